What follows belongs to an exercise in optimizing a design on an open flow for small area; a production flow would make more cautious choices. RTL that was checked went through simulation tests only; none was proved equivalent to the original. The runs stand in the order in which they began. Some may have run side by side, so a run need not build on the results above it, and the first need not be the original design. Some runs may be left out. An edit can pass the tests and still lose a function that they never use. No functional check of the RTL was part of runs 1, 2, 5, 11, 15 to 18, 22, 24 and 25. Power figures rest on the tool's default switching activity, not on a simulated workload.

### flow/run.sh
#!/bin/bash
# synth_recipe.tcl (not shown) runs the flow's synth.tcl, then flattens the netlist and writes it again
# the make line also repeats each setting of config.mk as NAME=value (left out here)
make -C /OpenROAD-flow-scripts/flow DESIGN_CONFIG=/design/flow/config.mk WORK_HOME=/design/flow/orfs CLKGATE_MAP_FILE= SYNTH_SCRIPT=/design/flow/synth_recipe.tcl finish
### flow/config.mk
export PLATFORM = sky130hd
export DESIGN_NAME = cordic_rotation_top
export DESIGN_NICKNAME = cordic_rotation_top
export VERILOG_FILES = /design/flow/design.v
export SDC_FILE = /design/flow/constraint.sdc
export NUM_CORES = 4
export LEC_CHECK = 0
export CAP_MARGIN = 20
export CORE_MARGIN = 2
export CORE_UTILIZATION = 40
export PLACE_DENSITY = 0.6
export SLEW_MARGIN = 20
### flow/constraint.sdc
create_clock -name core_clock -period 6.0 [get_ports {clk}]
set_input_delay 1.2000 -clock core_clock [delete_from_list [all_inputs] [get_ports {clk}]]
set_output_delay 1.2000 -clock core_clock [all_outputs]
set_load 0.01 [all_outputs]
### flow/design.v
`timescale 1ns / 1ps
module stages_rotation #(parameter data_width=16,angle_width=16,cordic_steps=16,stage_number=1)(
    input clk,
    input nreset,
    input enable,
    input signed [data_width-1:0] x_vec_in,
    input signed [data_width-1:0] y_vec_in,
    input signed [angle_width-1:0]angle_in,
    input signed [angle_width-1:0]target_angle,
    output signed [data_width-1:0] x_vec_out,
    output signed [data_width-1:0] y_vec_out,
    output reg signed [angle_width-1:0]angle_out,
    output reg signed [angle_width-1:0]target_angle_out,
    output reg done
    );
    wire signed [angle_width-1:0] atan [cordic_steps-1:0];
    assign atan[0] = 20'h02000; 
    assign atan[1] = 20'h012E4;
    assign atan[2] = 20'h009FB;
    assign atan[3] = 20'h00511;
    assign atan[4] = 20'h0028B;
    assign atan[5] = 20'h00145;
    assign atan[6] = 20'h000A2;
    assign atan[7] = 20'h00051;
    assign atan[8] = 20'h00028;
    assign atan[9] = 20'h00014;
    assign atan[10] = 20'h0000A;
    assign atan[11] = 20'h00005;
    assign atan[12] = 20'h00002;
    assign atan[13] = 20'h00001;
    assign atan[14] = 20'h00000;
    assign atan[15] = 20'h00000;
    reg signed [data_width-1:0]x_temp_out,y_temp_out;
    assign x_vec_out = x_temp_out;
    assign y_vec_out = y_temp_out;
    always @(posedge clk) begin
        if (~nreset) begin
            x_temp_out <= $signed({data_width{1'b0}});
            y_temp_out <= $signed({data_width{1'b0}});
				angle_out <= 0;
            done <= 1'b0;
        end
        else begin
            if (enable) begin
                if ($signed(target_angle) <= $signed(angle_in)) begin
                    x_temp_out <= x_vec_in + (y_vec_in>>>(stage_number-1));
                    y_temp_out <= y_vec_in - (x_vec_in>>>(stage_number-1));
                    angle_out <= angle_in - atan[stage_number-1];
                end
                else begin
                    x_temp_out <= x_vec_in - (y_vec_in>>>(stage_number-1));
                    y_temp_out <= y_vec_in + (x_vec_in>>>(stage_number-1));
                    angle_out <= angle_in + atan[(stage_number-1)];
                end
                target_angle_out <= target_angle;
                done <= 1'b1;
            end
            else begin
                x_temp_out <= $signed({data_width{1'b0}});
                y_temp_out <= $signed({data_width{1'b0}});
					 angle_out <= 0;
                done <= 1'b0;
            end
        end
    end
endmodule
`timescale 1ns / 1ps
module cordic_rotation_top#(parameter data_width=16,cordic_steps=16,angle_width=20)(
    input clk,
    input nreset,
    input enable,
    input signed [data_width-1:0] x_vec_in,
    input signed [data_width-1:0] y_vec_in,
    input [angle_width-1:0] target_angle,
    output wire signed  [data_width-1:0] x_vec_out,
    output wire signed  [data_width-1:0] y_vec_out,
    output reg done
    );
    wire signed [data_width-1:0] x [0:cordic_steps-1];
    wire signed [data_width-1:0] y [0:cordic_steps-1];
    wire signed [angle_width-1:0] angle_stages [0:cordic_steps-1];
    wire [1:cordic_steps] status;
	 reg signed [data_width-1+16:0] temp_x_vec_out,temp_y_vec_out;
	 wire done_last_stage;
	 reg signed [data_width-1:0] temp_x_vec_in,temp_y_vec_in;
	 reg [angle_width-1:0]temp_t_ang;
	 wire signed [angle_width-1:0] temp_target_angle [0:cordic_steps-1];
	 reg temp_enable;
	 always @(posedge clk) begin
		if(~nreset) begin
			temp_x_vec_in <= {data_width{1'b0}};
			temp_y_vec_in <= {data_width{1'b0}};
			temp_t_ang <= {angle_width{1'b0}};
			temp_enable <= 1'b0;
		end
		else begin
			if (enable) begin
				temp_enable <= 1'b1;				
				if ($signed(target_angle)>=$signed(20'h04000)) begin
				    if ($signed(target_angle)>=$signed(20'h08000)) begin
				        if ($signed(target_angle)>=$signed(20'h0C000)) begin
				            temp_x_vec_in <= x_vec_in;
                            temp_y_vec_in <= y_vec_in;
                            temp_t_ang <= $signed(target_angle) - $signed(20'h10000);
   				        end
				        else begin
				            temp_x_vec_in <= -x_vec_in;
                            temp_y_vec_in <= -y_vec_in;
                            temp_t_ang <= $signed(target_angle) - $signed(20'h08000);
				        end
				    end
				    else begin
                        temp_x_vec_in <= -x_vec_in;
                        temp_y_vec_in <= -y_vec_in;
                        temp_t_ang <= $signed(target_angle) - $signed(20'h08000);
  				    end
				end
                else if ($signed(target_angle)<=$signed(-20'h04000)) begin
                    if ($signed(target_angle)<=$signed(-20'h08000)) begin
                        if ($signed(target_angle)<=$signed(-20'h0C000)) begin
				            temp_x_vec_in <= x_vec_in;
                            temp_y_vec_in <= y_vec_in;
                            temp_t_ang <= $signed(target_angle) + $signed(20'h10000);
                        end
                        else begin
				            temp_x_vec_in <= -x_vec_in;
                            temp_y_vec_in <= -y_vec_in;
                            temp_t_ang <= $signed(target_angle) + $signed(20'h08000);
                        end
                    end
                    else begin
                        temp_x_vec_in <= -x_vec_in;
                        temp_y_vec_in <= -y_vec_in;
                        temp_t_ang <= $signed(target_angle) + $signed(20'h08000);
                    end
                end
				else begin
					temp_x_vec_in <= x_vec_in;
					temp_y_vec_in <= y_vec_in;
					temp_t_ang <= $signed(target_angle);
				end
			end
			else begin
				temp_enable <= 1'b0;
				temp_x_vec_in <= {data_width{1'b0}};
				temp_y_vec_in <= {data_width{1'b0}};
				temp_t_ang <= {angle_width{1'b0}};
			end
		end
	 end
    assign status[1] = temp_enable;
    assign x[0] = temp_x_vec_in;
    assign y[0] = temp_y_vec_in;
    assign angle_stages[0] = {angle_width{1'b0}};
    assign temp_target_angle[0] = temp_t_ang;
    genvar i;
    generate
        for (i=1;i<cordic_steps-1;i=i+1) begin:gen_rotation
            stages_rotation #(
                .data_width(data_width),
                .angle_width(angle_width),
                .cordic_steps(cordic_steps),
                .stage_number(i)
                )
            first(
                .clk(clk),
                .nreset(nreset),
                .enable(status[i]),
                .x_vec_in(x[i-1]),
                .y_vec_in(y[i-1]),
                .angle_in(angle_stages[i-1]),
                .target_angle(temp_target_angle[i-1]),
                .x_vec_out(x[i]),
                .y_vec_out(y[i]),
                .angle_out(angle_stages[i]),
                .target_angle_out(temp_target_angle[i]),
                .done(status[i+1])
                );
        end
    endgenerate
    stages_rotation #(
        .data_width(data_width),
        .angle_width(angle_width),
        .cordic_steps(cordic_steps),
        .stage_number(cordic_steps-1)
        )
    last(
        .clk(clk),
        .nreset(nreset),
        .enable(status[cordic_steps-1]),
        .x_vec_in(x[cordic_steps-2]),
        .y_vec_in(y[cordic_steps-2]),
        .angle_in(angle_stages[cordic_steps-2]),
        .target_angle(temp_target_angle[cordic_steps-2]),
        .x_vec_out(x[cordic_steps-1]),
        .y_vec_out(y[cordic_steps-1]),
        .angle_out(angle_stages[cordic_steps-1]),
        .target_angle_out(temp_target_angle[cordic_steps-1]),
        .done(done_last_stage)
        );
    reg counter;
	assign x_vec_out = temp_x_vec_out[data_width+7:8];
	assign y_vec_out = temp_y_vec_out[data_width+7:8];
	 always @(posedge clk) begin
        if (~nreset) begin
            done <= 1'b0;
        end
        else begin
            done <= done_last_stage;
            if (done_last_stage) begin
                    temp_x_vec_out <= $signed(x[cordic_steps-1])*$signed(16'b0000000010011011);
                    temp_y_vec_out <= $signed(y[cordic_steps-1])*$signed(16'b0000000010011011);
            end
        end
    end
endmodule
==> summary.md, run 1 <==
| Metric | Value |
|---|---|
| Register area share after synthesis | `34.3%` |
| Ys flop type | `dfxtp_1` |
| CP Buf/Inv Count | `2` |
| Largest net degree at the start of global routing | `52` |
| Iter 0 DRT Violations | `2835` |
| Post-Layout Cell Count | `10800` |
| Number of iterations in the first detailed-routing pass | `5` |
| Slowest stage delay, CP | `530 ps` |
| Crit-path max FO | `7` |
| Arrival @ worst endpoint | `6390 ps` |
| Final setup vio count | `0` |
| GRT Total Usage | `18.1%` |
| Post-Synth XOR/XNOR Area | `8.82%` |
| RR Startpoint | `gen_rotation[6].first.target_angle_out[5]$_DFFE_PP_` |
| CP startpoint | `gen_rotation[6].first.target_angle_out[5]$_DFFE_PP_` |
| CTS clock-pin slew for the worst setup and hold paths | `60 ps` |
| Max Slew Vio Count | `0` |
| FF/Latch Area | `25300 um^2` |
| R2R setup slack | `250 ps` |
| Family with the most delay on the worst path | `compound AO/OA/AOI/OAI gates` |
| CTS tree | `done` |
| Number of fill cells in the layout | `17500` |
| Seq pwr share | `45.9%` |
| Cell area after synthesis | `73800 um^2` |
| Synth Instances | `8108` |
| Worst path slowest cell | `edfxtp_1` |
| Post-detail-place hpwl | `138000 um` |
| Die Y | `434 um` |
| Worst skew pair latency | `760 ps` |
| Cell repeated most along the worst path | `o21ai_0` |
| Net Sw Power | `4.01 mW` |
| Total gr overflow | `0` |
| TritonCTS Sinks | `1109` |
| Final Skew | `20.0 ps` |
| Layout cell share with drive strength beyond 1 | `4.53%` |
| Worst slew pin tran | `990 ps` |
| Area contributors post-synth | `dfxtp_1 (22%), ha_1 (18%), edfxtp_1 (13%)` |
| Fin crit share | `95.9%` |
| Area of the multi-input gates | `45200 um^2` |
| Max clock buf depth | `3` |
| Capture point of the worst reg-to-reg path | `gen_rotation[7].first.y_temp_out[15]$_SDFF_PN0_` |
| Post-synth EDFFs | `312` |
| Hold path cells | `0` |
| CP Depth | `25` |
| Most frequent cells in the layout | `ha_1 (1082), nor2_1 (1044), dfxtp_1 (797)` |
| Core Region | `183000 um^2` |
| Post-DR wirelength/cell | `15.9 um` |
| Leading area contributor after synthesis | `dfxtp_1` |
| Pwr Total | `16.9 mW` |
| Vias in the first global route | `54800` |
| I/O pin cnt | `88` |
| Num rows | `157` |
| Comb pwr share | `8.1%` |
| Synth Area in Adders | `21.8%` |
| Switching share of total power | `23.7%` |
| CP startpoint kind | `flip-flop` |
| Max VDD drop | `0.285 mV` |
| Post-Synth Simple-Gate Area | `14.6%` |
| GPL Wtd Cong | `0.881` |
| DR vias | `55600` |
| Htree depth | `3` |
| Max frequency | `0.174 GHz` |
| Layout area overhead | `11.3%` |
| Mux cell area share after synthesis | `0.995%` |
| # placed instances | `10600` |
| Full die area | `188000 um^2` |
| Most common cell after layout, fill and taps aside | `ha_1` |
| Die X | `434 um` |
| Hold Path Class | `flip-flop to flip-flop` |
| Max-slew headroom | `33.8%` |
| Worst R2R Path Depth | `25` |
| CTS Hold Buffers Added | `0` |
| # DRC | `0` |
| Worst Setup EP | `gen_rotation[7].first.y_temp_out[15]$_SDFF_PN0_` |
| Final WS setup | `246 ps` |
| Period minus WS final | `5750 ps` |
| Cell-internal power | `12.9 mW` |
| Ys async rst share | `0%` |
| Synth cell types | `88` |
| Clock root cell | `clkbuf_16` |
| Power per Cell Area | `206 nW/um^2` |
| Input/output buffers | `87` |
| Layout net count | `9493` |
| Seq cells post-synth | `1109` |
| LEAKAGE | `36.6 nW` |
| Mean post-synth cell area | `9.10 um^2` |
| First-pass GRT wire length | `280000 um` |
| CP Data Required Time | `6630 ps` |
| Clock network power share | `46.0%` |
| Largest family of logic cells by synthesized area | `adder cells` |
| Post-route ant nets | `0` |
| Post-Route WL | `172000 um` |
| Final Hold Fails | `0` |
| Post-synth top area share | `21.6%` |
| Synth Net Count | `9371` |
| Post-layout util | `44.8%` |
| TritonCTS Buffers | `121` |
| Vias per inst | `5.15` |
| Dpl ws | `38.7 ps` |
| Initial antenna violation count | `2` |
| Crit path kind | `flip-flop to flip-flop` |
| Crit end category | `flip-flop` |
| YS warnings | `16` |
| Max-cap violations | `0` |
| Final hold slack | `432 ps` |
| Synth Area in Compound Gates | `14.6%` |
| Outcome | `finished clean` |
| Initial core utilization | `40.3%` |
==> registers in the layout, summed over array words and instances (netlist names), 20 cells and up <==
signal	count
gen_rotation.first.angle_out	249
gen_rotation.first.target_angle_out	280
gen_rotation.first.x_temp_out	224
gen_rotation.first.y_temp_out	223
temp_t_ang	20
==> cells by family (layout without fill, tap and decap cells) <==
logic type      count (synthesis)  count (layout)
fa+ha+maj                    1214            1214
flops                        1109            1109
mux                            70              70
buf+inv                       936            1167
compound gates               1702            1702
xor+xnor                      737             737
simple gates                 2340            2340
other cells                     0               1
==> cells in the mapped netlist, drive strengths merged, types with 8 or more instances <==
| library cell | count |
|---|---|
| nand3 | 84 |
| fa | 126 |
| ha | 1082 |
| nor3 | 286 |
| o31ai | 37 |
| a211oi | 51 |
| or4 | 12 |
| o21bai | 81 |
| nor3b | 21 |
| or3 | 55 |
| a31oi | 75 |
| mux2 | 24 |
| a211o | 16 |
| nand2 | 355 |
| o31a | 19 |
| nand2b | 77 |
| o21a | 79 |
| and4 | 11 |
| a31o | 9 |
| nor4b | 8 |
| mux2i | 46 |
| clkbuf | 149 |
| and3 | 116 |
| o21ai | 389 |
| dfxtp | 797 |
| a21o | 251 |
| xnor2 | 450 |
| nor2 | 1044 |
| buf | 14 |
| a21oi | 487 |
| a21boi | 57 |
| nor2b | 116 |
| nand3b | 11 |
| xor2 | 283 |
| o41ai | 58 |
| edfxtp | 312 |
| a221oi | 8 |
| and2 | 20 |
| nand4 | 69 |
| inv | 772 |
| nor4 | 33 |
| o211ai | 10 |
| or2 | 20 |
==> timing repair <==
action / CTS / global route
gates resized for setup: 1 / 52
pin swaps: 0 / 3
setup endpoints to repair: 1 / 54
setup buffers: 0 / 9
gates cloned: 0 / 1
==> stage by stage <==
step	setup TNS [ps]	cell area, um^2
after detailed placement	0	77700
after global routing	-54.8	82100
after CTS	0	81800
final	0	82100
after floorplan	0	73800
after global placement	0	77700
==> final cells by class <==
type                    instances  area share (%)
well taps                    2464            3.75
repair buffers                162            1.81
flip-flops and latches       1109            30.8
multi-input cells            6063            55.0
clock buffers                 154            4.00
diodes                          1         0.00305
clock inverters                78            1.08
inverters                     773            3.54
==> worst min-delay path by stage <==
stage	slack [ps]	endpoint	start
finish	430	gen_rotation[1].first.target_angle_out[8]$_DFFE_PP_	temp_t_ang[8]$_SDFF_PN0_
global route	450	gen_rotation[1].first.target_angle_out[14]$_DFFE_PP_	temp_t_ang[14]$_SDFF_PN0_
CTS	430	gen_rotation[1].first.target_angle_out[19]$_DFFE_PP_	temp_t_ang[19]$_SDFF_PN0_
detailed placement	420	gen_rotation[1].first.target_angle_out[8]$_DFFE_PP_	temp_t_ang[8]$_SDFF_PN0_
global placement	420	gen_rotation[1].first.target_angle_out[0]$_DFFE_PP_	temp_t_ang[0]$_SDFF_PN0_
floorplan	410	gen_rotation[1].first.target_angle_out[19]$_DFFE_PP_	temp_t_ang[19]$_SDFF_PN0_
==> per-layer routing <==
metal | up-vias | GRT usage (%) | part of all wire, %
met5 | - | 0 | 0
met1 | 26100 | 23.8 | 47
li1 | 28500 | - | -
met3 | 280 | 2.10 | 2.9
met4 | 0 | 5.42 | 3.0
met2 | 754 | 31.1 | 47
==> power groups by stage <==
stage / combinational, mW / clock, mW / sequential (mW)
2_1_floorplan: 1.06 / 0 / 7.90
3_3_place_gp: 1.33 / 0 / 7.92
3_5_place_dp: 1.35 / 0 / 7.92
4_1_cts: 1.36 / 7.99 / 7.76
5_1_grt: 1.53 / 8.28 / 7.76
6_report: 1.37 / 7.78 / 7.76
==> run 2: changes to the inputs <==
==> flow/design.v (replaced) <==
`timescale 1ns / 1ps
module cordic_rotation_top(
    input clk, input nreset, input enable,
    input signed [15:0] x_vec_in, input signed [15:0] y_vec_in,
    input [19:0] target_angle,
    output wire signed [15:0] x_vec_out, output wire signed [15:0] y_vec_out,
    output reg done);
    wire [0:0] t_ge4;
    wire [0:0] t_geC;
    wire [0:0] t_le4;
    wire [0:0] t_leC;
    wire [0:0] negv;
    wire [19:0] tpre;
    wire [0:0] big_pos;
    wire [0:0] big_neg;
    wire [15:0] r0;
    wire [0:0] d0;
    wire [14:0] q1;
    wire [0:0] dd0;
    wire [0:0] dd1;
    wire [13:0] q2;
    reg [13:0] q2_p1;
    wire [0:0] dd2;
    wire [12:0] q3;
    wire [0:0] dd3;
    wire [11:0] q4;
    reg [11:0] q4_p2;
    wire [0:0] dd4;
    wire [10:0] q5;
    wire [0:0] dd5;
    wire [9:0] q6;
    reg [9:0] q6_p3;
    wire [0:0] dd6;
    wire [8:0] q7;
    wire [0:0] dd7;
    wire [7:0] q8;
    reg [7:0] q8_p4;
    wire [0:0] dd8;
    wire [6:0] q9;
    wire [0:0] dd9;
    wire [5:0] q10;
    reg [5:0] q10_p5;
    wire [0:0] dd10;
    wire [4:0] q11;
    wire [0:0] dd11;
    wire [3:0] q12;
    reg [3:0] q12_p6;
    wire [0:0] dd12;
    wire [3:0] q13;
    wire [0:0] dd13;
    wire [3:0] q14;
    reg [3:0] q14_p7;
    wire [0:0] dd14;
    wire [15:0] nx;
    wire [15:0] ny;
    wire [15:0] xn;
    wire [15:0] yn;
    reg [15:0] xn_p1;
    reg [15:0] yn_p1;
    reg [0:0] dd0_p1;
    wire [15:0] ysh0;
    wire [15:0] xsh0;
    wire [15:0] yop0;
    wire [15:0] xop0;
    wire [15:0] x1;
    wire [15:0] y1;
    reg [0:0] dd1_p1;
    wire [15:0] ysh1;
    wire [15:0] xsh1;
    wire [15:0] yop1;
    wire [15:0] xop1;
    wire [15:0] x2;
    wire [15:0] y2;
    reg [15:0] x2_p2;
    reg [15:0] y2_p2;
    reg [0:0] dd2_p2;
    wire [15:0] ysh2;
    wire [15:0] xsh2;
    wire [15:0] yop2;
    wire [15:0] xop2;
    wire [15:0] x3;
    wire [15:0] y3;
    reg [0:0] dd3_p2;
    wire [15:0] ysh3;
    wire [15:0] xsh3;
    wire [15:0] yop3;
    wire [15:0] xop3;
    wire [15:0] x4;
    wire [15:0] y4;
    reg [15:0] x4_p3;
    reg [15:0] y4_p3;
    reg [0:0] dd4_p3;
    wire [15:0] ysh4;
    wire [15:0] xsh4;
    wire [15:0] yop4;
    wire [15:0] xop4;
    wire [15:0] x5;
    wire [15:0] y5;
    reg [0:0] dd5_p3;
    wire [15:0] ysh5;
    wire [15:0] xsh5;
    wire [15:0] yop5;
    wire [15:0] xop5;
    wire [15:0] x6;
    wire [15:0] y6;
    reg [15:0] x6_p4;
    reg [15:0] y6_p4;
    reg [0:0] dd6_p4;
    wire [15:0] ysh6;
    wire [15:0] xsh6;
    wire [15:0] yop6;
    wire [15:0] xop6;
    wire [15:0] x7;
    wire [15:0] y7;
    reg [0:0] dd7_p4;
    wire [15:0] ysh7;
    wire [15:0] xsh7;
    wire [15:0] yop7;
    wire [15:0] xop7;
    wire [15:0] x8;
    wire [15:0] y8;
    reg [15:0] x8_p5;
    reg [15:0] y8_p5;
    reg [0:0] dd8_p5;
    wire [15:0] ysh8;
    wire [15:0] xsh8;
    wire [15:0] yop8;
    wire [15:0] xop8;
    wire [15:0] x9;
    wire [15:0] y9;
    reg [0:0] dd9_p5;
    wire [15:0] ysh9;
    wire [15:0] xsh9;
    wire [15:0] yop9;
    wire [15:0] xop9;
    wire [15:0] x10;
    wire [15:0] y10;
    reg [15:0] x10_p6;
    reg [15:0] y10_p6;
    reg [0:0] dd10_p6;
    wire [15:0] ysh10;
    wire [15:0] xsh10;
    wire [15:0] yop10;
    wire [15:0] xop10;
    wire [15:0] x11;
    wire [15:0] y11;
    reg [0:0] dd11_p6;
    wire [15:0] ysh11;
    wire [15:0] xsh11;
    wire [15:0] yop11;
    wire [15:0] xop11;
    wire [15:0] x12;
    wire [15:0] y12;
    reg [15:0] x12_p7;
    reg [15:0] y12_p7;
    reg [0:0] dd12_p7;
    wire [15:0] ysh12;
    wire [15:0] xsh12;
    wire [15:0] yop12;
    wire [15:0] xop12;
    wire [15:0] x13;
    wire [15:0] y13;
    reg [0:0] dd13_p7;
    wire [15:0] ysh13;
    wire [15:0] xsh13;
    wire [15:0] yop13;
    wire [15:0] xop13;
    wire [15:0] x14;
    wire [15:0] y14;
    reg [15:0] x14_p8;
    reg [15:0] y14_p8;
    reg [0:0] dd14_p8;
    wire [15:0] ysh14;
    wire [15:0] xsh14;
    wire [15:0] yop14;
    wire [15:0] xop14;
    wire [15:0] x15;
    wire [15:0] y15;
    reg [15:0] x15_p9;
    wire [23:0] mxa;
    wire [23:0] mxb;
    wire [23:0] mx5;
    wire [23:0] mxc;
    wire [23:0] mxd;
    wire [23:0] mx155;
    wire [15:0] mxo;
    reg [15:0] y15_p9;
    wire [23:0] mya;
    wire [23:0] myb;
    wire [23:0] my5;
    wire [23:0] myc;
    wire [23:0] myd;
    wire [23:0] my155;
    wire [15:0] myo;
    reg [8:0] vld;
    assign t_ge4 = $signed(target_angle) >= $signed(20'h04000);
    assign t_geC = $signed(target_angle) >= $signed(20'h0C000);
    assign t_le4 = $signed(target_angle) <= -$signed(20'h04000);
    assign t_leC = $signed(target_angle) <= -$signed(20'h0C000);
    assign negv = (t_ge4 & ~t_geC) | (t_le4 & ~t_leC);
    assign tpre = t_ge4 ? (t_geC ? target_angle - 20'h10000 : target_angle - 20'h08000) : t_le4 ? (t_leC ? target_angle + 20'h10000 : target_angle + 20'h08000) : target_angle;
    assign big_pos = $signed(tpre) > $signed(20'd18177);
    assign big_neg = $signed(tpre) < -$signed(20'd18177);
    assign r0 = big_pos ? 16'd18178 : big_neg ? -16'sd18177 : tpre[15:0];
    assign d0 = r0[15] | (r0 == 16'd0);
    assign q1 = r0[14:0] + (d0 ? 15'd8191 : 15'd24575);
    assign dd0 = d0;
    assign dd1 = q1[14];
    assign q2 = q1[13:0] + (q1[14] ? 14'd4836 : 14'd11548);
    assign dd2 = q2_p1[13];
    assign q3 = q2_p1[12:0] + (q2_p1[13] ? 13'd2555 : 13'd5637);
    assign dd3 = q3[12];
    assign q4 = q3[11:0] + (q3[12] ? 12'd1297 : 12'd2799);
    assign dd4 = q4_p2[11];
    assign q5 = q4_p2[10:0] + (q4_p2[11] ? 11'd651 : 11'd1397);
    assign dd5 = q5[10];
    assign q6 = q5[9:0] + (q5[10] ? 10'd325 : 10'd699);
    assign dd6 = q6_p3[9];
    assign q7 = q6_p3[8:0] + (q6_p3[9] ? 9'd162 : 9'd350);
    assign dd7 = q7[8];
    assign q8 = q7[7:0] + (q7[8] ? 8'd81 : 8'd175);
    assign dd8 = q8_p4[7];
    assign q9 = q8_p4[6:0] + (q8_p4[7] ? 7'd40 : 7'd88);
    assign dd9 = q9[6];
    assign q10 = q9[5:0] + (q9[6] ? 6'd20 : 6'd44);
    assign dd10 = q10_p5[5];
    assign q11 = q10_p5[4:0] + (q10_p5[5] ? 5'd10 : 5'd22);
    assign dd11 = q11[4];
    assign q12 = q11[3:0] + (q11[4] ? 4'd5 : 4'd11);
    assign dd12 = q12_p6[3];
    assign q13 = q12_p6[3:0] + (q12_p6[3] ? 4'd2 : 4'd14);
    assign dd13 = q13[3];
    assign q14 = q13[3:0] + (q13[3] ? 4'd1 : 4'd15);
    assign dd14 = q14_p7[3];
    assign nx = x_vec_in ^ {16{negv}};
    assign ny = y_vec_in ^ {16{negv}};
    assign xn = nx + 16'd0 + {15'd0,negv};
    assign yn = ny + 16'd0 + {15'd0,negv};
    assign ysh0 = $signed(yn_p1) >>> 0;
    assign xsh0 = $signed(xn_p1) >>> 0;
    assign yop0 = ysh0 ^ {16{~dd0_p1}};
    assign xop0 = xsh0 ^ {16{dd0_p1}};
    assign x1 = xn_p1 + yop0 + {15'd0,~dd0_p1};
    assign y1 = yn_p1 + xop0 + {15'd0,dd0_p1};
    assign ysh1 = $signed(y1) >>> 1;
    assign xsh1 = $signed(x1) >>> 1;
    assign yop1 = ysh1 ^ {16{~dd1_p1}};
    assign xop1 = xsh1 ^ {16{dd1_p1}};
    assign x2 = x1 + yop1 + {15'd0,~dd1_p1};
    assign y2 = y1 + xop1 + {15'd0,dd1_p1};
    assign ysh2 = $signed(y2_p2) >>> 2;
    assign xsh2 = $signed(x2_p2) >>> 2;
    assign yop2 = ysh2 ^ {16{~dd2_p2}};
    assign xop2 = xsh2 ^ {16{dd2_p2}};
    assign x3 = x2_p2 + yop2 + {15'd0,~dd2_p2};
    assign y3 = y2_p2 + xop2 + {15'd0,dd2_p2};
    assign ysh3 = $signed(y3) >>> 3;
    assign xsh3 = $signed(x3) >>> 3;
    assign yop3 = ysh3 ^ {16{~dd3_p2}};
    assign xop3 = xsh3 ^ {16{dd3_p2}};
    assign x4 = x3 + yop3 + {15'd0,~dd3_p2};
    assign y4 = y3 + xop3 + {15'd0,dd3_p2};
    assign ysh4 = $signed(y4_p3) >>> 4;
    assign xsh4 = $signed(x4_p3) >>> 4;
    assign yop4 = ysh4 ^ {16{~dd4_p3}};
    assign xop4 = xsh4 ^ {16{dd4_p3}};
    assign x5 = x4_p3 + yop4 + {15'd0,~dd4_p3};
    assign y5 = y4_p3 + xop4 + {15'd0,dd4_p3};
    assign ysh5 = $signed(y5) >>> 5;
    assign xsh5 = $signed(x5) >>> 5;
    assign yop5 = ysh5 ^ {16{~dd5_p3}};
    assign xop5 = xsh5 ^ {16{dd5_p3}};
    assign x6 = x5 + yop5 + {15'd0,~dd5_p3};
    assign y6 = y5 + xop5 + {15'd0,dd5_p3};
    assign ysh6 = $signed(y6_p4) >>> 6;
    assign xsh6 = $signed(x6_p4) >>> 6;
    assign yop6 = ysh6 ^ {16{~dd6_p4}};
    assign xop6 = xsh6 ^ {16{dd6_p4}};
    assign x7 = x6_p4 + yop6 + {15'd0,~dd6_p4};
    assign y7 = y6_p4 + xop6 + {15'd0,dd6_p4};
    assign ysh7 = $signed(y7) >>> 7;
    assign xsh7 = $signed(x7) >>> 7;
    assign yop7 = ysh7 ^ {16{~dd7_p4}};
    assign xop7 = xsh7 ^ {16{dd7_p4}};
    assign x8 = x7 + yop7 + {15'd0,~dd7_p4};
    assign y8 = y7 + xop7 + {15'd0,dd7_p4};
    assign ysh8 = $signed(y8_p5) >>> 8;
    assign xsh8 = $signed(x8_p5) >>> 8;
    assign yop8 = ysh8 ^ {16{~dd8_p5}};
    assign xop8 = xsh8 ^ {16{dd8_p5}};
    assign x9 = x8_p5 + yop8 + {15'd0,~dd8_p5};
    assign y9 = y8_p5 + xop8 + {15'd0,dd8_p5};
    assign ysh9 = $signed(y9) >>> 9;
    assign xsh9 = $signed(x9) >>> 9;
    assign yop9 = ysh9 ^ {16{~dd9_p5}};
    assign xop9 = xsh9 ^ {16{dd9_p5}};
    assign x10 = x9 + yop9 + {15'd0,~dd9_p5};
    assign y10 = y9 + xop9 + {15'd0,dd9_p5};
    assign ysh10 = $signed(y10_p6) >>> 10;
    assign xsh10 = $signed(x10_p6) >>> 10;
    assign yop10 = ysh10 ^ {16{~dd10_p6}};
    assign xop10 = xsh10 ^ {16{dd10_p6}};
    assign x11 = x10_p6 + yop10 + {15'd0,~dd10_p6};
    assign y11 = y10_p6 + xop10 + {15'd0,dd10_p6};
    assign ysh11 = $signed(y11) >>> 11;
    assign xsh11 = $signed(x11) >>> 11;
    assign yop11 = ysh11 ^ {16{~dd11_p6}};
    assign xop11 = xsh11 ^ {16{dd11_p6}};
    assign x12 = x11 + yop11 + {15'd0,~dd11_p6};
    assign y12 = y11 + xop11 + {15'd0,dd11_p6};
    assign ysh12 = $signed(y12_p7) >>> 12;
    assign xsh12 = $signed(x12_p7) >>> 12;
    assign yop12 = ysh12 ^ {16{~dd12_p7}};
    assign xop12 = xsh12 ^ {16{dd12_p7}};
    assign x13 = x12_p7 + yop12 + {15'd0,~dd12_p7};
    assign y13 = y12_p7 + xop12 + {15'd0,dd12_p7};
    assign ysh13 = $signed(y13) >>> 13;
    assign xsh13 = $signed(x13) >>> 13;
    assign yop13 = ysh13 ^ {16{~dd13_p7}};
    assign xop13 = xsh13 ^ {16{dd13_p7}};
    assign x14 = x13 + yop13 + {15'd0,~dd13_p7};
    assign y14 = y13 + xop13 + {15'd0,dd13_p7};
    assign ysh14 = $signed(y14_p8) >>> 14;
    assign xsh14 = $signed(x14_p8) >>> 14;
    assign yop14 = ysh14 ^ {16{~dd14_p8}};
    assign xop14 = xsh14 ^ {16{dd14_p8}};
    assign x15 = x14_p8 + yop14 + {15'd0,~dd14_p8};
    assign y15 = y14_p8 + xop14 + {15'd0,dd14_p8};
    assign mxa = {{8{x15_p9[15]}},x15_p9};
    assign mxb = {{6{x15_p9[15]}},x15_p9,2'b00};
    assign mx5 = mxa + mxb + {23'd0,1'b0};
    assign mxc = {mx5[18:0],5'b0};
    assign mxd = ~mx5;
    assign mx155 = mxc + mxd + {23'd0,1'b1};
    assign mxo = mx155[23:8];
    assign mya = {{8{y15_p9[15]}},y15_p9};
    assign myb = {{6{y15_p9[15]}},y15_p9,2'b00};
    assign my5 = mya + myb + {23'd0,1'b0};
    assign myc = {my5[18:0],5'b0};
    assign myd = ~my5;
    assign my155 = myc + myd + {23'd0,1'b1};
    assign myo = my155[23:8];
    assign x_vec_out = mxo;
    assign y_vec_out = myo;
    always @(posedge clk) begin
        q2_p1 <= q2;
        q4_p2 <= q4;
        q6_p3 <= q6;
        q8_p4 <= q8;
        q10_p5 <= q10;
        q12_p6 <= q12;
        q14_p7 <= q14;
        xn_p1 <= xn;
        yn_p1 <= yn;
        dd0_p1 <= dd0;
        dd1_p1 <= dd1;
        x2_p2 <= x2;
        y2_p2 <= y2;
        dd2_p2 <= dd2;
        dd3_p2 <= dd3;
        x4_p3 <= x4;
        y4_p3 <= y4;
        dd4_p3 <= dd4;
        dd5_p3 <= dd5;
        x6_p4 <= x6;
        y6_p4 <= y6;
        dd6_p4 <= dd6;
        dd7_p4 <= dd7;
        x8_p5 <= x8;
        y8_p5 <= y8;
        dd8_p5 <= dd8;
        dd9_p5 <= dd9;
        x10_p6 <= x10;
        y10_p6 <= y10;
        dd10_p6 <= dd10;
        dd11_p6 <= dd11;
        x12_p7 <= x12;
        y12_p7 <= y12;
        dd12_p7 <= dd12;
        dd13_p7 <= dd13;
        x14_p8 <= x14;
        y14_p8 <= y14;
        dd14_p8 <= dd14;
        x15_p9 <= x15;
        y15_p9 <= y15;
    end
    always @(posedge clk) begin
        vld[0] <= nreset & enable;
        vld[1] <= nreset & vld[0];
        vld[2] <= nreset & vld[1];
        vld[3] <= nreset & vld[2];
        vld[4] <= nreset & vld[3];
        vld[5] <= nreset & vld[4];
        vld[6] <= nreset & vld[5];
        vld[7] <= nreset & vld[6];
        done <= nreset & vld[7];
    end
endmodule
--- a/flow/config.mk
+++ b/flow/config.mk
@@ -7,2 +7,3 @@
 export LEC_CHECK = 0
+export ABC_AREA = 1
 export CAP_MARGIN = 20
==> summary.md, run 2 <==
| Metric | Value |
|---|---|
| Synth Area in Adders | `22.3%` |
| Crit end category | `output port` |
| CTS tree | `done` |
| Max frequency | `0.164 GHz` |
| Hold Path Class | `flip-flop to flip-flop` |
| Input/output buffers | `87` |
| I/O pin cnt | `88` |
| Die Y | `302 um` |
| R2R setup slack | `440 ps` |
| Worst skew pair latency | `590 ps` |
| Hold path cells | `0` |
| CTS clock-pin slew for the worst setup and hold paths | `50 ps` |
| Post-Route WL | `71900 um` |
| Design Area, Final | `40300 um^2` |
| First-pass GRT wire length | `123000 um` |
| Area of the multi-input gates | `25600 um^2` |
| Total gr overflow | `0` |
| Number of fill cells in the layout | `8928` |
| Post-Synth XOR/XNOR Area | `21.7%` |
| Largest family of logic cells by synthesized area | `adder cells` |
| Die X | `302 um` |
| Cell repeated most along the worst path | `a21oi_2` |
| SO Viols | `setup timing` |
| Iter 0 DRT Violations | `809` |
| Number of iterations in the first detailed-routing pass | `5` |
| Arrival @ worst endpoint | `4880 ps` |
| Outcome | `finished with violations` |
| Synth cell types | `59` |
| Post-layout util | `45.7%` |
| Post-synth EDFFs | `0` |
| # DRC | `0` |
| Mean post-synth cell area | `7.80 um^2` |
| Vias in the first global route | `27800` |
| YS warnings | `1` |
| Final Skew | `20.2 ps` |
| RR Startpoint | `dd12_p7$_DFF_P_` |
| Slowest stage delay, CP | `360 ps` |
| Crit path kind | `flip-flop to output port` |
| CTS Hold Buffers Added | `0` |
| TritonCTS Sinks | `367` |
| CP Data Required Time | `4800 ps` |
| Full die area | `91100 um^2` |
| Post-detail-place hpwl | `60600 um` |
| Final setup vio count | `2` |
| Hold Path Origin | `q8_p4[0]$_DFF_P_` |
| Seq cells post-synth | `367` |
| Ys async rst share | `0%` |
| Placed cell areas | `38000 um^2` |
| Dpl ws | `-333 ps` |
| Post-DR wirelength/cell | `12.1 um` |
| Count leader, synth | `inv_1` |
| Synth Net Count | `5210` |
| Period minus WS final | `6080 ps` |
| Max Slew Vio Count | `0` |
| Area contributors post-synth | `dfxtp_1 (21%), ha_1 (20%), xor2_1 (16%)` |
| Layout area overhead | `13.4%` |
| Max-slew headroom | `52.9%` |
| Max-cap violations | `0` |
| Worst path slowest cell | `dfxtp_4` |
| Num rows | `109` |
| TritonCTS Buffers | `45` |
| Initial antenna violation count | `0` |
| Final Hold Fails | `0` |
| Most common cell after layout, fill and taps aside | `inv_1` |
| Layout net count | `5396` |
| Worst slew pin tran | `704 ps` |
| Register area share after synthesis | `20.7%` |
| RSZ-0062 raised after global routing | `true` |
| Post-synth top cells | `inv_1 (688), xor2_1 (650), ha_1 (566)` |
| GRT Total Usage | `15.9%` |
| Initial core utilization | `40.3%` |
| Post-Synth Simple-Gate Area | `12.8%` |
| Antenna Cells | `0` |
| Capture point of the worst reg-to-reg path | `x14_p8[14]$_DFF_P_` |
| Htree depth | `2` |
| Synth Area in Compound Gates | `14.0%` |
| GPL Wtd Cong | `0.841` |
| Core Region | `88100 um^2` |
| Cell area after synthesis | `35500 um^2` |
| Post-route ant nets | `0` |
| Worst R2R Path Depth | `38` |
| Mux cell area share after synthesis | `0.0599%` |
| Ys flop type | `dfxtp_1` |
| Final WS setup | `-81.8 ps` |
| Hold endpoint | `q10_p5[0]$_DFF_P_` |
| Clock root cell | `clkbuf_16` |
| Synth Instances | `4548` |
| Fin crit share | `101%` |
| Crit-path max FO | `3` |
| Leading area contributor after synthesis | `dfxtp_1` |
| Largest net degree at the start of global routing | `35` |
| Layout cell share with drive strength beyond 1 | `7.74%` |
| Vias per inst | `4.75` |
| FF/Latch Area | `7370 um^2` |
| Max clock buf depth | `3` |
| CP startpoint kind | `flip-flop` |
| Most frequent cells in the layout | `inv_1 (679), xor2_1 (645), ha_1 (554)` |
| Post-synth top area share | `20.7%` |
| DR vias | `28200` |
[run 2: cell types whose count changed in the layout (fill, tap and decap cells not counted), moves of 215 or more]
| cell | change |
|---|---|
| edfxtp_1 | -312 |
| ha_1 | -528 |
| nor2_1 | -872 |
| a21o_1 | -226 |
| dfxtp_1 | -441 |
| nor3_1 | -263 |
| xor2_1 | +362 |
| xnor2_1 | -228 |
| o21ai_0 | -215 |
[run 2: area by class of cell]
cell class	count	share of cell area (%)
inverters	701	6.53
multi-input cells	3417	63.6
well taps	1165	3.62
flip-flops and latches	367	18.3
clock buffers	66	3.24
clock inverters	15	0.482
repair buffers	202	4.20
[run 2: kinds of logic after synthesis]
family,count (synthesis)
AND/OR/NAND/NOR,1040
AO/OA/AOI/OAI,891
XOR/XNOR,877
buffers and inverters,764
adder cells (fa/ha/maj),607
flip-flops,367
multiplexers,2
[run 2: worst max-delay path, delay by kind of cell, from the launching register on]
kind	cells	cell delay [ps]
flops	1	360
simple gates	6	440
compound gates	16	2280
fa+ha+maj	2	530
buf+inv	4	350
xor+xnor	2	320
[run 2: worst max path at each step]
stage,from,endpoint
5_1_grt,y15_p9[4]$_DFF_P_,y_vec_out[14]
2_1_floorplan,y15_p9[0]$_DFF_P_,y_vec_out[14]
3_3_place_gp,y15_p9[2]$_DFF_P_,y_vec_out[14]
6_report,y15_p9[2]$_DFF_P_,y_vec_out[14]
4_1_cts,y15_p9[2]$_DFF_P_,y_vec_out[14]
3_5_place_dp,y15_p9[2]$_DFF_P_,y_vec_out[14]
[run 2: timing repair]
item / CTS / global route
pin swaps: 23 / 30
gates resized for setup: 107 / 78
setup endpoints to repair: 18 / 26
cloned: 0 / 0
setup buffers: 21 / 17
[run 2: per-layer routing]
metal  global-route usage [%]  vias to the layer above  routed length [um]
met5                        0                        -                   0
met4                     4.68                        0                1980
met3                     1.79                      112                1670
met2                     31.2                      283               37300
met1                     17.6                    12500               30900
li1                         -                    15300                   -
[run 2: through the flow]
| stage | hold WS [ps] | cells | TNS, ps |
|---|---|---|---|
| after floorplan | 310 | 4548 | 0 |
| after global placement | 313 | 5818 | -744 |
| after CTS | 331 | 5920 | -294 |
| after global routing | 332 | 5933 | -2410 |
| after detailed placement | 315 | 5818 | -1890 |
| final | 327 | 5933 | -137 |
Power of run 2 is not shown: default switching activity piles up to over one toggle a cycle in this logic, so the estimate is an artifact.
==> run 3: changes to the inputs <==
--- a/flow/design.v
+++ b/flow/design.v
@@ -178,3 +178,2 @@
     wire [15:0] y15;
-    reg [15:0] x15_p9;
     wire [23:0] mxa;
@@ -186,3 +185,3 @@
     wire [15:0] mxo;
-    reg [15:0] y15_p9;
+    reg [15:0] mxo_p9;
     wire [23:0] mya;
@@ -194,2 +193,3 @@
     wire [15:0] myo;
+    reg [15:0] myo_p9;
     reg [8:0] vld;
@@ -328,4 +328,4 @@
     assign y15 = y14_p8 + xop14 + {15'd0,dd14_p8};
-    assign mxa = {{8{x15_p9[15]}},x15_p9};
-    assign mxb = {{6{x15_p9[15]}},x15_p9,2'b00};
+    assign mxa = {{8{x15[15]}},x15};
+    assign mxb = {{6{x15[15]}},x15,2'b00};
     assign mx5 = mxa + mxb + {23'd0,1'b0};
@@ -335,4 +335,4 @@
     assign mxo = mx155[23:8];
-    assign mya = {{8{y15_p9[15]}},y15_p9};
-    assign myb = {{6{y15_p9[15]}},y15_p9,2'b00};
+    assign mya = {{8{y15[15]}},y15};
+    assign myb = {{6{y15[15]}},y15,2'b00};
     assign my5 = mya + myb + {23'd0,1'b0};
@@ -342,4 +342,4 @@
     assign myo = my155[23:8];
-    assign x_vec_out = mxo;
-    assign y_vec_out = myo;
+    assign x_vec_out = mxo_p9;
+    assign y_vec_out = myo_p9;
     always @(posedge clk) begin
@@ -383,4 +383,4 @@
         dd14_p8 <= dd14;
-        x15_p9 <= x15;
-        y15_p9 <= y15;
+        mxo_p9 <= mxo;
+        myo_p9 <= myo;
     end
==> summary.md, run 3 <==
| Metric | Value |
|---|---|
| Outcome | `finished clean` |
| CP Buf/Inv Count | `5` |
| Vias per inst | `4.68` |
| Register area share after synthesis | `21.0%` |
| CTS Hold Buffers Added | `0` |
| Worst slew pin tran | `748 ps` |
| I/O pin cnt | `88` |
| Post-Synth Simple-Gate Area | `12.6%` |
| Num rows | `108` |
| Core Region | `86600 um^2` |
| Layout net count | `5278` |
| Largest net degree at the start of global routing | `35` |
| Vias in the first global route | `26600` |
| Post-DR wirelength/cell | `12.2 um` |
| CP Data Required Time | `6490 ps` |
| Post-route ant nets | `0` |
| Ys async rst share | `0%` |
| Post-synth EDFFs | `0` |
| Synth Area in Compound Gates | `13.6%` |
| Synth Net Count | `5102` |
| Routed length on met2 | `34900 um` |
| Total gr overflow | `0` |
| Post-Route WL | `70800 um` |
| Seq cells post-synth | `367` |
| Slowest stage delay, CP | `370 ps` |
| Iter 0 DRT Violations | `900` |
| Max frequency | `0.177 GHz` |
| Mean post-synth cell area | `7.86 um^2` |
| Clock root cell | `clkbuf_16` |
| Synth Area in Adders | `22.6%` |
| Post-synth top area share | `21.0%` |
| DR vias | `27200` |
| FF/Latch Area | `7360 um^2` |
| Hold Path Class | `flip-flop to flip-flop` |
| Antenna Cells | `0` |
| Post-detail-place hpwl | `59400 um` |
| Cell area after synthesis | `34900 um^2` |
| Area of the multi-input gates | `25300 um^2` |
| Post-Synth XOR/XNOR Area | `22.4%` |
| Most frequent cells in the layout | `xor2_1 (660), inv_1 (651), nand2_1 (561)` |
| WL met3 | `1850 um` |
| Largest family of logic cells by synthesized area | `adder cells` |
| Number of iterations in the first detailed-routing pass | `5` |
| Final Skew | `34.4 ps` |
| Final setup vio count | `0` |
| # DRC | `0` |
| Layout cell share with drive strength beyond 1 | `5.86%` |
| Final Hold Fails | `0` |
| Leading area contributor after synthesis | `dfxtp_1` |
| Period minus WS final | `5660 ps` |
| Max-cap violations | `0` |
| Full die area | `89600 um^2` |
| First-pass GRT wire length | `121000 um` |
| Max Slew Vio Count | `0` |
| Fin crit share | `94.3%` |
| CTS tree | `done` |
| Final hold slack | `324 ps` |
| RSZ-0062 raised after global routing | `true` |
| CP startpoint kind | `flip-flop` |
| Max-slew headroom | `50.0%` |
| Number of fill cells in the layout | `8617` |
| Crit path kind | `flip-flop to flip-flop` |
| Initial core utilization | `40.3%` |
| Ys flop type | `dfxtp_1` |
| Die X | `299 um` |
| Max clock buf depth | `3` |
| Htree depth | `2` |
| Count leader, synth | `xor2_1` |
| Family with the most delay on the worst path | `compound AO/OA/AOI/OAI gates` |
| WL met1 | `32700 um` |
| Worst skew pair latency | `630 ps` |
| Area contributors post-synth | `dfxtp_1 (21%), ha_1 (20%), xor2_1 (17%)` |
| Synth Instances | `4440` |
| Die Y | `299 um` |
| CTS clock-pin slew for the worst setup and hold paths | `60 ps` |
| TritonCTS Buffers | `48` |
| Initial antenna violation count | `0` |
| Arrival @ worst endpoint | `6150 ps` |
| GPL Wtd Cong | `0.834` |
| Post-synth top cells | `xor2_1 (665), inv_1 (653), ha_1 (566)` |
| Worst path slowest cell | `dfxtp_4` |
| Synth cell types | `56` |
| Crit-path max FO | `4` |
| Input/output buffers | `87` |
| GRT Total Usage | `15.8%` |
| Crit end category | `flip-flop` |
| Most common cell after layout, fill and taps aside | `xor2_1` |
| TritonCTS Sinks | `367` |
| Design Area, Final | `39700 um^2` |
| Placed cell areas | `37400 um^2` |
| Top Metal Used | `met4` |
| Mux cell area share after synthesis | `0.0574%` |
| TNS Setup | `0 ps` |
| YS warnings | `1` |
| Layout area overhead | `13.7%` |
-- run 3: changes by cell type after synthesis, moves of 8 or more --
| cell | delta |
|---|---|
| a21oi_1 | -23 |
| a31oi_1 | -9 |
| buf_4 | -30 |
| inv_1 | -35 |
| nand3_1 | -15 |
| o21ai_1 | -8 |
| xor2_1 | +15 |
-- run 3: cells by family (layout without fill, tap and decap cells) --
logic type	after synthesis	count (layout)
DFF	367	367
and+or+nand+nor	1025	1025
xor gates and xnor gates	890	890
AOI/OAI and AO/OA	854	854
muxes	2	2
adders and majority gates	607	607
buffers and inverters	695	911
-- run 3: path summary, 6_finish.rpt --
| kind | cells past startpoint | slack, ps | startpoint | end |
|---|---|---|---|---|
| hold reg to reg | 0 | 320 | q8_p4[0]$_DFF_P_ | q10_p5[0]$_DFF_P_ |
| setup reg to reg | 34 | 340 | dd14_p8$_DFF_P_ | myo_p9[14]$_DFF_P_ |
| setup / recovery | 34 | 340 | dd14_p8$_DFF_P_ | myo_p9[14]$_DFF_P_ |
| hold / removal | 0 | 320 | q8_p4[0]$_DFF_P_ | q10_p5[0]$_DFF_P_ |
-- run 3: what timing repair did --
item | CTS | global route
pin swaps | 0 | 43
setup endpoints to repair | 4 | 22
setup buffers | 0 | 27
gates resized for setup | 5 | 75
-- run 3: metal layers --
layer | vias to the layer above | GRT usage [%]
met5 | - | 0
met4 | 0 | 3.83
met3 | 82 | 2.13
met2 | 281 | 29.3
met1 | 11900 | 19.3
li1 | 14900 | -
-- run 3: layout make-up --
type,count,area share (%)
multi-input combinational,3378,63.7
sequential,367,18.5
inverter,662,6.26
tap,1155,3.64
timing repair buffer,159,3.57
clock buffer,51,3.08
clock inverter,39,1.23
-- run 3: per-stage QoR --
step,util [%],std cells,worst slack [ps]
floorplan,-,4440,120
global placement,43.2,5694,68.8
detailed placement,43.2,5694,-65.9
CTS,45.2,5784,-6.43
global route,45.8,5811,-164
finish,45.8,5811,342
Power of run 3 is left out for the same reason.
==> run 4: changes to the inputs <==
--- a/flow/config.mk
+++ b/flow/config.mk
@@ -10,4 +10,5 @@
 export CORE_MARGIN = 2
-export CORE_UTILIZATION = 40
-export PLACE_DENSITY = 0.6
+export CORE_UTILIZATION = 60
+export CTS_BUF_LIST = sky130_fd_sc_hd__clkbuf_4 sky130_fd_sc_hd__clkbuf_8
+export PLACE_DENSITY = 0.7
 export SLEW_MARGIN = 20
==> summary.md, run 4 <==
| Metric | Value |
|---|---|
| Outcome | `finished clean` |
| Post-Synth Simple-Gate Area | `12.6%` |
| Num rows | `88` |
| CP Data Required Time | `6570 ps` |
| # DRC | `0` |
| Layout net count | `5305` |
| Max clock buf depth | `3` |
| Most common cell after layout, fill and taps aside | `xor2_1` |
| GRT busiest layer | `met2` |
| Hold Path Class | `flip-flop to flip-flop` |
| Synth Area in Compound Gates | `13.6%` |
| Total gr overflow | `0` |
| Period minus WS final | `5720 ps` |
| Worst R2R Path Depth | `37` |
| Initial antenna violation count | `1` |
| Htree depth | `3` |
| Crit-path max FO | `11` |
| Clock root cell | `clkbuf_8` |
| Post-synth EDFFs | `0` |
| Synth Instances | `4440` |
| CP startpoint kind | `flip-flop` |
| # placed instances | `5301` |
| Post-DR wirelength/cell | `12.8 um` |
| Crit end category | `flip-flop` |
| Post-Route WL | `70100 um` |
| Area contributors post-synth | `dfxtp_1 (21%), ha_1 (20%), xor2_1 (17%)` |
| Arrival @ worst endpoint | `6300 ps` |
| Post-Synth XOR/XNOR Area | `22.4%` |
| Die X | `245 um` |
| Seq cells post-synth | `367` |
| Synth Area in Adders | `22.6%` |
| Fin crit share | `95.4%` |
| Largest net degree at the start of global routing | `35` |
| Hold path cells | `0` |
| Post-detail-place hpwl | `57700 um` |
| Layout cell share with drive strength beyond 1 | `7.03%` |
| First-pass GRT wire length | `117000 um` |
| I/O pin cnt | `88` |
| Met1 Usage GRT | `28.6%` |
| R2R setup slack | `280 ps` |
| Final setup vio count | `0` |
| Vias per inst | `5.06` |
| Die Y | `245 um` |
| Input/output buffers | `87` |
| Max-slew headroom | `49.6%` |
| Final Hold Fails | `0` |
| TNS Setup | `0 ps` |
| Post-synth top area share | `21.0%` |
| GRT Total Usage | `23.2%` |
| Final Skew | `33.9 ps` |
| Hold endpoint | `q10_p5[1]$_DFF_P_` |
| Cell repeated most along the worst path | `inv_1` |
| Met2 GRT Util | `41.5%` |
| Post-route ant nets | `0` |
| CTS tree | `done` |
| Full die area | `60100 um^2` |
| Synth cell types | `56` |
| Slowest stage delay, CP | `390 ps` |
| TritonCTS Sinks | `367` |
| Final hold slack | `327 ps` |
| Max-cap violations | `0` |
| Post-Layout Cell Count | `5461` |
| RR Startpoint | `dd14_p8$_DFF_P_` |
| DR vias | `27600` |
| Core Region | `57600 um^2` |
| Worst slew pin tran | `751 ps` |
| Worst skew pair latency | `660 ps` |
| TritonCTS Buffers | `70` |
| Initial core utilization | `60.6%` |
| YS warnings | `1` |
| Count leader, synth | `xor2_1` |
| Max Slew Vio Count | `0` |
| Synth Net Count | `5102` |
| CTS clock-pin slew for the worst setup and hold paths | `60 ps` |
| Worst path slowest cell | `dfxtp_4` |
| Number of iterations in the first detailed-routing pass | `5` |
| Cell area after synthesis | `34900 um^2` |
| GPL Wtd Cong | `0.863` |
| Register area share after synthesis | `21.0%` |
| Met3 Usage GRT | `3.32%` |
| Hold Path Origin | `q8_p4[1]$_DFF_P_` |
| Crit path kind | `flip-flop to flip-flop` |
| Ys async rst share | `0%` |
| Vias in the first global route | `26300` |
| Most frequent cells in the layout | `xor2_1 (660), inv_1 (648), nand2_1 (558)` |
| Ys flop type | `dfxtp_1` |
| Largest family of logic cells by synthesized area | `adder cells` |
| Post-synth top cells | `xor2_1 (665), inv_1 (653), ha_1 (566)` |
| CTS Hold Buffers Added | `0` |
| Capture point of the worst reg-to-reg path | `mxo_p9[14]$_DFF_P_` |
| Layout area overhead | `12.2%` |
| Mean post-synth cell area | `7.86 um^2` |
| Leading area contributor after synthesis | `dfxtp_1` |
| Mux cell area share after synthesis | `0.0574%` |
| Max frequency | `0.175 GHz` |
| Iter 0 DRT Violations | `1000` |
run 4: what timing repair did:
action	4_1_cts	5_1_grt
endpoints found under the setup margin	6	25
hold endpoints to repair	0	0
buffers inserted	1	34
resized for setup	3	98
pin swaps	0	78
run 4: logic make-up after synthesis:
kind of cell    count (synthesis)
simple gates                 1025
fa+ha+maj                     607
mux                             2
compound gates                854
flops                         367
buf+inv                       695
xor+xnor                      890
run 4: cell type report:
| class | count | area [um^2] |
|---|---|---|
| antenna | 1 | 2.50 |
| clock buffer | 103 | 1340 |
| clock inverter | 21 | 224 |
| fill | 5042 | 18400 |
| inverter | 662 | 2480 |
| multi-input combinational | 3378 | 25300 |
| sequential | 367 | 7360 |
| tap | 765 | 957 |
| timing repair buffer | 164 | 1470 |
run 4: worst max-delay path: cells and delay by family, from the launching register on:
family	cells	cell delay, ps
AO/OA/AOI/OAI	15	2300
flip-flops	1	390
AND/OR/NAND/NOR	6	490
XOR/XNOR	4	770
adder cells (fa/ha/maj)	3	850
buffers and inverters	9	850
run 4: layer usage:
layer	part of all wire [%]	vias to the layer above
met5	0	-
met4	2.3	0
met3	3.1	129
met2	48	336
met1	46	12200
li1	-	15000
run 4: worst max path at each step:
stage                          startpoint                 end  slack [ps]  cells after the start
final                     dd14_p8$_DFF_P_  mxo_p9[14]$_DFF_P_         280                     37
after global routing      dd14_p8$_DFF_P_  mxo_p9[14]$_DFF_P_        -260                     37
after CTS                 dd14_p8$_DFF_P_  mxo_p9[14]$_DFF_P_         -50                     36
after detailed placement  dd14_p8$_DFF_P_  myo_p9[14]$_DFF_P_        -230                     34
after global placement    dd14_p8$_DFF_P_  myo_p9[14]$_DFF_P_         -80                     35
after floorplan           dd14_p8$_DFF_P_  myo_p9[14]$_DFF_P_         120                     35
run 4: metrics by stage:
stage	utilization, %	cell area, um^2	worst slack, ps
detailed placement	64.1	36900	-234
finish	68.0	39200	275
floorplan	-	34900	120
global route	68.0	39200	-262
CTS	66.8	38500	-50.7
global placement	64.1	36900	-82.0
Power of run 4 is left out for the same reason.
==> run 5: too many edits to list; what changed since run 4 <==
flow/design.v: 398 -> 4970 lines; modules unchanged: 0
  cordic_rotation_top: edited, 397 -> 4969 lines, shown in part
==> module cordic_rotation_top, changes in run 5, first 76 of 4915 lines <==
@@ -54,3 +54,139 @@
     wire [15:0] ny;
+    wire [15:0] xn_b;
+    wire [15:0] xn_p;
+    wire [15:0] xn_g;
+    wire [0:0] xn_g0c;
+    wire [0:0] xn_G1;
+    wire [0:0] xn_P1;
+    wire [0:0] xn_G2;
+    wire [0:0] xn_P2;
+    wire [0:0] xn_G3;
+    wire [0:0] xn_P3;
+    wire [0:0] xn_G4;
+    wire [0:0] xn_P4;
+    wire [0:0] xn_G5;
+    wire [0:0] xn_P5;
+    wire [0:0] xn_G6;
+    wire [0:0] xn_P6;
+    wire [0:0] xn_G7;
+    wire [0:0] xn_P7;
+    wire [0:0] xn_G8;
+    wire [0:0] xn_P8;
+    wire [0:0] xn_G9;
+    wire [0:0] xn_P9;
+    wire [0:0] xn_G10;
+    wire [0:0] xn_P10;
+    wire [0:0] xn_G11;
+    wire [0:0] xn_P11;
+    wire [0:0] xn_G12;
+    wire [0:0] xn_P12;
+    wire [0:0] xn_G13;
+    wire [0:0] xn_P13;
+    wire [0:0] xn_G14;
+    wire [0:0] xn_P14;
+    wire [0:0] xn_G15;
+    wire [0:0] xn_P15;
+    wire [0:0] xn_G16;
+    wire [0:0] xn_P16;
+    wire [0:0] xn_G17;
+    wire [0:0] xn_P17;
+    wire [0:0] xn_G18;
+    wire [0:0] xn_P18;
+    wire [0:0] xn_G19;
+    wire [0:0] xn_P19;
+    wire [0:0] xn_G20;
+    wire [0:0] xn_P20;
+    wire [0:0] xn_G21;
+    wire [0:0] xn_P21;
+    wire [0:0] xn_G22;
+    wire [0:0] xn_P22;
+    wire [0:0] xn_G23;
+    wire [0:0] xn_P23;
+    wire [0:0] xn_G24;
+    wire [0:0] xn_P24;
+    wire [0:0] xn_G25;
+    wire [0:0] xn_P25;
+    wire [0:0] xn_G26;
+    wire [0:0] xn_P26;
+    wire [0:0] xn_G27;
+    wire [0:0] xn_P27;
+    wire [0:0] xn_G28;
+    wire [0:0] xn_P28;
+    wire [0:0] xn_G29;
+    wire [0:0] xn_P29;
+    wire [0:0] xn_G30;
+    wire [0:0] xn_P30;
+    wire [0:0] xn_G31;
+    wire [0:0] xn_P31;
+    wire [0:0] xn_G32;
+    wire [0:0] xn_P32;
     wire [15:0] xn;
+    wire [15:0] yn_b;
+    wire [15:0] yn_p;
+    wire [15:0] yn_g;
+    wire [0:0] yn_g0c;
+    wire [0:0] yn_G1;
--- a/flow/config.mk
+++ b/flow/config.mk
@@ -10,5 +10,4 @@
 export CORE_MARGIN = 2
-export CORE_UTILIZATION = 60
-export CTS_BUF_LIST = sky130_fd_sc_hd__clkbuf_4 sky130_fd_sc_hd__clkbuf_8
-export PLACE_DENSITY = 0.7
+export CORE_UTILIZATION = 40
+export PLACE_DENSITY = 0.6
 export SLEW_MARGIN = 20
==> summary.md, run 5 <==
| Metric | Value |
|---|---|
| Crit path kind | `flip-flop to flip-flop` |
| Mean post-synth cell area | `7.83 um^2` |
| Capture point of the worst reg-to-reg path | `mxo_p9[14]$_DFF_P_` |
| Post-synth top area share | `23.0%` |
| Total gr overflow | `0` |
| RR Startpoint | `y14_p8[14]$_DFF_P_` |
| CP startpoint kind | `flip-flop` |
| Outcome | `finished clean` |
| Clock root cell | `clkbuf_16` |
| Hold endpoint | `q10_p5[0]$_DFF_P_` |
| Final Hold Fails | `0` |
| Cell area after synthesis | `32000 um^2` |
| Arrival @ worst endpoint | `6140 ps` |
| YS warnings | `1` |
| Cell repeated most along the worst path | `nand2_2` |
| Post-Route WL | `62600 um` |
| Post-synth top cells | `nand2_1 (681), inv_1 (661), xor2_1 (582)` |
| Ys flop type | `dfxtp_1` |
| Period minus WS final | `5660 ps` |
| Register area share after synthesis | `23.0%` |
| Layout area overhead | `14.3%` |
| Area of the multi-input gates | `22200 um^2` |
| Area contributors post-synth | `dfxtp_1 (23%), xor2_1 (16%), ha_1 (14%)` |
| Max Slew Vio Count | `0` |
| Vias per inst | `4.61` |
| CTS clock-pin slew for the worst setup and hold paths | `60 ps` |
| Number of fill cells in the layout | `7843` |
| Max-slew headroom | `51.7%` |
| CTS tree | `done` |
| Slowest stage delay, CP | `590 ps` |
| Die Y | `287 um` |
| Hold Path Class | `flip-flop to flip-flop` |
| GRT Total Usage | `15.5%` |
| Leading area contributor after synthesis | `dfxtp_1` |
| Worst skew pair latency | `600 ps` |
| I/O pin cnt | `88` |
| Worst slew pin tran | `715 ps` |
| Ys async rst share | `0%` |
| Full die area | `82300 um^2` |
| Core Region | `79100 um^2` |
| CP Data Required Time | `6480 ps` |
| Final Skew | `15.3 ps` |
| Iter 0 DRT Violations | `616` |
| Most common cell after layout, fill and taps aside | `nand2_1` |
| Worst R2R Path Depth | `39` |
| Final setup vio count | `0` |
| Post-DR wirelength/cell | `11.7 um` |
| TNS Setup | `0 ps` |
| # DRC | `0` |
| Max-cap violations | `0` |
| Synth cell types | `63` |
| Vias in the first global route | `24200` |
| TritonCTS Buffers | `47` |
| Number of iterations in the first detailed-routing pass | `4` |
| Post-synth EDFFs | `0` |
| Fin crit share | `94.3%` |
| Final WS setup | `343 ps` |
| Dpl ws | `71.5 ps` |
| Initial antenna violation count | `0` |
| GPL Wtd Cong | `0.870` |
| Synth Instances | `4084` |
| Initial core utilization | `40.4%` |
| Layout net count | `4787` |
| CTS Hold Buffers Added | `0` |
| Crit-path max FO | `5` |
| FF/Latch Area | `7360 um^2` |
| Die X | `287 um` |
| R2R setup slack | `340 ps` |
| Worst path slowest cell | `fa_2` |
| DR vias | `24600` |
| First-pass GRT wire length | `108000 um` |
| Htree depth | `2` |
| Hold path cells | `0` |
| Layout cell share with drive strength beyond 1 | `8.41%` |
| Num rows | `103` |
| Post-route ant nets | `0` |
| Input/output buffers | `87` |
| Hold Path Origin | `q8_p4[0]$_DFF_P_` |
| Seq cells post-synth | `367` |
| Final hold slack | `328 ps` |
| TritonCTS Sinks | `367` |
| Max clock buf depth | `3` |
| Count leader, synth | `nand2_1` |
| Max frequency | `0.177 GHz` |
| Most frequent cells in the layout | `nand2_1 (667), inv_1 (654), xor2_1 (574)` |
| Largest net degree at the start of global routing | `34` |
| Synth Net Count | `4615` |
| Post-detail-place hpwl | `52900 um` |
| Antenna Cells | `0` |
| Crit end category | `flip-flop` |
[run 5: how the worst max path moves through the flow]
| stage | startpoint | endpoint | slack (ps) | depth (start not counted) |
|---|---|---|---|---|
| floorplan | x14_p8[15]$_DFF_P_ | myo_p9[14]$_DFF_P_ | 360 | 34 |
| global placement | dd8_p5$_DFF_P_ | y10_p6[14]$_DFF_P_ | 90 | 35 |
| detailed placement | dd14_p8$_DFF_P_ | myo_p9[14]$_DFF_P_ | 70 | 35 |
| CTS | dd14_p8$_DFF_P_ | myo_p9[14]$_DFF_P_ | 50 | 35 |
| global route | y14_p8[14]$_DFF_P_ | mxo_p9[14]$_DFF_P_ | -120 | 40 |
| finish | y14_p8[14]$_DFF_P_ | mxo_p9[14]$_DFF_P_ | 340 | 39 |
[run 5: stage by stage]
stage          instance area [um^2]  std cells  util (%)
5_1_grt                       36600       5342      46.2
3_3_place_gp                  34500       5244      43.6
3_5_place_dp                  34500       5244      43.6
2_1_floorplan                 32000       4084         -
4_1_cts                       36100       5329      45.7
6_report                      36600       5342      46.2
[run 5: final cells by class]
type / count / share of cell area [%]
clock inverter: 23 / 0.907
timing repair buffer: 164 / 4.00
tap: 1050 / 3.59
inverter: 690 / 7.08
clock buffer: 62 / 3.64
multi-input combinational: 2986 / 60.7
sequential: 367 / 20.1
[run 5: metal layers]
layer	GRT usage (%)	vias up	share of wire [%]
li1	-	13200	-
met1	16.8	11000	41
met2	30.6	271	53
met3	1.95	108	2.7
met4	5.09	0	3.0
met5	0	-	0
[run 5: cell families (layout without fill, tap and decap cells)]
kind of cell	Yosys count	after routing	synth area share, %
buffers and inverters	731	939	8.69
XOR/XNOR	772	772	21.1
flip-flops	367	367	23.0
multiplexers	5	5	0.164
adder cells (fa/ha/maj)	476	476	21.4
AND/OR/NAND/NOR	1245	1245	17.0
AO/OA/AOI/OAI	488	488	8.65
[run 5: repair_timing]
item                       4_1_cts  5_1_grt
gates resized for setup          0      101
setup buffers                    0       13
setup endpoints to repair        0       47
[run 5: worst max-delay path: cells and delay by family, from the launching register on]
kind	cells	cell delay [ps]
compound gates	11	1730
simple gates	17	1450
fa+ha+maj	4	1370
flops	1	350
buf+inv	5	330
xor+xnor	2	280
Power of run 5 is left out for the same reason.
==> run 6: changes to the inputs <==
--- a/flow/design.v
+++ b/flow/design.v
@@ -17,2 +17,64 @@
     wire [0:0] d0;
+    wire [14:0] q1_k;
+    wire [14:0] q1_r;
+    wire [14:0] q1s_p;
+    wire [14:0] q1s_g;
+    wire [0:0] q1s_g0c;
+    wire [0:0] q1s_G1;
+    wire [0:0] q1s_P1;
+    wire [0:0] q1s_G2;
+    wire [0:0] q1s_P2;
+    wire [0:0] q1s_G3;
+    wire [0:0] q1s_P3;
+    wire [0:0] q1s_G4;
+    wire [0:0] q1s_P4;
+    wire [0:0] q1s_G5;
+    wire [0:0] q1s_P5;
+    wire [0:0] q1s_G6;
+    wire [0:0] q1s_P6;
+    wire [0:0] q1s_G7;
+    wire [0:0] q1s_P7;
+    wire [0:0] q1s_G8;
+    wire [0:0] q1s_P8;
+    wire [0:0] q1s_G9;
+    wire [0:0] q1s_P9;
+    wire [0:0] q1s_G10;
+    wire [0:0] q1s_P10;
+    wire [0:0] q1s_G11;
+    wire [0:0] q1s_P11;
+    wire [0:0] q1s_G12;
+    wire [0:0] q1s_P12;
+    wire [0:0] q1s_G13;
+    wire [0:0] q1s_P13;
+    wire [0:0] q1s_G14;
+    wire [0:0] q1s_P14;
+    wire [0:0] q1s_G15;
+    wire [0:0] q1s_P15;
+    wire [0:0] q1s_G16;
+    wire [0:0] q1s_P16;
+    wire [0:0] q1s_G17;
+    wire [0:0] q1s_P17;
+    wire [0:0] q1s_G18;
+    wire [0:0] q1s_P18;
+    wire [0:0] q1s_G19;
+    wire [0:0] q1s_P19;
+    wire [0:0] q1s_G20;
+    wire [0:0] q1s_P20;
+    wire [0:0] q1s_G21;
+    wire [0:0] q1s_P21;
+    wire [0:0] q1s_G22;
+    wire [0:0] q1s_P22;
+    wire [0:0] q1s_G23;
+    wire [0:0] q1s_P23;
+    wire [0:0] q1s_G24;
+    wire [0:0] q1s_P24;
+    wire [0:0] q1s_G25;
+    wire [0:0] q1s_P25;
+    wire [0:0] q1s_G26;
+    wire [0:0] q1s_P26;
+    wire [0:0] q1s_G27;
+    wire [0:0] q1s_P27;
+    wire [0:0] q1s_G28;
+    wire [0:0] q1s_P28;
+    wire [14:0] q1s;
     wire [14:0] q1;
@@ -20,2 +82,58 @@
     wire [0:0] dd1;
+    wire [13:0] q2_k;
+    wire [13:0] q2_r;
+    wire [13:0] q2s_p;
+    wire [13:0] q2s_g;
+    wire [0:0] q2s_g0c;
+    wire [0:0] q2s_G1;
+    wire [0:0] q2s_P1;
+    wire [0:0] q2s_G2;
+    wire [0:0] q2s_P2;
+    wire [0:0] q2s_G3;
+    wire [0:0] q2s_P3;
+    wire [0:0] q2s_G4;
+    wire [0:0] q2s_P4;
+    wire [0:0] q2s_G5;
+    wire [0:0] q2s_P5;
+    wire [0:0] q2s_G6;
+    wire [0:0] q2s_P6;
+    wire [0:0] q2s_G7;
+    wire [0:0] q2s_P7;
+    wire [0:0] q2s_G8;
+    wire [0:0] q2s_P8;
+    wire [0:0] q2s_G9;
+    wire [0:0] q2s_P9;
+    wire [0:0] q2s_G10;
+    wire [0:0] q2s_P10;
+    wire [0:0] q2s_G11;
+    wire [0:0] q2s_P11;
+    wire [0:0] q2s_G12;
+    wire [0:0] q2s_P12;
+    wire [0:0] q2s_G13;
+    wire [0:0] q2s_P13;
+    wire [0:0] q2s_G14;
+    wire [0:0] q2s_P14;
+    wire [0:0] q2s_G15;
+    wire [0:0] q2s_P15;
+    wire [0:0] q2s_G16;
+    wire [0:0] q2s_P16;
+    wire [0:0] q2s_G17;
+    wire [0:0] q2s_P17;
+    wire [0:0] q2s_G18;
+    wire [0:0] q2s_P18;
+    wire [0:0] q2s_G19;
+    wire [0:0] q2s_P19;
+    wire [0:0] q2s_G20;
+    wire [0:0] q2s_P20;
+    wire [0:0] q2s_G21;
+    wire [0:0] q2s_P21;
+    wire [0:0] q2s_G22;
+    wire [0:0] q2s_P22;
+    wire [0:0] q2s_G23;
+    wire [0:0] q2s_P23;
+    wire [0:0] q2s_G24;
+    wire [0:0] q2s_P24;
+    wire [0:0] q2s_G25;
+    wire [0:0] q2s_P25;
+    wire [13:0] q2s;
     wire [13:0] q2;
@@ -23,4 +141,100 @@
     wire [0:0] dd2;
+    wire [12:0] q3_k;
+    wire [12:0] q3_r;
+    wire [12:0] q3s_p;
+    wire [12:0] q3s_g;
+    wire [0:0] q3s_g0c;
+    wire [0:0] q3s_G1;
+    wire [0:0] q3s_P1;
+    wire [0:0] q3s_G2;
+    wire [0:0] q3s_P2;
+    wire [0:0] q3s_G3;
+    wire [0:0] q3s_P3;
+    wire [0:0] q3s_G4;
+    wire [0:0] q3s_P4;
+    wire [0:0] q3s_G5;
+    wire [0:0] q3s_P5;
+    wire [0:0] q3s_G6;
+    wire [0:0] q3s_P6;
+    wire [0:0] q3s_G7;
+    wire [0:0] q3s_P7;
+    wire [0:0] q3s_G8;
+    wire [0:0] q3s_P8;
+    wire [0:0] q3s_G9;
+    wire [0:0] q3s_P9;
+    wire [0:0] q3s_G10;
+    wire [0:0] q3s_P10;
+    wire [0:0] q3s_G11;
+    wire [0:0] q3s_P11;
+    wire [0:0] q3s_G12;
+    wire [0:0] q3s_P12;
+    wire [0:0] q3s_G13;
+    wire [0:0] q3s_P13;
+    wire [0:0] q3s_G14;
+    wire [0:0] q3s_P14;
+    wire [0:0] q3s_G15;
+    wire [0:0] q3s_P15;
+    wire [0:0] q3s_G16;
+    wire [0:0] q3s_P16;
+    wire [0:0] q3s_G17;
+    wire [0:0] q3s_P17;
+    wire [0:0] q3s_G18;
+    wire [0:0] q3s_P18;
+    wire [0:0] q3s_G19;
+    wire [0:0] q3s_P19;
+    wire [0:0] q3s_G20;
+    wire [0:0] q3s_P20;
+    wire [0:0] q3s_G21;
+    wire [0:0] q3s_P21;
+    wire [0:0] q3s_G22;
+    wire [0:0] q3s_P22;
+    wire [12:0] q3s;
     wire [12:0] q3;
     wire [0:0] dd3;
+    wire [11:0] q4_k;
+    wire [11:0] q4_r;
+    wire [11:0] q4s_p;
+    wire [11:0] q4s_g;
+    wire [0:0] q4s_g0c;
+    wire [0:0] q4s_G1;
+    wire [0:0] q4s_P1;
+    wire [0:0] q4s_G2;
+    wire [0:0] q4s_P2;
+    wire [0:0] q4s_G3;
+    wire [0:0] q4s_P3;
+    wire [0:0] q4s_G4;
+    wire [0:0] q4s_P4;
+    wire [0:0] q4s_G5;
+    wire [0:0] q4s_P5;
+    wire [0:0] q4s_G6;
+    wire [0:0] q4s_P6;
+    wire [0:0] q4s_G7;
+    wire [0:0] q4s_P7;
+    wire [0:0] q4s_G8;
+    wire [0:0] q4s_P8;
+    wire [0:0] q4s_G9;
+    wire [0:0] q4s_P9;
+    wire [0:0] q4s_G10;
+    wire [0:0] q4s_P10;
+    wire [0:0] q4s_G11;
+    wire [0:0] q4s_P11;
+    wire [0:0] q4s_G12;
+    wire [0:0] q4s_P12;
+    wire [0:0] q4s_G13;
+    wire [0:0] q4s_P13;
+    wire [0:0] q4s_G14;
+    wire [0:0] q4s_P14;
+    wire [0:0] q4s_G15;
+    wire [0:0] q4s_P15;
+    wire [0:0] q4s_G16;
+    wire [0:0] q4s_P16;
+    wire [0:0] q4s_G17;
+    wire [0:0] q4s_P17;
+    wire [0:0] q4s_G18;
+    wire [0:0] q4s_P18;
+    wire [0:0] q4s_G19;
+    wire [0:0] q4s_P19;
+    wire [0:0] q4s_G20;
+    wire [0:0] q4s_P20;
+    wire [11:0] q4s;
     wire [11:0] q4;
@@ -28,4 +242,80 @@
     wire [0:0] dd4;
+    wire [10:0] q5_k;
+    wire [10:0] q5_r;
+    wire [10:0] q5s_p;
+    wire [10:0] q5s_g;
+    wire [0:0] q5s_g0c;
+    wire [0:0] q5s_G1;
+    wire [0:0] q5s_P1;
+    wire [0:0] q5s_G2;
+    wire [0:0] q5s_P2;
+    wire [0:0] q5s_G3;
+    wire [0:0] q5s_P3;
+    wire [0:0] q5s_G4;
+    wire [0:0] q5s_P4;
+    wire [0:0] q5s_G5;
+    wire [0:0] q5s_P5;
+    wire [0:0] q5s_G6;
+    wire [0:0] q5s_P6;
+    wire [0:0] q5s_G7;
+    wire [0:0] q5s_P7;
+    wire [0:0] q5s_G8;
+    wire [0:0] q5s_P8;
+    wire [0:0] q5s_G9;
+    wire [0:0] q5s_P9;
+    wire [0:0] q5s_G10;
+    wire [0:0] q5s_P10;
+    wire [0:0] q5s_G11;
+    wire [0:0] q5s_P11;
+    wire [0:0] q5s_G12;
+    wire [0:0] q5s_P12;
+    wire [0:0] q5s_G13;
+    wire [0:0] q5s_P13;
+    wire [0:0] q5s_G14;
+    wire [0:0] q5s_P14;
+    wire [0:0] q5s_G15;
+    wire [0:0] q5s_P15;
+    wire [0:0] q5s_G16;
+    wire [0:0] q5s_P16;
+    wire [0:0] q5s_G17;
+    wire [0:0] q5s_P17;
+    wire [10:0] q5s;
     wire [10:0] q5;
     wire [0:0] dd5;
+    wire [9:0] q6_k;
+    wire [9:0] q6_r;
+    wire [9:0] q6s_p;
+    wire [9:0] q6s_g;
+    wire [0:0] q6s_g0c;
+    wire [0:0] q6s_G1;
+    wire [0:0] q6s_P1;
+    wire [0:0] q6s_G2;
+    wire [0:0] q6s_P2;
+    wire [0:0] q6s_G3;
+    wire [0:0] q6s_P3;
+    wire [0:0] q6s_G4;
+    wire [0:0] q6s_P4;
+    wire [0:0] q6s_G5;
+    wire [0:0] q6s_P5;
+    wire [0:0] q6s_G6;
+    wire [0:0] q6s_P6;
+    wire [0:0] q6s_G7;
+    wire [0:0] q6s_P7;
+    wire [0:0] q6s_G8;
+    wire [0:0] q6s_P8;
+    wire [0:0] q6s_G9;
+    wire [0:0] q6s_P9;
+    wire [0:0] q6s_G10;
+    wire [0:0] q6s_P10;
+    wire [0:0] q6s_G11;
+    wire [0:0] q6s_P11;
+    wire [0:0] q6s_G12;
+    wire [0:0] q6s_P12;
+    wire [0:0] q6s_G13;
+    wire [0:0] q6s_P13;
+    wire [0:0] q6s_G14;
+    wire [0:0] q6s_P14;
+    wire [0:0] q6s_G15;
+    wire [0:0] q6s_P15;
+    wire [9:0] q6s;
     wire [9:0] q6;
@@ -33,4 +323,40 @@
     wire [0:0] dd6;
+    wire [8:0] q7_k;
+    wire [8:0] q7_r;
+    wire [8:0] q7s_p;
+    wire [8:0] q7s_g;
+    wire [0:0] q7s_g0c;
+    wire [0:0] q7s_G1;
+    wire [0:0] q7s_P1;
+    wire [0:0] q7s_G2;
+    wire [0:0] q7s_P2;
+    wire [0:0] q7s_G3;
+    wire [0:0] q7s_P3;
+    wire [0:0] q7s_G4;
+    wire [0:0] q7s_P4;
+    wire [0:0] q7s_G5;
+    wire [0:0] q7s_P5;
+    wire [0:0] q7s_G6;
+    wire [0:0] q7s_P6;
+    wire [0:0] q7s_G7;
+    wire [0:0] q7s_P7;
+    wire [0:0] q7s_G8;
+    wire [0:0] q7s_P8;
+    wire [0:0] q7s_G9;
+    wire [0:0] q7s_P9;
+    wire [0:0] q7s_G10;
+    wire [0:0] q7s_P10;
+    wire [0:0] q7s_G11;
+    wire [0:0] q7s_P11;
+    wire [0:0] q7s_G12;
+    wire [0:0] q7s_P12;
+    wire [0:0] q7s_G13;
+    wire [0:0] q7s_P13;
+    wire [8:0] q7s;
     wire [8:0] q7;
     wire [0:0] dd7;
+    wire [7:0] q8_k;
+    wire [7:0] q8_r;
+    wire [8:0] q8s_c;
+    wire [7:0] q8s;
     wire [7:0] q8;
@@ -38,4 +364,12 @@
     wire [0:0] dd8;
+    wire [6:0] q9_k;
+    wire [6:0] q9_r;
+    wire [7:0] q9s_c;
+    wire [6:0] q9s;
     wire [6:0] q9;
     wire [0:0] dd9;
+    wire [5:0] q10_k;
+    wire [5:0] q10_r;
+    wire [6:0] q10s_c;
+    wire [5:0] q10s;
     wire [5:0] q10;
@@ -43,4 +377,12 @@
     wire [0:0] dd10;
+    wire [4:0] q11_k;
+    wire [4:0] q11_r;
+    wire [5:0] q11s_c;
+    wire [4:0] q11s;
     wire [4:0] q11;
     wire [0:0] dd11;
+    wire [3:0] q12_k;
+    wire [3:0] q12_r;
+    wire [4:0] q12s_c;
+    wire [3:0] q12s;
     wire [3:0] q12;
@@ -48,4 +390,12 @@
     wire [0:0] dd12;
+    wire [3:0] q13_k;
+    wire [3:0] q13_r;
+    wire [4:0] q13s_c;
+    wire [3:0] q13s;
     wire [3:0] q13;
     wire [0:0] dd13;
+    wire [3:0] q14_k;
+    wire [3:0] q14_r;
+    wire [4:0] q14s_c;
+    wire [3:0] q14s;
     wire [3:0] q14;
@@ -1435,15 +1785,3 @@
     wire [4:0] x13_lb;
-    wire [4:0] x13_lo_p;
-    wire [4:0] x13_lo_g;
-    wire [0:0] x13_lo_g0c;
-    wire [0:0] x13_lo_G1;
-    wire [0:0] x13_lo_P1;
-    wire [0:0] x13_lo_G2;
-    wire [0:0] x13_lo_P2;
-    wire [0:0] x13_lo_G3;
-    wire [0:0] x13_lo_P3;
-    wire [0:0] x13_lo_G4;
-    wire [0:0] x13_lo_P4;
-    wire [0:0] x13_lo_G5;
-    wire [0:0] x13_lo_P5;
+    wire [5:0] x13_lo_c;
     wire [4:0] x13_lo;
@@ -1457,15 +1795,3 @@
     wire [4:0] y13_lb;
-    wire [4:0] y13_lo_p;
-    wire [4:0] y13_lo_g;
-    wire [0:0] y13_lo_g0c;
-    wire [0:0] y13_lo_G1;
-    wire [0:0] y13_lo_P1;
-    wire [0:0] y13_lo_G2;
-    wire [0:0] y13_lo_P2;
-    wire [0:0] y13_lo_G3;
-    wire [0:0] y13_lo_P3;
-    wire [0:0] y13_lo_G4;
-    wire [0:0] y13_lo_P4;
-    wire [0:0] y13_lo_G5;
-    wire [0:0] y13_lo_P5;
+    wire [5:0] y13_lo_c;
     wire [4:0] y13_lo;
@@ -1480,13 +1806,3 @@
     wire [3:0] x14_lb;
-    wire [3:0] x14_lo_p;
-    wire [3:0] x14_lo_g;
-    wire [0:0] x14_lo_g0c;
-    wire [0:0] x14_lo_G1;
-    wire [0:0] x14_lo_P1;
-    wire [0:0] x14_lo_G2;
-    wire [0:0] x14_lo_P2;
-    wire [0:0] x14_lo_G3;
-    wire [0:0] x14_lo_P3;
-    wire [0:0] x14_lo_G4;
-    wire [0:0] x14_lo_P4;
+    wire [4:0] x14_lo_c;
     wire [3:0] x14_lo;
@@ -1500,13 +1816,3 @@
     wire [3:0] y14_lb;
-    wire [3:0] y14_lo_p;
-    wire [3:0] y14_lo_g;
-    wire [0:0] y14_lo_g0c;
-    wire [0:0] y14_lo_G1;
-    wire [0:0] y14_lo_P1;
-    wire [0:0] y14_lo_G2;
-    wire [0:0] y14_lo_P2;
-    wire [0:0] y14_lo_G3;
-    wire [0:0] y14_lo_P3;
-    wire [0:0] y14_lo_G4;
-    wire [0:0] y14_lo_P4;
+    wire [4:0] y14_lo_c;
     wire [3:0] y14_lo;
@@ -1523,9 +1829,3 @@
     wire [2:0] x15_lb;
-    wire [2:0] x15_lo_p;
-    wire [2:0] x15_lo_g;
-    wire [0:0] x15_lo_g0c;
-    wire [0:0] x15_lo_G1;
-    wire [0:0] x15_lo_P1;
-    wire [0:0] x15_lo_G2;
-    wire [0:0] x15_lo_P2;
+    wire [3:0] x15_lo_c;
     wire [2:0] x15_lo;
@@ -1539,9 +1839,3 @@
     wire [2:0] y15_lb;
-    wire [2:0] y15_lo_p;
-    wire [2:0] y15_lo_g;
-    wire [0:0] y15_lo_g0c;
-    wire [0:0] y15_lo_G1;
-    wire [0:0] y15_lo_P1;
-    wire [0:0] y15_lo_G2;
-    wire [0:0] y15_lo_P2;
+    wire [3:0] y15_lo_c;
     wire [2:0] y15_lo;
@@ -2007,30 +2301,485 @@
     assign d0 = r0[15] | (r0 == 16'd0);
-    assign q1 = r0[14:0] + (d0 ? 15'd8191 : 15'd24575);
+    assign q1_k = d0 ? 15'd8191 : 15'd24575;
+    assign q1_r = r0[14:0];
+    assign q1s_p = q1_r ^ q1_k;
+    assign q1s_g = q1_r & q1_k;
+    assign q1s_g0c = q1s_g[0] | (q1s_p[0] & 1'b0);
+    assign q1s_G1 = q1s_g[1] | (q1s_p[1] & q1s_g0c);
+    assign q1s_P1 = q1s_p[1] & q1s_p[0];
+    assign q1s_G2 = q1s_g[3] | (q1s_p[3] & q1s_g[2]);
+    assign q1s_P2 = q1s_p[3] & q1s_p[2];
+    assign q1s_G3 = q1s_g[5] | (q1s_p[5] & q1s_g[4]);
+    assign q1s_P3 = q1s_p[5] & q1s_p[4];
+    assign q1s_G4 = q1s_g[7] | (q1s_p[7] & q1s_g[6]);
+    assign q1s_P4 = q1s_p[7] & q1s_p[6];
+    assign q1s_G5 = q1s_g[9] | (q1s_p[9] & q1s_g[8]);
+    assign q1s_P5 = q1s_p[9] & q1s_p[8];
+    assign q1s_G6 = q1s_g[11] | (q1s_p[11] & q1s_g[10]);
+    assign q1s_P6 = q1s_p[11] & q1s_p[10];
+    assign q1s_G7 = q1s_g[13] | (q1s_p[13] & q1s_g[12]);
+    assign q1s_P7 = q1s_p[13] & q1s_p[12];
+    assign q1s_G8 = q1s_g[2] | (q1s_p[2] & q1s_G1);
+    assign q1s_P8 = q1s_p[2] & q1s_P1;
+    assign q1s_G9 = q1s_G2 | (q1s_P2 & q1s_G1);
+    assign q1s_P9 = q1s_P2 & q1s_P1;
+    assign q1s_G10 = q1s_g[6] | (q1s_p[6] & q1s_G3);
+    assign q1s_P10 = q1s_p[6] & q1s_P3;
+    assign q1s_G11 = q1s_G4 | (q1s_P4 & q1s_G3);
+    assign q1s_P11 = q1s_P4 & q1s_P3;
+    assign q1s_G12 = q1s_g[10] | (q1s_p[10] & q1s_G5);
+    assign q1s_P12 = q1s_p[10] & q1s_P5;
+    assign q1s_G13 = q1s_G6 | (q1s_P6 & q1s_G5);
+    assign q1s_P13 = q1s_P6 & q1s_P5;
+    assign q1s_G14 = q1s_g[14] | (q1s_p[14] & q1s_G7);
+    assign q1s_P14 = q1s_p[14] & q1s_P7;
+    assign q1s_G15 = q1s_g[4] | (q1s_p[4] & q1s_G9);
+    assign q1s_P15 = q1s_p[4] & q1s_P9;
+    assign q1s_G16 = q1s_G3 | (q1s_P3 & q1s_G9);
+    assign q1s_P16 = q1s_P3 & q1s_P9;
+    assign q1s_G17 = q1s_G10 | (q1s_P10 & q1s_G9);
+    assign q1s_P17 = q1s_P10 & q1s_P9;
+    assign q1s_G18 = q1s_G11 | (q1s_P11 & q1s_G9);
+    assign q1s_P18 = q1s_P11 & q1s_P9;
+    assign q1s_G19 = q1s_g[12] | (q1s_p[12] & q1s_G13);
+    assign q1s_P19 = q1s_p[12] & q1s_P13;
+    assign q1s_G20 = q1s_G7 | (q1s_P7 & q1s_G13);
+    assign q1s_P20 = q1s_P7 & q1s_P13;
+    assign q1s_G21 = q1s_G14 | (q1s_P14 & q1s_G13);
+    assign q1s_P21 = q1s_P14 & q1s_P13;
+    assign q1s_G22 = q1s_g[8] | (q1s_p[8] & q1s_G18);
+    assign q1s_P22 = q1s_p[8] & q1s_P18;
+    assign q1s_G23 = q1s_G5 | (q1s_P5 & q1s_G18);
+    assign q1s_P23 = q1s_P5 & q1s_P18;
+    assign q1s_G24 = q1s_G12 | (q1s_P12 & q1s_G18);
+    assign q1s_P24 = q1s_P12 & q1s_P18;
+    assign q1s_G25 = q1s_G13 | (q1s_P13 & q1s_G18);
+    assign q1s_P25 = q1s_P13 & q1s_P18;
+    assign q1s_G26 = q1s_G19 | (q1s_P19 & q1s_G18);
+    assign q1s_P26 = q1s_P19 & q1s_P18;
+    assign q1s_G27 = q1s_G20 | (q1s_P20 & q1s_G18);
+    assign q1s_P27 = q1s_P20 & q1s_P18;
+    assign q1s_G28 = q1s_G21 | (q1s_P21 & q1s_G18);
+    assign q1s_P28 = q1s_P21 & q1s_P18;
+    assign q1s[0] = q1s_p[0] ^ 1'b0;
+    assign q1s[1] = q1s_p[1] ^ q1s_g0c;
+    assign q1s[2] = q1s_p[2] ^ q1s_G1;
+    assign q1s[3] = q1s_p[3] ^ q1s_G8;
+    assign q1s[4] = q1s_p[4] ^ q1s_G9;
+    assign q1s[5] = q1s_p[5] ^ q1s_G15;
+    assign q1s[6] = q1s_p[6] ^ q1s_G16;
+    assign q1s[7] = q1s_p[7] ^ q1s_G17;
+    assign q1s[8] = q1s_p[8] ^ q1s_G18;
+    assign q1s[9] = q1s_p[9] ^ q1s_G22;
+    assign q1s[10] = q1s_p[10] ^ q1s_G23;
+    assign q1s[11] = q1s_p[11] ^ q1s_G24;
+    assign q1s[12] = q1s_p[12] ^ q1s_G25;
+    assign q1s[13] = q1s_p[13] ^ q1s_G26;
+    assign q1s[14] = q1s_p[14] ^ q1s_G27;
+    assign q1 = q1s;
     assign dd0 = d0;
     assign dd1 = q1[14];
-    assign q2 = q1[13:0] + (q1[14] ? 14'd4836 : 14'd11548);
+    assign q2_k = q1[14] ? 14'd4836 : 14'd11548;
+    assign q2_r = q1[13:0];
+    assign q2s_p = q2_r ^ q2_k;
+    assign q2s_g = q2_r & q2_k;
+    assign q2s_g0c = q2s_g[0] | (q2s_p[0] & 1'b0);
+    assign q2s_G1 = q2s_g[1] | (q2s_p[1] & q2s_g0c);
+    assign q2s_P1 = q2s_p[1] & q2s_p[0];
+    assign q2s_G2 = q2s_g[3] | (q2s_p[3] & q2s_g[2]);
+    assign q2s_P2 = q2s_p[3] & q2s_p[2];
+    assign q2s_G3 = q2s_g[5] | (q2s_p[5] & q2s_g[4]);
+    assign q2s_P3 = q2s_p[5] & q2s_p[4];
+    assign q2s_G4 = q2s_g[7] | (q2s_p[7] & q2s_g[6]);
+    assign q2s_P4 = q2s_p[7] & q2s_p[6];
+    assign q2s_G5 = q2s_g[9] | (q2s_p[9] & q2s_g[8]);
+    assign q2s_P5 = q2s_p[9] & q2s_p[8];
+    assign q2s_G6 = q2s_g[11] | (q2s_p[11] & q2s_g[10]);
+    assign q2s_P6 = q2s_p[11] & q2s_p[10];
+    assign q2s_G7 = q2s_g[13] | (q2s_p[13] & q2s_g[12]);
+    assign q2s_P7 = q2s_p[13] & q2s_p[12];
+    assign q2s_G8 = q2s_g[2] | (q2s_p[2] & q2s_G1);
+    assign q2s_P8 = q2s_p[2] & q2s_P1;
+    assign q2s_G9 = q2s_G2 | (q2s_P2 & q2s_G1);
+    assign q2s_P9 = q2s_P2 & q2s_P1;
+    assign q2s_G10 = q2s_g[6] | (q2s_p[6] & q2s_G3);
+    assign q2s_P10 = q2s_p[6] & q2s_P3;
+    assign q2s_G11 = q2s_G4 | (q2s_P4 & q2s_G3);
+    assign q2s_P11 = q2s_P4 & q2s_P3;
+    assign q2s_G12 = q2s_g[10] | (q2s_p[10] & q2s_G5);
+    assign q2s_P12 = q2s_p[10] & q2s_P5;
+    assign q2s_G13 = q2s_G6 | (q2s_P6 & q2s_G5);
+    assign q2s_P13 = q2s_P6 & q2s_P5;
+    assign q2s_G14 = q2s_g[4] | (q2s_p[4] & q2s_G9);
+    assign q2s_P14 = q2s_p[4] & q2s_P9;
+    assign q2s_G15 = q2s_G3 | (q2s_P3 & q2s_G9);
+    assign q2s_P15 = q2s_P3 & q2s_P9;
+    assign q2s_G16 = q2s_G10 | (q2s_P10 & q2s_G9);
+    assign q2s_P16 = q2s_P10 & q2s_P9;
+    assign q2s_G17 = q2s_G11 | (q2s_P11 & q2s_G9);
+    assign q2s_P17 = q2s_P11 & q2s_P9;
+    assign q2s_G18 = q2s_g[12] | (q2s_p[12] & q2s_G13);
+    assign q2s_P18 = q2s_p[12] & q2s_P13;
+    assign q2s_G19 = q2s_G7 | (q2s_P7 & q2s_G13);
+    assign q2s_P19 = q2s_P7 & q2s_P13;
+    assign q2s_G20 = q2s_g[8] | (q2s_p[8] & q2s_G17);
+    assign q2s_P20 = q2s_p[8] & q2s_P17;
+    assign q2s_G21 = q2s_G5 | (q2s_P5 & q2s_G17);
+    assign q2s_P21 = q2s_P5 & q2s_P17;
+    assign q2s_G22 = q2s_G12 | (q2s_P12 & q2s_G17);
+    assign q2s_P22 = q2s_P12 & q2s_P17;
+    assign q2s_G23 = q2s_G13 | (q2s_P13 & q2s_G17);
+    assign q2s_P23 = q2s_P13 & q2s_P17;
+    assign q2s_G24 = q2s_G18 | (q2s_P18 & q2s_G17);
+    assign q2s_P24 = q2s_P18 & q2s_P17;
+    assign q2s_G25 = q2s_G19 | (q2s_P19 & q2s_G17);
+    assign q2s_P25 = q2s_P19 & q2s_P17;
+    assign q2s[0] = q2s_p[0] ^ 1'b0;
+    assign q2s[1] = q2s_p[1] ^ q2s_g0c;
+    assign q2s[2] = q2s_p[2] ^ q2s_G1;
+    assign q2s[3] = q2s_p[3] ^ q2s_G8;
+    assign q2s[4] = q2s_p[4] ^ q2s_G9;
+    assign q2s[5] = q2s_p[5] ^ q2s_G14;
+    assign q2s[6] = q2s_p[6] ^ q2s_G15;
+    assign q2s[7] = q2s_p[7] ^ q2s_G16;
+    assign q2s[8] = q2s_p[8] ^ q2s_G17;
+    assign q2s[9] = q2s_p[9] ^ q2s_G20;
+    assign q2s[10] = q2s_p[10] ^ q2s_G21;
+    assign q2s[11] = q2s_p[11] ^ q2s_G22;
+    assign q2s[12] = q2s_p[12] ^ q2s_G23;
+    assign q2s[13] = q2s_p[13] ^ q2s_G24;
+    assign q2 = q2s;
     assign dd2 = q2_p1[13];
-    assign q3 = q2_p1[12:0] + (q2_p1[13] ? 13'd2555 : 13'd5637);
+    assign q3_k = q2_p1[13] ? 13'd2555 : 13'd5637;
+    assign q3_r = q2_p1[12:0];
+    assign q3s_p = q3_r ^ q3_k;
+    assign q3s_g = q3_r & q3_k;
+    assign q3s_g0c = q3s_g[0] | (q3s_p[0] & 1'b0);
+    assign q3s_G1 = q3s_g[1] | (q3s_p[1] & q3s_g0c);
+    assign q3s_P1 = q3s_p[1] & q3s_p[0];
+    assign q3s_G2 = q3s_g[3] | (q3s_p[3] & q3s_g[2]);
+    assign q3s_P2 = q3s_p[3] & q3s_p[2];
+    assign q3s_G3 = q3s_g[5] | (q3s_p[5] & q3s_g[4]);
+    assign q3s_P3 = q3s_p[5] & q3s_p[4];
+    assign q3s_G4 = q3s_g[7] | (q3s_p[7] & q3s_g[6]);
+    assign q3s_P4 = q3s_p[7] & q3s_p[6];
+    assign q3s_G5 = q3s_g[9] | (q3s_p[9] & q3s_g[8]);
+    assign q3s_P5 = q3s_p[9] & q3s_p[8];
+    assign q3s_G6 = q3s_g[11] | (q3s_p[11] & q3s_g[10]);
+    assign q3s_P6 = q3s_p[11] & q3s_p[10];
+    assign q3s_G7 = q3s_g[2] | (q3s_p[2] & q3s_G1);
+    assign q3s_P7 = q3s_p[2] & q3s_P1;
+    assign q3s_G8 = q3s_G2 | (q3s_P2 & q3s_G1);
+    assign q3s_P8 = q3s_P2 & q3s_P1;
+    assign q3s_G9 = q3s_g[6] | (q3s_p[6] & q3s_G3);
+    assign q3s_P9 = q3s_p[6] & q3s_P3;
+    assign q3s_G10 = q3s_G4 | (q3s_P4 & q3s_G3);
+    assign q3s_P10 = q3s_P4 & q3s_P3;
+    assign q3s_G11 = q3s_g[10] | (q3s_p[10] & q3s_G5);
+    assign q3s_P11 = q3s_p[10] & q3s_P5;
+    assign q3s_G12 = q3s_G6 | (q3s_P6 & q3s_G5);
+    assign q3s_P12 = q3s_P6 & q3s_P5;
+    assign q3s_G13 = q3s_g[4] | (q3s_p[4] & q3s_G8);
+    assign q3s_P13 = q3s_p[4] & q3s_P8;
+    assign q3s_G14 = q3s_G3 | (q3s_P3 & q3s_G8);
+    assign q3s_P14 = q3s_P3 & q3s_P8;
+    assign q3s_G15 = q3s_G9 | (q3s_P9 & q3s_G8);
+    assign q3s_P15 = q3s_P9 & q3s_P8;
+    assign q3s_G16 = q3s_G10 | (q3s_P10 & q3s_G8);
+    assign q3s_P16 = q3s_P10 & q3s_P8;
+    assign q3s_G17 = q3s_g[12] | (q3s_p[12] & q3s_G12);
+    assign q3s_P17 = q3s_p[12] & q3s_P12;
+    assign q3s_G18 = q3s_g[8] | (q3s_p[8] & q3s_G16);
+    assign q3s_P18 = q3s_p[8] & q3s_P16;
+    assign q3s_G19 = q3s_G5 | (q3s_P5 & q3s_G16);
+    assign q3s_P19 = q3s_P5 & q3s_P16;
+    assign q3s_G20 = q3s_G11 | (q3s_P11 & q3s_G16);
+    assign q3s_P20 = q3s_P11 & q3s_P16;
+    assign q3s_G21 = q3s_G12 | (q3s_P12 & q3s_G16);
+    assign q3s_P21 = q3s_P12 & q3s_P16;
+    assign q3s_G22 = q3s_G17 | (q3s_P17 & q3s_G16);
+    assign q3s_P22 = q3s_P17 & q3s_P16;
+    assign q3s[0] = q3s_p[0] ^ 1'b0;
+    assign q3s[1] = q3s_p[1] ^ q3s_g0c;
+    assign q3s[2] = q3s_p[2] ^ q3s_G1;
+    assign q3s[3] = q3s_p[3] ^ q3s_G7;
+    assign q3s[4] = q3s_p[4] ^ q3s_G8;
+    assign q3s[5] = q3s_p[5] ^ q3s_G13;
+    assign q3s[6] = q3s_p[6] ^ q3s_G14;
+    assign q3s[7] = q3s_p[7] ^ q3s_G15;
+    assign q3s[8] = q3s_p[8] ^ q3s_G16;
+    assign q3s[9] = q3s_p[9] ^ q3s_G18;
+    assign q3s[10] = q3s_p[10] ^ q3s_G19;
+    assign q3s[11] = q3s_p[11] ^ q3s_G20;
+    assign q3s[12] = q3s_p[12] ^ q3s_G21;
+    assign q3 = q3s;
     assign dd3 = q3[12];
-    assign q4 = q3[11:0] + (q3[12] ? 12'd1297 : 12'd2799);
+    assign q4_k = q3[12] ? 12'd1297 : 12'd2799;
+    assign q4_r = q3[11:0];
+    assign q4s_p = q4_r ^ q4_k;
+    assign q4s_g = q4_r & q4_k;
+    assign q4s_g0c = q4s_g[0] | (q4s_p[0] & 1'b0);
+    assign q4s_G1 = q4s_g[1] | (q4s_p[1] & q4s_g0c);
+    assign q4s_P1 = q4s_p[1] & q4s_p[0];
+    assign q4s_G2 = q4s_g[3] | (q4s_p[3] & q4s_g[2]);
+    assign q4s_P2 = q4s_p[3] & q4s_p[2];
+    assign q4s_G3 = q4s_g[5] | (q4s_p[5] & q4s_g[4]);
+    assign q4s_P3 = q4s_p[5] & q4s_p[4];
+    assign q4s_G4 = q4s_g[7] | (q4s_p[7] & q4s_g[6]);
+    assign q4s_P4 = q4s_p[7] & q4s_p[6];
+    assign q4s_G5 = q4s_g[9] | (q4s_p[9] & q4s_g[8]);
+    assign q4s_P5 = q4s_p[9] & q4s_p[8];
+    assign q4s_G6 = q4s_g[11] | (q4s_p[11] & q4s_g[10]);
+    assign q4s_P6 = q4s_p[11] & q4s_p[10];
+    assign q4s_G7 = q4s_g[2] | (q4s_p[2] & q4s_G1);
+    assign q4s_P7 = q4s_p[2] & q4s_P1;
+    assign q4s_G8 = q4s_G2 | (q4s_P2 & q4s_G1);
+    assign q4s_P8 = q4s_P2 & q4s_P1;
+    assign q4s_G9 = q4s_g[6] | (q4s_p[6] & q4s_G3);
+    assign q4s_P9 = q4s_p[6] & q4s_P3;
+    assign q4s_G10 = q4s_G4 | (q4s_P4 & q4s_G3);
+    assign q4s_P10 = q4s_P4 & q4s_P3;
+    assign q4s_G11 = q4s_g[10] | (q4s_p[10] & q4s_G5);
+    assign q4s_P11 = q4s_p[10] & q4s_P5;
+    assign q4s_G12 = q4s_G6 | (q4s_P6 & q4s_G5);
+    assign q4s_P12 = q4s_P6 & q4s_P5;
+    assign q4s_G13 = q4s_g[4] | (q4s_p[4] & q4s_G8);
+    assign q4s_P13 = q4s_p[4] & q4s_P8;
+    assign q4s_G14 = q4s_G3 | (q4s_P3 & q4s_G8);
+    assign q4s_P14 = q4s_P3 & q4s_P8;
+    assign q4s_G15 = q4s_G9 | (q4s_P9 & q4s_G8);
+    assign q4s_P15 = q4s_P9 & q4s_P8;
+    assign q4s_G16 = q4s_G10 | (q4s_P10 & q4s_G8);
+    assign q4s_P16 = q4s_P10 & q4s_P8;
+    assign q4s_G17 = q4s_g[8] | (q4s_p[8] & q4s_G16);
+    assign q4s_P17 = q4s_p[8] & q4s_P16;
+    assign q4s_G18 = q4s_G5 | (q4s_P5 & q4s_G16);
+    assign q4s_P18 = q4s_P5 & q4s_P16;
+    assign q4s_G19 = q4s_G11 | (q4s_P11 & q4s_G16);
+    assign q4s_P19 = q4s_P11 & q4s_P16;
+    assign q4s_G20 = q4s_G12 | (q4s_P12 & q4s_G16);
+    assign q4s_P20 = q4s_P12 & q4s_P16;
+    assign q4s[0] = q4s_p[0] ^ 1'b0;
+    assign q4s[1] = q4s_p[1] ^ q4s_g0c;
+    assign q4s[2] = q4s_p[2] ^ q4s_G1;
+    assign q4s[3] = q4s_p[3] ^ q4s_G7;
+    assign q4s[4] = q4s_p[4] ^ q4s_G8;
+    assign q4s[5] = q4s_p[5] ^ q4s_G13;
+    assign q4s[6] = q4s_p[6] ^ q4s_G14;
+    assign q4s[7] = q4s_p[7] ^ q4s_G15;
+    assign q4s[8] = q4s_p[8] ^ q4s_G16;
+    assign q4s[9] = q4s_p[9] ^ q4s_G17;
+    assign q4s[10] = q4s_p[10] ^ q4s_G18;
+    assign q4s[11] = q4s_p[11] ^ q4s_G19;
+    assign q4 = q4s;
     assign dd4 = q4_p2[11];
-    assign q5 = q4_p2[10:0] + (q4_p2[11] ? 11'd651 : 11'd1397);
+    assign q5_k = q4_p2[11] ? 11'd651 : 11'd1397;
+    assign q5_r = q4_p2[10:0];
+    assign q5s_p = q5_r ^ q5_k;
+    assign q5s_g = q5_r & q5_k;
+    assign q5s_g0c = q5s_g[0] | (q5s_p[0] & 1'b0);
+    assign q5s_G1 = q5s_g[1] | (q5s_p[1] & q5s_g0c);
+    assign q5s_P1 = q5s_p[1] & q5s_p[0];
+    assign q5s_G2 = q5s_g[3] | (q5s_p[3] & q5s_g[2]);
+    assign q5s_P2 = q5s_p[3] & q5s_p[2];
+    assign q5s_G3 = q5s_g[5] | (q5s_p[5] & q5s_g[4]);
+    assign q5s_P3 = q5s_p[5] & q5s_p[4];
+    assign q5s_G4 = q5s_g[7] | (q5s_p[7] & q5s_g[6]);
+    assign q5s_P4 = q5s_p[7] & q5s_p[6];
+    assign q5s_G5 = q5s_g[9] | (q5s_p[9] & q5s_g[8]);
+    assign q5s_P5 = q5s_p[9] & q5s_p[8];
+    assign q5s_G6 = q5s_g[2] | (q5s_p[2] & q5s_G1);
+    assign q5s_P6 = q5s_p[2] & q5s_P1;
+    assign q5s_G7 = q5s_G2 | (q5s_P2 & q5s_G1);
+    assign q5s_P7 = q5s_P2 & q5s_P1;
+    assign q5s_G8 = q5s_g[6] | (q5s_p[6] & q5s_G3);
+    assign q5s_P8 = q5s_p[6] & q5s_P3;
+    assign q5s_G9 = q5s_G4 | (q5s_P4 & q5s_G3);
+    assign q5s_P9 = q5s_P4 & q5s_P3;
+    assign q5s_G10 = q5s_g[10] | (q5s_p[10] & q5s_G5);
+    assign q5s_P10 = q5s_p[10] & q5s_P5;
+    assign q5s_G11 = q5s_g[4] | (q5s_p[4] & q5s_G7);
+    assign q5s_P11 = q5s_p[4] & q5s_P7;
+    assign q5s_G12 = q5s_G3 | (q5s_P3 & q5s_G7);
+    assign q5s_P12 = q5s_P3 & q5s_P7;
+    assign q5s_G13 = q5s_G8 | (q5s_P8 & q5s_G7);
+    assign q5s_P13 = q5s_P8 & q5s_P7;
+    assign q5s_G14 = q5s_G9 | (q5s_P9 & q5s_G7);
+    assign q5s_P14 = q5s_P9 & q5s_P7;
+    assign q5s_G15 = q5s_g[8] | (q5s_p[8] & q5s_G14);
+    assign q5s_P15 = q5s_p[8] & q5s_P14;
+    assign q5s_G16 = q5s_G5 | (q5s_P5 & q5s_G14);
+    assign q5s_P16 = q5s_P5 & q5s_P14;
+    assign q5s_G17 = q5s_G10 | (q5s_P10 & q5s_G14);
+    assign q5s_P17 = q5s_P10 & q5s_P14;
+    assign q5s[0] = q5s_p[0] ^ 1'b0;
+    assign q5s[1] = q5s_p[1] ^ q5s_g0c;
+    assign q5s[2] = q5s_p[2] ^ q5s_G1;
+    assign q5s[3] = q5s_p[3] ^ q5s_G6;
+    assign q5s[4] = q5s_p[4] ^ q5s_G7;
+    assign q5s[5] = q5s_p[5] ^ q5s_G11;
+    assign q5s[6] = q5s_p[6] ^ q5s_G12;
+    assign q5s[7] = q5s_p[7] ^ q5s_G13;
+    assign q5s[8] = q5s_p[8] ^ q5s_G14;
+    assign q5s[9] = q5s_p[9] ^ q5s_G15;
+    assign q5s[10] = q5s_p[10] ^ q5s_G16;
+    assign q5 = q5s;
     assign dd5 = q5[10];
-    assign q6 = q5[9:0] + (q5[10] ? 10'd325 : 10'd699);
+    assign q6_k = q5[10] ? 10'd325 : 10'd699;
+    assign q6_r = q5[9:0];
+    assign q6s_p = q6_r ^ q6_k;
+    assign q6s_g = q6_r & q6_k;
+    assign q6s_g0c = q6s_g[0] | (q6s_p[0] & 1'b0);
+    assign q6s_G1 = q6s_g[1] | (q6s_p[1] & q6s_g0c);
+    assign q6s_P1 = q6s_p[1] & q6s_p[0];
+    assign q6s_G2 = q6s_g[3] | (q6s_p[3] & q6s_g[2]);
+    assign q6s_P2 = q6s_p[3] & q6s_p[2];
+    assign q6s_G3 = q6s_g[5] | (q6s_p[5] & q6s_g[4]);
+    assign q6s_P3 = q6s_p[5] & q6s_p[4];
+    assign q6s_G4 = q6s_g[7] | (q6s_p[7] & q6s_g[6]);
+    assign q6s_P4 = q6s_p[7] & q6s_p[6];
+    assign q6s_G5 = q6s_g[9] | (q6s_p[9] & q6s_g[8]);
+    assign q6s_P5 = q6s_p[9] & q6s_p[8];
+    assign q6s_G6 = q6s_g[2] | (q6s_p[2] & q6s_G1);
+    assign q6s_P6 = q6s_p[2] & q6s_P1;
+    assign q6s_G7 = q6s_G2 | (q6s_P2 & q6s_G1);
+    assign q6s_P7 = q6s_P2 & q6s_P1;
+    assign q6s_G8 = q6s_g[6] | (q6s_p[6] & q6s_G3);
+    assign q6s_P8 = q6s_p[6] & q6s_P3;
+    assign q6s_G9 = q6s_G4 | (q6s_P4 & q6s_G3);
+    assign q6s_P9 = q6s_P4 & q6s_P3;
+    assign q6s_G10 = q6s_g[4] | (q6s_p[4] & q6s_G7);
+    assign q6s_P10 = q6s_p[4] & q6s_P7;
+    assign q6s_G11 = q6s_G3 | (q6s_P3 & q6s_G7);
+    assign q6s_P11 = q6s_P3 & q6s_P7;
+    assign q6s_G12 = q6s_G8 | (q6s_P8 & q6s_G7);
+    assign q6s_P12 = q6s_P8 & q6s_P7;
+    assign q6s_G13 = q6s_G9 | (q6s_P9 & q6s_G7);
+    assign q6s_P13 = q6s_P9 & q6s_P7;
+    assign q6s_G14 = q6s_g[8] | (q6s_p[8] & q6s_G13);
+    assign q6s_P14 = q6s_p[8] & q6s_P13;
+    assign q6s_G15 = q6s_G5 | (q6s_P5 & q6s_G13);
+    assign q6s_P15 = q6s_P5 & q6s_P13;
+    assign q6s[0] = q6s_p[0] ^ 1'b0;
+    assign q6s[1] = q6s_p[1] ^ q6s_g0c;
+    assign q6s[2] = q6s_p[2] ^ q6s_G1;
+    assign q6s[3] = q6s_p[3] ^ q6s_G6;
+    assign q6s[4] = q6s_p[4] ^ q6s_G7;
+    assign q6s[5] = q6s_p[5] ^ q6s_G10;
+    assign q6s[6] = q6s_p[6] ^ q6s_G11;
+    assign q6s[7] = q6s_p[7] ^ q6s_G12;
+    assign q6s[8] = q6s_p[8] ^ q6s_G13;
+    assign q6s[9] = q6s_p[9] ^ q6s_G14;
+    assign q6 = q6s;
     assign dd6 = q6_p3[9];
-    assign q7 = q6_p3[8:0] + (q6_p3[9] ? 9'd162 : 9'd350);
+    assign q7_k = q6_p3[9] ? 9'd162 : 9'd350;
+    assign q7_r = q6_p3[8:0];
+    assign q7s_p = q7_r ^ q7_k;
+    assign q7s_g = q7_r & q7_k;
+    assign q7s_g0c = q7s_g[0] | (q7s_p[0] & 1'b0);
+    assign q7s_G1 = q7s_g[1] | (q7s_p[1] & q7s_g0c);
+    assign q7s_P1 = q7s_p[1] & q7s_p[0];
+    assign q7s_G2 = q7s_g[3] | (q7s_p[3] & q7s_g[2]);
+    assign q7s_P2 = q7s_p[3] & q7s_p[2];
+    assign q7s_G3 = q7s_g[5] | (q7s_p[5] & q7s_g[4]);
+    assign q7s_P3 = q7s_p[5] & q7s_p[4];
+    assign q7s_G4 = q7s_g[7] | (q7s_p[7] & q7s_g[6]);
+    assign q7s_P4 = q7s_p[7] & q7s_p[6];
+    assign q7s_G5 = q7s_g[2] | (q7s_p[2] & q7s_G1);
+    assign q7s_P5 = q7s_p[2] & q7s_P1;
+    assign q7s_G6 = q7s_G2 | (q7s_P2 & q7s_G1);
+    assign q7s_P6 = q7s_P2 & q7s_P1;
+    assign q7s_G7 = q7s_g[6] | (q7s_p[6] & q7s_G3);
+    assign q7s_P7 = q7s_p[6] & q7s_P3;
+    assign q7s_G8 = q7s_G4 | (q7s_P4 & q7s_G3);
+    assign q7s_P8 = q7s_P4 & q7s_P3;
+    assign q7s_G9 = q7s_g[4] | (q7s_p[4] & q7s_G6);
+    assign q7s_P9 = q7s_p[4] & q7s_P6;
+    assign q7s_G10 = q7s_G3 | (q7s_P3 & q7s_G6);
+    assign q7s_P10 = q7s_P3 & q7s_P6;
+    assign q7s_G11 = q7s_G7 | (q7s_P7 & q7s_G6);
+    assign q7s_P11 = q7s_P7 & q7s_P6;
+    assign q7s_G12 = q7s_G8 | (q7s_P8 & q7s_G6);
+    assign q7s_P12 = q7s_P8 & q7s_P6;
+    assign q7s_G13 = q7s_g[8] | (q7s_p[8] & q7s_G12);
+    assign q7s_P13 = q7s_p[8] & q7s_P12;
+    assign q7s[0] = q7s_p[0] ^ 1'b0;
+    assign q7s[1] = q7s_p[1] ^ q7s_g0c;
+    assign q7s[2] = q7s_p[2] ^ q7s_G1;
+    assign q7s[3] = q7s_p[3] ^ q7s_G5;
+    assign q7s[4] = q7s_p[4] ^ q7s_G6;
+    assign q7s[5] = q7s_p[5] ^ q7s_G9;
+    assign q7s[6] = q7s_p[6] ^ q7s_G10;
+    assign q7s[7] = q7s_p[7] ^ q7s_G11;
+    assign q7s[8] = q7s_p[8] ^ q7s_G12;
+    assign q7 = q7s;
     assign dd7 = q7[8];
-    assign q8 = q7[7:0] + (q7[8] ? 8'd81 : 8'd175);
+    assign q8_k = q7[8] ? 8'd81 : 8'd175;
+    assign q8_r = q7[7:0];
+    assign q8s_c[0] = 1'b0;
+    genvar q8s_i;
+    for (q8s_i=0;q8s_i<8;q8s_i=q8s_i+1) begin : q8s_g
+        assign q8s[q8s_i] = q8_r[q8s_i] ^ q8_k[q8s_i] ^ q8s_c[q8s_i];
+        assign q8s_c[q8s_i+1] = (q8_r[q8s_i] & q8_k[q8s_i]) | (q8_r[q8s_i] & q8s_c[q8s_i]) | (q8_k[q8s_i] & q8s_c[q8s_i]);
+    end
+    assign q8 = q8s;
     assign dd8 = q8_p4[7];
-    assign q9 = q8_p4[6:0] + (q8_p4[7] ? 7'd40 : 7'd88);
+    assign q9_k = q8_p4[7] ? 7'd40 : 7'd88;
+    assign q9_r = q8_p4[6:0];
+    assign q9s_c[0] = 1'b0;
+    genvar q9s_i;
+    for (q9s_i=0;q9s_i<7;q9s_i=q9s_i+1) begin : q9s_g
+        assign q9s[q9s_i] = q9_r[q9s_i] ^ q9_k[q9s_i] ^ q9s_c[q9s_i];
+        assign q9s_c[q9s_i+1] = (q9_r[q9s_i] & q9_k[q9s_i]) | (q9_r[q9s_i] & q9s_c[q9s_i]) | (q9_k[q9s_i] & q9s_c[q9s_i]);
+    end
+    assign q9 = q9s;
     assign dd9 = q9[6];
-    assign q10 = q9[5:0] + (q9[6] ? 6'd20 : 6'd44);
+    assign q10_k = q9[6] ? 6'd20 : 6'd44;
+    assign q10_r = q9[5:0];
+    assign q10s_c[0] = 1'b0;
+    genvar q10s_i;
+    for (q10s_i=0;q10s_i<6;q10s_i=q10s_i+1) begin : q10s_g
+        assign q10s[q10s_i] = q10_r[q10s_i] ^ q10_k[q10s_i] ^ q10s_c[q10s_i];
+        assign q10s_c[q10s_i+1] = (q10_r[q10s_i] & q10_k[q10s_i]) | (q10_r[q10s_i] & q10s_c[q10s_i]) | (q10_k[q10s_i] & q10s_c[q10s_i]);
+    end
+    assign q10 = q10s;
     assign dd10 = q10_p5[5];
-    assign q11 = q10_p5[4:0] + (q10_p5[5] ? 5'd10 : 5'd22);
+    assign q11_k = q10_p5[5] ? 5'd10 : 5'd22;
+    assign q11_r = q10_p5[4:0];
+    assign q11s_c[0] = 1'b0;
+    genvar q11s_i;
+    for (q11s_i=0;q11s_i<5;q11s_i=q11s_i+1) begin : q11s_g
+        assign q11s[q11s_i] = q11_r[q11s_i] ^ q11_k[q11s_i] ^ q11s_c[q11s_i];
+        assign q11s_c[q11s_i+1] = (q11_r[q11s_i] & q11_k[q11s_i]) | (q11_r[q11s_i] & q11s_c[q11s_i]) | (q11_k[q11s_i] & q11s_c[q11s_i]);
+    end
+    assign q11 = q11s;
     assign dd11 = q11[4];
-    assign q12 = q11[3:0] + (q11[4] ? 4'd5 : 4'd11);
+    assign q12_k = q11[4] ? 4'd5 : 4'd11;
+    assign q12_r = q11[3:0];
+    assign q12s_c[0] = 1'b0;
+    genvar q12s_i;
+    for (q12s_i=0;q12s_i<4;q12s_i=q12s_i+1) begin : q12s_g
+        assign q12s[q12s_i] = q12_r[q12s_i] ^ q12_k[q12s_i] ^ q12s_c[q12s_i];
+        assign q12s_c[q12s_i+1] = (q12_r[q12s_i] & q12_k[q12s_i]) | (q12_r[q12s_i] & q12s_c[q12s_i]) | (q12_k[q12s_i] & q12s_c[q12s_i]);
+    end
+    assign q12 = q12s;
     assign dd12 = q12_p6[3];
-    assign q13 = q12_p6[3:0] + (q12_p6[3] ? 4'd2 : 4'd14);
+    assign q13_k = q12_p6[3] ? 4'd2 : 4'd14;
+    assign q13_r = q12_p6[3:0];
+    assign q13s_c[0] = 1'b0;
+    genvar q13s_i;
+    for (q13s_i=0;q13s_i<4;q13s_i=q13s_i+1) begin : q13s_g
+        assign q13s[q13s_i] = q13_r[q13s_i] ^ q13_k[q13s_i] ^ q13s_c[q13s_i];
+        assign q13s_c[q13s_i+1] = (q13_r[q13s_i] & q13_k[q13s_i]) | (q13_r[q13s_i] & q13s_c[q13s_i]) | (q13_k[q13s_i] & q13s_c[q13s_i]);
+    end
+    assign q13 = q13s;
     assign dd13 = q13[3];
-    assign q14 = q13[3:0] + (q13[3] ? 4'd1 : 4'd15);
+    assign q14_k = q13[3] ? 4'd1 : 4'd15;
+    assign q14_r = q13[3:0];
+    assign q14s_c[0] = 1'b0;
+    genvar q14s_i;
+    for (q14s_i=0;q14s_i<4;q14s_i=q14s_i+1) begin : q14s_g
+        assign q14s[q14s_i] = q14_r[q14s_i] ^ q14_k[q14s_i] ^ q14s_c[q14s_i];
+        assign q14s_c[q14s_i+1] = (q14_r[q14s_i] & q14_k[q14s_i]) | (q14_r[q14s_i] & q14s_c[q14s_i]) | (q14_k[q14s_i] & q14s_c[q14s_i]);
+    end
+    assign q14 = q14s;
     assign dd14 = q14_p7[3];
@@ -4021,20 +4770,8 @@
     assign x13_lb = {1'b0,x13_op};
-    assign x13_lo_p = x13_la ^ x13_lb;
-    assign x13_lo_g = x13_la & x13_lb;
-    assign x13_lo_g0c = x13_lo_g[0] | (x13_lo_p[0] & ~dd12_p7);
-    assign x13_lo_G1 = x13_lo_g[1] | (x13_lo_p[1] & x13_lo_g0c);
-    assign x13_lo_P1 = x13_lo_p[1] & x13_lo_p[0];
-    assign x13_lo_G2 = x13_lo_g[3] | (x13_lo_p[3] & x13_lo_g[2]);
-    assign x13_lo_P2 = x13_lo_p[3] & x13_lo_p[2];
-    assign x13_lo_G3 = x13_lo_g[2] | (x13_lo_p[2] & x13_lo_G1);
-    assign x13_lo_P3 = x13_lo_p[2] & x13_lo_P1;
-    assign x13_lo_G4 = x13_lo_G2 | (x13_lo_P2 & x13_lo_G1);
-    assign x13_lo_P4 = x13_lo_P2 & x13_lo_P1;
-    assign x13_lo_G5 = x13_lo_g[4] | (x13_lo_p[4] & x13_lo_G4);
-    assign x13_lo_P5 = x13_lo_p[4] & x13_lo_P4;
-    assign x13_lo[0] = x13_lo_p[0] ^ ~dd12_p7;
-    assign x13_lo[1] = x13_lo_p[1] ^ x13_lo_g0c;
-    assign x13_lo[2] = x13_lo_p[2] ^ x13_lo_G1;
-    assign x13_lo[3] = x13_lo_p[3] ^ x13_lo_G3;
-    assign x13_lo[4] = x13_lo_p[4] ^ x13_lo_G4;
+    assign x13_lo_c[0] = ~dd12_p7;
+    genvar x13_lo_i;
+    for (x13_lo_i=0;x13_lo_i<5;x13_lo_i=x13_lo_i+1) begin : x13_lo_g
+        assign x13_lo[x13_lo_i] = x13_la[x13_lo_i] ^ x13_lb[x13_lo_i] ^ x13_lo_c[x13_lo_i];
+        assign x13_lo_c[x13_lo_i+1] = (x13_la[x13_lo_i] & x13_lb[x13_lo_i]) | (x13_la[x13_lo_i] & x13_lo_c[x13_lo_i]) | (x13_lb[x13_lo_i] & x13_lo_c[x13_lo_i]);
+    end
     assign x13_ao[0] = 1'b1;
@@ -4082,20 +4819,8 @@
     assign y13_lb = {1'b0,y13_op};
-    assign y13_lo_p = y13_la ^ y13_lb;
-    assign y13_lo_g = y13_la & y13_lb;
-    assign y13_lo_g0c = y13_lo_g[0] | (y13_lo_p[0] & dd12_p7);
-    assign y13_lo_G1 = y13_lo_g[1] | (y13_lo_p[1] & y13_lo_g0c);
-    assign y13_lo_P1 = y13_lo_p[1] & y13_lo_p[0];
-    assign y13_lo_G2 = y13_lo_g[3] | (y13_lo_p[3] & y13_lo_g[2]);
-    assign y13_lo_P2 = y13_lo_p[3] & y13_lo_p[2];
-    assign y13_lo_G3 = y13_lo_g[2] | (y13_lo_p[2] & y13_lo_G1);
-    assign y13_lo_P3 = y13_lo_p[2] & y13_lo_P1;
-    assign y13_lo_G4 = y13_lo_G2 | (y13_lo_P2 & y13_lo_G1);
-    assign y13_lo_P4 = y13_lo_P2 & y13_lo_P1;
-    assign y13_lo_G5 = y13_lo_g[4] | (y13_lo_p[4] & y13_lo_G4);
-    assign y13_lo_P5 = y13_lo_p[4] & y13_lo_P4;
-    assign y13_lo[0] = y13_lo_p[0] ^ dd12_p7;
-    assign y13_lo[1] = y13_lo_p[1] ^ y13_lo_g0c;
-    assign y13_lo[2] = y13_lo_p[2] ^ y13_lo_G1;
-    assign y13_lo[3] = y13_lo_p[3] ^ y13_lo_G3;
-    assign y13_lo[4] = y13_lo_p[4] ^ y13_lo_G4;
+    assign y13_lo_c[0] = dd12_p7;
+    genvar y13_lo_i;
+    for (y13_lo_i=0;y13_lo_i<5;y13_lo_i=y13_lo_i+1) begin : y13_lo_g
+        assign y13_lo[y13_lo_i] = y13_la[y13_lo_i] ^ y13_lb[y13_lo_i] ^ y13_lo_c[y13_lo_i];
+        assign y13_lo_c[y13_lo_i+1] = (y13_la[y13_lo_i] & y13_lb[y13_lo_i]) | (y13_la[y13_lo_i] & y13_lo_c[y13_lo_i]) | (y13_lb[y13_lo_i] & y13_lo_c[y13_lo_i]);
+    end
     assign y13_ao[0] = 1'b1;
@@ -4143,17 +4868,8 @@
     assign x14_lb = {1'b0,x14_op};
-    assign x14_lo_p = x14_la ^ x14_lb;
-    assign x14_lo_g = x14_la & x14_lb;
-    assign x14_lo_g0c = x14_lo_g[0] | (x14_lo_p[0] & ~dd13_p7);
-    assign x14_lo_G1 = x14_lo_g[1] | (x14_lo_p[1] & x14_lo_g0c);
-    assign x14_lo_P1 = x14_lo_p[1] & x14_lo_p[0];
-    assign x14_lo_G2 = x14_lo_g[3] | (x14_lo_p[3] & x14_lo_g[2]);
-    assign x14_lo_P2 = x14_lo_p[3] & x14_lo_p[2];
-    assign x14_lo_G3 = x14_lo_g[2] | (x14_lo_p[2] & x14_lo_G1);
-    assign x14_lo_P3 = x14_lo_p[2] & x14_lo_P1;
-    assign x14_lo_G4 = x14_lo_G2 | (x14_lo_P2 & x14_lo_G1);
-    assign x14_lo_P4 = x14_lo_P2 & x14_lo_P1;
-    assign x14_lo[0] = x14_lo_p[0] ^ ~dd13_p7;
-    assign x14_lo[1] = x14_lo_p[1] ^ x14_lo_g0c;
-    assign x14_lo[2] = x14_lo_p[2] ^ x14_lo_G1;
-    assign x14_lo[3] = x14_lo_p[3] ^ x14_lo_G3;
+    assign x14_lo_c[0] = ~dd13_p7;
+    genvar x14_lo_i;
+    for (x14_lo_i=0;x14_lo_i<4;x14_lo_i=x14_lo_i+1) begin : x14_lo_g
+        assign x14_lo[x14_lo_i] = x14_la[x14_lo_i] ^ x14_lb[x14_lo_i] ^ x14_lo_c[x14_lo_i];
+        assign x14_lo_c[x14_lo_i+1] = (x14_la[x14_lo_i] & x14_lb[x14_lo_i]) | (x14_la[x14_lo_i] & x14_lo_c[x14_lo_i]) | (x14_lb[x14_lo_i] & x14_lo_c[x14_lo_i]);
+    end
     assign x14_ao[0] = 1'b1;
@@ -4204,17 +4920,8 @@
     assign y14_lb = {1'b0,y14_op};
-    assign y14_lo_p = y14_la ^ y14_lb;
-    assign y14_lo_g = y14_la & y14_lb;
-    assign y14_lo_g0c = y14_lo_g[0] | (y14_lo_p[0] & dd13_p7);
-    assign y14_lo_G1 = y14_lo_g[1] | (y14_lo_p[1] & y14_lo_g0c);
-    assign y14_lo_P1 = y14_lo_p[1] & y14_lo_p[0];
-    assign y14_lo_G2 = y14_lo_g[3] | (y14_lo_p[3] & y14_lo_g[2]);
-    assign y14_lo_P2 = y14_lo_p[3] & y14_lo_p[2];
-    assign y14_lo_G3 = y14_lo_g[2] | (y14_lo_p[2] & y14_lo_G1);
-    assign y14_lo_P3 = y14_lo_p[2] & y14_lo_P1;
-    assign y14_lo_G4 = y14_lo_G2 | (y14_lo_P2 & y14_lo_G1);
-    assign y14_lo_P4 = y14_lo_P2 & y14_lo_P1;
-    assign y14_lo[0] = y14_lo_p[0] ^ dd13_p7;
-    assign y14_lo[1] = y14_lo_p[1] ^ y14_lo_g0c;
-    assign y14_lo[2] = y14_lo_p[2] ^ y14_lo_G1;
-    assign y14_lo[3] = y14_lo_p[3] ^ y14_lo_G3;
+    assign y14_lo_c[0] = dd13_p7;
+    genvar y14_lo_i;
+    for (y14_lo_i=0;y14_lo_i<4;y14_lo_i=y14_lo_i+1) begin : y14_lo_g
+        assign y14_lo[y14_lo_i] = y14_la[y14_lo_i] ^ y14_lb[y14_lo_i] ^ y14_lo_c[y14_lo_i];
+        assign y14_lo_c[y14_lo_i+1] = (y14_la[y14_lo_i] & y14_lb[y14_lo_i]) | (y14_la[y14_lo_i] & y14_lo_c[y14_lo_i]) | (y14_lb[y14_lo_i] & y14_lo_c[y14_lo_i]);
+    end
     assign y14_ao[0] = 1'b1;
@@ -4265,12 +4972,8 @@
     assign x15_lb = {1'b0,x15_op};
-    assign x15_lo_p = x15_la ^ x15_lb;
-    assign x15_lo_g = x15_la & x15_lb;
-    assign x15_lo_g0c = x15_lo_g[0] | (x15_lo_p[0] & ~dd14_p8);
-    assign x15_lo_G1 = x15_lo_g[1] | (x15_lo_p[1] & x15_lo_g0c);
-    assign x15_lo_P1 = x15_lo_p[1] & x15_lo_p[0];
-    assign x15_lo_G2 = x15_lo_g[2] | (x15_lo_p[2] & x15_lo_G1);
-    assign x15_lo_P2 = x15_lo_p[2] & x15_lo_P1;
-    assign x15_lo[0] = x15_lo_p[0] ^ ~dd14_p8;
-    assign x15_lo[1] = x15_lo_p[1] ^ x15_lo_g0c;
-    assign x15_lo[2] = x15_lo_p[2] ^ x15_lo_G1;
+    assign x15_lo_c[0] = ~dd14_p8;
+    genvar x15_lo_i;
+    for (x15_lo_i=0;x15_lo_i<3;x15_lo_i=x15_lo_i+1) begin : x15_lo_g
+        assign x15_lo[x15_lo_i] = x15_la[x15_lo_i] ^ x15_lb[x15_lo_i] ^ x15_lo_c[x15_lo_i];
+        assign x15_lo_c[x15_lo_i+1] = (x15_la[x15_lo_i] & x15_lb[x15_lo_i]) | (x15_la[x15_lo_i] & x15_lo_c[x15_lo_i]) | (x15_lb[x15_lo_i] & x15_lo_c[x15_lo_i]);
+    end
     assign x15_ao[0] = 1'b1;
@@ -4324,12 +5027,8 @@
     assign y15_lb = {1'b0,y15_op};
-    assign y15_lo_p = y15_la ^ y15_lb;
-    assign y15_lo_g = y15_la & y15_lb;
-    assign y15_lo_g0c = y15_lo_g[0] | (y15_lo_p[0] & dd14_p8);
-    assign y15_lo_G1 = y15_lo_g[1] | (y15_lo_p[1] & y15_lo_g0c);
-    assign y15_lo_P1 = y15_lo_p[1] & y15_lo_p[0];
-    assign y15_lo_G2 = y15_lo_g[2] | (y15_lo_p[2] & y15_lo_G1);
-    assign y15_lo_P2 = y15_lo_p[2] & y15_lo_P1;
-    assign y15_lo[0] = y15_lo_p[0] ^ dd14_p8;
-    assign y15_lo[1] = y15_lo_p[1] ^ y15_lo_g0c;
-    assign y15_lo[2] = y15_lo_p[2] ^ y15_lo_G1;
+    assign y15_lo_c[0] = dd14_p8;
+    genvar y15_lo_i;
+    for (y15_lo_i=0;y15_lo_i<3;y15_lo_i=y15_lo_i+1) begin : y15_lo_g
+        assign y15_lo[y15_lo_i] = y15_la[y15_lo_i] ^ y15_lb[y15_lo_i] ^ y15_lo_c[y15_lo_i];
+        assign y15_lo_c[y15_lo_i+1] = (y15_la[y15_lo_i] & y15_lb[y15_lo_i]) | (y15_la[y15_lo_i] & y15_lo_c[y15_lo_i]) | (y15_lb[y15_lo_i] & y15_lo_c[y15_lo_i]);
+    end
     assign y15_ao[0] = 1'b1;
--- a/flow/config.mk
+++ b/flow/config.mk
@@ -11,2 +11,4 @@
 export CORE_UTILIZATION = 40
+export CTS_CLUSTER_DIAMETER = 80
+export CTS_CLUSTER_SIZE = 28
 export PLACE_DENSITY = 0.6
==> summary.md, run 6 <==
| Metric | Value |
|---|---|
| Worst R2R Path Depth | `30` |
| Post-route ant nets | `0` |
| Final setup vio count | `0` |
| Post-detail-place hpwl | `50600 um` |
| GPL Wtd Cong | `0.865` |
| Seq cells post-synth | `367` |
| Largest net degree at the start of global routing | `35` |
| Core Region | `77500 um^2` |
| Fin crit share | `93.4%` |
| Final Skew | `30.9 ps` |
| Mean post-synth cell area | `8.04 um^2` |
| Post-DR wirelength/cell | `11.7 um` |
| TNS Setup | `0 ps` |
| Max-cap violations | `0` |
| YS warnings | `1` |
| CTS tree | `done` |
| Synth Net Count | `4421` |
| Synth Instances | `3890` |
| Most common cell after layout, fill and taps aside | `inv_1` |
| Vias per inst | `4.55` |
| RR Startpoint | `dd14_p8$_DFF_P_` |
| Initial core utilization | `40.4%` |
| Synth cell types | `58` |
| Number of fill cells in the layout | `7660` |
| Antenna Cells | `0` |
| CTS clock-pin slew for the worst setup and hold paths | `70 ps` |
| Htree depth | `1` |
| Num rows | `102` |
| Layout cell share with drive strength beyond 1 | `8.67%` |
| Max Slew Vio Count | `0` |
| Arrival @ worst endpoint | `6090 ps` |
| TritonCTS Sinks | `367` |
| Period minus WS final | `5600 ps` |
| First-pass GRT wire length | `104000 um` |
| CP Data Required Time | `6480 ps` |
| Cell repeated most along the worst path | `a21o_1` |
| Post-Route WL | `59800 um` |
| Post-synth top area share | `23.5%` |
| CP startpoint kind | `flip-flop` |
| Final Hold Fails | `0` |
| Post-synth EDFFs | `0` |
| Worst path slowest cell | `fa_1` |
| Layout area overhead | `13.3%` |
| RSZ-0062 raised after global routing | `true` |
| Family with the most delay on the worst path | `compound AO/OA/AOI/OAI gates` |
| Ys async rst share | `0%` |
| Slowest stage delay, CP | `460 ps` |
| Leading area contributor after synthesis | `dfxtp_1` |
| Max frequency | `0.178 GHz` |
| Area contributors post-synth | `dfxtp_1 (23%), xor2_1 (16%), ha_1 (13%)` |
| Crit path kind | `flip-flop to flip-flop` |
| Cell area after synthesis | `31300 um^2` |
| Max-slew headroom | `46.6%` |
| I/O pin cnt | `88` |
| Hold Path Class | `flip-flop to flip-flop` |
| Worst slew pin tran | `795 ps` |
| Hold endpoint | `dd14_p8$_DFF_P_` |
| Register area share after synthesis | `23.5%` |
| Hold Path Origin | `q14_p7[3]$_DFF_P_` |
| Crit end category | `flip-flop` |
| Full die area | `80500 um^2` |
| CP Buf/Inv Count | `3` |
| Layout net count | `4592` |
| # DRC | `0` |
| DR vias | `23300` |
| Total gr overflow | `0` |
| GRT Total Usage | `15.1%` |
| R2R setup slack | `400 ps` |
| Die X | `284 um` |
| Most frequent cells in the layout | `inv_1 (615), nand2_1 (614), xor2_1 (552)` |
| Ys flop type | `dfxtp_1` |
| Outcome | `finished clean` |
| Crit-path max FO | `6` |
| Die Y | `284 um` |
| Count leader, synth | `inv_1` |
| Number of iterations in the first detailed-routing pass | `5` |
| Iter 0 DRT Violations | `751` |
| Input/output buffers | `87` |
| TritonCTS Buffers | `31` |
| Vias in the first global route | `23000` |
| Hold path cells | `0` |
| Initial antenna violation count | `0` |
| Capture point of the worst reg-to-reg path | `myo_p9[14]$_DFF_P_` |
| Max clock buf depth | `3` |
| Post-synth top cells | `inv_1 (619), nand2_1 (617), xor2_1 (560)` |
| Worst skew pair latency | `620 ps` |
| Clock root cell | `clkbuf_16` |
-- run 6: cell count changes after synthesis, moves of 13 or more --
cell	before	now
a21oi_1	195	174
xnor2_1	190	203
xor2_1	582	560
nand2_1	681	617
nand3_1	160	144
nand4_1	38	25
fa_1	119	143
o21ai_0	165	133
inv_1	661	619
ha_1	357	333
-- run 6: worst register-to-register path, delay by kind of cell (launching register included) --
kind	cells	cell delay, ps
buffers and inverters	3	290
adders and majority gates	5	1650
xor gates and xnor gates	2	330
AOI/OAI and AO/OA	14	2140
DFF	1	390
and+or+nand+nor	6	670
-- run 6: what timing repair did --
item | 4_1_cts | 5_1_grt
endpoints found under the setup margin | 0 | 64
resized for setup | 0 | 111
hold buffers | 0 | 0
buffers inserted | 0 | 9
-- run 6: through the flow --
| stage | setup WS [ps] | cells | utilization [%] | hold slack, ps | cell area, um^2 |
|---|---|---|---|---|---|
| finish | 396 | 5125 | 45.8 | 328 | 35500 |
| detailed placement | 23.9 | 5059 | 43.8 | 319 | 33900 |
| floorplan | 301 | 3890 | - | 310 | 31300 |
| global route | -130 | 5125 | 45.8 | 341 | 35500 |
| CTS | 6.50 | 5116 | 45.2 | 335 | 35000 |
| global placement | 158 | 5059 | 43.8 | 312 | 33900 |
-- run 6: how the worst max path moves through the flow --
stage          slack [ps]               start                  to  cells past startpoint
2_1_floorplan         300  x12_p7[12]$_DFF_P_  x14_p8[15]$_DFF_P_                     35
3_3_place_gp          160  x12_p7[12]$_DFF_P_  x14_p8[15]$_DFF_P_                     35
3_5_place_dp           20     dd14_p8$_DFF_P_  myo_p9[14]$_DFF_P_                     30
4_1_cts                 7     dd14_p8$_DFF_P_  myo_p9[14]$_DFF_P_                     30
5_1_grt              -130  x12_p7[12]$_DFF_P_  x14_p8[15]$_DFF_P_                     35
6_report              400     dd14_p8$_DFF_P_  myo_p9[14]$_DFF_P_                     30
-- run 6: layer usage --
metal	routed length (um)	global-route usage, %
met5	0	0
met4	1380	3.69
met3	1410	1.55
met2	29800	28.1
met1	27200	18.4
-- run 6: area by class of cell --
cell class / count / area [um^2] / area share, %
Multi-Input combinational cell: 2843 / 21700 / 61.2
Sequential cell: 367 / 7370 / 20.8
Inverter: 635 / 2390 / 6.73
Timing Repair Buffer: 183 / 1590 / 4.49
Tap cell: 1040 / 1300 / 3.67
Clock buffer: 35 / 811 / 2.29
Clock inverter: 22 / 304 / 0.857
-- run 6: logic make-up after synthesis --
kind of cell    after synthesis  share of synthesized area (%)
xor+xnor                    764                           21.4
fa+ha+maj                   476                           22.5
buf+inv                     680                           8.25
compound gates              444                           8.23
mux                           5                          0.168
flops                       367                           23.5
simple gates               1154                           16.0
Power of run 6 is left out for the same reason.
==> run 7: changes to the inputs <==
--- a/flow/config.mk
+++ b/flow/config.mk
@@ -11,4 +11,2 @@
 export CORE_UTILIZATION = 40
-export CTS_CLUSTER_DIAMETER = 80
-export CTS_CLUSTER_SIZE = 28
 export PLACE_DENSITY = 0.6
==> summary.md, run 7 <==
| Metric | Value |
|---|---|
| Outcome | `finished clean` |
| Initial antenna violation count | `0` |
| RR Startpoint | `dd14_p8$_DFF_P_` |
| Seq cells post-synth | `367` |
| Register area share after synthesis | `23.5%` |
| Most common cell after layout, fill and taps aside | `inv_1` |
| YS warnings | `1` |
| Die X | `284 um` |
| Cell repeated most along the worst path | `a21o_1` |
| CTS tree | `done` |
| Max Slew Vio Count | `0` |
| Hold Path Origin | `q14_p7[3]$_DFF_P_` |
| Htree depth | `2` |
| Crit-path max FO | `6` |
| Iter 0 DRT Violations | `802` |
| TritonCTS Sinks | `367` |
| R2R setup slack | `370 ps` |
| Arrival @ worst endpoint | `6090 ps` |
| Largest net degree at the start of global routing | `35` |
| Worst slew pin tran | `790 ps` |
| Initial core utilization | `40.4%` |
| Period minus WS final | `5630 ps` |
| Post-Route WL | `60300 um` |
| Area contributors post-synth | `dfxtp_1 (23%), xor2_1 (16%), ha_1 (13%)` |
| Max-cap violations | `0` |
| Layout cell share with drive strength beyond 1 | `9.26%` |
| Worst R2R Path Depth | `30` |
| Final Hold Fails | `0` |
| Post-synth top area share | `23.5%` |
| Number of fill cells in the layout | `7603` |
| Synth Net Count | `4421` |
| Final setup vio count | `0` |
| FF/Latch Area | `7370 um^2` |
| CP Buf/Inv Count | `3` |
| Max-slew headroom | `46.9%` |
| # DRC | `0` |
| Mean post-synth cell area | `8.04 um^2` |
| Slowest stage delay, CP | `460 ps` |
| Most frequent cells in the layout | `inv_1 (615), nand2_1 (614), xor2_1 (552)` |
| Core Region | `77500 um^2` |
| Vias in the first global route | `23100` |
| CTS clock-pin slew for the worst setup and hold paths | `60 ps` |
| I/O pin cnt | `88` |
| Max frequency | `0.177 GHz` |
| TNS Setup | `0 ps` |
| CP Data Required Time | `6460 ps` |
| Number of iterations in the first detailed-routing pass | `5` |
| Layout area overhead | `14.7%` |
| GRT Total Usage | `15.2%` |
| Full die area | `80500 um^2` |
| Num rows | `102` |
| Hold Path Class | `flip-flop to flip-flop` |
| Worst skew pair latency | `570 ps` |
| Ys flop type | `dfxtp_1` |
| Post-DR wirelength/cell | `11.7 um` |
| Ys async rst share | `0%` |
| CTS Hold Buffers Added | `0` |
| Crit end category | `flip-flop` |
| Max clock buf depth | `3` |
| Worst path slowest cell | `fa_1` |
| Count leader, synth | `inv_1` |
| Post-synth EDFFs | `0` |
| Capture point of the worst reg-to-reg path | `myo_p9[14]$_DFF_P_` |
| GPL Wtd Cong | `0.865` |
| Input/output buffers | `87` |
| Cell area after synthesis | `31300 um^2` |
| Synth Instances | `3890` |
| CP startpoint kind | `flip-flop` |
| Hold endpoint | `dd14_p8$_DFF_P_` |
| Die Y | `284 um` |
| TritonCTS Buffers | `46` |
| Post-detail-place hpwl | `50600 um` |
| Vias per inst | `4.55` |
| Layout net count | `4608` |
| Fin crit share | `93.9%` |
| Total gr overflow | `0` |
| Clock root cell | `clkbuf_16` |
| Hold path cells | `0` |
| Post-synth top cells | `inv_1 (619), nand2_1 (617), xor2_1 (560)` |
| Crit path kind | `flip-flop to flip-flop` |
| Post-route ant nets | `0` |
| DR vias | `23400` |
| Leading area contributor after synthesis | `dfxtp_1` |
| Antenna Cells | `0` |
| Family with the most delay on the worst path | `compound AO/OA/AOI/OAI gates` |
| Area of the multi-input gates | `21700 um^2` |
| Final Skew | `26.1 ps` |
| Synth cell types | `58` |
| First-pass GRT wire length | `104000 um` |
## run 7: cell counts after synthesis
No cell type changed its count.
## run 7: through the flow
stage                     worst slack [ps]  area [um^2]  utilization [%]  std cells  hold WS [ps]
after detailed placement              23.9        33900             43.8       5059           319
final                                  366        35900             46.3       5153           325
after floorplan                        301        31300                -       3890           310
after CTS                             5.95        35400             45.8       5143           327
after global placement                 158        33900             43.8       5059           312
after global routing                 -81.5        35900             46.3       5153           337
## run 7: layer usage
layer / GRT usage [%] / vias up / wire length [um]
met5: 0 / - / 0
met4: 4.39 / 0 / 1570
met2: 28.1 / 261 / 30000
li1: - / 12600 / -
met1: 18.3 / 10500 / 27100
met3: 2.00 / 88 / 1620
## run 7: how the worst max path moves through the flow
stage	to	from	cells after the start	slack [ps]
2_1_floorplan	x14_p8[15]$_DFF_P_	x12_p7[12]$_DFF_P_	35	300
6_report	myo_p9[14]$_DFF_P_	dd14_p8$_DFF_P_	30	370
3_3_place_gp	x14_p8[15]$_DFF_P_	x12_p7[12]$_DFF_P_	35	160
5_1_grt	x12_p7[13]$_DFF_P_	dd10_p6$_DFF_P_	30	-80
3_5_place_dp	myo_p9[14]$_DFF_P_	dd14_p8$_DFF_P_	30	20
4_1_cts	myo_p9[14]$_DFF_P_	dd14_p8$_DFF_P_	30	6
## run 7: cell families after synthesis
logic type	share of synthesized area, %
adders and majority gates	22.5
AOI/OAI and AO/OA	8.23
DFF	23.5
buffers and inverters	8.25
muxes	0.168
and+or+nand+nor	16.0
xor gates and xnor gates	21.4
## run 7: layout make-up
cell class	count	share of cell area, %
Sequential cell	367	20.5
Timing Repair Buffer	184	4.46
Clock buffer	62	3.66
Inverter	635	6.65
Tap cell	1040	3.63
Multi-Input combinational cell	2843	60.5
Clock inverter	22	0.582
## run 7: what timing repair did
| action | in CTS | in global routing |
|---|---|---|
| setup buffers | 0 | 10 |
| setup endpoints to repair | 0 | 63 |
| gates resized for setup | 0 | 115 |
| hold endpoints to repair | 0 | 0 |
Power of run 7 is left out for the same reason.
==> run 8: changes to the inputs <==
--- a/flow/config.mk
+++ b/flow/config.mk
@@ -8,6 +8,8 @@
 export ABC_AREA = 1
-export CAP_MARGIN = 20
+export CAP_MARGIN = 5
 export CORE_MARGIN = 2
 export CORE_UTILIZATION = 40
+export CTS_CLUSTER_DIAMETER = 80
+export CTS_CLUSTER_SIZE = 28
 export PLACE_DENSITY = 0.6
-export SLEW_MARGIN = 20
+export SLEW_MARGIN = 5
==> summary.md, run 8 <==
| Metric | Value |
|---|---|
| CP startpoint kind | `flip-flop` |
| Antenna Cells | `0` |
| Max-cap violations | `0` |
| Count leader, synth | `inv_1` |
| Max frequency | `0.178 GHz` |
| Layout net count | `4592` |
| Layout cell share with drive strength beyond 1 | `8.67%` |
| Seq cells post-synth | `367` |
| Dpl ws | `23.9 ps` |
| Number of fill cells in the layout | `7660` |
| Post-route ant nets | `0` |
| TNS Setup | `0 ps` |
| RSZ-0062 raised after global routing | `true` |
| Final Hold Fails | `0` |
| Largest net degree at the start of global routing | `35` |
| Synth Instances | `3890` |
| Initial antenna violation count | `0` |
| Routed length on met2 | `29800 um` |
| Synth Net Count | `4421` |
| Most frequent cells in the layout | `inv_1 (615), nand2_1 (614), xor2_1 (552)` |
| Final Skew | `30.9 ps` |
| Arrival @ worst endpoint | `6090 ps` |
| Worst skew pair latency | `620 ps` |
| Period minus WS final | `5600 ps` |
| Vias in the first global route | `23000` |
| Post-synth top cells | `inv_1 (619), nand2_1 (617), xor2_1 (560)` |
| Num rows | `102` |
| Worst path slowest cell | `fa_1` |
| Total gr overflow | `0` |
| Fin crit share | `93.4%` |
| WL met1 | `27200 um` |
| CTS clock-pin slew for the worst setup and hold paths | `70 ps` |
| Max Slew Vio Count | `0` |
| GRT Total Usage | `15.1%` |
| Post-synth EDFFs | `0` |
| Clock root cell | `clkbuf_16` |
| CTS Hold Buffers Added | `0` |
| Hold Path Class | `flip-flop to flip-flop` |
| YS warnings | `1` |
| CP Data Required Time | `6480 ps` |
| Die X | `284 um` |
| # DRC | `0` |
| Crit-path max FO | `6` |
| Post-synth top area share | `23.5%` |
| Max clock buf depth | `3` |
| Post-detail-place hpwl | `50600 um` |
| Area contributors post-synth | `dfxtp_1 (23%), xor2_1 (16%), ha_1 (13%)` |
| Final WS setup | `396 ps` |
| Cell area after synthesis | `31300 um^2` |
| Final setup vio count | `0` |
| Ys async rst share | `0%` |
| Max-slew headroom | `46.6%` |
| Core Region | `77500 um^2` |
| Most common cell after layout, fill and taps aside | `inv_1` |
| Initial core utilization | `40.4%` |
| Mean post-synth cell area | `8.04 um^2` |
| Placed cell areas | `33900 um^2` |
| Cell repeated most along the worst path | `a21o_1` |
| Layout area overhead | `13.3%` |
| Top Metal Used | `met4` |
| GPL Wtd Cong | `0.865` |
| Worst slew pin tran | `795 ps` |
| Crit path kind | `flip-flop to flip-flop` |
| Post-DR wirelength/cell | `11.7 um` |
| Full die area | `80500 um^2` |
| Input/output buffers | `87` |
| Design Area, Final | `35500 um^2` |
| Htree depth | `1` |
| I/O pin cnt | `88` |
| Synth cell types | `58` |
| Number of iterations in the first detailed-routing pass | `5` |
| Post-Route WL | `59800 um` |
| Iter 0 DRT Violations | `751` |
| TritonCTS Sinks | `367` |
| TritonCTS Buffers | `31` |
| First-pass GRT wire length | `104000 um` |
| DR vias | `23300` |
| Leading area contributor after synthesis | `dfxtp_1` |
| Ys flop type | `dfxtp_1` |
| Crit end category | `flip-flop` |
| Slowest stage delay, CP | `460 ps` |
| CTS tree | `done` |
| Register area share after synthesis | `23.5%` |
| Post-layout util | `45.8%` |
| Die Y | `284 um` |
| WL met3 | `1410 um` |
| Outcome | `finished clean` |
| Vias per inst | `4.55` |
## run 8: cell types whose count changed in the layout (fill, tap and decap cells not counted), moves of 2 or more
cell,change
clkbuf_16,-16
clkinv_2,-12
inv_8,+7
clkbuf_8,-6
clkbuf_1,-5
clkinv_4,-2
inv_12,+2
inv_6,+2
nor2_1,+2
nor2_2,-2
## run 8: path summary, 6_finish.rpt
path              cells after the start  slack (ps)         startpoint                  to
hold / removal                        0         330  q14_p7[3]$_DFF_P_     dd14_p8$_DFF_P_
setup / recovery                     30         400    dd14_p8$_DFF_P_  myo_p9[14]$_DFF_P_
setup reg to reg                     30         400    dd14_p8$_DFF_P_  myo_p9[14]$_DFF_P_
hold reg to reg                       0         330  q14_p7[3]$_DFF_P_     dd14_p8$_DFF_P_
## run 8: critical path, delay by kind of cell (launching register included)
| kind | cells | cell delay [ps] |
|---|---|---|
| compound gates | 14 | 2140 |
| xor+xnor | 2 | 330 |
| fa+ha+maj | 5 | 1650 |
| buf+inv | 3 | 290 |
| flops | 1 | 390 |
| simple gates | 6 | 670 |
## run 8: area by class of cell
class | count | area (um^2) | area share, %
inverters | 635 | 2390 | 6.73
multi-input cells | 2843 | 21700 | 61.2
clock inverters | 22 | 304 | 0.857
well taps | 1040 | 1300 | 3.67
repair buffers | 183 | 1590 | 4.49
clock buffers | 35 | 811 | 2.29
flip-flops and latches | 367 | 7370 | 20.8
## run 8: what timing repair did
action,in CTS,in global routing
setup buffers,0,9
endpoints found under the setup margin,0,64
resized for setup,0,111
## run 8: kinds of logic (layout without fill, tap and decap cells)
logic type                 Yosys count  after routing  synth area share, %
and+or+nand+nor                   1154           1154                 16.0
xor gates and xnor gates           764            764                 21.4
buffers and inverters              680            875                 8.25
adders and majority gates          476            476                 22.5
AOI/OAI and AO/OA                  444            444                 8.23
DFF                                367            367                 23.5
muxes                                5              5                0.168
## run 8: layer usage
| layer | GRT usage [%] | vias up |
|---|---|---|
| met5 | 0 | - |
| met4 | 3.69 | 0 |
| met3 | 1.55 | 80 |
| met2 | 28.1 | 205 |
| met1 | 18.4 | 10500 |
| li1 | - | 12500 |
## run 8: stage by stage
step           instances  hold slack (ps)
6_report            5125              328
5_1_grt             5125              341
4_1_cts             5116              335
3_5_place_dp        5059              319
3_3_place_gp        5059              312
2_1_floorplan       3890              310
Power of run 8 is left out for the same reason.
==> run 9: changes to the inputs <==
--- a/flow/config.mk
+++ b/flow/config.mk
@@ -8,8 +8,8 @@
 export ABC_AREA = 1
-export CAP_MARGIN = 5
+export CAP_MARGIN = 20
 export CORE_MARGIN = 2
 export CORE_UTILIZATION = 40
-export CTS_CLUSTER_DIAMETER = 80
-export CTS_CLUSTER_SIZE = 28
+export CTS_CLUSTER_DIAMETER = 100
+export CTS_CLUSTER_SIZE = 34
 export PLACE_DENSITY = 0.6
-export SLEW_MARGIN = 5
+export SLEW_MARGIN = 20
==> summary.md, run 9 <==
| Metric | Value |
|---|---|
| Outcome | `finished clean` |
| TritonCTS Buffers | `23` |
| Most frequent cells in the layout | `inv_1 (615), nand2_1 (613), xor2_1 (552)` |
| First-pass GRT wire length | `103000 um` |
| RSZ-0062 raised after global routing | `true` |
| Crit-path max FO | `6` |
| Count leader, synth | `inv_1` |
| Hold Path Origin | `q8_p4[1]$_DFF_P_` |
| Total gr overflow | `0` |
| YS warnings | `1` |
| Layout cell share with drive strength beyond 1 | `8.49%` |
| Max frequency | `0.179 GHz` |
| Crit path kind | `flip-flop to flip-flop` |
| CTS clock-pin slew for the worst setup and hold paths | `110 ps` |
| Hold path cells | `0` |
| TritonCTS Sinks | `367` |
| Dpl ws | `23.9 ps` |
| CTS Hold Buffers Added | `0` |
| Vias in the first global route | `22900` |
| DR vias | `23300` |
| Leading area contributor after synthesis | `dfxtp_1` |
| Final Hold Fails | `0` |
| Synth cell types | `58` |
| Die Y | `284 um` |
| Full die area | `80500 um^2` |
| Placed cell areas | `33900 um^2` |
| Post-synth top area share | `23.5%` |
| Period minus WS final | `5580 ps` |
| GPL Wtd Cong | `0.865` |
| Cell repeated most along the worst path | `a21o_1` |
| FF/Latch Area | `7370 um^2` |
| Post-detail-place hpwl | `50600 um` |
| Post-synth EDFFs | `0` |
| Initial antenna violation count | `0` |
| Final hold slack | `340 ps` |
| Max clock buf depth | `3` |
| Area contributors post-synth | `dfxtp_1 (23%), xor2_1 (16%), ha_1 (13%)` |
| Post-DR wirelength/cell | `11.7 um` |
| Ys flop type | `dfxtp_1` |
| Worst slew pin tran | `794 ps` |
| Area of the multi-input gates | `21700 um^2` |
| Number of iterations in the first detailed-routing pass | `5` |
| Initial core utilization | `40.4%` |
| TNS Setup | `0 ps` |
| Most common cell after layout, fill and taps aside | `inv_1` |
| Core Region | `77500 um^2` |
| Worst path slowest cell | `fa_1` |
| Cell area after synthesis | `31300 um^2` |
| Fin crit share | `93.1%` |
| Max-cap violations | `0` |
| Final setup vio count | `0` |
| Post-route ant nets | `0` |
| Htree depth | `1` |
| Register area share after synthesis | `23.5%` |
| Synth Net Count | `4421` |
| Clock root cell | `clkbuf_16` |
| Worst R2R Path Depth | `30` |
| Seq cells post-synth | `367` |
| Design Area, Final | `35200 um^2` |
| CP startpoint kind | `flip-flop` |
| Arrival @ worst endpoint | `6050 ps` |
| Number of fill cells in the layout | `7684` |
| Synth Instances | `3890` |
| Max-slew headroom | `46.7%` |
| GRT Total Usage | `15.0%` |
| Crit end category | `flip-flop` |
| Post-Route WL | `59600 um` |
| Hold Path Class | `flip-flop to flip-flop` |
| Layout area overhead | `12.5%` |
| Post-synth top cells | `inv_1 (619), nand2_1 (617), xor2_1 (560)` |
| Worst skew pair latency | `600 ps` |
| Max Slew Vio Count | `0` |
| Input/output buffers | `87` |
| # DRC | `0` |
| Num rows | `102` |
| RR Startpoint | `dd14_p8$_DFF_P_` |
| Ys async rst share | `0%` |
| CTS tree | `done` |
| Capture point of the worst reg-to-reg path | `myo_p9[14]$_DFF_P_` |
| Hold endpoint | `q10_p5[1]$_DFF_P_` |
| Largest net degree at the start of global routing | `35` |
| Iter 0 DRT Violations | `813` |
| CP Data Required Time | `6470 ps` |
| R2R setup slack | `420 ps` |
| Slowest stage delay, CP | `460 ps` |
| Antenna Cells | `0` |
| Final WS setup | `416 ps` |
| Final Skew | `34.8 ps` |
| Layout net count | `4587` |
| Vias per inst | `4.56` |
| Mean post-synth cell area | `8.04 um^2` |
| Die X | `284 um` |
| I/O pin cnt | `88` |
[run 9: through the flow]
stage	util (%)	cells
finish	45.4	5113
global route	45.4	5113
CTS	44.8	5101
detailed placement	43.8	5059
global placement	43.8	5059
floorplan	-	3890
[run 9: repair_timing]
action	CTS	global route
buffers inserted	0	12
resized for setup	0	117
setup endpoints to repair	0	65
[run 9: final cells by class]
type | count | share of cell area, %
Clock buffer | 24 | 1.65
Clock inverter | 18 | 0.690
Inverter | 635 | 6.78
Multi-Input combinational cell | 2843 | 61.6
Sequential cell | 367 | 21.0
Tap cell | 1040 | 3.70
Timing Repair Buffer | 186 | 4.59
[run 9: cell families (layout without fill, tap and decap cells)]
| logic type | after synthesis | in the layout | share of synthesized area, % |
|---|---|---|---|
| xor gates and xnor gates | 764 | 764 | 21.4 |
| and+or+nand+nor | 1154 | 1154 | 16.0 |
| buffers and inverters | 680 | 863 | 8.25 |
| DFF | 367 | 367 | 23.5 |
| muxes | 5 | 5 | 0.168 |
| adders and majority gates | 476 | 476 | 22.5 |
| AOI/OAI and AO/OA | 444 | 444 | 8.23 |
[run 9: worst max path at each step]
| stage | startpoint | endpoint | slack [ps] | depth (start not counted) |
|---|---|---|---|---|
| 2_1_floorplan | x12_p7[12]$_DFF_P_ | x14_p8[15]$_DFF_P_ | 300 | 35 |
| 3_3_place_gp | x12_p7[12]$_DFF_P_ | x14_p8[15]$_DFF_P_ | 160 | 35 |
| 3_5_place_dp | dd14_p8$_DFF_P_ | myo_p9[14]$_DFF_P_ | 20 | 30 |
| 4_1_cts | dd14_p8$_DFF_P_ | myo_p9[14]$_DFF_P_ | 10 | 30 |
| 5_1_grt | y14_p8[14]$_DFF_P_ | mxo_p9[14]$_DFF_P_ | -60 | 36 |
| 6_report | dd14_p8$_DFF_P_ | myo_p9[14]$_DFF_P_ | 420 | 30 |
[run 9: metal layers]
metal / global-route usage [%] / up-vias / wire length (um) / share of wire, %
met3: 1.41 / 74 / 1250 / 2.1
li1: - / 12500 / - / -
met5: 0 / - / 0 / 0
met1: 18.3 / 10500 / 27200 / 46
met2: 27.9 / 226 / 29600 / 50
met4: 3.72 / 0 / 1460 / 2.4
[run 9: worst max-delay path, delay by kind of cell, from the launching register on]
family	cells	cell delay [ps]
AOI/OAI and AO/OA	13	2070
xor gates and xnor gates	2	330
adders and majority gates	5	1510
buffers and inverters	3	260
DFF	1	380
and+or+nand+nor	7	920
Power of run 9 is left out for the same reason.
==> run 10: changes to the inputs <==
--- a/flow/design.v
+++ b/flow/design.v
@@ -406,138 +406,6 @@
     wire [15:0] xn_b;
-    wire [15:0] xn_p;
-    wire [15:0] xn_g;
-    wire [0:0] xn_g0c;
-    wire [0:0] xn_G1;
-    wire [0:0] xn_P1;
-    wire [0:0] xn_G2;
-    wire [0:0] xn_P2;
-    wire [0:0] xn_G3;
-    wire [0:0] xn_P3;
-    wire [0:0] xn_G4;
-    wire [0:0] xn_P4;
-    wire [0:0] xn_G5;
-    wire [0:0] xn_P5;
-    wire [0:0] xn_G6;
-    wire [0:0] xn_P6;
-    wire [0:0] xn_G7;
-    wire [0:0] xn_P7;
-    wire [0:0] xn_G8;
-    wire [0:0] xn_P8;
-    wire [0:0] xn_G9;
-    wire [0:0] xn_P9;
-    wire [0:0] xn_G10;
-    wire [0:0] xn_P10;
-    wire [0:0] xn_G11;
-    wire [0:0] xn_P11;
-    wire [0:0] xn_G12;
-    wire [0:0] xn_P12;
-    wire [0:0] xn_G13;
-    wire [0:0] xn_P13;
-    wire [0:0] xn_G14;
-    wire [0:0] xn_P14;
-    wire [0:0] xn_G15;
-    wire [0:0] xn_P15;
-    wire [0:0] xn_G16;
-    wire [0:0] xn_P16;
-    wire [0:0] xn_G17;
-    wire [0:0] xn_P17;
-    wire [0:0] xn_G18;
-    wire [0:0] xn_P18;
-    wire [0:0] xn_G19;
-    wire [0:0] xn_P19;
-    wire [0:0] xn_G20;
-    wire [0:0] xn_P20;
-    wire [0:0] xn_G21;
-    wire [0:0] xn_P21;
-    wire [0:0] xn_G22;
-    wire [0:0] xn_P22;
-    wire [0:0] xn_G23;
-    wire [0:0] xn_P23;
-    wire [0:0] xn_G24;
-    wire [0:0] xn_P24;
-    wire [0:0] xn_G25;
-    wire [0:0] xn_P25;
-    wire [0:0] xn_G26;
-    wire [0:0] xn_P26;
-    wire [0:0] xn_G27;
-    wire [0:0] xn_P27;
-    wire [0:0] xn_G28;
-    wire [0:0] xn_P28;
-    wire [0:0] xn_G29;
-    wire [0:0] xn_P29;
-    wire [0:0] xn_G30;
-    wire [0:0] xn_P30;
-    wire [0:0] xn_G31;
-    wire [0:0] xn_P31;
-    wire [0:0] xn_G32;
-    wire [0:0] xn_P32;
+    wire [16:0] xn_c;
     wire [15:0] xn;
     wire [15:0] yn_b;
-    wire [15:0] yn_p;
-    wire [15:0] yn_g;
-    wire [0:0] yn_g0c;
-    wire [0:0] yn_G1;
-    wire [0:0] yn_P1;
-    wire [0:0] yn_G2;
-    wire [0:0] yn_P2;
-    wire [0:0] yn_G3;
-    wire [0:0] yn_P3;
-    wire [0:0] yn_G4;
-    wire [0:0] yn_P4;
-    wire [0:0] yn_G5;
-    wire [0:0] yn_P5;
-    wire [0:0] yn_G6;
-    wire [0:0] yn_P6;
-    wire [0:0] yn_G7;
-    wire [0:0] yn_P7;
-    wire [0:0] yn_G8;
-    wire [0:0] yn_P8;
-    wire [0:0] yn_G9;
-    wire [0:0] yn_P9;
-    wire [0:0] yn_G10;
-    wire [0:0] yn_P10;
-    wire [0:0] yn_G11;
-    wire [0:0] yn_P11;
-    wire [0:0] yn_G12;
-    wire [0:0] yn_P12;
-    wire [0:0] yn_G13;
-    wire [0:0] yn_P13;
-    wire [0:0] yn_G14;
-    wire [0:0] yn_P14;
-    wire [0:0] yn_G15;
-    wire [0:0] yn_P15;
-    wire [0:0] yn_G16;
-    wire [0:0] yn_P16;
-    wire [0:0] yn_G17;
-    wire [0:0] yn_P17;
-    wire [0:0] yn_G18;
-    wire [0:0] yn_P18;
-    wire [0:0] yn_G19;
-    wire [0:0] yn_P19;
-    wire [0:0] yn_G20;
-    wire [0:0] yn_P20;
-    wire [0:0] yn_G21;
-    wire [0:0] yn_P21;
-    wire [0:0] yn_G22;
-    wire [0:0] yn_P22;
-    wire [0:0] yn_G23;
-    wire [0:0] yn_P23;
-    wire [0:0] yn_G24;
-    wire [0:0] yn_P24;
-    wire [0:0] yn_G25;
-    wire [0:0] yn_P25;
-    wire [0:0] yn_G26;
-    wire [0:0] yn_P26;
-    wire [0:0] yn_G27;
-    wire [0:0] yn_P27;
-    wire [0:0] yn_G28;
-    wire [0:0] yn_P28;
-    wire [0:0] yn_G29;
-    wire [0:0] yn_P29;
-    wire [0:0] yn_G30;
-    wire [0:0] yn_P30;
-    wire [0:0] yn_G31;
-    wire [0:0] yn_P31;
-    wire [0:0] yn_G32;
-    wire [0:0] yn_P32;
+    wire [16:0] yn_c;
     wire [15:0] yn;
@@ -1165,2 +1033,3 @@
     wire [12:0] x5_lo;
+    wire [3:0] x5_hi;
     wire [4:0] x5_ao;
@@ -1168,3 +1037,2 @@
     wire [3:0] x5_hc;
-    wire [3:0] x5_hi;
     wire [15:0] x5;
@@ -1221,2 +1089,3 @@
     wire [12:0] y5_lo;
+    wire [3:0] y5_hi;
     wire [4:0] y5_ao;
@@ -1224,3 +1093,2 @@
     wire [3:0] y5_hc;
-    wire [3:0] y5_hi;
     wire [15:0] y5;
@@ -1274,2 +1142,3 @@
     wire [11:0] x6_lo;
+    wire [4:0] x6_hi;
     wire [5:0] x6_ao;
@@ -1277,3 +1146,2 @@
     wire [4:0] x6_hc;
-    wire [4:0] x6_hi;
     wire [15:0] x6;
@@ -1326,2 +1194,3 @@
     wire [11:0] y6_lo;
+    wire [4:0] y6_hi;
     wire [5:0] y6_ao;
@@ -1329,3 +1198,2 @@
     wire [4:0] y6_hc;
-    wire [4:0] y6_hi;
     wire [15:0] y6;
@@ -1375,2 +1243,3 @@
     wire [10:0] x7_lo;
+    wire [5:0] x7_hi;
     wire [6:0] x7_ao;
@@ -1378,3 +1247,2 @@
     wire [5:0] x7_hc;
-    wire [5:0] x7_hi;
     wire [15:0] x7;
@@ -1421,2 +1289,3 @@
     wire [10:0] y7_lo;
+    wire [5:0] y7_hi;
     wire [6:0] y7_ao;
@@ -1424,3 +1293,2 @@
     wire [5:0] y7_hc;
-    wire [5:0] y7_hi;
     wire [15:0] y7;
@@ -1464,2 +1332,3 @@
     wire [9:0] x8_lo;
+    wire [6:0] x8_hi;
     wire [7:0] x8_ao;
@@ -1467,3 +1336,2 @@
     wire [6:0] x8_hc;
-    wire [6:0] x8_hi;
     wire [15:0] x8;
@@ -1506,2 +1374,3 @@
     wire [9:0] y8_lo;
+    wire [6:0] y8_hi;
     wire [7:0] y8_ao;
@@ -1509,3 +1378,2 @@
     wire [6:0] y8_hc;
-    wire [6:0] y8_hi;
     wire [15:0] y8;
@@ -1547,2 +1415,3 @@
     wire [8:0] x9_lo;
+    wire [7:0] x9_hi;
     wire [8:0] x9_ao;
@@ -1550,3 +1419,2 @@
     wire [7:0] x9_hc;
-    wire [7:0] x9_hi;
     wire [15:0] x9;
@@ -1585,2 +1453,3 @@
     wire [8:0] y9_lo;
+    wire [7:0] y9_hi;
     wire [8:0] y9_ao;
@@ -1588,3 +1457,2 @@
     wire [7:0] y9_hc;
-    wire [7:0] y9_hi;
     wire [15:0] y9;
@@ -1622,2 +1490,3 @@
     wire [7:0] x10_lo;
+    wire [8:0] x10_hi;
     wire [9:0] x10_ao;
@@ -1625,3 +1494,2 @@
     wire [8:0] x10_hc;
-    wire [8:0] x10_hi;
     wire [15:0] x10;
@@ -1658,2 +1526,3 @@
     wire [7:0] y10_lo;
+    wire [8:0] y10_hi;
     wire [9:0] y10_ao;
@@ -1661,3 +1530,2 @@
     wire [8:0] y10_hc;
-    wire [8:0] y10_hi;
     wire [15:0] y10;
@@ -1691,2 +1559,3 @@
     wire [6:0] x11_lo;
+    wire [9:0] x11_hi;
     wire [10:0] x11_ao;
@@ -1694,3 +1563,2 @@
     wire [9:0] x11_hc;
-    wire [9:0] x11_hi;
     wire [15:0] x11;
@@ -1721,2 +1589,3 @@
     wire [6:0] y11_lo;
+    wire [9:0] y11_hi;
     wire [10:0] y11_ao;
@@ -1724,3 +1593,2 @@
     wire [9:0] y11_hc;
-    wire [9:0] y11_hi;
     wire [15:0] y11;
@@ -1748,2 +1616,3 @@
     wire [5:0] x12_lo;
+    wire [10:0] x12_hi;
     wire [11:0] x12_ao;
@@ -1751,3 +1620,2 @@
     wire [10:0] x12_hc;
-    wire [10:0] x12_hi;
     wire [15:0] x12;
@@ -1774,2 +1642,3 @@
     wire [5:0] y12_lo;
+    wire [10:0] y12_hi;
     wire [11:0] y12_ao;
@@ -1777,3 +1646,2 @@
     wire [10:0] y12_hc;
-    wire [10:0] y12_hi;
     wire [15:0] y12;
@@ -1787,2 +1655,3 @@
     wire [4:0] x13_lo;
+    wire [11:0] x13_hi;
     wire [12:0] x13_ao;
@@ -1790,3 +1659,2 @@
     wire [11:0] x13_hc;
-    wire [11:0] x13_hi;
     wire [15:0] x13;
@@ -1797,2 +1665,3 @@
     wire [4:0] y13_lo;
+    wire [11:0] y13_hi;
     wire [12:0] y13_ao;
@@ -1800,3 +1669,2 @@
     wire [11:0] y13_hc;
-    wire [11:0] y13_hi;
     wire [15:0] y13;
@@ -1808,2 +1676,3 @@
     wire [3:0] x14_lo;
+    wire [12:0] x14_hi;
     wire [13:0] x14_ao;
@@ -1811,3 +1680,2 @@
     wire [12:0] x14_hc;
-    wire [12:0] x14_hi;
     wire [15:0] x14;
@@ -1818,2 +1686,3 @@
     wire [3:0] y14_lo;
+    wire [12:0] y14_hi;
     wire [13:0] y14_ao;
@@ -1821,3 +1690,2 @@
     wire [12:0] y14_hc;
-    wire [12:0] y14_hi;
     wire [15:0] y14;
@@ -1831,2 +1699,3 @@
     wire [2:0] x15_lo;
+    wire [13:0] x15_hi;
     wire [14:0] x15_ao;
@@ -1834,3 +1703,2 @@
     wire [13:0] x15_hc;
-    wire [13:0] x15_hi;
     wire [15:0] x15;
@@ -1841,2 +1709,3 @@
     wire [2:0] y15_lo;
+    wire [13:0] y15_hi;
     wire [14:0] y15_ao;
@@ -1844,3 +1713,2 @@
     wire [13:0] y15_hc;
-    wire [13:0] y15_hi;
     wire [15:0] y15;
@@ -2788,169 +2656,15 @@
     assign xn_b = 16'd0;
-    assign xn_p = nx ^ xn_b;
-    assign xn_g = nx & xn_b;
-    assign xn_g0c = xn_g[0] | (xn_p[0] & negv);
-    assign xn_G1 = xn_g[1] | (xn_p[1] & xn_g0c);
-    assign xn_P1 = xn_p[1] & xn_p[0];
-    assign xn_G2 = xn_g[3] | (xn_p[3] & xn_g[2]);
-    assign xn_P2 = xn_p[3] & xn_p[2];
-    assign xn_G3 = xn_g[5] | (xn_p[5] & xn_g[4]);
-    assign xn_P3 = xn_p[5] & xn_p[4];
-    assign xn_G4 = xn_g[7] | (xn_p[7] & xn_g[6]);
-    assign xn_P4 = xn_p[7] & xn_p[6];
-    assign xn_G5 = xn_g[9] | (xn_p[9] & xn_g[8]);
-    assign xn_P5 = xn_p[9] & xn_p[8];
-    assign xn_G6 = xn_g[11] | (xn_p[11] & xn_g[10]);
-    assign xn_P6 = xn_p[11] & xn_p[10];
-    assign xn_G7 = xn_g[13] | (xn_p[13] & xn_g[12]);
-    assign xn_P7 = xn_p[13] & xn_p[12];
-    assign xn_G8 = xn_g[15] | (xn_p[15] & xn_g[14]);
-    assign xn_P8 = xn_p[15] & xn_p[14];
-    assign xn_G9 = xn_g[2] | (xn_p[2] & xn_G1);
-    assign xn_P9 = xn_p[2] & xn_P1;
-    assign xn_G10 = xn_G2 | (xn_P2 & xn_G1);
-    assign xn_P10 = xn_P2 & xn_P1;
-    assign xn_G11 = xn_g[6] | (xn_p[6] & xn_G3);
-    assign xn_P11 = xn_p[6] & xn_P3;
-    assign xn_G12 = xn_G4 | (xn_P4 & xn_G3);
-    assign xn_P12 = xn_P4 & xn_P3;
-    assign xn_G13 = xn_g[10] | (xn_p[10] & xn_G5);
-    assign xn_P13 = xn_p[10] & xn_P5;
-    assign xn_G14 = xn_G6 | (xn_P6 & xn_G5);
-    assign xn_P14 = xn_P6 & xn_P5;
-    assign xn_G15 = xn_g[14] | (xn_p[14] & xn_G7);
-    assign xn_P15 = xn_p[14] & xn_P7;
-    assign xn_G16 = xn_G8 | (xn_P8 & xn_G7);
-    assign xn_P16 = xn_P8 & xn_P7;
-    assign xn_G17 = xn_g[4] | (xn_p[4] & xn_G10);
-    assign xn_P17 = xn_p[4] & xn_P10;
-    assign xn_G18 = xn_G3 | (xn_P3 & xn_G10);
-    assign xn_P18 = xn_P3 & xn_P10;
-    assign xn_G19 = xn_G11 | (xn_P11 & xn_G10);
-    assign xn_P19 = xn_P11 & xn_P10;
-    assign xn_G20 = xn_G12 | (xn_P12 & xn_G10);
-    assign xn_P20 = xn_P12 & xn_P10;
-    assign xn_G21 = xn_g[12] | (xn_p[12] & xn_G14);
-    assign xn_P21 = xn_p[12] & xn_P14;
-    assign xn_G22 = xn_G7 | (xn_P7 & xn_G14);
-    assign xn_P22 = xn_P7 & xn_P14;
-    assign xn_G23 = xn_G15 | (xn_P15 & xn_G14);
-    assign xn_P23 = xn_P15 & xn_P14;
-    assign xn_G24 = xn_G16 | (xn_P16 & xn_G14);
-    assign xn_P24 = xn_P16 & xn_P14;
-    assign xn_G25 = xn_g[8] | (xn_p[8] & xn_G20);
-    assign xn_P25 = xn_p[8] & xn_P20;
-    assign xn_G26 = xn_G5 | (xn_P5 & xn_G20);
-    assign xn_P26 = xn_P5 & xn_P20;
-    assign xn_G27 = xn_G13 | (xn_P13 & xn_G20);
-    assign xn_P27 = xn_P13 & xn_P20;
-    assign xn_G28 = xn_G14 | (xn_P14 & xn_G20);
-    assign xn_P28 = xn_P14 & xn_P20;
-    assign xn_G29 = xn_G21 | (xn_P21 & xn_G20);
-    assign xn_P29 = xn_P21 & xn_P20;
-    assign xn_G30 = xn_G22 | (xn_P22 & xn_G20);
-    assign xn_P30 = xn_P22 & xn_P20;
-    assign xn_G31 = xn_G23 | (xn_P23 & xn_G20);
-    assign xn_P31 = xn_P23 & xn_P20;
-    assign xn_G32 = xn_G24 | (xn_P24 & xn_G20);
-    assign xn_P32 = xn_P24 & xn_P20;
-    assign xn[0] = xn_p[0] ^ negv;
-    assign xn[1] = xn_p[1] ^ xn_g0c;
-    assign xn[2] = xn_p[2] ^ xn_G1;
-    assign xn[3] = xn_p[3] ^ xn_G9;
-    assign xn[4] = xn_p[4] ^ xn_G10;
-    assign xn[5] = xn_p[5] ^ xn_G17;
-    assign xn[6] = xn_p[6] ^ xn_G18;
-    assign xn[7] = xn_p[7] ^ xn_G19;
-    assign xn[8] = xn_p[8] ^ xn_G20;
-    assign xn[9] = xn_p[9] ^ xn_G25;
-    assign xn[10] = xn_p[10] ^ xn_G26;
-    assign xn[11] = xn_p[11] ^ xn_G27;
-    assign xn[12] = xn_p[12] ^ xn_G28;
-    assign xn[13] = xn_p[13] ^ xn_G29;
-    assign xn[14] = xn_p[14] ^ xn_G30;
-    assign xn[15] = xn_p[15] ^ xn_G31;
+    assign xn_c[0] = negv;
+    genvar xn_i;
+    for (xn_i=0;xn_i<16;xn_i=xn_i+1) begin : xn_g
+        assign xn[xn_i] = nx[xn_i] ^ xn_b[xn_i] ^ xn_c[xn_i];
+        assign xn_c[xn_i+1] = (nx[xn_i] & xn_b[xn_i]) | (nx[xn_i] & xn_c[xn_i]) | (xn_b[xn_i] & xn_c[xn_i]);
+    end
     assign yn_b = 16'd0;
-    assign yn_p = ny ^ yn_b;
-    assign yn_g = ny & yn_b;
-    assign yn_g0c = yn_g[0] | (yn_p[0] & negv);
-    assign yn_G1 = yn_g[1] | (yn_p[1] & yn_g0c);
-    assign yn_P1 = yn_p[1] & yn_p[0];
-    assign yn_G2 = yn_g[3] | (yn_p[3] & yn_g[2]);
-    assign yn_P2 = yn_p[3] & yn_p[2];
-    assign yn_G3 = yn_g[5] | (yn_p[5] & yn_g[4]);
-    assign yn_P3 = yn_p[5] & yn_p[4];
-    assign yn_G4 = yn_g[7] | (yn_p[7] & yn_g[6]);
-    assign yn_P4 = yn_p[7] & yn_p[6];
-    assign yn_G5 = yn_g[9] | (yn_p[9] & yn_g[8]);
-    assign yn_P5 = yn_p[9] & yn_p[8];
-    assign yn_G6 = yn_g[11] | (yn_p[11] & yn_g[10]);
-    assign yn_P6 = yn_p[11] & yn_p[10];
-    assign yn_G7 = yn_g[13] | (yn_p[13] & yn_g[12]);
-    assign yn_P7 = yn_p[13] & yn_p[12];
-    assign yn_G8 = yn_g[15] | (yn_p[15] & yn_g[14]);
-    assign yn_P8 = yn_p[15] & yn_p[14];
-    assign yn_G9 = yn_g[2] | (yn_p[2] & yn_G1);
-    assign yn_P9 = yn_p[2] & yn_P1;
-    assign yn_G10 = yn_G2 | (yn_P2 & yn_G1);
-    assign yn_P10 = yn_P2 & yn_P1;
-    assign yn_G11 = yn_g[6] | (yn_p[6] & yn_G3);
-    assign yn_P11 = yn_p[6] & yn_P3;
-    assign yn_G12 = yn_G4 | (yn_P4 & yn_G3);
-    assign yn_P12 = yn_P4 & yn_P3;
-    assign yn_G13 = yn_g[10] | (yn_p[10] & yn_G5);
-    assign yn_P13 = yn_p[10] & yn_P5;
-    assign yn_G14 = yn_G6 | (yn_P6 & yn_G5);
-    assign yn_P14 = yn_P6 & yn_P5;
-    assign yn_G15 = yn_g[14] | (yn_p[14] & yn_G7);
-    assign yn_P15 = yn_p[14] & yn_P7;
-    assign yn_G16 = yn_G8 | (yn_P8 & yn_G7);
-    assign yn_P16 = yn_P8 & yn_P7;
-    assign yn_G17 = yn_g[4] | (yn_p[4] & yn_G10);
-    assign yn_P17 = yn_p[4] & yn_P10;
-    assign yn_G18 = yn_G3 | (yn_P3 & yn_G10);
-    assign yn_P18 = yn_P3 & yn_P10;
-    assign yn_G19 = yn_G11 | (yn_P11 & yn_G10);
-    assign yn_P19 = yn_P11 & yn_P10;
-    assign yn_G20 = yn_G12 | (yn_P12 & yn_G10);
-    assign yn_P20 = yn_P12 & yn_P10;
-    assign yn_G21 = yn_g[12] | (yn_p[12] & yn_G14);
-    assign yn_P21 = yn_p[12] & yn_P14;
-    assign yn_G22 = yn_G7 | (yn_P7 & yn_G14);
-    assign yn_P22 = yn_P7 & yn_P14;
-    assign yn_G23 = yn_G15 | (yn_P15 & yn_G14);
-    assign yn_P23 = yn_P15 & yn_P14;
-    assign yn_G24 = yn_G16 | (yn_P16 & yn_G14);
-    assign yn_P24 = yn_P16 & yn_P14;
-    assign yn_G25 = yn_g[8] | (yn_p[8] & yn_G20);
-    assign yn_P25 = yn_p[8] & yn_P20;
-    assign yn_G26 = yn_G5 | (yn_P5 & yn_G20);
-    assign yn_P26 = yn_P5 & yn_P20;
-    assign yn_G27 = yn_G13 | (yn_P13 & yn_G20);
-    assign yn_P27 = yn_P13 & yn_P20;
-    assign yn_G28 = yn_G14 | (yn_P14 & yn_G20);
-    assign yn_P28 = yn_P14 & yn_P20;
-    assign yn_G29 = yn_G21 | (yn_P21 & yn_G20);
-    assign yn_P29 = yn_P21 & yn_P20;
-    assign yn_G30 = yn_G22 | (yn_P22 & yn_G20);
-    assign yn_P30 = yn_P22 & yn_P20;
-    assign yn_G31 = yn_G23 | (yn_P23 & yn_G20);
-    assign yn_P31 = yn_P23 & yn_P20;
-    assign yn_G32 = yn_G24 | (yn_P24 & yn_G20);
-    assign yn_P32 = yn_P24 & yn_P20;
-    assign yn[0] = yn_p[0] ^ negv;
-    assign yn[1] = yn_p[1] ^ yn_g0c;
-    assign yn[2] = yn_p[2] ^ yn_G1;
-    assign yn[3] = yn_p[3] ^ yn_G9;
-    assign yn[4] = yn_p[4] ^ yn_G10;
-    assign yn[5] = yn_p[5] ^ yn_G17;
-    assign yn[6] = yn_p[6] ^ yn_G18;
-    assign yn[7] = yn_p[7] ^ yn_G19;
-    assign yn[8] = yn_p[8] ^ yn_G20;
-    assign yn[9] = yn_p[9] ^ yn_G25;
-    assign yn[10] = yn_p[10] ^ yn_G26;
-    assign yn[11] = yn_p[11] ^ yn_G27;
-    assign yn[12] = yn_p[12] ^ yn_G28;
-    assign yn[13] = yn_p[13] ^ yn_G29;
-    assign yn[14] = yn_p[14] ^ yn_G30;
-    assign yn[15] = yn_p[15] ^ yn_G31;
+    assign yn_c[0] = negv;
+    genvar yn_i;
+    for (yn_i=0;yn_i<16;yn_i=yn_i+1) begin : yn_g
+        assign yn[yn_i] = ny[yn_i] ^ yn_b[yn_i] ^ yn_c[yn_i];
+        assign yn_c[yn_i+1] = (ny[yn_i] & yn_b[yn_i]) | (ny[yn_i] & yn_c[yn_i]) | (yn_b[yn_i] & yn_c[yn_i]);
+    end
     assign ysh0 = $signed(yn_p1) >>> 0;
==> summary.md, run 10 <==
| Metric | Value |
|---|---|
| CTS clock-pin slew for the worst setup and hold paths | `110 ps` |
| Post-layout util | `45.7%` |
| Post-synth top area share | `23.6%` |
| Final Hold Fails | `0` |
| CP Data Required Time | `6460 ps` |
| Clock root cell | `clkbuf_16` |
| Hold Path Class | `flip-flop to flip-flop` |
| Layout cell share with drive strength beyond 1 | `8.36%` |
| Count leader, synth | `nand2_1` |
| Slowest stage delay, CP | `460 ps` |
| Arrival @ worst endpoint | `6030 ps` |
| Die X | `283 um` |
| Seq cells post-synth | `367` |
| Total gr overflow | `0` |
| Initial antenna violation count | `1` |
| Leading area contributor after synthesis | `dfxtp_1` |
| Number of iterations in the first detailed-routing pass | `5` |
| CTS tree | `done` |
| Area of the multi-input gates | `21600 um^2` |
| Post-detail-place hpwl | `50400 um` |
| Final hold slack | `338 ps` |
| Fin crit share | `92.8%` |
| Core Region | `77300 um^2` |
| Most common cell after layout, fill and taps aside | `nand2_1` |
| Placed cell areas | `34100 um^2` |
| Layout net count | `4613` |
| Most frequent cells in the layout | `nand2_1 (641), inv_1 (606), xor2_1 (541)` |
| Input/output buffers | `87` |
| Full die area | `80200 um^2` |
| GRT busiest layer | `met2` |
| Vias in the first global route | `22900` |
| Met1 Usage GRT | `19.3%` |
| Max frequency | `0.180 GHz` |
| Post-Route WL | `59900 um` |
| Met3 Usage GRT | `1.38%` |
| Layout area overhead | `13.4%` |
| Vias per inst | `4.54` |
| # DRC | `0` |
| Cell area after synthesis | `31200 um^2` |
| Ys async rst share | `0%` |
| GPL Wtd Cong | `0.853` |
| Synth Instances | `3862` |
| Htree depth | `1` |
| Worst path slowest cell | `fa_2` |
| Worst slew pin tran | `659 ps` |
| Synth cell types | `61` |
| DR vias | `23200` |
| First-pass GRT wire length | `105000 um` |
| Largest net degree at the start of global routing | `32` |
| Post-synth top cells | `nand2_1 (641), inv_1 (607), xor2_1 (546)` |
| TritonCTS Buffers | `23` |
| Period minus WS final | `5570 ps` |
| Post-synth EDFFs | `0` |
| Number of fill cells in the layout | `7679` |
| I/O pin cnt | `88` |
| Antenna Cells | `0` |
| Met2 GRT Util | `27.9%` |
| Final Skew | `33.5 ps` |
| Crit-path max FO | `5` |
| Max-slew headroom | `55.9%` |
| Post-DR wirelength/cell | `11.7 um` |
| YS warnings | `1` |
| Post-route ant nets | `0` |
| Initial core utilization | `40.3%` |
| TNS Setup | `0 ps` |
| Max-cap violations | `0` |
| GRT Total Usage | `15.2%` |
| Crit end category | `flip-flop` |
| CTS Hold Buffers Added | `0` |
| Num rows | `102` |
| Ys flop type | `dfxtp_1` |
| Max Slew Vio Count | `0` |
| Worst skew pair latency | `580 ps` |
| Outcome | `finished clean` |
| Design Area, Final | `35400 um^2` |
| Die Y | `283 um` |
| Register area share after synthesis | `23.6%` |
| CP startpoint kind | `flip-flop` |
| Cell repeated most along the worst path | `a21o_1` |
| FF/Latch Area | `7370 um^2` |
| Synth Net Count | `4413` |
| Crit path kind | `flip-flop to flip-flop` |
| Area contributors post-synth | `dfxtp_1 (24%), xor2_1 (15%), ha_1 (14%)` |
| Final setup vio count | `0` |
| TritonCTS Sinks | `367` |
| Iter 0 DRT Violations | `813` |
| Mean post-synth cell area | `8.08 um^2` |
| Max clock buf depth | `3` |
## run 10: layer usage
layer / up-vias / wire length [um]
met2: 206 / 29600
met4: 0 / 1050
li1: 12500 / -
met5: - / 0
met3: 52 / 1210
met1: 10500 / 28000
## run 10: path summary, 6_finish.rpt
kind         depth (start not counted)                 end        startpoint  slack [ps]
max                                 31  myo_p9[14]$_DFF_P_   dd14_p8$_DFF_P_         430
min                                  0   q10_p5[1]$_DFF_P_  q8_p4[1]$_DFF_P_         340
max reg2reg                         31  myo_p9[14]$_DFF_P_   dd14_p8$_DFF_P_         430
min reg2reg                          0   q10_p5[1]$_DFF_P_  q8_p4[1]$_DFF_P_         340
## run 10: through the flow
stage          instances  worst slack [ps]
2_1_floorplan       3862               192
3_3_place_gp        5067              51.9
3_5_place_dp        5067             -4.96
4_1_cts             5107              63.7
5_1_grt             5117             -33.7
6_report            5117               430
## run 10: timing repair
| action | 4_1_cts | 5_1_grt |
|---|---|---|
| setup buffers | 0 | 10 |
| resized for setup | 1 | 87 |
| pin swaps | 0 | 16 |
| setup endpoints to repair | 1 | 58 |
## run 10: worst max-delay path: cells and delay by family (launching register included)
family | cells | cell delay (ps)
AO/OA/AOI/OAI | 15 | 2300
adder cells (fa/ha/maj) | 5 | 1670
AND/OR/NAND/NOR | 5 | 400
flip-flops | 1 | 380
buffers and inverters | 4 | 350
XOR/XNOR | 2 | 330
## run 10: final cells by class
cell class	instances	area share [%]
clock buffers	23	1.63
clock inverters	17	0.870
inverters	629	6.68
multi-input cells	2822	61.0
flip-flops and latches	367	20.8
well taps	1040	3.68
repair buffers	219	5.30
## run 10: logic make-up after synthesis
| kind of cell | share of synthesized area, % |
|---|---|
| simple gates | 15.4 |
| mux | 0.136 |
| fa+ha+maj | 23.3 |
| xor+xnor | 21.0 |
| compound gates | 8.43 |
| flops | 23.6 |
| buf+inv | 8.15 |
Power of run 10 is left out for the same reason.
## Run 11: large edit since run 10, in outline
flow/design.v: 5383 -> 4712 lines; modules unchanged: 0
  cordic_rotation_top: edited, 5382 -> 4711 lines, shown in part
==> module cordic_rotation_top, changes in run 11, first 82 of 3085 lines <==
@@ -138,3 +138,2 @@
     wire [13:0] q2;
-    reg [13:0] q2_p1;
     wire [0:0] dd2;
@@ -191,2 +190,3 @@
     wire [12:0] q3;
+    reg [12:0] q3_p1;
     wire [0:0] dd3;
@@ -239,3 +239,2 @@
     wire [11:0] q4;
-    reg [11:0] q4_p2;
     wire [0:0] dd4;
@@ -282,2 +281,3 @@
     wire [10:0] q5;
+    reg [10:0] q5_p2;
     wire [0:0] dd5;
@@ -320,3 +320,2 @@
     wire [9:0] q6;
-    reg [9:0] q6_p3;
     wire [0:0] dd6;
@@ -355,2 +354,3 @@
     wire [8:0] q7;
+    reg [8:0] q7_p3;
     wire [0:0] dd7;
@@ -361,3 +361,2 @@
     wire [7:0] q8;
-    reg [7:0] q8_p4;
     wire [0:0] dd8;
@@ -368,2 +367,3 @@
     wire [6:0] q9;
+    reg [6:0] q9_p4;
     wire [0:0] dd9;
@@ -374,3 +374,2 @@
     wire [5:0] q10;
-    reg [5:0] q10_p5;
     wire [0:0] dd10;
@@ -381,2 +380,3 @@
     wire [4:0] q11;
+    reg [4:0] q11_p5;
     wire [0:0] dd11;
@@ -387,3 +387,2 @@
     wire [3:0] q12;
-    reg [3:0] q12_p6;
     wire [0:0] dd12;
@@ -394,2 +393,3 @@
     wire [3:0] q13;
+    reg [3:0] q13_p6;
     wire [0:0] dd13;
@@ -400,3 +400,2 @@
     wire [3:0] q14;
-    reg [3:0] q14_p7;
     wire [0:0] dd14;
@@ -405,10 +404,139 @@
     wire [15:0] xn_b;
-    wire [16:0] xn_c;
+    wire [15:0] xn_p;
+    wire [15:0] xn_g;
+    wire [0:0] xn_g0c;
+    wire [0:0] xn_G1;
+    wire [0:0] xn_P1;
+    wire [0:0] xn_G2;
+    wire [0:0] xn_P2;
+    wire [0:0] xn_G3;
+    wire [0:0] xn_P3;
+    wire [0:0] xn_G4;
+    wire [0:0] xn_P4;
+    wire [0:0] xn_G5;
+    wire [0:0] xn_P5;
+    wire [0:0] xn_G6;
+    wire [0:0] xn_P6;
+    wire [0:0] xn_G7;
+    wire [0:0] xn_P7;
+    wire [0:0] xn_G8;
+    wire [0:0] xn_P8;
+    wire [0:0] xn_G9;
+    wire [0:0] xn_P9;
+    wire [0:0] xn_G10;
+    wire [0:0] xn_P10;
+    wire [0:0] xn_G11;
+    wire [0:0] xn_P11;
+    wire [0:0] xn_G12;
+    wire [0:0] xn_P12;
==> summary.md, run 11 <==
| Metric | Value |
|---|---|
| Crit-path max FO | `2` |
| CTS clock-pin slew for the worst setup and hold paths | `120 ps` |
| Number of iterations in the first detailed-routing pass | `5` |
| First-pass GRT wire length | `105000 um` |
| Die Y | `280 um` |
| Ys async rst share | `0%` |
| CTS Hold Buffers Added | `0` |
| TritonCTS Buffers | `20` |
| Clock root cell | `clkbuf_16` |
| Area contributors post-synth | `dfxtp_1 (21%), xor2_1 (16%), ha_1 (14%)` |
| Worst slew pin tran | `662 ps` |
| Post-DR wirelength/cell | `11.6 um` |
| Cell repeated most along the worst path | `a21oi_2` |
| Initial antenna violation count | `0` |
| Vias per inst | `4.55` |
| Die X | `280 um` |
| Largest net degree at the start of global routing | `35` |
| Max-slew headroom | `55.5%` |
| Outcome | `finished with violations` |
| Mean post-synth cell area | `7.83 um^2` |
| Total gr overflow | `0` |
| Initial core utilization | `40.3%` |
| Layout area overhead | `22.9%` |
| TNS Setup | `-39.8 ps` |
| Final WS setup | `-39.8 ps` |
| GRT Total Usage | `15.6%` |
| Slowest stage delay, CP | `370 ps` |
| CP startpoint kind | `flip-flop` |
| Worst path slowest cell | `dfxtp_4` |
| Seq cells post-synth | `326` |
| Final Skew | `49.0 ps` |
| Synth Instances | `3902` |
| Vias in the first global route | `23600` |
| SO Viols | `setup timing` |
| Hold path cells | `0` |
| Cell area after synthesis | `30600 um^2` |
| R2R setup slack | `230 ps` |
| Arrival @ worst endpoint | `4840 ps` |
| Num rows | `101` |
| Fin crit share | `101%` |
| Post-route ant nets | `0` |
| Post-Route WL | `62200 um` |
| TritonCTS Sinks | `326` |
| RSZ-0062 raised after global routing | `true` |
| CTS tree | `done` |
| CP Data Required Time | `4800 ps` |
| Layout cell share with drive strength beyond 1 | `19.5%` |
| Crit end category | `output port` |
| GPL Wtd Cong | `0.820` |
| Post-synth top area share | `21.3%` |
| Synth cell types | `53` |
| Htree depth | `1` |
| Iter 0 DRT Violations | `653` |
| Count leader, synth | `inv_1` |
| Most common cell after layout, fill and taps aside | `inv_1` |
| # DRC | `0` |
| Number of fill cells in the layout | `7245` |
| Worst skew pair latency | `580 ps` |
| Period minus WS final | `6040 ps` |
| Capture point of the worst reg-to-reg path | `y13_p7[5]$_DFF_P_` |
| Crit path kind | `flip-flop to output port` |
| Leading area contributor after synthesis | `dfxtp_1` |
| Hold Path Origin | `q9_p4[0]$_DFF_P_` |
| Max frequency | `0.166 GHz` |
| Full die area | `78700 um^2` |
| Max-cap violations | `0` |
| Register area share after synthesis | `21.3%` |
| Max clock buf depth | `3` |
| Hold Path Class | `flip-flop to flip-flop` |
| Hold endpoint | `q11_p5[0]$_DFF_P_` |
| I/O pin cnt | `88` |
| Post-detail-place hpwl | `51700 um` |
| Final Hold Fails | `0` |
| Max Slew Vio Count | `0` |
| Core Region | `75800 um^2` |
| YS warnings | `1` |
| RR Startpoint | `y11_p6[11]$_DFF_P_` |
| Input/output buffers | `87` |
| Synth Net Count | `4420` |
| Post-synth EDFFs | `0` |
| DR vias | `24400` |
| Post-synth top cells | `inv_1 (634), nand2_1 (607), xor2_1 (569)` |
| Antenna Cells | `0` |
| Most frequent cells in the layout | `inv_1 (615), nand2_1 (576), xor2_1 (554)` |
| Final setup vio count | `1` |
| Worst R2R Path Depth | `41` |
| Layout net count | `4882` |
| Ys flop type | `dfxtp_1` |
run 11: final cells by class:
class | instances | area, um^2 | area share (%)
clock buffer | 22 | 529 | 1.41
clock inverter | 13 | 231 | 0.616
inverter | 650 | 2450 | 6.52
multi-input combinational | 2843 | 22400 | 59.6
sequential | 326 | 6560 | 17.5
tap | 978 | 1220 | 3.26
timing repair buffer | 523 | 4190 | 11.2
run 11: repair_timing:
action | in CTS | in global routing
setup buffers | 52 | 40
endpoints found under the setup margin | 35 | 97
resized for setup | 97 | 285
pin swaps | 45 | 148
cloned | 0 | 1
run 11: per-layer routing:
layer | vias to the layer above | part of all wire [%] | global-route usage (%)
met5 | - | 0 | 0
met2 | 197 | 54 | 31.7
li1 | 13100 | - | -
met3 | 75 | 1.7 | 1.32
met1 | 10900 | 42 | 17.3
met4 | 0 | 2.3 | 3.63
run 11: cells by family (layout without fill, tap and decap cells):
kind of cell | count (synthesis) | in the layout | synth area share [%]
xor gates and xnor gates | 769 | 769 | 22.0
AOI/OAI and AO/OA | 493 | 493 | 9.17
DFF | 326 | 326 | 21.3
muxes | 4 | 4 | 0.143
adders and majority gates | 463 | 463 | 22.2
and+or+nand+nor | 1114 | 1114 | 15.7
buffers and inverters | 733 | 1208 | 9.46
run 11: critical path: cells and delay by family, from the launching register on:
| kind | cells | cell delay [ps] |
|---|---|---|
| fa+ha+maj | 3 | 780 |
| flops | 1 | 370 |
| buf+inv | 3 | 240 |
| simple gates | 2 | 180 |
| compound gates | 17 | 2410 |
| xor+xnor | 2 | 340 |
run 11: worst max-delay path by stage:
stage	slack [ps]	cells after the start	to	from
after detailed placement	-730	42	q3_p1[9]$_DFF_P_	target_angle[16]
after global placement	-640	42	q3_p1[9]$_DFF_P_	target_angle[16]
after global routing	-470	27	x_vec_out[14]	x15_p8[2]$_DFF_P_
after CTS	-130	27	x_vec_out[14]	x15_p8[2]$_DFF_P_
final	-40	27	x_vec_out[14]	x15_p8[2]$_DFF_P_
after floorplan	10	42	q3_p1[9]$_DFF_P_	target_angle[16]
run 11: metrics by stage:
step	hold WS (ps)	setup WS, ps	instances	cell area [um^2]	util [%]
6_report	342	-39.8	5355	37600	49.6
5_1_grt	364	-472	5355	37600	49.6
4_1_cts	347	-129	5314	36300	47.8
3_5_place_dp	318	-730	5228	35000	46.1
3_3_place_gp	312	-641	5228	35000	46.1
2_1_floorplan	310	10.1	3902	30700	-
Power of run 11 is left out for the same reason.
==> run 12: changes to the inputs <==
==> flow/design.v: back to that of run 10 <==
--- a/flow/config.mk
+++ b/flow/config.mk
@@ -13,2 +13,3 @@
 export CTS_CLUSTER_SIZE = 34
+export GPL_TIMING_DRIVEN = 0
 export PLACE_DENSITY = 0.6
==> summary.md, run 12 <==
| Metric | Value |
|---|---|
| Dpl ws | `-1110 ps` |
| GPL Wtd Cong | `0.863` |
| Max clock buf depth | `3` |
| Hold Path Origin | `q8_p4[0]$_DFF_P_` |
| Vias per inst | `4.58` |
| RR Startpoint | `dd14_p8$_DFF_P_` |
| Max-cap violations | `0` |
| Hold path cells | `0` |
| CTS Hold Buffers Added | `0` |
| Worst skew pair latency | `580 ps` |
| Final WS setup | `341 ps` |
| Count leader, synth | `nand2_1` |
| Hold Path Class | `flip-flop to flip-flop` |
| DR vias | `23100` |
| Post-Route WL | `59300 um` |
| Post-DR wirelength/cell | `11.7 um` |
| Largest net degree at the start of global routing | `29` |
| I/O pin cnt | `88` |
| Post-detail-place hpwl | `49700 um` |
| Num rows | `102` |
| CTS tree | `done` |
| Layout area overhead | `12.8%` |
| Final Hold Fails | `0` |
| FF/Latch Area | `7360 um^2` |
| Htree depth | `1` |
| Max-slew headroom | `47.9%` |
| Cell repeated most along the worst path | `a21o_1` |
| Vias in the first global route | `22700` |
| # DRC | `0` |
| Capture point of the worst reg-to-reg path | `myo_p9[14]$_DFF_P_` |
| Clock root cell | `clkbuf_16` |
| Post-route ant nets | `0` |
| Slowest stage delay, CP | `440 ps` |
| Area of the multi-input gates | `22000 um^2` |
| Initial core utilization | `40.3%` |
| Synth Net Count | `4413` |
| Cell area after synthesis | `31200 um^2` |
| Initial antenna violation count | `1` |
| YS warnings | `1` |
| CP Data Required Time | `6450 ps` |
| Synth Instances | `3862` |
| Most frequent cells in the layout | `nand2_1 (627), inv_1 (597), xor2_1 (532)` |
| Die Y | `283 um` |
| Number of iterations in the first detailed-routing pass | `6` |
| Core Region | `77300 um^2` |
| Layout net count | `4547` |
| Layout cell share with drive strength beyond 1 | `8.35%` |
| Ys async rst share | `0%` |
| Post-synth top area share | `23.6%` |
| GRT Total Usage | `14.8%` |
| Max Slew Vio Count | `0` |
| Synth cell types | `61` |
| Worst path slowest cell | `fa_2` |
| Post-synth top cells | `nand2_1 (641), inv_1 (607), xor2_1 (546)` |
| Final setup vio count | `0` |
| Worst slew pin tran | `782 ps` |
| Full die area | `80200 um^2` |
| CP startpoint kind | `flip-flop` |
| Crit-path max FO | `10` |
| Most common cell after layout, fill and taps aside | `nand2_1` |
| Post-synth EDFFs | `0` |
| Fin crit share | `94.3%` |
| TritonCTS Sinks | `367` |
| Register area share after synthesis | `23.6%` |
| Total gr overflow | `0` |
| Max frequency | `0.177 GHz` |
| Number of fill cells in the layout | `7715` |
| Die X | `283 um` |
| Leading area contributor after synthesis | `dfxtp_1` |
| Period minus WS final | `5660 ps` |
| Worst R2R Path Depth | `31` |
| Iter 0 DRT Violations | `728` |
| Input/output buffers | `86` |
| Outcome | `finished clean` |
| Ys flop type | `dfxtp_1` |
| CTS clock-pin slew for the worst setup and hold paths | `100 ps` |
| Mean post-synth cell area | `8.08 um^2` |
| Crit path kind | `flip-flop to flip-flop` |
| Arrival @ worst endpoint | `6110 ps` |
| TritonCTS Buffers | `22` |
| Seq cells post-synth | `367` |
| First-pass GRT wire length | `103000 um` |
| Antenna Cells | `0` |
| Area contributors post-synth | `dfxtp_1 (24%), xor2_1 (15%), ha_1 (14%)` |
| Final Skew | `23.0 ps` |
| Hold endpoint | `q10_p5[0]$_DFF_P_` |
| R2R setup slack | `340 ps` |
| Crit end category | `flip-flop` |
==> run 12: worst max-delay path by stage <==
stage | start | end | slack (ps)
after floorplan | dd6_p4$_DFF_P_ | y8_p5[14]$_DFF_P_ | 190
after global placement | dd6_p4$_DFF_P_ | y8_p5[14]$_DFF_P_ | -1060
after detailed placement | dd6_p4$_DFF_P_ | y8_p5[14]$_DFF_P_ | -1110
after CTS | dd12_p7$_DFF_P_ | y14_p8[15]$_DFF_P_ | 6
after global routing | dd12_p7$_DFF_P_ | y14_p8[15]$_DFF_P_ | -80
final | dd14_p8$_DFF_P_ | myo_p9[14]$_DFF_P_ | 340
==> run 12: worst max-delay path: cells and delay by family (launching register included) <==
kind                       cells  cell delay, ps
AOI/OAI and AO/OA             14            2240
xor gates and xnor gates       2             280
adders and majority gates      5            1640
buffers and inverters          4             380
DFF                            1             370
and+or+nand+nor                6             610
==> run 12: metal layers <==
| layer | track usage [%] | share of wire, % | vias to the layer above |
|---|---|---|---|
| met2 | 28.0 | 51 | 212 |
| met5 | 0 | 0 | - |
| li1 | - | - | 12400 |
| met4 | 3.39 | 2.1 | 0 |
| met3 | 1.39 | 2.1 | 61 |
| met1 | 18.0 | 45 | 10500 |
==> run 12: what timing repair did <==
item,in CTS,in global routing
gates resized for setup,49,188
gates cloned,0,0
buffers inserted,2,26
endpoints found under the setup margin,72,87
pin swaps,6,42
==> run 12: per-stage QoR <==
| stage | TNS [ps] | hold WS, ps | cells | area (um^2) | utilization, % |
|---|---|---|---|---|---|
| 6_report | 0 | 336 | 5052 | 35200 | 45.5 |
| 5_1_grt | -167 | 346 | 5052 | 35200 | 45.5 |
| 4_1_cts | 0 | 337 | 5027 | 34300 | 44.4 |
| 3_5_place_dp | -29110 | 312 | 4988 | 33400 | 43.1 |
| 3_3_place_gp | -24490 | 313 | 4988 | 33300 | 43.1 |
| 2_1_floorplan | 0 | 310 | 3862 | 31200 | - |
==> run 12: cell families after synthesis <==
group                      Yosys count  share of synthesized area [%]
and+or+nand+nor                   1124                           15.4
xor gates and xnor gates           745                           21.0
buffers and inverters              673                           8.15
adders and majority gates          496                           23.3
AOI/OAI and AO/OA                  453                           8.43
DFF                                367                           23.6
muxes                                4                          0.136
==> run 12: cell type report <==
class	count	share of cell area, %
flip-flops and latches	367	20.9
clock buffers	24	1.67
inverters	629	6.72
multi-input cells	2822	62.5
repair buffers	114	3.05
clock inverters	16	0.672
plain buffers	40	0.715
well taps	1040	3.70
Power of run 12 is left out for the same reason.
==> run 13: changes to the inputs <==
--- a/flow/config.mk
+++ b/flow/config.mk
@@ -10,3 +10,3 @@
 export CORE_MARGIN = 2
-export CORE_UTILIZATION = 40
+export CORE_UTILIZATION = 55
 export CTS_CLUSTER_DIAMETER = 100
@@ -14,3 +14,3 @@
 export GPL_TIMING_DRIVEN = 0
-export PLACE_DENSITY = 0.6
+export PLACE_DENSITY = 0.75
 export SLEW_MARGIN = 20
==> summary.md, run 13 <==
| Metric | Value |
|---|---|
| Met3 Usage GRT | `1.62%` |
| Crit path kind | `flip-flop to flip-flop` |
| I/O pin cnt | `88` |
| DR vias | `23300` |
| Post-route ant nets | `0` |
| Worst slew pin tran | `809 ps` |
| CTS tree | `done` |
| Core Region | `56300 um^2` |
| Iter 0 DRT Violations | `739` |
| Vias in the first global route | `22800` |
| Ys flop type | `dfxtp_1` |
| Most frequent cells in the layout | `nand2_1 (626), inv_1 (596), xor2_1 (530)` |
| Number of fill cells in the layout | `4871` |
| YS warnings | `1` |
| R2R setup slack | `240 ps` |
| CP Data Required Time | `6440 ps` |
| Post-synth EDFFs | `0` |
| Register area share after synthesis | `23.6%` |
| Design Area, Final | `34700 um^2` |
| CP startpoint | `x14_p8[15]$_DFF_P_` |
| RR Startpoint | `x14_p8[15]$_DFF_P_` |
| CTS clock-pin slew for the worst setup and hold paths | `110 ps` |
| Max frequency | `0.174 GHz` |
| Cell area after synthesis | `31200 um^2` |
| Clock root cell | `clkbuf_16` |
| Final hold slack | `340 ps` |
| Final Skew | `25.3 ps` |
| Input/output buffers | `86` |
| GRT busiest layer | `met2` |
| Vias per inst | `4.90` |
| Met2 GRT Util | `36.9%` |
| Layout cell share with drive strength beyond 1 | `8.31%` |
| Post-synth top cells | `nand2_1 (641), inv_1 (607), xor2_1 (546)` |
| Crit-path max FO | `4` |
| Die Y | `242 um` |
| Largest net degree at the start of global routing | `35` |
| GRT Total Usage | `19.5%` |
| Slowest stage delay, CP | `480 ps` |
| Met1 Usage GRT | `23.3%` |
| Die X | `242 um` |
| Post-synth top area share | `23.6%` |
| RSZ-0062 raised after global routing | `true` |
| Cell repeated most along the worst path | `a21o_1` |
| Max Slew Vio Count | `0` |
| Number of iterations in the first detailed-routing pass | `6` |
| Post-DR wirelength/cell | `12.1 um` |
| Crit end category | `flip-flop` |
| # DRC | `0` |
| Worst skew pair latency | `560 ps` |
| Hold path cells | `0` |
| Synth cell types | `61` |
| Capture point of the worst reg-to-reg path | `myo_p9[14]$_DFF_P_` |
| First-pass GRT wire length | `98900 um` |
| Seq cells post-synth | `367` |
| Post-detail-place hpwl | `47500 um` |
| Antenna Cells | `0` |
| Post-Route WL | `57400 um` |
| Outcome | `finished clean` |
| CP startpoint kind | `flip-flop` |
| Final setup vio count | `0` |
| Total gr overflow | `0` |
| Max-slew headroom | `46.1%` |
| Arrival @ worst endpoint | `6200 ps` |
| Worst R2R Path Depth | `30` |
| Most common cell after layout, fill and taps aside | `nand2_1` |
| Layout net count | `4548` |
| Max-cap violations | `0` |
| Htree depth | `1` |
| Final Hold Fails | `0` |
| Fin crit share | `96.0%` |
| Worst path slowest cell | `fa_2` |
| CTS Hold Buffers Added | `0` |
| Layout area overhead | `11.3%` |
| Synth Instances | `3862` |
| TritonCTS Sinks | `367` |
| TritonCTS Buffers | `18` |
| Hold Path Class | `flip-flop to flip-flop` |
| Worst Setup EP | `myo_p9[14]$_DFF_P_` |
| Period minus WS final | `5760 ps` |
| Full die area | `58600 um^2` |
| Ys async rst share | `0%` |
| Leading area contributor after synthesis | `dfxtp_1` |
| Initial antenna violation count | `0` |
| Synth Net Count | `4413` |
| Count leader, synth | `nand2_1` |
| GPL Wtd Cong | `0.879` |
| Mean post-synth cell area | `8.08 um^2` |
| Initial core utilization | `55.4%` |
| Placed cell areas | `33000 um^2` |
| Max clock buf depth | `3` |
| Num rows | `87` |
| Area contributors post-synth | `dfxtp_1 (24%), xor2_1 (15%), ha_1 (14%)` |
[run 13: cell count changes in the layout (fill, tap and decap cells not counted), sizes merged]
cell	change
clkinv	-6
buf	+3
clkbuf	-2
clkinvlp	+1
[run 13: per-layer routing]
layer / routed length (um) / share of wire (%)
met1: 25200 / 44
met2: 29100 / 51
met3: 1460 / 2.5
met4: 1610 / 2.8
met5: 0 / 0
[run 13: logic make-up after synthesis]
group	share of synthesized area [%]
compound gates	8.43
xor+xnor	21.0
fa+ha+maj	23.3
buf+inv	8.15
flops	23.6
mux	0.136
simple gates	15.4
[run 13: per-stage QoR]
stage               worst slack, ps  TNS (ps)  utilization [%]  cells
floorplan                       192         0                -   3862
global placement               -941    -20480             58.6   4704
detailed placement            -1000    -26050             58.6   4704
CTS                            10.6         0             60.2   4736
global route                  -91.7      -321             61.7   4764
finish                          237         0             61.7   4764
[run 13: area by class of cell]
type                    instances  area (um^2)  share of cell area, %
plain buffers                  40          250                  0.721
clock buffers                  20          489                   1.41
clock inverters                11          194                  0.559
inverters                     629         2370                   6.82
multi-input cells            2822        22000                   63.3
flip-flops and latches        367         7370                   21.2
well taps                     756          946                   2.72
repair buffers                119         1110                   3.20
[run 13: how the worst min path moves through the flow]
| stage | from | end |
|---|---|---|
| after floorplan | q14_p7[3]$_DFF_P_ | dd14_p8$_DFF_P_ |
| after global placement | q8_p4[0]$_DFF_P_ | q10_p5[0]$_DFF_P_ |
| after detailed placement | q8_p4[1]$_DFF_P_ | q10_p5[1]$_DFF_P_ |
| after CTS | q8_p4[1]$_DFF_P_ | q10_p5[1]$_DFF_P_ |
| after global routing | q8_p4[0]$_DFF_P_ | q10_p5[0]$_DFF_P_ |
| final | q8_p4[1]$_DFF_P_ | q10_p5[1]$_DFF_P_ |
[run 13: critical path: cells and delay by family, from the launching register on]
family / cells / cell delay (ps)
and+or+nand+nor: 4 / 280
xor gates and xnor gates: 2 / 420
buffers and inverters: 4 / 420
AOI/OAI and AO/OA: 16 / 2710
DFF: 1 / 380
adders and majority gates: 4 / 1430
[run 13: timing repair]
action                     in CTS  in global routing
resized for setup              51                183
buffers inserted                4                 29
pin swaps                       3                 59
setup endpoints to repair      68                 91
Power of run 13 is left out for the same reason.
==> run 14: changes to the inputs <==
==> flow/flow/run.sh (new file) <==
#!/bin/bash
# Own layout flow: the standard ORFS flow, with one change in synthesis: the ABC
# technology-mapping script (flow/abc_area.script) maps the combinational logic for area
# instead of ORFS's default script. Everything else (registers, flattening, renaming,
# floorplan, placement, CTS, routing) is the standard flow via standard.sh.
set -euo pipefail
W="$(pwd)"
# synthesis script: synth_recipe.tcl with the abc command redirected to our mapping script
{
  head -n 1 synth_recipe.tcl
  cat <<TCL
proc abc {args} {
  set i [lsearch -exact \$args -script]
  if {\$i >= 0} { lset args [expr {\$i+1}] {$W/flow/abc_area.script} }
  yosys abc {*}\$args
}
TCL
  tail -n +2 synth_recipe.tcl
} > "$W/own_synth.tcl"
bash standard.sh SYNTH_SCRIPT="$W/own_synth.tcl" finish > "$W/flow_make.log" 2>&1
==> flow/flow/abc_area.script (new file) <==
strash
dch
amap
topo
stime -c
buffer -c
upsize -c
dnsize -c
==> flow/standard.sh (new file) <==
#!/bin/bash
# synth_recipe.tcl (not shown) runs the flow's synth.tcl, then flattens the netlist and writes it again
# the make line also repeats each setting of config.mk as NAME=value (left out here)
make -C /OpenROAD-flow-scripts/flow DESIGN_CONFIG=/design/flow/config.mk WORK_HOME=/design/flow/orfs CLKGATE_MAP_FILE= SYNTH_SCRIPT=/design/flow/synth_recipe.tcl "${@:-finish}"
--- a/flow/config.mk
+++ b/flow/config.mk
@@ -10,3 +10,3 @@
 export CORE_MARGIN = 2
-export CORE_UTILIZATION = 55
+export CORE_UTILIZATION = 40
 export CTS_CLUSTER_DIAMETER = 100
@@ -14,3 +14,3 @@
 export GPL_TIMING_DRIVEN = 0
-export PLACE_DENSITY = 0.75
+export PLACE_DENSITY = 0.6
 export SLEW_MARGIN = 20
removed: flow/run.sh
==> summary.md, run 14 <==
| Metric | Value |
|---|---|
| Fin crit share | `116%` |
| Hold Path Class | `flip-flop to flip-flop` |
| Full die area | `75200 um^2` |
| Iter 0 DRT Violations | `1230` |
| Synth Instances | `3966` |
| Area contributors post-synth | `dfxtp_1 (25%), ha_1 (15%), fa_1 (9.8%)` |
| Crit path kind | `input pin to flip-flop` |
| Clock root cell | `clkbuf_16` |
| GRT Total Usage | `18.4%` |
| Most common cell after layout, fill and taps aside | `nor2_1` |
| R2R setup slack | `-430 ps` |
| Initial antenna violation count | `0` |
| Max Slew Vio Count | `0` |
| Post-synth EDFFs | `0` |
| Arrival @ worst endpoint | `7460 ps` |
| DR vias | `26800` |
| Post-Route WL | `72900 um` |
| Post-route ant nets | `0` |
| CP Data Required Time | `6520 ps` |
| Final Hold Fails | `0` |
| Worst skew pair latency | `580 ps` |
| Vias per inst | `5.09` |
| Mean post-synth cell area | `7.37 um^2` |
| Worst path slowest cell | `or4_4` |
| Final Skew | `34.8 ps` |
| Outcome | `finished with violations` |
| Slowest stage delay, CP | `450 ps` |
| Placed cell areas | `31700 um^2` |
| Number of iterations in the first detailed-routing pass | `5` |
| Input/output buffers | `87` |
| Dpl ws | `-2890 ps` |
| Period minus WS final | `6930 ps` |
| Post-synth top area share | `25.1%` |
| # placed instances | `5012` |
| Final WS setup | `-935 ps` |
| Crit end category | `flip-flop` |
| Largest net degree at the start of global routing | `35` |
| Max-slew headroom | `36.3%` |
| I/O pin cnt | `88` |
| Post-detail-place hpwl | `55800 um` |
| Ys flop type | `dfxtp_1` |
| # DRC | `0` |
| Max frequency | `0.144 GHz` |
| Seq cells post-synth | `367` |
| Vias in the first global route | `24600` |
| Most frequent cells in the layout | `nor2_1 (524), inv_1 (433), a21oi_1 (422)` |
| Design Area, Final | `36500 um^2` |
| CTS Hold Buffers Added | `0` |
| Htree depth | `1` |
| Antenna Cells | `0` |
| Cell area after synthesis | `29200 um^2` |
| YS warnings | `1` |
| Total gr overflow | `0` |
| RSZ-0062 raised after global routing | `true` |
| Max-cap violations | `0` |
| Max clock buf depth | `3` |
| CTS clock-pin slew for the worst setup and hold paths | `120 ps` |
| CTS tree | `done` |
| TritonCTS Sinks | `367` |
| Num rows | `99` |
| Core Region | `72600 um^2` |
| Ys async rst share | `0%` |
| Register area share after synthesis | `25.1%` |
| Leading area contributor after synthesis | `dfxtp_1` |
| Die Y | `274 um` |
| Synth Net Count | `4517` |
| Count leader, synth | `nor2_1` |
| Layout cell share with drive strength beyond 1 | `19.0%` |
| Post-DR wirelength/cell | `13.9 um` |
| Layout area overhead | `24.8%` |
| TNS Setup | `-9080 ps` |
| Layout net count | `4834` |
| Post-synth top cells | `nor2_1 (597), a21oi_1 (530), inv_1 (470)` |
| Worst slew pin tran | `945 ps` |
| Final setup vio count | `18` |
| GPL Wtd Cong | `0.835` |
| Cell repeated most along the worst path | `a21oi_4` |
| TritonCTS Buffers | `21` |
| Initial core utilization | `40.3%` |
| SO Viols | `setup timing` |
| Post-Layout Cell Count | `5256` |
| First-pass GRT wire length | `117000 um` |
| Crit-path max FO | `5` |
| Synth cell types | `64` |
| Die X | `274 um` |
| CP startpoint kind | `input pin` |
==> run 14: cell types whose count changed in the layout (fill, tap and decap cells not counted), sizes merged, moves of 211 or more <==
cell / previous run / this run
xor2: 546 / 7
nor2: 211 / 602
a21oi: 162 / 534
nand2: 657 / 412
o21ai: 160 / 374
o22ai: 10 / 221
==> run 14: path summary, 6_finish.rpt <==
check	start	endpoint	cells after the start
worst min-delay path	q8_p4[0]$_DFF_P_	q10_p5[0]$_DFF_P_	0
worst max-delay path	target_angle[16]	q2_p1[13]$_DFF_P_	44
worst max register to register	dd14_p8$_DFF_P_	mxo_p9[14]$_DFF_P_	42
worst min register to register	q8_p4[0]$_DFF_P_	q10_p5[0]$_DFF_P_	0
==> run 14: stage by stage <==
stage / hold slack (ps) / util [%]
finish: 325 / 50.3
global route: 346 / 50.3
CTS: 333 / 47.2
detailed placement: 312 / 43.6
global placement: 313 / 43.6
floorplan: 309 / -
==> run 14: timing repair <==
action / CTS / global route
endpoints found under the setup margin: 126 / 102
pin swaps: 120 / 209
cloned: 0 / 1
hold endpoints to repair: 0 / 0
resized for setup: 300 / 431
setup buffers: 116 / 121
==> run 14: routing by layer <==
layer,part of all wire [%],vias to the layer above,track usage [%],wire (um)
li1,-,14400,-,-
met1,46,11900,23.9,33200
met2,50,398,33.5,36300
met3,2.7,80,1.37,1940
met4,2.0,0,3.76,1430
met5,0,-,0,0
==> run 14: final cells by class <==
class | count | area [um^2]
Inverter | 491 | 1900
Timing Repair Buffer | 296 | 2540
Buffer | 65 | 402
Timing Repair inverter | 1 | 6.26
Clock buffer | 22 | 539
Multi-Input combinational cell | 3040 | 22300
Fill cell | 7042 | 36100
Sequential cell | 367 | 7380
Clock inverter | 15 | 250
Tap cell | 959 | 1200
==> run 14: critical path, delay by kind of cell <==
family,cells,cell delay (ps)
AO/OA/AOI/OAI,13,2150
adder cells (fa/ha/maj),3,570
buffers and inverters,9,920
AND/OR/NAND/NOR,19,2620
==> run 14: cells by family (layout without fill, tap and decap cells) <==
| group | after synthesis | in the layout | synth area share [%] |
|---|---|---|---|
| xor+xnor | 7 | 7 | 0.210 |
| compound gates | 1303 | 1303 | 25.0 |
| simple gates | 1234 | 1234 | 17.5 |
| flops | 367 | 367 | 25.1 |
| fa+ha+maj | 496 | 496 | 24.9 |
| buf+inv | 559 | 890 | 7.21 |
Power of run 14 is left out for the same reason.
--- run 15: outline of the changes from run 14 ---
flow/design.v: 5383 -> 4624 lines; modules unchanged: 0
  cordic_rotation_top: edited, 5382 -> 4623 lines, shown in part
==> module cordic_rotation_top, changes in run 15, first 82 of 3087 lines <==
@@ -138,3 +138,2 @@
     wire [13:0] q2;
-    reg [13:0] q2_p1;
     wire [0:0] dd2;
@@ -191,2 +190,3 @@
     wire [12:0] q3;
+    reg [12:0] q3_p1;
     wire [0:0] dd3;
@@ -239,3 +239,2 @@
     wire [11:0] q4;
-    reg [11:0] q4_p2;
     wire [0:0] dd4;
@@ -282,2 +281,3 @@
     wire [10:0] q5;
+    reg [10:0] q5_p2;
     wire [0:0] dd5;
@@ -320,3 +320,2 @@
     wire [9:0] q6;
-    reg [9:0] q6_p3;
     wire [0:0] dd6;
@@ -355,2 +354,3 @@
     wire [8:0] q7;
+    reg [8:0] q7_p3;
     wire [0:0] dd7;
@@ -361,3 +361,2 @@
     wire [7:0] q8;
-    reg [7:0] q8_p4;
     wire [0:0] dd8;
@@ -368,2 +367,3 @@
     wire [6:0] q9;
+    reg [6:0] q9_p4;
     wire [0:0] dd9;
@@ -374,3 +374,2 @@
     wire [5:0] q10;
-    reg [5:0] q10_p5;
     wire [0:0] dd10;
@@ -381,2 +380,3 @@
     wire [4:0] q11;
+    reg [4:0] q11_p5;
     wire [0:0] dd11;
@@ -387,3 +387,2 @@
     wire [3:0] q12;
-    reg [3:0] q12_p6;
     wire [0:0] dd12;
@@ -394,2 +393,3 @@
     wire [3:0] q13;
+    reg [3:0] q13_p6;
     wire [0:0] dd13;
@@ -400,3 +400,2 @@
     wire [3:0] q14;
-    reg [3:0] q14_p7;
     wire [0:0] dd14;
@@ -405,10 +404,139 @@
     wire [15:0] xn_b;
-    wire [16:0] xn_c;
+    wire [15:0] xn_p;
+    wire [15:0] xn_g;
+    wire [0:0] xn_g0c;
+    wire [0:0] xn_G1;
+    wire [0:0] xn_P1;
+    wire [0:0] xn_G2;
+    wire [0:0] xn_P2;
+    wire [0:0] xn_G3;
+    wire [0:0] xn_P3;
+    wire [0:0] xn_G4;
+    wire [0:0] xn_P4;
+    wire [0:0] xn_G5;
+    wire [0:0] xn_P5;
+    wire [0:0] xn_G6;
+    wire [0:0] xn_P6;
+    wire [0:0] xn_G7;
+    wire [0:0] xn_P7;
+    wire [0:0] xn_G8;
+    wire [0:0] xn_P8;
+    wire [0:0] xn_G9;
+    wire [0:0] xn_P9;
+    wire [0:0] xn_G10;
+    wire [0:0] xn_P10;
+    wire [0:0] xn_G11;
+    wire [0:0] xn_P11;
+    wire [0:0] xn_G12;
+    wire [0:0] xn_P12;
removed: flow/flow/run.sh
removed: flow/flow/abc_area.script
removed: flow/standard.sh
==> flow/run.sh (new file) <==
#!/bin/bash
# synth_recipe.tcl (not shown) runs the flow's synth.tcl, then flattens the netlist and writes it again
# the make line also repeats each setting of config.mk as NAME=value (left out here)
make -C /OpenROAD-flow-scripts/flow DESIGN_CONFIG=/design/flow/config.mk WORK_HOME=/design/flow/orfs CLKGATE_MAP_FILE= SYNTH_SCRIPT=/design/flow/synth_recipe.tcl finish
==> summary.md, run 15 <==
| Metric | Value |
|---|---|
| Most frequent cells in the layout | `nand2_1 (625), xor2_1 (562), inv_1 (535)` |
| Area contributors post-synth | `dfxtp_1 (22%), xor2_1 (17%), ha_1 (14%)` |
| Area of the multi-input gates | `22600 um^2` |
| Seq cells post-synth | `332` |
| Final setup vio count | `11` |
| Hold path cells | `0` |
| Fin crit share | `114%` |
| TritonCTS Buffers | `20` |
| Layout cell share with drive strength beyond 1 | `16.0%` |
| Post-synth EDFFs | `0` |
| RSZ-0062 raised after global routing | `true` |
| RR Startpoint | `dd11_p6$_DFF_P_` |
| Layout net count | `4515` |
| CP Data Required Time | `6450 ps` |
| Slowest stage delay, CP | `420 ps` |
| Cell repeated most along the worst path | `nand2_2` |
| Clock root cell | `clkbuf_16` |
| Count leader, synth | `nand2_1` |
| Crit end category | `flip-flop` |
| Leading area contributor after synthesis | `dfxtp_1` |
| Vias per inst | `4.57` |
| Max-cap violations | `0` |
| Mean post-synth cell area | `8.18 um^2` |
| Most common cell after layout, fill and taps aside | `nand2_1` |
| CTS clock-pin slew for the worst setup and hold paths | `120 ps` |
| Synth Net Count | `4255` |
| Post-DR wirelength/cell | `12.4 um` |
| Dpl ws | `-3010 ps` |
| Worst path slowest cell | `fa_2` |
| CP startpoint kind | `input pin` |
| GPL Wtd Cong | `0.812` |
| Total gr overflow | `0` |
| Final Hold Fails | `0` |
| First-pass GRT wire length | `103000 um` |
| Hold endpoint | `q11_p5[0]$_DFF_P_` |
| Die X | `280 um` |
| Post-detail-place hpwl | `50400 um` |
| Number of fill cells in the layout | `7361` |
| Initial core utilization | `40.2%` |
| Crit-path max FO | `7` |
| CTS Hold Buffers Added | `0` |
| Arrival @ worst endpoint | `7280 ps` |
| Outcome | `finished with violations` |
| Input/output buffers | `85` |
| Ys async rst share | `0%` |
| Final WS setup | `-836 ps` |
| Hold Path Class | `flip-flop to flip-flop` |
| Register area share after synthesis | `21.8%` |
| Vias in the first global route | `22700` |
| Initial antenna violation count | `0` |
| Post-Route WL | `61800 um` |
| Full die area | `78300 um^2` |
| GRT Total Usage | `15.7%` |
| TritonCTS Sinks | `332` |
| Iter 0 DRT Violations | `713` |
| Die Y | `280 um` |
| Max clock buf depth | `3` |
| YS warnings | `1` |
| I/O pin cnt | `88` |
| Synth cell types | `60` |
| Worst slew pin tran | `1010 ps` |
| Period minus WS final | `6840 ps` |
| Cell area after synthesis | `30400 um^2` |
| Core Region | `75700 um^2` |
| Max-slew headroom | `32.5%` |
| Antenna Cells | `0` |
| FF/Latch Area | `6660 um^2` |
| Final Skew | `35.9 ps` |
| DR vias | `22800` |
| Post-route ant nets | `0` |
| SO Viols | `setup timing` |
| Post-synth top area share | `21.8%` |
| CTS tree | `done` |
| Layout area overhead | `17.9%` |
| Post-synth top cells | `nand2_1 (656), xor2_1 (591), inv_1 (562)` |
| Hold Path Origin | `q9_p4[0]$_DFF_P_` |
| # DRC | `0` |
| Crit path kind | `input pin to flip-flop` |
| Htree depth | `1` |
| Synth Instances | `3722` |
| Final hold slack | `300 ps` |
| Largest net degree at the start of global routing | `35` |
| Max frequency | `0.146 GHz` |
| Capture point of the worst reg-to-reg path | `x13_p7[15]$_DFF_P_` |
| Num rows | `101` |
| Ys flop type | `dfxtp_1` |
| TNS Setup | `-7620 ps` |
| Top flop regs | `mxP_p8 x19, myP_p8 x19` |
| Number of iterations in the first detailed-routing pass | `5` |
| R2R setup slack | `250 ps` |
| Max Slew Vio Count | `0` |
| Worst R2R Path Depth | `29` |
| Worst skew pair latency | `590 ps` |
run 15: cell types whose count changed after synthesis, moves of 49 or more:
| cell | before | now |
|---|---|---|
| nand2_1 | 409 | 656 |
| inv_1 | 470 | 562 |
| nor2_1 | 597 | 129 |
| a21oi_1 | 530 | 162 |
| o21ai_0 | 358 | 89 |
| nand3_1 | 46 | 150 |
| xor2_1 | 7 | 591 |
| xnor2_1 | 0 | 197 |
| o22ai_1 | 221 | 0 |
| clkbuf_1 | 61 | 12 |
run 15: area by class of cell:
cell class / instances / share of cell area, %
multi-input combinational: 2759 / 63.1
timing repair buffer: 243 / 5.83
sequential: 332 / 18.5
inverter: 592 / 6.33
tap: 978 / 3.41
clock buffer: 23 / 1.49
buffer: 34 / 0.732
clock inverter: 13 / 0.600
run 15: cell families (layout without fill, tap and decap cells):
family	after synthesis	count (layout)	share of synthesized area, %
AND/OR/NAND/NOR	1126	1126	17.2
XOR/XNOR	791	791	22.8
buffers and inverters	631	905	8.08
adder cells (fa/ha/maj)	478	478	23.1
AO/OA/AOI/OAI	356	356	6.67
flip-flops	332	332	21.8
multiplexers	8	8	0.279
run 15: per-stage QoR:
stage	cells	utilization (%)	instance area (um^2)
floorplan	3722	-	30700
global placement	4785	43.3	32800
detailed placement	4785	43.3	32800
CTS	4924	45.8	34700
global route	4974	47.4	35900
finish	4974	47.4	35900
run 15: how the worst max path moves through the flow:
stage,endpoint,cells after the start,start
final,q3_p1[8]$_DFF_P_,45,target_angle[15]
after floorplan,q3_p1[9]$_DFF_P_,48,target_angle[3]
after global placement,q3_p1[9]$_DFF_P_,44,target_angle[17]
after detailed placement,q3_p1[9]$_DFF_P_,45,target_angle[16]
after CTS,q3_p1[9]$_DFF_P_,47,target_angle[7]
after global routing,q3_p1[8]$_DFF_P_,48,target_angle[17]
run 15: worst max-delay path, delay by kind of cell:
family | cells | cell delay, ps
compound gates | 6 | 950
xor+xnor | 1 | 260
fa+ha+maj | 5 | 1510
buf+inv | 9 | 1030
simple gates | 24 | 2320
run 15: routing by layer:
| layer | GRT usage [%] | up-vias | wire length (um) |
|---|---|---|---|
| met1 | 17.1 | 10400 | 25600 |
| met4 | 3.52 | 0 | 1600 |
| met2 | 32.2 | 196 | 33500 |
| li1 | - | 12100 | - |
| met3 | 1.41 | 78 | 1070 |
| met5 | 0 | - | 0 |
run 15: timing repair:
item / 4_1_cts / 5_1_grt
pin swaps: 81 / 103
resized for setup: 211 / 203
setup endpoints to repair: 83 / 96
buffers inserted: 110 / 55
Power of run 15 is left out for the same reason.
==> run 16: changes to the inputs <==
--- a/flow/design.v
+++ b/flow/design.v
@@ -1765,3 +1765,15 @@
     wire [4:0] x13_lb;
-    wire [5:0] x13_lo_c;
+    wire [4:0] x13_lo_p;
+    wire [4:0] x13_lo_g;
+    wire [0:0] x13_lo_g0c;
+    wire [0:0] x13_lo_G1;
+    wire [0:0] x13_lo_P1;
+    wire [0:0] x13_lo_G2;
+    wire [0:0] x13_lo_P2;
+    wire [0:0] x13_lo_G3;
+    wire [0:0] x13_lo_P3;
+    wire [0:0] x13_lo_G4;
+    wire [0:0] x13_lo_P4;
+    wire [0:0] x13_lo_G5;
+    wire [0:0] x13_lo_P5;
     wire [4:0] x13_lo;
@@ -1774,3 +1786,15 @@
     wire [4:0] y13_lb;
-    wire [5:0] y13_lo_c;
+    wire [4:0] y13_lo_p;
+    wire [4:0] y13_lo_g;
+    wire [0:0] y13_lo_g0c;
+    wire [0:0] y13_lo_G1;
+    wire [0:0] y13_lo_P1;
+    wire [0:0] y13_lo_G2;
+    wire [0:0] y13_lo_P2;
+    wire [0:0] y13_lo_G3;
+    wire [0:0] y13_lo_P3;
+    wire [0:0] y13_lo_G4;
+    wire [0:0] y13_lo_P4;
+    wire [0:0] y13_lo_G5;
+    wire [0:0] y13_lo_P5;
     wire [4:0] y13_lo;
@@ -1786,3 +1810,13 @@
     wire [3:0] x14_lb;
-    wire [4:0] x14_lo_c;
+    wire [3:0] x14_lo_p;
+    wire [3:0] x14_lo_g;
+    wire [0:0] x14_lo_g0c;
+    wire [0:0] x14_lo_G1;
+    wire [0:0] x14_lo_P1;
+    wire [0:0] x14_lo_G2;
+    wire [0:0] x14_lo_P2;
+    wire [0:0] x14_lo_G3;
+    wire [0:0] x14_lo_P3;
+    wire [0:0] x14_lo_G4;
+    wire [0:0] x14_lo_P4;
     wire [3:0] x14_lo;
@@ -1795,3 +1829,13 @@
     wire [3:0] y14_lb;
-    wire [4:0] y14_lo_c;
+    wire [3:0] y14_lo_p;
+    wire [3:0] y14_lo_g;
+    wire [0:0] y14_lo_g0c;
+    wire [0:0] y14_lo_G1;
+    wire [0:0] y14_lo_P1;
+    wire [0:0] y14_lo_G2;
+    wire [0:0] y14_lo_P2;
+    wire [0:0] y14_lo_G3;
+    wire [0:0] y14_lo_P3;
+    wire [0:0] y14_lo_G4;
+    wire [0:0] y14_lo_P4;
     wire [3:0] y14_lo;
@@ -1805,3 +1849,9 @@
     wire [2:0] x15_lb;
-    wire [3:0] x15_lo_c;
+    wire [2:0] x15_lo_p;
+    wire [2:0] x15_lo_g;
+    wire [0:0] x15_lo_g0c;
+    wire [0:0] x15_lo_G1;
+    wire [0:0] x15_lo_P1;
+    wire [0:0] x15_lo_G2;
+    wire [0:0] x15_lo_P2;
     wire [2:0] x15_lo;
@@ -1814,3 +1864,9 @@
     wire [2:0] y15_lb;
-    wire [3:0] y15_lo_c;
+    wire [2:0] y15_lo_p;
+    wire [2:0] y15_lo_g;
+    wire [0:0] y15_lo_g0c;
+    wire [0:0] y15_lo_G1;
+    wire [0:0] y15_lo_P1;
+    wire [0:0] y15_lo_G2;
+    wire [0:0] y15_lo_P2;
     wire [2:0] y15_lo;
@@ -1822,2 +1878,71 @@
     wire [16:0] mxb;
+    wire [16:0] mxph_p;
+    wire [16:0] mxph_g;
+    wire [0:0] mxph_g0c;
+    wire [0:0] mxph_G1;
+    wire [0:0] mxph_P1;
+    wire [0:0] mxph_G2;
+    wire [0:0] mxph_P2;
+    wire [0:0] mxph_G3;
+    wire [0:0] mxph_P3;
+    wire [0:0] mxph_G4;
+    wire [0:0] mxph_P4;
+    wire [0:0] mxph_G5;
+    wire [0:0] mxph_P5;
+    wire [0:0] mxph_G6;
+    wire [0:0] mxph_P6;
+    wire [0:0] mxph_G7;
+    wire [0:0] mxph_P7;
+    wire [0:0] mxph_G8;
+    wire [0:0] mxph_P8;
+    wire [0:0] mxph_G9;
+    wire [0:0] mxph_P9;
+    wire [0:0] mxph_G10;
+    wire [0:0] mxph_P10;
+    wire [0:0] mxph_G11;
+    wire [0:0] mxph_P11;
+    wire [0:0] mxph_G12;
+    wire [0:0] mxph_P12;
+    wire [0:0] mxph_G13;
+    wire [0:0] mxph_P13;
+    wire [0:0] mxph_G14;
+    wire [0:0] mxph_P14;
+    wire [0:0] mxph_G15;
+    wire [0:0] mxph_P15;
+    wire [0:0] mxph_G16;
+    wire [0:0] mxph_P16;
+    wire [0:0] mxph_G17;
+    wire [0:0] mxph_P17;
+    wire [0:0] mxph_G18;
+    wire [0:0] mxph_P18;
+    wire [0:0] mxph_G19;
+    wire [0:0] mxph_P19;
+    wire [0:0] mxph_G20;
+    wire [0:0] mxph_P20;
+    wire [0:0] mxph_G21;
+    wire [0:0] mxph_P21;
+    wire [0:0] mxph_G22;
+    wire [0:0] mxph_P22;
+    wire [0:0] mxph_G23;
+    wire [0:0] mxph_P23;
+    wire [0:0] mxph_G24;
+    wire [0:0] mxph_P24;
+    wire [0:0] mxph_G25;
+    wire [0:0] mxph_P25;
+    wire [0:0] mxph_G26;
+    wire [0:0] mxph_P26;
+    wire [0:0] mxph_G27;
+    wire [0:0] mxph_P27;
+    wire [0:0] mxph_G28;
+    wire [0:0] mxph_P28;
+    wire [0:0] mxph_G29;
+    wire [0:0] mxph_P29;
+    wire [0:0] mxph_G30;
+    wire [0:0] mxph_P30;
+    wire [0:0] mxph_G31;
+    wire [0:0] mxph_P31;
+    wire [0:0] mxph_G32;
+    wire [0:0] mxph_P32;
+    wire [0:0] mxph_G33;
+    wire [0:0] mxph_P33;
     wire [16:0] mxph;
@@ -1909,2 +2034,71 @@
     wire [16:0] myb;
+    wire [16:0] myph_p;
+    wire [16:0] myph_g;
+    wire [0:0] myph_g0c;
+    wire [0:0] myph_G1;
+    wire [0:0] myph_P1;
+    wire [0:0] myph_G2;
+    wire [0:0] myph_P2;
+    wire [0:0] myph_G3;
+    wire [0:0] myph_P3;
+    wire [0:0] myph_G4;
+    wire [0:0] myph_P4;
+    wire [0:0] myph_G5;
+    wire [0:0] myph_P5;
+    wire [0:0] myph_G6;
+    wire [0:0] myph_P6;
+    wire [0:0] myph_G7;
+    wire [0:0] myph_P7;
+    wire [0:0] myph_G8;
+    wire [0:0] myph_P8;
+    wire [0:0] myph_G9;
+    wire [0:0] myph_P9;
+    wire [0:0] myph_G10;
+    wire [0:0] myph_P10;
+    wire [0:0] myph_G11;
+    wire [0:0] myph_P11;
+    wire [0:0] myph_G12;
+    wire [0:0] myph_P12;
+    wire [0:0] myph_G13;
+    wire [0:0] myph_P13;
+    wire [0:0] myph_G14;
+    wire [0:0] myph_P14;
+    wire [0:0] myph_G15;
+    wire [0:0] myph_P15;
+    wire [0:0] myph_G16;
+    wire [0:0] myph_P16;
+    wire [0:0] myph_G17;
+    wire [0:0] myph_P17;
+    wire [0:0] myph_G18;
+    wire [0:0] myph_P18;
+    wire [0:0] myph_G19;
+    wire [0:0] myph_P19;
+    wire [0:0] myph_G20;
+    wire [0:0] myph_P20;
+    wire [0:0] myph_G21;
+    wire [0:0] myph_P21;
+    wire [0:0] myph_G22;
+    wire [0:0] myph_P22;
+    wire [0:0] myph_G23;
+    wire [0:0] myph_P23;
+    wire [0:0] myph_G24;
+    wire [0:0] myph_P24;
+    wire [0:0] myph_G25;
+    wire [0:0] myph_P25;
+    wire [0:0] myph_G26;
+    wire [0:0] myph_P26;
+    wire [0:0] myph_G27;
+    wire [0:0] myph_P27;
+    wire [0:0] myph_G28;
+    wire [0:0] myph_P28;
+    wire [0:0] myph_G29;
+    wire [0:0] myph_P29;
+    wire [0:0] myph_G30;
+    wire [0:0] myph_P30;
+    wire [0:0] myph_G31;
+    wire [0:0] myph_P31;
+    wire [0:0] myph_G32;
+    wire [0:0] myph_P32;
+    wire [0:0] myph_G33;
+    wire [0:0] myph_P33;
     wire [16:0] myph;
@@ -4218,8 +4412,20 @@
     assign x13_lb = {1'b0,x13_op};
-    assign x13_lo_c[0] = ~dd12_p6;
-    genvar x13_lo_i;
-    for (x13_lo_i=0;x13_lo_i<5;x13_lo_i=x13_lo_i+1) begin : x13_lo_g
-        assign x13_lo[x13_lo_i] = x13_la[x13_lo_i] ^ x13_lb[x13_lo_i] ^ x13_lo_c[x13_lo_i];
-        assign x13_lo_c[x13_lo_i+1] = (x13_la[x13_lo_i] & x13_lb[x13_lo_i]) | (x13_la[x13_lo_i] & x13_lo_c[x13_lo_i]) | (x13_lb[x13_lo_i] & x13_lo_c[x13_lo_i]);
-    end
+    assign x13_lo_p = x13_la ^ x13_lb;
+    assign x13_lo_g = x13_la & x13_lb;
+    assign x13_lo_g0c = x13_lo_g[0] | (x13_lo_p[0] & ~dd12_p6);
+    assign x13_lo_G1 = x13_lo_g[1] | (x13_lo_p[1] & x13_lo_g0c);
+    assign x13_lo_P1 = x13_lo_p[1] & x13_lo_p[0];
+    assign x13_lo_G2 = x13_lo_g[3] | (x13_lo_p[3] & x13_lo_g[2]);
+    assign x13_lo_P2 = x13_lo_p[3] & x13_lo_p[2];
+    assign x13_lo_G3 = x13_lo_g[2] | (x13_lo_p[2] & x13_lo_G1);
+    assign x13_lo_P3 = x13_lo_p[2] & x13_lo_P1;
+    assign x13_lo_G4 = x13_lo_G2 | (x13_lo_P2 & x13_lo_G1);
+    assign x13_lo_P4 = x13_lo_P2 & x13_lo_P1;
+    assign x13_lo_G5 = x13_lo_g[4] | (x13_lo_p[4] & x13_lo_G4);
+    assign x13_lo_P5 = x13_lo_p[4] & x13_lo_P4;
+    assign x13_lo[0] = x13_lo_p[0] ^ ~dd12_p6;
+    assign x13_lo[1] = x13_lo_p[1] ^ x13_lo_g0c;
+    assign x13_lo[2] = x13_lo_p[2] ^ x13_lo_G1;
+    assign x13_lo[3] = x13_lo_p[3] ^ x13_lo_G3;
+    assign x13_lo[4] = x13_lo_p[4] ^ x13_lo_G4;
     assign x13_u = x12[15:4] ^ {12{x13_op[3]}};
@@ -4242,8 +4448,20 @@
     assign y13_lb = {1'b0,y13_op};
-    assign y13_lo_c[0] = dd12_p6;
-    genvar y13_lo_i;
-    for (y13_lo_i=0;y13_lo_i<5;y13_lo_i=y13_lo_i+1) begin : y13_lo_g
-        assign y13_lo[y13_lo_i] = y13_la[y13_lo_i] ^ y13_lb[y13_lo_i] ^ y13_lo_c[y13_lo_i];
-        assign y13_lo_c[y13_lo_i+1] = (y13_la[y13_lo_i] & y13_lb[y13_lo_i]) | (y13_la[y13_lo_i] & y13_lo_c[y13_lo_i]) | (y13_lb[y13_lo_i] & y13_lo_c[y13_lo_i]);
-    end
+    assign y13_lo_p = y13_la ^ y13_lb;
+    assign y13_lo_g = y13_la & y13_lb;
+    assign y13_lo_g0c = y13_lo_g[0] | (y13_lo_p[0] & dd12_p6);
+    assign y13_lo_G1 = y13_lo_g[1] | (y13_lo_p[1] & y13_lo_g0c);
+    assign y13_lo_P1 = y13_lo_p[1] & y13_lo_p[0];
+    assign y13_lo_G2 = y13_lo_g[3] | (y13_lo_p[3] & y13_lo_g[2]);
+    assign y13_lo_P2 = y13_lo_p[3] & y13_lo_p[2];
+    assign y13_lo_G3 = y13_lo_g[2] | (y13_lo_p[2] & y13_lo_G1);
+    assign y13_lo_P3 = y13_lo_p[2] & y13_lo_P1;
+    assign y13_lo_G4 = y13_lo_G2 | (y13_lo_P2 & y13_lo_G1);
+    assign y13_lo_P4 = y13_lo_P2 & y13_lo_P1;
+    assign y13_lo_G5 = y13_lo_g[4] | (y13_lo_p[4] & y13_lo_G4);
+    assign y13_lo_P5 = y13_lo_p[4] & y13_lo_P4;
+    assign y13_lo[0] = y13_lo_p[0] ^ dd12_p6;
+    assign y13_lo[1] = y13_lo_p[1] ^ y13_lo_g0c;
+    assign y13_lo[2] = y13_lo_p[2] ^ y13_lo_G1;
+    assign y13_lo[3] = y13_lo_p[3] ^ y13_lo_G3;
+    assign y13_lo[4] = y13_lo_p[4] ^ y13_lo_G4;
     assign y13_u = y12[15:4] ^ {12{y13_op[3]}};
@@ -4266,8 +4484,17 @@
     assign x14_lb = {1'b0,x14_op};
-    assign x14_lo_c[0] = ~dd13_p7;
-    genvar x14_lo_i;
-    for (x14_lo_i=0;x14_lo_i<4;x14_lo_i=x14_lo_i+1) begin : x14_lo_g
-        assign x14_lo[x14_lo_i] = x14_la[x14_lo_i] ^ x14_lb[x14_lo_i] ^ x14_lo_c[x14_lo_i];
-        assign x14_lo_c[x14_lo_i+1] = (x14_la[x14_lo_i] & x14_lb[x14_lo_i]) | (x14_la[x14_lo_i] & x14_lo_c[x14_lo_i]) | (x14_lb[x14_lo_i] & x14_lo_c[x14_lo_i]);
-    end
+    assign x14_lo_p = x14_la ^ x14_lb;
+    assign x14_lo_g = x14_la & x14_lb;
+    assign x14_lo_g0c = x14_lo_g[0] | (x14_lo_p[0] & ~dd13_p7);
+    assign x14_lo_G1 = x14_lo_g[1] | (x14_lo_p[1] & x14_lo_g0c);
+    assign x14_lo_P1 = x14_lo_p[1] & x14_lo_p[0];
+    assign x14_lo_G2 = x14_lo_g[3] | (x14_lo_p[3] & x14_lo_g[2]);
+    assign x14_lo_P2 = x14_lo_p[3] & x14_lo_p[2];
+    assign x14_lo_G3 = x14_lo_g[2] | (x14_lo_p[2] & x14_lo_G1);
+    assign x14_lo_P3 = x14_lo_p[2] & x14_lo_P1;
+    assign x14_lo_G4 = x14_lo_G2 | (x14_lo_P2 & x14_lo_G1);
+    assign x14_lo_P4 = x14_lo_P2 & x14_lo_P1;
+    assign x14_lo[0] = x14_lo_p[0] ^ ~dd13_p7;
+    assign x14_lo[1] = x14_lo_p[1] ^ x14_lo_g0c;
+    assign x14_lo[2] = x14_lo_p[2] ^ x14_lo_G1;
+    assign x14_lo[3] = x14_lo_p[3] ^ x14_lo_G3;
     assign x14_u = x13_p7[15:3] ^ {13{x14_op[2]}};
@@ -4291,8 +4518,17 @@
     assign y14_lb = {1'b0,y14_op};
-    assign y14_lo_c[0] = dd13_p7;
-    genvar y14_lo_i;
-    for (y14_lo_i=0;y14_lo_i<4;y14_lo_i=y14_lo_i+1) begin : y14_lo_g
-        assign y14_lo[y14_lo_i] = y14_la[y14_lo_i] ^ y14_lb[y14_lo_i] ^ y14_lo_c[y14_lo_i];
-        assign y14_lo_c[y14_lo_i+1] = (y14_la[y14_lo_i] & y14_lb[y14_lo_i]) | (y14_la[y14_lo_i] & y14_lo_c[y14_lo_i]) | (y14_lb[y14_lo_i] & y14_lo_c[y14_lo_i]);
-    end
+    assign y14_lo_p = y14_la ^ y14_lb;
+    assign y14_lo_g = y14_la & y14_lb;
+    assign y14_lo_g0c = y14_lo_g[0] | (y14_lo_p[0] & dd13_p7);
+    assign y14_lo_G1 = y14_lo_g[1] | (y14_lo_p[1] & y14_lo_g0c);
+    assign y14_lo_P1 = y14_lo_p[1] & y14_lo_p[0];
+    assign y14_lo_G2 = y14_lo_g[3] | (y14_lo_p[3] & y14_lo_g[2]);
+    assign y14_lo_P2 = y14_lo_p[3] & y14_lo_p[2];
+    assign y14_lo_G3 = y14_lo_g[2] | (y14_lo_p[2] & y14_lo_G1);
+    assign y14_lo_P3 = y14_lo_p[2] & y14_lo_P1;
+    assign y14_lo_G4 = y14_lo_G2 | (y14_lo_P2 & y14_lo_G1);
+    assign y14_lo_P4 = y14_lo_P2 & y14_lo_P1;
+    assign y14_lo[0] = y14_lo_p[0] ^ dd13_p7;
+    assign y14_lo[1] = y14_lo_p[1] ^ y14_lo_g0c;
+    assign y14_lo[2] = y14_lo_p[2] ^ y14_lo_G1;
+    assign y14_lo[3] = y14_lo_p[3] ^ y14_lo_G3;
     assign y14_u = y13_p7[15:3] ^ {13{y14_op[2]}};
@@ -4316,8 +4552,12 @@
     assign x15_lb = {1'b0,x15_op};
-    assign x15_lo_c[0] = ~dd14_p7;
-    genvar x15_lo_i;
-    for (x15_lo_i=0;x15_lo_i<3;x15_lo_i=x15_lo_i+1) begin : x15_lo_g
-        assign x15_lo[x15_lo_i] = x15_la[x15_lo_i] ^ x15_lb[x15_lo_i] ^ x15_lo_c[x15_lo_i];
-        assign x15_lo_c[x15_lo_i+1] = (x15_la[x15_lo_i] & x15_lb[x15_lo_i]) | (x15_la[x15_lo_i] & x15_lo_c[x15_lo_i]) | (x15_lb[x15_lo_i] & x15_lo_c[x15_lo_i]);
-    end
+    assign x15_lo_p = x15_la ^ x15_lb;
+    assign x15_lo_g = x15_la & x15_lb;
+    assign x15_lo_g0c = x15_lo_g[0] | (x15_lo_p[0] & ~dd14_p7);
+    assign x15_lo_G1 = x15_lo_g[1] | (x15_lo_p[1] & x15_lo_g0c);
+    assign x15_lo_P1 = x15_lo_p[1] & x15_lo_p[0];
+    assign x15_lo_G2 = x15_lo_g[2] | (x15_lo_p[2] & x15_lo_G1);
+    assign x15_lo_P2 = x15_lo_p[2] & x15_lo_P1;
+    assign x15_lo[0] = x15_lo_p[0] ^ ~dd14_p7;
+    assign x15_lo[1] = x15_lo_p[1] ^ x15_lo_g0c;
+    assign x15_lo[2] = x15_lo_p[2] ^ x15_lo_G1;
     assign x15_u = x14[15:2] ^ {14{x15_op[1]}};
@@ -4342,8 +4582,12 @@
     assign y15_lb = {1'b0,y15_op};
-    assign y15_lo_c[0] = dd14_p7;
-    genvar y15_lo_i;
-    for (y15_lo_i=0;y15_lo_i<3;y15_lo_i=y15_lo_i+1) begin : y15_lo_g
-        assign y15_lo[y15_lo_i] = y15_la[y15_lo_i] ^ y15_lb[y15_lo_i] ^ y15_lo_c[y15_lo_i];
-        assign y15_lo_c[y15_lo_i+1] = (y15_la[y15_lo_i] & y15_lb[y15_lo_i]) | (y15_la[y15_lo_i] & y15_lo_c[y15_lo_i]) | (y15_lb[y15_lo_i] & y15_lo_c[y15_lo_i]);
-    end
+    assign y15_lo_p = y15_la ^ y15_lb;
+    assign y15_lo_g = y15_la & y15_lb;
+    assign y15_lo_g0c = y15_lo_g[0] | (y15_lo_p[0] & dd14_p7);
+    assign y15_lo_G1 = y15_lo_g[1] | (y15_lo_p[1] & y15_lo_g0c);
+    assign y15_lo_P1 = y15_lo_p[1] & y15_lo_p[0];
+    assign y15_lo_G2 = y15_lo_g[2] | (y15_lo_p[2] & y15_lo_G1);
+    assign y15_lo_P2 = y15_lo_p[2] & y15_lo_P1;
+    assign y15_lo[0] = y15_lo_p[0] ^ dd14_p7;
+    assign y15_lo[1] = y15_lo_p[1] ^ y15_lo_g0c;
+    assign y15_lo[2] = y15_lo_p[2] ^ y15_lo_G1;
     assign y15_u = y14[15:2] ^ {14{y15_op[1]}};
@@ -4367,3 +4611,88 @@
     assign mxb = {x15[15],x15};
-    assign mxph = mxa + mxb + {16'd0,1'b0};
+    assign mxph_p = mxa ^ mxb;
+    assign mxph_g = mxa & mxb;
+    assign mxph_g0c = mxph_g[0] | (mxph_p[0] & 1'b0);
+    assign mxph_G1 = mxph_g[1] | (mxph_p[1] & mxph_g0c);
+    assign mxph_P1 = mxph_p[1] & mxph_p[0];
+    assign mxph_G2 = mxph_g[3] | (mxph_p[3] & mxph_g[2]);
+    assign mxph_P2 = mxph_p[3] & mxph_p[2];
+    assign mxph_G3 = mxph_g[5] | (mxph_p[5] & mxph_g[4]);
+    assign mxph_P3 = mxph_p[5] & mxph_p[4];
+    assign mxph_G4 = mxph_g[7] | (mxph_p[7] & mxph_g[6]);
+    assign mxph_P4 = mxph_p[7] & mxph_p[6];
+    assign mxph_G5 = mxph_g[9] | (mxph_p[9] & mxph_g[8]);
+    assign mxph_P5 = mxph_p[9] & mxph_p[8];
+    assign mxph_G6 = mxph_g[11] | (mxph_p[11] & mxph_g[10]);
+    assign mxph_P6 = mxph_p[11] & mxph_p[10];
+    assign mxph_G7 = mxph_g[13] | (mxph_p[13] & mxph_g[12]);
+    assign mxph_P7 = mxph_p[13] & mxph_p[12];
+    assign mxph_G8 = mxph_g[15] | (mxph_p[15] & mxph_g[14]);
+    assign mxph_P8 = mxph_p[15] & mxph_p[14];
+    assign mxph_G9 = mxph_g[2] | (mxph_p[2] & mxph_G1);
+    assign mxph_P9 = mxph_p[2] & mxph_P1;
+    assign mxph_G10 = mxph_G2 | (mxph_P2 & mxph_G1);
+    assign mxph_P10 = mxph_P2 & mxph_P1;
+    assign mxph_G11 = mxph_g[6] | (mxph_p[6] & mxph_G3);
+    assign mxph_P11 = mxph_p[6] & mxph_P3;
+    assign mxph_G12 = mxph_G4 | (mxph_P4 & mxph_G3);
+    assign mxph_P12 = mxph_P4 & mxph_P3;
+    assign mxph_G13 = mxph_g[10] | (mxph_p[10] & mxph_G5);
+    assign mxph_P13 = mxph_p[10] & mxph_P5;
+    assign mxph_G14 = mxph_G6 | (mxph_P6 & mxph_G5);
+    assign mxph_P14 = mxph_P6 & mxph_P5;
+    assign mxph_G15 = mxph_g[14] | (mxph_p[14] & mxph_G7);
+    assign mxph_P15 = mxph_p[14] & mxph_P7;
+    assign mxph_G16 = mxph_G8 | (mxph_P8 & mxph_G7);
+    assign mxph_P16 = mxph_P8 & mxph_P7;
+    assign mxph_G17 = mxph_g[4] | (mxph_p[4] & mxph_G10);
+    assign mxph_P17 = mxph_p[4] & mxph_P10;
+    assign mxph_G18 = mxph_G3 | (mxph_P3 & mxph_G10);
+    assign mxph_P18 = mxph_P3 & mxph_P10;
+    assign mxph_G19 = mxph_G11 | (mxph_P11 & mxph_G10);
+    assign mxph_P19 = mxph_P11 & mxph_P10;
+    assign mxph_G20 = mxph_G12 | (mxph_P12 & mxph_G10);
+    assign mxph_P20 = mxph_P12 & mxph_P10;
+    assign mxph_G21 = mxph_g[12] | (mxph_p[12] & mxph_G14);
+    assign mxph_P21 = mxph_p[12] & mxph_P14;
+    assign mxph_G22 = mxph_G7 | (mxph_P7 & mxph_G14);
+    assign mxph_P22 = mxph_P7 & mxph_P14;
+    assign mxph_G23 = mxph_G15 | (mxph_P15 & mxph_G14);
+    assign mxph_P23 = mxph_P15 & mxph_P14;
+    assign mxph_G24 = mxph_G16 | (mxph_P16 & mxph_G14);
+    assign mxph_P24 = mxph_P16 & mxph_P14;
+    assign mxph_G25 = mxph_g[8] | (mxph_p[8] & mxph_G20);
+    assign mxph_P25 = mxph_p[8] & mxph_P20;
+    assign mxph_G26 = mxph_G5 | (mxph_P5 & mxph_G20);
+    assign mxph_P26 = mxph_P5 & mxph_P20;
+    assign mxph_G27 = mxph_G13 | (mxph_P13 & mxph_G20);
+    assign mxph_P27 = mxph_P13 & mxph_P20;
+    assign mxph_G28 = mxph_G14 | (mxph_P14 & mxph_G20);
+    assign mxph_P28 = mxph_P14 & mxph_P20;
+    assign mxph_G29 = mxph_G21 | (mxph_P21 & mxph_G20);
+    assign mxph_P29 = mxph_P21 & mxph_P20;
+    assign mxph_G30 = mxph_G22 | (mxph_P22 & mxph_G20);
+    assign mxph_P30 = mxph_P22 & mxph_P20;
+    assign mxph_G31 = mxph_G23 | (mxph_P23 & mxph_G20);
+    assign mxph_P31 = mxph_P23 & mxph_P20;
+    assign mxph_G32 = mxph_G24 | (mxph_P24 & mxph_G20);
+    assign mxph_P32 = mxph_P24 & mxph_P20;
+    assign mxph_G33 = mxph_g[16] | (mxph_p[16] & mxph_G32);
+    assign mxph_P33 = mxph_p[16] & mxph_P32;
+    assign mxph[0] = mxph_p[0] ^ 1'b0;
+    assign mxph[1] = mxph_p[1] ^ mxph_g0c;
+    assign mxph[2] = mxph_p[2] ^ mxph_G1;
+    assign mxph[3] = mxph_p[3] ^ mxph_G9;
+    assign mxph[4] = mxph_p[4] ^ mxph_G10;
+    assign mxph[5] = mxph_p[5] ^ mxph_G17;
+    assign mxph[6] = mxph_p[6] ^ mxph_G18;
+    assign mxph[7] = mxph_p[7] ^ mxph_G19;
+    assign mxph[8] = mxph_p[8] ^ mxph_G20;
+    assign mxph[9] = mxph_p[9] ^ mxph_G25;
+    assign mxph[10] = mxph_p[10] ^ mxph_G26;
+    assign mxph[11] = mxph_p[11] ^ mxph_G27;
+    assign mxph[12] = mxph_p[12] ^ mxph_G28;
+    assign mxph[13] = mxph_p[13] ^ mxph_G29;
+    assign mxph[14] = mxph_p[14] ^ mxph_G30;
+    assign mxph[15] = mxph_p[15] ^ mxph_G31;
+    assign mxph[16] = mxph_p[16] ^ mxph_G32;
     assign mxP = {mxph,x15[1:0]};
@@ -4471,3 +4800,88 @@
     assign myb = {y15[15],y15};
-    assign myph = mya + myb + {16'd0,1'b0};
+    assign myph_p = mya ^ myb;
+    assign myph_g = mya & myb;
+    assign myph_g0c = myph_g[0] | (myph_p[0] & 1'b0);
+    assign myph_G1 = myph_g[1] | (myph_p[1] & myph_g0c);
+    assign myph_P1 = myph_p[1] & myph_p[0];
+    assign myph_G2 = myph_g[3] | (myph_p[3] & myph_g[2]);
+    assign myph_P2 = myph_p[3] & myph_p[2];
+    assign myph_G3 = myph_g[5] | (myph_p[5] & myph_g[4]);
+    assign myph_P3 = myph_p[5] & myph_p[4];
+    assign myph_G4 = myph_g[7] | (myph_p[7] & myph_g[6]);
+    assign myph_P4 = myph_p[7] & myph_p[6];
+    assign myph_G5 = myph_g[9] | (myph_p[9] & myph_g[8]);
+    assign myph_P5 = myph_p[9] & myph_p[8];
+    assign myph_G6 = myph_g[11] | (myph_p[11] & myph_g[10]);
+    assign myph_P6 = myph_p[11] & myph_p[10];
+    assign myph_G7 = myph_g[13] | (myph_p[13] & myph_g[12]);
+    assign myph_P7 = myph_p[13] & myph_p[12];
+    assign myph_G8 = myph_g[15] | (myph_p[15] & myph_g[14]);
+    assign myph_P8 = myph_p[15] & myph_p[14];
+    assign myph_G9 = myph_g[2] | (myph_p[2] & myph_G1);
+    assign myph_P9 = myph_p[2] & myph_P1;
+    assign myph_G10 = myph_G2 | (myph_P2 & myph_G1);
+    assign myph_P10 = myph_P2 & myph_P1;
+    assign myph_G11 = myph_g[6] | (myph_p[6] & myph_G3);
+    assign myph_P11 = myph_p[6] & myph_P3;
+    assign myph_G12 = myph_G4 | (myph_P4 & myph_G3);
+    assign myph_P12 = myph_P4 & myph_P3;
+    assign myph_G13 = myph_g[10] | (myph_p[10] & myph_G5);
+    assign myph_P13 = myph_p[10] & myph_P5;
+    assign myph_G14 = myph_G6 | (myph_P6 & myph_G5);
+    assign myph_P14 = myph_P6 & myph_P5;
+    assign myph_G15 = myph_g[14] | (myph_p[14] & myph_G7);
+    assign myph_P15 = myph_p[14] & myph_P7;
+    assign myph_G16 = myph_G8 | (myph_P8 & myph_G7);
+    assign myph_P16 = myph_P8 & myph_P7;
+    assign myph_G17 = myph_g[4] | (myph_p[4] & myph_G10);
+    assign myph_P17 = myph_p[4] & myph_P10;
+    assign myph_G18 = myph_G3 | (myph_P3 & myph_G10);
+    assign myph_P18 = myph_P3 & myph_P10;
+    assign myph_G19 = myph_G11 | (myph_P11 & myph_G10);
+    assign myph_P19 = myph_P11 & myph_P10;
+    assign myph_G20 = myph_G12 | (myph_P12 & myph_G10);
+    assign myph_P20 = myph_P12 & myph_P10;
+    assign myph_G21 = myph_g[12] | (myph_p[12] & myph_G14);
+    assign myph_P21 = myph_p[12] & myph_P14;
+    assign myph_G22 = myph_G7 | (myph_P7 & myph_G14);
+    assign myph_P22 = myph_P7 & myph_P14;
+    assign myph_G23 = myph_G15 | (myph_P15 & myph_G14);
+    assign myph_P23 = myph_P15 & myph_P14;
+    assign myph_G24 = myph_G16 | (myph_P16 & myph_G14);
+    assign myph_P24 = myph_P16 & myph_P14;
+    assign myph_G25 = myph_g[8] | (myph_p[8] & myph_G20);
+    assign myph_P25 = myph_p[8] & myph_P20;
+    assign myph_G26 = myph_G5 | (myph_P5 & myph_G20);
+    assign myph_P26 = myph_P5 & myph_P20;
+    assign myph_G27 = myph_G13 | (myph_P13 & myph_G20);
+    assign myph_P27 = myph_P13 & myph_P20;
+    assign myph_G28 = myph_G14 | (myph_P14 & myph_G20);
+    assign myph_P28 = myph_P14 & myph_P20;
+    assign myph_G29 = myph_G21 | (myph_P21 & myph_G20);
+    assign myph_P29 = myph_P21 & myph_P20;
+    assign myph_G30 = myph_G22 | (myph_P22 & myph_G20);
+    assign myph_P30 = myph_P22 & myph_P20;
+    assign myph_G31 = myph_G23 | (myph_P23 & myph_G20);
+    assign myph_P31 = myph_P23 & myph_P20;
+    assign myph_G32 = myph_G24 | (myph_P24 & myph_G20);
+    assign myph_P32 = myph_P24 & myph_P20;
+    assign myph_G33 = myph_g[16] | (myph_p[16] & myph_G32);
+    assign myph_P33 = myph_p[16] & myph_P32;
+    assign myph[0] = myph_p[0] ^ 1'b0;
+    assign myph[1] = myph_p[1] ^ myph_g0c;
+    assign myph[2] = myph_p[2] ^ myph_G1;
+    assign myph[3] = myph_p[3] ^ myph_G9;
+    assign myph[4] = myph_p[4] ^ myph_G10;
+    assign myph[5] = myph_p[5] ^ myph_G17;
+    assign myph[6] = myph_p[6] ^ myph_G18;
+    assign myph[7] = myph_p[7] ^ myph_G19;
+    assign myph[8] = myph_p[8] ^ myph_G20;
+    assign myph[9] = myph_p[9] ^ myph_G25;
+    assign myph[10] = myph_p[10] ^ myph_G26;
+    assign myph[11] = myph_p[11] ^ myph_G27;
+    assign myph[12] = myph_p[12] ^ myph_G28;
+    assign myph[13] = myph_p[13] ^ myph_G29;
+    assign myph[14] = myph_p[14] ^ myph_G30;
+    assign myph[15] = myph_p[15] ^ myph_G31;
+    assign myph[16] = myph_p[16] ^ myph_G32;
     assign myP = {myph,y15[1:0]};
==> summary.md, run 16 <==
| Metric | Value |
|---|---|
| Synth Net Count | `4122` |
| Top flop regs | `mxP_p8 x19, myP_p8 x19` |
| Most common cell after layout, fill and taps aside | `xor2_1` |
| Most frequent cells in the layout | `xor2_1 (553), inv_1 (518), nand2_1 (500)` |
| Worst Setup EP | `myP_p8[16]$_DFF_P_` |
| Leading area contributor after synthesis | `dfxtp_1` |
| Worst skew pair latency | `560 ps` |
| TNS Setup | `-982 ps` |
| CP Data Required Time | `6450 ps` |
| Dpl ws | `-1960 ps` |
| GRT Total Usage | `14.9%` |
| Seq cells post-synth | `332` |
| Layout cell share with drive strength beyond 1 | `19.5%` |
| Full die area | `76400 um^2` |
| Core Region | `73200 um^2` |
| DR vias | `22100` |
| Worst R2R Path Depth | `40` |
| Post-synth EDFFs | `0` |
| Post-detail-place hpwl | `47300 um` |
| Crit path kind | `flip-flop to flip-flop` |
| Count leader, synth | `xor2_1` |
| Initial core utilization | `40.6%` |
| Mean post-synth cell area | `8.26 um^2` |
| Outcome | `finished with violations` |
| Area contributors post-synth | `dfxtp_1 (22%), xor2_1 (17%), ha_1 (14%)` |
| Largest net degree at the start of global routing | `33` |
| Post-synth top cells | `xor2_1 (588), nand2_1 (551), inv_1 (542)` |
| Fin crit share | `103%` |
| Max clock buf depth | `3` |
| Antenna Cells | `0` |
| Layout net count | `4431` |
| Num rows | `99` |
| CP startpoint kind | `flip-flop` |
| Post-DR wirelength/cell | `12.0 um` |
| Crit-path max FO | `4` |
| # DRC | `0` |
| Layout area overhead | `21.5%` |
| I/O pin cnt | `88` |
| Final setup vio count | `10` |
| CTS tree | `done` |
| Hold Path Class | `flip-flop to flip-flop` |
| Post-Route WL | `58600 um` |
| Max Slew Vio Count | `0` |
| SO Viols | `setup timing` |
| Synth cell types | `60` |
| RSZ-0062 raised after global routing | `true` |
| Final Hold Fails | `0` |
| Register area share after synthesis | `22.4%` |
| Number of fill cells in the layout | `6908` |
| YS warnings | `1` |
| CTS Hold Buffers Added | `0` |
| Crit end category | `flip-flop` |
| Htree depth | `1` |
| Max frequency | `0.161 GHz` |
| Vias per inst | `4.53` |
| Input/output buffers | `86` |
| Total gr overflow | `0` |
| Die Y | `276 um` |
| Cell repeated most along the worst path | `nand2_2` |
| TritonCTS Buffers | `21` |
| # placed instances | `4641` |
| R2R setup slack | `-200 ps` |
| Post-route ant nets | `0` |
| CP startpoint | `dd13_p7$_DFF_P_` |
| Final WS setup | `-201 ps` |
| Max-slew headroom | `48.1%` |
| Period minus WS final | `6200 ps` |
| First-pass GRT wire length | `96800 um` |
| Number of iterations in the first detailed-routing pass | `5` |
| Post-Layout Cell Count | `4878` |
| Ys flop type | `dfxtp_1` |
| Capture point of the worst reg-to-reg path | `myP_p8[16]$_DFF_P_` |
| Worst slew pin tran | `778 ps` |
| Clock root cell | `clkbuf_16` |
| Cell area after synthesis | `29700 um^2` |
| Area of the multi-input gates | `22600 um^2` |
| Post-synth top area share | `22.4%` |
| Slowest stage delay, CP | `390 ps` |
| Final Skew | `19.4 ps` |
| Iter 0 DRT Violations | `469` |
| Arrival @ worst endpoint | `6650 ps` |
| Vias in the first global route | `21800` |
| GPL Wtd Cong | `0.861` |
| TritonCTS Sinks | `332` |
| Die X | `276 um` |
| Synth Instances | `3596` |
| FF/Latch Area | `6670 um^2` |
| Worst path slowest cell | `dfxtp_4` |
| Max-cap violations | `0` |
| Ys async rst share | `0%` |
| RR Startpoint | `dd13_p7$_DFF_P_` |
| Initial antenna violation count | `0` |
| CTS clock-pin slew for the worst setup and hold paths | `110 ps` |
| Final hold slack | `341 ps` |
==> run 16: cell types whose count changed after synthesis, moves of 9 or more <==
cell / previous run / this run
nand2_2: 37 / 27
inv_1: 562 / 542
nor2_2: 20 / 4
or2_2: 35 / 44
xnor2_1: 197 / 207
nand2_1: 656 / 551
nand3_1: 150 / 140
nor2_1: 129 / 181
nand4_1: 18 / 9
==> run 16: cell families after synthesis <==
kind of cell             Yosys count  share of synthesized area, %
AND/OR/NAND/NOR                 1021                          15.3
XOR/XNOR                         798                          23.6
buffers and inverters            607                          7.90
adder cells (fa/ha/maj)          471                          23.4
AO/OA/AOI/OAI                    352                          6.75
flip-flops                       332                          22.4
multiplexers                      15                         0.586
==> run 16: critical path: cells and delay by family (launching register included) <==
kind / cells / cell delay (ps)
muxes: 1 / 210
DFF: 1 / 390
xor gates and xnor gates: 4 / 600
buffers and inverters: 4 / 400
adders and majority gates: 4 / 1350
AOI/OAI and AO/OA: 9 / 1190
and+or+nand+nor: 18 / 1920
==> run 16: per-stage QoR <==
stage,utilization (%),area [um^2]
3_5_place_dp,43.9,32100
3_3_place_gp,43.9,32100
2_1_floorplan,-,30000
6_report,49.3,36100
5_1_grt,49.3,36100
4_1_cts,47.0,34400
==> run 16: cell type report <==
type | count | share of cell area [%]
multi-input combinational | 2657 | 62.6
sequential | 332 | 18.5
timing repair buffer | 294 | 6.68
inverter | 566 | 5.98
tap | 959 | 3.33
clock buffer | 22 | 1.47
buffer | 33 | 0.784
clock inverter | 15 | 0.701
==> run 16: worst min path at each step <==
stage | startpoint | end | slack [ps] | cells after the start
2_1_floorplan | q9_p4[0]$_DFF_P_ | q11_p5[0]$_DFF_P_ | 310 | 0
3_3_place_gp | q9_p4[0]$_DFF_P_ | q11_p5[0]$_DFF_P_ | 310 | 0
3_5_place_dp | q9_p4[0]$_DFF_P_ | q11_p5[0]$_DFF_P_ | 320 | 0
4_1_cts | q9_p4[0]$_DFF_P_ | q11_p5[0]$_DFF_P_ | 350 | 0
5_1_grt | q9_p4[0]$_DFF_P_ | q11_p5[0]$_DFF_P_ | 350 | 0
6_report | q9_p4[0]$_DFF_P_ | q11_p5[0]$_DFF_P_ | 340 | 0
==> run 16: what timing repair did <==
action / in CTS / in global routing
pin swaps: 91 / 158
buffers inserted: 115 / 94
setup endpoints to repair: 122 / 100
gates resized for setup: 195 / 289
cloned: 0 / 0
==> run 16: layer usage <==
layer / vias up / GRT usage, % / routed length [um] / part of all wire [%]
met5: - / 0 / 0 / 0
met4: 0 / 4.89 / 2080 / 3.5
met3: 107 / 1.30 / 869 / 1.5
met2: 189 / 31.9 / 33600 / 57
met1: 10000 / 14.6 / 22000 / 38
li1: 11800 / - / - / -
Power of run 16 is left out for the same reason.
==> run 17: too many edits to list; what changed since run 16 <==
flow/design.v: 5038 -> 5317 lines; modules unchanged: 0
  cordic_rotation_top: edited, 5037 -> 5316 lines, shown in part
==> module cordic_rotation_top, changes in run 17, first 81 of 3667 lines <==
@@ -138,2 +138,3 @@
     wire [13:0] q2;
+    reg [13:0] q2_p1;
     wire [0:0] dd2;
@@ -190,3 +191,2 @@
     wire [12:0] q3;
-    reg [12:0] q3_p1;
     wire [0:0] dd3;
@@ -239,2 +239,3 @@
     wire [11:0] q4;
+    reg [11:0] q4_p2;
     wire [0:0] dd4;
@@ -281,3 +282,2 @@
     wire [10:0] q5;
-    reg [10:0] q5_p2;
     wire [0:0] dd5;
@@ -320,2 +320,3 @@
     wire [9:0] q6;
+    reg [9:0] q6_p3;
     wire [0:0] dd6;
@@ -354,3 +355,2 @@
     wire [8:0] q7;
-    reg [8:0] q7_p3;
     wire [0:0] dd7;
@@ -361,2 +361,3 @@
     wire [7:0] q8;
+    reg [7:0] q8_p4;
     wire [0:0] dd8;
@@ -367,3 +368,2 @@
     wire [6:0] q9;
-    reg [6:0] q9_p4;
     wire [0:0] dd9;
@@ -374,2 +374,3 @@
     wire [5:0] q10;
+    reg [5:0] q10_p5;
     wire [0:0] dd10;
@@ -380,3 +381,2 @@
     wire [4:0] q11;
-    reg [4:0] q11_p5;
     wire [0:0] dd11;
@@ -387,2 +387,3 @@
     wire [3:0] q12;
+    reg [3:0] q12_p6;
     wire [0:0] dd12;
@@ -393,3 +394,2 @@
     wire [3:0] q13;
-    reg [3:0] q13_p6;
     wire [0:0] dd13;
@@ -400,2 +400,3 @@
     wire [3:0] q14;
+    reg [3:0] q14_p7;
     wire [0:0] dd14;
@@ -404,139 +405,10 @@
     wire [15:0] xn_b;
-    wire [15:0] xn_p;
-    wire [15:0] xn_g;
-    wire [0:0] xn_g0c;
-    wire [0:0] xn_G1;
-    wire [0:0] xn_P1;
-    wire [0:0] xn_G2;
-    wire [0:0] xn_P2;
-    wire [0:0] xn_G3;
-    wire [0:0] xn_P3;
-    wire [0:0] xn_G4;
-    wire [0:0] xn_P4;
-    wire [0:0] xn_G5;
-    wire [0:0] xn_P5;
-    wire [0:0] xn_G6;
-    wire [0:0] xn_P6;
-    wire [0:0] xn_G7;
-    wire [0:0] xn_P7;
-    wire [0:0] xn_G8;
-    wire [0:0] xn_P8;
-    wire [0:0] xn_G9;
-    wire [0:0] xn_P9;
-    wire [0:0] xn_G10;
-    wire [0:0] xn_P10;
-    wire [0:0] xn_G11;
-    wire [0:0] xn_P11;
-    wire [0:0] xn_G12;
-    wire [0:0] xn_P12;
==> summary.md, run 17 <==
| Metric | Value |
|---|---|
| Post-synth top cells | `nand2_1 (659), inv_1 (623), xor2_1 (540)` |
| Leading area contributor after synthesis | `dfxtp_1` |
| Layout area overhead | `13.9%` |
| CP Buf/Inv Count | `8` |
| RSZ-0062 raised after global routing | `true` |
| Hold Path Class | `flip-flop to flip-flop` |
| Core Region | `77200 um^2` |
| CP Data Required Time | `6490 ps` |
| CTS Hold Buffers Added | `0` |
| Max-cap violations | `0` |
| Post-synth top area share | `23.6%` |
| Max clock buf depth | `3` |
| CTS clock-pin slew for the worst setup and hold paths | `110 ps` |
| Max-slew headroom | `48.2%` |
| DR vias | `23200` |
| Post-DR wirelength/cell | `11.7 um` |
| Synth Instances | `3873` |
| Seq cells post-synth | `367` |
| CTS tree | `done` |
| CP startpoint kind | `flip-flop` |
| Final Skew | `23.3 ps` |
| GPL Wtd Cong | `0.866` |
| Final Hold Fails | `0` |
| Synth cell types | `56` |
| Slowest stage delay, CP | `430 ps` |
| Number of iterations in the first detailed-routing pass | `5` |
| Cell repeated most along the worst path | `nor2_4` |
| Most frequent cells in the layout | `nand2_1 (644), inv_1 (612), xor2_1 (522)` |
| Vias per inst | `4.56` |
| Ys flop type | `dfxtp_1` |
| Synth Area in Compound Gates | `7.90%` |
| Area contributors post-synth | `dfxtp_1 (24%), xor2_1 (15%), ha_1 (14%)` |
| Placed cell areas | `33200 um^2` |
| Iter 0 DRT Violations | `722` |
| Antenna Cells | `0` |
| Full die area | `79900 um^2` |
| Die X | `283 um` |
| Largest family of logic cells by synthesized area | `adder cells` |
| Mux cell area share after synthesis | `0.133%` |
| Initial core utilization | `40.2%` |
| Total gr overflow | `0` |
| Num rows | `102` |
| Synth Net Count | `4422` |
| Fin crit share | `95.4%` |
| Crit-path max FO | `8` |
| Max Slew Vio Count | `0` |
| Max frequency | `0.175 GHz` |
| Crit end category | `flip-flop` |
| GRT Total Usage | `15.2%` |
| Clock root cell | `clkbuf_16` |
| Most common cell after layout, fill and taps aside | `nand2_1` |
| Layout net count | `4585` |
| Cell area after synthesis | `31100 um^2` |
| YS warnings | `1` |
| Layout cell share with drive strength beyond 1 | `9.33%` |
| Final setup vio count | `0` |
| Post-Synth XOR/XNOR Area | `21.1%` |
| Register area share after synthesis | `23.6%` |
| Mean post-synth cell area | `8.02 um^2` |
| Input/output buffers | `85` |
| Period minus WS final | `5730 ps` |
| Design Area, Final | `35400 um^2` |
| Initial antenna violation count | `0` |
| Post-synth EDFFs | `0` |
| TritonCTS Buffers | `21` |
| Number of fill cells in the layout | `7581` |
| Count leader, synth | `nand2_1` |
| Post-Route WL | `59700 um` |
| Synth Area in Adders | `23.4%` |
| Worst slew pin tran | `774 ps` |
| TritonCTS Sinks | `367` |
| Largest net degree at the start of global routing | `35` |
| Post-route ant nets | `0` |
| Htree depth | `1` |
| Crit path kind | `flip-flop to flip-flop` |
| Die Y | `283 um` |
| Outcome | `finished clean` |
| Post-Synth Simple-Gate Area | `15.5%` |
| First-pass GRT wire length | `102000 um` |
| Family with the most delay on the worst path | `simple AND/OR/NAND/NOR gates` |
| I/O pin cnt | `88` |
| Vias in the first global route | `22500` |
| Post-detail-place hpwl | `49100 um` |
| # DRC | `0` |
| Ys async rst share | `0%` |
| Worst path slowest cell | `fa_2` |
| Worst skew pair latency | `580 ps` |
| Arrival @ worst endpoint | `6220 ps` |
run 17: kinds of logic (layout without fill, tap and decap cells):
| logic type | count (synthesis) | in the layout |
|---|---|---|
| xor gates and xnor gates | 746 | 746 |
| AOI/OAI and AO/OA | 430 | 430 |
| adders and majority gates | 494 | 494 |
| and+or+nand+nor | 1147 | 1147 |
| muxes | 4 | 4 |
| DFF | 367 | 367 |
| buffers and inverters | 685 | 862 |
run 17: final cells by class:
class	count	area (um^2)	area share (%)
plain buffers	43	267	0.753
clock buffers	21	526	1.48
clock inverters	16	246	0.696
inverters	637	2400	6.78
multi-input cells	2821	22000	62.0
flip-flops and latches	367	7370	20.8
well taps	1040	1300	3.68
repair buffers	145	1320	3.73
run 17: metal layers:
| metal | part of all wire (%) | track usage (%) | wire [um] |
|---|---|---|---|
| met1 | 44 | 18.4 | 26500 |
| met5 | 0 | 0 | 0 |
| met3 | 2.2 | 1.34 | 1290 |
| met2 | 51 | 28.8 | 30500 |
| met4 | 2.2 | 3.38 | 1310 |
run 17: repair_timing:
action / 4_1_cts / 5_1_grt
pin swaps: 18 / 64
cloned: 0 / 0
buffers inserted: 23 / 37
setup endpoints to repair: 76 / 92
resized for setup: 81 / 203
run 17: stage by stage:
step	utilization (%)	setup TNS, ps	hold slack, ps	instances	worst slack [ps]
global placement	43.0	-32370	313	4998	-1030
global route	45.8	-471	346	5090	-166
floorplan	-	0	310	3873	93.2
CTS	44.6	0	342	5055	4.33
finish	45.8	0	339	5090	274
detailed placement	43.0	-35790	315	4998	-1120
run 17: worst paths after layout:
kind | from | depth (start not counted) | slack (ps) | to
setup reg to reg | dd12_p7$_DFF_P_ | 36 | 270 | x14_p8[14]$_DFF_P_
hold reg to reg | q8_p4[0]$_DFF_P_ | 0 | 340 | q10_p5[0]$_DFF_P_
hold / removal | q8_p4[0]$_DFF_P_ | 0 | 340 | q10_p5[0]$_DFF_P_
setup / recovery | dd12_p7$_DFF_P_ | 36 | 270 | x14_p8[14]$_DFF_P_
Power of run 17 is left out for the same reason.
--- run 18: outline of the changes from run 17 ---
flow/design.v: 5317 -> 5095 lines; modules unchanged: 0
  cordic_rotation_top: edited, 5316 -> 5094 lines, shown in part
==> module cordic_rotation_top, changes in run 18, first 70 of 1406 lines <==
@@ -1597,3 +1597,19 @@
     wire [5:0] x12_lb;
-    wire [6:0] x12_lo_c;
+    wire [5:0] x12_lo_p;
+    wire [5:0] x12_lo_g;
+    wire [0:0] x12_lo_g0c;
+    wire [0:0] x12_lo_G1;
+    wire [0:0] x12_lo_P1;
+    wire [0:0] x12_lo_G2;
+    wire [0:0] x12_lo_P2;
+    wire [0:0] x12_lo_G3;
+    wire [0:0] x12_lo_P3;
+    wire [0:0] x12_lo_G4;
+    wire [0:0] x12_lo_P4;
+    wire [0:0] x12_lo_G5;
+    wire [0:0] x12_lo_P5;
+    wire [0:0] x12_lo_G6;
+    wire [0:0] x12_lo_P6;
+    wire [0:0] x12_lo_G7;
+    wire [0:0] x12_lo_P7;
     wire [5:0] x12_lo;
@@ -1607,3 +1623,19 @@
     wire [5:0] y12_lb;
-    wire [6:0] y12_lo_c;
+    wire [5:0] y12_lo_p;
+    wire [5:0] y12_lo_g;
+    wire [0:0] y12_lo_g0c;
+    wire [0:0] y12_lo_G1;
+    wire [0:0] y12_lo_P1;
+    wire [0:0] y12_lo_G2;
+    wire [0:0] y12_lo_P2;
+    wire [0:0] y12_lo_G3;
+    wire [0:0] y12_lo_P3;
+    wire [0:0] y12_lo_G4;
+    wire [0:0] y12_lo_P4;
+    wire [0:0] y12_lo_G5;
+    wire [0:0] y12_lo_P5;
+    wire [0:0] y12_lo_G6;
+    wire [0:0] y12_lo_P6;
+    wire [0:0] y12_lo_G7;
+    wire [0:0] y12_lo_P7;
     wire [5:0] y12_lo;
@@ -1681,116 +1713,80 @@
     wire [15:0] y15;
-    wire [23:0] mxa;
-    wire [23:0] mxb;
-    wire [23:0] mx5_p;
-    wire [23:0] mx5_g;
-    wire [0:0] mx5_g0c;
-    wire [0:0] mx5_G1;
-    wire [0:0] mx5_P1;
-    wire [0:0] mx5_G2;
-    wire [0:0] mx5_P2;
-    wire [0:0] mx5_G3;
-    wire [0:0] mx5_P3;
-    wire [0:0] mx5_G4;
-    wire [0:0] mx5_P4;
-    wire [0:0] mx5_G5;
-    wire [0:0] mx5_P5;
-    wire [0:0] mx5_G6;
-    wire [0:0] mx5_P6;
-    wire [0:0] mx5_G7;
-    wire [0:0] mx5_P7;
-    wire [0:0] mx5_G8;
-    wire [0:0] mx5_P8;
-    wire [0:0] mx5_G9;
-    wire [0:0] mx5_P9;
-    wire [0:0] mx5_G10;
-    wire [0:0] mx5_P10;
-    wire [0:0] mx5_G11;
==> summary.md, run 18 <==
| Metric | Value |
|---|---|
| Outcome | `finished clean` |
| Largest net degree at the start of global routing | `26` |
| Max Slew Vio Count | `0` |
| Crit-path max FO | `9` |
| Synth cell types | `60` |
| Final hold slack | `325 ps` |
| Iter 0 DRT Violations | `711` |
| Family with the most delay on the worst path | `simple AND/OR/NAND/NOR gates` |
| Max-slew headroom | `48.0%` |
| Slowest stage delay, CP | `430 ps` |
| Post-detail-place hpwl | `50400 um` |
| Input/output buffers | `85` |
| Total gr overflow | `0` |
| Clock root cell | `clkbuf_16` |
| Post-Layout Cell Count | `5095` |
| Worst path slowest cell | `fa_2` |
| Hold Path Class | `flip-flop to flip-flop` |
| Final setup vio count | `0` |
| Number of iterations in the first detailed-routing pass | `5` |
| Ys flop type | `dfxtp_1` |
| First-pass GRT wire length | `103000 um` |
| Layout cell share with drive strength beyond 1 | `9.42%` |
| Top Metal Used | `met4` |
| GRT Total Usage | `14.9%` |
| Final Skew | `16.5 ps` |
| Max frequency | `0.176 GHz` |
| Vias in the first global route | `22600` |
| Post-route ant nets | `0` |
| YS warnings | `1` |
| Cell area after synthesis | `31300 um^2` |
| Layout net count | `4590` |
| CP Data Required Time | `6470 ps` |
| Fin crit share | `94.7%` |
| # DRC | `0` |
| Max-cap violations | `0` |
| TritonCTS Buffers | `27` |
| Count leader, synth | `inv_1` |
| GPL Wtd Cong | `0.842` |
| Synth Instances | `3878` |
| Initial antenna violation count | `0` |
| CTS tree | `done` |
| Final Hold Fails | `0` |
| Worst skew pair latency | `600 ps` |
| Mean post-synth cell area | `8.08 um^2` |
| Full die area | `80600 um^2` |
| Antenna Cells | `0` |
| I/O pin cnt | `88` |
| WL met3 | `1430 um` |
| TritonCTS Sinks | `367` |
| CTS clock-pin slew for the worst setup and hold paths | `90 ps` |
| Register area share after synthesis | `23.5%` |
| Cell repeated most along the worst path | `nand2_1` |
| Core Region | `77500 um^2` |
| Post-layout util | `46.0%` |
| CP Buf/Inv Count | `8` |
| Ys async rst share | `0%` |
| Post-synth EDFFs | `0` |
| Arrival @ worst endpoint | `6150 ps` |
| Crit end category | `flip-flop` |
| Leading area contributor after synthesis | `dfxtp_1` |
| Die Y | `284 um` |
| Post-DR wirelength/cell | `11.8 um` |
| Synth Net Count | `4433` |
| Initial core utilization | `40.4%` |
| Post-synth top cells | `inv_1 (623), nand2_1 (617), xor2_1 (554)` |
| Vias per inst | `4.54` |
| # placed instances | `5003` |
| Htree depth | `1` |
| Period minus WS final | `5680 ps` |
| Seq cells post-synth | `367` |
| Num rows | `102` |
| CP startpoint kind | `flip-flop` |
| Worst slew pin tran | `780 ps` |
| DR vias | `23200` |
| Die X | `284 um` |
| Crit path kind | `flip-flop to flip-flop` |
| Area contributors post-synth | `dfxtp_1 (23%), xor2_1 (15%), ha_1 (14%)` |
| Most frequent cells in the layout | `inv_1 (604), nand2_1 (597), xor2_1 (530)` |
| WL met1 | `24500 um` |
| CTS Hold Buffers Added | `0` |
| Layout area overhead | `13.9%` |
| Max clock buf depth | `3` |
| Post-synth top area share | `23.5%` |
| Routed length on met2 | `32800 um` |
| Post-Route WL | `60100 um` |
| Most common cell after layout, fill and taps aside | `inv_1` |
run 18: per-stage QoR:
step / setup slack, ps / instance area [um^2] / setup TNS, ps
6_report: 318 / 35700 / 0
2_1_floorplan: 128 / 31300 / 0
4_1_cts: 1.54 / 34800 / 0
3_5_place_dp: -1140 / 33500 / -41520
5_1_grt: -91.2 / 35700 / -321
3_3_place_gp: -1130 / 33500 / -38610
run 18: cell families after synthesis:
group | share of synthesized area, %
fa+ha+maj | 23.4
mux | 0.0679
compound gates | 8.23
buf+inv | 8.26
simple gates | 15.5
flops | 23.5
xor+xnor | 21.1
run 18: layout make-up:
class,instances,area (um^2)
clock buffer,28,679
buffer,43,268
clock inverter,21,282
tap,1040,1300
timing repair buffer,132,1210
sequential,367,7370
inverter,636,2390
multi-input combinational,2828,22200
fill,7757,41800
run 18: worst paths after layout:
| check | from | to | slack [ps] | cells after the start |
|---|---|---|---|---|
| setup / recovery | dd12_p7$_DFF_P_ | x14_p8[14]$_DFF_P_ | 320 | 40 |
| hold / removal | q14_p7[3]$_DFF_P_ | dd14_p8$_DFF_P_ | 320 | 0 |
| setup reg to reg | dd12_p7$_DFF_P_ | x14_p8[14]$_DFF_P_ | 320 | 40 |
| hold reg to reg | q14_p7[3]$_DFF_P_ | dd14_p8$_DFF_P_ | 320 | 0 |
run 18: metal layers:
metal | track usage [%] | vias to the layer above
met5 | 0 | -
li1 | - | 12500
met2 | 30.2 | 207
met4 | 4.05 | 0
met3 | 1.53 | 85
met1 | 16.0 | 10400
run 18: timing repair:
item,in CTS,in global routing
buffers inserted,12,35
endpoints found under the setup margin,83,99
pin swaps,15,54
gates resized for setup,84,179
Power of run 18 is left out for the same reason.
==> run 19: too many edits to list; what changed since run 18 <==
flow/design.v: 5095 -> 4943 lines; modules unchanged: 0
  cordic_rotation_top: edited, 5094 -> 4942 lines, shown in part
==> module cordic_rotation_top, changes in run 19, first 79 of 2440 lines <==
@@ -1033,5 +1033,4 @@
     wire [3:0] x5_hi;
-    wire [4:0] x5_ao;
-    wire [4:0] x5_oo;
-    wire [3:0] x5_hc;
+    wire [3:0] x5_u;
+    wire [3:0] x5_ta;
     wire [15:0] x5;
@@ -1089,5 +1088,4 @@
     wire [3:0] y5_hi;
-    wire [4:0] y5_ao;
-    wire [4:0] y5_oo;
-    wire [3:0] y5_hc;
+    wire [3:0] y5_u;
+    wire [3:0] y5_ta;
     wire [15:0] y5;
@@ -1142,5 +1140,4 @@
     wire [4:0] x6_hi;
-    wire [5:0] x6_ao;
-    wire [5:0] x6_oo;
-    wire [4:0] x6_hc;
+    wire [4:0] x6_u;
+    wire [4:0] x6_ta;
     wire [15:0] x6;
@@ -1194,5 +1191,4 @@
     wire [4:0] y6_hi;
-    wire [5:0] y6_ao;
-    wire [5:0] y6_oo;
-    wire [4:0] y6_hc;
+    wire [4:0] y6_u;
+    wire [4:0] y6_ta;
     wire [15:0] y6;
@@ -1243,5 +1239,4 @@
     wire [5:0] x7_hi;
-    wire [6:0] x7_ao;
-    wire [6:0] x7_oo;
-    wire [5:0] x7_hc;
+    wire [5:0] x7_u;
+    wire [5:0] x7_ta;
     wire [15:0] x7;
@@ -1289,5 +1284,4 @@
     wire [5:0] y7_hi;
-    wire [6:0] y7_ao;
-    wire [6:0] y7_oo;
-    wire [5:0] y7_hc;
+    wire [5:0] y7_u;
+    wire [5:0] y7_ta;
     wire [15:0] y7;
@@ -1332,5 +1326,4 @@
     wire [6:0] x8_hi;
-    wire [7:0] x8_ao;
-    wire [7:0] x8_oo;
-    wire [6:0] x8_hc;
+    wire [6:0] x8_u;
+    wire [6:0] x8_ta;
     wire [15:0] x8;
@@ -1374,5 +1367,4 @@
     wire [6:0] y8_hi;
-    wire [7:0] y8_ao;
-    wire [7:0] y8_oo;
-    wire [6:0] y8_hc;
+    wire [6:0] y8_u;
+    wire [6:0] y8_ta;
     wire [15:0] y8;
@@ -1415,5 +1407,4 @@
     wire [7:0] x9_hi;
-    wire [8:0] x9_ao;
-    wire [8:0] x9_oo;
-    wire [7:0] x9_hc;
+    wire [7:0] x9_u;
+    wire [7:0] x9_ta;
     wire [15:0] x9;
@@ -1453,5 +1444,4 @@
     wire [7:0] y9_hi;
-    wire [8:0] y9_ao;
-    wire [8:0] y9_oo;
-    wire [7:0] y9_hc;
+    wire [7:0] y9_u;
+    wire [7:0] y9_ta;
==> summary.md, run 19 <==
| Metric | Value |
|---|---|
| Slowest stage delay, CP | `450 ps` |
| R2R setup slack | `240 ps` |
| Final setup vio count | `0` |
| CTS clock-pin slew for the worst setup and hold paths | `100 ps` |
| I/O pin cnt | `88` |
| Synth Instances | `3841` |
| Synth cell types | `56` |
| Worst slew pin tran | `861 ps` |
| Crit-path max FO | `10` |
| Worst path slowest cell | `fa_1` |
| CTS tree | `done` |
| Cell area after synthesis | `31200 um^2` |
| Layout net count | `4552` |
| TritonCTS Sinks | `367` |
| Most frequent cells in the layout | `nand2_1 (710), inv_1 (600), xor2_1 (521)` |
| GRT Total Usage | `15.1%` |
| Post-synth top area share | `23.5%` |
| Register area share after synthesis | `23.5%` |
| Post-route ant nets | `0` |
| Mean post-synth cell area | `8.13 um^2` |
| Ys flop type | `dfxtp_1` |
| Post-DR wirelength/cell | `12.0 um` |
| Period minus WS final | `5760 ps` |
| Ys async rst share | `0%` |
| CP startpoint kind | `flip-flop` |
| Post-synth top cells | `nand2_1 (724), inv_1 (609), xor2_1 (540)` |
| CP startpoint | `dd14_p8$_DFF_P_` |
| Crit path kind | `flip-flop to flip-flop` |
| Dpl ws | `-1530 ps` |
| Input/output buffers | `86` |
| # placed instances | `4967` |
| Hold Path Class | `flip-flop to flip-flop` |
| CP Data Required Time | `6520 ps` |
| GPL Wtd Cong | `0.836` |
| Initial antenna violation count | `1` |
| Htree depth | `1` |
| Post-detail-place hpwl | `51500 um` |
| YS warnings | `1` |
| # DRC | `0` |
| Vias per inst | `4.51` |
| RR Startpoint | `dd14_p8$_DFF_P_` |
| Initial core utilization | `40.4%` |
| Crit end category | `flip-flop` |
| Post-Layout Cell Count | `5052` |
| Vias in the first global route | `22200` |
| Post-synth EDFFs | `0` |
| Placed cell areas | `33400 um^2` |
| Die X | `283 um` |
| Count leader, synth | `nand2_1` |
| Iter 0 DRT Violations | `684` |
| Clock root cell | `clkbuf_16` |
| Capture point of the worst reg-to-reg path | `myo_p9[15]$_DFF_P_` |
| Max frequency | `0.174 GHz` |
| Final WS setup | `237 ps` |
| Layout cell share with drive strength beyond 1 | `9.27%` |
| Max-cap violations | `0` |
| Area contributors post-synth | `dfxtp_1 (24%), xor2_1 (15%), ha_1 (14%)` |
| Worst Setup EP | `myo_p9[15]$_DFF_P_` |
| RSZ-0062 raised after global routing | `true` |
| Die Y | `283 um` |
| Antenna Cells | `0` |
| TritonCTS Buffers | `22` |
| Cell repeated most along the worst path | `a21o_1` |
| Worst skew pair latency | `580 ps` |
| Final hold slack | `335 ps` |
| Full die area | `80300 um^2` |
| Final Skew | `31.5 ps` |
| Max Slew Vio Count | `0` |
| Num rows | `102` |
| DR vias | `22800` |
| Final Hold Fails | `0` |
| Seq cells post-synth | `367` |
| Worst R2R Path Depth | `29` |
| Max-slew headroom | `42.6%` |
| Total gr overflow | `0` |
| Synth Net Count | `4397` |
| Outcome | `finished clean` |
| Design Area, Final | `35200 um^2` |
| Core Region | `77300 um^2` |
| Max clock buf depth | `3` |
| Most common cell after layout, fill and taps aside | `nand2_1` |
| First-pass GRT wire length | `103000 um` |
| Layout area overhead | `12.8%` |
| Number of iterations in the first detailed-routing pass | `5` |
| Arrival @ worst endpoint | `6280 ps` |
| Largest net degree at the start of global routing | `32` |
| Fin crit share | `96.1%` |
| Post-Route WL | `60600 um` |
| Leading area contributor after synthesis | `dfxtp_1` |
-- run 19: worst max-delay path: cells and delay by family, from the launching register on --
kind	cells	cell delay, ps
buffers and inverters	2	280
multiplexers	1	180
adder cells (fa/ha/maj)	4	1310
AO/OA/AOI/OAI	15	2580
AND/OR/NAND/NOR	6	750
flip-flops	1	370
XOR/XNOR	1	230
-- run 19: logic make-up (layout without fill, tap and decap cells) --
kind of cell               Yosys count  in the layout  share of synthesized area [%]
buffers and inverters              672            843                           8.30
xor gates and xnor gates           726            726                           20.4
AOI/OAI and AO/OA                  330            330                           6.10
muxes                                6              6                          0.204
adders and majority gates          501            501                           23.6
and+or+nand+nor                   1239           1239                           17.9
DFF                                367            367                           23.5
-- run 19: worst min-delay path by stage --
| stage | start | cells after the start | end | slack [ps] |
|---|---|---|---|---|
| final | q8_p4[1]$_DFF_P_ | 0 | q10_p5[1]$_DFF_P_ | 330 |
| after CTS | q8_p4[0]$_DFF_P_ | 0 | q10_p5[0]$_DFF_P_ | 340 |
| after global placement | q8_p4[1]$_DFF_P_ | 0 | q10_p5[1]$_DFF_P_ | 310 |
| after detailed placement | q8_p4[1]$_DFF_P_ | 0 | q10_p5[1]$_DFF_P_ | 310 |
| after global routing | q8_p4[0]$_DFF_P_ | 0 | q10_p5[0]$_DFF_P_ | 340 |
| after floorplan | q14_p7[3]$_DFF_P_ | 0 | dd14_p8$_DFF_P_ | 310 |
-- run 19: through the flow --
| step | TNS [ps] | utilization (%) |
|---|---|---|
| final | 0 | 45.5 |
| after floorplan | 0 | - |
| after global placement | -23810 | 43.2 |
| after detailed placement | -25960 | 43.2 |
| after global routing | -264 | 45.5 |
| after CTS | -256 | 44.5 |
-- run 19: layer usage --
| metal | vias to the layer above | wire length [um] | track usage [%] |
|---|---|---|---|
| met5 | - | 0 | 0 |
| li1 | 12300 | - | - |
| met2 | 209 | 31500 | 29.2 |
| met1 | 10300 | 26800 | 17.9 |
| met4 | 0 | 971 | 2.59 |
| met3 | 51 | 1360 | 1.49 |
-- run 19: final cells by class --
type | instances | area (um^2)
Buffer | 43 | 284
Clock buffer | 26 | 607
Clock inverter | 14 | 196
Fill cell | 7671 | 42100
Inverter | 627 | 2360
Multi-Input combinational cell | 2802 | 21900
Sequential cell | 367 | 7350
Tap cell | 1040 | 1300
Timing Repair Buffer | 133 | 1220
-- run 19: repair_timing --
item	4_1_cts	5_1_grt
pin swaps	8	58
hold endpoints to repair	0	0
gates resized for setup	45	150
hold buffers	0	0
endpoints found under the setup margin	54	52
setup buffers	12	35
Power of run 19 is left out for the same reason.
==> run 20: changes to the inputs <==
==> flow/design.v: back to that of run 10 <==
--- a/flow/config.mk
+++ b/flow/config.mk
@@ -9,4 +9,6 @@
 export CAP_MARGIN = 20
+export CELL_PAD_IN_SITES_DETAIL_PLACEMENT = 0
+export CELL_PAD_IN_SITES_GLOBAL_PLACEMENT = 0
 export CORE_MARGIN = 2
-export CORE_UTILIZATION = 40
+export CORE_UTILIZATION = 50
 export CTS_CLUSTER_DIAMETER = 100
@@ -14,3 +16,3 @@
 export GPL_TIMING_DRIVEN = 0
-export PLACE_DENSITY = 0.6
+export PLACE_DENSITY = 0.7
 export SLEW_MARGIN = 20
==> summary.md, run 20 <==
| Metric | Value |
|---|---|
| CTS tree | `done` |
| Die X | `254 um` |
| Ys flop type | `dfxtp_1` |
| Number of iterations in the first detailed-routing pass | `5` |
| CTS Hold Buffers Added | `0` |
| TritonCTS Sinks | `367` |
| Layout cell share with drive strength beyond 1 | `8.22%` |
| Max-slew headroom | `48.0%` |
| Max-cap violations | `0` |
| Capture point of the worst reg-to-reg path | `myo_p9[14]$_DFF_P_` |
| Vias per inst | `4.82` |
| Post-Route WL | `58700 um` |
| First-pass GRT wire length | `101000 um` |
| Outcome | `finished clean` |
| Cell area after synthesis | `31200 um^2` |
| Layout net count | `4554` |
| Register area share after synthesis | `23.6%` |
| Input/output buffers | `86` |
| CTS clock-pin slew for the worst setup and hold paths | `100 ps` |
| Count leader, synth | `nand2_1` |
| Most common cell after layout, fill and taps aside | `nand2_1` |
| TritonCTS Buffers | `21` |
| Mean post-synth cell area | `8.08 um^2` |
| Design Area, Final | `34800 um^2` |
| Initial core utilization | `50.5%` |
| CP startpoint | `dd14_p8$_DFF_P_` |
| Area contributors post-synth | `dfxtp_1 (24%), xor2_1 (15%), ha_1 (14%)` |
| Max frequency | `0.177 GHz` |
| Period minus WS final | `5670 ps` |
| Worst skew pair latency | `570 ps` |
| YS warnings | `1` |
| Worst Setup EP | `myo_p9[14]$_DFF_P_` |
| Final setup vio count | `0` |
| Placed cell areas | `33100 um^2` |
| Max clock buf depth | `3` |
| Die Y | `254 um` |
| RSZ-0062 raised after global routing | `true` |
| Worst slew pin tran | `780 ps` |
| Post-DR wirelength/cell | `12.1 um` |
| CP Data Required Time | `6450 ps` |
| Htree depth | `1` |
| Fin crit share | `94.4%` |
| Cell repeated most along the worst path | `a21o_1` |
| Final Hold Fails | `0` |
| Layout area overhead | `11.7%` |
| Synth cell types | `61` |
| Arrival @ worst endpoint | `6120 ps` |
| Vias in the first global route | `22900` |
| Iter 0 DRT Violations | `785` |
| Total gr overflow | `0` |
| Final Skew | `23.7 ps` |
| CP startpoint kind | `flip-flop` |
| Num rows | `91` |
| Post-route ant nets | `0` |
| GPL Wtd Cong | `0.885` |
| R2R setup slack | `330 ps` |
| Largest net degree at the start of global routing | `31` |
| Full die area | `64400 um^2` |
| Slowest stage delay, CP | `430 ps` |
| Post-synth EDFFs | `0` |
| # DRC | `0` |
| Max Slew Vio Count | `0` |
| RR Startpoint | `dd14_p8$_DFF_P_` |
| Post-synth top area share | `23.6%` |
| Initial antenna violation count | `0` |
| Post-synth top cells | `nand2_1 (641), inv_1 (607), xor2_1 (546)` |
| Antenna Cells | `0` |
| Core Region | `61700 um^2` |
| Ys async rst share | `0%` |
| Seq cells post-synth | `367` |
| I/O pin cnt | `88` |
| Hold Path Class | `flip-flop to flip-flop` |
| Post-detail-place hpwl | `48200 um` |
| Worst path slowest cell | `fa_2` |
| Crit-path max FO | `5` |
| Worst R2R Path Depth | `31` |
| Synth Instances | `3862` |
| Clock root cell | `clkbuf_16` |
| Crit end category | `flip-flop` |
| DR vias | `23400` |
| Post-layout util | `56.5%` |
| GRT Total Usage | `18.4%` |
| Most frequent cells in the layout | `nand2_1 (631), inv_1 (596), xor2_1 (530)` |
| Crit path kind | `flip-flop to flip-flop` |
| Synth Net Count | `4413` |
| Leading area contributor after synthesis | `dfxtp_1` |
[run 20: how the worst min path moves through the flow]
stage	from	endpoint	cells past startpoint
after floorplan	q14_p7[3]$_DFF_P_	dd14_p8$_DFF_P_	0
after global placement	q8_p4[0]$_DFF_P_	q10_p5[0]$_DFF_P_	0
after detailed placement	q8_p4[0]$_DFF_P_	q10_p5[0]$_DFF_P_	0
after CTS	q8_p4[0]$_DFF_P_	q10_p5[0]$_DFF_P_	0
after global routing	q8_p4[0]$_DFF_P_	q10_p5[0]$_DFF_P_	0
final	q8_p4[0]$_DFF_P_	q10_p5[0]$_DFF_P_	0
[run 20: repair_timing]
item	4_1_cts	5_1_grt
setup endpoints to repair	65	97
pin swaps	4	51
setup buffers	2	34
resized for setup	44	181
[run 20: per-layer routing]
layer	global-route usage (%)	wire, um	vias to the layer above
li1	-	-	12400
met4	4.55	1430	0
met3	1.60	1260	84
met2	35.0	29700	273
met1	22.2	26300	10600
met5	0	0	-
[run 20: through the flow]
| stage | std cells | setup TNS (ps) | setup WS (ps) | hold slack (ps) |
|---|---|---|---|---|
| global route | 4853 | -196 | -62.4 | 351 |
| finish | 4853 | 0 | 335 | 334 |
| floorplan | 3862 | 0 | 192 | 310 |
| detailed placement | 4785 | -25420 | -985 | 315 |
| CTS | 4820 | -28.2 | -28.2 | 338 |
| global placement | 4785 | -21870 | -947 | 312 |
[run 20: cell type report]
type,count,area [um^2]
Buffer,40,255
Clock buffer,22,529
Clock inverter,14,243
Fill cell,5688,26900
Inverter,629,2360
Multi-Input combinational cell,2822,21900
Sequential cell,367,7370
Tap cell,837,1050
Timing Repair Buffer,122,1130
[run 20: cell families (layout without fill, tap and decap cells)]
| group | Yosys count | count (layout) | synth area share, % |
|---|---|---|---|
| AO/OA/AOI/OAI | 453 | 453 | 8.43 |
| XOR/XNOR | 745 | 745 | 21.0 |
| adder cells (fa/ha/maj) | 496 | 496 | 23.3 |
| buffers and inverters | 673 | 827 | 8.15 |
| flip-flops | 367 | 367 | 23.6 |
| multiplexers | 4 | 4 | 0.136 |
| AND/OR/NAND/NOR | 1124 | 1124 | 15.4 |
[run 20: worst max-delay path: cells and delay by family, from the launching register on]
family	cells	cell delay, ps
compound gates	14	2300
xor+xnor	2	350
fa+ha+maj	5	1620
simple gates	6	550
buf+inv	4	350
flops	1	380
Power of run 20 is left out for the same reason.
==> run 21: changes to the inputs <==
==> flow/design.v: back to that of run 19 <==
--- a/flow/config.mk
+++ b/flow/config.mk
@@ -9,10 +9,8 @@
 export CAP_MARGIN = 20
-export CELL_PAD_IN_SITES_DETAIL_PLACEMENT = 0
-export CELL_PAD_IN_SITES_GLOBAL_PLACEMENT = 0
 export CORE_MARGIN = 2
-export CORE_UTILIZATION = 50
+export CORE_UTILIZATION = 55
 export CTS_CLUSTER_DIAMETER = 100
-export CTS_CLUSTER_SIZE = 34
+export CTS_CLUSTER_SIZE = 30
 export GPL_TIMING_DRIVEN = 0
-export PLACE_DENSITY = 0.7
+export PLACE_DENSITY = 0.75
 export SLEW_MARGIN = 20
==> summary.md, run 21 <==
| Metric | Value |
|---|---|
| Outcome | `finished clean` |
| Max clock buf depth | `3` |
| Ys flop type | `dfxtp_1` |
| Full die area | `58700 um^2` |
| Num rows | `87` |
| Initial core utilization | `55.5%` |
| Hold path cells | `0` |
| RSZ-0062 raised after global routing | `true` |
| Die X | `242 um` |
| CTS Hold Buffers Added | `0` |
| Vias per inst | `4.89` |
| Post-detail-place hpwl | `49800 um` |
| Cell area after synthesis | `31200 um^2` |
| Layout area overhead | `10.7%` |
| TritonCTS Buffers | `20` |
| Count leader, synth | `nand2_1` |
| Post-Route WL | `59700 um` |
| Seq cells post-synth | `367` |
| Capture point of the worst reg-to-reg path | `myo_p9[15]$_DFF_P_` |
| Largest net degree at the start of global routing | `31` |
| Initial antenna violation count | `0` |
| Period minus WS final | `5850 ps` |
| Post-DR wirelength/cell | `12.6 um` |
| Final setup vio count | `0` |
| Worst R2R Path Depth | `29` |
| Max-cap violations | `0` |
| RR Startpoint | `dd14_p8$_DFF_P_` |
| Number of iterations in the first detailed-routing pass | `5` |
| CP Data Required Time | `6480 ps` |
| Layout net count | `4540` |
| Final WS setup | `145 ps` |
| Family with the most delay on the worst path | `simple AND/OR/NAND/NOR gates` |
| GRT Total Usage | `20.4%` |
| First-pass GRT wire length | `102000 um` |
| Crit-path max FO | `6` |
| Final Skew | `35.3 ps` |
| Arrival @ worst endpoint | `6340 ps` |
| Worst slew pin tran | `1060 ps` |
| R2R setup slack | `210 ps` |
| Clock root cell | `clkbuf_16` |
| Htree depth | `1` |
| # DRC | `0` |
| Slowest stage delay, CP | `350 ps` |
| Max-slew headroom | `29.2%` |
| Iter 0 DRT Violations | `948` |
| Layout cell share with drive strength beyond 1 | `8.24%` |
| Mean post-synth cell area | `8.13 um^2` |
| Post-synth top cells | `nand2_1 (724), inv_1 (609), xor2_1 (540)` |
| YS warnings | `1` |
| DR vias | `23200` |
| Die Y | `242 um` |
| Vias in the first global route | `23100` |
| Max Slew Vio Count | `0` |
| CP Buf/Inv Count | `5` |
| Worst skew pair latency | `570 ps` |
| Crit path kind | `input pin to flip-flop` |
| Max frequency | `0.171 GHz` |
| Most common cell after layout, fill and taps aside | `nand2_1` |
| Total gr overflow | `0` |
| Post-route ant nets | `0` |
| Crit end category | `flip-flop` |
| CP startpoint | `target_angle[17]` |
| GPL Wtd Cong | `0.885` |
| Leading area contributor after synthesis | `dfxtp_1` |
| Synth Instances | `3841` |
| Area contributors post-synth | `dfxtp_1 (24%), xor2_1 (15%), ha_1 (14%)` |
| Number of fill cells in the layout | `4800` |
| Synth cell types | `56` |
| CTS clock-pin slew for the worst setup and hold paths | `110 ps` |
| CP Depth | `39` |
| Hold Path Class | `flip-flop to flip-flop` |
| CTS tree | `done` |
| Dpl ws | `-1550 ps` |
| Ys async rst share | `0%` |
| Final Hold Fails | `0` |
| Hold endpoint | `q10_p5[1]$_DFF_P_` |
| TritonCTS Sinks | `367` |
| Hold Path Origin | `q8_p4[1]$_DFF_P_` |
| Worst path slowest cell | `o21ai_4` |
| Register area share after synthesis | `23.5%` |
| CP startpoint kind | `input pin` |
| Fin crit share | `97.6%` |
| I/O pin cnt | `88` |
| Core Region | `56300 um^2` |
| Most frequent cells in the layout | `nand2_1 (715), inv_1 (603), xor2_1 (532)` |
| Post-synth EDFFs | `0` |
| Cell repeated most along the worst path | `nor2_1` |
| Post-synth top area share | `23.5%` |
| Input/output buffers | `86` |
| Antenna Cells | `0` |
| Synth Net Count | `4397` |
[run 21: repair_timing]
action	in CTS	in global routing
pin swaps	7	32
gates resized for setup	52	112
buffers inserted	10	28
cloned	0	1
setup endpoints to repair	52	54
[run 21: logic make-up (layout without fill, tap and decap cells)]
| kind of cell | after synthesis | after routing | synth area share, % |
|---|---|---|---|
| simple gates | 1239 | 1239 | 17.9 |
| xor+xnor | 726 | 726 | 20.4 |
| buf+inv | 672 | 824 | 8.30 |
| fa+ha+maj | 501 | 501 | 23.6 |
| flops | 367 | 367 | 23.5 |
| compound gates | 330 | 330 | 6.10 |
| mux | 6 | 6 | 0.204 |
[run 21: layout make-up]
| class | count | area (um^2) | share of cell area (%) |
|---|---|---|---|
| clock inverters | 10 | 174 | 0.503 |
| plain buffers | 41 | 270 | 0.782 |
| multi-input cells | 2802 | 21700 | 62.9 |
| repair buffers | 125 | 1180 | 3.42 |
| flip-flops and latches | 367 | 7360 | 21.3 |
| clock buffers | 21 | 526 | 1.52 |
| well taps | 756 | 946 | 2.74 |
| inverters | 627 | 2360 | 6.83 |
[run 21: how the worst max path moves through the flow]
stage | end | slack, ps
6_report | q2_p1[13]$_DFF_P_ | 150
5_1_grt | q2_p1[13]$_DFF_P_ | -320
4_1_cts | q2_p1[13]$_DFF_P_ | -170
3_5_place_dp | q2_p1[13]$_DFF_P_ | -1550
3_3_place_gp | q2_p1[13]$_DFF_P_ | -1470
2_1_floorplan | q2_p1[13]$_DFF_P_ | 20
[run 21: metrics by stage]
| stage | utilization, % | instance area [um^2] | hold slack [ps] | setup TNS [ps] | std cells |
|---|---|---|---|---|---|
| 2_1_floorplan | - | 31300 | 310 | 0 | 3841 |
| 3_5_place_dp | 58.8 | 33100 | 318 | -23460 | 4683 |
| 3_3_place_gp | 58.7 | 33100 | 312 | -20190 | 4683 |
| 4_1_cts | 60.4 | 34000 | 345 | -168 | 4721 |
| 6_report | 61.4 | 34500 | 342 | 0 | 4749 |
| 5_1_grt | 61.4 | 34500 | 347 | -550 | 4749 |
[run 21: layer usage]
layer	global-route usage, %	share of wire [%]	up-vias
li1	-	-	12300
met1	23.2	43	10600
met2	39.7	52	285
met3	1.84	2.5	84
met4	6.30	2.8	0
met5	0	0	-
Power of run 21 is left out for the same reason.
--- run 22: outline of the changes from run 21 ---
flow/design.v: 4943 -> 3938 lines; modules unchanged: 0
  cordic_rotation_top: edited, 4942 -> 3937 lines, shown in part
==> module cordic_rotation_top, changes in run 22, first 72 of 2153 lines <==
@@ -374,3 +374,2 @@
     wire [5:0] q10;
-    reg [5:0] q10_p5;
     wire [0:0] dd10;
@@ -381,2 +380,3 @@
     wire [4:0] q11;
+    reg [4:0] q11_p5;
     wire [0:0] dd11;
@@ -387,3 +387,2 @@
     wire [3:0] q12;
-    reg [3:0] q12_p6;
     wire [0:0] dd12;
@@ -400,3 +399,3 @@
     wire [3:0] q14;
-    reg [3:0] q14_p7;
+    reg [3:0] q14_p6;
     wire [0:0] dd14;
@@ -1377,30 +1376,3 @@
     wire [8:0] x9_lo_p;
-    wire [8:0] x9_lo_g;
-    wire [0:0] x9_lo_g0c;
-    wire [0:0] x9_lo_G1;
-    wire [0:0] x9_lo_P1;
-    wire [0:0] x9_lo_G2;
-    wire [0:0] x9_lo_P2;
-    wire [0:0] x9_lo_G3;
-    wire [0:0] x9_lo_P3;
-    wire [0:0] x9_lo_G4;
-    wire [0:0] x9_lo_P4;
-    wire [0:0] x9_lo_G5;
-    wire [0:0] x9_lo_P5;
-    wire [0:0] x9_lo_G6;
-    wire [0:0] x9_lo_P6;
-    wire [0:0] x9_lo_G7;
-    wire [0:0] x9_lo_P7;
-    wire [0:0] x9_lo_G8;
-    wire [0:0] x9_lo_P8;
-    wire [0:0] x9_lo_G9;
-    wire [0:0] x9_lo_P9;
-    wire [0:0] x9_lo_G10;
-    wire [0:0] x9_lo_P10;
-    wire [0:0] x9_lo_G11;
-    wire [0:0] x9_lo_P11;
-    wire [0:0] x9_lo_G12;
-    wire [0:0] x9_lo_P12;
-    wire [0:0] x9_lo_G13;
-    wire [0:0] x9_lo_P13;
+    wire [9:0] x9_lo_c;
     wire [8:0] x9_lo;
@@ -1414,30 +1386,3 @@
     wire [8:0] y9_lo_p;
-    wire [8:0] y9_lo_g;
-    wire [0:0] y9_lo_g0c;
-    wire [0:0] y9_lo_G1;
-    wire [0:0] y9_lo_P1;
-    wire [0:0] y9_lo_G2;
-    wire [0:0] y9_lo_P2;
-    wire [0:0] y9_lo_G3;
-    wire [0:0] y9_lo_P3;
-    wire [0:0] y9_lo_G4;
-    wire [0:0] y9_lo_P4;
-    wire [0:0] y9_lo_G5;
-    wire [0:0] y9_lo_P5;
-    wire [0:0] y9_lo_G6;
-    wire [0:0] y9_lo_P6;
-    wire [0:0] y9_lo_G7;
-    wire [0:0] y9_lo_P7;
-    wire [0:0] y9_lo_G8;
-    wire [0:0] y9_lo_P8;
-    wire [0:0] y9_lo_G9;
-    wire [0:0] y9_lo_P9;
-    wire [0:0] y9_lo_G10;
==> summary.md, run 22 <==
| Metric | Value |
|---|---|
| Max clock buf depth | `3` |
| # DRC | `0` |
| Post-route ant nets | `0` |
| CP startpoint kind | `flip-flop` |
| Largest net degree at the start of global routing | `31` |
| TritonCTS Buffers | `18` |
| Capture point of the worst reg-to-reg path | `x14_p7[15]$_DFF_P_` |
| Number of fill cells in the layout | `4304` |
| Post-layout util | `66.2%` |
| Mean post-synth cell area | `7.63 um^2` |
| Input/output buffers | `86` |
| Number of iterations in the first detailed-routing pass | `7` |
| TritonCTS Sinks | `329` |
| Most frequent cells in the layout | `nand2_1 (750), inv_1 (575), xor2_1 (525)` |
| Synth Net Count | `4377` |
| CTS clock-pin slew for the worst setup and hold paths | `110 ps` |
| Ys async rst share | `0%` |
| Max Slew Vio Count | `0` |
| YS warnings | `1` |
| Total gr overflow | `0` |
| Layout area overhead | `18.4%` |
| Post-synth EDFFs | `0` |
| Num rows | `85` |
| Worst R2R Path Depth | `48` |
| Count leader, synth | `nand2_1` |
| Crit end category | `flip-flop` |
| Hold path cells | `0` |
| Layout net count | `4642` |
| Post-detail-place hpwl | `49000 um` |
| Full die area | `56800 um^2` |
| RR Startpoint | `dd11_p6$_DFF_P_` |
| SO Viols | `setup timing` |
| Die Y | `238 um` |
| Final Skew | `36.7 ps` |
| Arrival @ worst endpoint | `6490 ps` |
| Post-synth top area share | `21.8%` |
| Core Region | `54000 um^2` |
| Final Hold Fails | `0` |
| Leading area contributor after synthesis | `dfxtp_1` |
| Outcome | `finished with violations` |
| CP Buf/Inv Count | `6` |
| Period minus WS final | `6020 ps` |
| Htree depth | `1` |
| Clock root cell | `clkbuf_16` |
| Post-DR wirelength/cell | `13.2 um` |
| Area of the multi-input gates | `22700 um^2` |
| Iter 0 DRT Violations | `990` |
| First-pass GRT wire length | `100000 um` |
| Vias in the first global route | `22500` |
| Final setup vio count | `1` |
| Seq cells post-synth | `329` |
| I/O pin cnt | `88` |
| Crit-path max FO | `5` |
| Synth Area in Adders | `17.5%` |
| Hold endpoint | `q11_p5[0]$_DFF_P_` |
| Family with the most delay on the worst path | `simple AND/OR/NAND/NOR gates` |
| Max-slew headroom | `41.9%` |
| Initial core utilization | `55.9%` |
| Post-Synth XOR/XNOR Area | `23.0%` |
| GRT Total Usage | `20.8%` |
| Worst skew pair latency | `570 ps` |
| Hold Path Origin | `q8_p4[0]$_DFF_P_` |
| FF/Latch Area | `6620 um^2` |
| CTS Hold Buffers Added | `0` |
| GPL Wtd Cong | `0.865` |
| Post-Route WL | `64900 um` |
| Final hold slack | `341 ps` |
| Largest family of logic cells by synthesized area | `XOR/XNOR gates` |
| Layout cell share with drive strength beyond 1 | `18.1%` |
| RSZ-0062 raised after global routing | `true` |
| Ys flop type | `dfxtp_1` |
| Final WS setup | `-15.5 ps` |
| Fin crit share | `100%` |
| Antenna Cells | `0` |
| Placed cell areas | `31900 um^2` |
| DR vias | `24700` |
| Synth Instances | `3959` |
| Cell area after synthesis | `30200 um^2` |
| R2R setup slack | `-20 ps` |
| CTS tree | `done` |
| Vias per inst | `5.01` |
| Max-cap violations | `0` |
| Die X | `238 um` |
| CP Data Required Time | `6470 ps` |
| Register area share after synthesis | `21.8%` |
| Hold Path Class | `flip-flop to flip-flop` |
| Max frequency | `0.166 GHz` |
| Slowest stage delay, CP | `420 ps` |
| Synth cell types | `71` |
| Synth Area in Compound Gates | `6.39%` |
| Most common cell after layout, fill and taps aside | `nand2_1` |
| Design Area, Final | `35700 um^2` |
| Post-Synth Simple-Gate Area | `22.6%` |
| Worst path slowest cell | `dfxtp_4` |
| Initial antenna violation count | `0` |
| Post-synth top cells | `nand2_1 (883), inv_1 (603), xor2_1 (568)` |
| Crit path kind | `flip-flop to flip-flop` |
| Area contributors post-synth | `dfxtp_1 (22%), xor2_1 (16%), ha_1 (11%)` |
| Worst slew pin tran | `871 ps` |
| Mux cell area share after synthesis | `0.141%` |
run 22: cell count changes in the layout (fill, tap and decap cells not counted), sizes merged, moves of 31 or more:
cell / change
fa: -48
xor2: +39
ha: -90
dfxtp: -38
nand3: +36
a21oi: -31
buf: +108
nand2: +178
run 22: layout make-up:
cell class | count | share of cell area, %
buffer | 37 | 0.739
clock buffer | 19 | 1.33
clock inverter | 12 | 0.536
inverter | 634 | 6.82
timing repair buffer | 245 | 6.00
multi-input combinational | 2959 | 63.6
tap | 696 | 2.44
sequential | 329 | 18.5
run 22: stage by stage:
stage               TNS (ps)  std cells  setup slack [ps]
floorplan                  0       3959              33.7
global placement      -33590       4741             -1390
detailed placement    -36300       4741             -1490
CTS                    -4.13       4782             -4.13
global route           -7300       4931              -384
finish                 -15.5       4931             -15.5
run 22: repair_timing:
item                       in CTS  in global routing
setup endpoints to repair      54                 91
pin swaps                      14                214
cloned                          0                  5
gates resized for setup        61                457
buffers inserted               12                144
run 22: how the worst max path moves through the flow:
| stage | startpoint | slack, ps | cells past startpoint | endpoint |
|---|---|---|---|---|
| 3_3_place_gp | target_angle[3] | -1390 | 32 | q2_p1[13]$_DFF_P_ |
| 6_report | dd11_p6$_DFF_P_ | -20 | 48 | x14_p7[15]$_DFF_P_ |
| 3_5_place_dp | target_angle[3] | -1490 | 32 | q2_p1[13]$_DFF_P_ |
| 5_1_grt | dd8_p5$_DFF_P_ | -380 | 51 | x11_p6[13]$_DFF_P_ |
| 4_1_cts | target_angle[16] | -4 | 27 | xn_p1[15]$_DFF_P_ |
| 2_1_floorplan | dd6_p4$_DFF_P_ | 30 | 28 | x8_p5[15]$_DFF_P_ |
run 22: worst register-to-register path, delay by kind of cell (launching register included):
kind                   cells  cell delay (ps)
AND/OR/NAND/NOR           39             4450
AO/OA/AOI/OAI              1              180
flip-flops                 1              420
XOR/XNOR                   2              360
buffers and inverters      6              530
run 22: routing by layer:
metal	global-route usage [%]	part of all wire, %	vias up	wire, um
met4	5.64	3.3	0	2130
met3	2.01	3.0	127	1940
met1	24.2	41	11400	26700
li1	-	-	12800	-
met5	0	0	-	0
met2	40.3	53	434	34100
run 22: cells by family (layout without fill, tap and decap cells):
family	after synthesis	count (layout)
adder cells (fa/ha/maj)	364	364
buffers and inverters	673	947
flip-flops	329	329
AO/OA/AOI/OAI	330	330
AND/OR/NAND/NOR	1480	1481
multiplexers	4	4
XOR/XNOR	779	780
Power of run 22 is left out for the same reason.
==> run 23: changes to the inputs <==
--- a/flow/design.v
+++ b/flow/design.v
@@ -375,2 +375,3 @@
     wire [5:0] q10;
+    reg [5:0] q10_p5;
     wire [0:0] dd10;
@@ -381,3 +382,2 @@
     wire [4:0] q11;
-    reg [4:0] q11_p5;
     wire [0:0] dd11;
@@ -388,2 +388,3 @@
     wire [3:0] q12;
+    reg [3:0] q12_p6;
     wire [0:0] dd12;
@@ -400,3 +401,3 @@
     wire [3:0] q14;
-    reg [3:0] q14_p6;
+    reg [3:0] q14_p7;
     wire [0:0] dd14;
@@ -1414,3 +1415,5 @@
     wire [15:0] y10;
-    reg [0:0] dd10_p5;
+    reg [15:0] x10_p6;
+    reg [15:0] y10_p6;
+    reg [0:0] dd10_p6;
     wire [5:0] x11_op;
@@ -1435,4 +1438,2 @@
     wire [15:0] y11;
-    reg [15:0] x11_p6;
-    reg [15:0] y11_p6;
     reg [0:0] dd11_p6;
@@ -1458,3 +1459,5 @@
     wire [15:0] y12;
-    reg [0:0] dd12_p6;
+    reg [15:0] x12_p7;
+    reg [15:0] y12_p7;
+    reg [0:0] dd12_p7;
     wire [3:0] x13_op;
@@ -1479,3 +1482,3 @@
     wire [15:0] y13;
-    reg [0:0] dd13_p6;
+    reg [0:0] dd13_p7;
     wire [2:0] x14_op;
@@ -1500,5 +1503,5 @@
     wire [15:0] y14;
-    reg [15:0] x14_p7;
-    reg [15:0] y14_p7;
-    reg [0:0] dd14_p7;
+    reg [15:0] x14_p8;
+    reg [15:0] y14_p8;
+    reg [0:0] dd14_p8;
     wire [1:0] x15_op;
@@ -1534,3 +1537,3 @@
     wire [15:0] mxo;
-    reg [15:0] mxo_p8;
+    reg [15:0] mxo_p9;
     wire [23:0] mya;
@@ -1546,4 +1549,4 @@
     wire [15:0] myo;
-    reg [15:0] myo_p8;
-    reg [7:0] vld;
+    reg [15:0] myo_p9;
+    reg [8:0] vld;
     assign t_ge4 = $signed(target_angle) >= $signed(20'h04000);
@@ -2001,5 +2004,5 @@
     assign q10 = q10s;
-    assign dd10 = q10[5];
-    assign q11_k = q10[5] ? 5'd10 : 5'd22;
-    assign q11_r = q10[4:0];
+    assign dd10 = q10_p5[5];
+    assign q11_k = q10_p5[5] ? 5'd10 : 5'd22;
+    assign q11_r = q10_p5[4:0];
     assign q11s_c[0] = 1'b0;
@@ -2011,5 +2014,5 @@
     assign q11 = q11s;
-    assign dd11 = q11_p5[4];
-    assign q12_k = q11_p5[4] ? 4'd5 : 4'd11;
-    assign q12_r = q11_p5[3:0];
+    assign dd11 = q11[4];
+    assign q12_k = q11[4] ? 4'd5 : 4'd11;
+    assign q12_r = q11[3:0];
     assign q12s_c[0] = 1'b0;
@@ -2021,5 +2024,5 @@
     assign q12 = q12s;
-    assign dd12 = q12[3];
-    assign q13_k = q12[3] ? 4'd2 : 4'd14;
-    assign q13_r = q12[3:0];
+    assign dd12 = q12_p6[3];
+    assign q13_k = q12_p6[3] ? 4'd2 : 4'd14;
+    assign q13_r = q12_p6[3:0];
     assign q13s_c[0] = 1'b0;
@@ -2041,3 +2044,3 @@
     assign q14 = q14s;
-    assign dd14 = q14_p6[3];
+    assign dd14 = q14_p7[3];
     assign nx = x_vec_in ^ {16{negv}};
@@ -3376,7 +3379,7 @@
     assign y10 = {y10_hi,y10_lo[6:0]};
-    assign x11_op = y10[15:10] ^ {6{~dd10_p5}};
-    assign x11_la = {1'b0,x10[5:0]};
+    assign x11_op = y10_p6[15:10] ^ {6{~dd10_p6}};
+    assign x11_la = {1'b0,x10_p6[5:0]};
     assign x11_lb = {1'b0,x11_op};
     assign x11_lo_p = x11_la ^ x11_lb;
-    assign x11_lo_c[0] = ~dd10_p5;
+    assign x11_lo_c[0] = ~dd10_p6;
     assign x11_lo_c[1] = x11_lo_p[0] ? x11_lo_c[0] : x11_la[0];
@@ -3395,3 +3398,3 @@
     assign x11_lo[6] = x11_lo_p[6] ^ x11_lo_c[6];
-    assign x11_u = x10[15:6] ^ {10{x11_op[5]}};
+    assign x11_u = x10_p6[15:6] ^ {10{x11_op[5]}};
     assign x11_ta[0] = x11_op[5] ^ x11_lo[6];
@@ -3406,9 +3409,9 @@
     assign x11_ta[9] = x11_ta[8] & x11_u[8];
-    assign x11_hi = x10[15:6] ^ x11_ta;
+    assign x11_hi = x10_p6[15:6] ^ x11_ta;
     assign x11 = {x11_hi,x11_lo[5:0]};
-    assign y11_op = x10[15:10] ^ {6{dd10_p5}};
-    assign y11_la = {1'b0,y10[5:0]};
+    assign y11_op = x10_p6[15:10] ^ {6{dd10_p6}};
+    assign y11_la = {1'b0,y10_p6[5:0]};
     assign y11_lb = {1'b0,y11_op};
     assign y11_lo_p = y11_la ^ y11_lb;
-    assign y11_lo_c[0] = dd10_p5;
+    assign y11_lo_c[0] = dd10_p6;
     assign y11_lo_c[1] = y11_lo_p[0] ? y11_lo_c[0] : y11_la[0];
@@ -3427,3 +3430,3 @@
     assign y11_lo[6] = y11_lo_p[6] ^ y11_lo_c[6];
-    assign y11_u = y10[15:6] ^ {10{y11_op[5]}};
+    assign y11_u = y10_p6[15:6] ^ {10{y11_op[5]}};
     assign y11_ta[0] = y11_op[5] ^ y11_lo[6];
@@ -3438,6 +3441,6 @@
     assign y11_ta[9] = y11_ta[8] & y11_u[8];
-    assign y11_hi = y10[15:6] ^ y11_ta;
+    assign y11_hi = y10_p6[15:6] ^ y11_ta;
     assign y11 = {y11_hi,y11_lo[5:0]};
-    assign x12_op = y11_p6[15:11] ^ {5{~dd11_p6}};
-    assign x12_la = {1'b0,x11_p6[4:0]};
+    assign x12_op = y11[15:11] ^ {5{~dd11_p6}};
+    assign x12_la = {1'b0,x11[4:0]};
     assign x12_lb = {1'b0,x12_op};
@@ -3457,3 +3460,3 @@
     assign x12_lo[5] = x12_lo_p[5] ^ x12_lo_c[5];
-    assign x12_u = x11_p6[15:5] ^ {11{x12_op[4]}};
+    assign x12_u = x11[15:5] ^ {11{x12_op[4]}};
     assign x12_ta[0] = x12_op[4] ^ x12_lo[5];
@@ -3469,6 +3472,6 @@
     assign x12_ta[10] = x12_ta[9] & x12_u[9];
-    assign x12_hi = x11_p6[15:5] ^ x12_ta;
+    assign x12_hi = x11[15:5] ^ x12_ta;
     assign x12 = {x12_hi,x12_lo[4:0]};
-    assign y12_op = x11_p6[15:11] ^ {5{dd11_p6}};
-    assign y12_la = {1'b0,y11_p6[4:0]};
+    assign y12_op = x11[15:11] ^ {5{dd11_p6}};
+    assign y12_la = {1'b0,y11[4:0]};
     assign y12_lb = {1'b0,y12_op};
@@ -3488,3 +3491,3 @@
     assign y12_lo[5] = y12_lo_p[5] ^ y12_lo_c[5];
-    assign y12_u = y11_p6[15:5] ^ {11{y12_op[4]}};
+    assign y12_u = y11[15:5] ^ {11{y12_op[4]}};
     assign y12_ta[0] = y12_op[4] ^ y12_lo[5];
@@ -3500,9 +3503,9 @@
     assign y12_ta[10] = y12_ta[9] & y12_u[9];
-    assign y12_hi = y11_p6[15:5] ^ y12_ta;
+    assign y12_hi = y11[15:5] ^ y12_ta;
     assign y12 = {y12_hi,y12_lo[4:0]};
-    assign x13_op = y12[15:12] ^ {4{~dd12_p6}};
-    assign x13_la = {1'b0,x12[3:0]};
+    assign x13_op = y12_p7[15:12] ^ {4{~dd12_p7}};
+    assign x13_la = {1'b0,x12_p7[3:0]};
     assign x13_lb = {1'b0,x13_op};
     assign x13_lo_p = x13_la ^ x13_lb;
-    assign x13_lo_c[0] = ~dd12_p6;
+    assign x13_lo_c[0] = ~dd12_p7;
     assign x13_lo_c[1] = x13_lo_p[0] ? x13_lo_c[0] : x13_la[0];
@@ -3517,3 +3520,3 @@
     assign x13_lo[4] = x13_lo_p[4] ^ x13_lo_c[4];
-    assign x13_u = x12[15:4] ^ {12{x13_op[3]}};
+    assign x13_u = x12_p7[15:4] ^ {12{x13_op[3]}};
     assign x13_ta[0] = x13_op[3] ^ x13_lo[4];
@@ -3530,9 +3533,9 @@
     assign x13_ta[11] = x13_ta[10] & x13_u[10];
-    assign x13_hi = x12[15:4] ^ x13_ta;
+    assign x13_hi = x12_p7[15:4] ^ x13_ta;
     assign x13 = {x13_hi,x13_lo[3:0]};
-    assign y13_op = x12[15:12] ^ {4{dd12_p6}};
-    assign y13_la = {1'b0,y12[3:0]};
+    assign y13_op = x12_p7[15:12] ^ {4{dd12_p7}};
+    assign y13_la = {1'b0,y12_p7[3:0]};
     assign y13_lb = {1'b0,y13_op};
     assign y13_lo_p = y13_la ^ y13_lb;
-    assign y13_lo_c[0] = dd12_p6;
+    assign y13_lo_c[0] = dd12_p7;
     assign y13_lo_c[1] = y13_lo_p[0] ? y13_lo_c[0] : y13_la[0];
@@ -3547,3 +3550,3 @@
     assign y13_lo[4] = y13_lo_p[4] ^ y13_lo_c[4];
-    assign y13_u = y12[15:4] ^ {12{y13_op[3]}};
+    assign y13_u = y12_p7[15:4] ^ {12{y13_op[3]}};
     assign y13_ta[0] = y13_op[3] ^ y13_lo[4];
@@ -3560,5 +3563,5 @@
     assign y13_ta[11] = y13_ta[10] & y13_u[10];
-    assign y13_hi = y12[15:4] ^ y13_ta;
+    assign y13_hi = y12_p7[15:4] ^ y13_ta;
     assign y13 = {y13_hi,y13_lo[3:0]};
-    assign x14_op = y13[15:13] ^ {3{~dd13_p6}};
+    assign x14_op = y13[15:13] ^ {3{~dd13_p7}};
     assign x14_la = {1'b0,x13[2:0]};
@@ -3566,3 +3569,3 @@
     assign x14_lo_p = x14_la ^ x14_lb;
-    assign x14_lo_c[0] = ~dd13_p6;
+    assign x14_lo_c[0] = ~dd13_p7;
     assign x14_lo_c[1] = x14_lo_p[0] ? x14_lo_c[0] : x14_la[0];
@@ -3591,3 +3594,3 @@
     assign x14 = {x14_hi,x14_lo[2:0]};
-    assign y14_op = x13[15:13] ^ {3{dd13_p6}};
+    assign y14_op = x13[15:13] ^ {3{dd13_p7}};
     assign y14_la = {1'b0,y13[2:0]};
@@ -3595,3 +3598,3 @@
     assign y14_lo_p = y14_la ^ y14_lb;
-    assign y14_lo_c[0] = dd13_p6;
+    assign y14_lo_c[0] = dd13_p7;
     assign y14_lo_c[1] = y14_lo_p[0] ? y14_lo_c[0] : y14_la[0];
@@ -3620,7 +3623,7 @@
     assign y14 = {y14_hi,y14_lo[2:0]};
-    assign x15_op = y14_p7[15:14] ^ {2{~dd14_p7}};
-    assign x15_la = {1'b0,x14_p7[1:0]};
+    assign x15_op = y14_p8[15:14] ^ {2{~dd14_p8}};
+    assign x15_la = {1'b0,x14_p8[1:0]};
     assign x15_lb = {1'b0,x15_op};
     assign x15_lo_p = x15_la ^ x15_lb;
-    assign x15_lo_c[0] = ~dd14_p7;
+    assign x15_lo_c[0] = ~dd14_p8;
     assign x15_lo_c[1] = x15_lo_p[0] ? x15_lo_c[0] : x15_la[0];
@@ -3631,3 +3634,3 @@
     assign x15_lo[2] = x15_lo_p[2] ^ x15_lo_c[2];
-    assign x15_u = x14_p7[15:2] ^ {14{x15_op[1]}};
+    assign x15_u = x14_p8[15:2] ^ {14{x15_op[1]}};
     assign x15_ta[0] = x15_op[1] ^ x15_lo[2];
@@ -3646,9 +3649,9 @@
     assign x15_ta[13] = x15_ta[12] & x15_u[12];
-    assign x15_hi = x14_p7[15:2] ^ x15_ta;
+    assign x15_hi = x14_p8[15:2] ^ x15_ta;
     assign x15 = {x15_hi,x15_lo[1:0]};
-    assign y15_op = x14_p7[15:14] ^ {2{dd14_p7}};
-    assign y15_la = {1'b0,y14_p7[1:0]};
+    assign y15_op = x14_p8[15:14] ^ {2{dd14_p8}};
+    assign y15_la = {1'b0,y14_p8[1:0]};
     assign y15_lb = {1'b0,y15_op};
     assign y15_lo_p = y15_la ^ y15_lb;
-    assign y15_lo_c[0] = dd14_p7;
+    assign y15_lo_c[0] = dd14_p8;
     assign y15_lo_c[1] = y15_lo_p[0] ? y15_lo_c[0] : y15_la[0];
@@ -3659,3 +3662,3 @@
     assign y15_lo[2] = y15_lo_p[2] ^ y15_lo_c[2];
-    assign y15_u = y14_p7[15:2] ^ {14{y15_op[1]}};
+    assign y15_u = y14_p8[15:2] ^ {14{y15_op[1]}};
     assign y15_ta[0] = y15_op[1] ^ y15_lo[2];
@@ -3674,3 +3677,3 @@
     assign y15_ta[13] = y15_ta[12] & y15_u[12];
-    assign y15_hi = y14_p7[15:2] ^ y15_ta;
+    assign y15_hi = y14_p8[15:2] ^ y15_ta;
     assign y15 = {y15_hi,y15_lo[1:0]};
@@ -3886,4 +3889,4 @@
     assign myo = my155[23:8];
-    assign x_vec_out = mxo_p8;
-    assign y_vec_out = myo_p8;
+    assign x_vec_out = mxo_p9;
+    assign y_vec_out = myo_p9;
     always @(posedge clk) begin
@@ -3893,4 +3896,5 @@
         q8_p4 <= q8;
-        q11_p5 <= q11;
-        q14_p6 <= q14;
+        q10_p5 <= q10;
+        q12_p6 <= q12;
+        q14_p7 <= q14;
         xn_p1 <= xn;
@@ -3915,13 +3919,15 @@
         dd9_p5 <= dd9;
-        dd10_p5 <= dd10;
-        x11_p6 <= x11;
-        y11_p6 <= y11;
+        x10_p6 <= x10;
+        y10_p6 <= y10;
+        dd10_p6 <= dd10;
         dd11_p6 <= dd11;
-        dd12_p6 <= dd12;
-        dd13_p6 <= dd13;
-        x14_p7 <= x14;
-        y14_p7 <= y14;
-        dd14_p7 <= dd14;
-        mxo_p8 <= mxo;
-        myo_p8 <= myo;
+        x12_p7 <= x12;
+        y12_p7 <= y12;
+        dd12_p7 <= dd12;
+        dd13_p7 <= dd13;
+        x14_p8 <= x14;
+        y14_p8 <= y14;
+        dd14_p8 <= dd14;
+        mxo_p9 <= mxo;
+        myo_p9 <= myo;
     end
@@ -3935,3 +3941,4 @@
         vld[6] <= nreset & vld[5];
-        done <= nreset & vld[6];
+        vld[7] <= nreset & vld[6];
+        done <= nreset & vld[7];
     end
==> summary.md, run 23 <==
| Metric | Value |
|---|---|
| Ys flop type | `dfxtp_1` |
| Total gr overflow | `0` |
| Worst skew pair latency | `550 ps` |
| Antenna Cells | `0` |
| Post-synth EDFFs | `0` |
| Number of fill cells in the layout | `4812` |
| Fin crit share | `94.5%` |
| GPL Wtd Cong | `0.894` |
| Final Hold Fails | `0` |
| Initial antenna violation count | `0` |
| YS warnings | `1` |
| GRT Total Usage | `20.6%` |
| TritonCTS Buffers | `18` |
| TritonCTS Sinks | `367` |
| Period minus WS final | `5670 ps` |
| Post-layout util | `61.2%` |
| Post-route ant nets | `0` |
| # DRC | `0` |
| Post-Route WL | `58600 um` |
| Largest net degree at the start of global routing | `31` |
| Mean post-synth cell area | `7.81 um^2` |
| Count leader, synth | `nand2_1` |
| Initial core utilization | `55.8%` |
| Input/output buffers | `86` |
| Register area share after synthesis | `23.9%` |
| CTS clock-pin slew for the worst setup and hold paths | `110 ps` |
| I/O pin cnt | `88` |
| Clock root cell | `clkbuf_16` |
| Slowest stage delay, CP | `440 ps` |
| Die X | `241 um` |
| Cell area after synthesis | `30800 um^2` |
| Most common cell after layout, fill and taps aside | `nand2_1` |
| Final WS setup | `328 ps` |
| Full die area | `57900 um^2` |
| CTS tree | `done` |
| Worst path slowest cell | `fa_1` |
| Post-detail-place hpwl | `49200 um` |
| TNS Setup | `0 ps` |
| Arrival @ worst endpoint | `6110 ps` |
| Max-slew headroom | `42.0%` |
| Area contributors post-synth | `dfxtp_1 (24%), xor2_1 (16%), ha_1 (11%)` |
| Max frequency | `0.176 GHz` |
| Synth Instances | `3940` |
| Htree depth | `1` |
| Ys async rst share | `0%` |
| RSZ-0062 raised after global routing | `true` |
| Die Y | `241 um` |
| Final Skew | `18.9 ps` |
| Worst slew pin tran | `867 ps` |
| Hold Path Class | `flip-flop to flip-flop` |
| Max-cap violations | `0` |
| Dpl ws | `-1480 ps` |
| Layout cell share with drive strength beyond 1 | `10.5%` |
| Post-synth top area share | `23.9%` |
| Seq cells post-synth | `367` |
| DR vias | `23300` |
| Layout net count | `4479` |
| Num rows | `86` |
| Max Slew Vio Count | `0` |
| Vias per inst | `4.84` |
| Crit path kind | `flip-flop to flip-flop` |
| Cell repeated most along the worst path | `nand2_1` |
| Crit-path max FO | `10` |
| Synth cell types | `68` |
| Post-synth top cells | `nand2_1 (809), xor2_1 (554), inv_1 (541)` |
| Crit end category | `flip-flop` |
| Most frequent cells in the layout | `nand2_1 (803), xor2_1 (542), inv_1 (536)` |
| Core Region | `55200 um^2` |
| Number of iterations in the first detailed-routing pass | `5` |
| CP startpoint kind | `flip-flop` |
| Final setup vio count | `0` |
| Post-DR wirelength/cell | `12.2 um` |
| CP Data Required Time | `6440 ps` |
| Outcome | `finished clean` |
| Layout area overhead | `9.79%` |
| Iter 0 DRT Violations | `701` |
| First-pass GRT wire length | `100000 um` |
| Synth Net Count | `4357` |
| Vias in the first global route | `22500` |
| CTS Hold Buffers Added | `0` |
| Max clock buf depth | `3` |
| Leading area contributor after synthesis | `dfxtp_1` |
run 23: critical path: cells and delay by family, from the launching register on:
kind / cells / cell delay, ps
AOI/OAI and AO/OA: 8 / 1360
adders and majority gates: 4 / 1560
DFF: 1 / 400
buffers and inverters: 3 / 390
xor gates and xnor gates: 3 / 580
muxes: 1 / 280
and+or+nand+nor: 10 / 950
run 23: final timing paths:
path                                       start           endpoint  slack, ps  cells past startpoint
worst max-delay path              dd6_p4$_DFF_P_  x8_p5[15]$_DFF_P_        330                     29
worst min-delay path            q8_p4[0]$_DFF_P_  q10_p5[0]$_DFF_P_        340                      0
worst max register to register    dd6_p4$_DFF_P_  x8_p5[15]$_DFF_P_        330                     29
worst min register to register  q8_p4[0]$_DFF_P_  q10_p5[0]$_DFF_P_        340                      0
run 23: final cells by class:
cell class                 count  area (um^2)  area share (%)
tap                          748          936            2.77
sequential                   367         7360            21.8
clock inverter                 9          125           0.370
buffer                        38          260           0.770
inverter                     593         2230            6.61
multi-input combinational   2940        21400            63.2
clock buffer                  21          503            1.49
timing repair buffer         104         1010            3.00
run 23: logic make-up after synthesis:
kind of cell / after synthesis / synth area share [%]
buffers and inverters: 633 / 7.93
AOI/OAI and AO/OA: 323 / 6.01
xor gates and xnor gates: 784 / 22.8
and+or+nand+nor: 1462 / 21.9
adders and majority gates: 365 / 17.2
muxes: 6 / 0.248
DFF: 367 / 23.9
run 23: metrics by stage:
| stage | cells | area, um^2 | hold slack, ps |
|---|---|---|---|
| after global routing | 4820 | 33800 | 355 |
| after floorplan | 3940 | 30800 | 310 |
| after CTS | 4805 | 33400 | 341 |
| final | 4820 | 33800 | 341 |
| after detailed placement | 4774 | 32600 | 315 |
| after global placement | 4774 | 32600 | 311 |
run 23: metal layers:
layer  up-vias  routed length (um)  share of wire, %  global-route usage, %
met4         0                1790               3.1                   6.61
met5         -                   0                 0                      0
li1      12500                   -                 -                      -
met2       235               31200                53                   41.0
met1     10500               24500                42                   22.7
met3        89                1210               2.1                   1.74
run 23: what timing repair did:
action	in CTS	in global routing
gates resized for setup	48	87
setup endpoints to repair	49	37
buffers inserted	3	15
pin swaps	2	14
hold endpoints to repair	0	0
Power of run 23 is left out for the same reason.
==> run 24: changes to the inputs <==
--- a/flow/design.v
+++ b/flow/design.v
@@ -245,38 +245,3 @@
     wire [10:0] q5s_p;
-    wire [10:0] q5s_g;
-    wire [0:0] q5s_g0c;
-    wire [0:0] q5s_G1;
-    wire [0:0] q5s_P1;
-    wire [0:0] q5s_G2;
-    wire [0:0] q5s_P2;
-    wire [0:0] q5s_G3;
-    wire [0:0] q5s_P3;
-    wire [0:0] q5s_G4;
-    wire [0:0] q5s_P4;
-    wire [0:0] q5s_G5;
-    wire [0:0] q5s_P5;
-    wire [0:0] q5s_G6;
-    wire [0:0] q5s_P6;
-    wire [0:0] q5s_G7;
-    wire [0:0] q5s_P7;
-    wire [0:0] q5s_G8;
-    wire [0:0] q5s_P8;
-    wire [0:0] q5s_G9;
-    wire [0:0] q5s_P9;
-    wire [0:0] q5s_G10;
-    wire [0:0] q5s_P10;
-    wire [0:0] q5s_G11;
-    wire [0:0] q5s_P11;
-    wire [0:0] q5s_G12;
-    wire [0:0] q5s_P12;
-    wire [0:0] q5s_G13;
-    wire [0:0] q5s_P13;
-    wire [0:0] q5s_G14;
-    wire [0:0] q5s_P14;
-    wire [0:0] q5s_G15;
-    wire [0:0] q5s_P15;
-    wire [0:0] q5s_G16;
-    wire [0:0] q5s_P16;
-    wire [0:0] q5s_G17;
-    wire [0:0] q5s_P17;
+    wire [11:0] q5s_c;
     wire [10:0] q5s;
@@ -287,34 +252,3 @@
     wire [9:0] q6s_p;
-    wire [9:0] q6s_g;
-    wire [0:0] q6s_g0c;
-    wire [0:0] q6s_G1;
-    wire [0:0] q6s_P1;
-    wire [0:0] q6s_G2;
-    wire [0:0] q6s_P2;
-    wire [0:0] q6s_G3;
-    wire [0:0] q6s_P3;
-    wire [0:0] q6s_G4;
-    wire [0:0] q6s_P4;
-    wire [0:0] q6s_G5;
-    wire [0:0] q6s_P5;
-    wire [0:0] q6s_G6;
-    wire [0:0] q6s_P6;
-    wire [0:0] q6s_G7;
-    wire [0:0] q6s_P7;
-    wire [0:0] q6s_G8;
-    wire [0:0] q6s_P8;
-    wire [0:0] q6s_G9;
-    wire [0:0] q6s_P9;
-    wire [0:0] q6s_G10;
-    wire [0:0] q6s_P10;
-    wire [0:0] q6s_G11;
-    wire [0:0] q6s_P11;
-    wire [0:0] q6s_G12;
-    wire [0:0] q6s_P12;
-    wire [0:0] q6s_G13;
-    wire [0:0] q6s_P13;
-    wire [0:0] q6s_G14;
-    wire [0:0] q6s_P14;
-    wire [0:0] q6s_G15;
-    wire [0:0] q6s_P15;
+    wire [10:0] q6s_c;
     wire [9:0] q6s;
@@ -326,30 +260,3 @@
     wire [8:0] q7s_p;
-    wire [8:0] q7s_g;
-    wire [0:0] q7s_g0c;
-    wire [0:0] q7s_G1;
-    wire [0:0] q7s_P1;
-    wire [0:0] q7s_G2;
-    wire [0:0] q7s_P2;
-    wire [0:0] q7s_G3;
-    wire [0:0] q7s_P3;
-    wire [0:0] q7s_G4;
-    wire [0:0] q7s_P4;
-    wire [0:0] q7s_G5;
-    wire [0:0] q7s_P5;
-    wire [0:0] q7s_G6;
-    wire [0:0] q7s_P6;
-    wire [0:0] q7s_G7;
-    wire [0:0] q7s_P7;
-    wire [0:0] q7s_G8;
-    wire [0:0] q7s_P8;
-    wire [0:0] q7s_G9;
-    wire [0:0] q7s_P9;
-    wire [0:0] q7s_G10;
-    wire [0:0] q7s_P10;
-    wire [0:0] q7s_G11;
-    wire [0:0] q7s_P11;
-    wire [0:0] q7s_G12;
-    wire [0:0] q7s_P12;
-    wire [0:0] q7s_G13;
-    wire [0:0] q7s_P13;
+    wire [9:0] q7s_c;
     wire [8:0] q7s;
@@ -359,2 +266,3 @@
     wire [7:0] q8_r;
+    wire [7:0] q8s_p;
     wire [8:0] q8s_c;
@@ -366,2 +274,3 @@
     wire [6:0] q9_r;
+    wire [6:0] q9s_p;
     wire [7:0] q9s_c;
@@ -372,2 +281,3 @@
     wire [5:0] q10_r;
+    wire [5:0] q10s_p;
     wire [6:0] q10s_c;
@@ -379,2 +289,3 @@
     wire [4:0] q11_r;
+    wire [4:0] q11s_p;
     wire [5:0] q11s_c;
@@ -385,2 +296,3 @@
     wire [3:0] q12_r;
+    wire [3:0] q12s_p;
     wire [4:0] q12s_c;
@@ -392,2 +304,3 @@
     wire [3:0] q13_r;
+    wire [3:0] q13s_p;
     wire [4:0] q13s_c;
@@ -398,2 +311,3 @@
     wire [3:0] q14_r;
+    wire [3:0] q14s_p;
     wire [4:0] q14s_c;
@@ -1837,49 +1751,25 @@
     assign q5s_p = q5_r ^ q5_k;
-    assign q5s_g = q5_r & q5_k;
-    assign q5s_g0c = q5s_g[0] | (q5s_p[0] & 1'b0);
-    assign q5s_G1 = q5s_g[1] | (q5s_p[1] & q5s_g0c);
-    assign q5s_P1 = q5s_p[1] & q5s_p[0];
-    assign q5s_G2 = q5s_g[3] | (q5s_p[3] & q5s_g[2]);
-    assign q5s_P2 = q5s_p[3] & q5s_p[2];
-    assign q5s_G3 = q5s_g[5] | (q5s_p[5] & q5s_g[4]);
-    assign q5s_P3 = q5s_p[5] & q5s_p[4];
-    assign q5s_G4 = q5s_g[7] | (q5s_p[7] & q5s_g[6]);
-    assign q5s_P4 = q5s_p[7] & q5s_p[6];
-    assign q5s_G5 = q5s_g[9] | (q5s_p[9] & q5s_g[8]);
-    assign q5s_P5 = q5s_p[9] & q5s_p[8];
-    assign q5s_G6 = q5s_g[2] | (q5s_p[2] & q5s_G1);
-    assign q5s_P6 = q5s_p[2] & q5s_P1;
-    assign q5s_G7 = q5s_G2 | (q5s_P2 & q5s_G1);
-    assign q5s_P7 = q5s_P2 & q5s_P1;
-    assign q5s_G8 = q5s_g[6] | (q5s_p[6] & q5s_G3);
-    assign q5s_P8 = q5s_p[6] & q5s_P3;
-    assign q5s_G9 = q5s_G4 | (q5s_P4 & q5s_G3);
-    assign q5s_P9 = q5s_P4 & q5s_P3;
-    assign q5s_G10 = q5s_g[10] | (q5s_p[10] & q5s_G5);
-    assign q5s_P10 = q5s_p[10] & q5s_P5;
-    assign q5s_G11 = q5s_g[4] | (q5s_p[4] & q5s_G7);
-    assign q5s_P11 = q5s_p[4] & q5s_P7;
-    assign q5s_G12 = q5s_G3 | (q5s_P3 & q5s_G7);
-    assign q5s_P12 = q5s_P3 & q5s_P7;
-    assign q5s_G13 = q5s_G8 | (q5s_P8 & q5s_G7);
-    assign q5s_P13 = q5s_P8 & q5s_P7;
-    assign q5s_G14 = q5s_G9 | (q5s_P9 & q5s_G7);
-    assign q5s_P14 = q5s_P9 & q5s_P7;
-    assign q5s_G15 = q5s_g[8] | (q5s_p[8] & q5s_G14);
-    assign q5s_P15 = q5s_p[8] & q5s_P14;
-    assign q5s_G16 = q5s_G5 | (q5s_P5 & q5s_G14);
-    assign q5s_P16 = q5s_P5 & q5s_P14;
-    assign q5s_G17 = q5s_G10 | (q5s_P10 & q5s_G14);
-    assign q5s_P17 = q5s_P10 & q5s_P14;
-    assign q5s[0] = q5s_p[0] ^ 1'b0;
-    assign q5s[1] = q5s_p[1] ^ q5s_g0c;
-    assign q5s[2] = q5s_p[2] ^ q5s_G1;
-    assign q5s[3] = q5s_p[3] ^ q5s_G6;
-    assign q5s[4] = q5s_p[4] ^ q5s_G7;
-    assign q5s[5] = q5s_p[5] ^ q5s_G11;
-    assign q5s[6] = q5s_p[6] ^ q5s_G12;
-    assign q5s[7] = q5s_p[7] ^ q5s_G13;
-    assign q5s[8] = q5s_p[8] ^ q5s_G14;
-    assign q5s[9] = q5s_p[9] ^ q5s_G15;
-    assign q5s[10] = q5s_p[10] ^ q5s_G16;
+    assign q5s_c[0] = 1'b0;
+    assign q5s_c[1] = q5s_p[0] ? q5s_c[0] : q5_r[0];
+    assign q5s[0] = q5s_p[0] ^ q5s_c[0];
+    assign q5s_c[2] = q5s_p[1] ? q5s_c[1] : q5_r[1];
+    assign q5s[1] = q5s_p[1] ^ q5s_c[1];
+    assign q5s_c[3] = q5s_p[2] ? q5s_c[2] : q5_r[2];
+    assign q5s[2] = q5s_p[2] ^ q5s_c[2];
+    assign q5s_c[4] = q5s_p[3] ? q5s_c[3] : q5_r[3];
+    assign q5s[3] = q5s_p[3] ^ q5s_c[3];
+    assign q5s_c[5] = q5s_p[4] ? q5s_c[4] : q5_r[4];
+    assign q5s[4] = q5s_p[4] ^ q5s_c[4];
+    assign q5s_c[6] = q5s_p[5] ? q5s_c[5] : q5_r[5];
+    assign q5s[5] = q5s_p[5] ^ q5s_c[5];
+    assign q5s_c[7] = q5s_p[6] ? q5s_c[6] : q5_r[6];
+    assign q5s[6] = q5s_p[6] ^ q5s_c[6];
+    assign q5s_c[8] = q5s_p[7] ? q5s_c[7] : q5_r[7];
+    assign q5s[7] = q5s_p[7] ^ q5s_c[7];
+    assign q5s_c[9] = q5s_p[8] ? q5s_c[8] : q5_r[8];
+    assign q5s[8] = q5s_p[8] ^ q5s_c[8];
+    assign q5s_c[10] = q5s_p[9] ? q5s_c[9] : q5_r[9];
+    assign q5s[9] = q5s_p[9] ^ q5s_c[9];
+    assign q5s_c[11] = q5s_p[10] ? q5s_c[10] : q5_r[10];
+    assign q5s[10] = q5s_p[10] ^ q5s_c[10];
     assign q5 = q5s;
@@ -1889,44 +1779,23 @@
     assign q6s_p = q6_r ^ q6_k;
-    assign q6s_g = q6_r & q6_k;
-    assign q6s_g0c = q6s_g[0] | (q6s_p[0] & 1'b0);
-    assign q6s_G1 = q6s_g[1] | (q6s_p[1] & q6s_g0c);
-    assign q6s_P1 = q6s_p[1] & q6s_p[0];
-    assign q6s_G2 = q6s_g[3] | (q6s_p[3] & q6s_g[2]);
-    assign q6s_P2 = q6s_p[3] & q6s_p[2];
-    assign q6s_G3 = q6s_g[5] | (q6s_p[5] & q6s_g[4]);
-    assign q6s_P3 = q6s_p[5] & q6s_p[4];
-    assign q6s_G4 = q6s_g[7] | (q6s_p[7] & q6s_g[6]);
-    assign q6s_P4 = q6s_p[7] & q6s_p[6];
-    assign q6s_G5 = q6s_g[9] | (q6s_p[9] & q6s_g[8]);
-    assign q6s_P5 = q6s_p[9] & q6s_p[8];
-    assign q6s_G6 = q6s_g[2] | (q6s_p[2] & q6s_G1);
-    assign q6s_P6 = q6s_p[2] & q6s_P1;
-    assign q6s_G7 = q6s_G2 | (q6s_P2 & q6s_G1);
-    assign q6s_P7 = q6s_P2 & q6s_P1;
-    assign q6s_G8 = q6s_g[6] | (q6s_p[6] & q6s_G3);
-    assign q6s_P8 = q6s_p[6] & q6s_P3;
-    assign q6s_G9 = q6s_G4 | (q6s_P4 & q6s_G3);
-    assign q6s_P9 = q6s_P4 & q6s_P3;
-    assign q6s_G10 = q6s_g[4] | (q6s_p[4] & q6s_G7);
-    assign q6s_P10 = q6s_p[4] & q6s_P7;
-    assign q6s_G11 = q6s_G3 | (q6s_P3 & q6s_G7);
-    assign q6s_P11 = q6s_P3 & q6s_P7;
-    assign q6s_G12 = q6s_G8 | (q6s_P8 & q6s_G7);
-    assign q6s_P12 = q6s_P8 & q6s_P7;
-    assign q6s_G13 = q6s_G9 | (q6s_P9 & q6s_G7);
-    assign q6s_P13 = q6s_P9 & q6s_P7;
-    assign q6s_G14 = q6s_g[8] | (q6s_p[8] & q6s_G13);
-    assign q6s_P14 = q6s_p[8] & q6s_P13;
-    assign q6s_G15 = q6s_G5 | (q6s_P5 & q6s_G13);
-    assign q6s_P15 = q6s_P5 & q6s_P13;
-    assign q6s[0] = q6s_p[0] ^ 1'b0;
-    assign q6s[1] = q6s_p[1] ^ q6s_g0c;
-    assign q6s[2] = q6s_p[2] ^ q6s_G1;
-    assign q6s[3] = q6s_p[3] ^ q6s_G6;
-    assign q6s[4] = q6s_p[4] ^ q6s_G7;
-    assign q6s[5] = q6s_p[5] ^ q6s_G10;
-    assign q6s[6] = q6s_p[6] ^ q6s_G11;
-    assign q6s[7] = q6s_p[7] ^ q6s_G12;
-    assign q6s[8] = q6s_p[8] ^ q6s_G13;
-    assign q6s[9] = q6s_p[9] ^ q6s_G14;
+    assign q6s_c[0] = 1'b0;
+    assign q6s_c[1] = q6s_p[0] ? q6s_c[0] : q6_r[0];
+    assign q6s[0] = q6s_p[0] ^ q6s_c[0];
+    assign q6s_c[2] = q6s_p[1] ? q6s_c[1] : q6_r[1];
+    assign q6s[1] = q6s_p[1] ^ q6s_c[1];
+    assign q6s_c[3] = q6s_p[2] ? q6s_c[2] : q6_r[2];
+    assign q6s[2] = q6s_p[2] ^ q6s_c[2];
+    assign q6s_c[4] = q6s_p[3] ? q6s_c[3] : q6_r[3];
+    assign q6s[3] = q6s_p[3] ^ q6s_c[3];
+    assign q6s_c[5] = q6s_p[4] ? q6s_c[4] : q6_r[4];
+    assign q6s[4] = q6s_p[4] ^ q6s_c[4];
+    assign q6s_c[6] = q6s_p[5] ? q6s_c[5] : q6_r[5];
+    assign q6s[5] = q6s_p[5] ^ q6s_c[5];
+    assign q6s_c[7] = q6s_p[6] ? q6s_c[6] : q6_r[6];
+    assign q6s[6] = q6s_p[6] ^ q6s_c[6];
+    assign q6s_c[8] = q6s_p[7] ? q6s_c[7] : q6_r[7];
+    assign q6s[7] = q6s_p[7] ^ q6s_c[7];
+    assign q6s_c[9] = q6s_p[8] ? q6s_c[8] : q6_r[8];
+    assign q6s[8] = q6s_p[8] ^ q6s_c[8];
+    assign q6s_c[10] = q6s_p[9] ? q6s_c[9] : q6_r[9];
+    assign q6s[9] = q6s_p[9] ^ q6s_c[9];
     assign q6 = q6s;
@@ -1936,39 +1805,21 @@
     assign q7s_p = q7_r ^ q7_k;
-    assign q7s_g = q7_r & q7_k;
-    assign q7s_g0c = q7s_g[0] | (q7s_p[0] & 1'b0);
-    assign q7s_G1 = q7s_g[1] | (q7s_p[1] & q7s_g0c);
-    assign q7s_P1 = q7s_p[1] & q7s_p[0];
-    assign q7s_G2 = q7s_g[3] | (q7s_p[3] & q7s_g[2]);
-    assign q7s_P2 = q7s_p[3] & q7s_p[2];
-    assign q7s_G3 = q7s_g[5] | (q7s_p[5] & q7s_g[4]);
-    assign q7s_P3 = q7s_p[5] & q7s_p[4];
-    assign q7s_G4 = q7s_g[7] | (q7s_p[7] & q7s_g[6]);
-    assign q7s_P4 = q7s_p[7] & q7s_p[6];
-    assign q7s_G5 = q7s_g[2] | (q7s_p[2] & q7s_G1);
-    assign q7s_P5 = q7s_p[2] & q7s_P1;
-    assign q7s_G6 = q7s_G2 | (q7s_P2 & q7s_G1);
-    assign q7s_P6 = q7s_P2 & q7s_P1;
-    assign q7s_G7 = q7s_g[6] | (q7s_p[6] & q7s_G3);
-    assign q7s_P7 = q7s_p[6] & q7s_P3;
-    assign q7s_G8 = q7s_G4 | (q7s_P4 & q7s_G3);
-    assign q7s_P8 = q7s_P4 & q7s_P3;
-    assign q7s_G9 = q7s_g[4] | (q7s_p[4] & q7s_G6);
-    assign q7s_P9 = q7s_p[4] & q7s_P6;
-    assign q7s_G10 = q7s_G3 | (q7s_P3 & q7s_G6);
-    assign q7s_P10 = q7s_P3 & q7s_P6;
-    assign q7s_G11 = q7s_G7 | (q7s_P7 & q7s_G6);
-    assign q7s_P11 = q7s_P7 & q7s_P6;
-    assign q7s_G12 = q7s_G8 | (q7s_P8 & q7s_G6);
-    assign q7s_P12 = q7s_P8 & q7s_P6;
-    assign q7s_G13 = q7s_g[8] | (q7s_p[8] & q7s_G12);
-    assign q7s_P13 = q7s_p[8] & q7s_P12;
-    assign q7s[0] = q7s_p[0] ^ 1'b0;
-    assign q7s[1] = q7s_p[1] ^ q7s_g0c;
-    assign q7s[2] = q7s_p[2] ^ q7s_G1;
-    assign q7s[3] = q7s_p[3] ^ q7s_G5;
-    assign q7s[4] = q7s_p[4] ^ q7s_G6;
-    assign q7s[5] = q7s_p[5] ^ q7s_G9;
-    assign q7s[6] = q7s_p[6] ^ q7s_G10;
-    assign q7s[7] = q7s_p[7] ^ q7s_G11;
-    assign q7s[8] = q7s_p[8] ^ q7s_G12;
+    assign q7s_c[0] = 1'b0;
+    assign q7s_c[1] = q7s_p[0] ? q7s_c[0] : q7_r[0];
+    assign q7s[0] = q7s_p[0] ^ q7s_c[0];
+    assign q7s_c[2] = q7s_p[1] ? q7s_c[1] : q7_r[1];
+    assign q7s[1] = q7s_p[1] ^ q7s_c[1];
+    assign q7s_c[3] = q7s_p[2] ? q7s_c[2] : q7_r[2];
+    assign q7s[2] = q7s_p[2] ^ q7s_c[2];
+    assign q7s_c[4] = q7s_p[3] ? q7s_c[3] : q7_r[3];
+    assign q7s[3] = q7s_p[3] ^ q7s_c[3];
+    assign q7s_c[5] = q7s_p[4] ? q7s_c[4] : q7_r[4];
+    assign q7s[4] = q7s_p[4] ^ q7s_c[4];
+    assign q7s_c[6] = q7s_p[5] ? q7s_c[5] : q7_r[5];
+    assign q7s[5] = q7s_p[5] ^ q7s_c[5];
+    assign q7s_c[7] = q7s_p[6] ? q7s_c[6] : q7_r[6];
+    assign q7s[6] = q7s_p[6] ^ q7s_c[6];
+    assign q7s_c[8] = q7s_p[7] ? q7s_c[7] : q7_r[7];
+    assign q7s[7] = q7s_p[7] ^ q7s_c[7];
+    assign q7s_c[9] = q7s_p[8] ? q7s_c[8] : q7_r[8];
+    assign q7s[8] = q7s_p[8] ^ q7s_c[8];
     assign q7 = q7s;
@@ -1977,8 +1828,20 @@
     assign q8_r = q7[7:0];
+    assign q8s_p = q8_r ^ q8_k;
     assign q8s_c[0] = 1'b0;
-    genvar q8s_i;
-    for (q8s_i=0;q8s_i<8;q8s_i=q8s_i+1) begin : q8s_g
-        assign q8s[q8s_i] = q8_r[q8s_i] ^ q8_k[q8s_i] ^ q8s_c[q8s_i];
-        assign q8s_c[q8s_i+1] = (q8_r[q8s_i] & q8_k[q8s_i]) | (q8_r[q8s_i] & q8s_c[q8s_i]) | (q8_k[q8s_i] & q8s_c[q8s_i]);
-    end
+    assign q8s_c[1] = q8s_p[0] ? q8s_c[0] : q8_r[0];
+    assign q8s[0] = q8s_p[0] ^ q8s_c[0];
+    assign q8s_c[2] = q8s_p[1] ? q8s_c[1] : q8_r[1];
+    assign q8s[1] = q8s_p[1] ^ q8s_c[1];
+    assign q8s_c[3] = q8s_p[2] ? q8s_c[2] : q8_r[2];
+    assign q8s[2] = q8s_p[2] ^ q8s_c[2];
+    assign q8s_c[4] = q8s_p[3] ? q8s_c[3] : q8_r[3];
+    assign q8s[3] = q8s_p[3] ^ q8s_c[3];
+    assign q8s_c[5] = q8s_p[4] ? q8s_c[4] : q8_r[4];
+    assign q8s[4] = q8s_p[4] ^ q8s_c[4];
+    assign q8s_c[6] = q8s_p[5] ? q8s_c[5] : q8_r[5];
+    assign q8s[5] = q8s_p[5] ^ q8s_c[5];
+    assign q8s_c[7] = q8s_p[6] ? q8s_c[6] : q8_r[6];
+    assign q8s[6] = q8s_p[6] ^ q8s_c[6];
+    assign q8s_c[8] = q8s_p[7] ? q8s_c[7] : q8_r[7];
+    assign q8s[7] = q8s_p[7] ^ q8s_c[7];
     assign q8 = q8s;
@@ -1987,8 +1850,18 @@
     assign q9_r = q8_p4[6:0];
+    assign q9s_p = q9_r ^ q9_k;
     assign q9s_c[0] = 1'b0;
-    genvar q9s_i;
-    for (q9s_i=0;q9s_i<7;q9s_i=q9s_i+1) begin : q9s_g
-        assign q9s[q9s_i] = q9_r[q9s_i] ^ q9_k[q9s_i] ^ q9s_c[q9s_i];
-        assign q9s_c[q9s_i+1] = (q9_r[q9s_i] & q9_k[q9s_i]) | (q9_r[q9s_i] & q9s_c[q9s_i]) | (q9_k[q9s_i] & q9s_c[q9s_i]);
-    end
+    assign q9s_c[1] = q9s_p[0] ? q9s_c[0] : q9_r[0];
+    assign q9s[0] = q9s_p[0] ^ q9s_c[0];
+    assign q9s_c[2] = q9s_p[1] ? q9s_c[1] : q9_r[1];
+    assign q9s[1] = q9s_p[1] ^ q9s_c[1];
+    assign q9s_c[3] = q9s_p[2] ? q9s_c[2] : q9_r[2];
+    assign q9s[2] = q9s_p[2] ^ q9s_c[2];
+    assign q9s_c[4] = q9s_p[3] ? q9s_c[3] : q9_r[3];
+    assign q9s[3] = q9s_p[3] ^ q9s_c[3];
+    assign q9s_c[5] = q9s_p[4] ? q9s_c[4] : q9_r[4];
+    assign q9s[4] = q9s_p[4] ^ q9s_c[4];
+    assign q9s_c[6] = q9s_p[5] ? q9s_c[5] : q9_r[5];
+    assign q9s[5] = q9s_p[5] ^ q9s_c[5];
+    assign q9s_c[7] = q9s_p[6] ? q9s_c[6] : q9_r[6];
+    assign q9s[6] = q9s_p[6] ^ q9s_c[6];
     assign q9 = q9s;
@@ -1997,8 +1870,16 @@
     assign q10_r = q9[5:0];
+    assign q10s_p = q10_r ^ q10_k;
     assign q10s_c[0] = 1'b0;
-    genvar q10s_i;
-    for (q10s_i=0;q10s_i<6;q10s_i=q10s_i+1) begin : q10s_g
-        assign q10s[q10s_i] = q10_r[q10s_i] ^ q10_k[q10s_i] ^ q10s_c[q10s_i];
-        assign q10s_c[q10s_i+1] = (q10_r[q10s_i] & q10_k[q10s_i]) | (q10_r[q10s_i] & q10s_c[q10s_i]) | (q10_k[q10s_i] & q10s_c[q10s_i]);
-    end
+    assign q10s_c[1] = q10s_p[0] ? q10s_c[0] : q10_r[0];
+    assign q10s[0] = q10s_p[0] ^ q10s_c[0];
+    assign q10s_c[2] = q10s_p[1] ? q10s_c[1] : q10_r[1];
+    assign q10s[1] = q10s_p[1] ^ q10s_c[1];
+    assign q10s_c[3] = q10s_p[2] ? q10s_c[2] : q10_r[2];
+    assign q10s[2] = q10s_p[2] ^ q10s_c[2];
+    assign q10s_c[4] = q10s_p[3] ? q10s_c[3] : q10_r[3];
+    assign q10s[3] = q10s_p[3] ^ q10s_c[3];
+    assign q10s_c[5] = q10s_p[4] ? q10s_c[4] : q10_r[4];
+    assign q10s[4] = q10s_p[4] ^ q10s_c[4];
+    assign q10s_c[6] = q10s_p[5] ? q10s_c[5] : q10_r[5];
+    assign q10s[5] = q10s_p[5] ^ q10s_c[5];
     assign q10 = q10s;
@@ -2007,8 +1888,14 @@
     assign q11_r = q10_p5[4:0];
+    assign q11s_p = q11_r ^ q11_k;
     assign q11s_c[0] = 1'b0;
-    genvar q11s_i;
-    for (q11s_i=0;q11s_i<5;q11s_i=q11s_i+1) begin : q11s_g
-        assign q11s[q11s_i] = q11_r[q11s_i] ^ q11_k[q11s_i] ^ q11s_c[q11s_i];
-        assign q11s_c[q11s_i+1] = (q11_r[q11s_i] & q11_k[q11s_i]) | (q11_r[q11s_i] & q11s_c[q11s_i]) | (q11_k[q11s_i] & q11s_c[q11s_i]);
-    end
+    assign q11s_c[1] = q11s_p[0] ? q11s_c[0] : q11_r[0];
+    assign q11s[0] = q11s_p[0] ^ q11s_c[0];
+    assign q11s_c[2] = q11s_p[1] ? q11s_c[1] : q11_r[1];
+    assign q11s[1] = q11s_p[1] ^ q11s_c[1];
+    assign q11s_c[3] = q11s_p[2] ? q11s_c[2] : q11_r[2];
+    assign q11s[2] = q11s_p[2] ^ q11s_c[2];
+    assign q11s_c[4] = q11s_p[3] ? q11s_c[3] : q11_r[3];
+    assign q11s[3] = q11s_p[3] ^ q11s_c[3];
+    assign q11s_c[5] = q11s_p[4] ? q11s_c[4] : q11_r[4];
+    assign q11s[4] = q11s_p[4] ^ q11s_c[4];
     assign q11 = q11s;
@@ -2017,8 +1904,12 @@
     assign q12_r = q11[3:0];
+    assign q12s_p = q12_r ^ q12_k;
     assign q12s_c[0] = 1'b0;
-    genvar q12s_i;
-    for (q12s_i=0;q12s_i<4;q12s_i=q12s_i+1) begin : q12s_g
-        assign q12s[q12s_i] = q12_r[q12s_i] ^ q12_k[q12s_i] ^ q12s_c[q12s_i];
-        assign q12s_c[q12s_i+1] = (q12_r[q12s_i] & q12_k[q12s_i]) | (q12_r[q12s_i] & q12s_c[q12s_i]) | (q12_k[q12s_i] & q12s_c[q12s_i]);
-    end
+    assign q12s_c[1] = q12s_p[0] ? q12s_c[0] : q12_r[0];
+    assign q12s[0] = q12s_p[0] ^ q12s_c[0];
+    assign q12s_c[2] = q12s_p[1] ? q12s_c[1] : q12_r[1];
+    assign q12s[1] = q12s_p[1] ^ q12s_c[1];
+    assign q12s_c[3] = q12s_p[2] ? q12s_c[2] : q12_r[2];
+    assign q12s[2] = q12s_p[2] ^ q12s_c[2];
+    assign q12s_c[4] = q12s_p[3] ? q12s_c[3] : q12_r[3];
+    assign q12s[3] = q12s_p[3] ^ q12s_c[3];
     assign q12 = q12s;
@@ -2027,8 +1918,12 @@
     assign q13_r = q12_p6[3:0];
+    assign q13s_p = q13_r ^ q13_k;
     assign q13s_c[0] = 1'b0;
-    genvar q13s_i;
-    for (q13s_i=0;q13s_i<4;q13s_i=q13s_i+1) begin : q13s_g
-        assign q13s[q13s_i] = q13_r[q13s_i] ^ q13_k[q13s_i] ^ q13s_c[q13s_i];
-        assign q13s_c[q13s_i+1] = (q13_r[q13s_i] & q13_k[q13s_i]) | (q13_r[q13s_i] & q13s_c[q13s_i]) | (q13_k[q13s_i] & q13s_c[q13s_i]);
-    end
+    assign q13s_c[1] = q13s_p[0] ? q13s_c[0] : q13_r[0];
+    assign q13s[0] = q13s_p[0] ^ q13s_c[0];
+    assign q13s_c[2] = q13s_p[1] ? q13s_c[1] : q13_r[1];
+    assign q13s[1] = q13s_p[1] ^ q13s_c[1];
+    assign q13s_c[3] = q13s_p[2] ? q13s_c[2] : q13_r[2];
+    assign q13s[2] = q13s_p[2] ^ q13s_c[2];
+    assign q13s_c[4] = q13s_p[3] ? q13s_c[3] : q13_r[3];
+    assign q13s[3] = q13s_p[3] ^ q13s_c[3];
     assign q13 = q13s;
@@ -2037,8 +1932,12 @@
     assign q14_r = q13[3:0];
+    assign q14s_p = q14_r ^ q14_k;
     assign q14s_c[0] = 1'b0;
-    genvar q14s_i;
-    for (q14s_i=0;q14s_i<4;q14s_i=q14s_i+1) begin : q14s_g
-        assign q14s[q14s_i] = q14_r[q14s_i] ^ q14_k[q14s_i] ^ q14s_c[q14s_i];
-        assign q14s_c[q14s_i+1] = (q14_r[q14s_i] & q14_k[q14s_i]) | (q14_r[q14s_i] & q14s_c[q14s_i]) | (q14_k[q14s_i] & q14s_c[q14s_i]);
-    end
+    assign q14s_c[1] = q14s_p[0] ? q14s_c[0] : q14_r[0];
+    assign q14s[0] = q14s_p[0] ^ q14s_c[0];
+    assign q14s_c[2] = q14s_p[1] ? q14s_c[1] : q14_r[1];
+    assign q14s[1] = q14s_p[1] ^ q14s_c[1];
+    assign q14s_c[3] = q14s_p[2] ? q14s_c[2] : q14_r[2];
+    assign q14s[2] = q14s_p[2] ^ q14s_c[2];
+    assign q14s_c[4] = q14s_p[3] ? q14s_c[3] : q14_r[3];
+    assign q14s[3] = q14s_p[3] ^ q14s_c[3];
     assign q14 = q14s;
==> summary.md, run 24 <==
| Metric | Value |
|---|---|
| Outcome | `finished clean` |
| Iter 0 DRT Violations | `883` |
| GPL Wtd Cong | `0.860` |
| Ys async rst share | `0%` |
| Final setup vio count | `0` |
| Cell repeated most along the worst path | `nand2_1` |
| Max Slew Vio Count | `0` |
| Worst path slowest cell | `fa_2` |
| CP Data Required Time | `6480 ps` |
| First-pass GRT wire length | `98600 um` |
| Count leader, synth | `nand2_1` |
| Max-cap violations | `0` |
| Number of iterations in the first detailed-routing pass | `5` |
| TritonCTS Sinks | `367` |
| Seq cells post-synth | `367` |
| Post-synth top area share | `24.0%` |
| Post-detail-place hpwl | `48100 um` |
| Register area share after synthesis | `24.0%` |
| Ys flop type | `dfxtp_1` |
| Vias in the first global route | `22600` |
| Mux cell area share after synthesis | `0.233%` |
| Final Skew | `34.1 ps` |
| Vias per inst | `4.84` |
| Layout cell share with drive strength beyond 1 | `9.53%` |
| Layout net count | `4562` |
| Period minus WS final | `5810 ps` |
| # DRC | `0` |
| Mean post-synth cell area | `7.54 um^2` |
| Hold Path Class | `flip-flop to flip-flop` |
| Crit-path max FO | `10` |
| # placed instances | `4892` |
| Clock root cell | `clkbuf_16` |
| R2R setup slack | `190 ps` |
| Slowest stage delay, CP | `420 ps` |
| Full die area | `57600 um^2` |
| Synth Net Count | `4430` |
| Crit end category | `flip-flop` |
| Fin crit share | `96.8%` |
| Most common cell after layout, fill and taps aside | `nand2_1` |
| I/O pin cnt | `88` |
| TritonCTS Buffers | `19` |
| Die X | `240 um` |
| Num rows | `86` |
| Synth Instances | `4058` |
| Hold path cells | `0` |
| Max-slew headroom | `44.2%` |
| Hold Path Origin | `q8_p4[1]$_DFF_P_` |
| Total gr overflow | `0` |
| Die Y | `240 um` |
| Leading area contributor after synthesis | `dfxtp_1` |
| YS warnings | `1` |
| Worst R2R Path Depth | `34` |
| Max frequency | `0.172 GHz` |
| Post-Layout Cell Count | `4947` |
| Input/output buffers | `86` |
| Crit path kind | `flip-flop to flip-flop` |
| Max clock buf depth | `3` |
| Post-Route WL | `58200 um` |
| Post-synth top cells | `nand2_1 (936), xor2_1 (572), inv_1 (548)` |
| Arrival @ worst endpoint | `6290 ps` |
| Worst skew pair latency | `560 ps` |
| Post-DR wirelength/cell | `11.8 um` |
| Largest family of logic cells by synthesized area | `simple AND/OR/NAND/NOR gates` |
| Largest net degree at the start of global routing | `31` |
| Synth Area in Compound Gates | `6.19%` |
| Worst slew pin tran | `834 ps` |
| Synth Area in Adders | `15.0%` |
| Initial core utilization | `55.6%` |
| RR Startpoint | `dd6_p4$_DFF_P_` |
| Post-Synth Simple-Gate Area | `23.7%` |
| Post-synth EDFFs | `0` |
| Layout area overhead | `10.3%` |
| Core Region | `55100 um^2` |
| RSZ-0062 raised after global routing | `true` |
| Capture point of the worst reg-to-reg path | `y8_p5[15]$_DFF_P_` |
| Initial antenna violation count | `0` |
| CTS clock-pin slew for the worst setup and hold paths | `110 ps` |
| Most frequent cells in the layout | `nand2_1 (931), xor2_1 (562), inv_1 (539)` |
| GRT Total Usage | `20.3%` |
| Antenna Cells | `0` |
| Final Hold Fails | `0` |
| Area contributors post-synth | `dfxtp_1 (24%), xor2_1 (16%), nand2_1 (11%)` |
| Post-route ant nets | `0` |
| CP startpoint kind | `flip-flop` |
| TNS Setup | `0 ps` |
| DR vias | `23900` |
| CTS tree | `done` |
| Cell area after synthesis | `30600 um^2` |
| Hold endpoint | `q10_p5[1]$_DFF_P_` |
| Synth cell types | `71` |
| Post-Synth XOR/XNOR Area | `23.2%` |
| Htree depth | `1` |
## run 24: worst max path at each step
stage / cells after the start / from / endpoint
6_report: 34 / dd6_p4$_DFF_P_ / y8_p5[15]$_DFF_P_
5_1_grt: 34 / dd6_p4$_DFF_P_ / y8_p5[15]$_DFF_P_
3_3_place_gp: 36 / target_angle[9] / q2_p1[13]$_DFF_P_
3_5_place_dp: 36 / target_angle[9] / q2_p1[13]$_DFF_P_
4_1_cts: 34 / target_angle[9] / q2_p1[13]$_DFF_P_
2_1_floorplan: 35 / target_angle[9] / q2_p1[13]$_DFF_P_
## run 24: per-stage QoR
stage / setup slack (ps) / utilization (%) / area, um^2 / hold WS, ps
3_5_place_dp: -1430 / 58.8 / 32400 / 316
2_1_floorplan: -56.7 / - / 30600 / 310
6_report: 192 / 61.3 / 33800 / 343
4_1_cts: -3.91 / 60.4 / 33300 / 340
3_3_place_gp: -1360 / 58.8 / 32400 / 313
5_1_grt: -121 / 61.3 / 33800 / 352
## run 24: timing repair
action / in CTS / in global routing
resized for setup: 50 / 88
setup buffers: 8 / 19
endpoints found under the setup margin: 51 / 38
hold buffers: 0 / 0
pin swaps: 5 / 23
## run 24: final cells by class
class                   instances  area (um^2)
well taps                     748          936
clock inverters                 7          123
inverters                     572         2150
multi-input cells            3076        21300
plain buffers                  41          269
repair buffers                113         1090
clock buffers                  23          531
fillers                      4909        21300
flip-flops and latches        367         7360
## run 24: per-layer routing
layer | share of wire [%] | vias to the layer above | track usage, % | wire, um
li1 | - | 12900 | - | -
met1 | 43 | 10700 | 23.1 | 24900
met2 | 52 | 257 | 39.6 | 30100
met3 | 2.5 | 91 | 1.87 | 1450
met4 | 3.0 | 0 | 6.19 | 1760
met5 | 0 | - | 0 | 0
## run 24: logic make-up (layout without fill, tap and decap cells)
family	Yosys count	in the layout
adders and majority gates	324	324
DFF	367	367
AOI/OAI and AO/OA	327	327
and+or+nand+nor	1624	1624
muxes	7	7
xor gates and xnor gates	794	794
buffers and inverters	615	756
## run 24: worst max-delay path: cells and delay by family (launching register included)
family | cells | cell delay [ps]
mux | 1 | 160
fa+ha+maj | 3 | 1110
xor+xnor | 4 | 890
simple gates | 14 | 1450
compound gates | 7 | 1150
flops | 1 | 410
buf+inv | 5 | 560
Power of run 24 is left out for the same reason.
==> run 25: changes to the inputs <==
--- a/flow/design.v
+++ b/flow/design.v
@@ -245,3 +245,38 @@
     wire [10:0] q5s_p;
-    wire [11:0] q5s_c;
+    wire [10:0] q5s_g;
+    wire [0:0] q5s_g0c;
+    wire [0:0] q5s_G1;
+    wire [0:0] q5s_P1;
+    wire [0:0] q5s_G2;
+    wire [0:0] q5s_P2;
+    wire [0:0] q5s_G3;
+    wire [0:0] q5s_P3;
+    wire [0:0] q5s_G4;
+    wire [0:0] q5s_P4;
+    wire [0:0] q5s_G5;
+    wire [0:0] q5s_P5;
+    wire [0:0] q5s_G6;
+    wire [0:0] q5s_P6;
+    wire [0:0] q5s_G7;
+    wire [0:0] q5s_P7;
+    wire [0:0] q5s_G8;
+    wire [0:0] q5s_P8;
+    wire [0:0] q5s_G9;
+    wire [0:0] q5s_P9;
+    wire [0:0] q5s_G10;
+    wire [0:0] q5s_P10;
+    wire [0:0] q5s_G11;
+    wire [0:0] q5s_P11;
+    wire [0:0] q5s_G12;
+    wire [0:0] q5s_P12;
+    wire [0:0] q5s_G13;
+    wire [0:0] q5s_P13;
+    wire [0:0] q5s_G14;
+    wire [0:0] q5s_P14;
+    wire [0:0] q5s_G15;
+    wire [0:0] q5s_P15;
+    wire [0:0] q5s_G16;
+    wire [0:0] q5s_P16;
+    wire [0:0] q5s_G17;
+    wire [0:0] q5s_P17;
     wire [10:0] q5s;
@@ -252,3 +287,34 @@
     wire [9:0] q6s_p;
-    wire [10:0] q6s_c;
+    wire [9:0] q6s_g;
+    wire [0:0] q6s_g0c;
+    wire [0:0] q6s_G1;
+    wire [0:0] q6s_P1;
+    wire [0:0] q6s_G2;
+    wire [0:0] q6s_P2;
+    wire [0:0] q6s_G3;
+    wire [0:0] q6s_P3;
+    wire [0:0] q6s_G4;
+    wire [0:0] q6s_P4;
+    wire [0:0] q6s_G5;
+    wire [0:0] q6s_P5;
+    wire [0:0] q6s_G6;
+    wire [0:0] q6s_P6;
+    wire [0:0] q6s_G7;
+    wire [0:0] q6s_P7;
+    wire [0:0] q6s_G8;
+    wire [0:0] q6s_P8;
+    wire [0:0] q6s_G9;
+    wire [0:0] q6s_P9;
+    wire [0:0] q6s_G10;
+    wire [0:0] q6s_P10;
+    wire [0:0] q6s_G11;
+    wire [0:0] q6s_P11;
+    wire [0:0] q6s_G12;
+    wire [0:0] q6s_P12;
+    wire [0:0] q6s_G13;
+    wire [0:0] q6s_P13;
+    wire [0:0] q6s_G14;
+    wire [0:0] q6s_P14;
+    wire [0:0] q6s_G15;
+    wire [0:0] q6s_P15;
     wire [9:0] q6s;
@@ -260,3 +326,30 @@
     wire [8:0] q7s_p;
-    wire [9:0] q7s_c;
+    wire [8:0] q7s_g;
+    wire [0:0] q7s_g0c;
+    wire [0:0] q7s_G1;
+    wire [0:0] q7s_P1;
+    wire [0:0] q7s_G2;
+    wire [0:0] q7s_P2;
+    wire [0:0] q7s_G3;
+    wire [0:0] q7s_P3;
+    wire [0:0] q7s_G4;
+    wire [0:0] q7s_P4;
+    wire [0:0] q7s_G5;
+    wire [0:0] q7s_P5;
+    wire [0:0] q7s_G6;
+    wire [0:0] q7s_P6;
+    wire [0:0] q7s_G7;
+    wire [0:0] q7s_P7;
+    wire [0:0] q7s_G8;
+    wire [0:0] q7s_P8;
+    wire [0:0] q7s_G9;
+    wire [0:0] q7s_P9;
+    wire [0:0] q7s_G10;
+    wire [0:0] q7s_P10;
+    wire [0:0] q7s_G11;
+    wire [0:0] q7s_P11;
+    wire [0:0] q7s_G12;
+    wire [0:0] q7s_P12;
+    wire [0:0] q7s_G13;
+    wire [0:0] q7s_P13;
     wire [8:0] q7s;
@@ -266,3 +359,2 @@
     wire [7:0] q8_r;
-    wire [7:0] q8s_p;
     wire [8:0] q8s_c;
@@ -274,3 +366,2 @@
     wire [6:0] q9_r;
-    wire [6:0] q9s_p;
     wire [7:0] q9s_c;
@@ -281,3 +372,2 @@
     wire [5:0] q10_r;
-    wire [5:0] q10s_p;
     wire [6:0] q10s_c;
@@ -289,3 +379,2 @@
     wire [4:0] q11_r;
-    wire [4:0] q11s_p;
     wire [5:0] q11s_c;
@@ -296,3 +385,2 @@
     wire [3:0] q12_r;
-    wire [3:0] q12s_p;
     wire [4:0] q12s_c;
@@ -304,3 +392,2 @@
     wire [3:0] q13_r;
-    wire [3:0] q13s_p;
     wire [4:0] q13s_c;
@@ -311,3 +398,2 @@
     wire [3:0] q14_r;
-    wire [3:0] q14s_p;
     wire [4:0] q14s_c;
@@ -1423,3 +1509,2 @@
     wire [2:0] x15_lb;
-    wire [2:0] x15_lo_p;
     wire [3:0] x15_lo_c;
@@ -1433,3 +1518,2 @@
     wire [2:0] y15_lb;
-    wire [2:0] y15_lo_p;
     wire [3:0] y15_lo_c;
@@ -1751,25 +1835,49 @@
     assign q5s_p = q5_r ^ q5_k;
-    assign q5s_c[0] = 1'b0;
-    assign q5s_c[1] = q5s_p[0] ? q5s_c[0] : q5_r[0];
-    assign q5s[0] = q5s_p[0] ^ q5s_c[0];
-    assign q5s_c[2] = q5s_p[1] ? q5s_c[1] : q5_r[1];
-    assign q5s[1] = q5s_p[1] ^ q5s_c[1];
-    assign q5s_c[3] = q5s_p[2] ? q5s_c[2] : q5_r[2];
-    assign q5s[2] = q5s_p[2] ^ q5s_c[2];
-    assign q5s_c[4] = q5s_p[3] ? q5s_c[3] : q5_r[3];
-    assign q5s[3] = q5s_p[3] ^ q5s_c[3];
-    assign q5s_c[5] = q5s_p[4] ? q5s_c[4] : q5_r[4];
-    assign q5s[4] = q5s_p[4] ^ q5s_c[4];
-    assign q5s_c[6] = q5s_p[5] ? q5s_c[5] : q5_r[5];
-    assign q5s[5] = q5s_p[5] ^ q5s_c[5];
-    assign q5s_c[7] = q5s_p[6] ? q5s_c[6] : q5_r[6];
-    assign q5s[6] = q5s_p[6] ^ q5s_c[6];
-    assign q5s_c[8] = q5s_p[7] ? q5s_c[7] : q5_r[7];
-    assign q5s[7] = q5s_p[7] ^ q5s_c[7];
-    assign q5s_c[9] = q5s_p[8] ? q5s_c[8] : q5_r[8];
-    assign q5s[8] = q5s_p[8] ^ q5s_c[8];
-    assign q5s_c[10] = q5s_p[9] ? q5s_c[9] : q5_r[9];
-    assign q5s[9] = q5s_p[9] ^ q5s_c[9];
-    assign q5s_c[11] = q5s_p[10] ? q5s_c[10] : q5_r[10];
-    assign q5s[10] = q5s_p[10] ^ q5s_c[10];
+    assign q5s_g = q5_r & q5_k;
+    assign q5s_g0c = q5s_g[0] | (q5s_p[0] & 1'b0);
+    assign q5s_G1 = q5s_g[1] | (q5s_p[1] & q5s_g0c);
+    assign q5s_P1 = q5s_p[1] & q5s_p[0];
+    assign q5s_G2 = q5s_g[3] | (q5s_p[3] & q5s_g[2]);
+    assign q5s_P2 = q5s_p[3] & q5s_p[2];
+    assign q5s_G3 = q5s_g[5] | (q5s_p[5] & q5s_g[4]);
+    assign q5s_P3 = q5s_p[5] & q5s_p[4];
+    assign q5s_G4 = q5s_g[7] | (q5s_p[7] & q5s_g[6]);
+    assign q5s_P4 = q5s_p[7] & q5s_p[6];
+    assign q5s_G5 = q5s_g[9] | (q5s_p[9] & q5s_g[8]);
+    assign q5s_P5 = q5s_p[9] & q5s_p[8];
+    assign q5s_G6 = q5s_g[2] | (q5s_p[2] & q5s_G1);
+    assign q5s_P6 = q5s_p[2] & q5s_P1;
+    assign q5s_G7 = q5s_G2 | (q5s_P2 & q5s_G1);
+    assign q5s_P7 = q5s_P2 & q5s_P1;
+    assign q5s_G8 = q5s_g[6] | (q5s_p[6] & q5s_G3);
+    assign q5s_P8 = q5s_p[6] & q5s_P3;
+    assign q5s_G9 = q5s_G4 | (q5s_P4 & q5s_G3);
+    assign q5s_P9 = q5s_P4 & q5s_P3;
+    assign q5s_G10 = q5s_g[10] | (q5s_p[10] & q5s_G5);
+    assign q5s_P10 = q5s_p[10] & q5s_P5;
+    assign q5s_G11 = q5s_g[4] | (q5s_p[4] & q5s_G7);
+    assign q5s_P11 = q5s_p[4] & q5s_P7;
+    assign q5s_G12 = q5s_G3 | (q5s_P3 & q5s_G7);
+    assign q5s_P12 = q5s_P3 & q5s_P7;
+    assign q5s_G13 = q5s_G8 | (q5s_P8 & q5s_G7);
+    assign q5s_P13 = q5s_P8 & q5s_P7;
+    assign q5s_G14 = q5s_G9 | (q5s_P9 & q5s_G7);
+    assign q5s_P14 = q5s_P9 & q5s_P7;
+    assign q5s_G15 = q5s_g[8] | (q5s_p[8] & q5s_G14);
+    assign q5s_P15 = q5s_p[8] & q5s_P14;
+    assign q5s_G16 = q5s_G5 | (q5s_P5 & q5s_G14);
+    assign q5s_P16 = q5s_P5 & q5s_P14;
+    assign q5s_G17 = q5s_G10 | (q5s_P10 & q5s_G14);
+    assign q5s_P17 = q5s_P10 & q5s_P14;
+    assign q5s[0] = q5s_p[0] ^ 1'b0;
+    assign q5s[1] = q5s_p[1] ^ q5s_g0c;
+    assign q5s[2] = q5s_p[2] ^ q5s_G1;
+    assign q5s[3] = q5s_p[3] ^ q5s_G6;
+    assign q5s[4] = q5s_p[4] ^ q5s_G7;
+    assign q5s[5] = q5s_p[5] ^ q5s_G11;
+    assign q5s[6] = q5s_p[6] ^ q5s_G12;
+    assign q5s[7] = q5s_p[7] ^ q5s_G13;
+    assign q5s[8] = q5s_p[8] ^ q5s_G14;
+    assign q5s[9] = q5s_p[9] ^ q5s_G15;
+    assign q5s[10] = q5s_p[10] ^ q5s_G16;
     assign q5 = q5s;
@@ -1779,23 +1887,44 @@
     assign q6s_p = q6_r ^ q6_k;
-    assign q6s_c[0] = 1'b0;
-    assign q6s_c[1] = q6s_p[0] ? q6s_c[0] : q6_r[0];
-    assign q6s[0] = q6s_p[0] ^ q6s_c[0];
-    assign q6s_c[2] = q6s_p[1] ? q6s_c[1] : q6_r[1];
-    assign q6s[1] = q6s_p[1] ^ q6s_c[1];
-    assign q6s_c[3] = q6s_p[2] ? q6s_c[2] : q6_r[2];
-    assign q6s[2] = q6s_p[2] ^ q6s_c[2];
-    assign q6s_c[4] = q6s_p[3] ? q6s_c[3] : q6_r[3];
-    assign q6s[3] = q6s_p[3] ^ q6s_c[3];
-    assign q6s_c[5] = q6s_p[4] ? q6s_c[4] : q6_r[4];
-    assign q6s[4] = q6s_p[4] ^ q6s_c[4];
-    assign q6s_c[6] = q6s_p[5] ? q6s_c[5] : q6_r[5];
-    assign q6s[5] = q6s_p[5] ^ q6s_c[5];
-    assign q6s_c[7] = q6s_p[6] ? q6s_c[6] : q6_r[6];
-    assign q6s[6] = q6s_p[6] ^ q6s_c[6];
-    assign q6s_c[8] = q6s_p[7] ? q6s_c[7] : q6_r[7];
-    assign q6s[7] = q6s_p[7] ^ q6s_c[7];
-    assign q6s_c[9] = q6s_p[8] ? q6s_c[8] : q6_r[8];
-    assign q6s[8] = q6s_p[8] ^ q6s_c[8];
-    assign q6s_c[10] = q6s_p[9] ? q6s_c[9] : q6_r[9];
-    assign q6s[9] = q6s_p[9] ^ q6s_c[9];
+    assign q6s_g = q6_r & q6_k;
+    assign q6s_g0c = q6s_g[0] | (q6s_p[0] & 1'b0);
+    assign q6s_G1 = q6s_g[1] | (q6s_p[1] & q6s_g0c);
+    assign q6s_P1 = q6s_p[1] & q6s_p[0];
+    assign q6s_G2 = q6s_g[3] | (q6s_p[3] & q6s_g[2]);
+    assign q6s_P2 = q6s_p[3] & q6s_p[2];
+    assign q6s_G3 = q6s_g[5] | (q6s_p[5] & q6s_g[4]);
+    assign q6s_P3 = q6s_p[5] & q6s_p[4];
+    assign q6s_G4 = q6s_g[7] | (q6s_p[7] & q6s_g[6]);
+    assign q6s_P4 = q6s_p[7] & q6s_p[6];
+    assign q6s_G5 = q6s_g[9] | (q6s_p[9] & q6s_g[8]);
+    assign q6s_P5 = q6s_p[9] & q6s_p[8];
+    assign q6s_G6 = q6s_g[2] | (q6s_p[2] & q6s_G1);
+    assign q6s_P6 = q6s_p[2] & q6s_P1;
+    assign q6s_G7 = q6s_G2 | (q6s_P2 & q6s_G1);
+    assign q6s_P7 = q6s_P2 & q6s_P1;
+    assign q6s_G8 = q6s_g[6] | (q6s_p[6] & q6s_G3);
+    assign q6s_P8 = q6s_p[6] & q6s_P3;
+    assign q6s_G9 = q6s_G4 | (q6s_P4 & q6s_G3);
+    assign q6s_P9 = q6s_P4 & q6s_P3;
+    assign q6s_G10 = q6s_g[4] | (q6s_p[4] & q6s_G7);
+    assign q6s_P10 = q6s_p[4] & q6s_P7;
+    assign q6s_G11 = q6s_G3 | (q6s_P3 & q6s_G7);
+    assign q6s_P11 = q6s_P3 & q6s_P7;
+    assign q6s_G12 = q6s_G8 | (q6s_P8 & q6s_G7);
+    assign q6s_P12 = q6s_P8 & q6s_P7;
+    assign q6s_G13 = q6s_G9 | (q6s_P9 & q6s_G7);
+    assign q6s_P13 = q6s_P9 & q6s_P7;
+    assign q6s_G14 = q6s_g[8] | (q6s_p[8] & q6s_G13);
+    assign q6s_P14 = q6s_p[8] & q6s_P13;
+    assign q6s_G15 = q6s_G5 | (q6s_P5 & q6s_G13);
+    assign q6s_P15 = q6s_P5 & q6s_P13;
+    assign q6s[0] = q6s_p[0] ^ 1'b0;
+    assign q6s[1] = q6s_p[1] ^ q6s_g0c;
+    assign q6s[2] = q6s_p[2] ^ q6s_G1;
+    assign q6s[3] = q6s_p[3] ^ q6s_G6;
+    assign q6s[4] = q6s_p[4] ^ q6s_G7;
+    assign q6s[5] = q6s_p[5] ^ q6s_G10;
+    assign q6s[6] = q6s_p[6] ^ q6s_G11;
+    assign q6s[7] = q6s_p[7] ^ q6s_G12;
+    assign q6s[8] = q6s_p[8] ^ q6s_G13;
+    assign q6s[9] = q6s_p[9] ^ q6s_G14;
     assign q6 = q6s;
@@ -1805,21 +1934,39 @@
     assign q7s_p = q7_r ^ q7_k;
-    assign q7s_c[0] = 1'b0;
-    assign q7s_c[1] = q7s_p[0] ? q7s_c[0] : q7_r[0];
-    assign q7s[0] = q7s_p[0] ^ q7s_c[0];
-    assign q7s_c[2] = q7s_p[1] ? q7s_c[1] : q7_r[1];
-    assign q7s[1] = q7s_p[1] ^ q7s_c[1];
-    assign q7s_c[3] = q7s_p[2] ? q7s_c[2] : q7_r[2];
-    assign q7s[2] = q7s_p[2] ^ q7s_c[2];
-    assign q7s_c[4] = q7s_p[3] ? q7s_c[3] : q7_r[3];
-    assign q7s[3] = q7s_p[3] ^ q7s_c[3];
-    assign q7s_c[5] = q7s_p[4] ? q7s_c[4] : q7_r[4];
-    assign q7s[4] = q7s_p[4] ^ q7s_c[4];
-    assign q7s_c[6] = q7s_p[5] ? q7s_c[5] : q7_r[5];
-    assign q7s[5] = q7s_p[5] ^ q7s_c[5];
-    assign q7s_c[7] = q7s_p[6] ? q7s_c[6] : q7_r[6];
-    assign q7s[6] = q7s_p[6] ^ q7s_c[6];
-    assign q7s_c[8] = q7s_p[7] ? q7s_c[7] : q7_r[7];
-    assign q7s[7] = q7s_p[7] ^ q7s_c[7];
-    assign q7s_c[9] = q7s_p[8] ? q7s_c[8] : q7_r[8];
-    assign q7s[8] = q7s_p[8] ^ q7s_c[8];
+    assign q7s_g = q7_r & q7_k;
+    assign q7s_g0c = q7s_g[0] | (q7s_p[0] & 1'b0);
+    assign q7s_G1 = q7s_g[1] | (q7s_p[1] & q7s_g0c);
+    assign q7s_P1 = q7s_p[1] & q7s_p[0];
+    assign q7s_G2 = q7s_g[3] | (q7s_p[3] & q7s_g[2]);
+    assign q7s_P2 = q7s_p[3] & q7s_p[2];
+    assign q7s_G3 = q7s_g[5] | (q7s_p[5] & q7s_g[4]);
+    assign q7s_P3 = q7s_p[5] & q7s_p[4];
+    assign q7s_G4 = q7s_g[7] | (q7s_p[7] & q7s_g[6]);
+    assign q7s_P4 = q7s_p[7] & q7s_p[6];
+    assign q7s_G5 = q7s_g[2] | (q7s_p[2] & q7s_G1);
+    assign q7s_P5 = q7s_p[2] & q7s_P1;
+    assign q7s_G6 = q7s_G2 | (q7s_P2 & q7s_G1);
+    assign q7s_P6 = q7s_P2 & q7s_P1;
+    assign q7s_G7 = q7s_g[6] | (q7s_p[6] & q7s_G3);
+    assign q7s_P7 = q7s_p[6] & q7s_P3;
+    assign q7s_G8 = q7s_G4 | (q7s_P4 & q7s_G3);
+    assign q7s_P8 = q7s_P4 & q7s_P3;
+    assign q7s_G9 = q7s_g[4] | (q7s_p[4] & q7s_G6);
+    assign q7s_P9 = q7s_p[4] & q7s_P6;
+    assign q7s_G10 = q7s_G3 | (q7s_P3 & q7s_G6);
+    assign q7s_P10 = q7s_P3 & q7s_P6;
+    assign q7s_G11 = q7s_G7 | (q7s_P7 & q7s_G6);
+    assign q7s_P11 = q7s_P7 & q7s_P6;
+    assign q7s_G12 = q7s_G8 | (q7s_P8 & q7s_G6);
+    assign q7s_P12 = q7s_P8 & q7s_P6;
+    assign q7s_G13 = q7s_g[8] | (q7s_p[8] & q7s_G12);
+    assign q7s_P13 = q7s_p[8] & q7s_P12;
+    assign q7s[0] = q7s_p[0] ^ 1'b0;
+    assign q7s[1] = q7s_p[1] ^ q7s_g0c;
+    assign q7s[2] = q7s_p[2] ^ q7s_G1;
+    assign q7s[3] = q7s_p[3] ^ q7s_G5;
+    assign q7s[4] = q7s_p[4] ^ q7s_G6;
+    assign q7s[5] = q7s_p[5] ^ q7s_G9;
+    assign q7s[6] = q7s_p[6] ^ q7s_G10;
+    assign q7s[7] = q7s_p[7] ^ q7s_G11;
+    assign q7s[8] = q7s_p[8] ^ q7s_G12;
     assign q7 = q7s;
@@ -1828,20 +1975,8 @@
     assign q8_r = q7[7:0];
-    assign q8s_p = q8_r ^ q8_k;
     assign q8s_c[0] = 1'b0;
-    assign q8s_c[1] = q8s_p[0] ? q8s_c[0] : q8_r[0];
-    assign q8s[0] = q8s_p[0] ^ q8s_c[0];
-    assign q8s_c[2] = q8s_p[1] ? q8s_c[1] : q8_r[1];
-    assign q8s[1] = q8s_p[1] ^ q8s_c[1];
-    assign q8s_c[3] = q8s_p[2] ? q8s_c[2] : q8_r[2];
-    assign q8s[2] = q8s_p[2] ^ q8s_c[2];
-    assign q8s_c[4] = q8s_p[3] ? q8s_c[3] : q8_r[3];
-    assign q8s[3] = q8s_p[3] ^ q8s_c[3];
-    assign q8s_c[5] = q8s_p[4] ? q8s_c[4] : q8_r[4];
-    assign q8s[4] = q8s_p[4] ^ q8s_c[4];
-    assign q8s_c[6] = q8s_p[5] ? q8s_c[5] : q8_r[5];
-    assign q8s[5] = q8s_p[5] ^ q8s_c[5];
-    assign q8s_c[7] = q8s_p[6] ? q8s_c[6] : q8_r[6];
-    assign q8s[6] = q8s_p[6] ^ q8s_c[6];
-    assign q8s_c[8] = q8s_p[7] ? q8s_c[7] : q8_r[7];
-    assign q8s[7] = q8s_p[7] ^ q8s_c[7];
+    genvar q8s_i;
+    for (q8s_i=0;q8s_i<8;q8s_i=q8s_i+1) begin : q8s_g
+        assign q8s[q8s_i] = q8_r[q8s_i] ^ q8_k[q8s_i] ^ q8s_c[q8s_i];
+        assign q8s_c[q8s_i+1] = (q8_r[q8s_i] & q8_k[q8s_i]) | (q8_r[q8s_i] & q8s_c[q8s_i]) | (q8_k[q8s_i] & q8s_c[q8s_i]);
+    end
     assign q8 = q8s;
@@ -1850,18 +1985,8 @@
     assign q9_r = q8_p4[6:0];
-    assign q9s_p = q9_r ^ q9_k;
     assign q9s_c[0] = 1'b0;
-    assign q9s_c[1] = q9s_p[0] ? q9s_c[0] : q9_r[0];
-    assign q9s[0] = q9s_p[0] ^ q9s_c[0];
-    assign q9s_c[2] = q9s_p[1] ? q9s_c[1] : q9_r[1];
-    assign q9s[1] = q9s_p[1] ^ q9s_c[1];
-    assign q9s_c[3] = q9s_p[2] ? q9s_c[2] : q9_r[2];
-    assign q9s[2] = q9s_p[2] ^ q9s_c[2];
-    assign q9s_c[4] = q9s_p[3] ? q9s_c[3] : q9_r[3];
-    assign q9s[3] = q9s_p[3] ^ q9s_c[3];
-    assign q9s_c[5] = q9s_p[4] ? q9s_c[4] : q9_r[4];
-    assign q9s[4] = q9s_p[4] ^ q9s_c[4];
-    assign q9s_c[6] = q9s_p[5] ? q9s_c[5] : q9_r[5];
-    assign q9s[5] = q9s_p[5] ^ q9s_c[5];
-    assign q9s_c[7] = q9s_p[6] ? q9s_c[6] : q9_r[6];
-    assign q9s[6] = q9s_p[6] ^ q9s_c[6];
+    genvar q9s_i;
+    for (q9s_i=0;q9s_i<7;q9s_i=q9s_i+1) begin : q9s_g
+        assign q9s[q9s_i] = q9_r[q9s_i] ^ q9_k[q9s_i] ^ q9s_c[q9s_i];
+        assign q9s_c[q9s_i+1] = (q9_r[q9s_i] & q9_k[q9s_i]) | (q9_r[q9s_i] & q9s_c[q9s_i]) | (q9_k[q9s_i] & q9s_c[q9s_i]);
+    end
     assign q9 = q9s;
@@ -1870,16 +1995,8 @@
     assign q10_r = q9[5:0];
-    assign q10s_p = q10_r ^ q10_k;
     assign q10s_c[0] = 1'b0;
-    assign q10s_c[1] = q10s_p[0] ? q10s_c[0] : q10_r[0];
-    assign q10s[0] = q10s_p[0] ^ q10s_c[0];
-    assign q10s_c[2] = q10s_p[1] ? q10s_c[1] : q10_r[1];
-    assign q10s[1] = q10s_p[1] ^ q10s_c[1];
-    assign q10s_c[3] = q10s_p[2] ? q10s_c[2] : q10_r[2];
-    assign q10s[2] = q10s_p[2] ^ q10s_c[2];
-    assign q10s_c[4] = q10s_p[3] ? q10s_c[3] : q10_r[3];
-    assign q10s[3] = q10s_p[3] ^ q10s_c[3];
-    assign q10s_c[5] = q10s_p[4] ? q10s_c[4] : q10_r[4];
-    assign q10s[4] = q10s_p[4] ^ q10s_c[4];
-    assign q10s_c[6] = q10s_p[5] ? q10s_c[5] : q10_r[5];
-    assign q10s[5] = q10s_p[5] ^ q10s_c[5];
+    genvar q10s_i;
+    for (q10s_i=0;q10s_i<6;q10s_i=q10s_i+1) begin : q10s_g
+        assign q10s[q10s_i] = q10_r[q10s_i] ^ q10_k[q10s_i] ^ q10s_c[q10s_i];
+        assign q10s_c[q10s_i+1] = (q10_r[q10s_i] & q10_k[q10s_i]) | (q10_r[q10s_i] & q10s_c[q10s_i]) | (q10_k[q10s_i] & q10s_c[q10s_i]);
+    end
     assign q10 = q10s;
@@ -1888,14 +2005,8 @@
     assign q11_r = q10_p5[4:0];
-    assign q11s_p = q11_r ^ q11_k;
     assign q11s_c[0] = 1'b0;
-    assign q11s_c[1] = q11s_p[0] ? q11s_c[0] : q11_r[0];
-    assign q11s[0] = q11s_p[0] ^ q11s_c[0];
-    assign q11s_c[2] = q11s_p[1] ? q11s_c[1] : q11_r[1];
-    assign q11s[1] = q11s_p[1] ^ q11s_c[1];
-    assign q11s_c[3] = q11s_p[2] ? q11s_c[2] : q11_r[2];
-    assign q11s[2] = q11s_p[2] ^ q11s_c[2];
-    assign q11s_c[4] = q11s_p[3] ? q11s_c[3] : q11_r[3];
-    assign q11s[3] = q11s_p[3] ^ q11s_c[3];
-    assign q11s_c[5] = q11s_p[4] ? q11s_c[4] : q11_r[4];
-    assign q11s[4] = q11s_p[4] ^ q11s_c[4];
+    genvar q11s_i;
+    for (q11s_i=0;q11s_i<5;q11s_i=q11s_i+1) begin : q11s_g
+        assign q11s[q11s_i] = q11_r[q11s_i] ^ q11_k[q11s_i] ^ q11s_c[q11s_i];
+        assign q11s_c[q11s_i+1] = (q11_r[q11s_i] & q11_k[q11s_i]) | (q11_r[q11s_i] & q11s_c[q11s_i]) | (q11_k[q11s_i] & q11s_c[q11s_i]);
+    end
     assign q11 = q11s;
@@ -1904,12 +2015,8 @@
     assign q12_r = q11[3:0];
-    assign q12s_p = q12_r ^ q12_k;
     assign q12s_c[0] = 1'b0;
-    assign q12s_c[1] = q12s_p[0] ? q12s_c[0] : q12_r[0];
-    assign q12s[0] = q12s_p[0] ^ q12s_c[0];
-    assign q12s_c[2] = q12s_p[1] ? q12s_c[1] : q12_r[1];
-    assign q12s[1] = q12s_p[1] ^ q12s_c[1];
-    assign q12s_c[3] = q12s_p[2] ? q12s_c[2] : q12_r[2];
-    assign q12s[2] = q12s_p[2] ^ q12s_c[2];
-    assign q12s_c[4] = q12s_p[3] ? q12s_c[3] : q12_r[3];
-    assign q12s[3] = q12s_p[3] ^ q12s_c[3];
+    genvar q12s_i;
+    for (q12s_i=0;q12s_i<4;q12s_i=q12s_i+1) begin : q12s_g
+        assign q12s[q12s_i] = q12_r[q12s_i] ^ q12_k[q12s_i] ^ q12s_c[q12s_i];
+        assign q12s_c[q12s_i+1] = (q12_r[q12s_i] & q12_k[q12s_i]) | (q12_r[q12s_i] & q12s_c[q12s_i]) | (q12_k[q12s_i] & q12s_c[q12s_i]);
+    end
     assign q12 = q12s;
@@ -1918,12 +2025,8 @@
     assign q13_r = q12_p6[3:0];
-    assign q13s_p = q13_r ^ q13_k;
     assign q13s_c[0] = 1'b0;
-    assign q13s_c[1] = q13s_p[0] ? q13s_c[0] : q13_r[0];
-    assign q13s[0] = q13s_p[0] ^ q13s_c[0];
-    assign q13s_c[2] = q13s_p[1] ? q13s_c[1] : q13_r[1];
-    assign q13s[1] = q13s_p[1] ^ q13s_c[1];
-    assign q13s_c[3] = q13s_p[2] ? q13s_c[2] : q13_r[2];
-    assign q13s[2] = q13s_p[2] ^ q13s_c[2];
-    assign q13s_c[4] = q13s_p[3] ? q13s_c[3] : q13_r[3];
-    assign q13s[3] = q13s_p[3] ^ q13s_c[3];
+    genvar q13s_i;
+    for (q13s_i=0;q13s_i<4;q13s_i=q13s_i+1) begin : q13s_g
+        assign q13s[q13s_i] = q13_r[q13s_i] ^ q13_k[q13s_i] ^ q13s_c[q13s_i];
+        assign q13s_c[q13s_i+1] = (q13_r[q13s_i] & q13_k[q13s_i]) | (q13_r[q13s_i] & q13s_c[q13s_i]) | (q13_k[q13s_i] & q13s_c[q13s_i]);
+    end
     assign q13 = q13s;
@@ -1932,12 +2035,8 @@
     assign q14_r = q13[3:0];
-    assign q14s_p = q14_r ^ q14_k;
     assign q14s_c[0] = 1'b0;
-    assign q14s_c[1] = q14s_p[0] ? q14s_c[0] : q14_r[0];
-    assign q14s[0] = q14s_p[0] ^ q14s_c[0];
-    assign q14s_c[2] = q14s_p[1] ? q14s_c[1] : q14_r[1];
-    assign q14s[1] = q14s_p[1] ^ q14s_c[1];
-    assign q14s_c[3] = q14s_p[2] ? q14s_c[2] : q14_r[2];
-    assign q14s[2] = q14s_p[2] ^ q14s_c[2];
-    assign q14s_c[4] = q14s_p[3] ? q14s_c[3] : q14_r[3];
-    assign q14s[3] = q14s_p[3] ^ q14s_c[3];
+    genvar q14s_i;
+    for (q14s_i=0;q14s_i<4;q14s_i=q14s_i+1) begin : q14s_g
+        assign q14s[q14s_i] = q14_r[q14s_i] ^ q14_k[q14s_i] ^ q14s_c[q14s_i];
+        assign q14s_c[q14s_i+1] = (q14_r[q14s_i] & q14_k[q14s_i]) | (q14_r[q14s_i] & q14s_c[q14s_i]) | (q14_k[q14s_i] & q14s_c[q14s_i]);
+    end
     assign q14 = q14s;
@@ -3525,10 +3624,8 @@
     assign x15_lb = {1'b0,x15_op};
-    assign x15_lo_p = x15_la ^ x15_lb;
     assign x15_lo_c[0] = ~dd14_p8;
-    assign x15_lo_c[1] = x15_lo_p[0] ? x15_lo_c[0] : x15_la[0];
-    assign x15_lo[0] = x15_lo_p[0] ^ x15_lo_c[0];
-    assign x15_lo_c[2] = x15_lo_p[1] ? x15_lo_c[1] : x15_la[1];
-    assign x15_lo[1] = x15_lo_p[1] ^ x15_lo_c[1];
-    assign x15_lo_c[3] = x15_lo_p[2] ? x15_lo_c[2] : x15_la[2];
-    assign x15_lo[2] = x15_lo_p[2] ^ x15_lo_c[2];
+    genvar x15_lo_i;
+    for (x15_lo_i=0;x15_lo_i<3;x15_lo_i=x15_lo_i+1) begin : x15_lo_g
+        assign x15_lo[x15_lo_i] = x15_la[x15_lo_i] ^ x15_lb[x15_lo_i] ^ x15_lo_c[x15_lo_i];
+        assign x15_lo_c[x15_lo_i+1] = (x15_la[x15_lo_i] & x15_lb[x15_lo_i]) | (x15_la[x15_lo_i] & x15_lo_c[x15_lo_i]) | (x15_lb[x15_lo_i] & x15_lo_c[x15_lo_i]);
+    end
     assign x15_u = x14_p8[15:2] ^ {14{x15_op[1]}};
@@ -3553,10 +3650,8 @@
     assign y15_lb = {1'b0,y15_op};
-    assign y15_lo_p = y15_la ^ y15_lb;
     assign y15_lo_c[0] = dd14_p8;
-    assign y15_lo_c[1] = y15_lo_p[0] ? y15_lo_c[0] : y15_la[0];
-    assign y15_lo[0] = y15_lo_p[0] ^ y15_lo_c[0];
-    assign y15_lo_c[2] = y15_lo_p[1] ? y15_lo_c[1] : y15_la[1];
-    assign y15_lo[1] = y15_lo_p[1] ^ y15_lo_c[1];
-    assign y15_lo_c[3] = y15_lo_p[2] ? y15_lo_c[2] : y15_la[2];
-    assign y15_lo[2] = y15_lo_p[2] ^ y15_lo_c[2];
+    genvar y15_lo_i;
+    for (y15_lo_i=0;y15_lo_i<3;y15_lo_i=y15_lo_i+1) begin : y15_lo_g
+        assign y15_lo[y15_lo_i] = y15_la[y15_lo_i] ^ y15_lb[y15_lo_i] ^ y15_lo_c[y15_lo_i];
+        assign y15_lo_c[y15_lo_i+1] = (y15_la[y15_lo_i] & y15_lb[y15_lo_i]) | (y15_la[y15_lo_i] & y15_lo_c[y15_lo_i]) | (y15_lb[y15_lo_i] & y15_lo_c[y15_lo_i]);
+    end
     assign y15_u = y14_p8[15:2] ^ {14{y15_op[1]}};
==> summary.md, run 25 <==
| Metric | Value |
|---|---|
| Crit path kind | `input pin to flip-flop` |
| Leading area contributor after synthesis | `dfxtp_1` |
| Layout net count | `4460` |
| Post-DR wirelength/cell | `12.4 um` |
| Die Y | `240 um` |
| Dpl ws | `-1270 ps` |
| Largest net degree at the start of global routing | `31` |
| Area of the multi-input gates | `21400 um^2` |
| Die X | `240 um` |
| Count leader, synth | `nand2_1` |
| # DRC | `0` |
| Max-cap violations | `0` |
| Core Region | `55100 um^2` |
| Ys flop type | `dfxtp_1` |
| CP Data Required Time | `6400 ps` |
| Max clock buf depth | `3` |
| Hold Path Class | `flip-flop to flip-flop` |
| Htree depth | `1` |
| Initial antenna violation count | `0` |
| Capture point of the worst reg-to-reg path | `y8_p5[15]$_DFF_P_` |
| Worst path slowest cell | `clkdlybuf4s50_1` |
| Final hold slack | `350 ps` |
| Final Skew | `33.6 ps` |
| Max Slew Vio Count | `0` |
| Layout cell share with drive strength beyond 1 | `10.3%` |
| CTS clock-pin slew for the worst setup and hold paths | `110 ps` |
| Slowest stage delay, CP | `490 ps` |
| Number of fill cells in the layout | `4848` |
| Final Hold Fails | `0` |
| GPL Wtd Cong | `0.871` |
| Synth Instances | `3916` |
| Placed cell areas | `32400 um^2` |
| Fin crit share | `94.5%` |
| Total gr overflow | `0` |
| Final WS setup | `328 ps` |
| R2R setup slack | `340 ps` |
| Outcome | `finished clean` |
| Num rows | `86` |
| Most frequent cells in the layout | `nand2_1 (790), inv_1 (550), xor2_1 (542)` |
| Post-synth top area share | `24.0%` |
| Worst skew pair latency | `570 ps` |
| CTS Hold Buffers Added | `0` |
| Post-synth top cells | `nand2_1 (805), inv_1 (556), xor2_1 (556)` |
| Routed length on met2 | `31400 um` |
| Max-slew headroom | `38.5%` |
| Mean post-synth cell area | `7.83 um^2` |
| Iter 0 DRT Violations | `906` |
| Crit-path max FO | `11` |
| Layout area overhead | `10.6%` |
| Hold path cells | `0` |
| Period minus WS final | `5670 ps` |
| Clock root cell | `clkbuf_16` |
| Cell repeated most along the worst path | `ha_1` |
| Vias in the first global route | `22600` |
| I/O pin cnt | `88` |
| CP startpoint kind | `input pin` |
| CTS tree | `done` |
| Initial core utilization | `55.6%` |
| Antenna Cells | `0` |
| Cell area after synthesis | `30600 um^2` |
| WL met1 | `25400 um` |
| DR vias | `23600` |
| Register area share after synthesis | `24.0%` |
| Design Area, Final | `33900 um^2` |
| YS warnings | `1` |
| Crit end category | `flip-flop` |
| Vias per inst | `4.92` |
| Area contributors post-synth | `dfxtp_1 (24%), xor2_1 (16%), ha_1 (11%)` |
| GRT Total Usage | `20.8%` |
| RR Startpoint | `dd6_p4$_DFF_P_` |
| Final setup vio count | `0` |
| TritonCTS Sinks | `367` |
| Post-synth EDFFs | `0` |
| Hold endpoint | `q10_p5[1]$_DFF_P_` |
| Most common cell after layout, fill and taps aside | `nand2_1` |
| Post-route ant nets | `0` |
| Max frequency | `0.176 GHz` |
| Post-detail-place hpwl | `49100 um` |
| FF/Latch Area | `7370 um^2` |
| Worst R2R Path Depth | `33` |
| Post-Route WL | `59800 um` |
| First-pass GRT wire length | `101000 um` |
| TNS Setup | `0 ps` |
| Arrival @ worst endpoint | `6070 ps` |
| TritonCTS Buffers | `20` |
| Number of iterations in the first detailed-routing pass | `5` |
| Input/output buffers | `86` |
| Worst slew pin tran | `923 ps` |
| Seq cells post-synth | `367` |
| Synth cell types | `72` |
| Top Metal Used | `met4` |
| WL met3 | `1430 um` |
| Hold Path Origin | `q8_p4[1]$_DFF_P_` |
| Synth Net Count | `4335` |
| Ys async rst share | `0%` |
| Full die area | `57600 um^2` |
[run 25: cell types whose count changed after synthesis, sizes merged, moves of 5 or more]
cell / before / now
clkinv: 9 / 1
a21oi: 130 / 122
clkbuf: 24 / 19
nor2: 176 / 150
ha: 243 / 264
or2: 95 / 70
inv: 563 / 574
fa: 74 / 100
xor2: 583 / 567
and2: 9 / 14
nand2: 1010 / 892
nand3: 293 / 284
[run 25: worst max-delay path by stage]
stage          cells past startpoint             start  slack, ps                 to
6_report                          28  target_angle[17]        330  yn_p1[15]$_DFF_P_
5_1_grt                           33    dd6_p4$_DFF_P_       -100  y8_p5[15]$_DFF_P_
4_1_cts                           28  target_angle[17]          1  xn_p1[15]$_DFF_P_
3_5_place_dp                      28    dd4_p3$_DFF_P_      -1270  y6_p4[15]$_DFF_P_
3_3_place_gp                      27  target_angle[17]      -1120  xn_p1[15]$_DFF_P_
2_1_floorplan                     30    dd6_p4$_DFF_P_         50  x8_p5[15]$_DFF_P_
[run 25: cell families after synthesis]
logic type,Yosys count,share of synthesized area [%]
fa+ha+maj,369,17.5
flops,367,24.0
buf+inv,618,7.85
mux,7,0.257
compound gates,323,6.12
xor+xnor,782,22.7
simple gates,1450,21.6
[run 25: repair_timing]
item / 4_1_cts / 5_1_grt
setup endpoints to repair: 42 / 39
resized for setup: 37 / 116
pin swaps: 1 / 20
buffers inserted: 4 / 15
[run 25: stage by stage]
stage          cells  util (%)
2_1_floorplan   3916         -
3_3_place_gp    4750      58.9
3_5_place_dp    4750      58.9
4_1_cts         4787      60.5
5_1_grt         4802      61.5
6_report        4802      61.5
[run 25: worst max-delay path, delay by kind of cell]
kind | cells | cell delay (ps)
adder cells (fa/ha/maj) | 16 | 2990
XOR/XNOR | 2 | 310
buffers and inverters | 6 | 1020
AO/OA/AOI/OAI | 2 | 330
AND/OR/NAND/NOR | 2 | 180
[run 25: final cells by class]
type,count,share of cell area [%]
Buffer,41,0.879
Timing Repair Buffer,105,2.97
Inverter,575,6.39
Multi-Input combinational cell,2931,63.0
Tap cell,748,2.76
Clock buffer,23,1.60
Clock inverter,12,0.646
Sequential cell,367,21.7
[run 25: per-layer routing]
layer,global-route usage (%),vias to the layer above
met5,0,-
met4,6.02,0
met3,2.06,89
met2,40.5,265
met1,23.7,10800
li1,-,12400
Power of run 25 is left out for the same reason.
==> run 26: changes to the inputs <==
--- a/flow/design.v
+++ b/flow/design.v
@@ -1509,2 +1509,3 @@
     wire [2:0] x15_lb;
+    wire [2:0] x15_lo_p;
     wire [3:0] x15_lo_c;
@@ -1518,2 +1519,3 @@
     wire [2:0] y15_lb;
+    wire [2:0] y15_lo_p;
     wire [3:0] y15_lo_c;
@@ -3624,8 +3626,10 @@
     assign x15_lb = {1'b0,x15_op};
+    assign x15_lo_p = x15_la ^ x15_lb;
     assign x15_lo_c[0] = ~dd14_p8;
-    genvar x15_lo_i;
-    for (x15_lo_i=0;x15_lo_i<3;x15_lo_i=x15_lo_i+1) begin : x15_lo_g
-        assign x15_lo[x15_lo_i] = x15_la[x15_lo_i] ^ x15_lb[x15_lo_i] ^ x15_lo_c[x15_lo_i];
-        assign x15_lo_c[x15_lo_i+1] = (x15_la[x15_lo_i] & x15_lb[x15_lo_i]) | (x15_la[x15_lo_i] & x15_lo_c[x15_lo_i]) | (x15_lb[x15_lo_i] & x15_lo_c[x15_lo_i]);
-    end
+    assign x15_lo_c[1] = x15_lo_p[0] ? x15_lo_c[0] : x15_la[0];
+    assign x15_lo[0] = x15_lo_p[0] ^ x15_lo_c[0];
+    assign x15_lo_c[2] = x15_lo_p[1] ? x15_lo_c[1] : x15_la[1];
+    assign x15_lo[1] = x15_lo_p[1] ^ x15_lo_c[1];
+    assign x15_lo_c[3] = x15_lo_p[2] ? x15_lo_c[2] : x15_la[2];
+    assign x15_lo[2] = x15_lo_p[2] ^ x15_lo_c[2];
     assign x15_u = x14_p8[15:2] ^ {14{x15_op[1]}};
@@ -3650,8 +3654,10 @@
     assign y15_lb = {1'b0,y15_op};
+    assign y15_lo_p = y15_la ^ y15_lb;
     assign y15_lo_c[0] = dd14_p8;
-    genvar y15_lo_i;
-    for (y15_lo_i=0;y15_lo_i<3;y15_lo_i=y15_lo_i+1) begin : y15_lo_g
-        assign y15_lo[y15_lo_i] = y15_la[y15_lo_i] ^ y15_lb[y15_lo_i] ^ y15_lo_c[y15_lo_i];
-        assign y15_lo_c[y15_lo_i+1] = (y15_la[y15_lo_i] & y15_lb[y15_lo_i]) | (y15_la[y15_lo_i] & y15_lo_c[y15_lo_i]) | (y15_lb[y15_lo_i] & y15_lo_c[y15_lo_i]);
-    end
+    assign y15_lo_c[1] = y15_lo_p[0] ? y15_lo_c[0] : y15_la[0];
+    assign y15_lo[0] = y15_lo_p[0] ^ y15_lo_c[0];
+    assign y15_lo_c[2] = y15_lo_p[1] ? y15_lo_c[1] : y15_la[1];
+    assign y15_lo[1] = y15_lo_p[1] ^ y15_lo_c[1];
+    assign y15_lo_c[3] = y15_lo_p[2] ? y15_lo_c[2] : y15_la[2];
+    assign y15_lo[2] = y15_lo_p[2] ^ y15_lo_c[2];
     assign y15_u = y14_p8[15:2] ^ {14{y15_op[1]}};
--- a/flow/config.mk
+++ b/flow/config.mk
@@ -10,7 +10,7 @@
 export CORE_MARGIN = 2
-export CORE_UTILIZATION = 55
+export CORE_UTILIZATION = 40
 export CTS_CLUSTER_DIAMETER = 100
-export CTS_CLUSTER_SIZE = 30
+export CTS_CLUSTER_SIZE = 34
 export GPL_TIMING_DRIVEN = 0
-export PLACE_DENSITY = 0.75
+export PLACE_DENSITY = 0.6
 export SLEW_MARGIN = 20
==> summary.md, run 26 <==
| Metric | Value |
|---|---|
| Antenna Cells | `0` |
| YS warnings | `1` |
| Ys flop type | `dfxtp_1` |
| Post-Route WL | `59900 um` |
| Most common cell after layout, fill and taps aside | `nand2_1` |
| Capture point of the worst reg-to-reg path | `y6_p4[15]$_DFF_P_` |
| First-pass GRT wire length | `104000 um` |
| CP startpoint kind | `input pin` |
| Register area share after synthesis | `23.9%` |
| TritonCTS Buffers | `24` |
| Max-slew headroom | `38.8%` |
| Max clock buf depth | `3` |
| Core Region | `76100 um^2` |
| GPL Wtd Cong | `0.829` |
| CTS tree | `done` |
| Input/output buffers | `86` |
| Layout cell share with drive strength beyond 1 | `11.0%` |
| Total gr overflow | `0` |
| Htree depth | `1` |
| Final setup vio count | `0` |
| Most frequent cells in the layout | `nand2_1 (804), xor2_1 (540), inv_1 (535)` |
| Post-detail-place hpwl | `50900 um` |
| Outcome | `finished clean` |
| Layout area overhead | `11.9%` |
| Initial antenna violation count | `0` |
| Vias in the first global route | `22400` |
| Post-synth top area share | `23.9%` |
| TritonCTS Sinks | `367` |
| DR vias | `23000` |
| TNS Setup | `0 ps` |
| Max-cap violations | `0` |
| Num rows | `101` |
| Crit path kind | `input pin to flip-flop` |
| Leading area contributor after synthesis | `dfxtp_1` |
| Synth Net Count | `4357` |
| Synth cell types | `68` |
| Worst R2R Path Depth | `27` |
| Seq cells post-synth | `367` |
| Mean post-synth cell area | `7.81 um^2` |
| Synth Instances | `3940` |
| Final Hold Fails | `0` |
| Full die area | `79200 um^2` |
| CP startpoint | `target_angle[7]` |
| Number of iterations in the first detailed-routing pass | `5` |
| Max Slew Vio Count | `0` |
| Max frequency | `0.173 GHz` |
| Largest net degree at the start of global routing | `28` |
| Worst slew pin tran | `918 ps` |
| CP Data Required Time | `6450 ps` |
| Worst Setup EP | `yn_p1[15]$_DFF_P_` |
| Iter 0 DRT Violations | `624` |
| Clock root cell | `clkbuf_16` |
| CTS clock-pin slew for the worst setup and hold paths | `100 ps` |
| Count leader, synth | `nand2_1` |
| Layout net count | `4492` |
| RR Startpoint | `dd4_p3$_DFF_P_` |
| Worst skew pair latency | `580 ps` |
| Cell area after synthesis | `30800 um^2` |
| R2R setup slack | `440 ps` |
| Post-route ant nets | `0` |
| Post-synth top cells | `nand2_1 (809), xor2_1 (554), inv_1 (541)` |
| Die X | `281 um` |
| Vias per inst | `4.48` |
| Ys async rst share | `0%` |
| Post-DR wirelength/cell | `11.7 um` |
| Hold Path Class | `flip-flop to flip-flop` |
| I/O pin cnt | `88` |
| Post-synth EDFFs | `0` |
| Die Y | `281 um` |
| # DRC | `0` |
| Area contributors post-synth | `dfxtp_1 (24%), xor2_1 (16%), ha_1 (11%)` |
| Fin crit share | `96.3%` |
| Crit end category | `flip-flop` |
| Arrival @ worst endpoint | `6230 ps` |
| Crit-path max FO | `10` |
| Initial core utilization | `40.5%` |
| GRT Total Usage | `15.5%` |
| Period minus WS final | `5780 ps` |
| Final Skew | `25.0 ps` |
[run 26: cell count changes after synthesis, sizes merged, moves of 3 or more]
cell    change
nand2      +24
inv         +9
nand3       -5
a21oi       +5
clkinv      +8
and2        -5
nor2        -3
or2         +5
o41ai       +3
nand4       -9
[run 26: cell families after synthesis]
family                   Yosys count  share of synthesized area [%]
AO/OA/AOI/OAI                    323                           6.01
XOR/XNOR                         784                           22.8
adder cells (fa/ha/maj)          365                           17.2
buffers and inverters            633                           7.93
flip-flops                       367                           23.9
multiplexers                       6                          0.248
AND/OR/NAND/NOR                 1462                           21.9
[run 26: worst min path at each step]
stage                     slack [ps]                end  depth (start not counted)              start
after CTS                        340  q10_p5[1]$_DFF_P_                          0   q8_p4[1]$_DFF_P_
after global placement           310  q10_p5[1]$_DFF_P_                          0   q8_p4[1]$_DFF_P_
after global routing             350  q10_p5[0]$_DFF_P_                          0   q8_p4[0]$_DFF_P_
after floorplan                  310    dd14_p8$_DFF_P_                          0  q14_p7[3]$_DFF_P_
final                            330  q10_p5[1]$_DFF_P_                          0   q8_p4[1]$_DFF_P_
after detailed placement         310  q10_p5[1]$_DFF_P_                          0   q8_p4[1]$_DFF_P_
[run 26: through the flow]
| stage | instance area (um^2) | util, % | worst slack (ps) | hold WS (ps) | instances |
|---|---|---|---|---|---|
| after floorplan | 30800 | - | 48.1 | 310 | 3940 |
| after global placement | 32900 | 43.3 | -1350 | 313 | 5056 |
| after detailed placement | 32900 | 43.3 | -1360 | 312 | 5056 |
| after CTS | 34100 | 44.8 | 1.90 | 335 | 5107 |
| after global routing | 34400 | 45.3 | -76.4 | 353 | 5123 |
| final | 34400 | 45.3 | 224 | 332 | 5123 |
[run 26: cell type report]
class                           count  area [um^2]
Tap cell                         1030         1290
Clock inverter                     16          214
Inverter                          593         2240
Clock buffer                       28          647
Fill cell                        7589        41600
Sequential cell                   367         7360
Multi-Input combinational cell   2940        21400
Buffer                             38          259
Timing Repair Buffer              111         1070
[run 26: routing by layer]
metal / up-vias / track usage, % / share of wire, %
li1: 12500 / - / -
met1: 10200 / 17.6 / 43
met2: 183 / 30.8 / 52
met3: 63 / 1.36 / 2.1
met4: 0 / 3.97 / 2.5
met5: - / 0 / 0
[run 26: critical path: stages]
cell,delay (ps)
clkdlybuf4s50_1,440
inv_1,100
nand3_1,130
nor4_4,310
nand3_1,150
nand2_2,120
inv_1,70
nand2_1,130
nand2_2,150
clkbuf_4,260
xor2_1,170
ha_1,210
ha_1,180
ha_1,190
ha_1,230
ha_1,210
ha_1,190
ha_1,190
ha_1,190
ha_1,180
ha_1,180
ha_1,180
ha_1,180
ha_1,180
ha_1,180
xor2_1,150
xor2_1,160
[run 26: what timing repair did]
item / 4_1_cts / 5_1_grt
hold buffers: 0 / 0
gates resized for setup: 59 / 80
buffers inserted: 8 / 17
pin swaps: 5 / 10
endpoints found under the setup margin: 49 / 37
cloned: 0 / 0
Power of run 26 is left out for the same reason.

port drivers added, routing unchanged:
Ports are ideal in the flow. The routed layouts listed here were re-timed in OpenROAD.
Step 1 (the two cells are an assumption about what drives the block):
set clk [get_ports {clk}]
set_driving_cell -lib_cell sky130_fd_sc_hd__clkbuf_16 $clk
set_driving_cell -lib_cell sky130_fd_sc_hd__buf_2 [delete_from_list [all_inputs] $clk]
Step 2 also shifts input and output timing later by t, the mid clock arrival at the registers, as if the neighbouring blocks saw the same clock.
Three values: ideal, step 1, step 2; two values: the first two.
run	t (ns)	setup WS [ns]	clock arrival spread, ns
run 1	0.829	0.246 / 0.246 / 0.246	0.025 / 0.025
run 2	0.643	-0.082 / -0.142 / 0.088	0.023 / 0.023
run 3	0.680	0.342 / 0.342 / 0.081	0.038 / 0.038
run 4	0.703	0.275 / 0.275 / 0.061	0.035 / 0.035
run 5	0.650	0.343 / 0.343 / 0.058	0.017 / 0.016
run 6	0.666	0.396 / 0.396 / 0.188	0.036 / 0.036
run 7	0.623	0.366 / 0.366 / 0.191	0.030 / 0.031
run 8	0.666	0.396 / 0.396 / 0.188	0.036 / 0.036
run 9	0.637	0.416 / 0.416 / 0.211	0.046 / 0.046
run 10	0.627	0.430 / 0.430 / 0.045	0.038 / 0.039
run 11	0.615	-0.040 / -0.098 / -0.179	0.053 / 0.053
run 12	0.635	0.341 / 0.341 / -0.215	0.024 / 0.024
run 13	0.610	0.237 / 0.237 / -0.229	0.030 / 0.030
run 14	0.625	-0.935 / -0.934 / -1.559	0.038 / 0.038
run 15	0.631	-0.836 / -0.832 / -1.463	0.040 / 0.040
run 16	0.615	-0.201 / -0.201 / -0.329	0.022 / 0.021
run 17	0.623	0.274 / 0.274 / -0.238	0.033 / 0.033
run 18	0.644	0.318 / 0.318 / -0.229	0.023 / 0.022
run 19	0.635	0.237 / 0.237 / -0.358	0.036 / 0.036
run 20	0.617	0.335 / 0.335 / -0.238	0.028 / 0.028
run 21	0.614	0.145 / 0.177 / -0.437	0.037 / 0.036
run 22	0.608	-0.015 / -0.015 / -0.363	0.038 / 0.038
run 23	0.604	0.328 / 0.328 / -0.209	0.023 / 0.024
run 24	0.605	0.192 / 0.192 / -0.282	0.039 / 0.039
run 25	0.609	0.328 / 0.340 / -0.250	0.033 / 0.033
run 26	0.635	0.224 / 0.249 / -0.387	0.029 / 0.029
Met with ideal ports but missed after step 2: setup timing in 11 of these runs. For run 15, which loses most, drivers alone change the setup slack by +0.004 ns; drivers and shift together by -0.627 ns.
